Source: an optimization exercise on an open RTL-to-GDS flow (aim: small area, a short achievable clock period and few clock cycles). Production flows keep margins and buffers that such runs may drop.
Where RTL was checked, it was by simulation tests only, not by an equivalence proof against the original.
Order is by start time. A run may have started before the one above it ended, and the first run may already hold edits.
Some runs may be left out. An edit can pass the tests and still lose a function that they never use.
For runs 3 to 7, 9 to 13, 16, 18, 19, 22 and 35, only the layout was checked, not whether the RTL still works.

$ cat flow/config.mk
export PLATFORM = sky130hd
export DESIGN_NAME = SimpleCPU
export DESIGN_NICKNAME = SimpleCPU
export VERILOG_FILES = /design/flow/design.v
export SDC_FILE = /design/flow/constraint.sdc
export NUM_CORES = 4
export LEC_CHECK = 0
export CAP_MARGIN = 20
export CORE_MARGIN = 2
export CORE_UTILIZATION = 40
export SLEW_MARGIN = 20
$ cat flow/constraint.sdc
create_clock -name core_clock -period 7.0 [get_ports {clk}]
set_input_delay 1.4000 -clock core_clock [delete_from_list [all_inputs] [get_ports {clk}]]
set_output_delay 1.4000 -clock core_clock [all_outputs]
set_load 0.01 [all_outputs]
$ cat flow/design.v
`timescale 1ns / 1ps
module SimpleCPU(clk, rst, data_fromRAM, wrEn, addr_toRAM, data_toRAM, pCounter);
parameter SIZE = 10;
input clk, rst;
input wire [15:0] data_fromRAM;
output reg wrEn;
output reg [SIZE-1:0] addr_toRAM;
output reg [15:0] data_toRAM;
output reg [SIZE-1:0] pCounter;
reg [ 2:0] opcode, opcodeNext;
reg [12:0] operand1, operand1Next;
reg [SIZE-1:0]   pCounterNext;
reg [15:0] num1,  num1Next;
reg [ 3:0] stateNext;
reg [ 3:0] state;
reg [15:0] W;
reg [ 15:0] WNext;
always @(posedge clk)begin
	state    <= stateNext;
	pCounter <= pCounterNext;
	opcode   <= opcodeNext;
	operand1 <= operand1Next;
	num1     <= num1Next;
	W        <= WNext;
end
always @*begin
	stateNext    = state;
	pCounterNext = pCounter;
	opcodeNext   = opcode;
	operand1Next = operand1;
	num1Next     = num1;
	WNext        = W;
	addr_toRAM   = 0;
	wrEn         = 0;
	data_toRAM   = 0;
if(rst)
	begin
	stateNext    = 0;
	pCounterNext = 0;
	opcodeNext   = 0;
	operand1Next = 0;
	num1Next     = 0;
	WNext        = W;
	addr_toRAM   = 0;
	wrEn         = 0;
	data_toRAM   = 0;
	end
else 
	case(state)                       
		0: begin											 
			pCounterNext = pCounter;
			opcodeNext   = opcode;
			operand1Next = 0;
			addr_toRAM   = pCounter;
			num1Next     = 0;
			WNext        = W;
			wrEn         = 0;
			data_toRAM   = 0;
			stateNext    = 1;
		end 
		1:begin  
			pCounterNext = pCounter;
			opcodeNext   = data_fromRAM[15:13]; 
			operand1Next = data_fromRAM[12:0];
			addr_toRAM   = data_fromRAM[12:0];
			num1Next     = 0;
			wrEn         = 0;
			data_toRAM   = 0;
			stateNext    = 2;
			if(operand1Next == 0)begin
				stateNext = 4;
				addr_toRAM = 4;
			end
		end
		2: begin          
			pCounterNext = pCounter;
			operand1Next = operand1;
			opcodeNext   = opcode;
			num1Next     = data_fromRAM;
			stateNext = 3;
		end
		3: begin            
			pCounterNext = pCounter + 1;
			opcodeNext = opcode;
			operand1Next = operand1;
			if(opcode == 3'b000)  
				WNext = num1 + W;
			if(opcode == 3'b001)  
				WNext = ~( num1 & W);
			if(opcode == 3'b010)begin  
				if(num1 <= 16)
					WNext = W >> num1;
				else
					WNext = W << (num1 -16);
			end
			if(opcode == 3'b011)  
				WNext = W < num1;
			if(opcode == 3'b100)begin  
				if( W == 0 ) 
					pCounterNext = num1;
			end
			if(opcode == 3'b101)begin  
				WNext = num1;
				data_toRAM = num1;
		end
			if(opcode == 3'b110)begin  
				wrEn = 1;
				data_toRAM = W;
				addr_toRAM   = operand1;
			end
			if(opcode == 3'b111)  
				WNext = W * num1 ;
			 stateNext = 0;
		end
		4: begin
			pCounterNext = pCounter;
			operand1Next = operand1;
			opcodeNext   = opcode;
			addr_toRAM   = data_fromRAM;
			num1Next   = data_fromRAM;
			stateNext = 5;
		end
		5: begin
			pCounterNext = pCounter;
			operand1Next = operand1;
			opcodeNext   = opcode;
			num1Next    = data_fromRAM; 
			addr_toRAM  = operand1; 
			stateNext = 3;
			if(opcode == 3'b110)begin  
				wrEn = 1;
				data_toRAM = W;
				addr_toRAM   = num1;
				stateNext = 0;
				pCounterNext = pCounter+1;
			end
		end
		6: begin
			pCounterNext = pCounter;
			operand1Next = operand1;
			opcodeNext   = opcode;
			wrEn         = 0;
			data_toRAM   = num1;
			stateNext = 2;
		end
		default: begin
			stateNext    = 0;
			pCounterNext = 0;
			opcodeNext   = 0;
			operand1Next = 0;
			num1Next     = 0;
			addr_toRAM   = 0;
			wrEn         = 0;
			data_toRAM   = 0;
		end
	endcase
end
endmodule
$ cat flow/run.sh
#!/bin/bash
# synth_recipe.tcl (not shown) runs the flow's synth.tcl, then flattens the netlist and writes it again
# the make line also repeats each setting of config.mk as NAME=value (left out here)
make -C /OpenROAD-flow-scripts/flow DESIGN_CONFIG=/design/flow/config.mk WORK_HOME=/design/flow/orfs CLKGATE_MAP_FILE= SYNTH_SCRIPT=/design/flow/synth_recipe.tcl finish
==> parameters.txt, run 1 <==
Parameter                              Value

Clock tree
  Clock tree sinks ... 58
  Hold buffer count at cts ... 0
  Clock latency on the worst-skew pair ... 350 ps
  Clock-pin transition on the worst setup and hold timing paths ... approximately 60 ps
  Buffers inserted by post-CTS timing repair ... 0
  Number of H-tree levels ... 3
  Number of gates resized after cts ... 0
  Inserted Clock Buffers ... 9
  Clock tree buffer depth ... 2
  Clock tree from TritonCTS ... yes
  CTS root buf ... clkbuf_16

Final layout
  Register Area ... 1330 um^2
  Area taken by multi-input logic gates ... slightly above 8000 um^2
  Filler cells ... 2587
  Post-layout instance count excluding filler cells ... between 1500 and 2000
  Fraction of the core area covered by cells at the end of the flow ... 0.452
  Share of cells above drive strength 1 ... 0.0634
  Final nets ... ~1600
  Antenna fix cells ... 0
  Post-synthesis to final-layout area growth ... 10.8%

Logic synthesis
  Post-synthesis async set-or-reset flop share ... 0
  Count of flip-flops with a built-in enable after synthesis ... 16
  Gate count of the mapped netlist ... ~1400
  Leading area contributor after synthesis ... fa_1
  Most instantiated cells after synthesis ... nor2_1, nand2_1, inv_1
  Cell types occupying the most area after synthesis ... fa_1, ha_1, dfxtp_1
  Top_reg_cell synth ... dfxtp_1
  Proportion of netlist area held by the largest area contributor ... 0.155
  Summed instance area of the synthesized netlist ... 10300 um^2
  Sequential element share of the synthesized area ... 0.128
  Yosys reg bits ... 58
  Most frequent cell after synthesis ... nor2_1
  Post-synth cell types ... between 70 and 80
  Number of warnings reported in the yosys synthesis log ... 1
  Synth Area per Inst ... 7.56 um^2

Placement
  Input/output buffers ... 54
  DP Cell Count ... ~1700
  Routability cong. ... between 1 and 1.5
  Post-detail-place hpwl ... roughly 28000 um

Timing
  Maximum clock frequency ... roughly 0.16 GHz
  Hold_ws ... ~520 ps
  Period utilisation layout ... 0.878
  Transition time of the tightest slew-check pin ... 1080 ps
  Max-slew violation total from the final report ... 0
  Final total negative setup slack ... 0 ps
  Post-route clock skew ... approximately 11 ps
  Final count of hold timing violations ... 0
  Rel. slew slack ... 0.275
  Crit path time final ... around 6100 ps
  Unrepaired setup endpoints after global routing ... no
  Final Setup Violations ... 0

Setup path
  Worst Path Class, Setup ... register to register
  Worst setup slack for register-to-register paths ... ~860 ps
  Buffer and inverter count on the worst path ... 3
  Critical register-to-register path startpoint ... num1[3]
  Data arrival time of the critical path ... approximately 6300 ps
  R2R depth ... 17
  Type of destination of the critical path ... register
  Critical path launch point type ... register
  Worst reg2reg endpoint ... W[15]
  Slowest stage cell, crit path ... dfxtp_1
  Largest stage delay on the critical path ... 860 ps
  Series of cell instances along the critical path ... nand2_1 -> fa_1 -> fa_1 -> fa_1 -> fa_1 -> inv_1 -> fa_1 -> inv_1 -> fa_1 -> inv_1 -> ha_1 -> a21o_1 -> a221o_1 -> a21o_1 -> a21oi_1 -> xnor2_1 -> o221a_1
  Critical Path RT ... 7100 ps
  Largest delay share family, worst path ... adder cells
  Largest fanout on the critical path ... 17
  Top cell by count, worst path ... fa_1

Worst hold path
  Hold path cells ... 2
  Hold Crit Class ... register to register
  Hold Path Sink ... operand1[5]
  Hold path start ... operand1[5]

Status
  Result of the run ... finished clean

Floorplan
  Horizontal die dimension ... 165 um
  IO Pins ... 55
  Number of cell rows ... 58
  Chip Height ... ~160 um
  Initial core utilization ... 0.408
  Core Area ... ~25000 um^2
  Total Die Area ... 27100 um^2

Run
  Max-cap violations ... 0

Route
  First DRT Iteration DRCs ... between 1000 and 1500
  Average routed wire per standard cell ... between 20 and 25 um
  Router iterations before antenna repair ... 7
  DR vias/cell ... roughly 6.0
  Antenna Violating Nets Remaining ... 0
  DRC violations left ... 0
  Detailed-route via count ... between 10000 and 15000
  Total length of routed wires ... 38000 um

GRT
  Maximum number of pins on one net before global-route repair ... 49
  Number of global-route vias before repair ... roughly 10000
  Wire length of the first global-routing pass ... 58700 um
  Gr ovfl total ... 0
  Antenna violations before repair ... 0
  GRT Util Overall ... 0.285
==> cell type report <==
class,instances,area share
flip-flops and latches,58,0.116
clock inverters,5,0.00307
well taps,330,0.0361
clock buffers,11,0.0222
multi-input cells,1068,0.707
repair buffers,87,0.0690
inverters,143,0.0470
==> layer usage <==
layer  up-vias  wire length (um)  GRT usage
li1       4663                 -          -
met1      4988             16300      0.392
met2       521             17400      0.459
met3        71              3090     0.0324
met4         0              1200      0.111
met5         -                 0          0
==> worst max-delay path by stage <==
stage | endpoint | cells past startpoint | start | slack (ps)
2_1_floorplan | W[15] | 21 | num1[3] | 640
3_3_place_gp | W[15] | 17 | num1[3] | 980
3_5_place_dp | W[15] | 17 | num1[3] | 940
4_1_cts | W[15] | 17 | num1[3] | 920
5_1_grt | W[15] | 18 | num1[6] | 630
6_report | W[15] | 17 | num1[3] | 860
==> sequential cells by signal, indices dropped and copies added, names as in the netlist <==
signal and flops:
opcode 3, pCounter 10, W 16, state 3
operand1 10, num1 16
==> through the flow <==
step           instance area (um^2)  setup slack (ps)
3_3_place_gp                  11100               978
4_1_cts                       11400               923
2_1_floorplan                 10300               638
3_5_place_dp                  11100               938
5_1_grt                       11400               632
6_report                      11400               857
==> placed cells by master (no fill, tap or decap), types with 7 or more instances in the layout <==
cell type,synthesis,layout
clkbuf_16,0,10
fa_1,80,80
and3_1,7,7
buf_4,1,33
nand2b_1,13,13
o21ai_0,60,60
o21a_1,7,7
and2_1,55,55
xor2_1,14,14
a31oi_1,7,7
a21oi_1,90,90
nor2b_1,14,14
o22ai_1,15,15
a22o_1,18,18
o211ai_1,8,8
ha_1,86,86
a22oi_1,39,39
a222oi_1,9,9
edfxtp_1,16,16
a211oi_1,18,18
nor3_1,21,21
o31ai_1,7,7
mux2i_1,23,23
dfxtp_1,42,39
nor2_1,171,169
clkdlybuf4s50_1,0,54
xnor2_1,39,39
nand3_1,9,9
nand2_1,151,151
mux2_2,9,9
inv_1,141,141
==> logic make-up after synthesis <==
logic type / count (synthesis) / synth area share
adders and majority gates: 166 / 0.260
and+or+nand+nor: 479 / 0.218
muxes: 38 / 0.0453
AOI/OAI and AO/OA: 332 / 0.214
xor gates and xnor gates: 53 / 0.0450
DFF: 58 / 0.128
buffers and inverters: 238 / 0.0892
==> tightest hold or removal path, stage by stage (launching register included) <==
cell and delay (ps):
dfxtp_1 330, a22oi_1 80, nor2_1 80
Testbench counts, summed over its fixed seeds: cycles 204,167.
Power of run 1 is not shown: the default activity estimate is doubtful for this run.
==> run 2: changes to the inputs <==
==> flow/design.v (replaced) <==
`timescale 1ns / 1ps
module SimpleCPU(clk, rst, data_fromRAM, wrEn, addr_toRAM, data_toRAM, pCounter);
parameter SIZE = 10;
input clk, rst;
input wire [15:0] data_fromRAM;
output reg wrEn;
output reg [SIZE-1:0] addr_toRAM;
output wire [15:0] data_toRAM;
output reg [SIZE-1:0] pCounter;
localparam S_D = 2'd0;    
localparam S_E = 2'd1;    
localparam S_F = 2'd2;    
localparam S_I = 2'd3;    
reg [1:0]  state, stateNext;
reg [2:0]  op, opNext;
reg [15:0] W, WNext;
reg [9:0]  S4, S4Next;
reg        s4v, s4vNext;
reg [9:0]  pcNext;
wire [15:0] I     = data_fromRAM;
wire [2:0]  iop   = I[15:13];
wire        azero = (I[12:0] == 13'd0);
wire [9:0]  ea_d  = azero ? S4 : I[9:0];
wire [9:0]  pc1   = pCounter + 10'd1;
wire        Wz    = (W == 16'd0);
assign data_toRAM = W;
wire [15:0] M = data_fromRAM;
wire        sh_zero = (|M[15:5]) | (M[4] & ~|M[3:0]);
wire [15:0] Wrev, sh_in, sh_out, sh_rev;
genvar g;
generate for (g = 0; g < 16; g = g + 1) begin : rv
  assign Wrev[g] = W[15-g];
  assign sh_rev[g] = sh_out[15-g];
end endgenerate
assign sh_in  = M[4] ? Wrev : W;
assign sh_out = sh_in >> M[3:0];
wire [15:0] srl_res = sh_zero ? 16'd0 : (M[4] ? sh_rev : sh_out);
reg [15:0] alu;
always @* begin
  case (op)
    3'd0: alu = W + M;
    3'd1: alu = ~(W & M);
    3'd2: alu = srl_res;
    3'd3: alu = {15'd0, W < M};
    3'd7: alu = W * M;
    default: alu = M;
  endcase
end
always @(posedge clk) begin
  state    <= stateNext;
  pCounter <= pcNext;
  op       <= opNext;
  W        <= WNext;
  S4       <= S4Next;
  s4v      <= s4vNext;
end
always @* begin
  stateNext  = state;
  pcNext     = pCounter;
  opNext     = op;
  WNext      = W;
  S4Next     = S4;
  s4vNext    = s4v;
  addr_toRAM = pCounter;
  wrEn       = 1'b0;
  if (rst) begin
    stateNext  = S_D;
    pcNext     = 10'd0;
    s4vNext    = 1'b0;
    addr_toRAM = 10'd0;
  end else begin
    case (state)
      S_D: begin
        opNext = iop;
        if (iop == 3'd4 && !Wz) begin          
          addr_toRAM = pc1;
          pcNext     = pc1;
          stateNext  = S_D;
        end else if (azero && !s4v) begin      
          addr_toRAM = 10'd4;
          stateNext  = S_I;
        end else if (iop == 3'd6) begin        
          addr_toRAM = ea_d;
          wrEn       = 1'b1;
          pcNext     = pc1;
          stateNext  = S_F;
          if (ea_d == 10'd4) S4Next = W[9:0];
        end else begin
          addr_toRAM = ea_d;
          stateNext  = S_E;
        end
      end
      S_I: begin
        S4Next  = I[9:0];
        s4vNext = 1'b1;
        addr_toRAM = I[9:0];
        if (op == 3'd6) begin
          wrEn      = 1'b1;
          pcNext    = pc1;
          stateNext = S_F;
          if (I[9:0] == 10'd4) S4Next = W[9:0];
        end else begin
          stateNext = S_E;
        end
      end
      S_E: begin
        if (op == 3'd4) begin                  
          addr_toRAM = M[9:0];
          pcNext     = M[9:0];
        end else begin
          WNext      = alu;
          addr_toRAM = pc1;
          pcNext     = pc1;
        end
        stateNext = S_D;
      end
      default: begin                           
        addr_toRAM = pCounter;
        stateNext  = S_D;
      end
    endcase
  end
end
endmodule
==> run 2 against run 1 <==
- still clean on timing, DRC and antenna
- wire length decreased by 19%
- global-route usage shrank 2.1 points
- cell area shrank 8.6%
- worst hold slack better by 26 ps
- fmax shrank 8.7%
- synthesized cell count decreased by 18%
- setup slack got worse by 580 ps
- sequential share of layout area shrank 0.77 points
- register-to-register slack better by 110 ps
==> parameters.txt, run 2 <==
Parameter                              Value

Route
  Antenna Violating Nets Remaining ... 0 (unchanged)
  Average routed wire per standard cell ... 21.0 um (-6.0%)
  Router iterations before antenna repair ... 5 (-2)
  First DRT Iteration DRCs ... 835 (-18%)
  DR vias/cell ... 5.79 (-3.8%)
  DRC violations left ... 0 (unchanged)
  Detailed-route via count ... 8541 (-17%)
  Total length of routed wires ... 30900 um (-19%)

Clock tree
  Clock tree buffer depth ... 2 (unchanged)
  Clock latency on the worst-skew pair ... 290 ps (-60 ps)
  Number of H-tree levels ... 2 (-1)
  CTS root buf ... clkbuf_16
  Clock-pin transition on the worst setup and hold timing paths ... 70 ps (about the same)
  Clock tree from TritonCTS ... yes
  Clock tree sinks ... 42 (-28%)
  Buffers inserted by post-CTS timing repair ... 0 (unchanged)
  Inserted Clock Buffers ... 5 (-4)
  Hold buffer count at cts ... 0 (unchanged)

Logic synthesis
  Most frequent cell after synthesis ... inv_1
  Post-synthesis async set-or-reset flop share ... 0 (unchanged)
  Synth Area per Inst ... 8.11 um^2 (+7.3%)
  Cell types occupying the most area after synthesis ... fa_1, ha_1, edfxtp_1
  Sequential element share of the synthesized area ... 0.125 (-0.00312)
  Proportion of netlist area held by the largest area contributor ... 0.177 (+0.0217)
  Most instantiated cells after synthesis ... inv_1, nand2_1, ha_1
  Summed instance area of the synthesized netlist ... 9040 um^2 (-12%)
  Gate count of the mapped netlist ... 1115 (-18%)
  Count of flip-flops with a built-in enable after synthesis ... 29 (+13)
  Number of warnings reported in the yosys synthesis log ... 1 (unchanged)
  Yosys reg bits ... 42 (-28%)
  Top_reg_cell synth ... edfxtp_1
  Post-synth cell types ... 77 (-1.3%)
  Leading area contributor after synthesis ... fa_1

Timing
  Crit path time final ... 6720 ps (+582 ps)
  Max-slew violation total from the final report ... 0 (unchanged)
  Unrepaired setup endpoints after global routing ... no
  Rel. slew slack ... 0.291 (+0.0161)
  Transition time of the tightest slew-check pin ... 1060 ps (-21.3 ps)
  Post-route clock skew ... 3.12 ps (-7.60 ps)
  Final Setup Violations ... 0 (unchanged)
  Maximum clock frequency ... 0.149 GHz (-8.7%)
  Final count of hold timing violations ... 0 (unchanged)
  Period utilisation layout ... 0.961 (+0.0831)

Final layout
  Share of cells above drive strength 1 ... 0.110 (+0.0467)
  Filler cells ... 2218 (-14%)
  Post-synthesis to final-layout area growth ... 15.5%
  Flip-flop count of the largest register after layout ... 16
  Register containing the most flip-flops in the final layout ... W
  Final nets ... 1375 (-11%)
  Antenna fix cells ... 0 (unchanged)
  Fraction of the core area covered by cells at the end of the flow ... 0.466 (+0.0133)
  Leading cell types in the layout, fill and taps excluded ... inv_1, nand2_1, ha_1
  Leading registers by flop count ... W (16), S4 (10), pCounter (10)
  Most common cell after layout, fill and taps aside ... inv_1

Run
  Max-cap violations ... 0 (unchanged)

Setup path
  Critical path launch point type ... input port
  Data arrival time of the critical path ... 6760 ps (+510 ps)
  Worst Path Class, Setup ... input port to register
  Critical path origin ... data_fromRAM[1]
  Buffer and inverter count on the worst path ... 6 (+3)
  Largest fanout on the critical path ... 9 (-8)
  Top cell by count, worst path ... fa_1
  Worst reg2reg endpoint ... W[15]
  Worst setup slack for register-to-register paths ... 970 ps (+110 ps)
  Largest stage delay on the critical path ... 540 ps (-320 ps)
  Critical Path RT ... 7040 ps (-60 ps)
  Critical register-to-register path startpoint ... W[6]
  R2R depth ... 18 (+1)
  Slowest stage cell, crit path ... fa_1
  Type of destination of the critical path ... register
  Largest delay share family, worst path ... adder cells
  Series of cell instances along the critical path ... clkdlybuf4s50_1 -> buf_4 -> and2_1 -> fa_1 -> inv_1 -> fa_1 -> inv_1 -> fa_1 -> fa_1 -> inv_1 -> fa_1 -> fa_1 -> inv_1 -> ha_1 -> or3_1 -> nor3_2 -> o31a_1 -> nor3_1 -> o32a_1

Floorplan
  Chip Height ... 154 um (-6.2%)
  Total Die Area ... 23800 um^2 (-12%)
  Horizontal die dimension ... 154 um (-6.2%)
  Initial core utilization ... 0.403 (-0.00502)
  Number of cell rows ... 55 (-5.2%)
  Core Area ... 22400 um^2 (-11%)
  IO Pins ... 55 (unchanged)

GRT
  Number of global-route vias before repair ... 8525 (-14%)
  Maximum number of pins on one net before global-route repair ... 31 (-37%)
  Wire length of the first global-routing pass ... 49100 um (-16%)
  GRT Util Overall ... 0.264 (-0.0210)
  Antenna violations before repair ... 0 (unchanged)
  Gr ovfl total ... 0 (unchanged)

Placement
  Input/output buffers ... 54 (unchanged)
  Post-detail-place hpwl ... 24100 um (-14%)
  Routability cong. ... 1.04 (+3.7%)

Worst hold path
  Hold path cells ... 2 (unchanged)
  Hold Path Sink ... s4v
  Hold Crit Class ... register to register
  Hold path start ... s4v

Status
  Result of the run ... finished clean
==> run 2: cell types whose count changed in the layout (fill, tap and decap cells not counted), sizes merged, moves of 28 or more <==
cell   change
a21oi     -32
a22oi     -31
dfxtp     -29
nand2     -28
buf       +48
nor2      -87
==> run 2: logic make-up after synthesis <==
logic type | Yosys count | synth area share
DFF | 42 | 0.125
buffers and inverters | 213 | 0.0932
muxes | 37 | 0.0622
and+or+nand+nor | 357 | 0.190
AOI/OAI and AO/OA | 241 | 0.172
adders and majority gates | 168 | 0.299
xor gates and xnor gates | 57 | 0.0584
==> run 2: worst reg2reg max path: stages, from the launching register on <==
cell and delay [ps]:
edfxtp_1 1040, ha_1 360, fa_1 430, inv_1 80, fa_1 410, inv_1 90, fa_1 450, fa_1 530
fa_1 500, inv_1 50, fa_1 490, inv_1 70, ha_4 280, nand3_1 80, a21oi_2 160, nor3_2 80
nor4_2 260, nor3_1 90, o32a_1 350
==> run 2: area by class of cell <==
cell class / instances / area, um^2 / share of cell area
repair buffers: 133 / 1150 / 0.110
clock inverters: 2 / 13.8 / 0.00132
well taps: 285 / 357 / 0.0341
inverters: 147 / 552 / 0.0528
flip-flops and latches: 42 / 1130 / 0.108
clock buffers: 6 / 129 / 0.0123
multi-input cells: 860 / 7120 / 0.681
==> run 2: worst max-delay path by stage <==
stage,slack (ps),cells after the start,end
after CTS,80,20,W[15]
after floorplan,50,20,W[14]
final,280,19,W[15]
after global routing,40,21,W[11]
after detailed placement,-210,20,W[15]
after global placement,-130,20,W[15]
==> run 2: per-layer routing <==
layer  wire length [um]  GRT usage  vias up
met5                  0          0        -
met4                914     0.0754        0
met3               2840     0.0375       61
met2              13600      0.415      416
met1              13500      0.380     4131
li1                   -          -     3933
==> run 2: timing repair <==
item / 4_1_cts / 5_1_grt
setup endpoints to repair: 0 / 3
resized for setup: 0 / 7
hold endpoints to repair: 0 / 0
==> run 2: per-stage QoR <==
step | cell area (um^2) | TNS (ps) | hold WS (ps) | setup slack (ps) | std cells
finish | 10400 | 0 | 545 | 275 | 1475
floorplan | 9050 | 0 | 493 | 46.3 | 1115
CTS | 10400 | 0 | 543 | 77.8 | 1475
global placement | 10300 | -238 | 518 | -134 | 1467
detailed placement | 10300 | -451 | 535 | -208 | 1467
global route | 10400 | 0 | 582 | 38.6 | 1475
Testbench counts for the RTL of run 2, summed over its fixed seeds: cycles 97,789.
Power of run 2 is not shown: the default activity estimate is doubtful for this run.
==> run 3: changes to the inputs <==
--- a/flow/design.v
+++ b/flow/design.v
@@ -17,4 +17,6 @@
 reg [9:0]  S4, S4Next;
 reg        s4v, s4vNext;
+reg        pend, pendNext;    
+reg [15:0] Mreg;
 reg [9:0]  pcNext;
 wire [15:0] I     = data_fromRAM;
@@ -43,5 +45,4 @@
     3'd2: alu = srl_res;
     3'd3: alu = {15'd0, W < M};
-    3'd7: alu = W * M;
     default: alu = M;
   endcase
@@ -54,5 +55,8 @@
   S4       <= S4Next;
   s4v      <= s4vNext;
+  pend     <= pendNext;
+  Mreg     <= data_fromRAM;
 end
+wire [15:0] prod = W * Mreg;
 always @* begin
   stateNext  = state;
@@ -62,4 +66,6 @@
   S4Next     = S4;
   s4vNext    = s4v;
+  pendNext   = 1'b0;
+  if (pend) WNext = prod;
   addr_toRAM = pCounter;
   wrEn       = 1'b0;
@@ -73,5 +79,8 @@
       S_D: begin
         opNext = iop;
-        if (iop == 3'd4 && !Wz) begin          
+        if (pend && (iop == 3'd4 || iop == 3'd6)) begin   
+          addr_toRAM = pCounter;
+          stateNext  = S_D;
+        end else if (iop == 3'd4 && !Wz) begin          
           addr_toRAM = pc1;
           pcNext     = pc1;
@@ -109,5 +118,6 @@
           pcNext     = M[9:0];
         end else begin
-          WNext      = alu;
+          if (op == 3'd7) pendNext = 1'b1;
+          else WNext = alu;
           addr_toRAM = pc1;
           pcNext     = pc1;
--- a/flow/config.mk
+++ b/flow/config.mk
@@ -9,3 +9,4 @@
 export CORE_MARGIN = 2
 export CORE_UTILIZATION = 40
+export SETUP_SLACK_MARGIN = 3.0
 export SLEW_MARGIN = 20
==> run 3 against run 2 <==
- fmax grew 31%
- via count is 8.0% higher
- sequential share of layout area rose by 1.0 points
- synthesized cell count rose by 6.1%
- setup slack improved by 1600 ps
- critical path depth decreased by 1
- worst hold slack got worse by 47 ps
- die area grew 6.4%
- area after synthesis grew 6.6%
- non-clock buffer count fell by 8
- clock-buffer cell count grew 5
- wire length up 9.8%
- critical endpoint is now W[14]
- highest routed layer unchanged
==> parameters.txt, run 3 <==
Parameter                              Value

Setup path
  Top cell by count, worst path ... fa_1
  Largest fanout on the critical path ... 6 (-3)
  Critical Path RT ... 7230 ps (+190 ps)
  Largest delay share family, worst path ... adder cells
  Buffer and inverter count on the worst path ... 5 (-1)
  Worst setup slack for register-to-register paths ... 1850 ps (+880 ps)
  Type of destination of the critical path ... register
  Number of cells on the critical path ... 18 (-1)
  Data arrival time of the critical path ... 5380 ps (-1380 ps)
  Largest stage delay on the critical path ... 530 ps (about the same)
  Worst Path Class, Setup ... register to register
  Critical register-to-register path startpoint ... Mreg[4]
  Series of cell instances along the critical path ... buf_6 -> and2_4 -> fa_1 -> inv_1 -> fa_1 -> inv_1 -> fa_2 -> fa_1 -> fa_1 -> inv_1 -> fa_1 -> inv_2 -> ha_4 -> or2_4 -> o31a_1 -> a21oi_2 -> and3b_2 -> o32a_1
  Slowest stage cell, crit path ... fa_1
  Worst reg2reg endpoint ... W[14]
  R2R depth ... 18 (unchanged)
  Critical path launch point type ... register

Logic synthesis
  Summed instance area of the synthesized netlist ... 9640 um^2 (+6.6%)
  Top_reg_cell synth ... dfxtp_1
  Sequential element share of the synthesized area ... 0.136 (+0.0109)
  Most instantiated cells after synthesis ... inv_1, nand2_1, ha_1
  Count of flip-flops with a built-in enable after synthesis ... 13 (-55%)
  Proportion of netlist area held by the largest area contributor ... 0.168 (-0.00891)
  Yosys reg bits ... 59 (+40%)
  Cell types occupying the most area after synthesis ... fa_1, ha_1, dfxtp_1
  Post-synth cell types ... 79 (+2.6%)
  Gate count of the mapped netlist ... 1183 (+6.1%)
  Most frequent cell after synthesis ... inv_1
  Post-synthesis async set-or-reset flop share ... 0 (unchanged)
  Leading area contributor after synthesis ... fa_1
  Synth Area per Inst ... 8.15 um^2 (+0.48%)
  Number of warnings reported in the yosys synthesis log ... 1 (unchanged)

Clock tree
  Clock tree sinks ... 59 (+40%)
  Clock latency on the worst-skew pair ... 340 ps (+50 ps)
  CTS root buf ... clkbuf_16
  Clock tree buffer depth ... 2 (unchanged)
  Clock-pin transition on the worst setup and hold timing paths ... 60 ps (about the same)
  Number of H-tree levels ... 3 (+1)
  Inserted Clock Buffers ... 9 (+4)
  Clock tree from TritonCTS ... yes
  Hold buffer count at cts ... 0 (unchanged)

Timing
  Transition time of the tightest slew-check pin ... 1060 ps (-3.04 ps)
  Period utilisation layout ... 0.735 (-0.225)
  Hold_ws ... 498 ps (-47.3 ps)
  Unrepaired setup endpoints after global routing ... yes
  Post-route clock skew ... 12.1 ps (+9.00 ps)
  Max-slew violation total from the final report ... 0 (unchanged)
  Final Setup Violations ... 0 (unchanged)
  Rel. slew slack ... 0.294 (+0.00279)
  Crit path time final ... 5150 ps (-1580 ps)
  Final count of hold timing violations ... 0 (unchanged)
  Maximum clock frequency ... 0.194 GHz (+31%)
  Final total negative setup slack ... 0 ps (unchanged)

GRT
  Number of global-route vias before repair ... 9011 (+5.7%)
  Wire length of the first global-routing pass ... 52500 um (+6.9%)
  Gr ovfl total ... 0 (unchanged)
  Antenna violations before repair ... 1 (+1)
  Maximum number of pins on one net before global-route repair ... 46 (+48%)
  GRT Util Overall ... 0.265 (+0.000795)

Floorplan
  Total Die Area ... 25400 um^2 (+6.4%)
  Core Area ... 23500 um^2 (+4.9%)
  Number of cell rows ... 56 (+1.8%)
  IO Pins ... 55 (unchanged)
  Horizontal die dimension ... 159 um (+3.2%)
  Initial core utilization ... 0.410 (+0.00642)
  Chip Height ... 159 um (+3.2%)

Route
  First DRT Iteration DRCs ... 997 (+19%)
  Router iterations before antenna repair ... 5 (unchanged)
  DR WL met2 ... 15000 um (+10%)
  Antenna Violating Nets Remaining ... 0 (unchanged)
  Total length of routed wires ... 34000 um (+9.8%)
  Average routed wire per standard cell ... 21.7 um (+3.3%)
  Highest routing layer actually used ... met4
  Detailed-route via count ... 9225 (+8.0%)
  Length of routed wiring on met1 ... 14900 um (+9.8%)
  WL met3 ... 2530 um (-11%)
  DR vias/cell ... 5.88 (+1.6%)
  DRC violations left ... 0 (unchanged)

Run
  Max-cap violations ... 0 (unchanged)

Final layout
  Final nets ... 1429 (+3.9%)
  Most common cell after layout, fill and taps aside ... inv_1
  Post-synthesis to final-layout area growth ... 21.7%
  Leading registers by flop count ... Mreg (16), W (16)
  Antenna fix cells ... 0 (unchanged)
  Share of cells above drive strength 1 ... 0.208 (+0.0981)
  Filler cells ... 2305 (+3.9%)
  Leading cell types in the layout, fill and taps excluded ... inv_1, nand2_1, fa_1, ha_1, nor2_1

Status
  Result of the run ... finished clean

Placement
  Post-detail-place hpwl ... 22600 um (-6.5%)
  Input/output buffers ... 54 (unchanged)
  Routability cong. ... 0.935 (-10%)

Worst hold path
  Hold path start ... s4v
  Hold path cells ... 2 (unchanged)
  Hold Path Sink ... s4v
  Hold Crit Class ... register to register
==> run 3: cell types whose count changed after synthesis, moves of 11 or more <==
cell / previous run / this run
a21oi_1: 57 / 77
a221oi_1: 7 / 21
and2_1: 54 / 72
dfxtp_1: 13 / 46
edfxtp_1: 29 / 13
nor2_1: 84 / 73
o21ai_0: 50 / 33
o21ai_1: 20 / 4
==> run 3: worst reg2reg max path, stage by stage, from the launching register on <==
cell and delay (ps):
dfxtp_4 380, buf_6 140, and2_4 130, fa_1 530, inv_1 60, fa_1 480
inv_1 50, fa_2 520, fa_1 440, fa_1 520, inv_1 50, fa_1 490
inv_2 40, ha_4 200, or2_4 240, o31a_1 120, a21oi_2 110, and3b_2 260
o32a_1 290
==> run 3: cells by family after synthesis <==
kind of cell,after synthesis,share of synthesized area
fa+ha+maj,167,0.280
buf+inv,229,0.0947
mux,48,0.0733
xor+xnor,54,0.0505
compound gates,251,0.176
flops,59,0.136
simple gates,375,0.190
==> run 3: area by class of cell <==
class	instances	area [um^2]	share of cell area
clock buffers	11	264	0.0225
clock inverters	5	25.0	0.00213
inverters	153	579	0.0494
multi-input cells	896	7990	0.681
flip-flops and latches	59	1390	0.118
well taps	319	399	0.0340
repair buffers	125	1080	0.0924
==> run 3: per-layer routing <==
layer,global-route usage,vias to the layer above
met2,0.416,427
met1,0.366,4528
met4,0.112,0
met5,0,-
li1,-,4183
met3,0.0388,87
==> run 3: worst max-delay path by stage <==
stage                         start             to  slack, ps
floorplan                      W[9]          W[14]       2030
global placement    data_fromRAM[6]  addr_toRAM[6]       1000
detailed placement  data_fromRAM[7]  addr_toRAM[6]        950
CTS                         Mreg[4]          W[15]       1920
global route                Mreg[4]          W[14]       1720
finish                      Mreg[4]          W[14]       1850
==> run 3: what timing repair did <==
item,CTS,global route
endpoints found under the setup margin,26,22
cloned,1,0
setup buffers,44,10
resized for setup,159,48
pin swaps,43,40
==> run 3: through the flow <==
stage               std cells  setup slack, ps  area [um^2]  utilization
CTS                      1558             1920        11500        0.488
detailed placement       1497              946        10700        0.453
global placement         1497             1000        10700        0.453
finish                   1568             1850        11700        0.498
global route             1568             1720        11700        0.498
floorplan                1183             2030        10100            -
Power of run 3 is not shown: default switching activity piles up to over one toggle a cycle in this logic, so the estimate is an artifact.
==> run 4: changes to the inputs <==
--- a/flow/design.v
+++ b/flow/design.v
@@ -8,9 +8,10 @@
 output wire [15:0] data_toRAM;
 output reg [SIZE-1:0] pCounter;
-localparam S_D = 2'd0;    
-localparam S_E = 2'd1;    
-localparam S_F = 2'd2;    
-localparam S_I = 2'd3;    
-reg [1:0]  state, stateNext;
+localparam S_D = 3'd0;    
+localparam S_E = 3'd1;    
+localparam S_F = 3'd2;    
+localparam S_I = 3'd3;    
+localparam S_M = 3'd4;    
+reg [2:0]  state, stateNext;
 reg [2:0]  op, opNext;
 reg [15:0] W, WNext;
@@ -19,4 +20,6 @@
 reg        pend, pendNext;    
 reg [15:0] Mreg;
+reg [15:0] acc, accNext;
+reg [1:0]  cnt, cntNext;
 reg [9:0]  pcNext;
 wire [15:0] I     = data_fromRAM;
@@ -56,7 +59,20 @@
   s4v      <= s4vNext;
   pend     <= pendNext;
-  Mreg     <= data_fromRAM;
+  acc      <= accNext;
+  cnt      <= cntNext;
+  if (state != S_M) Mreg <= data_fromRAM;
 end
-wire [15:0] prod = W * Mreg;
+reg [3:0] nib;
+always @* begin
+  case (cnt)
+    2'd0: nib = Mreg[15:12];
+    2'd1: nib = Mreg[11:8];
+    2'd2: nib = Mreg[7:4];
+    default: nib = Mreg[3:0];
+  endcase
+end
+wire [15:0] accs = (cnt == 2'd0) ? 16'd0 : {acc[11:0], 4'd0};
+wire [15:0] prod = accs + (nib[0] ? W : 16'd0) + (nib[1] ? {W[14:0], 1'b0} : 16'd0)
+                 + (nib[2] ? {W[13:0], 2'd0} : 16'd0) + (nib[3] ? {W[12:0], 3'd0} : 16'd0);
 always @* begin
   stateNext  = state;
@@ -67,4 +83,6 @@
   s4vNext    = s4v;
   pendNext   = 1'b0;
+  accNext    = prod;
+  cntNext    = 2'd0;
   if (pend) WNext = prod;
   addr_toRAM = pCounter;
@@ -118,10 +136,24 @@
           pcNext     = M[9:0];
         end else begin
-          if (op == 3'd7) pendNext = 1'b1;
-          else WNext = alu;
+          WNext      = alu;
           addr_toRAM = pc1;
           pcNext     = pc1;
         end
         stateNext = S_D;
+        if (op == 3'd7) begin                  
+          WNext      = W;
+          addr_toRAM = pCounter;
+          pcNext     = pCounter;
+          stateNext  = S_M;
+        end
+      end
+      S_M: begin
+        cntNext = cnt + 2'd1;
+        if (cnt == 2'd2) begin                
+          addr_toRAM = pc1;
+          pcNext     = pc1;
+          pendNext   = 1'b1;
+          stateNext  = S_D;
+        end
       end
       default: begin                           
==> run 4 against run 3 <==
- sequential share of layout area grew 6.8 points
- flip-flop and latch count increased by 15
- fmax fell by 0.12%
- non-clock buffer count grew 1
- via count down 8.8%
- synthesized cell count shrank 15%
- critical path depth decreased by 5
- clock-buffer cell count down 2
- final cell count shrank 14%
- register-to-register slack improved by 60 ps
- global-route usage grew 1.1 points
- highest routed layer unchanged
==> parameters.txt, run 4 <==
Parameter                              Value

Worst hold path
  Hold Crit Class ... register to register

Timing
  Max-slew violation total from the final report ... 0 (unchanged)
  Transition time of the tightest slew-check pin ... 1170 ps (+110 ps)
  Final total negative setup slack ... 0 ps (unchanged)
  Maximum clock frequency ... 0.194 GHz (-0.12%)
  Rel. slew slack ... 0.220 (-0.0733)
  Hold_ws ... 521 ps (+23.7 ps)
  Final count of hold timing violations ... 0 (unchanged)
  Period utilisation layout ... 0.736 (+0.000884)
  Crit path time final ... 5150 ps (+6.19 ps)
  Final Setup Violations ... 0 (unchanged)
  Post-route clock skew ... 12.6 ps (+0.531 ps)
  Unrepaired setup endpoints after global routing ... yes

Floorplan
  Total Die Area ... 22200 um^2 (-12%)
  IO Pins ... 55 (unchanged)
  Initial core utilization ... 0.404 (-0.00580)
  Number of cell rows ... 53 (-5.4%)
  Chip Height ... 149 um (-6.5%)
  Horizontal die dimension ... 149 um (-6.5%)
  Core Area ... 20800 um^2 (-12%)

Placement
  Post-detail-place hpwl ... 21000 um (-7.1%)
  Input/output buffers ... 54 (unchanged)
  Routability cong. ... 0.964 (+3.1%)

Clock tree
  Inserted Clock Buffers ... 9 (unchanged)
  Clock latency on the worst-skew pair ... 350 ps (about the same)
  Clock tree sinks ... 74 (+25%)
  Clock-pin transition on the worst setup and hold timing paths ... 50 ps (about the same)
  Clock tree buffer depth ... 2 (unchanged)
  Hold buffer count at cts ... 0 (unchanged)
  Clock tree from TritonCTS ... yes
  Number of H-tree levels ... 3 (unchanged)
  CTS root buf ... clkbuf_16

Route
  DRC violations left ... 0 (unchanged)
  First DRT Iteration DRCs ... 988 (-0.90%)
  Average routed wire per standard cell ... 22.8 um (+5.1%)
  Antenna Violating Nets Remaining ... 0 (unchanged)
  Detailed-route via count ... 8409 (-8.8%)
  DR vias/cell ... 6.22 (+5.8%)
  Router iterations before antenna repair ... 7 (+2)
  Total length of routed wires ... 30800 um (-9.4%)

Logic synthesis
  Synth Area per Inst ... 8.37 um^2 (+2.7%)
  Post-synth cell types ... 75 (-5.1%)
  Gate count of the mapped netlist ... 1004 (-15%)
  Proportion of netlist area held by the largest area contributor ... 0.161 (-0.00744)
  Number of warnings reported in the yosys synthesis log ... 1 (unchanged)
  Top_reg_cell synth ... edfxtp_1
  Sequential element share of the synthesized area ... 0.230 (+0.0938)
  Leading area contributor after synthesis ... edfxtp_1
  Count of flip-flops with a built-in enable after synthesis ... 45 (+32)
  Cell types occupying the most area after synthesis ... edfxtp_1, fa_1, ha_1
  Most instantiated cells after synthesis ... nand2_1, inv_1, nor2_1
  Most frequent cell after synthesis ... nand2_1
  Post-synthesis async set-or-reset flop share ... 0 (unchanged)
  Summed instance area of the synthesized netlist ... 8410 um^2 (-13%)
  Yosys reg bits ... 74 (+25%)

Setup path
  Worst Path Class, Setup ... input port to output pin
  Largest fanout on the critical path ... 4 (-2)
  Critical Path RT ... 5600 ps (-1630 ps)
  Capture point of the critical path ... addr_toRAM[0]
  Worst reg2reg endpoint ... W[8]
  R2R depth ... 23 (+5)
  Type of destination of the critical path ... output pin
  Largest stage delay on the critical path ... 570 ps (+40 ps)
  Critical path origin ... data_fromRAM[1]
  Critical path launch point type ... input port
  Series of cell instances along the critical path ... buf_6 -> or4_4 -> nor4_4 -> buf_6 -> buf_6 -> buf_6 -> nand2_2 -> nand2_1 -> nand4_1 -> a21oi_2 -> o21bai_1 -> a211oi_2 -> buf_2
  Slowest stage cell, crit path ... or4_4
  Worst setup slack for register-to-register paths ... 1910 ps (+60 ps)
  Data arrival time of the critical path ... 3750 ps (-1630 ps)
  Critical register-to-register path startpoint ... cnt[0]
  Top cell by count, worst path ... buf_6

Final layout
  Antenna fix cells ... 0 (unchanged)
  Leading registers by flop count ... Mreg (16), W (16), acc (12)
  Leading cell types in the layout, fill and taps excluded ... nand2_1, nor2_1, inv_1
  Filler cells ... 1991 (-14%)
  Post-synthesis to final-layout area growth ... 23.6%
  Final nets ... 1178 (-18%)
  Most common cell after layout, fill and taps aside ... nand2_1
  Share of cells above drive strength 1 ... 0.217 (+0.00838)
  Area taken by multi-input logic gates ... 6370 um^2 (-20%)
  Register Area ... 1940 um^2 (+39%)

Run
  Max-cap violations ... 0 (unchanged)

GRT
  Gr ovfl total ... 0 (unchanged)
  Number of global-route vias before repair ... 8084 (-10%)
  GRT Util Overall ... 0.276 (+0.0110)
  Maximum number of pins on one net before global-route repair ... 44 (-4.3%)
  Antenna violations before repair ... 1 (unchanged)
  Wire length of the first global-routing pass ... 47000 um (-11%)

Status
  Result of the run ... finished clean
run 4: cell types whose count changed after synthesis, sizes merged, moves of 20 or more:
| cell | previous run | this run |
|---|---|---|
| fa | 81 | 38 |
| xnor2 | 41 | 21 |
| ha | 86 | 51 |
| edfxtp | 13 | 45 |
| o21ai | 37 | 57 |
| inv | 150 | 80 |
| nand2 | 119 | 85 |
| and2 | 72 | 39 |
run 4: kinds of logic (layout without fill, tap and decap cells):
logic type | Yosys count | count (layout) | synth area share
buffers and inverters | 152 | 224 | 0.0720
DFF | 74 | 74 | 0.230
xor gates and xnor gates | 29 | 29 | 0.0318
AOI/OAI and AO/OA | 287 | 287 | 0.228
and+or+nand+nor | 329 | 329 | 0.198
adders and majority gates | 89 | 89 | 0.166
muxes | 44 | 44 | 0.0743
run 4: what timing repair did:
item	CTS	global route
setup endpoints to repair	54	45
setup buffers	34	11
pin swaps	48	46
gates resized for setup	125	71
run 4: worst min-delay path by stage:
| stage | start | end | slack [ps] | cells past startpoint |
|---|---|---|---|---|
| after floorplan | cnt[0] | cnt[0] | 430 | 1 |
| after global placement | cnt[0] | cnt[0] | 440 | 1 |
| after detailed placement | cnt[0] | cnt[0] | 440 | 1 |
| after CTS | s4v | s4v | 530 | 2 |
| after global routing | s4v | s4v | 550 | 2 |
| final | s4v | s4v | 520 | 2 |
run 4: per-stage QoR:
step,instance area (um^2),std cells,util,setup slack (ps)
2_1_floorplan,8520,1004,-,2290
3_3_place_gp,9280,1290,0.446,882
3_5_place_dp,9280,1290,0.446,877
4_1_cts,10100,1340,0.487,1860
5_1_grt,10400,1351,0.499,1690
6_report,10400,1351,0.499,1850
run 4: final cells by class:
| class | instances | share of cell area |
|---|---|---|
| sequential | 74 | 0.186 |
| tap | 275 | 0.0331 |
| multi-input combinational | 778 | 0.613 |
| inverter | 82 | 0.0299 |
| clock buffer | 9 | 0.0217 |
| timing repair buffer | 126 | 0.105 |
| clock inverter | 7 | 0.0113 |
run 4: critical path, delay by kind of cell:
kind | cells | cell delay [ps]
simple gates | 5 | 1130
buf+inv | 5 | 630
compound gates | 3 | 590
run 4: metal layers:
| metal | part of all wire | wire length, um | global-route usage |
|---|---|---|---|
| met1 | 0.42 | 13000 | 0.374 |
| met3 | 0.088 | 2720 | 0.0495 |
| met5 | 0 | 0 | 0 |
| met2 | 0.45 | 13700 | 0.429 |
| met4 | 0.043 | 1340 | 0.129 |
Power of run 4 is not shown: the default activity estimate is doubtful for this run.
==> run 5: changes to the inputs <==
==> flow/design.v (replaced) <==
`timescale 1ns / 1ps
module SimpleCPU(clk, rst, data_fromRAM, wrEn, addr_toRAM, data_toRAM, pCounter);
parameter SIZE = 10;
input clk, rst;
input wire [15:0] data_fromRAM;
output reg wrEn;
output reg [SIZE-1:0] addr_toRAM;
output wire [15:0] data_toRAM;
output reg [SIZE-1:0] pCounter;
localparam S_D = 3'd0;    
localparam S_E = 3'd1;    
localparam S_F = 3'd2;    
localparam S_I = 3'd3;    
localparam S_M = 3'd4;    
reg [2:0]  state, stateNext;
reg [2:0]  op, opNext;
reg [15:0] W, WNext;
reg [9:0]  S4, S4Next;      
reg        s4v, s4vNext;
reg        pend, pendNext;  
reg [15:0] Mreg;
reg [15:0] acc;
reg [1:0]  cnt, cntNext;
reg [9:0]  pcNext;
wire [15:0] I     = data_fromRAM;
wire [2:0]  iop   = I[15:13];
wire        azero = (I[12:0] == 13'd0);
wire [9:0]  pc1   = pCounter + 10'd1;
wire        Wz    = (W == 16'd0);
assign data_toRAM = W;
wire [15:0] M = data_fromRAM;
wire        sh_zero = (|M[15:5]) | (M[4] & ~|M[3:0]);
wire [15:0] Wrev, sh_in, sh_out, sh_rev;
genvar g;
generate for (g = 0; g < 16; g = g + 1) begin : rv
  assign Wrev[g] = W[15-g];
  assign sh_rev[g] = sh_out[15-g];
end endgenerate
assign sh_in  = M[4] ? Wrev : W;
assign sh_out = sh_in >> M[3:0];
wire [15:0] srl_res = sh_zero ? 16'd0 : (M[4] ? sh_rev : sh_out);
reg [15:0] alu;
always @* begin
  case (op)
    3'd0: alu = W + M;
    3'd1: alu = ~(W & M);
    3'd2: alu = srl_res;
    3'd3: alu = {15'd0, W < M};
    default: alu = M;
  endcase
end
reg [3:0] nib;
always @* begin
  case (cnt)
    2'd0: nib = Mreg[15:12];
    2'd1: nib = Mreg[11:8];
    2'd2: nib = Mreg[7:4];
    default: nib = Mreg[3:0];
  endcase
end
wire [15:0] accs = (cnt == 2'd0) ? 16'd0 : {acc[11:0], 4'd0};
wire [15:0] prod = accs + (nib[0] ? W : 16'd0) + (nib[1] ? {W[14:0], 1'b0} : 16'd0)
                 + (nib[2] ? {W[13:0], 2'd0} : 16'd0) + (nib[3] ? {W[12:0], 3'd0} : 16'd0);
wire inD = (state == S_D);
wire inE = (state == S_E);
wire inI = (state == S_I);
wire inM = (state == S_M);
wire inF = (state == S_F);
wire d_bz    = (iop == 3'd4);
wire d_st    = (iop == 3'd6);
wire d_stall = pend & (d_bz | d_st);      
wire d_bznt  = d_bz & ~Wz;                
wire d_ea    = ~d_stall & ~d_bznt;        
reg selI, selEA, selP1, selP;
always @* begin
  selI  = 1'b0;
  selEA = 1'b0;
  selP1 = 1'b0;
  selP  = 1'b0;
  if (!rst) begin
    if (inD) begin
      selEA = d_ea;
      selP1 = ~d_stall & d_bznt;
      selP  = d_stall;
    end
    if (inE) begin
      selI  = (op == 3'd4);
      selP1 = (op != 3'd4) && (op != 3'd7);
      selP  = (op == 3'd7);
    end
    if (inI) selI = 1'b1;
    if (inM) begin
      selP1 = (cnt == 2'd2);
      selP  = (cnt != 2'd2);
    end
    if (inF) selP = 1'b1;
  end
end
always @* begin
  addr_toRAM = ({10{selI | selEA}} & I[9:0]) | ({10{selEA & azero}} & S4)
             | ({10{selP1}} & pc1) | ({10{selP}} & pCounter);
  wrEn = ~rst & ((inD & d_ea & d_st & ~(azero & ~s4v)) | (inI & (op == 3'd6)));
end
always @(posedge clk) begin
  state    <= stateNext;
  pCounter <= pcNext;
  op       <= opNext;
  W        <= WNext;
  S4       <= S4Next;
  s4v      <= s4vNext;
  pend     <= pendNext;
  acc      <= prod;
  cnt      <= cntNext;
  if (!inM) Mreg <= data_fromRAM;
end
wire [9:0] ea_d = I[9:0] | ({10{azero}} & S4);
always @* begin
  stateNext = state;
  pcNext    = pCounter;
  opNext    = op;
  WNext     = pend ? prod : W;
  S4Next    = S4;
  s4vNext   = s4v;
  pendNext  = 1'b0;
  cntNext   = 2'd0;
  if (rst) begin
    stateNext = S_D;
    pcNext    = 10'd0;
    S4Next    = 10'd4;
    s4vNext   = 1'b0;
  end else begin
    case (state)
      S_D: begin
        opNext = iop;
        if (d_stall) begin
          stateNext = S_D;
        end else if (d_bznt) begin
          pcNext    = pc1;
          stateNext = S_D;
        end else if (azero && !s4v) begin      
          stateNext = S_I;
        end else if (d_st) begin               
          pcNext    = pc1;
          stateNext = S_F;
          if (ea_d == 10'd4) begin
            S4Next  = W[9:0];
            s4vNext = 1'b1;
          end
        end else begin
          stateNext = S_E;
        end
      end
      S_I: begin
        S4Next  = I[9:0];
        s4vNext = 1'b1;
        if (op == 3'd6) begin
          pcNext    = pc1;
          stateNext = S_F;
          if (I[9:0] == 10'd4) S4Next = W[9:0];
        end else begin
          stateNext = S_E;
        end
      end
      S_E: begin
        stateNext = S_D;
        if (op == 3'd4) begin                  
          pcNext = M[9:0];
        end else if (op == 3'd7) begin         
          stateNext = S_M;
        end else begin
          WNext  = alu;
          pcNext = pc1;
        end
      end
      S_M: begin
        cntNext = cnt + 2'd1;
        if (cnt == 2'd2) begin                 
          pcNext    = pc1;
          pendNext  = 1'b1;
          stateNext = S_D;
        end
      end
      default: begin                           
        stateNext = S_D;
      end
    endcase
  end
end
endmodule
==> run 5 against run 4 <==
- utilization is 0.66 points higher
- worst hold slack lost 55 ps
- highest routed layer unchanged
- synthesized cell count decreased by 4.5%
- final cell count fell by 3.8%
- via count decreased by 7.8%
- clock skew decreased by 3.9 ps
- critical path depth increased by 6
- still clean
- non-clock buffer count down 9
- setup slack improved by 240 ps
==> parameters.txt, run 5 <==
Parameter                              Value

Logic synthesis
  Proportion of netlist area held by the largest area contributor ... 0.137 (-0.0241)
  Most frequent cell after synthesis ... nand2_1
  Most instantiated cells after synthesis ... nand2_1, inv_1, nor2_1
  Leading area contributor after synthesis ... dfxtp_1
  Gate count of the mapped netlist ... 959 (-4.5%)
  Number of warnings reported in the yosys synthesis log ... 1 (unchanged)
  Synth Area per Inst ... 8.40 um^2 (+0.35%)
  Top_reg_cell synth ... dfxtp_1
  Count of flip-flops with a built-in enable after synthesis ... 19 (-58%)
  Post-synth cell types ... 84 (+12%)
  Sequential element share of the synthesized area ... 0.207 (-0.0223)
  Cell types occupying the most area after synthesis ... dfxtp_1, fa_1, ha_1
  Post-synthesis async set-or-reset flop share ... 0 (unchanged)
  Yosys reg bits ... 74 (unchanged)
  Summed instance area of the synthesized netlist ... 8060 um^2 (-4.2%)

Clock tree
  Clock-pin transition on the worst setup and hold timing paths ... 70 ps (+20 ps)
  Clock tree buffer depth ... 2 (unchanged)
  Clock tree from TritonCTS ... yes
  Clock tree sinks ... 74 (unchanged)
  Hold buffer count at cts ... 0 (unchanged)
  Clock latency on the worst-skew pair ... 360 ps (about the same)
  Inserted Clock Buffers ... 9 (unchanged)
  CTS root buf ... clkbuf_16
  Number of H-tree levels ... 3 (unchanged)

Setup path
  Series of cell instances along the critical path ... inv_4 -> ha_4 -> a222oi_1 -> mux2i_4 -> and2_4 -> fa_1 -> inv_1 -> fa_2 -> fa_1 -> inv_2 -> ha_4 -> fa_2 -> a21oi_2 -> o21ai_2 -> a2111oi_4 -> nor2_1 -> xor2_1 -> a211oi_2 -> a211oi_1
  Data arrival time of the critical path ... 5180 ps (+1430 ps)
  Critical Path RT ... 7270 ps (+1670 ps)
  Largest delay share family, worst path ... adder cells
  Worst Path Class, Setup ... register to register
  Largest fanout on the critical path ... 8 (+4)
  Slowest stage cell, crit path ... fa_1
  Largest stage delay on the critical path ... 520 ps (-50 ps)
  Type of destination of the critical path ... register
  Critical path launch point type ... register
  Buffer and inverter count on the worst path ... 3 (-2)

Final layout
  Final nets ... 1136 (-3.6%)
  Register Area ... 1680 um^2 (-13%)
  Area taken by multi-input logic gates ... 6230 um^2 (-2.2%)
  Share of cells above drive strength 1 ... 0.213 (-0.00378)
  Filler cells ... 1878 (-5.7%)
  Most common cell after layout, fill and taps aside ... nand2_1
  Antenna fix cells ... 0 (unchanged)
  Fraction of the core area covered by cells at the end of the flow ... 0.506 (+0.00662)
  Post-synthesis to final-layout area growth ... 22.9%
  Leading registers by flop count ... Mreg (16), W (16), acc (12)
  Leading cell types in the layout, fill and taps excluded ... nand2_1, inv_1, nor2_1

Timing
  Crit path time final ... 4910 ps (-242 ps)
  Final count of hold timing violations ... 0 (unchanged)
  Final total negative setup slack ... 0 ps (unchanged)
  Max-slew violation total from the final report ... 0 (unchanged)
  Period utilisation layout ... 0.702 (-0.0345)
  Rel. slew slack ... 0.326 (+0.106)
  Maximum clock frequency ... 0.204 GHz (+4.9%)
  Post-route clock skew ... 8.71 ps (-3.94 ps)
  Final Setup Violations ... 0 (unchanged)
  Unrepaired setup endpoints after global routing ... yes
  Transition time of the tightest slew-check pin ... 1010 ps (-160 ps)

GRT
  Antenna violations before repair ... 0 (-1)
  Maximum number of pins on one net before global-route repair ... 36 (-18%)
  GRT Util Overall ... 0.262 (-0.0144)
  Gr ovfl total ... 0 (unchanged)
  Number of global-route vias before repair ... 7407 (-8.4%)
  Wire length of the first global-routing pass ... 43500 um (-7.4%)

Status
  Result of the run ... finished clean

Route
  First DRT Iteration DRCs ... 673 (-32%)
  Total length of routed wires ... 27700 um (-10%)
  Antenna Violating Nets Remaining ... 0 (unchanged)
  Average routed wire per standard cell ... 21.3 um (-6.5%)
  DRC violations left ... 0 (unchanged)
  Router iterations before antenna repair ... 5 (-2)
  DR vias/cell ... 5.97 (-4.1%)
  Detailed-route via count ... 7757 (-7.8%)

Worst hold path
  Hold Crit Class ... register to register

Floorplan
  Chip Height ... 146 um (-2.0%)
  Initial core utilization ... 0.411 (+0.00758)
  Core Area ... 19600 um^2 (-5.9%)
  IO Pins ... 55 (unchanged)
  Total Die Area ... 21300 um^2 (-4.0%)
  Number of cell rows ... 51 (-3.8%)
  Horizontal die dimension ... 146 um (-2.0%)

Placement
  Routability cong. ... 0.950 (-1.4%)
  Post-detail-place hpwl ... 19300 um (-7.8%)
  Input/output buffers ... 54 (unchanged)

Run
  Max-cap violations ... 0 (unchanged)
-- run 5: cell types whose count changed after synthesis, sizes merged, moves of 5 or more --
cell,change
a21oi,-30
dfxtp,+26
edfxtp,-26
nand2,+12
a22o,-11
clkbuf,-11
o311ai,+10
nor2,-8
nor3,+7
inv,+6
a22oi,-5
nor2b,-5
o21ai,-5
o22ai,-5
-- run 5: per-stage QoR --
| stage | setup slack [ps] | instances | instance area [um^2] | hold slack [ps] |
|---|---|---|---|---|
| global route | 1910 | 1299 | 9910 | 477 |
| global placement | 1130 | 1231 | 8810 | 447 |
| finish | 2090 | 1299 | 9910 | 467 |
| CTS | 2170 | 1289 | 9780 | 483 |
| detailed placement | 1110 | 1231 | 8810 | 450 |
| floorplan | 2410 | 959 | 8180 | 427 |
-- run 5: worst paths after layout --
kind | from | to | slack (ps) | cells after the start
max | cnt[1] | W[12] | 2090 | 19
max reg2reg | cnt[1] | W[12] | 2090 | 19
min | cnt[0] | cnt[0] | 470 | 1
min reg2reg | cnt[0] | cnt[0] | 470 | 1
-- run 5: cell families after synthesis --
group           synth area share
simple gates               0.213
compound gates             0.207
buf+inv                   0.0807
fa+ha+maj                  0.174
flops                      0.207
mux                       0.0843
xor+xnor                  0.0331
-- run 5: final cells by class --
cell class | instances | area share
multi-input combinational | 740 | 0.629
sequential | 74 | 0.169
timing repair buffer | 117 | 0.103
inverter | 87 | 0.0342
tap | 265 | 0.0335
clock buffer | 9 | 0.0227
clock inverter | 7 | 0.00871
-- run 5: timing repair --
action	in CTS	in global routing
gates cloned	2	0
resized for setup	152	26
buffers inserted	40	10
pin swaps	43	35
endpoints found under the hold margin	0	0
setup endpoints to repair	31	29
-- run 5: routing by layer --
metal | track usage | up-vias | wire [um]
met1 | 0.359 | 3773 | 11900
li1 | - | 3580 | -
met5 | 0 | - | 0
met2 | 0.395 | 331 | 12400
met3 | 0.0495 | 73 | 2060
met4 | 0.129 | 0 | 1290
Power of run 5 is not shown: the default activity estimate is doubtful for this run.
==> run 6: changes to the inputs <==
--- a/flow/design.v
+++ b/flow/design.v
@@ -50,14 +50,6 @@
   endcase
 end
-reg [3:0] nib;
-always @* begin
-  case (cnt)
-    2'd0: nib = Mreg[15:12];
-    2'd1: nib = Mreg[11:8];
-    2'd2: nib = Mreg[7:4];
-    default: nib = Mreg[3:0];
-  endcase
-end
-wire [15:0] accs = (cnt == 2'd0) ? 16'd0 : {acc[11:0], 4'd0};
+wire [3:0] nib = Mreg[15:12];    
+wire [15:0] accs = {acc[11:0], 4'd0};    
 wire [15:0] prod = accs + (nib[0] ? W : 16'd0) + (nib[1] ? {W[14:0], 1'b0} : 16'd0)
                  + (nib[2] ? {W[13:0], 2'd0} : 16'd0) + (nib[3] ? {W[12:0], 3'd0} : 16'd0);
@@ -69,36 +61,18 @@
 wire d_bz    = (iop == 3'd4);
 wire d_st    = (iop == 3'd6);
-wire d_stall = pend & (d_bz | d_st);      
-wire d_bznt  = d_bz & ~Wz;                
-wire d_ea    = ~d_stall & ~d_bznt;        
-reg selI, selEA, selP1, selP;
+wire dq      = ~rst & inD;
+wire bzq     = dq & ~pend & ~Wz;          
+wire t_bznt  = bzq & d_bz;
+wire eaq     = dq & ~t_bznt;
+wire e_bzt   = (op == 3'd4) & Wz;         
+wire rI      = ~rst & ((inE & e_bzt) | inI);
+wire rP1     = ~rst & ((inE & ~e_bzt & (op != 3'd7)) | (inM & (cnt == 2'd2)));
+wire rP      = ~rst & ((inE & (op == 3'd7)) | (inM & (cnt != 2'd2)) | inF);
 always @* begin
-  selI  = 1'b0;
-  selEA = 1'b0;
-  selP1 = 1'b0;
-  selP  = 1'b0;
-  if (!rst) begin
-    if (inD) begin
-      selEA = d_ea;
-      selP1 = ~d_stall & d_bznt;
-      selP  = d_stall;
-    end
-    if (inE) begin
-      selI  = (op == 3'd4);
-      selP1 = (op != 3'd4) && (op != 3'd7);
-      selP  = (op == 3'd7);
-    end
-    if (inI) selI = 1'b1;
-    if (inM) begin
-      selP1 = (cnt == 2'd2);
-      selP  = (cnt != 2'd2);
-    end
-    if (inF) selP = 1'b1;
-  end
-end
-always @* begin
-  addr_toRAM = ({10{selI | selEA}} & I[9:0]) | ({10{selEA & azero}} & S4)
-             | ({10{selP1}} & pc1) | ({10{selP}} & pCounter);
-  wrEn = ~rst & ((inD & d_ea & d_st & ~(azero & ~s4v)) | (inI & (op == 3'd6)));
+  addr_toRAM = ({10{eaq}} & (I[9:0] | ({10{azero}} & S4)))
+             | ({10{rI}} & I[9:0])
+             | ({10{t_bznt | rP1}} & pc1)
+             | ({10{rP}} & pCounter);
+  wrEn = (dq & ~pend & d_st & ~(azero & ~s4v)) | (~rst & inI & (op == 3'd6));
 end
 always @(posedge clk) begin
@@ -110,7 +84,7 @@
   s4v      <= s4vNext;
   pend     <= pendNext;
-  acc      <= prod;
+  acc      <= inE ? 16'd0 : prod;
   cnt      <= cntNext;
-  if (!inM) Mreg <= data_fromRAM;
+  Mreg     <= inM ? {Mreg[11:0], 4'd0} : data_fromRAM;
 end
 wire [9:0] ea_d = I[9:0] | ({10{azero}} & S4);
@@ -133,7 +107,5 @@
       S_D: begin
         opNext = iop;
-        if (d_stall) begin
-          stateNext = S_D;
-        end else if (d_bznt) begin
+        if (t_bznt) begin                      
           pcNext    = pc1;
           stateNext = S_D;
@@ -141,9 +113,11 @@
           stateNext = S_I;
         end else if (d_st) begin               
-          pcNext    = pc1;
           stateNext = S_F;
-          if (ea_d == 10'd4) begin
-            S4Next  = W[9:0];
-            s4vNext = 1'b1;
+          if (!pend) begin                     
+            pcNext = pc1;
+            if (ea_d == 10'd4) begin
+              S4Next  = W[9:0];
+              s4vNext = 1'b1;
+            end
           end
         end else begin
@@ -165,5 +139,5 @@
         stateNext = S_D;
         if (op == 3'd4) begin                  
-          pcNext = M[9:0];
+          pcNext = Wz ? M[9:0] : pc1;
         end else if (op == 3'd7) begin         
           stateNext = S_M;
--- a/flow/config.mk
+++ b/flow/config.mk
@@ -9,4 +9,4 @@
 export CORE_MARGIN = 2
 export CORE_UTILIZATION = 40
-export SETUP_SLACK_MARGIN = 3.0
+export SETUP_SLACK_MARGIN = 3.3
 export SLEW_MARGIN = 20
==> run 6 against run 5 <==
- critical path type is now input port to output pin
- area after synthesis shrank 3.6%
- worst hold slack worse by 45 ps
- wire length increased by 2.8%
- die area shrank 3.5%
- non-clock buffer count rose by 25
- flip-flop and latch count did not move
- register-to-register slack improved by 900 ps
- fmax grew 1.7%
- critical path depth down 10
- first-iteration DRC count is 59% higher
- cell area is 2.2% higher
- via count grew 2.2%
==> parameters.txt, run 6 <==
Parameter                              Value

Final layout
  Share of cells above drive strength 1 ... 0.252 (+0.0391)
  Final nets ... 1187 (+4.5%)
  Post-layout instance count excluding filler cells ... 1348 (+3.8%)
  Leading cell types in the layout, fill and taps excluded ... nand2_1, inv_1, nor2_1
  Most common cell after layout, fill and taps aside ... nand2_1
  Filler cells ... 1810 (-3.6%)
  Leading registers by flop count ... Mreg (16), W (16), acc (12)
  Antenna fix cells ... 0 (unchanged)
  Post-synthesis to final-layout area growth ... 30.4%

Route
  Detailed-route via count ... 7929 (+2.2%)
  Total length of routed wires ... 28400 um (+2.8%)
  Antenna Violating Nets Remaining ... 0 (unchanged)
  Router iterations before antenna repair ... 5 (unchanged)
  Average routed wire per standard cell ... 21.1 um (-0.96%)
  DR vias/cell ... 5.88 (-1.5%)
  DRC violations left ... 0 (unchanged)
  First DRT Iteration DRCs ... 1072 (+59%)

Logic synthesis
  Post-synthesis async set-or-reset flop share ... 0 (unchanged)
  Summed instance area of the synthesized netlist ... 7770 um^2 (-3.6%)
  Gate count of the mapped netlist ... 992 (+3.4%)
  Sequential element share of the synthesized area ... 0.195 (-0.0129)
  Number of warnings reported in the yosys synthesis log ... 1 (unchanged)
  Count of flip-flops with a built-in enable after synthesis ... 3 (-16)
  Post-synth cell types ... 72 (-14%)
  Most frequent cell after synthesis ... nand2_1
  Synth Area per Inst ... 7.83 um^2 (-6.8%)
  Yosys reg bits ... 74 (unchanged)
  Leading area contributor after synthesis ... dfxtp_1
  Most instantiated cells after synthesis ... nand2_1, inv_1, nor2_1
  Top_reg_cell synth ... dfxtp_1
  Proportion of netlist area held by the largest area contributor ... 0.183 (+0.0463)
  Cell types occupying the most area after synthesis ... dfxtp_1, fa_1, ha_1

Placement
  Routability cong. ... 0.917 (-3.5%)
  Post-detail-place hpwl ... 19300 um (-0.20%)
  Input/output buffers ... 54 (unchanged)
  DP Cell Count ... 1265 (+2.8%)
  Place WS ... 1400 ps (+290 ps)

Timing
  Crit path time final ... 4830 ps (-80.4 ps)
  Final total negative setup slack ... 0 ps (unchanged)
  Post-layout worst setup margin ... 2170 ps (+80.4 ps)
  Maximum clock frequency ... 0.207 GHz (+1.7%)
  Unrepaired setup endpoints after global routing ... yes
  Period utilisation layout ... 0.690 (-0.0115)
  Rel. slew slack ... 0.273 (-0.0531)
  Max-slew violation total from the final report ... 0 (unchanged)
  Transition time of the tightest slew-check pin ... 1080 ps (+72.8 ps)
  Final Setup Violations ... 0 (unchanged)
  Final count of hold timing violations ... 0 (unchanged)
  Post-route clock skew ... 13.5 ps (+4.78 ps)

Clock tree
  Clock tree buffer depth ... 2 (unchanged)
  Number of H-tree levels ... 3 (unchanged)
  Inserted Clock Buffers ... 9 (unchanged)
  Hold buffer count at cts ... 0 (unchanged)
  Clock-pin transition on the worst setup and hold timing paths ... 70 ps (about the same)
  Clock latency on the worst-skew pair ... 360 ps (about the same)
  CTS root buf ... clkbuf_16
  Clock tree sinks ... 74 (unchanged)
  Clock tree from TritonCTS ... yes

Setup path
  Worst Path Class, Setup ... input port to output pin
  Data arrival time of the critical path ... 3430 ps (-1750 ps)
  Worst reg2reg endpoint ... W[14]
  Critical register-to-register path startpoint ... W[3]
  Critical Path RT ... 5600 ps (-1670 ps)
  Worst setup slack for register-to-register paths ... 2990 ps (+900 ps)
  Type of destination of the critical path ... output pin
  Largest fanout on the critical path ... 5 (-3)
  R2R depth ... 17 (-2)
  Critical path origin ... rst
  Capture point of the critical path ... addr_toRAM[0]
  Critical path launch point type ... input port

Floorplan
  Chip Height ... 143 um (-1.8%)
  Horizontal die dimension ... 143 um (-1.8%)
  Initial core utilization ... 0.411 (about the same)
  Total Die Area ... 20600 um^2 (-3.5%)
  Core Area ... 18900 um^2 (-3.6%)
  Number of cell rows ... 50 (-2.0%)
  IO Pins ... 55 (unchanged)

GRT
  Gr ovfl total ... 0 (unchanged)
  Maximum number of pins on one net before global-route repair ... 31 (-14%)
  Antenna violations before repair ... 0 (unchanged)
  GRT Util Overall ... 0.283 (+0.0210)
  Wire length of the first global-routing pass ... 44000 um (+1.1%)
  Number of global-route vias before repair ... 7571 (+2.2%)

Run
  Max-cap violations ... 0 (unchanged)

Worst hold path
  Hold Crit Class ... register to register

Status
  Result of the run ... finished clean
==> run 6: changes by cell type after synthesis, sizes merged, moves of 10 or more <==
cell    previous run  this run
dfxtp             55        71
clkbuf            43        53
o21ai             52        64
and2              40        27
mux2               7        18
nor2              72        89
nor2b             20         9
inv               86       102
edfxtp            19         3
==> run 6: final cells by class <==
cell class                 instances  area [um^2]  share of cell area
multi-input combinational        753         6180               0.610
sequential                        74         1550               0.153
timing repair buffer             142         1380               0.136
inverter                         103          395              0.0390
tap                              260          325              0.0321
clock buffer                      10          239              0.0236
clock inverter                     6         65.1             0.00642
==> run 6: routing by layer <==
layer | track usage | vias up | routed length [um]
li1 | - | 3666 | -
met1 | 0.392 | 3792 | 12000
met2 | 0.428 | 404 | 12700
met3 | 0.0583 | 67 | 2640
met4 | 0.117 | 0 | 1060
met5 | 0 | - | 0
==> run 6: worst min path at each step <==
stage,from,endpoint,slack (ps),depth (start not counted)
final,cnt[0],cnt[0],420,1
after global routing,cnt[0],cnt[0],450,1
after CTS,cnt[0],cnt[0],420,1
after detailed placement,cnt[0],cnt[0],410,1
after global placement,Mreg[4],Mreg[8],410,2
after floorplan,cnt[0],cnt[0],400,1
==> run 6: logic make-up after synthesis <==
group / share of synthesized area
AOI/OAI and AO/OA: 0.209
xor gates and xnor gates: 0.0327
adders and majority gates: 0.175
buffers and inverters: 0.0829
DFF: 0.195
muxes: 0.107
and+or+nand+nor: 0.199
==> run 6: what timing repair did <==
item | in CTS | in global routing
cloned | 2 | 1
pin swaps | 40 | 40
setup buffers | 49 | 15
setup endpoints to repair | 37 | 32
gates resized for setup | 213 | 34
==> run 6: metrics by stage <==
step | hold WS [ps] | area [um^2] | utilization
2_1_floorplan | 397 | 8020 | -
3_3_place_gp | 408 | 8680 | 0.459
3_5_place_dp | 413 | 8680 | 0.459
4_1_cts | 422 | 9830 | 0.520
5_1_grt | 447 | 10100 | 0.536
6_report | 422 | 10100 | 0.536
==> run 6: worst max-delay path, cell delays in order <==
cell and delay, ps:
buf_6 90, or4_4 420, or4_4 510, o21a_4 260, buf_12 130, and3_4 210
a21oi_2 160, o221ai_2 100, buf_2 150
Power of run 6 is not shown: the default activity estimate is doubtful for this run.
==> run 7: changes to the inputs <==
--- a/flow/design.v
+++ b/flow/design.v
@@ -61,12 +61,12 @@
 wire d_bz    = (iop == 3'd4);
 wire d_st    = (iop == 3'd6);
-wire dq      = ~rst & inD;
+wire dq      = inD;
 wire bzq     = dq & ~pend & ~Wz;          
 wire t_bznt  = bzq & d_bz;
 wire eaq     = dq & ~t_bznt;
 wire e_bzt   = (op == 3'd4) & Wz;         
-wire rI      = ~rst & ((inE & e_bzt) | inI);
-wire rP1     = ~rst & ((inE & ~e_bzt & (op != 3'd7)) | (inM & (cnt == 2'd2)));
-wire rP      = ~rst & ((inE & (op == 3'd7)) | (inM & (cnt != 2'd2)) | inF);
+wire rI      = (inE & e_bzt) | inI;
+wire rP1     = (inE & ~e_bzt & (op != 3'd7)) | (inM & (cnt == 2'd2));
+wire rP      = (inE & (op == 3'd7)) | (inM & (cnt != 2'd2)) | inF;
 always @* begin
   addr_toRAM = ({10{eaq}} & (I[9:0] | ({10{azero}} & S4)))
@@ -74,5 +74,5 @@
              | ({10{t_bznt | rP1}} & pc1)
              | ({10{rP}} & pCounter);
-  wrEn = (dq & ~pend & d_st & ~(azero & ~s4v)) | (~rst & inI & (op == 3'd6));
+  wrEn = ~rst & ((dq & ~pend & d_st & ~(azero & ~s4v)) | (inI & (op == 3'd6)));
 end
 always @(posedge clk) begin
@@ -99,5 +99,5 @@
   cntNext   = 2'd0;
   if (rst) begin
-    stateNext = S_D;
+    stateNext = S_F;
     pcNext    = 10'd0;
     S4Next    = 10'd4;
==> run 7 against run 6 <==
- still clean
- worst hold slack better by 2.3 ps
- setup slack better by 320 ps
- flip-flop and latch count unchanged
- sequential share of layout area down 0.26 points
- wire length up 4.1%
- die area up 2.3%
- area after synthesis up 2.3%
- via count up 1.7%
- global-route usage down 0.22 points
- critical path depth unchanged
- critical endpoint is now addr_toRAM[7]
==> parameters.txt, run 7 <==
Parameter                              Value

Status
  Result of the run ... finished clean

Floorplan
  Core Area ... 19500 um^2 (+3.0%)
  Number of cell rows ... 51 (+2.0%)
  Chip Height ... 145 um (+1.1%)
  Initial core utilization ... 0.408 (-0.00271)
  Horizontal die dimension ... 145 um (+1.1%)
  Total Die Area ... 21000 um^2 (+2.3%)
  IO Pins ... 55 (unchanged)

Route
  Detailed-route via count ... 8060 (+1.7%)
  DR vias/cell ... 5.96 (+1.3%)
  First DRT Iteration DRCs ... 821 (-23%)
  Antenna Violating Nets Remaining ... 0 (unchanged)
  Router iterations before antenna repair ... 6 (+1)
  DRC violations left ... 0 (unchanged)
  Average routed wire per standard cell ... 21.9 um (+3.7%)
  Total length of routed wires ... 29600 um (+4.1%)

Final layout
  Final Cell Area ... 10300 um^2 (+2.0%)
  Most common cell after layout, fill and taps aside ... nand2_1
  Share of cells above drive strength 1 ... 0.250 (-0.00184)
  Final nets ... 1187 (unchanged)
  Antenna fix cells ... 0 (unchanged)
  Post-synthesis to final-layout area growth ... 29.9%
  Leading registers by flop count ... Mreg (16), W (16), acc (12)
  Leading cell types in the layout, fill and taps excluded ... nand2_1, inv_1, nor2_1

Setup path
  Data arrival time of the critical path ... 3110 ps (-320 ps)
  Largest stage delay on the critical path ... 540 ps (+30 ps)
  Worst Path Class, Setup ... input port to output pin
  Critical Path RT ... 5600 ps (about the same)
  Type of destination of the critical path ... output pin
  Largest fanout on the critical path ... 6 (+1)
  Series of cell instances along the critical path ... buf_8 -> nor2_4 -> or4b_4 -> o21ai_4 -> a21boi_4 -> buf_12 -> o32a_1 -> nand2_2 -> buf_6
  Slowest stage cell, crit path ... or4b_4
  Critical path launch point type ... input port

Placement
  Routability cong. ... 0.978 (+6.6%)
  Post-detail-place hpwl ... 20200 um (+4.6%)
  Instance area after placement ... 8840 um^2 (+1.9%)
  Input/output buffers ... 54 (unchanged)

Logic synthesis
  Proportion of netlist area held by the largest area contributor ... 0.179 (-0.00418)
  Post-synth cell types ... 75 (+4.2%)
  Yosys reg bits ... 74 (unchanged)
  Most instantiated cells after synthesis ... nand2_1, inv_1, nor2_1
  Top_reg_cell synth ... dfxtp_1
  Gate count of the mapped netlist ... 996 (+0.40%)
  Post-synthesis async set-or-reset flop share ... 0 (unchanged)
  Synth Area per Inst ... 7.98 um^2 (+1.9%)
  Count of flip-flops with a built-in enable after synthesis ... 3 (unchanged)
  Cell types occupying the most area after synthesis ... dfxtp_1, fa_1, ha_1
  Number of warnings reported in the yosys synthesis log ... 1 (unchanged)
  Summed instance area of the synthesized netlist ... 7950 um^2 (+2.3%)
  Leading area contributor after synthesis ... dfxtp_1
  Sequential element share of the synthesized area ... 0.190 (-0.00444)
  Most frequent cell after synthesis ... nand2_1

Timing
  Unrepaired setup endpoints after global routing ... yes
  Final total negative setup slack ... 0 ps (unchanged)
  Crit path time final ... 4510 ps (-323 ps)
  Rel. slew slack ... 0.331 (+0.0582)
  Final Setup Violations ... 0 (unchanged)
  Hold_ws ... 424 ps (+2.26 ps)
  Transition time of the tightest slew-check pin ... 996 ps (-86.6 ps)
  Max-slew violation total from the final report ... 0 (unchanged)
  Period utilisation layout ... 0.644 (-0.0461)
  Post-route clock skew ... 6.93 ps (-6.55 ps)
  Maximum clock frequency ... 0.222 GHz (+7.2%)
  Final count of hold timing violations ... 0 (unchanged)

Clock tree
  Clock latency on the worst-skew pair ... 350 ps (about the same)
  Clock tree from TritonCTS ... yes
  Inserted Clock Buffers ... 9 (unchanged)
  CTS root buf ... clkbuf_16
  Number of H-tree levels ... 3 (unchanged)
  Clock tree buffer depth ... 2 (unchanged)
  Hold buffer count at cts ... 0 (unchanged)
  Clock-pin transition on the worst setup and hold timing paths ... 60 ps (about the same)
  Clock tree sinks ... 74 (unchanged)

GRT
  Wire length of the first global-routing pass ... 46000 um (+4.5%)
  Gr ovfl total ... 0 (unchanged)
  Antenna violations before repair ... 0 (unchanged)
  Number of global-route vias before repair ... 7881 (+4.1%)
  GRT Util Overall ... 0.281 (-0.00216)
  Maximum number of pins on one net before global-route repair ... 38 (+23%)

Run
  Max-cap violations ... 0 (unchanged)

Worst hold path
  Hold Crit Class ... register to register
## run 7: layout make-up
type                            count  area, um^2
Fill cell                        1851        9130
Multi-Input combinational cell    760        6380
Sequential cell                    74        1550
Timing Repair Buffer              140        1380
Inverter                           98         372
Tap cell                          265         332
Clock buffer                       13         293
Clock inverter                      3        17.5
## run 7: metal layers
metal	vias to the layer above	track usage	wire, um
li1	3705	-	-
met5	-	0	0
met2	373	0.447	13300
met1	3898	0.363	12200
met4	0	0.131	1430
met3	84	0.0597	2650
## run 7: worst paths after layout
check / startpoint / to / slack (ps) / cells after the start
max: data_fromRAM[14] / addr_toRAM[7] / 2490 / 9
min: Mreg[0] / Mreg[4] / 420 / 2
max reg2reg: Mreg[12] / W[12] / 2690 / 14
min reg2reg: Mreg[0] / Mreg[4] / 420 / 2
## run 7: critical path, delay by kind of cell
kind / cells / cell delay [ps]
AND/OR/NAND/NOR: 3 / 750
AO/OA/AOI/OAI: 3 / 600
buffers and inverters: 3 / 350
## run 7: repair_timing
item,4_1_cts,5_1_grt
buffers inserted,57,11
pin swaps,55,31
cloned,1,0
resized for setup,217,42
endpoints found under the setup margin,51,31
## run 7: cells by family after synthesis
kind of cell               after synthesis  synth area share
and+or+nand+nor                        332             0.207
AOI/OAI and AO/OA                      246             0.211
buffers and inverters                  162            0.0787
adders and majority gates               86             0.171
DFF                                     74             0.190
muxes                                   69             0.111
xor gates and xnor gates                27            0.0315
## run 7: metrics by stage
stage | util | std cells | setup WS (ps)
after floorplan | - | 996 | 2730
after global placement | 0.454 | 1268 | 1410
after detailed placement | 0.454 | 1268 | 1400
after CTS | 0.516 | 1342 | 2540
after global routing | 0.531 | 1353 | 2430
final | 0.531 | 1353 | 2490
Power of run 7 is not shown: the default activity estimate is doubtful for this run.
==> run 8: changes to the inputs <==
--- a/flow/design.v
+++ b/flow/design.v
@@ -61,18 +61,36 @@
 wire d_bz    = (iop == 3'd4);
 wire d_st    = (iop == 3'd6);
-wire dq      = inD;
-wire bzq     = dq & ~pend & ~Wz;          
-wire t_bznt  = bzq & d_bz;
-wire eaq     = dq & ~t_bznt;
-wire e_bzt   = (op == 3'd4) & Wz;         
-wire rI      = (inE & e_bzt) | inI;
-wire rP1     = (inE & ~e_bzt & (op != 3'd7)) | (inM & (cnt == 2'd2));
-wire rP      = (inE & (op == 3'd7)) | (inM & (cnt != 2'd2)) | inF;
+wire d_stall = pend & (d_bz | d_st);      
+wire d_bznt  = d_bz & ~Wz;                
+wire d_ea    = ~d_stall & ~d_bznt;        
+reg selI, selEA, selP1, selP;
 always @* begin
-  addr_toRAM = ({10{eaq}} & (I[9:0] | ({10{azero}} & S4)))
-             | ({10{rI}} & I[9:0])
-             | ({10{t_bznt | rP1}} & pc1)
-             | ({10{rP}} & pCounter);
-  wrEn = ~rst & ((dq & ~pend & d_st & ~(azero & ~s4v)) | (inI & (op == 3'd6)));
+  selI  = 1'b0;
+  selEA = 1'b0;
+  selP1 = 1'b0;
+  selP  = 1'b0;
+  if (!rst) begin
+    if (inD) begin
+      selEA = d_ea;
+      selP1 = ~d_stall & d_bznt;
+      selP  = d_stall;
+    end
+    if (inE) begin
+      selI  = (op == 3'd4);
+      selP1 = (op != 3'd4) && (op != 3'd7);
+      selP  = (op == 3'd7);
+    end
+    if (inI) selI = 1'b1;
+    if (inM) begin
+      selP1 = (cnt == 2'd2);
+      selP  = (cnt != 2'd2);
+    end
+    if (inF) selP = 1'b1;
+  end
+end
+always @* begin
+  addr_toRAM = ({10{selI | selEA}} & I[9:0]) | ({10{selEA & azero}} & S4)
+             | ({10{selP1}} & pc1) | ({10{selP}} & pCounter);
+  wrEn = ~rst & ((inD & d_ea & d_st & ~(azero & ~s4v)) | (inI & (op == 3'd6)));
 end
 always @(posedge clk) begin
@@ -99,5 +117,5 @@
   cntNext   = 2'd0;
   if (rst) begin
-    stateNext = S_F;
+    stateNext = S_D;
     pcNext    = 10'd0;
     S4Next    = 10'd4;
@@ -107,5 +125,7 @@
       S_D: begin
         opNext = iop;
-        if (t_bznt) begin                      
+        if (d_stall) begin
+          stateNext = S_D;
+        end else if (d_bznt) begin
           pcNext    = pc1;
           stateNext = S_D;
@@ -113,11 +133,9 @@
           stateNext = S_I;
         end else if (d_st) begin               
+          pcNext    = pc1;
           stateNext = S_F;
-          if (!pend) begin                     
-            pcNext = pc1;
-            if (ea_d == 10'd4) begin
-              S4Next  = W[9:0];
-              s4vNext = 1'b1;
-            end
+          if (ea_d == 10'd4) begin
+            S4Next  = W[9:0];
+            s4vNext = 1'b1;
           end
         end else begin
@@ -139,5 +157,5 @@
         stateNext = S_D;
         if (op == 3'd4) begin                  
-          pcNext = Wz ? M[9:0] : pc1;
+          pcNext = M[9:0];
         end else if (op == 3'd7) begin         
           stateNext = S_M;
==> run 8 against run 7 <==
- synthesized cell count grew 2.6%
- flip-flop and latch count unchanged
- global-route usage is 0.35 points higher
- critical path depth is 1 lower
- setup slack improved by 87 ps
- non-clock buffer count down 15
- utilization is 2.0 points lower
- cell area decreased by 2.9%
- via count is 1.5% higher
- area after synthesis rose by 1.6%
- wire length grew 2.8%
- fmax grew 2.0%
- critical endpoint is now addr_toRAM[3]
- largest cell class unchanged
==> parameters.txt, run 8 <==
Parameter                              Value

Timing
  Unrepaired setup endpoints after global routing ... yes
  Final count of hold timing violations ... 0 (unchanged)
  Period utilisation layout ... 0.632 (-0.0125)
  Final total negative setup slack ... 0 ps (unchanged)
  Rel. slew slack ... 0.164 (-0.166)
  Post-route clock skew ... 6.98 ps (+0.0475 ps)
  Max-slew violation total from the final report ... 0 (unchanged)
  Maximum clock frequency ... 0.226 GHz (+2.0%)
  Transition time of the tightest slew-check pin ... 1240 ps (+248 ps)
  Crit path time final ... 4420 ps (-87.2 ps)
  Final Setup Violations ... 0 (unchanged)

Logic synthesis
  Proportion of netlist area held by the largest area contributor ... 0.176 (-0.00288)
  Count of flip-flops with a built-in enable after synthesis ... 3 (unchanged)
  Most instantiated cells after synthesis ... nand2_1, inv_1, nor2_1
  Number of warnings reported in the yosys synthesis log ... 1 (unchanged)
  Top_reg_cell synth ... dfxtp_1
  Sequential element share of the synthesized area ... 0.187 (-0.00306)
  Synth Area per Inst ... 7.91 um^2 (-0.95%)
  Leading area contributor after synthesis ... dfxtp_1
  Summed instance area of the synthesized netlist ... 8080 um^2 (+1.6%)
  Cell types occupying the most area after synthesis ... dfxtp_1, fa_1, ha_1
  Yosys reg bits ... 74 (unchanged)
  Most frequent cell after synthesis ... nand2_1
  Post-synth cell types ... 78 (+4.0%)
  Gate count of the mapped netlist ... 1022 (+2.6%)
  Post-synthesis async set-or-reset flop share ... 0 (unchanged)

Worst hold path
  Hold path start ... cnt[0]
  Hold Crit Class ... register to register

Floorplan
  Initial core utilization ... 0.411 (+0.00264)
  Number of cell rows ... 51 (unchanged)
  Core Area ... 19700 um^2 (+0.98%)
  Horizontal die dimension ... 146 um (+0.79%)
  Total Die Area ... 21400 um^2 (+1.6%)
  IO Pins ... 55 (unchanged)
  Chip Height ... 146 um (+0.79%)

Setup path
  Critical register-to-register path startpoint ... Mreg[13]
  Data arrival time of the critical path ... 3020 ps (-90 ps)
  Critical Path RT ... 5600 ps (about the same)
  Largest fanout on the critical path ... 3 (-3)
  Worst Path Class, Setup ... input port to output pin
  Type of destination of the critical path ... output pin
  Critical path origin ... data_fromRAM[13]
  Critical path launch point type ... input port

GRT
  Maximum number of pins on one net before global-route repair ... 39 (+2.6%)
  Antenna violations before repair ... 0 (unchanged)
  Gr ovfl total ... 0 (unchanged)
  Wire length of the first global-routing pass ... 46800 um (+1.8%)
  GRT Util Overall ... 0.284 (+0.00354)
  Number of global-route vias before repair ... 7878 (-0.038%)

Placement
  Routability cong. ... 0.976 (-0.16%)
  DP Cell Count ... 1291 (+1.8%)
  Input/output buffers ... 54 (unchanged)
  Post-detail-place hpwl ... 21100 um (+4.5%)

Final layout
  Final nets ... 1196 (+0.76%)
  Most common cell after layout, fill and taps aside ... nand2_1
  Leading cell types in the layout, fill and taps excluded ... nand2_1, inv_1, nor2_1
  Share of cells above drive strength 1 ... 0.219 (-0.0312)
  Filler cells ... 1941 (+4.9%)
  Leading registers by flop count ... Mreg (16), W (16), acc (12)
  Antenna fix cells ... 0 (unchanged)
  Post-layout instance count excluding filler cells ... 1362 (+0.67%)
  Post-synthesis to final-layout area growth ... 24.1%

Route
  First DRT Iteration DRCs ... 905 (+10%)
  DR vias/cell ... 6.00 (+0.79%)
  DRC violations left ... 0 (unchanged)
  Detailed-route via count ... 8178 (+1.5%)
  Average routed wire per standard cell ... 22.3 um (+2.1%)
  Antenna Violating Nets Remaining ... 0 (unchanged)
  Router iterations before antenna repair ... 6 (unchanged)
  Total length of routed wires ... 30400 um (+2.8%)

Status
  Result of the run ... finished clean

Clock tree
  CTS root buf ... clkbuf_16
  Inserted Clock Buffers ... 9 (unchanged)
  Clock-pin transition on the worst setup and hold timing paths ... 60 ps (about the same)
  Clock tree from TritonCTS ... yes
  Clock tree buffer depth ... 2 (unchanged)
  Clock tree sinks ... 74 (unchanged)
  Clock latency on the worst-skew pair ... 360 ps (about the same)
  Number of H-tree levels ... 3 (unchanged)

Run
  Max-cap violations ... 0 (unchanged)
run 8: changes by cell type after synthesis, moves of 11 or more:
| cell | change |
|---|---|
| mux2_1 | +16 |
| mux2_2 | -15 |
| nor2_1 | +13 |
| nand2_1 | +17 |
| buf_2 | +11 |
| o21ai_0 | -14 |
run 8: layer usage:
layer	global-route usage	vias up	wire, um
met4	0.120	0	1200
met2	0.420	396	13200
met1	0.403	3968	13400
li1	-	3730	-
met3	0.0588	84	2560
met5	0	-	0
run 8: final timing paths:
| kind | end | slack (ps) | depth (start not counted) |
|---|---|---|---|
| setup / recovery | addr_toRAM[3] | 2580 | 8 |
| hold / removal | cnt[0] | 430 | 1 |
| setup reg to reg | W[12] | 3040 | 14 |
| hold reg to reg | cnt[0] | 430 | 1 |
run 8: cell families (layout without fill, tap and decap cells):
logic type               Yosys count  in the layout  share of synthesized area
AND/OR/NAND/NOR                  363            363                      0.216
AO/OA/AOI/OAI                    225            225                      0.185
buffers and inverters            165            240                     0.0819
adder cells (fa/ha/maj)           86             86                      0.168
multiplexers                      80             80                      0.130
flip-flops                        74             74                      0.187
XOR/XNOR                          29             29                     0.0314
run 8: what timing repair did:
| item | CTS | global route |
|---|---|---|
| setup endpoints to repair | 42 | 33 |
| pin swaps | 31 | 31 |
| buffers inserted | 50 | 5 |
| hold buffers | 0 | 0 |
| gates resized for setup | 176 | 49 |
run 8: through the flow:
step | util | setup WS, ps | area [um^2] | hold WS (ps)
6_report | 0.510 | 2580 | 10000 | 431
5_1_grt | 0.510 | 2490 | 10000 | 448
4_1_cts | 0.498 | 2600 | 9780 | 437
3_5_place_dp | 0.452 | 1290 | 8880 | 420
3_3_place_gp | 0.451 | 1350 | 8870 | 408
2_1_floorplan | - | 2840 | 8270 | 397
run 8: worst max-delay path: stages:
cell and delay (ps):
buf_12 100, buf_12 110, nor3_4 250, nand4_1 220
buf_4 200, a211o_4 340, o31ai_2 210, buf_2 170
run 8: layout make-up:
type,instances,area [um^2],area share
repair buffers,125,1090,0.109
clock buffers,9,225,0.0225
clock inverters,7,76.3,0.00761
flip-flops and latches,74,1560,0.156
multi-input cells,783,6360,0.634
well taps,265,332,0.0331
inverters,99,385,0.0384
Testbench counts for the RTL of run 8, summed over its fixed seeds: cycles 107,331.
Power of run 8 is not shown: the default activity estimate is doubtful for this run.
==> run 9: changes to the inputs <==
--- a/flow/design.v
+++ b/flow/design.v
@@ -30,28 +30,10 @@
 assign data_toRAM = W;
 wire [15:0] M = data_fromRAM;
-wire        sh_zero = (|M[15:5]) | (M[4] & ~|M[3:0]);
-wire [15:0] Wrev, sh_in, sh_out, sh_rev;
-genvar g;
-generate for (g = 0; g < 16; g = g + 1) begin : rv
-  assign Wrev[g] = W[15-g];
-  assign sh_rev[g] = sh_out[15-g];
-end endgenerate
-assign sh_in  = M[4] ? Wrev : W;
-assign sh_out = sh_in >> M[3:0];
-wire [15:0] srl_res = sh_zero ? 16'd0 : (M[4] ? sh_rev : sh_out);
-reg [15:0] alu;
-always @* begin
-  case (op)
-    3'd0: alu = W + M;
-    3'd1: alu = ~(W & M);
-    3'd2: alu = srl_res;
-    3'd3: alu = {15'd0, W < M};
-    default: alu = M;
-  endcase
-end
+wire [15:0] alu;
+SimpleCPU_alu u_alu (.op(op), .W(W), .M(M), .alu(alu));
 wire [3:0] nib = Mreg[15:12];    
 wire [15:0] accs = {acc[11:0], 4'd0};    
-wire [15:0] prod = accs + (nib[0] ? W : 16'd0) + (nib[1] ? {W[14:0], 1'b0} : 16'd0)
-                 + (nib[2] ? {W[13:0], 2'd0} : 16'd0) + (nib[3] ? {W[12:0], 3'd0} : 16'd0);
+wire [15:0] prod;
+SimpleCPU_mul u_mul (.W(W), .nib(nib), .accs(accs), .prod(prod));
 wire inD = (state == S_D);
 wire inE = (state == S_E);
@@ -61,36 +43,20 @@
 wire d_bz    = (iop == 3'd4);
 wire d_st    = (iop == 3'd6);
-wire d_stall = pend & (d_bz | d_st);      
-wire d_bznt  = d_bz & ~Wz;                
-wire d_ea    = ~d_stall & ~d_bznt;        
-reg selI, selEA, selP1, selP;
+wire dq      = inD;
+wire bzq     = dq & ~pend & ~Wz;          
+wire t_bznt  = bzq & d_bz;
+wire eaq     = dq & ~t_bznt;
+wire e_bzt   = (op == 3'd4) & Wz;         
+wire rI      = (inE & e_bzt) | inI;
+wire rP1     = (inE & ~e_bzt & (op != 3'd7)) | (inM & (cnt == 2'd2));
+wire rP      = (inE & (op == 3'd7)) | (inM & (cnt != 2'd2)) | inF;
+wire [9:0] addr_w;
+wire       wrEn_w;
+SimpleCPU_bus u_bus (.I(I), .S4(S4), .pc(pCounter), .pc1(pc1), .eaq(eaq), .rI(rI),
+                     .p1q(t_bznt | rP1), .rP(rP), .wq(~rst & dq & ~pend & d_st),
+                     .s4v(s4v), .wI(~rst & inI & (op == 3'd6)), .addr(addr_w), .wrEn(wrEn_w));
 always @* begin
-  selI  = 1'b0;
-  selEA = 1'b0;
-  selP1 = 1'b0;
-  selP  = 1'b0;
-  if (!rst) begin
-    if (inD) begin
-      selEA = d_ea;
-      selP1 = ~d_stall & d_bznt;
-      selP  = d_stall;
-    end
-    if (inE) begin
-      selI  = (op == 3'd4);
-      selP1 = (op != 3'd4) && (op != 3'd7);
-      selP  = (op == 3'd7);
-    end
-    if (inI) selI = 1'b1;
-    if (inM) begin
-      selP1 = (cnt == 2'd2);
-      selP  = (cnt != 2'd2);
-    end
-    if (inF) selP = 1'b1;
-  end
-end
-always @* begin
-  addr_toRAM = ({10{selI | selEA}} & I[9:0]) | ({10{selEA & azero}} & S4)
-             | ({10{selP1}} & pc1) | ({10{selP}} & pCounter);
-  wrEn = ~rst & ((inD & d_ea & d_st & ~(azero & ~s4v)) | (inI & (op == 3'd6)));
+  addr_toRAM = addr_w;
+  wrEn       = wrEn_w;
 end
 always @(posedge clk) begin
@@ -117,5 +83,5 @@
   cntNext   = 2'd0;
   if (rst) begin
-    stateNext = S_D;
+    stateNext = S_F;
     pcNext    = 10'd0;
     S4Next    = 10'd4;
@@ -125,7 +91,5 @@
       S_D: begin
         opNext = iop;
-        if (d_stall) begin
-          stateNext = S_D;
-        end else if (d_bznt) begin
+        if (t_bznt) begin                      
           pcNext    = pc1;
           stateNext = S_D;
@@ -133,9 +97,11 @@
           stateNext = S_I;
         end else if (d_st) begin               
-          pcNext    = pc1;
           stateNext = S_F;
-          if (ea_d == 10'd4) begin
-            S4Next  = W[9:0];
-            s4vNext = 1'b1;
+          if (!pend) begin                     
+            pcNext = pc1;
+            if (ea_d == 10'd4) begin
+              S4Next  = W[9:0];
+              s4vNext = 1'b1;
+            end
           end
         end else begin
@@ -157,5 +123,5 @@
         stateNext = S_D;
         if (op == 3'd4) begin                  
-          pcNext = M[9:0];
+          pcNext = Wz ? M[9:0] : pc1;
         end else if (op == 3'd7) begin         
           stateNext = S_M;
@@ -180,2 +146,46 @@
 end
 endmodule
+module SimpleCPU_bus(I, S4, pc, pc1, eaq, rI, p1q, rP, wq, s4v, wI, addr, wrEn);
+input  [15:0] I;
+input  [9:0]  S4, pc, pc1;
+input         eaq, rI, p1q, rP, wq, s4v, wI;
+output [9:0]  addr;
+output        wrEn;
+wire azero = (I[12:0] == 13'd0);
+assign addr = ({10{eaq}} & (I[9:0] | ({10{azero}} & S4)))
+            | ({10{rI}} & I[9:0])
+            | ({10{p1q}} & pc1)
+            | ({10{rP}} & pc);
+assign wrEn = (wq & ~(azero & ~s4v)) | wI;
+endmodule
+module SimpleCPU_alu(op, W, M, alu);
+input  [2:0]  op;
+input  [15:0] W, M;
+output reg [15:0] alu;
+wire        sh_zero = (|M[15:5]) | (M[4] & ~|M[3:0]);
+wire [15:0] Wrev, sh_in, sh_out, sh_rev;
+genvar g;
+generate for (g = 0; g < 16; g = g + 1) begin : rv
+  assign Wrev[g] = W[15-g];
+  assign sh_rev[g] = sh_out[15-g];
+end endgenerate
+assign sh_in  = M[4] ? Wrev : W;
+assign sh_out = sh_in >> M[3:0];
+wire [15:0] srl_res = sh_zero ? 16'd0 : (M[4] ? sh_rev : sh_out);
+always @* begin
+  case (op)
+    3'd0: alu = W + M;
+    3'd1: alu = ~(W & M);
+    3'd2: alu = srl_res;
+    3'd3: alu = {15'd0, W < M};
+    default: alu = M;
+  endcase
+end
+endmodule
+module SimpleCPU_mul(W, nib, accs, prod);
+input  [15:0] W, accs;
+input  [3:0]  nib;
+output [15:0] prod;
+assign prod = accs + (nib[0] ? W : 16'd0) + (nib[1] ? {W[14:0], 1'b0} : 16'd0)
+            + (nib[2] ? {W[13:0], 2'd0} : 16'd0) + (nib[3] ? {W[12:0], 3'd0} : 16'd0);
+endmodule
--- a/flow/config.mk
+++ b/flow/config.mk
@@ -11,2 +11,3 @@
 export SETUP_SLACK_MARGIN = 3.3
 export SLEW_MARGIN = 20
+export SYNTH_HIERARCHICAL = 1
==> run 9 against run 8 <==
- critical path depth unchanged
- sequential share of layout area decreased by 0.31 points
- flip-flop and latch count unchanged
- synthesized cell count about the same
- wire length increased by 2.2%
- area after synthesis increased by 3.1%
- final cell count increased by 1.5%
- worst hold slack got worse by 5.9 ps
- first-iteration DRC count decreased by 13%
- highest routed layer unchanged
==> parameters.txt, run 9 <==
Parameter                              Value

Logic synthesis
  Cell types occupying the most area after synthesis ... dfxtp_1, fa_1, ha_1
  Proportion of netlist area held by the largest area contributor ... 0.171 (-0.00534)
  Gate count of the mapped netlist ... 1023 (+0.098%)
  Sequential element share of the synthesized area ... 0.181 (-0.00567)
  Post-synth cell types ... 86 (+10%)
  Yosys reg bits ... 74 (unchanged)
  Leading area contributor after synthesis ... dfxtp_1
  Summed instance area of the synthesized netlist ... 8330 um^2 (+3.1%)
  Synth Area per Inst ... 8.15 um^2 (+3.0%)
  Count of flip-flops with a built-in enable after synthesis ... 3 (unchanged)
  Post-synthesis async set-or-reset flop share ... 0 (unchanged)
  Most frequent cell after synthesis ... nand2_1
  Most instantiated cells after synthesis ... nand2_1, inv_1, dfxtp_1
  Top_reg_cell synth ... dfxtp_1
  Number of warnings reported in the yosys synthesis log ... 8 (+7)

Final layout
  Most common cell after layout, fill and taps aside ... inv_1
  Final nets ... 1216 (+1.7%)
  Leading cell types in the layout, fill and taps excluded ... inv_1, nand2_1, dfxtp_1
  Area taken by multi-input logic gates ... 6490 um^2 (+2.1%)
  Leading registers by flop count ... Mreg (16), W (16), acc (12)
  Register Area ... 1560 um^2 (about the same)
  Post-synthesis to final-layout area growth ... 22.7%
  Filler cells ... 1969 (+1.4%)
  Post-layout instance count excluding filler cells ... 1383 (+1.5%)
  Share of cells above drive strength 1 ... 0.205 (-0.0139)
  Antenna fix cells ... 0 (unchanged)

Clock tree
  CTS root buf ... clkbuf_16
  Number of H-tree levels ... 3 (unchanged)
  Clock tree buffer depth ... 2 (unchanged)
  Clock latency on the worst-skew pair ... 350 ps (about the same)
  Clock tree sinks ... 74 (unchanged)
  Clock-pin transition on the worst setup and hold timing paths ... 60 ps (about the same)
  Inserted Clock Buffers ... 9 (unchanged)
  Clock tree from TritonCTS ... yes

Setup path
  Type of destination of the critical path ... output pin
  Worst Path Class, Setup ... input port to output pin
  Slowest stage cell, crit path ... nor4b_4
  Data arrival time of the critical path ... 2930 ps (-90 ps)
  Series of cell instances along the critical path ... buf_12 -> nor4b_4 -> a21oi_1 -> buf_4 -> or2_4 -> a222oi_1 -> o21ai_1 -> buf_2
  Critical path launch point type ... input port
  Critical Path RT ... 5600 ps (about the same)
  Buffer and inverter count on the worst path ... 3 (-1)
  Largest fanout on the critical path ... 5 (+2)
  Largest stage delay on the critical path ... 290 ps (-50 ps)
  Largest delay share family, worst path ... simple AND/OR/NAND/NOR gates

Placement
  Input/output buffers ... 54 (unchanged)
  DP Cell Count ... 1316 (+1.9%)
  Place WS ... 1660 ps (+366 ps)
  Post-detail-place hpwl ... 21200 um (+0.68%)
  Routability cong. ... 0.964 (-1.2%)

Timing
  Unrepaired setup endpoints after global routing ... yes
  Max-slew violation total from the final report ... 0 (unchanged)
  Transition time of the tightest slew-check pin ... 794 ps (-450 ps)
  Period utilisation layout ... 0.619 (-0.0131)
  Final Setup Violations ... 0 (unchanged)
  Post-route clock skew ... 12.8 ps (+5.77 ps)
  Crit path time final ... 4330 ps (-91.5 ps)
  Rel. slew slack ... 0.470 (+0.305)
  Hold_ws ... 425 ps (-5.95 ps)
  Maximum clock frequency ... 0.231 GHz (+2.1%)
  Post-layout worst setup margin ... 2670 ps (+91.5 ps)
  Final count of hold timing violations ... 0 (unchanged)
  Final total negative setup slack ... 0 ps (unchanged)

GRT
  Number of global-route vias before repair ... 8041 (+2.1%)
  Antenna violations before repair ... 0 (unchanged)
  GRT Util Overall ... 0.280 (-0.00379)
  Gr ovfl total ... 0 (unchanged)
  Wire length of the first global-routing pass ... 47400 um (+1.2%)
  Maximum number of pins on one net before global-route repair ... 33 (-15%)

Status
  Result of the run ... finished clean

Route
  DR vias/cell ... 6.03 (+0.46%)
  Antenna Violating Nets Remaining ... 0 (unchanged)
  Detailed-route via count ... 8342 (+2.0%)
  Total length of routed wires ... 31100 um (+2.2%)
  DRC violations left ... 0 (unchanged)
  Router iterations before antenna repair ... 7 (+1)
  First DRT Iteration DRCs ... 789 (-13%)
  Average routed wire per standard cell ... 22.5 um (+0.67%)

Floorplan
  Chip Height ... 148 um (+1.5%)
  Horizontal die dimension ... 148 um (+1.5%)
  Core Area ... 20400 um^2 (+3.6%)
  Initial core utilization ... 0.409 (-0.00194)
  Total Die Area ... 22000 um^2 (+3.0%)
  IO Pins ... 55 (unchanged)
  Number of cell rows ... 52 (+2.0%)

Run
  Max-cap violations ... 0 (unchanged)

Worst hold path
  Hold Crit Class ... register to register
==> run 9: logic make-up after synthesis <==
family | Yosys count | synth area share
buffers and inverters | 176 | 0.0850
flip-flops | 74 | 0.181
other | 1 | 0.000450
AO/OA/AOI/OAI | 249 | 0.209
XOR/XNOR | 32 | 0.0336
multiplexers | 73 | 0.116
AND/OR/NAND/NOR | 328 | 0.203
adder cells (fa/ha/maj) | 90 | 0.172
==> run 9: final timing paths <==
path / end / slack (ps) / cells after the start / start
setup / recovery: addr_toRAM[3] / 2670 / 8 / data_fromRAM[13]
hold / removal: cnt[0] / 430 / 1 / cnt[0]
setup reg to reg: W[11] / 3000 / 16 / Mreg[13]
hold reg to reg: cnt[0] / 430 / 1 / cnt[0]
==> run 9: final cells by class <==
cell class / count / share of cell area
Multi-Input combinational cell: 777 / 0.635
Tap cell: 270 / 0.0330
Clock inverter: 5 / 0.00404
Timing Repair Buffer: 120 / 0.102
Inverter: 126 / 0.0467
Sequential cell: 74 / 0.153
Clock buffer: 11 / 0.0269
==> run 9: metrics by stage <==
stage,util,area (um^2)
floorplan,-,8480
global placement,0.452,9210
detailed placement,0.452,9210
CTS,0.489,9950
global route,0.502,10200
finish,0.502,10200
==> run 9: timing repair <==
item                       in CTS  in global routing
buffers inserted               36                 14
gates resized for setup       186                 51
pin swaps                      24                 31
cloned                          1                  0
setup endpoints to repair      40                 37
hold buffers                    0                  0
==> run 9: modules after synthesis (local to each module, per instance) <==
module         cell area, um^2  cells  times used  flip-flops and latches
SimpleCPU                 3360    357           1                      74
SimpleCPU_bus              323     45           1                       0
SimpleCPU_alu             2700    370           1                       0
SimpleCPU_mul             1950    251           1                       0
==> run 9: per-layer routing <==
metal | part of all wire | up-vias | global-route usage
met5 | 0 | - | 0
met1 | 0.43 | 4089 | 0.386
li1 | - | 3826 | -
met3 | 0.074 | 57 | 0.0423
met4 | 0.032 | 0 | 0.0990
met2 | 0.46 | 370 | 0.448
Power of run 9 is not shown: the default activity estimate is doubtful for this run.
==> run 10: changes to the inputs <==
--- a/flow/config.mk
+++ b/flow/config.mk
@@ -8,5 +8,6 @@
 export CAP_MARGIN = 20
 export CORE_MARGIN = 2
-export CORE_UTILIZATION = 40
+export CORE_UTILIZATION = 50
+export CTS_BUF_LIST = sky130_fd_sc_hd__clkbuf_4 sky130_fd_sc_hd__clkbuf_8
 export SETUP_SLACK_MARGIN = 3.3
 export SLEW_MARGIN = 20
==> run 10 against run 9 <==
- highest routed layer unchanged
- largest cell class unchanged
- worst hold slack worse by 1.0 ps
- critical path type unchanged
- still clean on timing, DRC and antenna
- die area fell by 19%
- wire length down 3.6%
- final cell count shrank 2.4%
- register-to-register slack hardly changed
==> parameters.txt, run 10 <==
Parameter                              Value

GRT
  Gr ovfl total ... 0 (unchanged)
  Wire length of the first global-routing pass ... 46300 um (-2.2%)
  Maximum number of pins on one net before global-route repair ... 33 (unchanged)
  GRT Util Overall ... 0.338 (+0.0574)
  Number of global-route vias before repair ... 7976 (-0.81%)
  Antenna violations before repair ... 0 (unchanged)

Logic synthesis
  Synth Area per Inst ... 8.15 um^2 (unchanged)
  Post-synth cell types ... 86 (unchanged)
  Number of warnings reported in the yosys synthesis log ... 8 (unchanged)
  Most frequent cell after synthesis ... nand2_1
  Sequential element share of the synthesized area ... 0.181 (unchanged)
  Cell types occupying the most area after synthesis ... dfxtp_1, fa_1, ha_1
  Top_reg_cell synth ... dfxtp_1
  Post-synthesis async set-or-reset flop share ... 0 (unchanged)
  Count of flip-flops with a built-in enable after synthesis ... 3 (unchanged)
  Most instantiated cells after synthesis ... nand2_1, inv_1, dfxtp_1
  Gate count of the mapped netlist ... 1023 (unchanged)
  Yosys reg bits ... 74 (unchanged)
  Summed instance area of the synthesized netlist ... 8330 um^2 (unchanged)
  Proportion of netlist area held by the largest area contributor ... 0.171 (unchanged)
  Leading area contributor after synthesis ... dfxtp_1

Setup path
  Buffer and inverter count on the worst path ... 4 (+1)
  Worst Path Class, Setup ... input port to output pin
  Largest fanout on the critical path ... 5 (unchanged)
  Largest stage delay on the critical path ... 290 ps (about the same)
  Critical path launch point type ... input port
  Series of cell instances along the critical path ... buf_6 -> buf_6 -> nor4b_4 -> a21oi_1 -> buf_4 -> or2_4 -> a222oi_1 -> o21ai_1 -> buf_2
  Data arrival time of the critical path ... 2930 ps (about the same)
  Largest delay share family, worst path ... buffers and inverters
  Slowest stage cell, crit path ... a222oi_1
  Worst setup slack for register-to-register paths ... 2990 ps (about the same)
  Worst reg2reg endpoint ... W[11]
  Critical register-to-register path startpoint ... Mreg[12]
  Top cell by count, worst path ... buf_6
  R2R depth ... 15 (-1)
  Critical Path RT ... 5600 ps (about the same)
  Type of destination of the critical path ... output pin

Route
  Router iterations before antenna repair ... 8 (+1)
  Detailed-route via count ... 8387 (+0.54%)
  Total length of routed wires ... 30000 um (-3.6%)
  First DRT Iteration DRCs ... 909 (+15%)
  DR vias/cell ... 6.21 (+3.0%)
  Antenna Violating Nets Remaining ... 0 (unchanged)
  DRC violations left ... 0 (unchanged)
  Average routed wire per standard cell ... 22.2 um (-1.3%)

Final layout
  Share of cells above drive strength 1 ... 0.219 (+0.0137)
  Post-synthesis to final-layout area growth ... 23.2%
  Leading cell types in the layout, fill and taps excluded ... inv_1, nand2_1, buf_4
  Leading registers by flop count ... Mreg (16), W (16), acc (12)
  Final nets ... 1233 (+1.4%)
  Filler cells ... 1498 (-24%)
  Antenna fix cells ... 0 (unchanged)
  Most common cell after layout, fill and taps aside ... inv_1

Clock tree
  Number of H-tree levels ... 3 (unchanged)
  Clock latency on the worst-skew pair ... 380 ps (+30 ps)
  Clock-pin transition on the worst setup and hold timing paths ... 80 ps (+20 ps)
  Inserted Clock Buffers ... 9 (unchanged)
  CTS root buf ... clkbuf_8
  Clock tree from TritonCTS ... yes
  Clock tree sinks ... 74 (unchanged)
  Clock tree buffer depth ... 2 (unchanged)

Timing
  Final count of hold timing violations ... 0 (unchanged)
  Transition time of the tightest slew-check pin ... 828 ps (+33.9 ps)
  Crit path time final ... 4330 ps (-3.87 ps)
  Post-route clock skew ... 18.3 ps (+5.52 ps)
  Period utilisation layout ... 0.618 (about the same)
  Max-slew violation total from the final report ... 0 (unchanged)
  Unrepaired setup endpoints after global routing ... yes
  Maximum clock frequency ... 0.231 GHz (about the same)
  Final Setup Violations ... 0 (unchanged)
  Final total negative setup slack ... 0 ps (unchanged)
  Rel. slew slack ... 0.448 (-0.0220)

Placement
  Routability cong. ... 0.935 (-3.0%)
  Input/output buffers ... 54 (unchanged)
  Post-detail-place hpwl ... 20100 um (-5.4%)

Run
  Max-cap violations ... 0 (unchanged)

Floorplan
  IO Pins ... 55 (unchanged)
  Core Area ... 16400 um^2 (-19%)
  Initial core utilization ... 0.508 (+0.0987)
  Total Die Area ... 17700 um^2 (-19%)
  Horizontal die dimension ... 133 um (-10%)
  Number of cell rows ... 47 (-9.6%)
  Chip Height ... 133 um (-10%)

Worst hold path
  Hold path cells ... 1 (unchanged)
  Hold Crit Class ... register to register
  Hold path start ... cnt[0]
  Hold Path Sink ... cnt[0]

Status
  Result of the run ... finished clean
==> run 10: how the worst max path moves through the flow <==
stage               cells after the start  slack (ps)            end        startpoint
global route                            9        2600  addr_toRAM[2]  data_fromRAM[14]
floorplan                               7        2970  addr_toRAM[0]  data_fromRAM[14]
detailed placement                      7        1390  addr_toRAM[3]  data_fromRAM[15]
CTS                                     9        2700  addr_toRAM[3]  data_fromRAM[14]
global placement                        7        1390  addr_toRAM[2]  data_fromRAM[15]
finish                                  9        2670  addr_toRAM[6]  data_fromRAM[14]
==> run 10: metal layers <==
layer,vias up,track usage,share of wire
met2,431,0.514,0.44
li1,3843,-,-
met1,4042,0.480,0.43
met3,71,0.0658,0.097
met4,0,0.119,0.033
met5,-,0,0
==> run 10: timing repair <==
| item | 4_1_cts | 5_1_grt |
|---|---|---|
| hold buffers | 0 | 0 |
| endpoints found under the setup margin | 33 | 28 |
| gates cloned | 4 | 0 |
| gates resized for setup | 187 | 37 |
| pin swaps | 38 | 29 |
| buffers inserted | 45 | 17 |
==> run 10: per-module statistics from Yosys, one instance, submodules excluded <==
module         area (um^2)  flip-flops and latches  copies in the design  cells inside
SimpleCPU_mul         1950                       0                     1           251
SimpleCPU             3360                      74                     1           357
SimpleCPU_bus          323                       0                     1            45
SimpleCPU_alu         2700                       0                     1           370
==> run 10: kinds of logic after synthesis <==
family                   count (synthesis)  synth area share
adder cells (fa/ha/maj)                 90             0.172
flip-flops                              74             0.181
AO/OA/AOI/OAI                          249             0.209
multiplexers                            73             0.116
other                                    1          0.000450
XOR/XNOR                                32            0.0336
AND/OR/NAND/NOR                        328             0.203
buffers and inverters                  176            0.0850
==> run 10: layout make-up <==
| class | instances | area [um^2] | area share |
|---|---|---|---|
| multi-input combinational | 777 | 6490 | 0.633 |
| sequential | 74 | 1550 | 0.151 |
| timing repair buffer | 137 | 1260 | 0.123 |
| inverter | 126 | 477 | 0.0464 |
| tap | 220 | 275 | 0.0268 |
| clock buffer | 12 | 153 | 0.0149 |
| clock inverter | 4 | 52.6 | 0.00512 |
==> run 10: per-stage QoR <==
step | std cells | cell area, um^2 | utilization | setup WS [ps] | hold slack [ps]
after floorplan | 1026 | 8480 | - | 2970 | 401
after global placement | 1268 | 9160 | 0.559 | 1390 | 412
after detailed placement | 1268 | 9160 | 0.559 | 1390 | 412
after CTS | 1333 | 10000 | 0.612 | 2700 | 424
after global routing | 1350 | 10300 | 0.626 | 2600 | 451
final | 1350 | 10300 | 0.626 | 2670 | 424
Power of run 10 is not shown: the default activity estimate is doubtful for this run.
==> run 11: changes to the inputs <==
--- a/flow/design.v
+++ b/flow/design.v
@@ -44,6 +44,5 @@
 wire d_st    = (iop == 3'd6);
 wire dq      = inD;
-wire bzq     = dq & ~pend & ~Wz;          
-wire t_bznt  = bzq & d_bz;
+wire t_bznt  = 1'b0;                     
 wire eaq     = dq & ~t_bznt;
 wire e_bzt   = (op == 3'd4) & Wz;         
@@ -91,8 +90,5 @@
       S_D: begin
         opNext = iop;
-        if (t_bznt) begin                      
-          pcNext    = pc1;
-          stateNext = S_D;
-        end else if (azero && !s4v) begin      
+        if (azero && !s4v) begin      
           stateNext = S_I;
         end else if (d_st) begin               
--- a/flow/config.mk
+++ b/flow/config.mk
@@ -8,6 +8,5 @@
 export CAP_MARGIN = 20
 export CORE_MARGIN = 2
-export CORE_UTILIZATION = 50
-export CTS_BUF_LIST = sky130_fd_sc_hd__clkbuf_4 sky130_fd_sc_hd__clkbuf_8
+export CORE_UTILIZATION = 40
 export SETUP_SLACK_MARGIN = 3.3
 export SLEW_MARGIN = 20
==> run 11 against run 10 <==
- largest cell class unchanged
- first-iteration DRC count grew 36%
- via count up 5.2%
- critical path depth down 2
==> parameters.txt, run 11 <==
Parameter                              Value

Status
  Result of the run ... finished clean

Setup path
  Buffer and inverter count on the worst path ... 4 (unchanged)
  Slowest stage cell, crit path ... nor4_4
  Worst Path Class, Setup ... input port to output pin
  Type of destination of the critical path ... output pin
  Series of cell instances along the critical path ... buf_8 -> buf_12 -> nor4_4 -> buf_4 -> nand4_4 -> o21ai_1 -> buf_2
  Critical path launch point type ... input port
  Critical Path RT ... 5600 ps (about the same)
  Largest delay share family, worst path ... buffers and inverters
  Data arrival time of the critical path ... 2590 ps (-340 ps)
  Largest stage delay on the critical path ... 310 ps (+20 ps)
  Largest fanout on the critical path ... 7 (+2)

Clock tree
  Clock latency on the worst-skew pair ... 350 ps (-30 ps)
  Clock tree sinks ... 74 (unchanged)
  Clock-pin transition on the worst setup and hold timing paths ... 60 ps (-20 ps)
  Number of H-tree levels ... 3 (unchanged)
  Clock tree from TritonCTS ... yes
  CTS root buf ... clkbuf_16
  Inserted Clock Buffers ... 9 (unchanged)
  Clock tree buffer depth ... 2 (unchanged)
  Hold buffer count at cts ... 0 (unchanged)

Floorplan
  Total Die Area ... 22600 um^2 (+28%)
  Chip Height ... 150 um (+13%)
  IO Pins ... 55 (unchanged)
  Initial core utilization ... 0.407 (-0.101)
  Core Area ... 21000 um^2 (+28%)
  Number of cell rows ... 53 (+13%)
  Horizontal die dimension ... 150 um (+13%)

Timing
  Final count of hold timing violations ... 0 (unchanged)
  Crit path time final ... 3990 ps (-336 ps)
  Final Setup Violations ... 0 (unchanged)
  Hold_ws ... 415 ps (-8.70 ps)
  Rel. slew slack ... 0.530 (+0.0819)
  Transition time of the tightest slew-check pin ... 699 ps (-129 ps)
  Final total negative setup slack ... 0 ps (unchanged)
  Max-slew violation total from the final report ... 0 (unchanged)
  Post-route clock skew ... 11.5 ps (-6.82 ps)
  Unrepaired setup endpoints after global routing ... yes
  Period utilisation layout ... 0.570 (-0.0479)
  Maximum clock frequency ... 0.251 GHz (+8.4%)

Route
  DRC violations left ... 0 (unchanged)
  Antenna Violating Nets Remaining ... 0 (unchanged)
  DR vias/cell ... 6.12 (-1.6%)
  Total length of routed wires ... 33700 um (+12%)
  Router iterations before antenna repair ... 7 (-1)
  Detailed-route via count ... 8825 (+5.2%)
  Average routed wire per standard cell ... 23.4 um (+5.2%)
  First DRT Iteration DRCs ... 1240 (+36%)

Final layout
  Leading cell types in the layout, fill and taps excluded ... nand2_1, inv_1, buf_4
  Fraction of the core area covered by cells at the end of the flow ... 0.509 (-0.117)
  Final nets ... 1268 (+2.8%)
  Most common cell after layout, fill and taps aside ... nand2_1
  Share of cells above drive strength 1 ... 0.218 (-0.000558)
  Post-synthesis to final-layout area growth ... 25.0%
  Leading registers by flop count ... Mreg (16), W (16), acc (12)

GRT
  Wire length of the first global-routing pass ... 51300 um (+11%)
  Number of global-route vias before repair ... 8422 (+5.6%)
  GRT Util Overall ... 0.302 (-0.0352)
  Antenna violations before repair ... 3 (+3)
  Maximum number of pins on one net before global-route repair ... 33 (unchanged)
  Gr ovfl total ... 0 (unchanged)

Logic synthesis
  Gate count of the mapped netlist ... 1065 (+4.1%)
  Most frequent cell after synthesis ... nand2_1
  Post-synth cell types ... 97 (+13%)
  Yosys reg bits ... 74 (unchanged)
  Proportion of netlist area held by the largest area contributor ... 0.166 (-0.00454)
  Count of flip-flops with a built-in enable after synthesis ... 3 (unchanged)
  Synth Area per Inst ... 8.04 um^2 (-1.3%)
  Post-synthesis async set-or-reset flop share ... 0 (unchanged)
  Sequential element share of the synthesized area ... 0.177 (-0.00482)
  Leading area contributor after synthesis ... dfxtp_1
  Number of warnings reported in the yosys synthesis log ... 8 (unchanged)
  Top_reg_cell synth ... dfxtp_1
  Most instantiated cells after synthesis ... nand2_1, inv_1, dfxtp_1
  Summed instance area of the synthesized netlist ... 8560 um^2 (+2.7%)
  Cell types occupying the most area after synthesis ... dfxtp_1, fa_1, ha_1

Worst hold path
  Hold Crit Class ... register to register

Placement
  Post-detail-place hpwl ... 22300 um (+11%)
  Input/output buffers ... 54 (unchanged)
  Routability cong. ... 0.985 (+5.3%)

Run
  Max-cap violations ... 0 (unchanged)
## run 11: Yosys stat by module (local to each module, per instance)
module         cells  flip-flops and latches
SimpleCPU_mul    235                       0
SimpleCPU_alu    407                       0
SimpleCPU_bus     45                       0
SimpleCPU        378                      74
## run 11: cell type report
| cell class | count | area [um^2] |
|---|---|---|
| fillers | 2015 | 10300 |
| multi-input cells | 824 | 6720 |
| flip-flops and latches | 74 | 1560 |
| repair buffers | 135 | 1350 |
| inverters | 116 | 442 |
| well taps | 275 | 344 |
| clock buffers | 10 | 239 |
| clock inverters | 6 | 40.0 |
| diodes | 3 | 7.51 |
## run 11: logic make-up (layout without fill, tap and decap cells)
family | count (synthesis) | count (layout) | share of synthesized area
other cells | 1 | 7 | 0.000438
mux | 70 | 70 | 0.102
xor+xnor | 32 | 32 | 0.0327
simple gates | 379 | 379 | 0.227
fa+ha+maj | 90 | 90 | 0.167
compound gates | 248 | 249 | 0.213
flops | 74 | 74 | 0.177
buf+inv | 171 | 267 | 0.0799
## run 11: final timing paths
path / slack, ps / cells past startpoint / endpoint / startpoint
hold reg to reg: 420 / 2 / Mreg[9] / Mreg[5]
setup reg to reg: 3190 / 17 / W[15] / W[8]
hold / removal: 420 / 2 / Mreg[9] / Mreg[5]
setup / recovery: 3010 / 7 / addr_toRAM[9] / data_fromRAM[0]
## run 11: what timing repair did
item | 4_1_cts | 5_1_grt
buffers inserted | 47 | 7
cloned | 7 | 0
endpoints found under the setup margin | 50 | 33
pin swaps | 38 | 31
resized for setup | 206 | 40
## run 11: layer usage
| layer | up-vias | global-route usage | part of all wire |
|---|---|---|---|
| met5 | - | 0 | 0 |
| met4 | 0 | 0.109 | 0.043 |
| met3 | 118 | 0.0627 | 0.10 |
| met2 | 509 | 0.447 | 0.42 |
| met1 | 4204 | 0.434 | 0.43 |
| li1 | 3994 | - | - |
## run 11: worst min-delay path, delay by kind of cell (launching register included)
family / cells / cell delay (ps)
flip-flops: 1 / 300
AND/OR/NAND/NOR: 2 / 80
## run 11: through the flow
stage	setup slack [ps]	instance area [um^2]	instances
3_3_place_gp	2090	9390	1363
3_5_place_dp	2000	9390	1363
5_1_grt	2950	10700	1440
2_1_floorplan	3300	8620	1068
4_1_cts	3060	10500	1433
6_report	3010	10700	1443
Power of run 11 is not shown: the default activity estimate is doubtful for this run.
==> run 12: changes to the inputs <==
--- a/flow/config.mk
+++ b/flow/config.mk
@@ -9,5 +9,5 @@
 export CORE_MARGIN = 2
 export CORE_UTILIZATION = 40
-export SETUP_SLACK_MARGIN = 3.3
+export SETUP_SLACK_MARGIN = 2.9
 export SLEW_MARGIN = 20
 export SYNTH_HIERARCHICAL = 1
==> run 12 against run 11 <==
- die area unchanged
- global-route usage decreased by 2.5 points
- setup slack got worse by 48 ps
- area after synthesis unchanged
- cell area decreased by 4.3%
- critical path depth decreased by 1
- first-iteration DRC count decreased by 16%
- highest routed layer unchanged
==> parameters.txt, run 12 <==
Parameter                              Value

Setup path
  Critical Path RT ... 5600 ps (about the same)
  Data arrival time of the critical path ... 2640 ps (+50 ps)
  Largest stage delay on the critical path ... 280 ps (-30 ps)
  Largest fanout on the critical path ... 6 (-1)
  Series of cell instances along the critical path ... clkdlybuf4s15_2 -> nor4_4 -> nand4_1 -> buf_4 -> o22a_1 -> buf_2
  Critical path origin ... data_fromRAM[11]
  Type of destination of the critical path ... output pin
  Critical path launch point type ... input port
  Worst Path Class, Setup ... input port to output pin
  Slowest stage cell, crit path ... clkdlybuf4s15_2
  Critical register-to-register path startpoint ... Mreg[13]

Logic synthesis
  Synth Area per Inst ... 8.04 um^2 (unchanged)
  Compound-gate portion of the synthesized area ... 0.213 (unchanged)
  Gate count of the mapped netlist ... 1065 (unchanged)
  Most instantiated cells after synthesis ... nand2_1, inv_1, dfxtp_1
  Post-synthesis share of cell area spent on xor and xnor gates ... 0.0327 (unchanged)
  Post-synthesis simple-gate area fraction ... 0.227 (unchanged)
  Post-synth cell types ... 97 (unchanged)
  Fraction of the mapped netlist area in adder cells ... 0.167 (unchanged)
  Sequential element share of the synthesized area ... 0.177 (unchanged)
  Dominant combinational cell family by area after synthesis ... simple AND/OR/NAND/NOR gates
  Number of warnings reported in the yosys synthesis log ... 8 (unchanged)
  Summed instance area of the synthesized netlist ... 8560 um^2 (unchanged)
  Proportion of netlist area held by the largest area contributor ... 0.166 (unchanged)
  Yosys reg bits ... 74 (unchanged)
  Count of flip-flops with a built-in enable after synthesis ... 3 (unchanged)
  Mux contribution to synthesized area ... 0.102 (unchanged)
  Most frequent cell after synthesis ... nand2_1
  Top_reg_cell synth ... dfxtp_1
  Post-synthesis async set-or-reset flop share ... 0 (unchanged)
  Cell types occupying the most area after synthesis ... dfxtp_1, fa_1, ha_1
  Leading area contributor after synthesis ... dfxtp_1

Clock tree
  Clock tree sinks ... 74 (unchanged)
  Clock tree from TritonCTS ... yes
  Number of H-tree levels ... 3 (unchanged)
  CTS root buf ... clkbuf_16
  Clock-pin transition on the worst setup and hold timing paths ... 60 ps (about the same)
  Clock latency on the worst-skew pair ... 360 ps (about the same)
  Clock tree buffer depth ... 2 (unchanged)
  Inserted Clock Buffers ... 9 (unchanged)
  Hold buffer count at cts ... 0 (unchanged)

Final layout
  Final nets ... 1242 (-2.1%)
  Area taken by multi-input logic gates ... 6530 um^2 (-2.8%)
  Final Cell Area ... 10200 um^2 (-4.3%)
  Register Area ... 1550 um^2 (-0.88%)
  Most common cell after layout, fill and taps aside ... nand2_1
  Antenna fix cells ... 0 (-3)
  Post-synthesis to final-layout area growth ... 19.6%
  Leading registers by flop count ... Mreg (16), W (16), acc (12)
  Filler cells ... 2073 (+2.9%)
  Share of cells above drive strength 1 ... 0.168 (-0.0503)
  Leading cell types in the layout, fill and taps excluded ... nand2_1, inv_1, nor2_1

Route
  Antenna Violating Nets Remaining ... 0 (unchanged)
  Total length of routed wires ... 31200 um (-7.5%)
  DR vias/cell ... 6.11 (about the same)
  Detailed-route via count ... 8640 (-2.1%)
  Router iterations before antenna repair ... 5 (-2)
  First DRT Iteration DRCs ... 1044 (-16%)
  Average routed wire per standard cell ... 22.1 um (-5.6%)
  DRC violations left ... 0 (unchanged)

Worst hold path
  Hold path start ... Mreg[6]
  Hold Crit Class ... register to register

GRT
  Number of global-route vias before repair ... 8095 (-3.9%)
  Wire length of the first global-routing pass ... 47700 um (-7.1%)
  GRT Util Overall ... 0.277 (-0.0250)
  Antenna violations before repair ... 0 (-3)
  Gr ovfl total ... 0 (unchanged)
  Maximum number of pins on one net before global-route repair ... 35 (+6.1%)

Timing
  Transition time of the tightest slew-check pin ... 871 ps (+172 ps)
  Crit path time final ... 4040 ps (+47.7 ps)
  Final count of hold timing violations ... 0 (unchanged)
  Unrepaired setup endpoints after global routing ... yes
  Hold_ws ... 418 ps (+2.24 ps)
  Final Setup Violations ... 0 (unchanged)
  Final total negative setup slack ... 0 ps (unchanged)
  Period utilisation layout ... 0.577 (+0.00681)
  Rel. slew slack ... 0.415 (-0.115)
  Post-route clock skew ... 16.8 ps (+5.35 ps)
  Maximum clock frequency ... 0.248 GHz (-1.2%)
  Max-slew violation total from the final report ... 0 (unchanged)

Status
  Result of the run ... finished clean

Floorplan
  Initial core utilization ... 0.407 (unchanged)
  Core Area ... 21000 um^2 (unchanged)
  Chip Height ... 150 um (unchanged)
  Number of cell rows ... 53 (unchanged)
  IO Pins ... 55 (unchanged)
  Horizontal die dimension ... 150 um (unchanged)
  Total Die Area ... 22600 um^2 (unchanged)

Placement
  Instance area after placement ... 9400 um^2 (+0.15%)
  Routability cong. ... 1.02 (+3.9%)
  Post-detail-place hpwl ... 21700 um (-2.9%)
  Input/output buffers ... 54 (unchanged)

Run
  Max-cap violations ... 0 (unchanged)
-- run 12: cell types whose count changed in the layout (fill, tap and decap cells not counted), sizes merged --
cell and change:
buf -32, bufbuf -2, clkbuf +4, clkdlybuf4s15 +1
clkinv -1, diode -3, dlygate4sd2 +2, dlymetal6s2s +1
or2 +1
-- run 12: routing by layer --
metal	global-route usage	vias to the layer above	share of wire
li1	-	3926	-
met1	0.405	4131	0.45
met2	0.393	497	0.42
met3	0.0582	86	0.098
met4	0.116	0	0.037
met5	0	-	0
-- run 12: path summary, 6_finish.rpt --
check | end | slack, ps | cells after the start
worst max-delay path | wrEn | 2960 | 6
worst min-delay path | Mreg[10] | 420 | 2
worst max register to register | W[13] | 3090 | 16
worst min register to register | Mreg[10] | 420 | 2
-- run 12: kinds of logic (layout without fill, tap and decap cells) --
logic type	Yosys count	count (layout)
mux	70	70
buf+inv	171	240
simple gates	379	380
fa+ha+maj	90	90
flops	74	74
other cells	1	4
compound gates	248	249
xor+xnor	32	32
-- run 12: per-stage QoR --
stage,setup slack (ps),std cells,util
global placement,2120,1368,0.447
finish,2960,1414,0.487
CTS,2880,1398,0.477
global route,2880,1414,0.487
detailed placement,2070,1368,0.447
floorplan,3070,1068,-
-- run 12: layout make-up --
class	instances	area share
multi-input combinational	825	0.638
sequential	74	0.151
timing repair buffer	108	0.107
inverter	116	0.0429
tap	275	0.0336
clock buffer	11	0.0248
clock inverter	5	0.00342
-- run 12: repair_timing --
action,in CTS,in global routing
resized for setup,129,50
endpoints found under the setup margin,29,17
setup buffers,9,14
pin swaps,13,12
cloned,5,2
-- run 12: worst max-delay path, delay by kind of cell --
kind	cells	cell delay, ps
AO/OA/AOI/OAI	1	180
buffers and inverters	3	600
AND/OR/NAND/NOR	2	460
-- run 12: Yosys stat by module (local to each module, per instance) --
module / cell area (um^2) / cells / times used
SimpleCPU: 3370 / 378 / 1
SimpleCPU_alu: 2960 / 407 / 1
SimpleCPU_bus: 323 / 45 / 1
SimpleCPU_mul: 1910 / 235 / 1
Power of run 12 is not shown: the default activity estimate is doubtful for this run.
==> run 13: changes to the inputs <==
--- a/flow/design.v
+++ b/flow/design.v
@@ -30,10 +30,28 @@
 assign data_toRAM = W;
 wire [15:0] M = data_fromRAM;
-wire [15:0] alu;
-SimpleCPU_alu u_alu (.op(op), .W(W), .M(M), .alu(alu));
+wire        sh_zero = (|M[15:5]) | (M[4] & ~|M[3:0]);
+wire [15:0] Wrev, sh_in, sh_out, sh_rev;
+genvar g;
+generate for (g = 0; g < 16; g = g + 1) begin : rv
+  assign Wrev[g] = W[15-g];
+  assign sh_rev[g] = sh_out[15-g];
+end endgenerate
+assign sh_in  = M[4] ? Wrev : W;
+assign sh_out = sh_in >> M[3:0];
+wire [15:0] srl_res = sh_zero ? 16'd0 : (M[4] ? sh_rev : sh_out);
+reg [15:0] alu;
+always @* begin
+  case (op)
+    3'd0: alu = W + M;
+    3'd1: alu = ~(W & M);
+    3'd2: alu = srl_res;
+    3'd3: alu = {15'd0, W < M};
+    default: alu = M;
+  endcase
+end
 wire [3:0] nib = Mreg[15:12];    
 wire [15:0] accs = {acc[11:0], 4'd0};    
-wire [15:0] prod;
-SimpleCPU_mul u_mul (.W(W), .nib(nib), .accs(accs), .prod(prod));
+wire [15:0] prod = accs + (nib[0] ? W : 16'd0) + (nib[1] ? {W[14:0], 1'b0} : 16'd0)
+                 + (nib[2] ? {W[13:0], 2'd0} : 16'd0) + (nib[3] ? {W[12:0], 3'd0} : 16'd0);
 wire inD = (state == S_D);
 wire inE = (state == S_E);
@@ -155,33 +173,2 @@
 assign wrEn = (wq & ~(azero & ~s4v)) | wI;
 endmodule
-module SimpleCPU_alu(op, W, M, alu);
-input  [2:0]  op;
-input  [15:0] W, M;
-output reg [15:0] alu;
-wire        sh_zero = (|M[15:5]) | (M[4] & ~|M[3:0]);
-wire [15:0] Wrev, sh_in, sh_out, sh_rev;
-genvar g;
-generate for (g = 0; g < 16; g = g + 1) begin : rv
-  assign Wrev[g] = W[15-g];
-  assign sh_rev[g] = sh_out[15-g];
-end endgenerate
-assign sh_in  = M[4] ? Wrev : W;
-assign sh_out = sh_in >> M[3:0];
-wire [15:0] srl_res = sh_zero ? 16'd0 : (M[4] ? sh_rev : sh_out);
-always @* begin
-  case (op)
-    3'd0: alu = W + M;
-    3'd1: alu = ~(W & M);
-    3'd2: alu = srl_res;
-    3'd3: alu = {15'd0, W < M};
-    default: alu = M;
-  endcase
-end
-endmodule
-module SimpleCPU_mul(W, nib, accs, prod);
-input  [15:0] W, accs;
-input  [3:0]  nib;
-output [15:0] prod;
-assign prod = accs + (nib[0] ? W : 16'd0) + (nib[1] ? {W[14:0], 1'b0} : 16'd0)
-            + (nib[2] ? {W[13:0], 2'd0} : 16'd0) + (nib[3] ? {W[12:0], 3'd0} : 16'd0);
-endmodule
==> run 13 against run 12 <==
- utilization shrank 0.27 points
- cell area fell by 5.2%
- setup slack got worse by 57 ps
- synthesized cell count is 4.0% lower
- die area is 5.4% lower
- register-to-register slack got worse by 30 ps
- clock skew fell by 3.5 ps
- clock-buffer cell count down 2
==> parameters.txt, run 13 <==
Parameter                              Value

Setup path
  Critical Path RT ... 5600 ps (about the same)
  Data arrival time of the critical path ... 2700 ps (+60 ps)
  Worst Path Class, Setup ... input port to output pin
  Largest fanout on the critical path ... 7 (+1)
  Type of destination of the critical path ... output pin
  Critical path launch point type ... input port

Route
  DR vias/cell ... 5.95 (-2.7%)
  DRC violations left ... 0 (unchanged)
  Router iterations before antenna repair ... 6 (+1)
  Antenna Violating Nets Remaining ... 0 (unchanged)
  Average routed wire per standard cell ... 21.6 um (-2.0%)
  Detailed-route via count ... 8069 (-6.6%)
  First DRT Iteration DRCs ... 1070 (+2.5%)
  Total length of routed wires ... 29300 um (-6.0%)

Final layout
  Antenna fix cells ... 0 (unchanged)
  Leading registers by flop count ... Mreg (16), W (16), acc (12)
  Leading cell types in the layout, fill and taps excluded ... inv_1, nand2_1, nor2_1
  Post-synthesis to final-layout area growth ... 20.1%
  Fraction of the core area covered by cells at the end of the flow ... 0.485 (-0.00266)
  Post-layout instance count excluding filler cells ... 1357 (-4.0%)
  Most common cell after layout, fill and taps aside ... inv_1
  Final Cell Area ... 9710 um^2 (-5.2%)
  Share of cells above drive strength 1 ... 0.189 (+0.0209)
  Filler cells ... 2029 (-2.1%)
  Final nets ... 1186 (-4.5%)

Timing
  Final count of hold timing violations ... 0 (unchanged)
  Unrepaired setup endpoints after global routing ... yes
  Final total negative setup slack ... 0 ps (unchanged)
  Rel. slew slack ... 0.379 (-0.0352)
  Period utilisation layout ... 0.585 (+0.00812)
  Maximum clock frequency ... 0.244 GHz (-1.4%)
  Max-slew violation total from the final report ... 0 (unchanged)
  Crit path time final ... 4100 ps (+56.8 ps)
  Final Setup Violations ... 0 (unchanged)
  Post-route clock skew ... 13.3 ps (-3.51 ps)
  Transition time of the tightest slew-check pin ... 931 ps (+60.3 ps)

Clock tree
  Clock-pin transition on the worst setup and hold timing paths ... 60 ps (about the same)
  Number of H-tree levels ... 3 (unchanged)
  Clock tree from TritonCTS ... yes
  Clock tree sinks ... 74 (unchanged)
  Clock tree buffer depth ... 2 (unchanged)
  Clock latency on the worst-skew pair ... 360 ps (about the same)
  Inserted Clock Buffers ... 9 (unchanged)
  CTS root buf ... clkbuf_16

Logic synthesis
  Number of warnings reported in the yosys synthesis log ... 7 (-1)
  Cell types occupying the most area after synthesis ... dfxtp_1, fa_1, ha_1
  Proportion of netlist area held by the largest area contributor ... 0.176 (+0.00979)
  Post-synthesis async set-or-reset flop share ... 0 (unchanged)
  Count of flip-flops with a built-in enable after synthesis ... 3 (unchanged)
  Sequential element share of the synthesized area ... 0.187 (+0.0104)
  Post-synth cell types ... 76 (-22%)
  Summed instance area of the synthesized netlist ... 8080 um^2 (-5.6%)
  Yosys reg bits ... 74 (unchanged)
  Most instantiated cells after synthesis ... inv_1, nand2_1, nor2_1
  Gate count of the mapped netlist ... 1022 (-4.0%)
  Most frequent cell after synthesis ... inv_1
  Top_reg_cell synth ... dfxtp_1
  Leading area contributor after synthesis ... dfxtp_1
  Synth Area per Inst ... 7.91 um^2 (-1.6%)

Placement
  DP Cell Count ... 1302 (-4.8%)
  Routability cong. ... 0.956 (-6.6%)
  Post-detail-place hpwl ... 19900 um (-8.0%)
  Instance area after placement ... 8810 um^2 (-6.3%)
  Input/output buffers ... 54 (unchanged)

Run
  Max-cap violations ... 0 (unchanged)

GRT
  Antenna violations before repair ... 0 (unchanged)
  Gr ovfl total ... 0 (unchanged)
  Number of global-route vias before repair ... 7493 (-7.4%)
  Maximum number of pins on one net before global-route repair ... 46 (+31%)
  GRT Util Overall ... 0.271 (-0.00624)
  Wire length of the first global-routing pass ... 44600 um (-6.5%)

Floorplan
  IO Pins ... 55 (unchanged)
  Total Die Area ... 21400 um^2 (-5.4%)
  Horizontal die dimension ... 146 um (-2.8%)
  Number of cell rows ... 52 (-1.9%)
  Chip Height ... 146 um (-2.8%)
  Core Area ... 20000 um^2 (-4.7%)
  Initial core utilization ... 0.403 (-0.00383)

Worst hold path
  Hold Crit Class ... register to register

Status
  Result of the run ... finished clean
[run 13: final timing paths]
kind	start	to	slack, ps	depth (start not counted)
worst max-delay path	data_fromRAM[14]	wrEn	2900	5
worst min-delay path	cnt[0]	cnt[0]	420	1
worst max register to register	Mreg[12]	W[11]	3060	17
worst min register to register	cnt[0]	cnt[0]	420	1
[run 13: modules after synthesis, one instance, submodules excluded]
module / cells inside / flops+latches / times used
SimpleCPU_bus: 45 / 0 / 1
SimpleCPU: 977 / 74 / 1
[run 13: cells by family after synthesis]
kind of cell	Yosys count	share of synthesized area
flops	74	0.187
buf+inv	174	0.0898
fa+ha+maj	86	0.168
simple gates	343	0.213
xor+xnor	36	0.0390
mux	70	0.112
compound gates	239	0.191
[run 13: area by class of cell]
cell class / count / area [um^2] / share of cell area
sequential: 74 / 1550 / 0.159
tap: 270 / 338 / 0.0348
timing repair buffer: 116 / 1060 / 0.110
inverter: 107 / 403 / 0.0415
clock buffer: 9 / 225 / 0.0232
multi-input combinational: 774 / 6050 / 0.623
clock inverter: 7 / 82.6 / 0.00850
[run 13: through the flow]
| stage | setup WS [ps] | hold WS, ps |
|---|---|---|
| 5_1_grt | 2860 | 441 |
| 3_3_place_gp | 2120 | 415 |
| 4_1_cts | 2860 | 423 |
| 3_5_place_dp | 2030 | 414 |
| 2_1_floorplan | 2940 | 401 |
| 6_report | 2900 | 420 |
[run 13: repair_timing]
action / CTS / global route
cloned: 3 / 1
endpoints found under the setup margin: 26 / 20
buffers inserted: 23 / 12
resized for setup: 132 / 51
hold endpoints to repair: 0 / 0
hold buffers: 0 / 0
pin swaps: 10 / 16
[run 13: critical path, cell delays in order]
cell and delay (ps):
clkdlybuf4s15_1 390, nand3_1 180, nor4_2 220, o22a_1 230, dlygate4sd2_1 270
[run 13: routing by layer]
layer,track usage,part of all wire
met5,0,0
met4,0.119,0.043
met3,0.0666,0.10
met2,0.391,0.42
met1,0.384,0.44
Power of run 13 is not shown: the default activity estimate is doubtful for this run.
==> run 14: changes to the inputs <==
--- a/flow/design.v
+++ b/flow/design.v
@@ -11,5 +11,5 @@
 localparam S_E = 3'd1;    
 localparam S_F = 3'd2;    
-localparam S_I = 3'd3;    
+localparam S_R = 3'd3;    
 localparam S_M = 3'd4;    
 reg [2:0]  state, stateNext;
@@ -17,5 +17,4 @@
 reg [15:0] W, WNext;
 reg [9:0]  S4, S4Next;      
-reg        s4v, s4vNext;
 reg        pend, pendNext;  
 reg [15:0] Mreg;
@@ -50,5 +49,5 @@
   endcase
 end
-wire [3:0] nib = Mreg[15:12];    
+wire [3:0]  nib  = Mreg[15:12];
 wire [15:0] accs = {acc[11:0], 4'd0};    
 wire [15:0] prod = accs + (nib[0] ? W : 16'd0) + (nib[1] ? {W[14:0], 1'b0} : 16'd0)
@@ -56,21 +55,17 @@
 wire inD = (state == S_D);
 wire inE = (state == S_E);
-wire inI = (state == S_I);
 wire inM = (state == S_M);
 wire inF = (state == S_F);
-wire d_bz    = (iop == 3'd4);
-wire d_st    = (iop == 3'd6);
-wire dq      = inD;
-wire t_bznt  = 1'b0;                     
-wire eaq     = dq & ~t_bznt;
-wire e_bzt   = (op == 3'd4) & Wz;         
-wire rI      = (inE & e_bzt) | inI;
-wire rP1     = (inE & ~e_bzt & (op != 3'd7)) | (inM & (cnt == 2'd2));
-wire rP      = (inE & (op == 3'd7)) | (inM & (cnt != 2'd2)) | inF;
+wire inR = (state == S_R);
+wire d_st  = (iop == 3'd6);
+wire e_bzt = (op == 3'd4) & Wz;           
+wire rI    = inE & e_bzt;
+wire rP1   = (inE & ~e_bzt & (op != 3'd7)) | (inM & (cnt == 2'd2));
+wire rP    = (inE & (op == 3'd7)) | (inM & (cnt != 2'd2)) | inF;
 wire [9:0] addr_w;
 wire       wrEn_w;
-SimpleCPU_bus u_bus (.I(I), .S4(S4), .pc(pCounter), .pc1(pc1), .eaq(eaq), .rI(rI),
-                     .p1q(t_bznt | rP1), .rP(rP), .wq(~rst & dq & ~pend & d_st),
-                     .s4v(s4v), .wI(~rst & inI & (op == 3'd6)), .addr(addr_w), .wrEn(wrEn_w));
+SimpleCPU_bus u_bus (.I(I), .S4(S4), .pc(pCounter), .pc1(pc1), .eaq(inD), .rI(rI),
+                     .p1q(rP1), .rP(rP), .r4(inR), .wq(~rst & inD & ~pend),
+                     .addr(addr_w), .wrEn(wrEn_w));
 always @* begin
   addr_toRAM = addr_w;
@@ -83,5 +78,4 @@
   W        <= WNext;
   S4       <= S4Next;
-  s4v      <= s4vNext;
   pend     <= pendNext;
   acc      <= inE ? 16'd0 : prod;
@@ -96,38 +90,24 @@
   WNext     = pend ? prod : W;
   S4Next    = S4;
-  s4vNext   = s4v;
   pendNext  = 1'b0;
   cntNext   = 2'd0;
   if (rst) begin
-    stateNext = S_F;
+    stateNext = S_R;
     pcNext    = 10'd0;
-    S4Next    = 10'd4;
-    s4vNext   = 1'b0;
+    if (inR) S4Next = I[9:0];
   end else begin
     case (state)
+      S_R: begin                               
+        S4Next    = I[9:0];
+        stateNext = S_F;
+      end
       S_D: begin
         opNext = iop;
-        if (azero && !s4v) begin      
-          stateNext = S_I;
-        end else if (d_st) begin               
+        if (d_st) begin                        
           stateNext = S_F;
           if (!pend) begin                     
             pcNext = pc1;
-            if (ea_d == 10'd4) begin
-              S4Next  = W[9:0];
-              s4vNext = 1'b1;
-            end
+            if (ea_d == 10'd4) S4Next = W[9:0];
           end
-        end else begin
-          stateNext = S_E;
-        end
-      end
-      S_I: begin
-        S4Next  = I[9:0];
-        s4vNext = 1'b1;
-        if (op == 3'd6) begin
-          pcNext    = pc1;
-          stateNext = S_F;
-          if (I[9:0] == 10'd4) S4Next = W[9:0];
         end else begin
           stateNext = S_E;
@@ -160,8 +140,8 @@
 end
 endmodule
-module SimpleCPU_bus(I, S4, pc, pc1, eaq, rI, p1q, rP, wq, s4v, wI, addr, wrEn);
+module SimpleCPU_bus(I, S4, pc, pc1, eaq, rI, p1q, rP, r4, wq, addr, wrEn);
 input  [15:0] I;
 input  [9:0]  S4, pc, pc1;
-input         eaq, rI, p1q, rP, wq, s4v, wI;
+input         eaq, rI, p1q, rP, r4, wq;
 output [9:0]  addr;
 output        wrEn;
@@ -170,5 +150,6 @@
             | ({10{rI}} & I[9:0])
             | ({10{p1q}} & pc1)
-            | ({10{rP}} & pc);
-assign wrEn = (wq & ~(azero & ~s4v)) | wI;
+            | ({10{rP}} & pc)
+            | {7'd0, r4, 2'd0};
+assign wrEn = wq & (I[15:13] == 3'd6);
 endmodule
==> run 14 against run 13 <==
- sequential share of layout area increased by 1.4 points
- area after synthesis is 3.6% lower
- setup slack got worse by 31 ps
- die area fell by 3.5%
- critical path depth is 13 higher
- clock skew down 7.5 ps
- synthesized cell count is 3.4% lower
- utilization barely moved
- critical endpoint is now W[14]
- highest routed layer unchanged
==> parameters.txt, run 14 <==
Parameter                              Value

Route
  Antenna Violating Nets Remaining ... 0 (unchanged)
  DRC violations left ... 0 (unchanged)
  Average routed wire per standard cell ... 21.4 um (-1.1%)
  First DRT Iteration DRCs ... 769 (-28%)
  Total length of routed wires ... 28000 um (-4.5%)
  Detailed-route via count ... 7659 (-5.1%)
  DR vias/cell ... 5.85 (-1.7%)
  Router iterations before antenna repair ... 5 (-1)

Run
  Max-cap violations ... 0 (unchanged)

Worst hold path
  Hold path cells ... 1 (unchanged)
  Hold Path Sink ... cnt[0]
  Hold path start ... cnt[0]
  Hold Crit Class ... register to register

Clock tree
  Clock latency on the worst-skew pair ... 350 ps (about the same)
  Clock tree from TritonCTS ... yes
  Clock tree sinks ... 73 (-1.4%)
  Number of H-tree levels ... 3 (unchanged)
  Clock-pin transition on the worst setup and hold timing paths ... 60 ps (about the same)
  Hold buffer count at cts ... 0 (unchanged)
  Clock tree buffer depth ... 2 (unchanged)
  Inserted Clock Buffers ... 9 (unchanged)
  CTS root buf ... clkbuf_16

Floorplan
  IO Pins ... 55 (unchanged)
  Number of cell rows ... 51 (-1.9%)
  Initial core utilization ... 0.405 (+0.00115)
  Chip Height ... 144 um (-1.7%)
  Core Area ... 19300 um^2 (-3.8%)
  Horizontal die dimension ... 144 um (-1.7%)
  Total Die Area ... 20600 um^2 (-3.5%)

Logic synthesis
  Leading area contributor after synthesis ... dfxtp_1
  Synth Area per Inst ... 7.90 um^2 (-0.14%)
  Top_reg_cell synth ... dfxtp_1
  Cell types occupying the most area after synthesis ... dfxtp_1, fa_1, ha_1
  Gate count of the mapped netlist ... 987 (-3.4%)
  Proportion of netlist area held by the largest area contributor ... 0.154 (-0.0218)
  Number of warnings reported in the yosys synthesis log ... 7 (unchanged)
  Summed instance area of the synthesized netlist ... 7800 um^2 (-3.6%)
  Sequential element share of the synthesized area ... 0.204 (+0.0172)
  Yosys reg bits ... 73 (-1.4%)
  Most instantiated cells after synthesis ... nand2_1, inv_1, nor2_1
  Post-synthesis async set-or-reset flop share ... 0 (unchanged)
  Count of flip-flops with a built-in enable after synthesis ... 13 (+10)
  Post-synth cell types ... 76 (unchanged)
  Most frequent cell after synthesis ... nand2_1

Status
  Result of the run ... finished clean

Final layout
  Post-synthesis to final-layout area growth ... 19.7%
  Most common cell after layout, fill and taps aside ... nand2_1
  Final nets ... 1144 (-3.5%)
  Share of cells above drive strength 1 ... 0.152 (-0.0364)
  Post-layout instance count excluding filler cells ... 1310 (-3.5%)
  Antenna fix cells ... 0 (unchanged)
  Leading registers by flop count ... Mreg (16), W (16), acc (12)
  Final Cell Area ... 9330 um^2 (-3.9%)
  Leading cell types in the layout, fill and taps excluded ... nand2_1, inv_1, nor2_1

GRT
  Wire length of the first global-routing pass ... 43000 um (-3.5%)
  Number of global-route vias before repair ... 7311 (-2.4%)
  GRT Util Overall ... 0.277 (+0.00580)
  Maximum number of pins on one net before global-route repair ... 36 (-22%)
  Gr ovfl total ... 0 (unchanged)
  Antenna violations before repair ... 1 (+1)

Setup path
  R2R depth ... 18 (+1)
  Critical register-to-register path startpoint ... Mreg[13]
  Type of destination of the critical path ... register
  Worst Path Class, Setup ... register to register
  Largest fanout on the critical path ... 6 (-1)
  Data arrival time of the critical path ... 4360 ps (+1660 ps)
  Worst reg2reg endpoint ... W[14]
  Critical Path RT ... 7230 ps (+1630 ps)
  Worst setup slack for register-to-register paths ... 2870 ps (-190 ps)
  Critical path launch point type ... register

Timing
  Transition time of the tightest slew-check pin ... 1010 ps (+76.7 ps)
  Post-route clock skew ... 5.76 ps (-7.54 ps)
  Post-layout worst setup margin ... 2870 ps (-30.9 ps)
  Max-slew violation total from the final report ... 0 (unchanged)
  Final Setup Violations ... 0 (unchanged)
  Period utilisation layout ... 0.589 (+0.00441)
  Crit path time final ... 4130 ps (+30.9 ps)
  Maximum clock frequency ... 0.242 GHz (-0.75%)
  Unrepaired setup endpoints after global routing ... yes
  Final count of hold timing violations ... 0 (unchanged)
  Final total negative setup slack ... 0 ps (unchanged)
  Rel. slew slack ... 0.323 (-0.0563)

Placement
  Instance area after placement ... 8500 um^2 (-3.5%)
  Place WS ... 1830 ps (-208 ps)
  DP Cell Count ... 1257 (-3.5%)
  Post-detail-place hpwl ... 19200 um (-3.5%)
  Routability cong. ... 0.985 (+3.0%)
  Input/output buffers ... 54 (unchanged)
## run 14: cell types whose count changed after synthesis, moves of 7 or more
cell      change
clkbuf_1     +13
mux4_2        -7
a21oi_1      -14
edfxtp_1     +10
o22ai_1       +8
o21ai_0      +23
dfxtp_1      -11
mux2_2        -9
nor2_1       -14
nand2_1       +8
xnor2_1       +7
or3_1         -7
nand4_1       -7
nand3_1      -12
## run 14: layout make-up
cell class / count / area [um^2]
repair buffers: 107 / 1030
multi-input cells: 747 / 5680
clock buffers: 10 / 229
inverters: 102 / 383
well taps: 265 / 332
fillers: 1965 / 9940
flip-flops and latches: 73 / 1620
clock inverters: 6 / 66.3
## run 14: timing repair
item / 4_1_cts / 5_1_grt
resized for setup: 111 / 23
cloned: 6 / 0
setup buffers: 25 / 6
pin swaps: 11 / 15
endpoints found under the setup margin: 23 / 16
endpoints found under the hold margin: 0 / 0
## run 14: modules after synthesis (local to each module, per instance)
module | flip-flops and latches | times used | cells | cell area (um^2)
SimpleCPU | 73 | 1 | 944 | 7470
SimpleCPU_bus | 0 | 1 | 43 | 329
## run 14: worst max-delay path by stage
| stage | start | endpoint | slack, ps |
|---|---|---|---|
| floorplan | W[5] | W[14] | 2900 |
| global placement | rst | wrEn | 1870 |
| detailed placement | rst | wrEn | 1830 |
| CTS | Mreg[13] | W[14] | 2880 |
| global route | W[6] | W[15] | 2730 |
| finish | Mreg[13] | W[14] | 2870 |
## run 14: kinds of logic after synthesis
family          Yosys count  synth area share
simple gates            318             0.201
compound gates          255             0.214
buf+inv                 168            0.0868
fa+ha+maj                86             0.175
flops                    73             0.204
mux                      49            0.0767
xor+xnor                 38            0.0427
## run 14: through the flow
step / utilization / hold WS (ps)
after floorplan: - / 401
after global placement: 0.441 / 413
after detailed placement: 0.441 / 415
after CTS: 0.481 / 423
after global routing: 0.484 / 458
final: 0.484 / 420
## run 14: metal layers
| metal | track usage | wire length (um) | up-vias |
|---|---|---|---|
| li1 | - | - | 3563 |
| met1 | 0.377 | 12400 | 3747 |
| met2 | 0.438 | 12700 | 297 |
| met3 | 0.0520 | 2020 | 52 |
| met4 | 0.102 | 877 | 0 |
| met5 | 0 | 0 | - |
## run 14: worst max-delay path: stages (launching register included)
cell,delay (ps)
dfxtp_4,410
nand2_2,70
fa_1,500
inv_1,50
fa_1,480
inv_1,60
fa_1,480
inv_1,60
ha_4,170
inv_2,60
fa_2,200
nor2b_1,40
o21a_1,180
a311o_1,390
o31a_1,290
a31oi_1,180
xnor2_1,110
a21oi_1,200
a21oi_1,60
Testbench counts for the RTL of run 14, summed over its fixed seeds: cycles 110,587.
Power of run 14 is not shown: the default activity estimate is doubtful for this run.
==> run 15: changes to the inputs <==
--- a/flow/config.mk
+++ b/flow/config.mk
@@ -9,5 +9,6 @@
 export CORE_MARGIN = 2
 export CORE_UTILIZATION = 40
-export SETUP_SLACK_MARGIN = 2.9
+export SETUP_SLACK_MARGIN = 3.0
 export SLEW_MARGIN = 20
 export SYNTH_HIERARCHICAL = 1
+export TNS_END_PERCENT = 10
==> run 15 against run 14 <==
- fmax shrank 0.53%
- worst hold slack gained 9.5 ps
- first-iteration DRC count shrank 24%
- highest routed layer unchanged
- global-route usage is essentially flat
- wire length grew 0.17%
- die area is the same
- utilization shrank 0.16 points
- via count grew 0.71%
- register-to-register slack lost 20 ps
==> parameters.txt, run 15 <==
Parameter                              Value

Setup path
  Critical path launch point type ... register
  Worst setup slack for register-to-register paths ... 2850 ps (-20 ps)
  Critical Path RT ... 7270 ps (+40 ps)
  Data arrival time of the critical path ... 4420 ps (+60 ps)
  Largest fanout on the critical path ... 13 (+7)
  Largest delay share family, worst path ... adder cells
  Series of cell instances along the critical path ... nand2_1 -> fa_1 -> inv_1 -> fa_1 -> inv_1 -> fa_1 -> inv_1 -> ha_1 -> nor2b_1 -> a311oi_2 -> a21oi_1 -> xnor2_1 -> and3_1 -> a211oi_1
  Type of destination of the critical path ... register
  Slowest stage cell, crit path ... dfxtp_1
  Worst Path Class, Setup ... register to register
  Largest stage delay on the critical path ... 790 ps (+290 ps)
  Buffer and inverter count on the worst path ... 3 (-1)

Floorplan
  Number of cell rows ... 51 (unchanged)
  Chip Height ... 144 um (unchanged)
  IO Pins ... 55 (unchanged)
  Total Die Area ... 20600 um^2 (unchanged)
  Horizontal die dimension ... 144 um (unchanged)
  Initial core utilization ... 0.405 (unchanged)
  Core Area ... 19300 um^2 (unchanged)

Logic synthesis
  Leading area contributor after synthesis ... dfxtp_1
  Yosys reg bits ... 73 (unchanged)
  Proportion of netlist area held by the largest area contributor ... 0.154 (unchanged)
  Count of flip-flops with a built-in enable after synthesis ... 13 (unchanged)
  Cell types occupying the most area after synthesis ... dfxtp_1, fa_1, ha_1
  Post-synthesis async set-or-reset flop share ... 0 (unchanged)
  Gate count of the mapped netlist ... 987 (unchanged)
  Most frequent cell after synthesis ... nand2_1
  Post-synth cell types ... 76 (unchanged)
  Number of warnings reported in the yosys synthesis log ... 7 (unchanged)
  Top_reg_cell synth ... dfxtp_1
  Most instantiated cells after synthesis ... nand2_1, inv_1, nor2_1
  Sequential element share of the synthesized area ... 0.204 (unchanged)
  Summed instance area of the synthesized netlist ... 7800 um^2 (unchanged)
  Synth Area per Inst ... 7.90 um^2 (unchanged)

GRT
  GRT Util Overall ... 0.277 (about the same)
  Wire length of the first global-routing pass ... 42800 um (-0.48%)
  Gr ovfl total ... 0 (unchanged)
  Antenna violations before repair ... 0 (-1)
  Maximum number of pins on one net before global-route repair ... 45 (+25%)
  Number of global-route vias before repair ... 7313 (+0.027%)

Timing
  Crit path time final ... 4150 ps (+21.9 ps)
  Final Setup Violations ... 0 (unchanged)
  Post-route clock skew ... 7.25 ps (+1.49 ps)
  Hold_ws ... 430 ps (+9.46 ps)
  Post-layout worst setup margin ... 2850 ps (-21.9 ps)
  Max-slew violation total from the final report ... 0 (unchanged)
  Final total negative setup slack ... 0 ps (unchanged)
  Period utilisation layout ... 0.593 (+0.00313)
  Maximum clock frequency ... 0.241 GHz (-0.53%)
  Final count of hold timing violations ... 0 (unchanged)
  Rel. slew slack ... 0.358 (+0.0346)
  Transition time of the tightest slew-check pin ... 956 ps (-51.6 ps)
  Unrepaired setup endpoints after global routing ... yes

Route
  Router iterations before antenna repair ... 6 (+1)
  Antenna Violating Nets Remaining ... 0 (unchanged)
  DR vias/cell ... 5.89 (+0.78%)
  DRC violations left ... 0 (unchanged)
  Detailed-route via count ... 7713 (+0.71%)
  Total length of routed wires ... 28100 um (+0.17%)
  Average routed wire per standard cell ... 21.4 um (+0.25%)
  First DRT Iteration DRCs ... 586 (-24%)

Final layout
  Share of cells above drive strength 1 ... 0.154 (+0.00206)
  Leading cell types in the layout, fill and taps excluded ... nand2_1, inv_1, nor2_1
  Antenna fix cells ... 0 (unchanged)
  Filler cells ... 1952 (-0.66%)
  Post-synthesis to final-layout area growth ... 19.3%
  Final nets ... 1143 (-0.087%)
  Leading registers by flop count ... Mreg (16), W (16), acc (12)
  Most common cell after layout, fill and taps aside ... nand2_1
  Fraction of the core area covered by cells at the end of the flow ... 0.483 (-0.00162)

Clock tree
  CTS root buf ... clkbuf_16
  Number of H-tree levels ... 3 (unchanged)
  Clock latency on the worst-skew pair ... 350 ps (about the same)
  Clock tree from TritonCTS ... yes
  Clock tree buffer depth ... 2 (unchanged)
  Clock-pin transition on the worst setup and hold timing paths ... 60 ps (about the same)
  Clock tree sinks ... 73 (unchanged)
  Inserted Clock Buffers ... 9 (unchanged)

Placement
  Place WS ... 1960 ps (+130 ps)
  Input/output buffers ... 54 (unchanged)
  Post-detail-place hpwl ... 19000 um (-1.0%)
  Routability cong. ... 1.01 (+2.0%)

Status
  Result of the run ... finished clean

Worst hold path
  Hold Crit Class ... register to register

Run
  Max-cap violations ... 0 (unchanged)
==> run 15: cell counts after synthesis <==
No cell type changed its count.
==> run 15: metal layers <==
layer	vias up	track usage	share of wire
met3	82	0.0763	0.086
met1	3763	0.355	0.42
met4	0	0.117	0.041
li1	3551	-	-
met2	317	0.440	0.45
met5	-	0	0
==> run 15: worst reg2reg max path, delay by kind of cell (launching register included) <==
family | cells | cell delay, ps
xor gates and xnor gates | 1 | 130
and+or+nand+nor | 3 | 490
buffers and inverters | 3 | 140
adders and majority gates | 4 | 1890
DFF | 1 | 790
AOI/OAI and AO/OA | 3 | 600
==> run 15: cell type report <==
cell class | instances | area, um^2 | share of cell area
clock buffers | 11 | 264 | 0.0284
clock inverters | 5 | 60.1 | 0.00646
inverters | 102 | 383 | 0.0412
multi-input cells | 748 | 5660 | 0.609
flip-flops and latches | 73 | 1630 | 0.175
well taps | 265 | 332 | 0.0356
repair buffers | 105 | 971 | 0.104
==> run 15: cell families (layout without fill, tap and decap cells) <==
logic type,count (synthesis),after routing,synth area share
compound gates,255,255,0.214
flops,73,73,0.204
xor+xnor,38,38,0.0427
simple gates,318,320,0.201
fa+ha+maj,86,86,0.175
buf+inv,168,223,0.0868
mux,49,49,0.0767
==> run 15: repair_timing <==
| item | CTS | global route |
|---|---|---|
| resized for setup | 146 | 1 |
| hold buffers | 0 | 0 |
| setup buffers | 32 | 0 |
| pin swaps | 23 | 0 |
| endpoints found under the setup margin | 26 | 27 |
| cloned | 5 | 0 |
==> run 15: stage by stage <==
step | cells | instance area [um^2]
floorplan | 987 | 7840
CTS | 1309 | 9300
finish | 1309 | 9300
global route | 1309 | 9300
global placement | 1256 | 8500
detailed placement | 1256 | 8500
==> run 15: worst paths after layout <==
kind,cells past startpoint,to,startpoint
worst min register to register,1,cnt[0],cnt[0]
worst max register to register,14,W[15],W[11]
worst min-delay path,1,cnt[0],cnt[0]
worst max-delay path,14,W[15],W[11]
==> run 15: per-module statistics from Yosys (local to each module, per instance) <==
module	flops+latches	cell area (um^2)	cells inside
SimpleCPU_bus	0	329	43
SimpleCPU	73	7470	944
Power of run 15 is not shown: the default activity estimate is doubtful for this run.
==> run 16: changes to the inputs <==
--- a/flow/design.v
+++ b/flow/design.v
@@ -22,4 +22,6 @@
 reg [1:0]  cnt, cntNext;
 reg [9:0]  pcNext;
+reg        sD, sI, sP1, sP, s4;
+reg        sDn, sIn, sP1n, sPn, s4n;
 wire [15:0] I     = data_fromRAM;
 wire [2:0]  iop   = I[15:13];
@@ -59,12 +61,9 @@
 wire inR = (state == S_R);
 wire d_st  = (iop == 3'd6);
-wire e_bzt = (op == 3'd4) & Wz;           
-wire rI    = inE & e_bzt;
-wire rP1   = (inE & ~e_bzt & (op != 3'd7)) | (inM & (cnt == 2'd2));
-wire rP    = (inE & (op == 3'd7)) | (inM & (cnt != 2'd2)) | inF;
+wire d_bz  = (iop == 3'd4);
 wire [9:0] addr_w;
 wire       wrEn_w;
-SimpleCPU_bus u_bus (.I(I), .S4(S4), .pc(pCounter), .pc1(pc1), .eaq(inD), .rI(rI),
-                     .p1q(rP1), .rP(rP), .r4(inR), .wq(~rst & inD & ~pend),
+SimpleCPU_bus u_bus (.I(I), .S4(S4), .pc(pCounter), .pc1(pc1), .eaq(sD), .rI(sI),
+                     .p1q(sP1), .rP(sP), .r4(s4), .wq(~rst & sD & ~pend),
                      .addr(addr_w), .wrEn(wrEn_w));
 always @* begin
@@ -82,4 +81,9 @@
   cnt      <= cntNext;
   Mreg     <= inM ? {Mreg[11:0], 4'd0} : data_fromRAM;
+  sD       <= sDn;
+  sI       <= sIn;
+  sP1      <= sP1n;
+  sP       <= sPn;
+  s4       <= s4n;
 end
 wire [9:0] ea_d = I[9:0] | ({10{azero}} & S4);
@@ -92,6 +96,8 @@
   pendNext  = 1'b0;
   cntNext   = 2'd0;
+  sDn = 1'b0; sIn = 1'b0; sP1n = 1'b0; sPn = 1'b0; s4n = 1'b0;
   if (rst) begin
     stateNext = S_R;
+    s4n       = 1'b1;
     pcNext    = 10'd0;
     if (inR) S4Next = I[9:0];
@@ -101,4 +107,5 @@
         S4Next    = I[9:0];
         stateNext = S_F;
+        sPn       = 1'b1;
       end
       S_D: begin
@@ -106,18 +113,28 @@
         if (d_st) begin                        
           stateNext = S_F;
+          sPn       = 1'b1;
           if (!pend) begin                     
             pcNext = pc1;
             if (ea_d == 10'd4) S4Next = W[9:0];
           end
+        end else if (d_bz && pend) begin       
+          stateNext = S_F;
+          sPn       = 1'b1;
         end else begin
           stateNext = S_E;
+          sIn  = d_bz & Wz;                    
+          sP1n = ~(d_bz & Wz) & (iop != 3'd7);
+          sPn  = (iop == 3'd7);
         end
       end
       S_E: begin
         stateNext = S_D;
+        sDn       = 1'b1;
         if (op == 3'd4) begin                  
           pcNext = Wz ? M[9:0] : pc1;
         end else if (op == 3'd7) begin         
           stateNext = S_M;
+          sDn       = 1'b0;
+          sPn       = 1'b1;
         end else begin
           WNext  = alu;
@@ -127,12 +144,16 @@
       S_M: begin
         cntNext = cnt + 2'd1;
+        sP1n    = (cnt == 2'd1);
+        sPn     = (cnt == 2'd0);
         if (cnt == 2'd2) begin                 
           pcNext    = pc1;
           pendNext  = 1'b1;
           stateNext = S_D;
+          sDn       = 1'b1;
         end
       end
       default: begin                           
         stateNext = S_D;
+        sDn       = 1'b1;
       end
     endcase
--- a/flow/config.mk
+++ b/flow/config.mk
@@ -9,6 +9,5 @@
 export CORE_MARGIN = 2
 export CORE_UTILIZATION = 40
-export SETUP_SLACK_MARGIN = 3.0
+export SETUP_SLACK_MARGIN = 2.9
 export SLEW_MARGIN = 20
 export SYNTH_HIERARCHICAL = 1
-export TNS_END_PERCENT = 10
==> run 16 against run 15 <==
- wire length up 0.40%
- synthesized cell count is 0.61% higher
- cell area shrank 0.98%
- critical path type is now input port to output pin
==> parameters.txt, run 16 <==
Parameter                              Value

Status
  Result of the run ... finished clean

Clock tree
  Number of H-tree levels ... 3 (unchanged)
  Clock tree buffer depth ... 2 (unchanged)
  CTS root buf ... clkbuf_16
  Clock-pin transition on the worst setup and hold timing paths ... 60 ps (about the same)
  Clock tree from TritonCTS ... yes
  Clock tree sinks ... 78 (+6.8%)
  Inserted Clock Buffers ... 9 (unchanged)
  Clock latency on the worst-skew pair ... 360 ps (about the same)

Setup path
  Largest fanout on the critical path ... 8 (-5)
  Critical Path RT ... 5600 ps (-1670 ps)
  Slowest stage cell, crit path ... clkdlybuf4s50_1
  Critical register-to-register path startpoint ... Mreg[12]
  Worst Path Class, Setup ... input port to output pin
  Worst reg2reg endpoint ... W[13]
  Series of cell instances along the critical path ... dlygate4sd2_1 -> and4b_1 -> clkdlybuf4s50_1
  Worst setup slack for register-to-register paths ... 3030 ps (+180 ps)
  Largest stage delay on the critical path ... 530 ps (-260 ps)
  Type of destination of the critical path ... output pin
  Critical path launch point type ... input port
  R2R depth ... 15 (+1)
  Data arrival time of the critical path ... 2650 ps (-1770 ps)

Floorplan
  Chip Height ... 145 um (+0.71%)
  Core Area ... 19500 um^2 (+0.99%)
  Initial core utilization ... 0.406 (+0.00187)
  Number of cell rows ... 51 (unchanged)
  Horizontal die dimension ... 145 um (+0.71%)
  Total Die Area ... 20900 um^2 (+1.4%)
  IO Pins ... 55 (unchanged)

Timing
  Post-route clock skew ... 6.42 ps (-0.837 ps)
  Post-layout worst setup margin ... 2950 ps (+103 ps)
  Rel. slew slack ... 0.366 (+0.00815)
  Unrepaired setup endpoints after global routing ... yes
  Final count of hold timing violations ... 0 (unchanged)
  Final Setup Violations ... 0 (unchanged)
  Crit path time final ... 4050 ps (-103 ps)
  Maximum clock frequency ... 0.247 GHz (+2.5%)
  Transition time of the tightest slew-check pin ... 951 ps (-4.86 ps)
  Max-slew violation total from the final report ... 0 (unchanged)
  Period utilisation layout ... 0.578 (-0.0147)
  Final total negative setup slack ... 0 ps (unchanged)

Logic synthesis
  Sequential element share of the synthesized area ... 0.214 (+0.00972)
  Mux contribution to synthesized area ... 0.0843 (+0.00760)
  Post-synthesis async set-or-reset flop share ... 0 (unchanged)
  Proportion of netlist area held by the largest area contributor ... 0.165 (+0.0104)
  Cell types occupying the most area after synthesis ... dfxtp_1, fa_1, ha_1
  Synth Area per Inst ... 7.97 um^2 (+0.85%)
  Leading area contributor after synthesis ... dfxtp_1
  Gate count of the mapped netlist ... 993 (+0.61%)
  Compound-gate portion of the synthesized area ... 0.203 (-0.0105)
  Post-synthesis simple-gate area fraction ... 0.198 (-0.00369)
  Most frequent cell after synthesis ... nand2_1
  Dominant combinational cell family by area after synthesis ... compound AO/OA/AOI/OAI gates
  Number of warnings reported in the yosys synthesis log ... 7 (unchanged)
  Count of flip-flops with a built-in enable after synthesis ... 13 (unchanged)
  Top_reg_cell synth ... dfxtp_1
  Fraction of the mapped netlist area in adder cells ... 0.175 (+0.000650)
  Post-synth cell types ... 76 (unchanged)
  Post-synthesis share of cell area spent on xor and xnor gates ... 0.0388 (-0.00394)
  Yosys reg bits ... 78 (+6.8%)
  Most instantiated cells after synthesis ... nand2_1, inv_1, nor2_1
  Summed instance area of the synthesized netlist ... 7910 um^2 (+1.5%)

Final layout
  Leading cell types in the layout, fill and taps excluded ... nand2_1, inv_1, nor2_1
  Post-synthesis to final-layout area growth ... 16.4%
  Final Cell Area ... 9210 um^2 (-0.98%)
  Share of cells above drive strength 1 ... 0.129 (-0.0247)
  Most common cell after layout, fill and taps aside ... nand2_1
  Filler cells ... 1987 (+1.8%)
  Fraction of the core area covered by cells at the end of the flow ... 0.473 (-0.00944)
  Leading registers by flop count ... Mreg (16), W (16), acc (12)
  Final nets ... 1136 (-0.61%)
  Area taken by multi-input logic gates ... 5680 um^2 (+0.35%)
  Antenna fix cells ... 0 (unchanged)
  Register Area ... 1730 um^2 (+5.8%)

Placement
  Routability cong. ... 1.01 (+0.74%)
  Input/output buffers ... 54 (unchanged)
  Place WS ... 1820 ps (-138 ps)
  Instance area after placement ... 8610 um^2 (+1.3%)
  Post-detail-place hpwl ... 19800 um (+4.2%)

Worst hold path
  Hold path cells ... 2 (+1)
  Hold Crit Class ... register to register
  Hold path start ... Mreg[7]
  Hold Path Sink ... Mreg[11]

Route
  Router iterations before antenna repair ... 5 (-1)
  Total length of routed wires ... 28200 um (+0.40%)
  First DRT Iteration DRCs ... 958 (+63%)
  Detailed-route via count ... 7791 (+1.0%)
  DR vias/cell ... 5.99 (+1.7%)
  Antenna Violating Nets Remaining ... 0 (unchanged)
  Average routed wire per standard cell ... 21.7 um (+1.1%)
  DRC violations left ... 0 (unchanged)

Run
  Max-cap violations ... 0 (unchanged)

GRT
  Antenna violations before repair ... 1 (+1)
  Wire length of the first global-routing pass ... 42300 um (-1.4%)
  Gr ovfl total ... 0 (unchanged)
  Number of global-route vias before repair ... 7028 (-3.9%)
  GRT Util Overall ... 0.271 (-0.00595)
  Maximum number of pins on one net before global-route repair ... 36 (-20%)
## run 16: cell types whose count changed in the layout (fill, tap and decap cells not counted), moves of 5 or more
cell / change
o22ai_1: -9
nor2b_1: -9
dfxtp_1: +5
a21oi_1: -5
nand3_1: +6
o211ai_1: +8
nor3_1: -14
buf_4: -15
nor2_1: +5
inv_1: +10
nand2_1: +12
xnor2_1: -5
dlygate4sd2_1: +6
## run 16: Yosys stat by module, one instance, submodules excluded
module	flops+latches	cells
SimpleCPU	78	950
SimpleCPU_bus	0	43
## run 16: worst max-delay path by stage
stage | cells after the start | slack (ps) | startpoint | endpoint
floorplan | 12 | 3120 | data_fromRAM[4] | W[14]
global placement | 10 | 1870 | data_fromRAM[2] | W[14]
detailed placement | 10 | 1820 | data_fromRAM[2] | W[14]
CTS | 6 | 2910 | data_fromRAM[0] | addr_toRAM[2]
global route | 11 | 2870 | data_fromRAM[0] | W[14]
finish | 3 | 2950 | data_fromRAM[13] | wrEn
## run 16: area by class of cell
type	instances	share of cell area
multi-input cells	744	0.617
inverters	112	0.0456
repair buffers	85	0.0826
flip-flops and latches	78	0.187
well taps	265	0.0360
clock buffers	10	0.0249
clock inverters	6	0.00666
## run 16: cell families (layout without fill, tap and decap cells)
logic type                 Yosys count  count (layout)
xor gates and xnor gates            35              35
muxes                               51              51
AOI/OAI and AO/OA                  250             250
adders and majority gates           88              88
buffers and inverters              172             213
and+or+nand+nor                    319             320
DFF                                 78              78
## run 16: timing repair
item                       CTS  global route
gates cloned                 2             0
buffers inserted             7            10
setup endpoints to repair   23            16
pin swaps                   14            13
resized for setup          102            34
hold buffers                 0             0
## run 16: routing by layer
layer,wire [um],up-vias,global-route usage
met5,0,-,0
met4,969,0,0.114
met3,2650,62,0.0510
met2,11900,411,0.390
met1,12600,3778,0.395
li1,-,3540,-
## run 16: per-stage QoR
stage                     hold slack (ps)  instances
after floorplan                       401        993
after global placement                406       1265
after detailed placement              419       1265
after CTS                             436       1290
after global routing                  446       1300
final                                 430       1300
## run 16: worst max-delay path: cells and delay by family
kind,cells,cell delay [ps]
simple gates,1,310
buf+inv,2,930
Power of run 16 is not shown: the default activity estimate is doubtful for this run.
==> run 17: changes to the inputs <==
--- a/flow/design.v
+++ b/flow/design.v
@@ -51,8 +51,20 @@
   endcase
 end
-wire [3:0]  nib  = Mreg[15:12];
-wire [15:0] accs = {acc[11:0], 4'd0};    
-wire [15:0] prod = accs + (nib[0] ? W : 16'd0) + (nib[1] ? {W[14:0], 1'b0} : 16'd0)
-                 + (nib[2] ? {W[13:0], 2'd0} : 16'd0) + (nib[3] ? {W[12:0], 3'd0} : 16'd0);
+wire [3:0]  nib   = Mreg[15:12];
+wire        blo   = Mreg[11];
+wire [15:0] accs  = {acc[11:0], 4'd0};   
+wire        one_l = nib[0] ^ blo;
+wire        two_l = (nib[1] & ~nib[0] & ~blo) | (~nib[1] & nib[0] & blo);
+wire        neg_l = nib[1];
+wire        one_h = nib[2] ^ nib[1];
+wire        two_h = (nib[3] & ~nib[2] & ~nib[1]) | (~nib[3] & nib[2] & nib[1]);
+wire        neg_h = nib[3];
+wire [15:0] Wx2   = {W[14:0], 1'b0};
+wire [15:0] row_l = (({16{one_l}} & W) | ({16{two_l}} & Wx2)) ^ {16{neg_l}};
+wire [15:0] row_h = ((({16{one_h}} & W) | ({16{two_h}} & Wx2)) ^ {16{neg_h}}) << 2;
+wire [15:0] row_a = {accs[15:4], 1'b0, neg_h, 1'b0, neg_l};
+wire [15:0] cs_s  = row_l ^ row_h ^ row_a;
+wire [15:0] cs_c  = {((row_l[14:0] & row_h[14:0]) | (row_l[14:0] & row_a[14:0]) | (row_h[14:0] & row_a[14:0])), 1'b0};
+wire [15:0] prod  = cs_s + cs_c;
 wire inD = (state == S_D);
 wire inE = (state == S_E);
==> run 17 against run 16 <==
- still clean on timing, DRC and antenna
- utilization down 0.19 points
- non-clock buffer count down 4
- worst hold slack better by 22 ps
- final cell count down 2.1%
- critical path depth up 2
- synthesized cell count down 0.91%
- setup slack worse by 14 ps
- global-route usage down 0.83 points
- register-to-register slack about the same
- clock-buffer cell count up 1
- largest cell class unchanged
==> parameters.txt, run 17 <==
Parameter                              Value

Final layout
  Filler cells ... 1965 (-1.1%)
  Antenna fix cells ... 0 (unchanged)
  Leading registers by flop count ... Mreg (16), W (16), acc (12)
  Leading cell types in the layout, fill and taps excluded ... nor2_1, a21oi_1, nand2_1
  Post-synthesis to final-layout area growth ... 15.0%
  Most common cell after layout, fill and taps aside ... nor2_1
  Share of cells above drive strength 1 ... 0.156 (+0.0263)
  Final Cell Area ... 9200 um^2 (about the same)
  Final nets ... 1085 (-4.5%)

Logic synthesis
  Count of flip-flops with a built-in enable after synthesis ... 13 (unchanged)
  Number of warnings reported in the yosys synthesis log ... 7 (unchanged)
  Post-synth cell types ... 75 (-1.3%)
  Gate count of the mapped netlist ... 984 (-0.91%)
  Top_reg_cell synth ... dfxtp_1
  Leading area contributor after synthesis ... dfxtp_1
  Post-synthesis async set-or-reset flop share ... 0 (unchanged)
  Proportion of netlist area held by the largest area contributor ... 0.163 (-0.00193)
  Synth Area per Inst ... 8.13 um^2 (+2.1%)
  Cell types occupying the most area after synthesis ... dfxtp_1, ha_1, mux4_2
  Most instantiated cells after synthesis ... nor2_1, a21oi_1, nand2_1
  Yosys reg bits ... 78 (unchanged)
  Summed instance area of the synthesized netlist ... 8000 um^2 (+1.2%)
  Sequential element share of the synthesized area ... 0.211 (-0.00251)
  Most frequent cell after synthesis ... nor2_1

Setup path
  Type of destination of the critical path ... output pin
  Critical path origin ... data_fromRAM[6]
  R2R depth ... 12 (-3)
  Data arrival time of the critical path ... 2660 ps (about the same)
  Worst setup slack for register-to-register paths ... 3020 ps (about the same)
  Critical register-to-register path startpoint ... Mreg[12]
  Worst Path Class, Setup ... input port to output pin
  Critical Path RT ... 5600 ps (about the same)
  Critical path launch point type ... input port
  Worst reg2reg endpoint ... W[15]
  Largest fanout on the critical path ... 8 (unchanged)

Route
  Router iterations before antenna repair ... 6 (+1)
  Detailed-route via count ... 7948 (+2.0%)
  Total length of routed wires ... 28100 um (-0.28%)
  Antenna Violating Nets Remaining ... 0 (unchanged)
  DR vias/cell ... 6.24 (+4.2%)
  First DRT Iteration DRCs ... 925 (-3.4%)
  Average routed wire per standard cell ... 22.1 um (+1.8%)
  DRC violations left ... 0 (unchanged)

Clock tree
  Clock tree sinks ... 78 (unchanged)
  CTS root buf ... clkbuf_16
  Number of H-tree levels ... 3 (unchanged)
  Clock tree buffer depth ... 2 (unchanged)
  Clock latency on the worst-skew pair ... 350 ps (about the same)
  Hold buffer count at cts ... 0 (unchanged)
  Clock-pin transition on the worst setup and hold timing paths ... 60 ps (about the same)
  Inserted Clock Buffers ... 9 (unchanged)
  Clock tree from TritonCTS ... yes

GRT
  Wire length of the first global-routing pass ... 43800 um (+3.8%)
  Met1 Track Usage GR ... 0.381 (-0.0139)
  Top Usage Layer GRT ... met1
  Antenna violations before repair ... 0 (-1)
  Number of global-route vias before repair ... 7427 (+5.7%)
  GRT Util Overall ... 0.263 (-0.00833)
  Met3 track demand over resource ... 0.0555 (+0.00449)
  Gr ovfl total ... 0 (unchanged)
  Global routing met2 resource utilization ... 0.380 (-0.00979)
  Maximum number of pins on one net before global-route repair ... 39 (+8.3%)

Worst hold path
  Hold path cells ... 1 (-1)
  Hold Path Sink ... Mreg[11]
  Hold Crit Class ... register to register
  Hold path start ... Mreg[7]

Timing
  Rel. slew slack ... 0.428 (+0.0623)
  Max-slew violation total from the final report ... 0 (unchanged)
  Final Setup Violations ... 0 (unchanged)
  Unrepaired setup endpoints after global routing ... yes
  Post-route clock skew ... 8.35 ps (+1.93 ps)
  Period utilisation layout ... 0.580 (+0.00204)
  Transition time of the tightest slew-check pin ... 858 ps (-93.4 ps)
  Crit path time final ... 4060 ps (+14.3 ps)
  Final total negative setup slack ... 0 ps (unchanged)
  Post-layout worst setup margin ... 2940 ps (-14.3 ps)
  Maximum clock frequency ... 0.246 GHz (-0.35%)
  Final count of hold timing violations ... 0 (unchanged)

Status
  Result of the run ... finished clean

Floorplan
  Horizontal die dimension ... 145 um (+0.57%)
  Initial core utilization ... 0.410 (+0.00348)
  Total Die Area ... 21200 um^2 (+1.2%)
  Core Area ... 19500 um^2 (+0.33%)
  IO Pins ... 55 (unchanged)
  Chip Height ... 145 um (+0.57%)
  Number of cell rows ... 51 (unchanged)

Placement
  Routability cong. ... 0.912 (-9.9%)
  Post-detail-place hpwl ... 20100 um (+1.3%)
  Input/output buffers ... 54 (unchanged)
  Place WS ... 1710 ps (-110 ps)
  Instance area after placement ... 8690 um^2 (+0.86%)

Run
  Max-cap violations ... 0 (unchanged)
## run 17: cell count changes after synthesis, moves of 13 or more
cell,before,now
a21oi_1,57,86
a221oi_1,2,23
mux4_2,7,21
and2_1,24,4
o22ai_1,3,16
clkbuf_1,42,57
fa_1,38,12
nand2_1,115,70
inv_1,108,52
o21ai_0,67,54
nor2_1,80,96
## run 17: cells by family (layout without fill, tap and decap cells)
family / count (synthesis) / in the layout / share of synthesized area
xor gates and xnor gates: 39 / 39 / 0.0427
DFF: 78 / 78 / 0.211
muxes: 74 / 74 / 0.133
adders and majority gates: 64 / 64 / 0.111
buffers and inverters: 129 / 152 / 0.0639
and+or+nand+nor: 294 / 295 / 0.184
AOI/OAI and AO/OA: 306 / 306 / 0.253
## run 17: area by class of cell
cell class	count	area [um^2]	area share
Timing Repair Buffer	81	733	0.0797
Sequential cell	78	1700	0.185
Inverter	55	215	0.0234
Multi-Input combinational cell	778	5930	0.644
Tap cell	265	332	0.0360
Clock inverter	5	38.8	0.00421
Clock buffer	11	254	0.0276
## run 17: worst max-delay path, cell delays in order
cell	delay, ps
clkdlybuf4s15_2	300
nor3_4	380
a41oi_1	180
o21ai_1	220
buf_2	170
## run 17: routing by layer
layer	up-vias	part of all wire	wire length [um]
met5	-	0	0
met3	50	0.085	2400
met2	362	0.43	12100
met4	0	0.030	833
li1	3697	-	-
met1	3839	0.46	12800
## run 17: what timing repair did
item	CTS	global route
gates resized for setup	100	32
buffers inserted	5	5
gates cloned	2	0
pin swaps	11	2
endpoints found under the setup margin	27	19
## run 17: Yosys stat by module (local to each module, per instance)
module,times used,cells inside,cell area [um^2]
SimpleCPU,1,941,7670
SimpleCPU_bus,1,43,329
## run 17: worst max path at each step
stage                    endpoint  slack [ps]  depth (start not counted)
finish              addr_toRAM[9]        2940                          5
global route                W[15]        2800                         14
CTS                 addr_toRAM[4]        2900                          7
detailed placement          W[13]        1710                         11
global placement            W[13]        1750                         11
floorplan                   W[15]        3000                         13
## run 17: per-stage QoR
step                hold WS [ps]  instances   util
CTS                          456       1268  0.467
global placement             436       1245  0.445
detailed placement           442       1245  0.445
global route                 463       1273  0.471
floorplan                    427        984      -
finish                       453       1273  0.471
Testbench counts for the RTL of run 17, summed over its fixed seeds: cycles 110,687.
Power of run 17 is not shown: the default activity estimate is doubtful for this run.
==> run 18: changes to the inputs <==
--- a/flow/design.v
+++ b/flow/design.v
@@ -51,20 +51,8 @@
   endcase
 end
-wire [3:0]  nib   = Mreg[15:12];
-wire        blo   = Mreg[11];
-wire [15:0] accs  = {acc[11:0], 4'd0};   
-wire        one_l = nib[0] ^ blo;
-wire        two_l = (nib[1] & ~nib[0] & ~blo) | (~nib[1] & nib[0] & blo);
-wire        neg_l = nib[1];
-wire        one_h = nib[2] ^ nib[1];
-wire        two_h = (nib[3] & ~nib[2] & ~nib[1]) | (~nib[3] & nib[2] & nib[1]);
-wire        neg_h = nib[3];
-wire [15:0] Wx2   = {W[14:0], 1'b0};
-wire [15:0] row_l = (({16{one_l}} & W) | ({16{two_l}} & Wx2)) ^ {16{neg_l}};
-wire [15:0] row_h = ((({16{one_h}} & W) | ({16{two_h}} & Wx2)) ^ {16{neg_h}}) << 2;
-wire [15:0] row_a = {accs[15:4], 1'b0, neg_h, 1'b0, neg_l};
-wire [15:0] cs_s  = row_l ^ row_h ^ row_a;
-wire [15:0] cs_c  = {((row_l[14:0] & row_h[14:0]) | (row_l[14:0] & row_a[14:0]) | (row_h[14:0] & row_a[14:0])), 1'b0};
-wire [15:0] prod  = cs_s + cs_c;
+wire [3:0]  nib  = Mreg[15:12];
+wire [15:0] accs = {acc[11:0], 4'd0};    
+wire [15:0] prod = accs + (nib[0] ? W : 16'd0) + (nib[1] ? {W[14:0], 1'b0} : 16'd0)
+                 + (nib[2] ? {W[13:0], 2'd0} : 16'd0) + (nib[3] ? {W[12:0], 3'd0} : 16'd0);
 wire inD = (state == S_D);
 wire inE = (state == S_E);
--- a/flow/config.mk
+++ b/flow/config.mk
@@ -9,4 +9,5 @@
 export CORE_MARGIN = 2
 export CORE_UTILIZATION = 40
+export CTS_BUF_LIST = sky130_fd_sc_hd__clkbuf_4 sky130_fd_sc_hd__clkbuf_8
 export SETUP_SLACK_MARGIN = 2.9
 export SLEW_MARGIN = 20
==> run 18 against run 17 <==
- first-iteration DRC count grew 16%
- setup slack improved by 28 ps
- clock-buffer cell count down 1
- via count shrank 2.9%
- critical path depth fell by 2
- non-clock buffer count is 3 higher
- sequential share of layout area increased by 0.44 points
- clock skew rose by 4.7 ps
==> parameters.txt, run 18 <==
Parameter                              Value

Placement
  Post-detail-place hpwl ... 19800 um (-1.3%)
  Place WS ... 1820 ps (+110 ps)
  Input/output buffers ... 54 (unchanged)
  Routability cong. ... 1.01 (+11%)

Final layout
  Most common cell after layout, fill and taps aside ... nand2_1
  Share of cells above drive strength 1 ... 0.132 (-0.0242)
  Antenna fix cells ... 0 (unchanged)
  Final nets ... 1135 (+4.6%)
  Leading registers by flop count ... Mreg (16), W (16), acc (12)
  Post-synthesis to final-layout area growth ... 15.1%
  Leading cell types in the layout, fill and taps excluded ... nand2_1, inv_1, nor2_1

Worst hold path
  Hold Path Sink ... Mreg[11]
  Hold Crit Class ... register to register
  Hold path start ... Mreg[7]
  Hold path cells ... 2 (+1)

Timing
  Final Setup Violations ... 0 (unchanged)
  Max-slew violation total from the final report ... 0 (unchanged)
  Post-route clock skew ... 13.1 ps (+4.73 ps)
  Unrepaired setup endpoints after global routing ... no
  Final count of hold timing violations ... 0 (unchanged)
  Transition time of the tightest slew-check pin ... 1000 ps (+145 ps)
  Post-layout worst setup margin ... 2970 ps (+27.8 ps)
  Crit path time final ... 4030 ps (-27.8 ps)
  Period utilisation layout ... 0.576 (-0.00398)
  Maximum clock frequency ... 0.248 GHz (+0.69%)
  Rel. slew slack ... 0.331 (-0.0967)
  Final total negative setup slack ... 0 ps (unchanged)

Logic synthesis
  Most instantiated cells after synthesis ... nand2_1, inv_1, nor2_1
  Summed instance area of the synthesized netlist ... 7910 um^2 (-1.2%)
  Proportion of netlist area held by the largest area contributor ... 0.165 (+0.00193)
  Post-synth cell types ... 76 (+1.3%)
  Leading area contributor after synthesis ... dfxtp_1
  Sequential element share of the synthesized area ... 0.214 (+0.00251)
  Post-synthesis async set-or-reset flop share ... 0 (unchanged)
  Yosys reg bits ... 78 (unchanged)
  Gate count of the mapped netlist ... 993 (+0.91%)
  Cell types occupying the most area after synthesis ... dfxtp_1, fa_1, ha_1
  Number of warnings reported in the yosys synthesis log ... 7 (unchanged)
  Most frequent cell after synthesis ... nand2_1
  Top_reg_cell synth ... dfxtp_1
  Count of flip-flops with a built-in enable after synthesis ... 13 (unchanged)
  Synth Area per Inst ... 7.97 um^2 (-2.1%)

Setup path
  Critical register-to-register path startpoint ... Mreg[12]
  Buffer and inverter count on the worst path ... 2 (unchanged)
  Largest delay share family, worst path ... buffers and inverters
  R2R depth ... 16 (+4)
  Critical Path RT ... 5600 ps (about the same)
  Slowest stage cell, crit path ... clkdlybuf4s50_1
  Largest stage delay on the critical path ... 530 ps (+150 ps)
  Worst setup slack for register-to-register paths ... 3050 ps (+30 ps)
  Worst Path Class, Setup ... input port to output pin
  Series of cell instances along the critical path ... dlygate4sd2_1 -> and4b_1 -> clkdlybuf4s50_1
  Worst reg2reg endpoint ... W[12]
  Critical path launch point type ... input port
  Data arrival time of the critical path ... 2630 ps (-30 ps)
  Type of destination of the critical path ... output pin
  Largest fanout on the critical path ... 8 (unchanged)

GRT
  GRT Util Overall ... 0.270 (+0.00761)
  Maximum number of pins on one net before global-route repair ... 36 (-7.7%)
  Gr ovfl total ... 0 (unchanged)
  Wire length of the first global-routing pass ... 41700 um (-4.9%)
  Number of global-route vias before repair ... 6923 (-6.8%)
  Antenna violations before repair ... 1 (+1)

Clock tree
  Clock tree buffer depth ... 2 (unchanged)
  Clock latency on the worst-skew pair ... 390 ps (+40 ps)
  Inserted Clock Buffers ... 9 (unchanged)
  Number of H-tree levels ... 3 (unchanged)
  CTS root buf ... clkbuf_8
  Clock tree from TritonCTS ... yes
  Clock-pin transition on the worst setup and hold timing paths ... 80 ps (+20 ps)
  Hold buffer count at cts ... 0 (unchanged)
  Clock tree sinks ... 78 (unchanged)

Route
  Average routed wire per standard cell ... 21.6 um (-2.3%)
  DRC violations left ... 0 (unchanged)
  Detailed-route via count ... 7720 (-2.9%)
  Router iterations before antenna repair ... 7 (+1)
  Antenna Violating Nets Remaining ... 0 (unchanged)
  First DRT Iteration DRCs ... 1077 (+16%)
  DR vias/cell ... 5.94 (-4.8%)
  Total length of routed wires ... 28000 um (-0.31%)

Floorplan
  Chip Height ... 145 um (-0.57%)
  Total Die Area ... 20900 um^2 (-1.1%)
  IO Pins ... 55 (unchanged)
  Initial core utilization ... 0.406 (-0.00348)
  Horizontal die dimension ... 145 um (-0.57%)
  Core Area ... 19500 um^2 (-0.33%)
  Number of cell rows ... 51 (unchanged)

Run
  Max-cap violations ... 0 (unchanged)

Status
  Result of the run ... finished clean
run 18: cell types whose count changed after synthesis, moves of 20 or more:
cell / before / now
a221oi_1: 23 / 2
inv_1: 52 / 108
fa_1: 12 / 38
nand2_1: 70 / 115
a21oi_1: 86 / 57
and2_1: 4 / 24
run 18: cell type report:
cell class,instances,area (um^2)
clock buffer,10,131
timing repair buffer,84,752
clock inverter,6,61.3
sequential,78,1730
multi-input combinational,744,5680
fill,2003,10400
tap,265,332
inverter,112,420
run 18: per-module statistics from Yosys, one instance, submodules excluded:
module,area [um^2],flops+latches,cells,copies in the design
SimpleCPU,7580,78,950,1
SimpleCPU_bus,329,0,43,1
run 18: per-stage QoR:
| step | hold WS (ps) | cell area (um^2) | utilization | instances |
|---|---|---|---|---|
| after detailed placement | 419 | 8610 | 0.443 | 1265 |
| final | 434 | 9110 | 0.468 | 1299 |
| after global placement | 406 | 8610 | 0.443 | 1265 |
| after CTS | 440 | 8940 | 0.460 | 1291 |
| after floorplan | 401 | 7910 | - | 993 |
| after global routing | 447 | 9110 | 0.468 | 1299 |
run 18: logic make-up (layout without fill, tap and decap cells):
| group | Yosys count | after routing | synth area share |
|---|---|---|---|
| simple gates | 319 | 320 | 0.198 |
| compound gates | 250 | 250 | 0.203 |
| buf+inv | 172 | 212 | 0.0870 |
| fa+ha+maj | 88 | 88 | 0.175 |
| flops | 78 | 78 | 0.214 |
| mux | 51 | 51 | 0.0843 |
| xor+xnor | 35 | 35 | 0.0388 |
run 18: worst register-to-register path: cells and delay by family, from the launching register on:
family	cells	cell delay, ps
xor gates and xnor gates	1	130
AOI/OAI and AO/OA	5	850
adders and majority gates	5	1940
and+or+nand+nor	2	210
DFF	1	410
buffers and inverters	3	320
run 18: metal layers:
| layer | routed length [um] | up-vias | GRT usage |
|---|---|---|---|
| li1 | - | 3534 | - |
| met1 | 12300 | 3732 | 0.394 |
| met2 | 11700 | 385 | 0.386 |
| met3 | 2780 | 69 | 0.0546 |
| met4 | 1170 | 0 | 0.116 |
| met5 | 0 | - | 0 |
run 18: repair_timing:
action / CTS / global route
setup buffers: 8 / 8
pin swaps: 12 / 11
gates resized for setup: 105 / 36
cloned: 2 / 0
endpoints found under the setup margin: 23 / 18
run 18: how the worst max path moves through the flow:
stage,startpoint,end,slack (ps),cells past startpoint
detailed placement,data_fromRAM[2],W[14],1820,10
finish,data_fromRAM[13],wrEn,2970,3
floorplan,data_fromRAM[4],W[14],3120,12
global route,Mreg[12],W[9],2860,15
global placement,data_fromRAM[2],W[14],1870,10
CTS,W[11],W[13],2900,14
Power of run 18 is not shown: the default activity estimate is doubtful for this run.
==> run 19: changes to the inputs <==
--- a/flow/config.mk
+++ b/flow/config.mk
@@ -8,5 +8,5 @@
 export CAP_MARGIN = 20
 export CORE_MARGIN = 2
-export CORE_UTILIZATION = 40
+export CORE_UTILIZATION = 50
 export CTS_BUF_LIST = sky130_fd_sc_hd__clkbuf_4 sky130_fd_sc_hd__clkbuf_8
 export SETUP_SLACK_MARGIN = 2.9
==> run 19 against run 18 <==
- die area decreased by 19%
- fmax decreased by 1.3%
- final cell count is 4.2% lower
- wire length increased by 6.9%
- synthesized cell count unchanged
- non-clock buffer count fell by 2
- cell area fell by 0.62%
- utilization up 12 points
- critical path depth did not move
- critical path type unchanged
- highest routed layer unchanged
==> parameters.txt, run 19 <==
Parameter                              Value

Logic synthesis
  Post-synth cell types ... 76 (unchanged)
  Sequential element share of the synthesized area ... 0.214 (unchanged)
  Synth Area per Inst ... 7.97 um^2 (unchanged)
  Most frequent cell after synthesis ... nand2_1
  Top_reg_cell synth ... dfxtp_1
  Summed instance area of the synthesized netlist ... 7910 um^2 (unchanged)
  Leading area contributor after synthesis ... dfxtp_1
  Post-synthesis async set-or-reset flop share ... 0 (unchanged)
  Cell types occupying the most area after synthesis ... dfxtp_1, fa_1, ha_1
  Yosys reg bits ... 78 (unchanged)
  Gate count of the mapped netlist ... 993 (unchanged)
  Most instantiated cells after synthesis ... nand2_1, inv_1, nor2_1
  Count of flip-flops with a built-in enable after synthesis ... 13 (unchanged)
  Proportion of netlist area held by the largest area contributor ... 0.165 (unchanged)
  Number of warnings reported in the yosys synthesis log ... 7 (unchanged)

Final layout
  Area taken by multi-input logic gates ... 5670 um^2 (-0.31%)
  Leading cell types in the layout, fill and taps excluded ... nand2_1, inv_1, nor2_1
  Most common cell after layout, fill and taps aside ... nand2_1
  Post-synthesis to final-layout area growth ... 14.4%
  Filler cells ... 1468 (-27%)
  Leading registers by flop count ... Mreg (16), W (16), acc (12)
  Register Area ... 1730 um^2 (+0.29%)
  Share of cells above drive strength 1 ... 0.135 (+0.00316)
  Final Cell Area ... 9050 um^2 (-0.62%)
  Final nets ... 1133 (-0.18%)

Worst hold path
  Hold Crit Class ... register to register
  Hold path start ... Mreg[5]

Timing
  Post-route clock skew ... 9.52 ps (-3.55 ps)
  Max-slew violation total from the final report ... 0 (unchanged)
  Unrepaired setup endpoints after global routing ... yes
  Final count of hold timing violations ... 0 (unchanged)
  Final Setup Violations ... 0 (unchanged)
  Crit path time final ... 4080 ps (+53.0 ps)
  Maximum clock frequency ... 0.245 GHz (-1.3%)
  Rel. slew slack ... 0.295 (-0.0364)
  Transition time of the tightest slew-check pin ... 1050 ps (+50.6 ps)
  Final total negative setup slack ... 0 ps (unchanged)
  Period utilisation layout ... 0.584 (+0.00756)

Placement
  Instance area after placement ... 8540 um^2 (-0.90%)
  Routability cong. ... 0.957 (-5.5%)
  Input/output buffers ... 54 (unchanged)
  Post-detail-place hpwl ... 21600 um (+8.9%)

Clock tree
  CTS root buf ... clkbuf_8
  Number of H-tree levels ... 3 (unchanged)
  Clock latency on the worst-skew pair ... 390 ps (about the same)
  Hold buffer count at cts ... 0 (unchanged)
  Inserted Clock Buffers ... 9 (unchanged)
  Clock tree sinks ... 78 (unchanged)
  Clock-pin transition on the worst setup and hold timing paths ... 90 ps (about the same)
  Clock tree from TritonCTS ... yes
  Clock tree buffer depth ... 2 (unchanged)

Floorplan
  Total Die Area ... 16800 um^2 (-19%)
  Initial core utilization ... 0.517 (+0.110)
  Chip Height ... 130 um (-10%)
  Number of cell rows ... 45 (-12%)
  Core Area ... 15300 um^2 (-21%)
  Horizontal die dimension ... 130 um (-10%)
  IO Pins ... 55 (unchanged)

GRT
  Antenna violations before repair ... 1 (unchanged)
  Maximum number of pins on one net before global-route repair ... 29 (-19%)
  Number of global-route vias before repair ... 7579 (+9.5%)
  Top Usage Layer GRT ... met2
  Met1 Track Usage GR ... 0.519 (+0.125)
  Met3 track demand over resource ... 0.0759 (+0.0212)
  Gr ovfl total ... 0 (unchanged)
  Global routing met2 resource utilization ... 0.529 (+0.144)
  Wire length of the first global-routing pass ... 44900 um (+7.7%)
  GRT Util Overall ... 0.360 (+0.0893)

Setup path
  Critical Path RT ... 5600 ps (about the same)
  Series of cell instances along the critical path ... dlygate4sd2_1 -> and4b_1 -> clkdlybuf4s50_1
  Critical path launch point type ... input port
  Slowest stage cell, crit path ... clkdlybuf4s50_1
  Data arrival time of the critical path ... 2680 ps (+50 ps)
  Critical path origin ... data_fromRAM[15]
  Largest fanout on the critical path ... 9 (+1)
  Critical register-to-register path startpoint ... Mreg[12]
  Worst Path Class, Setup ... input port to output pin
  Type of destination of the critical path ... output pin
  Largest stage delay on the critical path ... 530 ps (about the same)

Status
  Result of the run ... finished clean

Route
  Average routed wire per standard cell ... 24.1 um (+12%)
  Router iterations before antenna repair ... 8 (+1)
  Antenna Violating Nets Remaining ... 0 (unchanged)
  First DRT Iteration DRCs ... 957 (-11%)
  Detailed-route via count ... 7922 (+2.6%)
  DRC violations left ... 0 (unchanged)
  Total length of routed wires ... 29900 um (+6.9%)
  DR vias/cell ... 6.37 (+7.2%)

Run
  Max-cap violations ... 0 (unchanged)
run 19: cell counts after synthesis:
Identical to the previous run, type by type.
run 19: metal layers:
metal  wire length, um  share of wire
met4              1060          0.035
met1             13000           0.44
met5                 0              0
met3              3110           0.10
met2             12700           0.43
run 19: cells by family (layout without fill, tap and decap cells):
| group | count (synthesis) | in the layout | synth area share |
|---|---|---|---|
| compound gates | 250 | 250 | 0.203 |
| xor+xnor | 35 | 35 | 0.0388 |
| fa+ha+maj | 88 | 88 | 0.175 |
| buf+inv | 172 | 210 | 0.0870 |
| flops | 78 | 78 | 0.214 |
| mux | 51 | 51 | 0.0843 |
| other cells | 0 | 1 | 0 |
| simple gates | 319 | 320 | 0.198 |
run 19: layout make-up:
| cell class | count | area share |
|---|---|---|
| Tap cell | 211 | 0.0292 |
| Inverter | 112 | 0.0470 |
| Antenna cell | 1 | 0.000276 |
| Clock inverter | 7 | 0.00622 |
| Clock buffer | 9 | 0.0137 |
| Timing Repair Buffer | 82 | 0.0863 |
| Multi-Input combinational cell | 744 | 0.626 |
| Sequential cell | 78 | 0.191 |
run 19: critical path: cells and delay by family:
kind	cells	cell delay [ps]
buffers and inverters	2	1010
AND/OR/NAND/NOR	1	270
run 19: worst paths after layout:
path         endpoint  slack [ps]  cells past startpoint
max reg2reg     W[10]        2940                     16
min reg2reg   Mreg[9]         450                      2
min           Mreg[9]         450                      2
max              wrEn        2920                      3
run 19: Yosys stat by module, one instance, submodules excluded:
| module | flops+latches | times used |
|---|---|---|
| SimpleCPU_bus | 0 | 1 |
| SimpleCPU | 78 | 1 |
run 19: metrics by stage:
step | cells | hold slack (ps) | util | worst slack, ps
floorplan | 993 | 401 | - | 3120
global placement | 1209 | 423 | 0.557 | 1920
detailed placement | 1209 | 422 | 0.557 | 1770
CTS | 1240 | 452 | 0.587 | 2900
global route | 1243 | 502 | 0.591 | 2820
finish | 1244 | 448 | 0.591 | 2920
run 19: timing repair:
| item | 4_1_cts | 5_1_grt |
|---|---|---|
| setup endpoints to repair | 38 | 15 |
| setup buffers | 12 | 3 |
| pin swaps | 12 | 9 |
| cloned | 3 | 0 |
| resized for setup | 116 | 35 |
Power of run 19 is not shown: the default activity estimate is doubtful for this run.
==> run 20: changes to the inputs <==
--- a/flow/design.v
+++ b/flow/design.v
@@ -51,8 +51,20 @@
   endcase
 end
-wire [3:0]  nib  = Mreg[15:12];
-wire [15:0] accs = {acc[11:0], 4'd0};    
-wire [15:0] prod = accs + (nib[0] ? W : 16'd0) + (nib[1] ? {W[14:0], 1'b0} : 16'd0)
-                 + (nib[2] ? {W[13:0], 2'd0} : 16'd0) + (nib[3] ? {W[12:0], 3'd0} : 16'd0);
+wire [3:0]  nib   = Mreg[15:12];
+wire        blo   = Mreg[11];
+wire [15:0] accs  = {acc[11:0], 4'd0};   
+wire        one_l = nib[0] ^ blo;
+wire        two_l = (nib[1] & ~nib[0] & ~blo) | (~nib[1] & nib[0] & blo);
+wire        neg_l = nib[1];
+wire        one_h = nib[2] ^ nib[1];
+wire        two_h = (nib[3] & ~nib[2] & ~nib[1]) | (~nib[3] & nib[2] & nib[1]);
+wire        neg_h = nib[3];
+wire [15:0] Wx2   = {W[14:0], 1'b0};
+wire [15:0] row_l = (({16{one_l}} & W) | ({16{two_l}} & Wx2)) ^ {16{neg_l}};
+wire [15:0] row_h = ((({16{one_h}} & W) | ({16{two_h}} & Wx2)) ^ {16{neg_h}}) << 2;
+wire [15:0] row_a = {accs[15:4], 1'b0, neg_h, 1'b0, neg_l};
+wire [15:0] cs_s  = row_l ^ row_h ^ row_a;
+wire [15:0] cs_c  = {((row_l[14:0] & row_h[14:0]) | (row_l[14:0] & row_a[14:0]) | (row_h[14:0] & row_a[14:0])), 1'b0};
+wire [15:0] prod  = cs_s + cs_c;
 wire inD = (state == S_D);
 wire inE = (state == S_E);
--- a/flow/config.mk
+++ b/flow/config.mk
@@ -6,8 +6,8 @@
 export NUM_CORES = 4
 export LEC_CHECK = 0
+export ABC_AREA = 1
 export CAP_MARGIN = 20
 export CORE_MARGIN = 2
-export CORE_UTILIZATION = 50
-export CTS_BUF_LIST = sky130_fd_sc_hd__clkbuf_4 sky130_fd_sc_hd__clkbuf_8
+export CORE_UTILIZATION = 40
 export SETUP_SLACK_MARGIN = 2.9
 export SLEW_MARGIN = 20
==> run 20 against run 19 <==
- still clean
- area after synthesis is 3.7% lower
- utilization is 12 points lower
- global-route usage is 7.7 points lower
- via count is 6.4% higher
- fmax is 2.9% higher
- clock skew is 1.1 ps lower
- clock-buffer cell count stayed put
- register-to-register slack better by 90 ps
- worst hold slack worse by 13 ps
- largest cell class unchanged
==> parameters.txt, run 20 <==
Parameter                              Value

GRT
  GRT Util Overall ... 0.283 (-0.0772)
  Maximum number of pins on one net before global-route repair ... 56 (+93%)
  Gr ovfl total ... 0 (unchanged)
  Wire length of the first global-routing pass ... 43500 um (-3.0%)
  Number of global-route vias before repair ... 7586 (+0.092%)
  Antenna violations before repair ... 0 (-1)

Status
  Result of the run ... finished clean

Setup path
  Capture point of the critical path ... W[11]
  Critical path launch point type ... register
  Largest fanout on the critical path ... 18 (+9)
  R2R depth ... 16 (unchanged)
  Type of destination of the critical path ... register
  Worst reg2reg endpoint ... W[11]
  Worst Path Class, Setup ... register to register
  Worst setup slack for register-to-register paths ... 3030 ps (+90 ps)
  Data arrival time of the critical path ... 4220 ps (+1540 ps)
  Critical Path RT ... 7250 ps (+1650 ps)
  Critical register-to-register path startpoint ... Mreg[13]
  Critical path origin ... Mreg[13]

Logic synthesis
  Gate count of the mapped netlist ... 1171 (+18%)
  Sequential element share of the synthesized area ... 0.222 (+0.00829)
  Cell types occupying the most area after synthesis ... dfxtp_1, nand2_1, ha_1
  Post-synth cell types ... 55 (-28%)
  Number of warnings reported in the yosys synthesis log ... 7 (unchanged)
  Top_reg_cell synth ... dfxtp_1
  Synth Area per Inst ... 6.50 um^2 (-18%)
  Count of flip-flops with a built-in enable after synthesis ... 13 (unchanged)
  Most frequent cell after synthesis ... nand2_1
  Most instantiated cells after synthesis ... nand2_1, inv_1, nand3_1
  Leading area contributor after synthesis ... dfxtp_1
  Post-synthesis async set-or-reset flop share ... 0 (unchanged)
  Proportion of netlist area held by the largest area contributor ... 0.171 (+0.00638)
  Yosys reg bits ... 78 (unchanged)
  Summed instance area of the synthesized netlist ... 7610 um^2 (-3.7%)

Timing
  Max-slew violation total from the final report ... 0 (unchanged)
  Crit path time final ... 3970 ps (-115 ps)
  Rel. slew slack ... 0.447 (+0.152)
  Final count of hold timing violations ... 0 (unchanged)
  Maximum clock frequency ... 0.252 GHz (+2.9%)
  Final Setup Violations ... 0 (unchanged)
  Final total negative setup slack ... 0 ps (unchanged)
  Unrepaired setup endpoints after global routing ... yes
  Transition time of the tightest slew-check pin ... 825 ps (-228 ps)
  Post-route clock skew ... 8.40 ps (-1.12 ps)
  Period utilisation layout ... 0.567 (-0.0164)

Placement
  Instance area after placement ... 8310 um^2 (-2.7%)
  Input/output buffers ... 54 (unchanged)
  Routability cong. ... 1.03 (+7.9%)
  Post-detail-place hpwl ... 21600 um (-0.15%)

Clock tree
  Inserted Clock Buffers ... 9 (unchanged)
  Clock latency on the worst-skew pair ... 360 ps (-30 ps)
  Clock tree buffer depth ... 2 (unchanged)
  CTS root buf ... clkbuf_16
  Clock tree sinks ... 78 (unchanged)
  Number of H-tree levels ... 3 (unchanged)
  Hold buffer count at cts ... 0 (unchanged)
  Clock-pin transition on the worst setup and hold timing paths ... 70 ps (-20 ps)
  Clock tree from TritonCTS ... yes

Floorplan
  Total Die Area ... 20200 um^2 (+20%)
  IO Pins ... 55 (unchanged)
  Chip Height ... 142 um (+9.4%)
  Core Area ... 18700 um^2 (+22%)
  Horizontal die dimension ... 142 um (+9.4%)
  Number of cell rows ... 50 (+11%)
  Initial core utilization ... 0.407 (-0.109)

Final layout
  Antenna fix cells ... 0 (-1)
  Leading registers by flop count ... Mreg (16), W (16), acc (12)
  Register Area ... 1700 um^2 (-2.0%)
  Area taken by multi-input logic gates ... 5160 um^2 (-8.9%)
  Final nets ... 1293 (+14%)
  Most common cell after layout, fill and taps aside ... nand2_1
  Filler cells ... 1972 (+34%)
  Post-synthesis to final-layout area growth ... 15.3%
  Share of cells above drive strength 1 ... 0.0715 (-0.0631)
  Final Cell Area ... 8780 um^2 (-3.0%)
  Leading cell types in the layout, fill and taps excluded ... nand2_1, inv_1, nand3_1

Route
  First DRT Iteration DRCs ... 842 (-12%)
  Total length of routed wires ... 28700 um (-4.2%)
  DR vias/cell ... 5.81 (-8.7%)
  Antenna Violating Nets Remaining ... 0 (unchanged)
  Router iterations before antenna repair ... 5 (-3)
  Average routed wire per standard cell ... 19.8 um (-18%)
  Detailed-route via count ... 8428 (+6.4%)
  DRC violations left ... 0 (unchanged)

Run
  Max-cap violations ... 0 (unchanged)

Worst hold path
  Hold Crit Class ... register to register
==> run 20: worst min path at each step <==
stage | start | endpoint | slack [ps] | cells past startpoint
floorplan | Mreg[6] | Mreg[10] | 410 | 2
global placement | Mreg[4] | Mreg[8] | 410 | 2
global route | Mreg[5] | Mreg[9] | 460 | 2
CTS | Mreg[6] | Mreg[10] | 440 | 2
finish | Mreg[6] | Mreg[10] | 440 | 2
detailed placement | Mreg[6] | Mreg[10] | 420 | 2
==> run 20: per-stage QoR <==
step	setup slack [ps]	std cells	util	hold slack [ps]
final	3030	1450	0.469	436
after global routing	2800	1450	0.469	457
after CTS	2890	1444	0.469	435
after detailed placement	1850	1422	0.444	419
after global placement	1910	1422	0.444	411
after floorplan	3420	1171	-	406
==> run 20: metal layers <==
metal | GRT usage | up-vias | part of all wire
met4 | 0.0642 | 0 | 0.018
met3 | 0.0343 | 35 | 0.084
li1 | - | 4038 | -
met2 | 0.433 | 395 | 0.43
met1 | 0.423 | 3960 | 0.47
met5 | 0 | - | 0
==> run 20: timing repair <==
action / CTS / global route
setup buffers: 4 / 4
gates resized for setup: 82 / 34
gates cloned: 2 / 2
pin swaps: 3 / 5
endpoints found under the setup margin: 29 / 15
==> run 20: kinds of logic (layout without fill, tap and decap cells) <==
group | Yosys count | in the layout | synth area share
simple gates | 490 | 490 | 0.277
xor+xnor | 48 | 48 | 0.0552
fa+ha+maj | 64 | 64 | 0.117
flops | 78 | 78 | 0.222
mux | 4 | 4 | 0.00526
buf+inv | 199 | 244 | 0.104
compound gates | 288 | 288 | 0.220
==> run 20: worst max-delay path, cell delays in order (launching register included) <==
cell and delay (ps):
dfxtp_4 530, inv_2 160, nand2_1 150, nand2_1 320
o22ai_1 280, xor2_1 240, fa_1 450, ha_1 370
a21o_1 200, o21bai_1 160, a21oi_1 230, inv_1 70
a21oi_1 150, xor2_1 300, o21ai_0 130, nand2_1 90
inv_1 30
==> run 20: modules after synthesis, one instance, submodules excluded <==
module	cell area (um^2)	flops+latches
SimpleCPU	7170	78
SimpleCPU_bus	445	0
==> run 20: layout make-up <==
type | instances | share of cell area
clock inverters | 7 | 0.00855
clock buffers | 9 | 0.0257
multi-input cells | 894 | 0.588
inverters | 151 | 0.0650
repair buffers | 77 | 0.0859
flip-flops and latches | 78 | 0.193
well taps | 234 | 0.0334
Testbench counts for the RTL of run 20, summed over its fixed seeds: cycles 110,687.
Power of run 20 is not shown: the default activity estimate is doubtful for this run.
==> run 21: changes to the inputs <==
--- a/flow/config.mk
+++ b/flow/config.mk
@@ -6,8 +6,8 @@
 export NUM_CORES = 4
 export LEC_CHECK = 0
-export ABC_AREA = 1
 export CAP_MARGIN = 20
 export CORE_MARGIN = 2
 export CORE_UTILIZATION = 40
+export CTS_BUF_LIST = sky130_fd_sc_hd__clkbuf_4 sky130_fd_sc_hd__clkbuf_8
 export SETUP_SLACK_MARGIN = 2.9
 export SLEW_MARGIN = 20
==> run 21 against run 20 <==
- still clean on timing, DRC and antenna
- non-clock buffer count is 1 higher
- fmax is 2.0% lower
- sequential share of layout area is 0.53 points lower
- critical endpoint is now addr_toRAM[9]
- highest routed layer unchanged
==> parameters.txt, run 21 <==
Parameter                              Value

Status
  Result of the run ... finished clean

Route
  First DRT Iteration DRCs ... 840 (-0.24%)
  DR vias/cell ... 6.21 (+6.8%)
  Antenna Violating Nets Remaining ... 0 (unchanged)
  Detailed-route via count ... 7882 (-6.5%)
  Total length of routed wires ... 28000 um (-2.4%)
  DRC violations left ... 0 (unchanged)
  Router iterations before antenna repair ... 6 (+1)
  Average routed wire per standard cell ... 22.0 um (+11%)

Clock tree
  Clock tree from TritonCTS ... yes
  Inserted Clock Buffers ... 9 (unchanged)
  Hold buffer count at cts ... 0 (unchanged)
  Clock tree sinks ... 78 (unchanged)
  Clock latency on the worst-skew pair ... 400 ps (+40 ps)
  CTS root buf ... clkbuf_8
  Number of H-tree levels ... 3 (unchanged)
  Clock-pin transition on the worst setup and hold timing paths ... 90 ps (+20 ps)
  Clock tree buffer depth ... 2 (unchanged)

Placement
  Post-detail-place hpwl ... 20100 um (-6.9%)
  Place WS ... 1710 ps (-139 ps)
  Routability cong. ... 0.912 (-12%)
  Input/output buffers ... 54 (unchanged)
  Instance area after placement ... 8690 um^2 (+4.6%)

Logic synthesis
  Number of warnings reported in the yosys synthesis log ... 7 (unchanged)
  Yosys reg bits ... 78 (unchanged)
  Post-synthesis async set-or-reset flop share ... 0 (unchanged)
  Count of flip-flops with a built-in enable after synthesis ... 13 (unchanged)
  Compound-gate portion of the synthesized area ... 0.253 (+0.0334)
  Gate count of the mapped netlist ... 984 (-16%)
  Most frequent cell after synthesis ... nor2_1
  Proportion of netlist area held by the largest area contributor ... 0.163 (-0.00831)
  Most instantiated cells after synthesis ... nor2_1, a21oi_1, nand2_1
  Mux contribution to synthesized area ... 0.133 (+0.128)
  Dominant combinational cell family by area after synthesis ... compound AO/OA/AOI/OAI gates
  Sequential element share of the synthesized area ... 0.211 (-0.0108)
  Leading area contributor after synthesis ... dfxtp_1
  Top_reg_cell synth ... dfxtp_1
  Post-synthesis simple-gate area fraction ... 0.184 (-0.0924)
  Cell types occupying the most area after synthesis ... dfxtp_1, ha_1, mux4_2
  Fraction of the mapped netlist area in adder cells ... 0.111 (-0.00569)
  Summed instance area of the synthesized netlist ... 8000 um^2 (+5.1%)
  Post-synth cell types ... 75 (+36%)
  Post-synthesis share of cell area spent on xor and xnor gates ... 0.0427 (-0.0125)
  Synth Area per Inst ... 8.13 um^2 (+25%)

Floorplan
  Total Die Area ... 21200 um^2 (+5.0%)
  Initial core utilization ... 0.410 (+0.00282)
  IO Pins ... 55 (unchanged)
  Horizontal die dimension ... 145 um (+2.5%)
  Chip Height ... 145 um (+2.5%)
  Number of cell rows ... 51 (+2.0%)
  Core Area ... 19500 um^2 (+4.4%)

GRT
  Gr ovfl total ... 0 (unchanged)
  GRT Util Overall ... 0.262 (-0.0203)
  Number of global-route vias before repair ... 7435 (-2.0%)
  Antenna violations before repair ... 0 (unchanged)
  Wire length of the first global-routing pass ... 43800 um (+0.60%)
  Maximum number of pins on one net before global-route repair ... 39 (-30%)

Timing
  Crit path time final ... 4050 ps (+79.7 ps)
  Transition time of the tightest slew-check pin ... 883 ps (+57.4 ps)
  Unrepaired setup endpoints after global routing ... yes
  Final count of hold timing violations ... 0 (unchanged)
  Post-layout worst setup margin ... 2950 ps (-79.7 ps)
  Period utilisation layout ... 0.578 (+0.0114)
  Rel. slew slack ... 0.412 (-0.0352)
  Maximum clock frequency ... 0.247 GHz (-2.0%)
  Final Setup Violations ... 0 (unchanged)
  Post-route clock skew ... 15.9 ps (+7.51 ps)
  Max-slew violation total from the final report ... 0 (unchanged)
  Final total negative setup slack ... 0 ps (unchanged)

Setup path
  Critical path launch point type ... input port
  Type of destination of the critical path ... output pin
  Top cell by count, worst path ... buf_4
  Data arrival time of the critical path ... 2650 ps (-1570 ps)
  Buffer and inverter count on the worst path ... 4 (+1)
  Largest stage delay on the critical path ... 280 ps (-250 ps)
  Largest delay share family, worst path ... buffers and inverters
  Critical Path RT ... 5600 ps (-1650 ps)
  Slowest stage cell, crit path ... nor4_4
  Series of cell instances along the critical path ... buf_8 -> nor4_4 -> buf_4 -> buf_4 -> a41oi_1 -> o21ai_1 -> buf_2
  Largest fanout on the critical path ... 33 (+15)
  Worst Path Class, Setup ... input port to output pin

Final layout
  Share of cells above drive strength 1 ... 0.152 (+0.0807)
  Filler cells ... 1977 (+0.25%)
  Register Area ... 1710 um^2 (+0.59%)
  Final nets ... 1082 (-16%)
  Most common cell after layout, fill and taps aside ... nor2_1
  Antenna fix cells ... 0 (unchanged)
  Area taken by multi-input logic gates ... 5920 um^2 (+15%)
  Leading cell types in the layout, fill and taps excluded ... nor2_1, a21oi_1, nand2_1
  Leading registers by flop count ... Mreg (16), W (16), acc (12)
  Final Cell Area ... 9080 um^2 (+3.4%)
  Post-synthesis to final-layout area growth ... 13.5%

Worst hold path
  Hold Crit Class ... register to register

Run
  Max-cap violations ... 0 (unchanged)
==> run 21: cell count changes in the layout (fill, tap and decap cells not counted), sizes merged, moves of 22 or more <==
cell,previous run,this run
mux2,0,28
mux4,0,22
xnor2,4,26
o21ai,97,66
nand3,108,11
nand2,256,71
xor2,44,13
inv,150,55
==> run 21: what timing repair did <==
action / CTS / global route
gates cloned: 2 / 0
gates resized for setup: 103 / 32
setup buffers: 7 / 0
setup endpoints to repair: 27 / 19
pin swaps: 11 / 4
==> run 21: area by class of cell <==
| cell class | count | area share |
|---|---|---|
| multi-input combinational | 778 | 0.652 |
| sequential | 78 | 0.188 |
| timing repair buffer | 78 | 0.0784 |
| tap | 265 | 0.0365 |
| inverter | 55 | 0.0233 |
| clock buffer | 10 | 0.0145 |
| clock inverter | 6 | 0.00758 |
==> run 21: per-module statistics from Yosys (local to each module, per instance) <==
module	area [um^2]	times used
SimpleCPU	7670	1
SimpleCPU_bus	329	1
==> run 21: final timing paths <==
path / endpoint / from / slack [ps] / cells past startpoint
setup reg to reg: W[15] / Mreg[13] / 3080 / 15
hold / removal: Mreg[11] / Mreg[7] / 460 / 1
setup / recovery: addr_toRAM[9] / data_fromRAM[0] / 2950 / 7
hold reg to reg: Mreg[11] / Mreg[7] / 460 / 1
==> run 21: metrics by stage <==
stage / utilization / cells / hold WS (ps)
2_1_floorplan: - / 984 / 427
3_3_place_gp: 0.445 / 1245 / 436
3_5_place_dp: 0.445 / 1245 / 442
4_1_cts: 0.463 / 1270 / 461
5_1_grt: 0.465 / 1270 / 468
6_report: 0.465 / 1270 / 456
==> run 21: per-layer routing <==
| metal | GRT usage | routed length, um | share of wire | up-vias |
|---|---|---|---|---|
| met1 | 0.381 | 13100 | 0.47 | 3817 |
| met2 | 0.382 | 11900 | 0.43 | 323 |
| li1 | - | - | - | 3689 |
| met4 | 0.100 | 846 | 0.030 | 0 |
| met5 | 0 | 0 | 0 | - |
| met3 | 0.0520 | 2140 | 0.076 | 53 |
==> run 21: kinds of logic (layout without fill, tap and decap cells) <==
logic type	Yosys count	after routing
xor gates and xnor gates	39	39
and+or+nand+nor	294	295
DFF	78	78
muxes	74	74
AOI/OAI and AO/OA	306	306
buffers and inverters	129	149
adders and majority gates	64	64
==> run 21: worst reg2reg max path, stage by stage (launching register included) <==
cell and delay (ps):
dfxtp_4 420, buf_8 200, nand2_2 220, o22ai_1 100
nor2_1 140, nor2_1 50, a221oi_1 330, fa_1 480
ha_1 360, a21oi_2 210, o21ai_0 230, a2111o_1 460
a41oi_1 260, xnor2_1 150, mux2i_1 100, a32oi_1 170
Power of run 21 is not shown: the default activity estimate is doubtful for this run.
==> run 22: changes to the inputs <==
--- a/flow/design.v
+++ b/flow/design.v
@@ -18,10 +18,15 @@
 reg [9:0]  S4, S4Next;      
 reg        pend, pendNext;  
-reg [15:0] Mreg;
+reg [11:0] Mr;              
 reg [15:0] acc;
-reg [1:0]  cnt, cntNext;
+reg        cnt, cntNext;
 reg [9:0]  pcNext;
 reg        sD, sI, sP1, sP, s4;
 reg        sDn, sIn, sP1n, sPn, s4n;
+wire inD = (state == S_D);
+wire inE = (state == S_E);
+wire inM = (state == S_M);
+wire inF = (state == S_F);
+wire inR = (state == S_R);
 wire [15:0] I     = data_fromRAM;
 wire [2:0]  iop   = I[15:13];
@@ -51,6 +56,6 @@
   endcase
 end
-wire [3:0]  nib   = Mreg[15:12];
-wire        blo   = Mreg[11];
+wire [3:0]  nib   = inE ? data_fromRAM[15:12] : Mr[11:8];
+wire        blo   = inE ? data_fromRAM[11] : Mr[7];
 wire [15:0] accs  = {acc[11:0], 4'd0};   
 wire        one_l = nib[0] ^ blo;
@@ -67,9 +72,4 @@
 wire [15:0] cs_c  = {((row_l[14:0] & row_h[14:0]) | (row_l[14:0] & row_a[14:0]) | (row_h[14:0] & row_a[14:0])), 1'b0};
 wire [15:0] prod  = cs_s + cs_c;
-wire inD = (state == S_D);
-wire inE = (state == S_E);
-wire inM = (state == S_M);
-wire inF = (state == S_F);
-wire inR = (state == S_R);
 wire d_st  = (iop == 3'd6);
 wire d_bz  = (iop == 3'd4);
@@ -90,7 +90,7 @@
   S4       <= S4Next;
   pend     <= pendNext;
-  acc      <= inE ? 16'd0 : prod;
+  acc      <= inD ? 16'd0 : prod;
   cnt      <= cntNext;
-  Mreg     <= inM ? {Mreg[11:0], 4'd0} : data_fromRAM;
+  Mr       <= inM ? {Mr[7:0], 4'd0} : data_fromRAM[11:0];
   sD       <= sDn;
   sI       <= sIn;
@@ -107,5 +107,5 @@
   S4Next    = S4;
   pendNext  = 1'b0;
-  cntNext   = 2'd0;
+  cntNext   = 1'b0;
   sDn = 1'b0; sIn = 1'b0; sP1n = 1'b0; sPn = 1'b0; s4n = 1'b0;
   if (rst) begin
@@ -155,8 +155,7 @@
       end
       S_M: begin
-        cntNext = cnt + 2'd1;
-        sP1n    = (cnt == 2'd1);
-        sPn     = (cnt == 2'd0);
-        if (cnt == 2'd2) begin                 
+        cntNext = 1'b1;
+        sP1n    = ~cnt;
+        if (cnt) begin                         
           pcNext    = pc1;
           pendNext  = 1'b1;
==> run 22 against run 21 <==
- still clean
- cell area grew 4.6%
- sequential share of layout area is 2.0 points lower
- critical path depth is 12 higher
- flip-flop and latch count shrank 5
- setup slack worse by 650 ps
- fmax decreased by 14%
- utilization increased by 4.3 points
==> parameters.txt, run 22 <==
Parameter                              Value

Logic synthesis
  Synth Area per Inst ... 7.82 um^2 (-3.9%)
  Cell types occupying the most area after synthesis ... dfxtp_1, ha_1, edfxtp_1
  Yosys reg bits ... 73 (-6.4%)
  Proportion of netlist area held by the largest area contributor ... 0.158 (-0.00497)
  Sequential element share of the synthesized area ... 0.209 (-0.00252)
  Post-synthesis async set-or-reset flop share ... 0 (unchanged)
  Summed instance area of the synthesized netlist ... 7620 um^2 (-4.8%)
  Post-synth cell types ... 79 (+5.3%)
  Count of flip-flops with a built-in enable after synthesis ... 13 (unchanged)
  Number of warnings reported in the yosys synthesis log ... 7 (unchanged)
  Top_reg_cell synth ... dfxtp_1
  Gate count of the mapped netlist ... 975 (-0.91%)
  Most instantiated cells after synthesis ... nor2_1, nand2_1, o21ai_0
  Most frequent cell after synthesis ... nor2_1
  Leading area contributor after synthesis ... dfxtp_1

Final layout
  Most common cell after layout, fill and taps aside ... nor2_1
  Antenna fix cells ... 0 (unchanged)
  Final nets ... 1128 (+4.3%)
  Leading cell types in the layout, fill and taps excluded ... nor2_1, nand2_1, o21ai_0
  Share of cells above drive strength 1 ... 0.213 (+0.0612)
  Register containing the most flip-flops in the final layout ... W
  Leading registers by flop count ... W (16), Mr (12), acc (12)
  Filler cells ... 1800 (-9.0%)
  Flip-flop count of the largest register after layout ... 16
  Post-synthesis to final-layout area growth ... 24.7%

Setup path
  Critical Path RT ... 7270 ps (+1670 ps)
  Critical path launch point type ... input port
  Series of cell instances along the critical path ... buf_6 -> buf_6 -> mux2i_4 -> nand2_4 -> o22ai_4 -> buf_12 -> a22oi_2 -> xor2_1 -> fa_1 -> ha_4 -> a21oi_4 -> o21bai_1 -> a21o_1 -> a21o_1 -> a211o_1 -> a21oi_2 -> o21ai_2 -> xor2_1 -> o311a_1
  Largest stage delay on the critical path ... 490 ps (+210 ps)
  Type of destination of the critical path ... register
  Data arrival time of the critical path ... 4970 ps (+2320 ps)
  Worst Path Class, Setup ... input port to register
  Largest fanout on the critical path ... 5 (-85%)
  Buffer and inverter count on the worst path ... 3 (-1)
  Largest delay share family, worst path ... compound AO/OA/AOI/OAI gates
  Slowest stage cell, crit path ... fa_1

GRT
  Number of global-route vias before repair ... 7473 (+0.51%)
  Maximum number of pins on one net before global-route repair ... 44 (+13%)
  GRT Util Overall ... 0.275 (+0.0128)
  Global routing met2 resource utilization ... 0.434 (+0.0510)
  Antenna violations before repair ... 0 (unchanged)
  Wire length of the first global-routing pass ... 42800 um (-2.3%)
  Met1 Track Usage GR ... 0.378 (-0.00265)
  Met3 track demand over resource ... 0.0542 (+0.00213)
  Top Usage Layer GRT ... met2
  Gr ovfl total ... 0 (unchanged)

Placement
  Routability cong. ... 0.960 (+5.3%)
  Input/output buffers ... 54 (unchanged)
  Post-detail-place hpwl ... 18700 um (-7.2%)

Timing
  Final count of hold timing violations ... 0 (unchanged)
  Unrepaired setup endpoints after global routing ... yes
  Period utilisation layout ... 0.672 (+0.0932)
  Crit path time final ... 4700 ps (+652 ps)
  Rel. slew slack ... 0.331 (-0.0809)
  Post-route clock skew ... 16.4 ps (+0.481 ps)
  Transition time of the tightest slew-check pin ... 996 ps (+114 ps)
  Max-slew violation total from the final report ... 0 (unchanged)
  Final total negative setup slack ... 0 ps (unchanged)
  Final Setup Violations ... 0 (unchanged)
  Maximum clock frequency ... 0.213 GHz (-14%)

Route
  Antenna Violating Nets Remaining ... 0 (unchanged)
  Total length of routed wires ... 27800 um (-0.78%)
  Average routed wire per standard cell ... 21.6 um (-2.2%)
  DR vias/cell ... 6.09 (-1.8%)
  First DRT Iteration DRCs ... 705 (-16%)
  Router iterations before antenna repair ... 6 (unchanged)
  Detailed-route via count ... 7848 (-0.43%)
  DRC violations left ... 0 (unchanged)

Clock tree
  Clock tree sinks ... 73 (-6.4%)
  Clock latency on the worst-skew pair ... 380 ps (-20 ps)
  Clock tree buffer depth ... 2 (unchanged)
  CTS root buf ... clkbuf_8
  Number of H-tree levels ... 3 (unchanged)
  Inserted Clock Buffers ... 9 (unchanged)
  Hold buffer count at cts ... 0 (unchanged)
  Clock-pin transition on the worst setup and hold timing paths ... 80 ps (about the same)
  Clock tree from TritonCTS ... yes

Run
  Max-cap violations ... 0 (unchanged)

Floorplan
  Total Die Area ... 20200 um^2 (-4.7%)
  Core Area ... 18700 um^2 (-4.2%)
  Initial core utilization ... 0.407 (-0.00248)
  IO Pins ... 55 (unchanged)
  Number of cell rows ... 50 (-2.0%)
  Chip Height ... 142 um (-2.4%)
  Horizontal die dimension ... 142 um (-2.4%)

Worst hold path
  Hold Crit Class ... register to register

Status
  Result of the run ... finished clean
run 22: area by class of cell:
class / count / area (um^2) / share of cell area
repair inverters: 1 / 8.76 / 0.000922
clock buffers: 11 / 139 / 0.0146
well taps: 234 / 293 / 0.0308
inverters: 56 / 226 / 0.0238
repair buffers: 133 / 1190 / 0.125
flip-flops and latches: 73 / 1590 / 0.168
clock inverters: 5 / 56.3 / 0.00593
multi-input cells: 775 / 6000 / 0.632
run 22: final timing paths:
| path | startpoint | cells past startpoint | endpoint | slack (ps) |
|---|---|---|---|---|
| min reg2reg | Mr[3] | 2 | Mr[7] | 430 |
| max reg2reg | state[0] | 19 | W[14] | 2520 |
| max | data_fromRAM[15] | 19 | W[14] | 2300 |
| min | Mr[3] | 2 | Mr[7] | 430 |
run 22: routing by layer:
metal  up-vias  share of wire
met5         -              0
met4         0          0.025
met3        45          0.077
met2       342           0.46
met1      3783           0.44
li1       3678              -
run 22: kinds of logic (layout without fill, tap and decap cells):
logic type,after synthesis,count (layout),share of synthesized area
xor+xnor,56,56,0.0644
buf+inv,128,206,0.0676
mux,53,53,0.0974
simple gates,318,319,0.207
flops,73,73,0.209
compound gates,286,286,0.243
fa+ha+maj,61,61,0.112
run 22: timing repair:
action | in CTS | in global routing
pin swaps | 56 | 35
setup endpoints to repair | 37 | 28
setup buffers | 49 | 12
gates resized for setup | 163 | 39
cloned | 4 | 0
run 22: through the flow:
step,hold WS (ps),std cells,util,area [um^2],worst slack (ps)
floorplan,401,975,-,7710,2070
global placement,416,1206,0.446,8340,855
detailed placement,416,1206,0.446,8340,772
CTS,434,1275,0.499,9340,2350
global route,456,1288,0.508,9500,2150
finish,430,1288,0.508,9500,2300
run 22: modules after synthesis, one instance, submodules excluded:
module | times used | area [um^2]
SimpleCPU | 1 | 7290
SimpleCPU_bus | 1 | 329
run 22: tightest hold or removal path: stages (launching register included):
cell and delay, ps:
dfxtp_1 310, nand2_1 40, o21ai_0 50
Power of run 22 is not shown: the default activity estimate is doubtful for this run.
==> run 23: changes to the inputs <==
--- a/flow/design.v
+++ b/flow/design.v
@@ -18,15 +18,10 @@
 reg [9:0]  S4, S4Next;      
 reg        pend, pendNext;  
-reg [11:0] Mr;              
+reg [15:0] Mreg;
 reg [15:0] acc;
-reg        cnt, cntNext;
+reg [1:0]  cnt, cntNext;
 reg [9:0]  pcNext;
 reg        sD, sI, sP1, sP, s4;
 reg        sDn, sIn, sP1n, sPn, s4n;
-wire inD = (state == S_D);
-wire inE = (state == S_E);
-wire inM = (state == S_M);
-wire inF = (state == S_F);
-wire inR = (state == S_R);
 wire [15:0] I     = data_fromRAM;
 wire [2:0]  iop   = I[15:13];
@@ -56,6 +51,6 @@
   endcase
 end
-wire [3:0]  nib   = inE ? data_fromRAM[15:12] : Mr[11:8];
-wire        blo   = inE ? data_fromRAM[11] : Mr[7];
+wire [3:0]  nib   = Mreg[15:12];
+wire        blo   = Mreg[11];
 wire [15:0] accs  = {acc[11:0], 4'd0};   
 wire        one_l = nib[0] ^ blo;
@@ -72,4 +67,9 @@
 wire [15:0] cs_c  = {((row_l[14:0] & row_h[14:0]) | (row_l[14:0] & row_a[14:0]) | (row_h[14:0] & row_a[14:0])), 1'b0};
 wire [15:0] prod  = cs_s + cs_c;
+wire inD = (state == S_D);
+wire inE = (state == S_E);
+wire inM = (state == S_M);
+wire inF = (state == S_F);
+wire inR = (state == S_R);
 wire d_st  = (iop == 3'd6);
 wire d_bz  = (iop == 3'd4);
@@ -90,7 +90,7 @@
   S4       <= S4Next;
   pend     <= pendNext;
-  acc      <= inD ? 16'd0 : prod;
+  acc      <= inE ? 16'd0 : prod;
   cnt      <= cntNext;
-  Mr       <= inM ? {Mr[7:0], 4'd0} : data_fromRAM[11:0];
+  Mreg     <= inM ? {Mreg[11:0], 4'd0} : data_fromRAM;
   sD       <= sDn;
   sI       <= sIn;
@@ -107,5 +107,5 @@
   S4Next    = S4;
   pendNext  = 1'b0;
-  cntNext   = 1'b0;
+  cntNext   = 2'd0;
   sDn = 1'b0; sIn = 1'b0; sP1n = 1'b0; sPn = 1'b0; s4n = 1'b0;
   if (rst) begin
@@ -155,7 +155,8 @@
       end
       S_M: begin
-        cntNext = 1'b1;
-        sP1n    = ~cnt;
-        if (cnt) begin                         
+        cntNext = cnt + 2'd1;
+        sP1n    = (cnt == 2'd1);
+        sPn     = (cnt == 2'd0);
+        if (cnt == 2'd2) begin                 
           pcNext    = pc1;
           pendNext  = 1'b1;
--- a/flow/config.mk
+++ b/flow/config.mk
@@ -6,9 +6,9 @@
 export NUM_CORES = 4
 export LEC_CHECK = 0
+export ABC_AREA = 1
 export CAP_MARGIN = 20
 export CORE_MARGIN = 2
 export CORE_UTILIZATION = 40
-export CTS_BUF_LIST = sky130_fd_sc_hd__clkbuf_4 sky130_fd_sc_hd__clkbuf_8
-export SETUP_SLACK_MARGIN = 2.9
+export SETUP_SLACK_MARGIN = 3.1
 export SLEW_MARGIN = 20
 export SYNTH_HIERARCHICAL = 1
==> run 23 against run 22 <==
- still clean
- register-to-register slack gained 810 ps
- cell area shrank 5.5%
- first-iteration DRC count grew 20%
- global-route usage grew 1.4 points
- sequential share of layout area grew 2.2 points
- critical path type is now input port to output pin
==> parameters.txt, run 23 <==
Parameter                              Value

Floorplan
  Chip Height ... 142 um (about the same)
  Total Die Area ... 20200 um^2 (about the same)
  Initial core utilization ... 0.407 (about the same)
  Core Area ... 18700 um^2 (unchanged)
  IO Pins ... 55 (unchanged)
  Horizontal die dimension ... 142 um (about the same)
  Number of cell rows ... 50 (unchanged)

Final layout
  Final Cell Area ... 8980 um^2 (-5.5%)
  Antenna fix cells ... 0 (unchanged)
  Leading cell types in the layout, fill and taps excluded ... nand2_1, inv_1, nand3_1
  Share of cells above drive strength 1 ... 0.0899 (-0.124)
  Filler cells ... 1955 (+8.6%)
  Leading registers by flop count ... Mreg (16), W (16), acc (12)
  Fraction of the core area covered by cells at the end of the flow ... 0.480 (-0.0279)
  Most common cell after layout, fill and taps aside ... nand2_1
  Post-synthesis to final-layout area growth ... 17.9%
  Post-layout instance count excluding filler cells ... 1458 (+13%)
  Final nets ... 1301 (+15%)

Logic synthesis
  Summed instance area of the synthesized netlist ... 7610 um^2 (about the same)
  Number of warnings reported in the yosys synthesis log ... 7 (unchanged)
  Gate count of the mapped netlist ... 1171 (+20%)
  Proportion of netlist area held by the largest area contributor ... 0.171 (+0.0133)
  Yosys reg bits ... 78 (+6.8%)
  Post-synth cell types ... 55 (-30%)
  Most frequent cell after synthesis ... nand2_1
  Cell types occupying the most area after synthesis ... dfxtp_1, nand2_1, ha_1
  Most instantiated cells after synthesis ... nand2_1, inv_1, nand3_1
  Sequential element share of the synthesized area ... 0.222 (+0.0133)
  Count of flip-flops with a built-in enable after synthesis ... 13 (unchanged)
  Leading area contributor after synthesis ... dfxtp_1
  Synth Area per Inst ... 6.50 um^2 (-17%)
  Top_reg_cell synth ... dfxtp_1
  Post-synthesis async set-or-reset flop share ... 0 (unchanged)

Route
  Total length of routed wires ... 29100 um (+4.8%)
  Average routed wire per standard cell ... 20.0 um (-7.5%)
  DRC violations left ... 0 (unchanged)
  Antenna Violating Nets Remaining ... 0 (unchanged)
  Router iterations before antenna repair ... 5 (-1)
  First DRT Iteration DRCs ... 848 (+20%)
  DR vias/cell ... 5.82 (-4.5%)
  Detailed-route via count ... 8480 (+8.1%)

Setup path
  Data arrival time of the critical path ... 2490 ps (-2480 ps)
  Top cell by count, worst path ... nand2_1
  Largest fanout on the critical path ... 5 (unchanged)
  Series of cell instances along the critical path ... buf_8 -> nor2_4 -> nand2_2 -> nor2_4 -> buf_6 -> buf_6 -> buf_12 -> nand3_2 -> nand2_1 -> nand2_1 -> nand2_1 -> buf_2
  Worst Path Class, Setup ... input port to output pin
  Critical path origin ... data_fromRAM[11]
  Critical register-to-register path startpoint ... W[7]
  Critical path launch point type ... input port
  Largest stage delay on the critical path ... 140 ps (-350 ps)
  Critical Path RT ... 5600 ps (-1670 ps)
  Type of destination of the critical path ... output pin
  Slowest stage cell, crit path ... nor2_4

Clock tree
  Clock latency on the worst-skew pair ... 360 ps (-20 ps)
  Inserted Clock Buffers ... 9 (unchanged)
  CTS root buf ... clkbuf_16
  Hold buffer count at cts ... 0 (unchanged)
  Clock-pin transition on the worst setup and hold timing paths ... 70 ps (about the same)
  Clock tree buffer depth ... 2 (unchanged)
  Number of H-tree levels ... 3 (unchanged)
  Clock tree sinks ... 78 (+6.8%)
  Clock tree from TritonCTS ... yes

GRT
  Number of global-route vias before repair ... 7703 (+3.1%)
  Gr ovfl total ... 0 (unchanged)
  Maximum number of pins on one net before global-route repair ... 32 (-27%)
  Antenna violations before repair ... 0 (unchanged)
  Wire length of the first global-routing pass ... 44400 um (+3.7%)
  GRT Util Overall ... 0.289 (+0.0139)

Timing
  Rel. slew slack ... 0.454 (+0.124)
  Final total negative setup slack ... 0 ps (unchanged)
  Final Setup Violations ... 0 (unchanged)
  Transition time of the tightest slew-check pin ... 814 ps (-182 ps)
  Unrepaired setup endpoints after global routing ... yes
  Period utilisation layout ... 0.556 (-0.116)
  Post-route clock skew ... 8.04 ps (-8.36 ps)
  Maximum clock frequency ... 0.257 GHz (+21%)
  Final count of hold timing violations ... 0 (unchanged)
  Max-slew violation total from the final report ... 0 (unchanged)
  Crit path time final ... 3890 ps (-810 ps)

Placement
  Input/output buffers ... 54 (unchanged)
  Post-detail-place hpwl ... 21600 um (+16%)
  DP Cell Count ... 1422 (+18%)
  Routability cong. ... 1.03 (+7.5%)
  Instance area after placement ... 8310 um^2 (-0.36%)

Worst hold path
  Hold Crit Class ... register to register
  Hold path start ... Mreg[5]

Run
  Max-cap violations ... 0 (unchanged)

Status
  Result of the run ... finished clean
==> run 23: cell count changes after synthesis, moves of 19 or more <==
cell and change:
a21oi_1 +27, clkbuf_1 -31, inv_1 +89, mux2i_1 -26
nand2_1 +160, nand3_1 +89, o21ai_0 +19, o22ai_1 +25
xnor2_1 -25
==> run 23: layout make-up <==
class / count / area, um^2 / area share
multi-input cells: 894 / 5230 / 0.582
flip-flops and latches: 78 / 1700 / 0.189
repair buffers: 85 / 883 / 0.0984
inverters: 151 / 574 / 0.0640
well taps: 234 / 293 / 0.0326
clock buffers: 9 / 225 / 0.0251
clock inverters: 7 / 75.1 / 0.00836
==> run 23: logic make-up (layout without fill, tap and decap cells) <==
kind of cell	after synthesis	after routing	share of synthesized area
xor gates and xnor gates	48	48	0.0552
muxes	4	4	0.00526
buffers and inverters	199	252	0.104
DFF	78	78	0.222
and+or+nand+nor	490	490	0.277
adders and majority gates	64	64	0.117
AOI/OAI and AO/OA	288	288	0.220
==> run 23: worst max-delay path: cells and delay by family <==
| family | cells | cell delay [ps] |
|---|---|---|
| and+or+nand+nor | 7 | 550 |
| buffers and inverters | 5 | 520 |
==> run 23: per-layer routing <==
| layer | track usage | vias up | wire length, um |
|---|---|---|---|
| met5 | 0 | - | 0 |
| met4 | 0.0653 | 0 | 543 |
| met3 | 0.0377 | 36 | 2240 |
| met2 | 0.446 | 438 | 12600 |
| met1 | 0.429 | 3952 | 13700 |
| li1 | - | 4054 | - |
==> run 23: worst paths after layout <==
| check | end | slack [ps] | depth (start not counted) |
|---|---|---|---|
| min | Mreg[9] | 440 | 2 |
| max reg2reg | W[11] | 3330 | 14 |
| max | addr_toRAM[9] | 3110 | 12 |
| min reg2reg | Mreg[9] | 440 | 2 |
==> run 23: Yosys stat by module (local to each module, per instance) <==
module / times used / cells
SimpleCPU: 1 / 1082
SimpleCPU_bus: 1 / 89
==> run 23: repair_timing <==
| action | in CTS | in global routing |
|---|---|---|
| cloned | 5 | 0 |
| resized for setup | 127 | 35 |
| buffers inserted | 9 | 6 |
| endpoints found under the setup margin | 34 | 16 |
| pin swaps | 7 | 17 |
==> run 23: per-stage QoR <==
step | hold WS, ps | setup slack [ps]
4_1_cts | 435 | 2960
3_3_place_gp | 411 | 1910
6_report | 435 | 3110
5_1_grt | 457 | 3020
2_1_floorplan | 406 | 3420
3_5_place_dp | 419 | 1850
Testbench counts for the RTL of run 23, summed over its fixed seeds: cycles 110,687.
Power of run 23 is not shown: the default activity estimate is doubtful for this run.
==> run 24: changes to the inputs <==
==> flow/flow/run.sh (new file) <==
#!/bin/bash
# The standard layout (standard.sh), with two changes to how the
# resizer treats the port buffers: buffer_ports inserts buf_4 cells instead of
# its default delay-cell buffer, and sizing may swap a cell for one of another
# footprint, so that the port buffers can be sized for speed.
# Each tool's output goes to standard.log in this folder.
set -o pipefail
bash standard.sh MATCH_CELL_FOOTPRINT=0 "BUFFER_PORTS_ARGS=-buffer_cell sky130_fd_sc_hd__buf_4" finish > standard.log 2>&1
==> flow/standard.sh (new file) <==
#!/bin/bash
# synth_recipe.tcl (not shown) runs the flow's synth.tcl, then flattens the netlist and writes it again
# the make line also repeats each setting of config.mk as NAME=value (left out here)
make -C /OpenROAD-flow-scripts/flow DESIGN_CONFIG=/design/flow/config.mk WORK_HOME=/design/flow/orfs CLKGATE_MAP_FILE= SYNTH_SCRIPT=/design/flow/synth_recipe.tcl "${@:-finish}"
--- a/flow/config.mk
+++ b/flow/config.mk
@@ -10,5 +10,5 @@
 export CORE_MARGIN = 2
 export CORE_UTILIZATION = 40
-export SETUP_SLACK_MARGIN = 3.1
+export SETUP_SLACK_MARGIN = 2.9
 export SLEW_MARGIN = 20
 export SYNTH_HIERARCHICAL = 1
removed: flow/run.sh
==> run 24 against run 23 <==
- register-to-register slack lost 90 ps
- clock-buffer cell count is the same
- flip-flop and latch count is the same
- cell area decreased by 5.6%
- first-iteration DRC count increased by 5.2%
- utilization fell by 2.7 points
- non-clock buffer count decreased by 25
- via count shrank 2.8%
- critical path depth shrank 5
- final cell count shrank 1.6%
- sequential share of layout area up 1.1 points
- wire length is 5.0% lower
==> parameters.txt, run 24 <==
Parameter                              Value

Clock tree
  Inserted Clock Buffers ... 9 (unchanged)
  Number of H-tree levels ... 3 (unchanged)
  CTS root buf ... clkbuf_16
  Hold buffer count at cts ... 0 (unchanged)
  Clock tree sinks ... 78 (unchanged)
  Clock tree from TritonCTS ... yes
  Clock-pin transition on the worst setup and hold timing paths ... 80 ps (about the same)
  Buffers inserted by post-CTS timing repair ... 0 (-9)
  Clock tree buffer depth ... 2 (unchanged)
  Clock latency on the worst-skew pair ... 360 ps (about the same)

Logic synthesis
  Synth Area per Inst ... 6.50 um^2 (unchanged)
  Cell types occupying the most area after synthesis ... dfxtp_1, nand2_1, ha_1
  Count of flip-flops with a built-in enable after synthesis ... 13 (unchanged)
  Proportion of netlist area held by the largest area contributor ... 0.171 (unchanged)
  Post-synth cell types ... 55 (unchanged)
  Summed instance area of the synthesized netlist ... 7610 um^2 (unchanged)
  Leading area contributor after synthesis ... dfxtp_1
  Gate count of the mapped netlist ... 1171 (unchanged)
  Top_reg_cell synth ... dfxtp_1
  Yosys reg bits ... 78 (unchanged)
  Sequential element share of the synthesized area ... 0.222 (unchanged)
  Most frequent cell after synthesis ... nand2_1
  Post-synthesis async set-or-reset flop share ... 0 (unchanged)
  Number of warnings reported in the yosys synthesis log ... 7 (unchanged)
  Most instantiated cells after synthesis ... nand2_1, inv_1, nand3_1

Timing
  Post-route clock skew ... 18.2 ps (+10.1 ps)
  Period utilisation layout ... 0.572 (+0.0159)
  Unrepaired setup endpoints after global routing ... no
  Crit path time final ... 4000 ps (+112 ps)
  Transition time of the tightest slew-check pin ... 936 ps (+122 ps)
  Maximum clock frequency ... 0.250 GHz (-2.8%)
  Final Setup Violations ... 0 (unchanged)
  Max-slew violation total from the final report ... 0 (unchanged)
  Final total negative setup slack ... 0 ps (unchanged)
  Rel. slew slack ... 0.372 (-0.0818)
  Final count of hold timing violations ... 0 (unchanged)

Route
  Average routed wire per standard cell ... 19.3 um (-3.4%)
  Detailed-route via count ... 8239 (-2.8%)
  DRC violations left ... 0 (unchanged)
  Antenna Violating Nets Remaining ... 0 (unchanged)
  Total length of routed wires ... 27700 um (-5.0%)
  Router iterations before antenna repair ... 6 (+1)
  First DRT Iteration DRCs ... 892 (+5.2%)
  DR vias/cell ... 5.75 (-1.2%)

Setup path
  Critical path launch point type ... input port
  Series of cell instances along the critical path ... buf_4 -> inv_1 -> nand2_1 -> nor2_1 -> nand2_1 -> nor3b_1 -> buf_4
  Type of destination of the critical path ... output pin
  Worst setup slack for register-to-register paths ... 3240 ps (-90 ps)
  Critical Path RT ... 5600 ps (about the same)
  Critical register-to-register path startpoint ... Mreg[13]
  Slowest stage cell, crit path ... inv_1
  Largest fanout on the critical path ... 13 (+8)
  R2R depth ... 16 (+2)
  Worst Path Class, Setup ... input port to output pin
  Worst reg2reg endpoint ... W[11]
  Largest stage delay on the critical path ... 330 ps (+190 ps)
  Data arrival time of the critical path ... 2600 ps (+110 ps)

Final layout
  Final nets ... 1277 (-1.8%)
  Antenna fix cells ... 0 (unchanged)
  Share of cells above drive strength 1 ... 0.0833 (-0.00654)
  Leading registers by flop count ... Mreg (16), W (16), acc (12)
  Most common cell after layout, fill and taps aside ... nand2_1
  Post-synthesis to final-layout area growth ... 11.3%
  Leading cell types in the layout, fill and taps excluded ... nand2_1, inv_1, nand3_1

Floorplan
  Number of cell rows ... 50 (unchanged)
  IO Pins ... 55 (unchanged)
  Total Die Area ... 20200 um^2 (unchanged)
  Initial core utilization ... 0.407 (unchanged)
  Horizontal die dimension ... 142 um (unchanged)
  Core Area ... 18700 um^2 (unchanged)
  Chip Height ... 142 um (unchanged)

Worst hold path
  Hold Crit Class ... register to register
  Hold path start ... Mreg[4]
  Hold Path Sink ... Mreg[8]
  Hold path cells ... 2 (unchanged)

GRT
  Maximum number of pins on one net before global-route repair ... 56 (+75%)
  Antenna violations before repair ... 0 (unchanged)
  Number of global-route vias before repair ... 7552 (-2.0%)
  Gr ovfl total ... 0 (unchanged)
  Wire length of the first global-routing pass ... 42800 um (-3.6%)
  GRT Util Overall ... 0.276 (-0.0126)

Placement
  Input/output buffers ... 54 (unchanged)
  Post-detail-place hpwl ... 20900 um (-3.1%)
  Routability cong. ... 0.985 (-4.6%)

Run
  Max-cap violations ... 0 (unchanged)

Status
  Result of the run ... finished clean
==> run 24: metal layers <==
layer	vias up	track usage	share of wire
li1	4006	-	-
met1	3838	0.394	0.46
met2	355	0.427	0.44
met3	40	0.0508	0.079
met4	0	0.0789	0.020
met5	-	0	0
==> run 24: worst max-delay path by stage <==
stage / slack [ps] / start / to
6_report: 3000 / rst / wrEn
5_1_grt: 2900 / data_fromRAM[9] / addr_toRAM[5]
4_1_cts: 2980 / Mreg[13] / W[11]
3_5_place_dp: 2560 / Mreg[13] / W[11]
3_3_place_gp: 2590 / Mreg[13] / W[11]
2_1_floorplan: 3420 / rst / wrEn
==> run 24: what timing repair did <==
item / 4_1_cts / 5_1_grt
endpoints found under the hold margin: 0 / 0
pin swaps: 0 / 1
gates cloned: 0 / 1
setup endpoints to repair: 13 / 15
resized for setup: 2 / 5
==> run 24: cell type report <==
cell class / count / area (um^2)
Fill cell: 1950 / 10200
Multi-Input combinational cell: 895 / 5160
Sequential cell: 78 / 1700
Inverter: 151 / 571
Timing Repair Buffer: 60 / 454
Tap cell: 234 / 293
Clock buffer: 9 / 225
Clock inverter: 7 / 75.1
==> run 24: logic make-up (layout without fill, tap and decap cells) <==
group	after synthesis	count (layout)	synth area share
multiplexers	4	4	0.00526
XOR/XNOR	48	48	0.0552
AO/OA/AOI/OAI	288	288	0.220
buffers and inverters	199	227	0.104
AND/OR/NAND/NOR	490	491	0.277
adder cells (fa/ha/maj)	64	64	0.117
flip-flops	78	78	0.222
==> run 24: through the flow <==
stage / area (um^2) / hold WS (ps) / util / std cells / setup slack, ps
2_1_floorplan: 7610 / 406 / - / 1171 / 3420
3_3_place_gp: 8140 / 409 / 0.435 / 1417 / 2590
3_5_place_dp: 8140 / 418 / 0.435 / 1417 / 2560
4_1_cts: 8450 / 435 / 0.452 / 1433 / 2980
5_1_grt: 8480 / 461 / 0.453 / 1434 / 2900
6_report: 8480 / 438 / 0.453 / 1434 / 3000
==> run 24: worst max-delay path, delay by kind of cell <==
family                 cells  cell delay [ps]
buffers and inverters      3              680
and+or+nand+nor            4              520
==> run 24: modules after synthesis (local to each module, per instance) <==
module / flops+latches / times used / cells inside / cell area [um^2]
SimpleCPU: 78 / 1 / 1082 / 7170
SimpleCPU_bus: 0 / 1 / 89 / 445
Power of run 24 is not shown: the default activity estimate is doubtful for this run.
==> run 25: changes to the inputs <==
==> flow/run.sh (new file) <==
#!/bin/bash
# synth_recipe.tcl (not shown) runs the flow's synth.tcl, then flattens the netlist and writes it again
# the make line also repeats each setting of config.mk as NAME=value (left out here)
make -C /OpenROAD-flow-scripts/flow DESIGN_CONFIG=/design/flow/config.mk WORK_HOME=/design/flow/orfs CLKGATE_MAP_FILE= SYNTH_SCRIPT=/design/flow/synth_recipe.tcl finish
--- a/flow/config.mk
+++ b/flow/config.mk
@@ -10,4 +10,5 @@
 export CORE_MARGIN = 2
 export CORE_UTILIZATION = 40
+export CTS_BUF_LIST = sky130_fd_sc_hd__clkbuf_4 sky130_fd_sc_hd__clkbuf_8
 export SETUP_SLACK_MARGIN = 2.9
 export SLEW_MARGIN = 20
removed: flow/flow/run.sh
removed: flow/standard.sh
==> run 25 against run 24 <==
- first-iteration DRC count is 5.8% lower
- via count is 1.3% higher
- synthesized cell count stayed put
- flip-flop and latch count stayed put
- wire length is 3.4% higher
- largest cell class unchanged
==> parameters.txt, run 25 <==
Parameter                              Value

Timing
  Final count of hold timing violations ... 0 (unchanged)
  Post-route clock skew ... 10.0 ps (-8.14 ps)
  Unrepaired setup endpoints after global routing ... yes
  Rel. slew slack ... 0.449 (+0.0761)
  Period utilisation layout ... 0.567 (-0.00473)
  Max-slew violation total from the final report ... 0 (unchanged)
  Maximum clock frequency ... 0.252 GHz (+0.83%)
  Final total negative setup slack ... 0 ps (unchanged)
  Transition time of the tightest slew-check pin ... 823 ps (-114 ps)
  Crit path time final ... 3970 ps (-33.1 ps)
  Final Setup Violations ... 0 (unchanged)

Clock tree
  Inserted Clock Buffers ... 9 (unchanged)
  Clock tree buffer depth ... 2 (unchanged)
  Clock tree sinks ... 78 (unchanged)
  Number of H-tree levels ... 3 (unchanged)
  CTS root buf ... clkbuf_8
  Clock tree from TritonCTS ... yes
  Clock latency on the worst-skew pair ... 380 ps (+20 ps)
  Hold buffer count at cts ... 0 (unchanged)
  Clock-pin transition on the worst setup and hold timing paths ... 100 ps (+20 ps)

Logic synthesis
  Number of warnings reported in the yosys synthesis log ... 7 (unchanged)
  Most frequent cell after synthesis ... nand2_1
  Sequential element share of the synthesized area ... 0.222 (unchanged)
  Gate count of the mapped netlist ... 1171 (unchanged)
  Synth Area per Inst ... 6.50 um^2 (unchanged)
  Post-synthesis async set-or-reset flop share ... 0 (unchanged)
  Leading area contributor after synthesis ... dfxtp_1
  Most instantiated cells after synthesis ... nand2_1, inv_1, nand3_1
  Cell types occupying the most area after synthesis ... dfxtp_1, nand2_1, ha_1
  Summed instance area of the synthesized netlist ... 7610 um^2 (unchanged)
  Top_reg_cell synth ... dfxtp_1
  Count of flip-flops with a built-in enable after synthesis ... 13 (unchanged)
  Proportion of netlist area held by the largest area contributor ... 0.171 (unchanged)
  Post-synth cell types ... 55 (unchanged)
  Yosys reg bits ... 78 (unchanged)

Route
  Total length of routed wires ... 28600 um (+3.4%)
  First DRT Iteration DRCs ... 840 (-5.8%)
  Average routed wire per standard cell ... 19.7 um (+2.2%)
  Antenna Violating Nets Remaining ... 0 (unchanged)
  Detailed-route via count ... 8346 (+1.3%)
  DR vias/cell ... 5.75 (+0.11%)
  Router iterations before antenna repair ... 5 (-1)
  DRC violations left ... 0 (unchanged)

Final layout
  Final nets ... 1293 (+1.3%)
  Fraction of the core area covered by cells at the end of the flow ... 0.464 (+0.0110)
  Filler cells ... 1986 (+1.8%)
  Leading registers by flop count ... Mreg (16), W (16), acc (12)
  Most common cell after layout, fill and taps aside ... nand2_1
  Post-synthesis to final-layout area growth ... 14.0%
  Leading cell types in the layout, fill and taps excluded ... nand2_1, inv_1, nand3_1
  Share of cells above drive strength 1 ... 0.0715 (-0.0118)

Setup path
  Critical Path RT ... 7290 ps (+1690 ps)
  Largest stage delay on the critical path ... 530 ps (+200 ps)
  Worst reg2reg endpoint ... W[11]
  Worst setup slack for register-to-register paths ... 3030 ps (-210 ps)
  R2R depth ... 16 (unchanged)
  Data arrival time of the critical path ... 4260 ps (+1660 ps)
  Critical path launch point type ... register
  Worst Path Class, Setup ... register to register
  Top cell by count, worst path ... nand2_1
  Largest fanout on the critical path ... 18 (+5)
  Slowest stage cell, crit path ... dfxtp_4
  Series of cell instances along the critical path ... inv_2 -> nand2_1 -> nand2_1 -> o22ai_1 -> xor2_1 -> fa_1 -> ha_1 -> a21o_1 -> o21bai_1 -> a21oi_1 -> inv_1 -> a21oi_1 -> xor2_1 -> o21ai_0 -> nand2_1 -> inv_1
  Capture point of the critical path ... W[11]
  Critical path origin ... Mreg[13]
  Critical register-to-register path startpoint ... Mreg[13]
  Type of destination of the critical path ... register

Floorplan
  Total Die Area ... 20200 um^2 (unchanged)
  IO Pins ... 55 (unchanged)
  Horizontal die dimension ... 142 um (unchanged)
  Core Area ... 18700 um^2 (unchanged)
  Initial core utilization ... 0.407 (unchanged)
  Number of cell rows ... 50 (unchanged)
  Chip Height ... 142 um (unchanged)

Worst hold path
  Hold Crit Class ... register to register

GRT
  Antenna violations before repair ... 1 (+1)
  Wire length of the first global-routing pass ... 43400 um (+1.3%)
  GRT Util Overall ... 0.282 (+0.00536)
  Number of global-route vias before repair ... 7630 (+1.0%)
  Gr ovfl total ... 0 (unchanged)
  Maximum number of pins on one net before global-route repair ... 56 (unchanged)

Placement
  Input/output buffers ... 54 (unchanged)
  Routability cong. ... 1.03 (+4.8%)
  Post-detail-place hpwl ... 21600 um (+3.2%)

Run
  Max-cap violations ... 0 (unchanged)

Status
  Result of the run ... finished clean
## run 25: routing by layer
metal	track usage	vias up	part of all wire
met5	0	-	0
met4	0.0842	0	0.028
met3	0.0491	42	0.084
met2	0.418	387	0.42
met1	0.416	3874	0.47
li1	-	4043	-
## run 25: modules after synthesis, one instance, submodules excluded
module	copies in the design	area (um^2)	flip-flops and latches
SimpleCPU	1	7170	78
SimpleCPU_bus	1	445	0
## run 25: repair_timing
item,4_1_cts,5_1_grt
pin swaps,3,5
setup buffers,4,4
setup endpoints to repair,29,15
cloned,2,2
resized for setup,82,30
## run 25: stage by stage
| step | worst slack (ps) | instances | cell area [um^2] | hold slack, ps |
|---|---|---|---|---|
| 2_1_floorplan | 3420 | 1171 | 7610 | 406 |
| 3_3_place_gp | 1910 | 1422 | 8310 | 411 |
| 3_5_place_dp | 1850 | 1422 | 8310 | 419 |
| 4_1_cts | 2890 | 1444 | 8660 | 442 |
| 5_1_grt | 2800 | 1450 | 8680 | 465 |
| 6_report | 3030 | 1451 | 8680 | 442 |
## run 25: critical path, delay by kind of cell, from the launching register on
kind,cells,cell delay (ps)
and+or+nand+nor,3,550
xor gates and xnor gates,2,540
AOI/OAI and AO/OA,6,1150
DFF,1,530
adders and majority gates,2,820
buffers and inverters,3,270
## run 25: kinds of logic after synthesis
kind of cell	synth area share
flip-flops	0.222
AND/OR/NAND/NOR	0.277
XOR/XNOR	0.0552
AO/OA/AOI/OAI	0.220
multiplexers	0.00526
adder cells (fa/ha/maj)	0.117
buffers and inverters	0.104
## run 25: worst min path at each step
stage,depth (start not counted),slack (ps),to,start
final,2,440,Mreg[10],Mreg[6]
after global routing,2,460,Mreg[9],Mreg[5]
after CTS,2,440,Mreg[10],Mreg[6]
after detailed placement,2,420,Mreg[10],Mreg[6]
after global placement,2,410,Mreg[8],Mreg[4]
after floorplan,2,410,Mreg[10],Mreg[6]
## run 25: layout make-up
class / count / area (um^2) / area share
antenna: 1 / 2.50 / 0.000288
clock buffer: 9 / 124 / 0.0143
clock inverter: 7 / 75.1 / 0.00865
inverter: 151 / 571 / 0.0657
multi-input combinational: 894 / 5160 / 0.595
sequential: 78 / 1700 / 0.195
tap: 234 / 293 / 0.0337
timing repair buffer: 77 / 758 / 0.0873
Power of run 25 is not shown: the default activity estimate is doubtful for this run.
==> run 26: changes to the inputs <==
--- a/flow/config.mk
+++ b/flow/config.mk
@@ -11,5 +11,5 @@
 export CORE_UTILIZATION = 40
 export CTS_BUF_LIST = sky130_fd_sc_hd__clkbuf_4 sky130_fd_sc_hd__clkbuf_8
-export SETUP_SLACK_MARGIN = 2.9
+export SETUP_SLACK_MARGIN = 3.1
 export SLEW_MARGIN = 20
 export SYNTH_HIERARCHICAL = 1
==> run 26 against run 25 <==
- first-iteration DRC count is 12% lower
- critical path depth is 5 lower
- critical path type is now input port to output pin
- setup slack better by 98 ps
- final cell count is 0.55% higher
- flip-flop and latch count stayed put
==> parameters.txt, run 26 <==
Parameter                              Value

Status
  Result of the run ... finished clean

Logic synthesis
  Post-synth cell types ... 55 (unchanged)
  Most frequent cell after synthesis ... nand2_1
  Post-synthesis async set-or-reset flop share ... 0 (unchanged)
  Top_reg_cell synth ... dfxtp_1
  Yosys reg bits ... 78 (unchanged)
  Cell types occupying the most area after synthesis ... dfxtp_1, nand2_1, ha_1
  Gate count of the mapped netlist ... 1171 (unchanged)
  Proportion of netlist area held by the largest area contributor ... 0.171 (unchanged)
  Summed instance area of the synthesized netlist ... 7610 um^2 (unchanged)
  Leading area contributor after synthesis ... dfxtp_1
  Number of warnings reported in the yosys synthesis log ... 7 (unchanged)
  Most instantiated cells after synthesis ... nand2_1, inv_1, nand3_1
  Synth Area per Inst ... 6.50 um^2 (unchanged)
  Count of flip-flops with a built-in enable after synthesis ... 13 (unchanged)
  Sequential element share of the synthesized area ... 0.222 (unchanged)

Timing
  Unrepaired setup endpoints after global routing ... yes
  Post-route clock skew ... 10.3 ps (+0.261 ps)
  Final count of hold timing violations ... 0 (unchanged)
  Maximum clock frequency ... 0.258 GHz (+2.5%)
  Rel. slew slack ... 0.459 (+0.0102)
  Final Setup Violations ... 0 (unchanged)
  Max-slew violation total from the final report ... 0 (unchanged)
  Post-layout worst setup margin ... 3130 ps (+98.5 ps)
  Crit path time final ... 3870 ps (-98.5 ps)
  Final total negative setup slack ... 0 ps (unchanged)
  Transition time of the tightest slew-check pin ... 808 ps (-15.2 ps)
  Period utilisation layout ... 0.553 (-0.0141)

Floorplan
  Chip Height ... 142 um (unchanged)
  Number of cell rows ... 50 (unchanged)
  Horizontal die dimension ... 142 um (unchanged)
  Core Area ... 18700 um^2 (unchanged)
  Initial core utilization ... 0.407 (unchanged)
  Total Die Area ... 20200 um^2 (unchanged)
  IO Pins ... 55 (unchanged)

Route
  Total length of routed wires ... 28900 um (+1.2%)
  Average routed wire per standard cell ... 19.8 um (+0.68%)
  First DRT Iteration DRCs ... 736 (-12%)
  Detailed-route via count ... 8450 (+1.2%)
  Antenna Violating Nets Remaining ... 0 (unchanged)
  DR vias/cell ... 5.79 (+0.69%)
  Router iterations before antenna repair ... 5 (unchanged)
  DRC violations left ... 0 (unchanged)

Final layout
  Leading registers by flop count ... Mreg (16), W (16), acc (12)
  Register Area ... 1700 um^2 (unchanged)
  Filler cells ... 1972 (-0.70%)
  Share of cells above drive strength 1 ... 0.0932 (+0.0217)
  Post-synthesis to final-layout area growth ... 17.1%
  Area taken by multi-input logic gates ... 5260 um^2 (+1.8%)
  Final nets ... 1300 (+0.54%)
  Most common cell after layout, fill and taps aside ... nand2_1
  Leading cell types in the layout, fill and taps excluded ... nand2_1, inv_1, nand3_1

Setup path
  Worst Path Class, Setup ... input port to output pin
  Critical path launch point type ... input port
  Data arrival time of the critical path ... 2470 ps (-1790 ps)
  Type of destination of the critical path ... output pin
  Largest fanout on the critical path ... 5 (-13)
  Critical Path RT ... 5600 ps (-1690 ps)

Placement
  Input/output buffers ... 54 (unchanged)
  Post-detail-place hpwl ... 21600 um (unchanged)
  Place WS ... 1850 ps (unchanged)
  Routability cong. ... 1.03 (unchanged)

GRT
  Wire length of the first global-routing pass ... 44200 um (+2.0%)
  Number of global-route vias before repair ... 7751 (+1.6%)
  GRT Util Overall ... 0.288 (+0.00629)
  Gr ovfl total ... 0 (unchanged)
  Maximum number of pins on one net before global-route repair ... 32 (-43%)
  Antenna violations before repair ... 2 (+1)

Clock tree
  Number of H-tree levels ... 3 (unchanged)
  Clock latency on the worst-skew pair ... 390 ps (about the same)
  Clock tree sinks ... 78 (unchanged)
  Clock tree from TritonCTS ... yes
  Clock tree buffer depth ... 2 (unchanged)
  Inserted Clock Buffers ... 9 (unchanged)
  Clock-pin transition on the worst setup and hold timing paths ... 100 ps (about the same)
  Hold buffer count at cts ... 0 (unchanged)
  CTS root buf ... clkbuf_8

Worst hold path
  Hold Crit Class ... register to register

Run
  Max-cap violations ... 0 (unchanged)
==> run 26: through the flow <==
| stage | util | cells | instance area (um^2) | hold WS (ps) |
|---|---|---|---|---|
| after floorplan | - | 1171 | 7610 | 406 |
| after global placement | 0.444 | 1422 | 8310 | 411 |
| after detailed placement | 0.444 | 1422 | 8310 | 419 |
| after CTS | 0.468 | 1452 | 8760 | 442 |
| after global routing | 0.476 | 1457 | 8910 | 465 |
| final | 0.477 | 1459 | 8910 | 443 |
==> run 26: cell type report <==
type,count,share of cell area
clock inverter,7,0.00842
clock buffer,9,0.0139
inverter,151,0.0644
sequential,78,0.190
antenna,2,0.000561
tap,234,0.0328
multi-input combinational,894,0.590
timing repair buffer,84,0.0999
==> run 26: layer usage <==
metal	vias to the layer above	wire length (um)	GRT usage
met5	-	0	0
met4	0	809	0.0916
met3	42	2420	0.0572
met2	400	12200	0.429
met1	3956	13500	0.418
li1	4052	-	-
==> run 26: worst paths after layout <==
path | startpoint | endpoint | slack (ps) | cells past startpoint
worst max-delay path | data_fromRAM[11] | addr_toRAM[4] | 3130 | 11
worst min-delay path | Mreg[6] | Mreg[10] | 440 | 2
worst max register to register | W[5] | W[11] | 3240 | 14
worst min register to register | Mreg[6] | Mreg[10] | 440 | 2
==> run 26: logic make-up after synthesis <==
group,after synthesis,share of synthesized area
buffers and inverters,199,0.104
muxes,4,0.00526
and+or+nand+nor,490,0.277
AOI/OAI and AO/OA,288,0.220
xor gates and xnor gates,48,0.0552
adders and majority gates,64,0.117
DFF,78,0.222
==> run 26: Yosys stat by module, one instance, submodules excluded <==
module / area [um^2] / flip-flops and latches
SimpleCPU: 7170 / 78
SimpleCPU_bus: 445 / 0
==> run 26: critical path, cell delays in order <==
cell and delay [ps]:
buf_8 100, nor2_4 150, nand2_2 80, nor2_4 120
buf_12 120, buf_16 110, nand3_2 50, nand2_1 60
nand2_1 40, nand2_1 80, buf_2 130
==> run 26: repair_timing <==
action	CTS	global route
pin swaps	7	31
resized for setup	129	38
gates cloned	5	0
buffers inserted	9	5
endpoints found under the setup margin	33	16
Power of run 26 is not shown: the default activity estimate is doubtful for this run.
==> run 27: changes to the inputs <==
==> flow/flow/run.sh (new file) <==
#!/bin/bash
# The standard layout (standard.sh), with two changes to how the
# resizer treats the port buffers: buffer_ports inserts buf_4 cells instead of
# its default delay-cell buffer, and sizing may swap a cell for one of another
# footprint, so that the port buffers can be sized for speed.
# Each tool's output goes to standard.log in this folder.
set -o pipefail
bash standard.sh MATCH_CELL_FOOTPRINT=0 "BUFFER_PORTS_ARGS=-buffer_cell sky130_fd_sc_hd__buf_4" finish > standard.log 2>&1
==> flow/standard.sh (new file) <==
#!/bin/bash
# synth_recipe.tcl (not shown) runs the flow's synth.tcl, then flattens the netlist and writes it again
# the make line also repeats each setting of config.mk as NAME=value (left out here)
make -C /OpenROAD-flow-scripts/flow DESIGN_CONFIG=/design/flow/config.mk WORK_HOME=/design/flow/orfs CLKGATE_MAP_FILE= SYNTH_SCRIPT=/design/flow/synth_recipe.tcl "${@:-finish}"
--- a/flow/config.mk
+++ b/flow/config.mk
@@ -11,5 +11,5 @@
 export CORE_UTILIZATION = 40
 export CTS_BUF_LIST = sky130_fd_sc_hd__clkbuf_4 sky130_fd_sc_hd__clkbuf_8
-export SETUP_SLACK_MARGIN = 3.1
+export SETUP_SLACK_MARGIN = 3.4
 export SLEW_MARGIN = 20
 export SYNTH_HIERARCHICAL = 1
removed: flow/run.sh
==> run 27 against run 26 <==
- via count is 1.3% lower
- sequential share of layout area increased by 0.59 points
- critical endpoint is now addr_toRAM[6]
- non-clock buffer count up 1
- global-route usage down 1.1 points
==> parameters.txt, run 27 <==
Parameter                              Value

Final layout
  Antenna fix cells ... 0 (-2)
  Leading registers by flop count ... Mreg (16), W (16), acc (12)
  Final Cell Area ... 8690 um^2 (-2.5%)
  Most common cell after layout, fill and taps aside ... nand2_1
  Leading cell types in the layout, fill and taps excluded ... nand2_1, inv_1, nand3_1
  Final nets ... 1303 (+0.23%)
  Post-synthesis to final-layout area growth ... 14.1%
  Fraction of the core area covered by cells at the end of the flow ... 0.465 (-0.0119)
  Share of cells above drive strength 1 ... 0.125 (+0.0316)

Route
  Router iterations before antenna repair ... 5 (unchanged)
  Antenna Violating Nets Remaining ... 0 (unchanged)
  Detailed-route via count ... 8342 (-1.3%)
  Total length of routed wires ... 27900 um (-3.5%)
  Average routed wire per standard cell ... 19.1 um (-3.6%)
  First DRT Iteration DRCs ... 878 (+19%)
  DRC violations left ... 0 (unchanged)
  DR vias/cell ... 5.71 (-1.3%)

Clock tree
  Clock latency on the worst-skew pair ... 390 ps (about the same)
  Inserted Clock Buffers ... 9 (unchanged)
  Clock-pin transition on the worst setup and hold timing paths ... 110 ps (about the same)
  Number of H-tree levels ... 3 (unchanged)
  Clock tree sinks ... 78 (unchanged)
  Clock tree from TritonCTS ... yes
  CTS root buf ... clkbuf_8
  Clock tree buffer depth ... 2 (unchanged)
  Hold buffer count at cts ... 0 (unchanged)

Timing
  Period utilisation layout ... 0.549 (-0.00388)
  Final count of hold timing violations ... 0 (unchanged)
  Maximum clock frequency ... 0.260 GHz (+0.71%)
  Final Setup Violations ... 0 (unchanged)
  Max-slew violation total from the final report ... 0 (unchanged)
  Final total negative setup slack ... 0 ps (unchanged)
  Rel. slew slack ... 0.390 (-0.0683)
  Hold_ws ... 443 ps (-0.257 ps)
  Crit path time final ... 3840 ps (-27.2 ps)
  Transition time of the tightest slew-check pin ... 909 ps (+102 ps)
  Unrepaired setup endpoints after global routing ... yes
  Post-route clock skew ... 26.9 ps (+16.6 ps)

Placement
  Post-detail-place hpwl ... 20900 um (-3.1%)
  Input/output buffers ... 54 (unchanged)
  Instance area after placement ... 8140 um^2 (-2.0%)
  Routability cong. ... 0.985 (-4.6%)

Setup path
  Type of destination of the critical path ... output pin
  Critical path launch point type ... input port
  R2R depth ... 16 (+2)
  Worst Path Class, Setup ... input port to output pin
  Critical Path RT ... 5600 ps (about the same)
  Largest fanout on the critical path ... 10 (+5)
  Data arrival time of the critical path ... 2440 ps (-30 ps)

Logic synthesis
  Gate count of the mapped netlist ... 1171 (unchanged)
  Cell types occupying the most area after synthesis ... dfxtp_1, nand2_1, ha_1
  Yosys reg bits ... 78 (unchanged)
  Synth Area per Inst ... 6.50 um^2 (unchanged)
  Post-synth cell types ... 55 (unchanged)
  Most instantiated cells after synthesis ... nand2_1, inv_1, nand3_1
  Post-synthesis async set-or-reset flop share ... 0 (unchanged)
  Summed instance area of the synthesized netlist ... 7610 um^2 (unchanged)
  Proportion of netlist area held by the largest area contributor ... 0.171 (unchanged)
  Top_reg_cell synth ... dfxtp_1
  Number of warnings reported in the yosys synthesis log ... 7 (unchanged)
  Post-synthesis simple-gate area fraction ... 0.277 (unchanged)
  Leading area contributor after synthesis ... dfxtp_1
  Sequential element share of the synthesized area ... 0.222 (unchanged)
  Dominant combinational cell family by area after synthesis ... simple AND/OR/NAND/NOR gates
  Fraction of the mapped netlist area in adder cells ... 0.117 (unchanged)
  Count of flip-flops with a built-in enable after synthesis ... 13 (unchanged)
  Most frequent cell after synthesis ... nand2_1
  Mux contribution to synthesized area ... 0.00526 (unchanged)
  Compound-gate portion of the synthesized area ... 0.220 (unchanged)
  Post-synthesis share of cell area spent on xor and xnor gates ... 0.0552 (unchanged)

Status
  Result of the run ... finished clean

Floorplan
  Initial core utilization ... 0.407 (unchanged)
  Chip Height ... 142 um (unchanged)
  Core Area ... 18700 um^2 (unchanged)
  Total Die Area ... 20200 um^2 (unchanged)
  Number of cell rows ... 50 (unchanged)
  Horizontal die dimension ... 142 um (unchanged)
  IO Pins ... 55 (unchanged)

GRT
  Antenna violations before repair ... 0 (-2)
  Gr ovfl total ... 0 (unchanged)
  Maximum number of pins on one net before global-route repair ... 56 (+75%)
  Number of global-route vias before repair ... 7562 (-2.4%)
  GRT Util Overall ... 0.277 (-0.0113)
  Wire length of the first global-routing pass ... 42900 um (-3.0%)

Worst hold path
  Hold path cells ... 2 (unchanged)
  Hold Crit Class ... register to register

Run
  Max-cap violations ... 0 (unchanged)
[run 27: cell counts after synthesis]
Identical to the previous run, type by type.
[run 27: final cells by class]
type                            instances  area, um^2
Multi-Input combinational cell        895        5230
Fill cell                            1945       10000
Timing Repair Buffer                   85         671
Sequential cell                        78        1710
Inverter                              151         586
Clock inverter                          7        75.1
Timing Repair inverter                  1        5.00
Tap cell                              234         293
Clock buffer                            9         124
[run 27: through the flow]
stage	cells	worst slack, ps
detailed placement	1417	2560
global placement	1417	2590
floorplan	1171	3420
global route	1460	3070
CTS	1436	3190
finish	1460	3160
[run 27: metal layers]
metal / vias up / routed length, um / track usage
met5: - / 0 / 0
met4: 0 / 533 / 0.0742
met3: 36 / 2360 / 0.0474
met2: 394 / 12400 / 0.427
met1: 3848 / 12600 / 0.399
li1: 4064 / - / -
[run 27: critical path: stages]
cell	delay (ps)
buf_4	160
nor2_4	130
nand2_2	70
nor2_4	130
buf_12	140
nand3_1	80
nand2_1	60
nand2_1	70
nand2_1	80
buf_4	110
[run 27: path summary, 6_finish.rpt]
check | endpoint | slack, ps | from
worst max register to register | W[11] | 3450 | Mreg[13]
worst min register to register | Mreg[8] | 440 | Mreg[4]
worst max-delay path | addr_toRAM[6] | 3160 | data_fromRAM[9]
worst min-delay path | Mreg[8] | 440 | Mreg[4]
[run 27: modules after synthesis (local to each module, per instance)]
| module | cells inside | flip-flops and latches | cell area, um^2 | times used |
|---|---|---|---|---|
| SimpleCPU_bus | 89 | 0 | 445 | 1 |
| SimpleCPU | 1082 | 78 | 7170 | 1 |
[run 27: kinds of logic after synthesis]
kind of cell,count (synthesis)
compound gates,288
fa+ha+maj,64
simple gates,490
xor+xnor,48
mux,4
flops,78
buf+inv,199
[run 27: timing repair]
item | 4_1_cts | 5_1_grt
setup endpoints to repair | 31 | 25
pin swaps | 3 | 0
buffers inserted | 2 | 23
gates resized for setup | 22 | 23
gates cloned | 1 | 1
hold endpoints to repair | 0 | 0
Power of run 27 is not shown: the default activity estimate is doubtful for this run.
==> run 28: changes to the inputs <==
--- a/flow/config.mk
+++ b/flow/config.mk
@@ -11,5 +11,5 @@
 export CORE_UTILIZATION = 40
 export CTS_BUF_LIST = sky130_fd_sc_hd__clkbuf_4 sky130_fd_sc_hd__clkbuf_8
-export SETUP_SLACK_MARGIN = 3.4
+export SETUP_SLACK_MARGIN = 3.2
 export SLEW_MARGIN = 20
 export SYNTH_HIERARCHICAL = 1
==> run 28 against run 27 <==
- non-clock buffer count shrank 18
- clock-buffer cell count is the same
- fmax is essentially flat
- area after synthesis is the same
- global-route usage is the same
- final cell count shrank 1.3%
- register-to-register slack lost 110 ps
- die area is the same
- first-iteration DRC count shrank 3.8%
- cell area shrank 2.1%
- highest routed layer unchanged
==> parameters.txt, run 28 <==
Parameter                              Value

Status
  Result of the run ... finished clean

Timing
  Max-slew violation total from the final report ... 0 (unchanged)
  Post-route clock skew ... 30.2 ps (+3.28 ps)
  Unrepaired setup endpoints after global routing ... yes
  Final Setup Violations ... 0 (unchanged)
  Period utilisation layout ... 0.549 (about the same)
  Final total negative setup slack ... 0 ps (unchanged)
  Post-layout worst setup margin ... 3160 ps (+0.330 ps)
  Final count of hold timing violations ... 0 (unchanged)
  Transition time of the tightest slew-check pin ... 912 ps (+2.52 ps)
  Maximum clock frequency ... 0.260 GHz (about the same)
  Rel. slew slack ... 0.389 (-0.00169)
  Crit path time final ... 3840 ps (-0.330 ps)

Logic synthesis
  Most instantiated cells after synthesis ... nand2_1, inv_1, nand3_1
  Number of warnings reported in the yosys synthesis log ... 7 (unchanged)
  Summed instance area of the synthesized netlist ... 7610 um^2 (unchanged)
  Post-synthesis async set-or-reset flop share ... 0 (unchanged)
  Most frequent cell after synthesis ... nand2_1
  Gate count of the mapped netlist ... 1171 (unchanged)
  Mux contribution to synthesized area ... 0.00526 (unchanged)
  Post-synthesis simple-gate area fraction ... 0.277 (unchanged)
  Dominant combinational cell family by area after synthesis ... simple AND/OR/NAND/NOR gates
  Post-synth cell types ... 55 (unchanged)
  Sequential element share of the synthesized area ... 0.222 (unchanged)
  Synth Area per Inst ... 6.50 um^2 (unchanged)
  Fraction of the mapped netlist area in adder cells ... 0.117 (unchanged)
  Leading area contributor after synthesis ... dfxtp_1
  Post-synthesis share of cell area spent on xor and xnor gates ... 0.0552 (unchanged)
  Compound-gate portion of the synthesized area ... 0.220 (unchanged)
  Count of flip-flops with a built-in enable after synthesis ... 13 (unchanged)
  Cell types occupying the most area after synthesis ... dfxtp_1, nand2_1, ha_1
  Proportion of netlist area held by the largest area contributor ... 0.171 (unchanged)
  Top_reg_cell synth ... dfxtp_1
  Yosys reg bits ... 78 (unchanged)

Final layout
  Final nets ... 1284 (-1.5%)
  Register Area ... 1700 um^2 (-0.51%)
  Most common cell after layout, fill and taps aside ... nand2_1
  Filler cells ... 1954 (+0.46%)
  Leading cell types in the layout, fill and taps excluded ... nand2_1, inv_1, nand3_1
  Share of cells above drive strength 1 ... 0.0986 (-0.0262)
  Leading registers by flop count ... Mreg (16), W (16), acc (12)
  Antenna fix cells ... 0 (unchanged)
  Post-synthesis to final-layout area growth ... 11.7%
  Area taken by multi-input logic gates ... 5200 um^2 (-0.55%)

Worst hold path
  Hold path start ... Mreg[6]
  Hold path cells ... 2 (unchanged)
  Hold Crit Class ... register to register
  Hold Path Sink ... Mreg[10]

Floorplan
  Chip Height ... 142 um (unchanged)
  Horizontal die dimension ... 142 um (unchanged)
  Number of cell rows ... 50 (unchanged)
  Initial core utilization ... 0.407 (unchanged)
  IO Pins ... 55 (unchanged)
  Core Area ... 18700 um^2 (unchanged)
  Total Die Area ... 20200 um^2 (unchanged)

Route
  First DRT Iteration DRCs ... 845 (-3.8%)
  DR vias/cell ... 5.73 (+0.36%)
  Average routed wire per standard cell ... 19.1 um (+0.12%)
  Total length of routed wires ... 27600 um (-1.2%)
  DRC violations left ... 0 (unchanged)
  Detailed-route via count ... 8263 (-0.95%)
  Antenna Violating Nets Remaining ... 0 (unchanged)
  Router iterations before antenna repair ... 7 (+2)

Setup path
  Worst Path Class, Setup ... input port to output pin
  Top cell by count, worst path ... nand2_1
  Type of destination of the critical path ... output pin
  Worst reg2reg endpoint ... W[11]
  Slowest stage cell, crit path ... buf_4
  Data arrival time of the critical path ... 2440 ps (about the same)
  Critical Path RT ... 5600 ps (about the same)
  Series of cell instances along the critical path ... buf_4 -> nor2_4 -> nand2_2 -> nor2_4 -> buf_12 -> nand3_1 -> nand2_1 -> nand2_1 -> nand2_1 -> buf_4
  Critical path origin ... data_fromRAM[9]
  Largest stage delay on the critical path ... 160 ps (about the same)
  Worst setup slack for register-to-register paths ... 3340 ps (-110 ps)
  Largest fanout on the critical path ... 10 (unchanged)
  Critical path launch point type ... input port
  Critical register-to-register path startpoint ... W[8]
  R2R depth ... 14 (-2)

Placement
  Routability cong. ... 0.985 (unchanged)
  Post-detail-place hpwl ... 20900 um (unchanged)
  Place WS ... 2560 ps (unchanged)
  Input/output buffers ... 54 (unchanged)

Clock tree
  Inserted Clock Buffers ... 9 (unchanged)
  CTS root buf ... clkbuf_8
  Clock tree from TritonCTS ... yes
  Clock tree buffer depth ... 2 (unchanged)
  Number of H-tree levels ... 3 (unchanged)
  Clock tree sinks ... 78 (unchanged)
  Clock latency on the worst-skew pair ... 400 ps (about the same)
  Clock-pin transition on the worst setup and hold timing paths ... 110 ps (about the same)

GRT
  Gr ovfl total ... 0 (unchanged)
  Wire length of the first global-routing pass ... 42900 um (unchanged)
  Number of global-route vias before repair ... 7568 (+0.079%)
  Maximum number of pins on one net before global-route repair ... 56 (unchanged)
  GRT Util Overall ... 0.277 (unchanged)
  Antenna violations before repair ... 0 (unchanged)

Run
  Max-cap violations ... 0 (unchanged)
[run 28: cell families after synthesis]
| group | after synthesis |
|---|---|
| simple gates | 490 |
| buf+inv | 199 |
| mux | 4 |
| fa+ha+maj | 64 |
| xor+xnor | 48 |
| flops | 78 |
| compound gates | 288 |
[run 28: metal layers]
| layer | vias up | part of all wire | GRT usage |
|---|---|---|---|
| met1 | 3816 | 0.45 | 0.398 |
| li1 | 4025 | - | - |
| met3 | 35 | 0.090 | 0.0474 |
| met5 | - | 0 | 0 |
| met2 | 387 | 0.44 | 0.428 |
| met4 | 0 | 0.020 | 0.0742 |
[run 28: worst max-delay path, delay by kind of cell]
family	cells	cell delay, ps
AND/OR/NAND/NOR	7	620
buffers and inverters	3	410
[run 28: layout make-up]
| type | count | share of cell area |
|---|---|---|
| Clock buffer | 9 | 0.0146 |
| Clock inverter | 7 | 0.00883 |
| Inverter | 151 | 0.0680 |
| Multi-Input combinational cell | 895 | 0.612 |
| Sequential cell | 78 | 0.199 |
| Tap cell | 234 | 0.0344 |
| Timing Repair Buffer | 67 | 0.0628 |
[run 28: worst max-delay path by stage]
stage / to / slack (ps) / cells after the start
global route: addr_toRAM[5] / 3070 / 10
detailed placement: W[11] / 2560 / 15
finish: addr_toRAM[6] / 3160 / 10
CTS: addr_toRAM[6] / 3190 / 10
floorplan: wrEn / 3420 / 6
global placement: W[11] / 2590 / 15
[run 28: stage by stage]
| step | hold WS (ps) | utilization | instance area, um^2 | cells |
|---|---|---|---|---|
| 6_report | 446 | 0.455 | 8510 | 1441 |
| 4_1_cts | 434 | 0.451 | 8430 | 1436 |
| 2_1_floorplan | 406 | - | 7610 | 1171 |
| 5_1_grt | 470 | 0.455 | 8510 | 1441 |
| 3_5_place_dp | 418 | 0.435 | 8140 | 1417 |
| 3_3_place_gp | 409 | 0.435 | 8140 | 1417 |
[run 28: what timing repair did]
item,in CTS,in global routing
gates resized for setup,20,7
endpoints found under the setup margin,29,17
pin swaps,3,0
hold endpoints to repair,0,0
buffers inserted,2,5
hold buffers,0,0
gates cloned,1,0
[run 28: per-module statistics from Yosys, one instance, submodules excluded]
module | cells inside | area (um^2)
SimpleCPU_bus | 89 | 445
SimpleCPU | 1082 | 7170
Power of run 28 is not shown: the default activity estimate is doubtful for this run.
==> run 29: changes to the inputs <==
--- a/flow/config.mk
+++ b/flow/config.mk
@@ -10,5 +10,4 @@
 export CORE_MARGIN = 2
 export CORE_UTILIZATION = 40
-export CTS_BUF_LIST = sky130_fd_sc_hd__clkbuf_4 sky130_fd_sc_hd__clkbuf_8
 export SETUP_SLACK_MARGIN = 3.2
 export SLEW_MARGIN = 20
==> run 29 against run 28 <==
- critical path type unchanged
- critical endpoint unchanged
- cell area increased by 1.8%
- utilization grew 0.80 points
- global-route usage grew 0.14 points
- still clean
==> parameters.txt, run 29 <==
Parameter                              Value

Final layout
  Share of cells above drive strength 1 ... 0.103 (+0.00446)
  Area taken by multi-input logic gates ... 5200 um^2 (unchanged)
  Fraction of the core area covered by cells at the end of the flow ... 0.463 (+0.00803)
  Final nets ... 1290 (+0.47%)
  Leading registers by flop count ... Mreg (16), W (16), acc (12)
  Most common cell after layout, fill and taps aside ... nand2_1
  Antenna fix cells ... 0 (unchanged)
  Register Area ... 1700 um^2 (unchanged)
  Post-synthesis to final-layout area growth ... 13.7%
  Filler cells ... 1943 (-0.56%)
  Leading cell types in the layout, fill and taps excluded ... nand2_1, inv_1, nand3_1

Placement
  Input/output buffers ... 54 (unchanged)
  Post-detail-place hpwl ... 20900 um (unchanged)
  Routability cong. ... 0.985 (unchanged)

Logic synthesis
  Count of flip-flops with a built-in enable after synthesis ... 13 (unchanged)
  Sequential element share of the synthesized area ... 0.222 (unchanged)
  Synth Area per Inst ... 6.50 um^2 (unchanged)
  Number of warnings reported in the yosys synthesis log ... 7 (unchanged)
  Most instantiated cells after synthesis ... nand2_1, inv_1, nand3_1
  Cell types occupying the most area after synthesis ... dfxtp_1, nand2_1, ha_1
  Leading area contributor after synthesis ... dfxtp_1
  Gate count of the mapped netlist ... 1171 (unchanged)
  Top_reg_cell synth ... dfxtp_1
  Proportion of netlist area held by the largest area contributor ... 0.171 (unchanged)
  Post-synthesis async set-or-reset flop share ... 0 (unchanged)
  Most frequent cell after synthesis ... nand2_1
  Yosys reg bits ... 78 (unchanged)
  Summed instance area of the synthesized netlist ... 7610 um^2 (unchanged)
  Post-synth cell types ... 55 (unchanged)

GRT
  Maximum number of pins on one net before global-route repair ... 56 (unchanged)
  GRT Util Overall ... 0.278 (+0.00139)
  Gr ovfl total ... 0 (unchanged)
  Antenna violations before repair ... 0 (unchanged)
  Wire length of the first global-routing pass ... 43100 um (+0.39%)
  Number of global-route vias before repair ... 7576 (+0.11%)

Setup path
  Critical Path RT ... 5600 ps (about the same)
  Largest fanout on the critical path ... 10 (unchanged)
  Worst Path Class, Setup ... input port to output pin
  Type of destination of the critical path ... output pin
  Critical path launch point type ... input port
  Data arrival time of the critical path ... 2430 ps (about the same)

Timing
  Rel. slew slack ... 0.396 (+0.00686)
  Final Setup Violations ... 0 (unchanged)
  Final count of hold timing violations ... 0 (unchanged)
  Post-route clock skew ... 18.6 ps (-11.6 ps)
  Period utilisation layout ... 0.547 (-0.00162)
  Transition time of the tightest slew-check pin ... 902 ps (-10.2 ps)
  Max-slew violation total from the final report ... 0 (unchanged)
  Final total negative setup slack ... 0 ps (unchanged)
  Maximum clock frequency ... 0.261 GHz (+0.30%)
  Unrepaired setup endpoints after global routing ... yes
  Crit path time final ... 3830 ps (-11.3 ps)

Clock tree
  Clock-pin transition on the worst setup and hold timing paths ... 70 ps (-40 ps)
  Clock tree buffer depth ... 2 (unchanged)
  Clock tree sinks ... 78 (unchanged)
  Number of H-tree levels ... 3 (unchanged)
  Clock latency on the worst-skew pair ... 360 ps (-40 ps)
  Inserted Clock Buffers ... 9 (unchanged)
  Clock tree from TritonCTS ... yes
  CTS root buf ... clkbuf_16

Route
  Total length of routed wires ... 27800 um (+0.71%)
  DRC violations left ... 0 (unchanged)
  Detailed-route via count ... 8255 (-0.097%)
  Router iterations before antenna repair ... 6 (-1)
  Average routed wire per standard cell ... 19.2 um (+0.30%)
  Antenna Violating Nets Remaining ... 0 (unchanged)
  DR vias/cell ... 5.70 (-0.51%)
  First DRT Iteration DRCs ... 947 (+12%)

Status
  Result of the run ... finished clean

Floorplan
  Chip Height ... 142 um (unchanged)
  Initial core utilization ... 0.407 (unchanged)
  Total Die Area ... 20200 um^2 (unchanged)
  IO Pins ... 55 (unchanged)
  Horizontal die dimension ... 142 um (unchanged)
  Core Area ... 18700 um^2 (unchanged)
  Number of cell rows ... 50 (unchanged)

Worst hold path
  Hold Crit Class ... register to register

Run
  Max-cap violations ... 0 (unchanged)
run 29: cell type report:
class / count / share of cell area
sequential: 78 / 0.196
inverter: 151 / 0.0672
clock buffer: 9 / 0.0260
tap: 234 / 0.0338
timing repair buffer: 73 / 0.0669
multi-input combinational: 895 / 0.601
clock inverter: 7 / 0.00867
run 29: critical path, cell delays in order:
cell	delay [ps]
buf_4	160
nor2_4	120
nand2_2	70
nor2_4	130
buf_12	140
nand3_1	80
nand2_1	60
nand2_1	60
nand2_1	80
buf_4	110
run 29: path summary, 6_finish.rpt:
path	start	endpoint	slack, ps	cells after the start
worst max register to register	W[8]	W[11]	3350	14
worst min register to register	Mreg[4]	Mreg[8]	430	2
worst max-delay path	data_fromRAM[9]	addr_toRAM[6]	3170	10
worst min-delay path	Mreg[4]	Mreg[8]	430	2
run 29: cell families after synthesis:
family / count (synthesis) / share of synthesized area
AND/OR/NAND/NOR: 490 / 0.277
AO/OA/AOI/OAI: 288 / 0.220
buffers and inverters: 199 / 0.104
flip-flops: 78 / 0.222
adder cells (fa/ha/maj): 64 / 0.117
XOR/XNOR: 48 / 0.0552
multiplexers: 4 / 0.00526
run 29: layer usage:
layer / track usage / part of all wire / up-vias
met5: 0 / 0 / -
met4: 0.0732 / 0.017 / 0
met3: 0.0508 / 0.085 / 37
met2: 0.434 / 0.45 / 375
met1: 0.396 / 0.45 / 3803
li1: - / - / 4040
run 29: modules after synthesis (local to each module, per instance):
| module | copies in the design | area (um^2) | cells inside |
|---|---|---|---|
| SimpleCPU | 1 | 7170 | 1082 |
| SimpleCPU_bus | 1 | 445 | 89 |
run 29: per-stage QoR:
| step | std cells | setup WS (ps) | area (um^2) | hold slack (ps) |
|---|---|---|---|---|
| after floorplan | 1171 | 3420 | 7610 | 406 |
| after global placement | 1417 | 2590 | 8140 | 409 |
| after detailed placement | 1417 | 2560 | 8140 | 418 |
| after CTS | 1436 | 3190 | 8540 | 435 |
| after global routing | 1447 | 3070 | 8660 | 461 |
| final | 1447 | 3170 | 8660 | 433 |
run 29: repair_timing:
action	CTS	global route
setup endpoints to repair	28	18
hold buffers	0	0
buffers inserted	2	11
pin swaps	3	1
gates resized for setup	20	8
gates cloned	1	0
Power of run 29 is not shown: the default activity estimate is doubtful for this run.
==> run 30: changes to the inputs <==
--- a/flow/config.mk
+++ b/flow/config.mk
@@ -10,4 +10,5 @@
 export CORE_MARGIN = 2
 export CORE_UTILIZATION = 40
+export CTS_BUF_LIST = sky130_fd_sc_hd__clkbuf_8
 export SETUP_SLACK_MARGIN = 3.2
 export SLEW_MARGIN = 20
==> run 30 against run 29 <==
- still clean on timing, DRC and antenna
- non-clock buffer count down 6
- die area unchanged
- wire length down 0.71%
- via count about the same
- global-route usage down 0.14 points
- sequential share of layout area up 0.35 points
- critical path depth unchanged
- area after synthesis unchanged
- utilization down 0.80 points
- flip-flop and latch count unchanged
- first-iteration DRC count down 11%
- synthesized cell count unchanged
==> parameters.txt, run 30 <==
Parameter                              Value

Status
  Result of the run ... finished clean

GRT
  Gr ovfl total ... 0 (unchanged)
  GRT Util Overall ... 0.277 (-0.00139)
  Antenna violations before repair ... 0 (unchanged)
  Number of global-route vias before repair ... 7568 (-0.11%)
  Wire length of the first global-routing pass ... 42900 um (-0.39%)
  Maximum number of pins on one net before global-route repair ... 56 (unchanged)

Clock tree
  Clock tree buffer depth ... 2 (unchanged)
  Number of H-tree levels ... 3 (unchanged)
  Hold buffer count at cts ... 0 (unchanged)
  Clock tree from TritonCTS ... yes
  Inserted Clock Buffers ... 9 (unchanged)
  Clock latency on the worst-skew pair ... 400 ps (+40 ps)
  Clock-pin transition on the worst setup and hold timing paths ... 110 ps (+40 ps)
  CTS root buf ... clkbuf_8
  Clock tree sinks ... 78 (unchanged)

Logic synthesis
  Leading area contributor after synthesis ... dfxtp_1
  Gate count of the mapped netlist ... 1171 (unchanged)
  Sequential element share of the synthesized area ... 0.222 (unchanged)
  Yosys reg bits ... 78 (unchanged)
  Cell types occupying the most area after synthesis ... dfxtp_1, nand2_1, ha_1
  Proportion of netlist area held by the largest area contributor ... 0.171 (unchanged)
  Summed instance area of the synthesized netlist ... 7610 um^2 (unchanged)
  Number of warnings reported in the yosys synthesis log ... 7 (unchanged)
  Most frequent cell after synthesis ... nand2_1
  Count of flip-flops with a built-in enable after synthesis ... 13 (unchanged)
  Top_reg_cell synth ... dfxtp_1
  Most instantiated cells after synthesis ... nand2_1, inv_1, nand3_1
  Post-synthesis async set-or-reset flop share ... 0 (unchanged)
  Post-synth cell types ... 55 (unchanged)
  Synth Area per Inst ... 6.50 um^2 (unchanged)

Timing
  Crit path time final ... 3840 ps (+11.3 ps)
  Final count of hold timing violations ... 0 (unchanged)
  Max-slew violation total from the final report ... 0 (unchanged)
  Post-route clock skew ... 30.2 ps (+11.6 ps)
  Unrepaired setup endpoints after global routing ... yes
  Period utilisation layout ... 0.549 (+0.00162)
  Final total negative setup slack ... 0 ps (unchanged)
  Rel. slew slack ... 0.389 (-0.00686)
  Final Setup Violations ... 0 (unchanged)
  Maximum clock frequency ... 0.260 GHz (-0.29%)
  Transition time of the tightest slew-check pin ... 912 ps (+10.2 ps)

Route
  Router iterations before antenna repair ... 7 (+1)
  DR vias/cell ... 5.73 (+0.51%)
  DRC violations left ... 0 (unchanged)
  Detailed-route via count ... 8263 (+0.097%)
  First DRT Iteration DRCs ... 845 (-11%)
  Antenna Violating Nets Remaining ... 0 (unchanged)
  Total length of routed wires ... 27600 um (-0.71%)
  Average routed wire per standard cell ... 19.1 um (-0.30%)

Final layout
  Share of cells above drive strength 1 ... 0.0986 (-0.00446)
  Post-layout instance count excluding filler cells ... 1441 (-0.41%)
  Fraction of the core area covered by cells at the end of the flow ... 0.455 (-0.00803)
  Antenna fix cells ... 0 (unchanged)
  Leading registers by flop count ... Mreg (16), W (16), acc (12)
  Final nets ... 1284 (-0.47%)
  Post-synthesis to final-layout area growth ... 11.7%
  Leading cell types in the layout, fill and taps excluded ... nand2_1, inv_1, nand3_1
  Most common cell after layout, fill and taps aside ... nand2_1

Setup path
  Buffer and inverter count on the worst path ... 3 (unchanged)
  Data arrival time of the critical path ... 2440 ps (about the same)
  Top cell by count, worst path ... nand2_1
  Series of cell instances along the critical path ... buf_4 -> nor2_4 -> nand2_2 -> nor2_4 -> buf_12 -> nand3_1 -> nand2_1 -> nand2_1 -> nand2_1 -> buf_4
  Worst Path Class, Setup ... input port to output pin
  Critical Path RT ... 5600 ps (about the same)
  Slowest stage cell, crit path ... buf_4
  Largest stage delay on the critical path ... 160 ps (about the same)
  Largest fanout on the critical path ... 10 (unchanged)
  Type of destination of the critical path ... output pin
  Critical path launch point type ... input port
  Largest delay share family, worst path ... simple AND/OR/NAND/NOR gates

Placement
  Routability cong. ... 0.985 (unchanged)
  Post-detail-place hpwl ... 20900 um (unchanged)
  Input/output buffers ... 54 (unchanged)
  DP Cell Count ... 1417 (unchanged)

Floorplan
  Number of cell rows ... 50 (unchanged)
  Total Die Area ... 20200 um^2 (unchanged)
  Horizontal die dimension ... 142 um (unchanged)
  IO Pins ... 55 (unchanged)
  Core Area ... 18700 um^2 (unchanged)
  Initial core utilization ... 0.407 (unchanged)
  Chip Height ... 142 um (unchanged)

Run
  Max-cap violations ... 0 (unchanged)

Worst hold path
  Hold Crit Class ... register to register
-- run 30: cell counts after synthesis --
No cell type changed its count.
-- run 30: what timing repair did --
action,in CTS,in global routing
pin swaps,3,0
gates resized for setup,20,7
cloned,1,0
endpoints found under the hold margin,0,0
setup buffers,2,5
endpoints found under the setup margin,29,17
-- run 30: worst register-to-register path, delay by kind of cell, from the launching register on --
family / cells / cell delay [ps]
xor+xnor: 2 / 480
compound gates: 6 / 1160
buf+inv: 3 / 360
flops: 1 / 660
fa+ha+maj: 2 / 820
simple gates: 1 / 100
-- run 30: logic make-up after synthesis --
logic type	Yosys count	share of synthesized area
AO/OA/AOI/OAI	288	0.220
XOR/XNOR	48	0.0552
adder cells (fa/ha/maj)	64	0.117
buffers and inverters	199	0.104
flip-flops	78	0.222
multiplexers	4	0.00526
AND/OR/NAND/NOR	490	0.277
-- run 30: final cells by class --
| type | count | area [um^2] |
|---|---|---|
| Multi-Input combinational cell | 895 | 5200 |
| Sequential cell | 78 | 1700 |
| Timing Repair Buffer | 67 | 534 |
| Clock buffer | 9 | 124 |
| Tap cell | 234 | 293 |
| Fill cell | 1954 | 10200 |
| Clock inverter | 7 | 75.1 |
| Inverter | 151 | 578 |
-- run 30: path summary, 6_finish.rpt --
path	depth (start not counted)	start	to	slack [ps]
max	10	data_fromRAM[9]	addr_toRAM[6]	3160
min	2	Mreg[6]	Mreg[10]	450
max reg2reg	14	W[8]	W[11]	3340
min reg2reg	2	Mreg[6]	Mreg[10]	450
-- run 30: routing by layer --
metal | global-route usage | wire [um]
met5 | 0 | 0
met4 | 0.0742 | 543
met3 | 0.0474 | 2490
met2 | 0.428 | 12200
met1 | 0.398 | 12400
-- run 30: modules after synthesis, one instance, submodules excluded --
module / area [um^2] / flops+latches / cells / times used
SimpleCPU: 7170 / 78 / 1082 / 1
SimpleCPU_bus: 445 / 0 / 89 / 1
-- run 30: per-stage QoR --
stage	worst slack, ps	hold slack, ps	area (um^2)
2_1_floorplan	3420	406	7610
3_3_place_gp	2590	409	8140
3_5_place_dp	2560	418	8140
4_1_cts	3190	434	8430
5_1_grt	3070	470	8510
6_report	3160	446	8510
Power of run 30 is not shown: the default activity estimate is doubtful for this run.
==> run 31: changes to the inputs <==
--- a/flow/config.mk
+++ b/flow/config.mk
@@ -10,6 +10,6 @@
 export CORE_MARGIN = 2
 export CORE_UTILIZATION = 40
-export CTS_BUF_LIST = sky130_fd_sc_hd__clkbuf_8
-export SETUP_SLACK_MARGIN = 3.2
+export CTS_BUF_LIST = sky130_fd_sc_hd__clkbuf_4 sky130_fd_sc_hd__clkbuf_8
+export SETUP_SLACK_MARGIN = 3.0
 export SLEW_MARGIN = 20
 export SYNTH_HIERARCHICAL = 1
==> run 31 against run 30 <==
- global-route usage fell by 0.16 points
- first-iteration DRC count up 1.3%
- clock skew decreased by 3.0 ps
- critical endpoint is now addr_toRAM[1]
==> parameters.txt, run 31 <==
Parameter                              Value

Setup path
  Critical register-to-register path startpoint ... W[8]
  Data arrival time of the critical path ... 2490 ps (+50 ps)
  Largest stage delay on the critical path ... 160 ps (about the same)
  Worst Path Class, Setup ... input port to output pin
  Largest fanout on the critical path ... 10 (unchanged)
  Critical path origin ... data_fromRAM[9]
  Type of destination of the critical path ... output pin
  Critical path launch point type ... input port
  Slowest stage cell, crit path ... nor2_2
  Top cell by count, worst path ... nand2_1
  Critical Path RT ... 5600 ps (about the same)
  Series of cell instances along the critical path ... buf_4 -> nor2_2 -> nand2_2 -> nor2_4 -> buf_12 -> nand3_1 -> nand2_1 -> nand2_1 -> nand2_1 -> buf_4

Clock tree
  Clock latency on the worst-skew pair ... 400 ps (about the same)
  Hold buffer count at cts ... 0 (unchanged)
  Clock tree from TritonCTS ... yes
  Clock tree buffer depth ... 2 (unchanged)
  CTS root buf ... clkbuf_8
  Number of H-tree levels ... 3 (unchanged)
  Clock tree sinks ... 78 (unchanged)
  Inserted Clock Buffers ... 9 (unchanged)
  Clock-pin transition on the worst setup and hold timing paths ... 110 ps (about the same)

Final layout
  Register Area ... 1700 um^2 (unchanged)
  Antenna fix cells ... 0 (unchanged)
  Fraction of the core area covered by cells at the end of the flow ... 0.452 (-0.00281)
  Leading registers by flop count ... Mreg (16), W (16), acc (12)
  Final nets ... 1283 (-0.078%)
  Leading cell types in the layout, fill and taps excluded ... nand2_1, inv_1, nand3_1
  Most common cell after layout, fill and taps aside ... nand2_1
  Share of cells above drive strength 1 ... 0.0904 (-0.00821)
  Area taken by multi-input logic gates ... 5180 um^2 (-0.43%)
  Post-synthesis to final-layout area growth ... 11.0%
  Filler cells ... 1954 (unchanged)

Logic synthesis
  Top_reg_cell synth ... dfxtp_1
  Cell types occupying the most area after synthesis ... dfxtp_1, nand2_1, ha_1
  Leading area contributor after synthesis ... dfxtp_1
  Most instantiated cells after synthesis ... nand2_1, inv_1, nand3_1
  Yosys reg bits ... 78 (unchanged)
  Post-synthesis async set-or-reset flop share ... 0 (unchanged)
  Synth Area per Inst ... 6.50 um^2 (unchanged)
  Summed instance area of the synthesized netlist ... 7610 um^2 (unchanged)
  Number of warnings reported in the yosys synthesis log ... 7 (unchanged)
  Gate count of the mapped netlist ... 1171 (unchanged)
  Post-synth cell types ... 55 (unchanged)
  Proportion of netlist area held by the largest area contributor ... 0.171 (unchanged)
  Count of flip-flops with a built-in enable after synthesis ... 13 (unchanged)
  Most frequent cell after synthesis ... nand2_1
  Sequential element share of the synthesized area ... 0.222 (unchanged)

Floorplan
  Total Die Area ... 20200 um^2 (unchanged)
  Number of cell rows ... 50 (unchanged)
  Horizontal die dimension ... 142 um (unchanged)
  Core Area ... 18700 um^2 (unchanged)
  IO Pins ... 55 (unchanged)
  Initial core utilization ... 0.407 (unchanged)
  Chip Height ... 142 um (unchanged)

Timing
  Post-route clock skew ... 27.2 ps (-3.04 ps)
  Final total negative setup slack ... 0 ps (unchanged)
  Rel. slew slack ... 0.382 (-0.00643)
  Unrepaired setup endpoints after global routing ... no
  Period utilisation layout ... 0.555 (+0.00592)
  Transition time of the tightest slew-check pin ... 921 ps (+9.59 ps)
  Final Setup Violations ... 0 (unchanged)
  Final count of hold timing violations ... 0 (unchanged)
  Maximum clock frequency ... 0.257 GHz (-1.1%)
  Crit path time final ... 3890 ps (+41.5 ps)
  Max-slew violation total from the final report ... 0 (unchanged)

Route
  DR vias/cell ... 5.74 (about the same)
  First DRT Iteration DRCs ... 856 (+1.3%)
  Average routed wire per standard cell ... 19.2 um (+0.31%)
  Total length of routed wires ... 27700 um (+0.24%)
  Detailed-route via count ... 8265 (+0.024%)
  Router iterations before antenna repair ... 9 (+2)
  Antenna Violating Nets Remaining ... 0 (unchanged)
  DRC violations left ... 0 (unchanged)

Run
  Max-cap violations ... 0 (unchanged)

GRT
  Global routing met2 resource utilization ... 0.421 (-0.00715)
  Top Usage Layer GRT ... met2
  Met3 track demand over resource ... 0.0468 (-0.000673)
  Number of global-route vias before repair ... 7536 (-0.42%)
  GRT Util Overall ... 0.275 (-0.00157)
  Wire length of the first global-routing pass ... 42600 um (-0.59%)
  Met1 Track Usage GR ... 0.399 (+0.000626)
  Gr ovfl total ... 0 (unchanged)
  Antenna violations before repair ... 0 (unchanged)
  Maximum number of pins on one net before global-route repair ... 56 (unchanged)

Placement
  Routability cong. ... 0.985 (unchanged)
  Input/output buffers ... 54 (unchanged)
  Post-detail-place hpwl ... 20900 um (unchanged)

Worst hold path
  Hold Crit Class ... register to register
  Hold path start ... Mreg[4]

Status
  Result of the run ... finished clean
run 31: cell families after synthesis:
group                      synth area share
adders and majority gates             0.117
xor gates and xnor gates             0.0552
AOI/OAI and AO/OA                     0.220
and+or+nand+nor                       0.277
buffers and inverters                 0.104
muxes                               0.00526
DFF                                   0.222
run 31: through the flow:
step	cells	hold slack (ps)	area, um^2	setup slack [ps]
6_report	1440	440	8450	3110
3_5_place_dp	1417	418	8140	2560
5_1_grt	1440	470	8450	3000
3_3_place_gp	1417	409	8140	2590
2_1_floorplan	1171	406	7610	3420
4_1_cts	1433	434	8350	3020
run 31: cell type report:
type                       count  area share
inverter                     151      0.0675
tap                          234      0.0346
clock buffer                   9      0.0147
sequential                    78       0.201
timing repair buffer          66      0.0605
clock inverter                 7     0.00888
multi-input combinational    895       0.613
run 31: path summary, 6_finish.rpt:
| kind | to | slack, ps | cells after the start |
|---|---|---|---|
| max | addr_toRAM[1] | 3110 | 10 |
| min | Mreg[8] | 440 | 2 |
| max reg2reg | W[11] | 3340 | 14 |
| min reg2reg | Mreg[8] | 440 | 2 |
run 31: what timing repair did:
action	in CTS	in global routing
resized for setup	3	9
endpoints found under the setup margin	15	18
gates cloned	0	1
endpoints found under the hold margin	0	0
buffers inserted	0	6
pin swaps	0	2
run 31: per-module statistics from Yosys (local to each module, per instance):
module	flip-flops and latches	times used
SimpleCPU	78	1
SimpleCPU_bus	0	1
run 31: routing by layer:
layer	up-vias	share of wire
li1	4027	-
met1	3819	0.45
met2	382	0.44
met3	37	0.086
met4	0	0.020
met5	-	0
run 31: critical path: cells and delay by family:
| family | cells | cell delay (ps) |
|---|---|---|
| simple gates | 7 | 680 |
| buf+inv | 3 | 410 |
Power of run 31 is not shown: the default activity estimate is doubtful for this run.
==> run 32: changes to the inputs <==
--- a/flow/config.mk
+++ b/flow/config.mk
@@ -11,5 +11,5 @@
 export CORE_UTILIZATION = 40
 export CTS_BUF_LIST = sky130_fd_sc_hd__clkbuf_4 sky130_fd_sc_hd__clkbuf_8
-export SETUP_SLACK_MARGIN = 3.0
+export SETUP_SLACK_MARGIN = 3.1
 export SLEW_MARGIN = 20
 export SYNTH_HIERARCHICAL = 1
==> run 32 against run 31 <==
- flip-flop and latch count did not move
- setup slack better by 18 ps
- utilization increased by 0.16 points
- wire length fell by 0.17%
- largest cell class unchanged
- register-to-register slack hardly changed
- clock-buffer cell count did not move
- critical path depth shrank 3
- die area unchanged
- worst hold slack better by 3.2 ps
- clock skew grew 0.94 ps
- final cell count is the same
==> parameters.txt, run 32 <==
Parameter                              Value

Logic synthesis
  Most frequent cell after synthesis ... nand2_1
  Summed instance area of the synthesized netlist ... 7610 um^2 (unchanged)
  Leading area contributor after synthesis ... dfxtp_1
  Synth Area per Inst ... 6.50 um^2 (unchanged)
  Count of flip-flops with a built-in enable after synthesis ... 13 (unchanged)
  Sequential element share of the synthesized area ... 0.222 (unchanged)
  Yosys reg bits ... 78 (unchanged)
  Proportion of netlist area held by the largest area contributor ... 0.171 (unchanged)
  Cell types occupying the most area after synthesis ... dfxtp_1, nand2_1, ha_1
  Number of warnings reported in the yosys synthesis log ... 7 (unchanged)
  Post-synthesis async set-or-reset flop share ... 0 (unchanged)
  Post-synth cell types ... 55 (unchanged)
  Gate count of the mapped netlist ... 1171 (unchanged)
  Top_reg_cell synth ... dfxtp_1
  Most instantiated cells after synthesis ... nand2_1, inv_1, nand3_1

Floorplan
  Number of cell rows ... 50 (unchanged)
  Total Die Area ... 20200 um^2 (unchanged)
  Initial core utilization ... 0.407 (unchanged)
  Chip Height ... 142 um (unchanged)
  Core Area ... 18700 um^2 (unchanged)
  IO Pins ... 55 (unchanged)
  Horizontal die dimension ... 142 um (unchanged)

Route
  Router iterations before antenna repair ... 7 (-2)
  Antenna Violating Nets Remaining ... 0 (unchanged)
  DRC violations left ... 0 (unchanged)
  DR WL met2 ... 12200 um (+0.60%)
  Detailed-route via count ... 8273 (+0.097%)
  Highest routing layer actually used ... met4
  Average routed wire per standard cell ... 19.2 um (-0.17%)
  Length of routed wiring on met1 ... 12500 um (-0.41%)
  Total length of routed wires ... 27600 um (-0.17%)
  First DRT Iteration DRCs ... 879 (+2.7%)
  DR vias/cell ... 5.75 (about the same)
  WL met3 ... 2330 um (-1.5%)

Placement
  Post-detail-place hpwl ... 20900 um (unchanged)
  Routability cong. ... 0.985 (unchanged)
  DP Cell Count ... 1417 (unchanged)
  Input/output buffers ... 54 (unchanged)

Timing
  Period utilisation layout ... 0.552 (-0.00260)
  Max-slew violation total from the final report ... 0 (unchanged)
  Transition time of the tightest slew-check pin ... 902 ps (-19.6 ps)
  Final count of hold timing violations ... 0 (unchanged)
  Unrepaired setup endpoints after global routing ... yes
  Post-route clock skew ... 28.1 ps (+0.937 ps)
  Crit path time final ... 3870 ps (-18.2 ps)
  Final total negative setup slack ... 0 ps (unchanged)
  Maximum clock frequency ... 0.259 GHz (+0.47%)
  Final Setup Violations ... 0 (unchanged)
  Rel. slew slack ... 0.395 (+0.0131)

Clock tree
  Inserted Clock Buffers ... 9 (unchanged)
  Number of H-tree levels ... 3 (unchanged)
  Clock latency on the worst-skew pair ... 400 ps (about the same)
  Clock tree buffer depth ... 2 (unchanged)
  CTS root buf ... clkbuf_8
  Clock tree sinks ... 78 (unchanged)
  Clock-pin transition on the worst setup and hold timing paths ... 110 ps (about the same)
  Clock tree from TritonCTS ... yes

Setup path
  Critical path launch point type ... input port
  Type of destination of the critical path ... output pin
  Data arrival time of the critical path ... 2470 ps (-20 ps)
  Worst Path Class, Setup ... input port to output pin
  Largest fanout on the critical path ... 13 (+3)
  R2R depth ... 14 (unchanged)
  Critical Path RT ... 5600 ps (about the same)

Final layout
  Post-layout instance count excluding filler cells ... 1440 (unchanged)
  Share of cells above drive strength 1 ... 0.0954 (+0.00498)
  Post-synthesis to final-layout area growth ... 11.4%
  Fraction of the core area covered by cells at the end of the flow ... 0.454 (+0.00161)
  Leading cell types in the layout, fill and taps excluded ... nand2_1, inv_1, nand3_1
  Antenna fix cells ... 0 (unchanged)
  Leading registers by flop count ... Mreg (16), W (16), acc (12)
  Final nets ... 1283 (unchanged)
  Most common cell after layout, fill and taps aside ... nand2_1

Worst hold path
  Hold Crit Class ... register to register
  Hold path cells ... 2 (unchanged)

Run
  Max-cap violations ... 0 (unchanged)

GRT
  GRT Util Overall ... 0.276 (+0.00136)
  Maximum number of pins on one net before global-route repair ... 56 (unchanged)
  Antenna violations before repair ... 0 (unchanged)
  Gr ovfl total ... 0 (unchanged)
  Number of global-route vias before repair ... 7551 (+0.20%)
  Wire length of the first global-routing pass ... 42800 um (+0.44%)

Status
  Result of the run ... finished clean
==> run 32: cell counts after synthesis <==
Identical to the previous run, type by type.
==> run 32: final timing paths <==
check,slack [ps],to,from
setup / recovery,3130,wrEn,rst
setup reg to reg,3330,W[11],W[8]
hold / removal,440,Mreg[8],Mreg[4]
hold reg to reg,440,Mreg[8],Mreg[4]
==> run 32: critical path, cell delays in order <==
cell,delay [ps]
buf_4,180
clkinvlp_4,210
nand2_1,80
nor2_1,100
nand2_1,60
nor3b_1,250
buf_4,180
==> run 32: metrics by stage <==
stage               instance area, um^2  hold slack (ps)  setup WS (ps)
floorplan                          7610              406           3420
global placement                   8140              409           2590
detailed placement                 8140              418           2560
CTS                                8390              434           3050
global route                       8480              470           3080
finish                             8480              443           3130
==> run 32: what timing repair did <==
item,CTS,global route
cloned,1,0
hold buffers,0,0
endpoints found under the setup margin,28,21
gates resized for setup,7,17
pin swaps,2,2
buffers inserted,1,5
==> run 32: kinds of logic after synthesis <==
family | share of synthesized area
fa+ha+maj | 0.117
xor+xnor | 0.0552
compound gates | 0.220
buf+inv | 0.104
mux | 0.00526
simple gates | 0.277
flops | 0.222
==> run 32: layout make-up <==
class | instances | area, um^2
Tap cell | 234 | 293
Multi-Input combinational cell | 895 | 5200
Sequential cell | 78 | 1700
Fill cell | 1951 | 10200
Clock buffer | 9 | 124
Clock inverter | 7 | 75.1
Inverter | 151 | 571
Timing Repair Buffer | 66 | 524
==> run 32: metal layers <==
| metal | vias to the layer above | GRT usage |
|---|---|---|
| met4 | 0 | 0.0747 |
| li1 | 4030 | - |
| met5 | - | 0 |
| met1 | 3832 | 0.396 |
| met3 | 35 | 0.0511 |
| met2 | 376 | 0.427 |
==> run 32: Yosys stat by module, one instance, submodules excluded <==
| module | cells inside | flops+latches | area, um^2 |
|---|---|---|---|
| SimpleCPU_bus | 89 | 0 | 445 |
| SimpleCPU | 1082 | 78 | 7170 |
Power of run 32 is not shown: the default activity estimate is doubtful for this run.
==> run 33: changes to the inputs <==
--- a/flow/config.mk
+++ b/flow/config.mk
@@ -11,5 +11,5 @@
 export CORE_UTILIZATION = 40
 export CTS_BUF_LIST = sky130_fd_sc_hd__clkbuf_4 sky130_fd_sc_hd__clkbuf_8
-export SETUP_SLACK_MARGIN = 3.1
+export SETUP_SLACK_MARGIN = 3.3
 export SLEW_MARGIN = 20
 export SYNTH_HIERARCHICAL = 1
==> run 33 against run 32 <==
- still clean
- synthesized cell count unchanged
- critical path depth is 3 higher
- register-to-register slack lost 30 ps
- largest cell class unchanged
- highest routed layer unchanged
==> parameters.txt, run 33 <==
Parameter                              Value

Final layout
  Leading registers by flop count ... Mreg (16), W (16), acc (12)
  Post-layout instance count excluding filler cells ... 1447 (+0.49%)
  Leading cell types in the layout, fill and taps excluded ... nand2_1, inv_1, nand3_1
  Most common cell after layout, fill and taps aside ... nand2_1
  Share of cells above drive strength 1 ... 0.107 (+0.0118)
  Post-synthesis to final-layout area growth ... 12.5%
  Filler cells ... 1952 (+0.051%)
  Antenna fix cells ... 0 (unchanged)
  Final nets ... 1290 (+0.55%)

Setup path
  Largest stage delay on the critical path ... 160 ps (-90 ps)
  R2R depth ... 14 (unchanged)
  Critical Path RT ... 5600 ps (about the same)
  Series of cell instances along the critical path ... buf_4 -> nor2_4 -> nand2_2 -> nor2_4 -> buf_12 -> nand3_1 -> nand2_1 -> nand2_1 -> nand2_1 -> buf_4
  Buffer and inverter count on the worst path ... 3 (unchanged)
  Worst setup slack for register-to-register paths ... 3300 ps (-30 ps)
  Critical path launch point type ... input port
  Critical register-to-register path startpoint ... W[8]
  Data arrival time of the critical path ... 2430 ps (-40 ps)
  Worst reg2reg endpoint ... W[11]
  Largest fanout on the critical path ... 10 (-3)
  Largest delay share family, worst path ... simple AND/OR/NAND/NOR gates
  Slowest stage cell, crit path ... buf_4
  Top cell by count, worst path ... nand2_1
  Worst Path Class, Setup ... input port to output pin
  Type of destination of the critical path ... output pin

Worst hold path
  Hold Path Sink ... Mreg[8]
  Hold path start ... Mreg[4]
  Hold Crit Class ... register to register
  Hold path cells ... 2 (unchanged)

GRT
  Gr ovfl total ... 0 (unchanged)
  Antenna violations before repair ... 0 (unchanged)
  Wire length of the first global-routing pass ... 42900 um (+0.16%)
  GRT Util Overall ... 0.277 (about the same)
  Maximum number of pins on one net before global-route repair ... 56 (unchanged)
  Number of global-route vias before repair ... 7568 (+0.23%)

Logic synthesis
  Synth Area per Inst ... 6.50 um^2 (unchanged)
  Proportion of netlist area held by the largest area contributor ... 0.171 (unchanged)
  Sequential element share of the synthesized area ... 0.222 (unchanged)
  Most instantiated cells after synthesis ... nand2_1, inv_1, nand3_1
  Cell types occupying the most area after synthesis ... dfxtp_1, nand2_1, ha_1
  Summed instance area of the synthesized netlist ... 7610 um^2 (unchanged)
  Gate count of the mapped netlist ... 1171 (unchanged)
  Most frequent cell after synthesis ... nand2_1
  Leading area contributor after synthesis ... dfxtp_1
  Number of warnings reported in the yosys synthesis log ... 7 (unchanged)
  Top_reg_cell synth ... dfxtp_1
  Count of flip-flops with a built-in enable after synthesis ... 13 (unchanged)
  Yosys reg bits ... 78 (unchanged)
  Post-synthesis async set-or-reset flop share ... 0 (unchanged)
  Post-synth cell types ... 55 (unchanged)

Timing
  Maximum clock frequency ... 0.261 GHz (+0.96%)
  Transition time of the tightest slew-check pin ... 923 ps (+20.8 ps)
  Rel. slew slack ... 0.382 (-0.0139)
  Period utilisation layout ... 0.547 (-0.00524)
  Post-route clock skew ... 28.3 ps (+0.227 ps)
  Crit path time final ... 3830 ps (-36.7 ps)
  Final count of hold timing violations ... 0 (unchanged)
  Post-layout worst setup margin ... 3170 ps (+36.7 ps)
  Final total negative setup slack ... 0 ps (unchanged)
  Max-slew violation total from the final report ... 0 (unchanged)
  Final Setup Violations ... 0 (unchanged)
  Unrepaired setup endpoints after global routing ... yes

Clock tree
  CTS root buf ... clkbuf_8
  Inserted Clock Buffers ... 9 (unchanged)
  Clock tree from TritonCTS ... yes
  Clock latency on the worst-skew pair ... 400 ps (about the same)
  Number of H-tree levels ... 3 (unchanged)
  Clock tree sinks ... 78 (unchanged)
  Hold buffer count at cts ... 0 (unchanged)
  Clock tree buffer depth ... 2 (unchanged)
  Clock-pin transition on the worst setup and hold timing paths ... 110 ps (about the same)

Run
  Max-cap violations ... 0 (unchanged)

Placement
  Input/output buffers ... 54 (unchanged)
  Post-detail-place hpwl ... 20900 um (unchanged)
  Routability cong. ... 0.985 (unchanged)
  DP Cell Count ... 1417 (unchanged)
  Place WS ... 2560 ps (unchanged)

Route
  DRC violations left ... 0 (unchanged)
  Total length of routed wires ... 27800 um (+0.57%)
  Average routed wire per standard cell ... 19.2 um (about the same)
  Router iterations before antenna repair ... 5 (-2)
  Detailed-route via count ... 8270 (-0.036%)
  Antenna Violating Nets Remaining ... 0 (unchanged)
  DR vias/cell ... 5.72 (-0.52%)
  First DRT Iteration DRCs ... 858 (-2.4%)

Floorplan
  Number of cell rows ... 50 (unchanged)
  Chip Height ... 142 um (unchanged)
  Total Die Area ... 20200 um^2 (unchanged)
  IO Pins ... 55 (unchanged)
  Initial core utilization ... 0.407 (unchanged)
  Horizontal die dimension ... 142 um (unchanged)
  Core Area ... 18700 um^2 (unchanged)

Status
  Result of the run ... finished clean
run 33: area by class of cell:
| class | count | area, um^2 | area share |
|---|---|---|---|
| flip-flops and latches | 78 | 1700 | 0.198 |
| repair buffers | 73 | 579 | 0.0676 |
| clock buffers | 9 | 124 | 0.0145 |
| inverters | 151 | 582 | 0.0679 |
| well taps | 234 | 293 | 0.0342 |
| clock inverters | 7 | 75.1 | 0.00876 |
| multi-input cells | 895 | 5220 | 0.609 |
run 33: worst max-delay path by stage:
stage	start	endpoint	slack [ps]	cells after the start
after floorplan	rst	wrEn	3420	6
after global placement	Mreg[13]	W[11]	2590	15
after detailed placement	Mreg[13]	W[11]	2560	15
after CTS	data_fromRAM[9]	addr_toRAM[6]	3190	10
after global routing	data_fromRAM[9]	addr_toRAM[5]	3070	10
final	data_fromRAM[9]	addr_toRAM[1]	3170	10
run 33: routing by layer:
layer  routed length (um)  part of all wire  track usage
met1                12500              0.45        0.398
met5                    0                 0            0
met3                 2380             0.086       0.0474
met2                12300              0.44        0.428
met4                  614             0.022       0.0742
run 33: logic make-up (layout without fill, tap and decap cells):
kind of cell | Yosys count | after routing | synth area share
DFF | 78 | 78 | 0.222
and+or+nand+nor | 490 | 491 | 0.277
muxes | 4 | 4 | 0.00526
AOI/OAI and AO/OA | 288 | 288 | 0.220
buffers and inverters | 199 | 240 | 0.104
xor gates and xnor gates | 48 | 48 | 0.0552
adders and majority gates | 64 | 64 | 0.117
run 33: what timing repair did:
item / CTS / global route
pin swaps: 3 / 0
setup endpoints to repair: 29 / 23
cloned: 1 / 0
setup buffers: 2 / 11
resized for setup: 20 / 13
run 33: Yosys stat by module, one instance, submodules excluded:
| module | cell area (um^2) | cells inside | flip-flops and latches |
|---|---|---|---|
| SimpleCPU | 7170 | 1082 | 78 |
| SimpleCPU_bus | 445 | 89 | 0 |
run 33: per-stage QoR:
step	utilization	instance area, um^2	hold WS [ps]
CTS	0.451	8430	434
finish	0.458	8570	442
global placement	0.435	8140	409
floorplan	-	7610	406
global route	0.458	8570	470
detailed placement	0.435	8140	418
run 33: worst register-to-register path, cell delays in order, from the launching register on:
cell      delay, ps
dfxtp_1         690
inv_1           260
o22ai_1         250
xor2_1          230
fa_1            460
ha_1            360
a21o_1          200
o21bai_1        170
a21oi_1         220
inv_1            60
a21oi_1         170
xor2_1          270
o21ai_0         150
nand2_1         100
inv_1            30
Power of run 33 is not shown: the default activity estimate is doubtful for this run.
==> run 34: changes to the inputs <==
==> flow/flow/run.sh (replaced) <==
#!/bin/bash
# The standard layout (standard.sh), with two changes to how the
# resizer treats the port buffers: buffer_ports inserts buf_1 cells instead of
# its default delay-cell buffer, and sizing may swap a cell for one of another
# footprint, so that the port buffers can be sized for speed.
# Each tool's output goes to standard.log in this folder.
set -o pipefail
bash standard.sh MATCH_CELL_FOOTPRINT=0 "BUFFER_PORTS_ARGS=-buffer_cell sky130_fd_sc_hd__buf_1" finish > standard.log 2>&1
--- a/flow/config.mk
+++ b/flow/config.mk
@@ -11,5 +11,5 @@
 export CORE_UTILIZATION = 40
 export CTS_BUF_LIST = sky130_fd_sc_hd__clkbuf_4 sky130_fd_sc_hd__clkbuf_8
-export SETUP_SLACK_MARGIN = 3.3
+export SETUP_SLACK_MARGIN = 3.2
 export SLEW_MARGIN = 20
 export SYNTH_HIERARCHICAL = 1
==> run 34 against run 33 <==
- highest routed layer unchanged
- first-iteration DRC count fell by 14%
- flip-flop and latch count did not move
- still clean
- fmax fell by 1.0%
- clock-buffer cell count did not move
- register-to-register slack improved by 130 ps
- via count rose by 0.17%
- synthesized cell count did not move
- critical path type unchanged
- non-clock buffer count rose by 7
- die area did not move
==> parameters.txt, run 34 <==
Parameter                              Value

Logic synthesis
  Post-synth cell types ... 55 (unchanged)
  Cell types occupying the most area after synthesis ... dfxtp_1, nand2_1, ha_1
  Top_reg_cell synth ... dfxtp_1
  Post-synthesis async set-or-reset flop share ... 0 (unchanged)
  Summed instance area of the synthesized netlist ... 7610 um^2 (unchanged)
  Proportion of netlist area held by the largest area contributor ... 0.171 (unchanged)
  Gate count of the mapped netlist ... 1171 (unchanged)
  Yosys reg bits ... 78 (unchanged)
  Most frequent cell after synthesis ... nand2_1
  Most instantiated cells after synthesis ... nand2_1, inv_1, nand3_1
  Synth Area per Inst ... 6.50 um^2 (unchanged)
  Leading area contributor after synthesis ... dfxtp_1
  Sequential element share of the synthesized area ... 0.222 (unchanged)
  Count of flip-flops with a built-in enable after synthesis ... 13 (unchanged)
  Number of warnings reported in the yosys synthesis log ... 7 (unchanged)

Run
  Max-cap violations ... 0 (unchanged)

Worst hold path
  Hold path cells ... 2 (unchanged)
  Hold Path Sink ... Mreg[10]
  Hold path start ... Mreg[6]
  Hold Crit Class ... register to register

Timing
  Maximum clock frequency ... 0.258 GHz (-1.0%)
  Post-route clock skew ... 17.3 ps (-11.0 ps)
  Final count of hold timing violations ... 0 (unchanged)
  Final total negative setup slack ... 0 ps (unchanged)
  Period utilisation layout ... 0.553 (+0.00561)
  Hold_ws ... 441 ps (-0.605 ps)
  Rel. slew slack ... 0.361 (-0.0204)
  Crit path time final ... 3870 ps (+39.3 ps)
  Unrepaired setup endpoints after global routing ... yes
  Max-slew violation total from the final report ... 0 (unchanged)
  Transition time of the tightest slew-check pin ... 953 ps (+30.4 ps)
  Final Setup Violations ... 0 (unchanged)

Route
  WL met3 ... 2240 um (-5.9%)
  Highest routing layer actually used ... met4
  Detailed-route via count ... 8284 (+0.17%)
  Antenna Violating Nets Remaining ... 0 (unchanged)
  DRC violations left ... 0 (unchanged)
  Router iterations before antenna repair ... 7 (+2)
  First DRT Iteration DRCs ... 735 (-14%)
  Total length of routed wires ... 28700 um (+3.5%)
  Length of routed wiring on met1 ... 13100 um (+4.6%)
  Average routed wire per standard cell ... 19.8 um (+3.0%)
  DR vias/cell ... 5.70 (-0.31%)
  DR WL met2 ... 12700 um (+3.2%)

Clock tree
  Clock tree sinks ... 78 (unchanged)
  Hold buffer count at cts ... 0 (unchanged)
  Clock tree from TritonCTS ... yes
  CTS root buf ... clkbuf_8
  Clock-pin transition on the worst setup and hold timing paths ... 110 ps (about the same)
  Clock latency on the worst-skew pair ... 390 ps (about the same)
  Inserted Clock Buffers ... 9 (unchanged)
  Clock tree buffer depth ... 2 (unchanged)
  Number of H-tree levels ... 3 (unchanged)

Placement
  Post-detail-place hpwl ... 21200 um (+1.4%)
  Routability cong. ... 0.963 (-2.3%)
  Input/output buffers ... 54 (unchanged)

Setup path
  Data arrival time of the critical path ... 2470 ps (+40 ps)
  R2R depth ... 11 (-3)
  Critical Path RT ... 5600 ps (about the same)
  Worst Path Class, Setup ... input port to output pin
  Worst reg2reg endpoint ... W[6]
  Series of cell instances along the critical path ... clkbuf_4 -> nor2_4 -> nand2_2 -> nor2_4 -> buf_12 -> nand3_2 -> nand2_1 -> nand2_1 -> nand2_1 -> buf_2
  Type of destination of the critical path ... output pin
  Largest fanout on the critical path ... 10 (unchanged)
  Top cell by count, worst path ... nand2_1
  Critical path launch point type ... input port
  Worst setup slack for register-to-register paths ... 3430 ps (+130 ps)
  Critical register-to-register path startpoint ... W[5]
  Largest stage delay on the critical path ... 180 ps (+20 ps)
  Slowest stage cell, crit path ... clkbuf_4

Floorplan
  Horizontal die dimension ... 142 um (unchanged)
  Total Die Area ... 20200 um^2 (unchanged)
  Core Area ... 18700 um^2 (unchanged)
  Chip Height ... 142 um (unchanged)
  Initial core utilization ... 0.407 (unchanged)
  IO Pins ... 55 (unchanged)
  Number of cell rows ... 50 (unchanged)

GRT
  GRT Util Overall ... 0.290 (+0.0135)
  Antenna violations before repair ... 0 (unchanged)
  Wire length of the first global-routing pass ... 44500 um (+3.8%)
  Gr ovfl total ... 0 (unchanged)
  Maximum number of pins on one net before global-route repair ... 32 (-43%)
  Number of global-route vias before repair ... 7593 (+0.33%)

Final layout
  Post-synthesis to final-layout area growth ... 13.0%
  Share of cells above drive strength 1 ... 0.0852 (-0.0219)
  Antenna fix cells ... 0 (unchanged)
  Filler cells ... 1997 (+2.3%)
  Most common cell after layout, fill and taps aside ... nand2_1
  Leading cell types in the layout, fill and taps excluded ... nand2_1, inv_1, nand3_1
  Leading registers by flop count ... Mreg (16), W (16), acc (12)
  Fraction of the core area covered by cells at the end of the flow ... 0.460 (+0.00214)
  Final nets ... 1297 (+0.54%)

Status
  Result of the run ... finished clean
run 34: cell types whose count changed in the layout (fill, tap and decap cells not counted), sizes merged:
cell	delta
buf	-8
bufinv	+1
clkbuf	+15
clkinv	+1
clkinvlp	-1
inv	-1
run 34: routing by layer:
| metal | track usage | vias up |
|---|---|---|
| li1 | - | 4039 |
| met1 | 0.410 | 3852 |
| met2 | 0.451 | 350 |
| met3 | 0.0555 | 43 |
| met4 | 0.0847 | 0 |
| met5 | 0 | - |
run 34: how the worst max path moves through the flow:
stage / cells past startpoint / slack [ps] / startpoint / end
final: 10 / 3130 / data_fromRAM[8] / addr_toRAM[6]
after global placement: 14 / 2560 / data_fromRAM[3] / W[8]
after CTS: 10 / 3140 / data_fromRAM[8] / addr_toRAM[7]
after floorplan: 6 / 3420 / rst / wrEn
after detailed placement: 15 / 2550 / data_fromRAM[3] / W[14]
after global routing: 10 / 3040 / data_fromRAM[8] / addr_toRAM[4]
run 34: per-stage QoR:
step           cells  area (um^2)  worst slack [ps]
2_1_floorplan   1171         7610              3420
3_3_place_gp    1422         7980              2560
3_5_place_dp    1422         7980              2550
4_1_cts         1452         8560              3140
5_1_grt         1454         8610              3040
6_report        1454         8610              3130
run 34: cell families (layout without fill, tap and decap cells):
| kind of cell | Yosys count | after routing | share of synthesized area |
|---|---|---|---|
| AOI/OAI and AO/OA | 288 | 288 | 0.220 |
| xor gates and xnor gates | 48 | 48 | 0.0552 |
| adders and majority gates | 64 | 64 | 0.117 |
| buffers and inverters | 199 | 247 | 0.104 |
| DFF | 78 | 78 | 0.222 |
| muxes | 4 | 4 | 0.00526 |
| and+or+nand+nor | 490 | 491 | 0.277 |
run 34: cell type report:
cell class | instances | area [um^2] | area share
Multi-Input combinational cell | 895 | 5260 | 0.610
Sequential cell | 78 | 1700 | 0.197
Timing Repair Buffer | 80 | 584 | 0.0679
Inverter | 151 | 578 | 0.0672
Tap cell | 234 | 293 | 0.0340
Clock buffer | 9 | 124 | 0.0144
Clock inverter | 7 | 77.6 | 0.00901
run 34: critical path: cells and delay by family:
kind	cells	cell delay, ps
simple gates	7	610
buf+inv	3	450
run 34: modules after synthesis (local to each module, per instance):
module | times used | cells | flops+latches
SimpleCPU | 1 | 1082 | 78
SimpleCPU_bus | 1 | 89 | 0
run 34: timing repair:
action,in CTS,in global routing
gates resized for setup,83,8
pin swaps,11,0
setup endpoints to repair,29,27
setup buffers,8,2
gates cloned,6,0
Power of run 34 is not shown: the default activity estimate is doubtful for this run.
==> run 35: changes to the inputs <==
--- a/flow/design.v
+++ b/flow/design.v
@@ -76,7 +76,8 @@
 wire [9:0] addr_w;
 wire       wrEn_w;
-SimpleCPU_bus u_bus (.I(I), .S4(S4), .pc(pCounter), .pc1(pc1), .eaq(sD), .rI(sI),
-                     .p1q(sP1), .rP(sP), .r4(s4), .wq(~rst & sD & ~pend),
-                     .addr(addr_w), .wrEn(wrEn_w));
+wire [9:0] a_reg = ({10{sP1}} & pc1) | ({10{sP}} & pCounter) | {7'd0, s4, 2'd0};
+wire [9:0] a_s4  = {10{sD}} & S4;
+SimpleCPU_bus u_bus (.I(I), .rst(rst), .sDI(sD | sI), .a_s4(a_s4), .a_reg(a_reg),
+                     .wq(sD & ~pend), .addr(addr_w), .wrEn(wrEn_w));
 always @* begin
   addr_toRAM = addr_w;
@@ -173,16 +174,32 @@
 end
 endmodule
-module SimpleCPU_bus(I, S4, pc, pc1, eaq, rI, p1q, rP, r4, wq, addr, wrEn);
+module SimpleCPU_bus(I, rst, sDI, a_s4, a_reg, wq, addr, wrEn);
 input  [15:0] I;
-input  [9:0]  S4, pc, pc1;
-input         eaq, rI, p1q, rP, r4, wq;
+input         rst, sDI, wq;
+input  [9:0]  a_s4, a_reg;
 output [9:0]  addr;
 output        wrEn;
-wire azero = (I[12:0] == 13'd0);
-assign addr = ({10{eaq}} & (I[9:0] | ({10{azero}} & S4)))
-            | ({10{rI}} & I[9:0])
-            | ({10{p1q}} & pc1)
-            | ({10{rP}} & pc)
-            | {7'd0, r4, 2'd0};
-assign wrEn = wq & (I[15:13] == 3'd6);
-endmodule
+wire azero;
+SimpleCPU_az u_az (.A(I[12:0]), .z(azero));
+genvar i;
+generate for (i = 0; i < 10; i = i + 1) begin : ab
+  SimpleCPU_abit u_ab (.i(I[i]), .si(sDI), .z(azero), .s4(a_s4[i]), .r(a_reg[i]), .a(addr[i]));
+end endgenerate
+SimpleCPU_we u_we (.op(I[15:13]), .rst(rst), .wq(wq), .we(wrEn));
+endmodule
+module SimpleCPU_az(A, z);
+input  [12:0] A;
+output        z;
+assign z = ~|A;
+endmodule
+module SimpleCPU_abit(i, si, z, s4, r, a);
+input  i, si, z, s4, r;
+output a;
+assign a = (i & si) | (z & s4) | r;
+endmodule
+module SimpleCPU_we(op, rst, wq, we);
+input  [2:0] op;
+input        rst, wq;
+output       we;
+assign we = wq & ~rst & op[2] & op[1] & ~op[0];
+endmodule
==> flow/flow/run.sh (replaced) <==
#!/bin/bash
# The standard layout (standard.sh), with two changes to how the
# resizer treats the port buffers: buffer_ports inserts buf_4 cells instead of
# its default delay-cell buffer, and sizing may swap a cell for one of another
# footprint, so that the port buffers can be sized for speed.
# Each tool's output goes to standard.log in this folder.
set -o pipefail
bash standard.sh MATCH_CELL_FOOTPRINT=0 "BUFFER_PORTS_ARGS=-buffer_cell sky130_fd_sc_hd__buf_4" finish > standard.log 2>&1
--- a/flow/config.mk
+++ b/flow/config.mk
@@ -11,5 +11,5 @@
 export CORE_UTILIZATION = 40
 export CTS_BUF_LIST = sky130_fd_sc_hd__clkbuf_4 sky130_fd_sc_hd__clkbuf_8
-export SETUP_SLACK_MARGIN = 3.2
+export SETUP_SLACK_MARGIN = 3.3
 export SLEW_MARGIN = 20
 export SYNTH_HIERARCHICAL = 1
==> run 35 against run 34 <==
- still clean
- non-clock buffer count shrank 12
- sequential share of layout area shrank 0.67 points
- area after synthesis grew 2.9%
- die area grew 2.8%
- flip-flop and latch count is the same
- clock-buffer cell count is the same
- critical path depth shrank 1
- via count grew 0.88%
- final cell count grew 3.6%
- worst hold slack lost 3.2 ps
- register-to-register slack gained 150 ps
- critical path type unchanged
- critical endpoint is now addr_toRAM[7]
==> parameters.txt, run 35 <==
Parameter                              Value

Status
  Result of the run ... finished clean

Floorplan
  Initial core utilization ... 0.405 (-0.00173)
  Total Die Area ... 20700 um^2 (+2.8%)
  Number of cell rows ... 51 (+2.0%)
  Horizontal die dimension ... 144 um (+1.4%)
  Chip Height ... 144 um (+1.4%)
  IO Pins ... 55 (unchanged)
  Core Area ... 19300 um^2 (+3.4%)

Logic synthesis
  Yosys reg bits ... 78 (unchanged)
  Summed instance area of the synthesized netlist ... 7840 um^2 (+2.9%)
  Sequential element share of the synthesized area ... 0.216 (-0.00631)
  Synth Area per Inst ... 6.53 um^2 (+0.35%)
  Most instantiated cells after synthesis ... nand2_1, inv_1, nor2_1
  Count of flip-flops with a built-in enable after synthesis ... 13 (unchanged)
  Proportion of netlist area held by the largest area contributor ... 0.166 (-0.00486)
  Leading area contributor after synthesis ... dfxtp_1
  Most frequent cell after synthesis ... nand2_1
  Top_reg_cell synth ... dfxtp_1
  Post-synthesis async set-or-reset flop share ... 0 (unchanged)
  Number of warnings reported in the yosys synthesis log ... 7 (unchanged)
  Cell types occupying the most area after synthesis ... dfxtp_1, nand2_1, ha_1
  Gate count of the mapped netlist ... 1201 (+2.6%)
  Post-synth cell types ... 57 (+3.6%)

Timing
  Rel. slew slack ... 0.511 (+0.150)
  Final Setup Violations ... 0 (unchanged)
  Post-route clock skew ... 22.6 ps (+5.21 ps)
  Final count of hold timing violations ... 0 (unchanged)
  Unrepaired setup endpoints after global routing ... yes
  Crit path time final ... 3690 ps (-180 ps)
  Maximum clock frequency ... 0.271 GHz (+4.9%)
  Period utilisation layout ... 0.527 (-0.0257)
  Transition time of the tightest slew-check pin ... 731 ps (-223 ps)
  Max-slew violation total from the final report ... 0 (unchanged)
  Final total negative setup slack ... 0 ps (unchanged)
  Post-layout worst setup margin ... 3310 ps (+180 ps)

Final layout
  Final nets ... 1319 (+1.7%)
  Share of cells above drive strength 1 ... 0.150 (+0.0645)
  Leading registers by flop count ... Mreg (16), W (16), acc (12)
  Area taken by multi-input logic gates ... 5430 um^2 (+3.3%)
  Post-layout instance count excluding filler cells ... 1507 (+3.6%)
  Most common cell after layout, fill and taps aside ... nand2_1
  Filler cells ... 2034 (+1.9%)
  Antenna fix cells ... 0 (unchanged)
  Leading cell types in the layout, fill and taps excluded ... nand2_1, inv_1, nor2_1
  Post-synthesis to final-layout area growth ... 14.6%
  Register Area ... 1710 um^2 (+0.81%)

Setup path
  Worst setup slack for register-to-register paths ... 3580 ps (+150 ps)
  Worst reg2reg endpoint ... W[15]
  Worst Path Class, Setup ... input port to output pin
  Data arrival time of the critical path ... 2290 ps (-180 ps)
  R2R depth ... 17 (+6)
  Critical path launch point type ... input port
  Critical Path RT ... 5600 ps (about the same)
  Type of destination of the critical path ... output pin
  Largest fanout on the critical path ... 5 (-5)
  Critical register-to-register path startpoint ... W[2]

Route
  Router iterations before antenna repair ... 7 (unchanged)
  Total length of routed wires ... 27500 um (-4.3%)
  First DRT Iteration DRCs ... 668 (-9.1%)
  Detailed-route via count ... 8357 (+0.88%)
  DRC violations left ... 0 (unchanged)
  Antenna Violating Nets Remaining ... 0 (unchanged)
  Average routed wire per standard cell ... 18.2 um (-7.7%)
  DR vias/cell ... 5.55 (-2.7%)

Worst hold path
  Hold path cells ... 2 (unchanged)
  Hold Crit Class ... register to register
  Hold path start ... Mreg[1]
  Hold Path Sink ... Mreg[5]

Clock tree
  Clock tree sinks ... 78 (unchanged)
  Inserted Clock Buffers ... 9 (unchanged)
  CTS root buf ... clkbuf_8
  Clock tree buffer depth ... 2 (unchanged)
  Hold buffer count at cts ... 0 (unchanged)
  Clock-pin transition on the worst setup and hold timing paths ... 90 ps (-20 ps)
  Number of H-tree levels ... 3 (unchanged)
  Clock tree from TritonCTS ... yes
  Clock latency on the worst-skew pair ... 390 ps (about the same)

GRT
  Number of global-route vias before repair ... 7582 (-0.14%)
  GRT Util Overall ... 0.269 (-0.0208)
  Wire length of the first global-routing pass ... 42700 um (-4.2%)
  Antenna violations before repair ... 0 (unchanged)
  Gr ovfl total ... 0 (unchanged)
  Maximum number of pins on one net before global-route repair ... 53 (+66%)

Placement
  Input/output buffers ... 54 (unchanged)
  DP Cell Count ... 1481 (+4.1%)
  Post-detail-place hpwl ... 20800 um (-1.7%)
  Routability cong. ... 0.927 (-3.7%)
  Place WS ... 2660 ps (+106 ps)

Run
  Max-cap violations ... 0 (unchanged)
==> run 35: worst max-delay path, cell delays in order <==
cell,delay (ps)
buf_6,110
inv_4,60
nand2_2,60
nor2_4,110
nand2_4,90
nor2_4,190
nand2_2,80
nand3_2,80
buf_6,100
==> run 35: modules after synthesis (local to each module, per instance), a selection <==
module | copies in the design | cells
SimpleCPU | 1 | 1139
SimpleCPU_abit | 10 | 4
SimpleCPU_az | 1 | 17
SimpleCPU_we | 1 | 5
==> run 35: cells by family (layout without fill, tap and decap cells) <==
kind of cell	Yosys count	after routing	share of synthesized area
AO/OA/AOI/OAI	293	293	0.220
XOR/XNOR	47	47	0.0525
adder cells (fa/ha/maj)	64	64	0.114
buffers and inverters	215	255	0.112
flip-flops	78	78	0.216
multiplexers	1	1	0.00128
AND/OR/NAND/NOR	503	504	0.285
==> run 35: repair_timing <==
action / 4_1_cts / 5_1_grt
gates cloned: 1 / 2
pin swaps: 16 / 14
resized for setup: 45 / 38
setup buffers: 3 / 4
setup endpoints to repair: 28 / 20
==> run 35: worst max path at each step <==
| stage | startpoint | endpoint | cells past startpoint |
|---|---|---|---|
| after global placement | Mreg[13] | W[15] | 18 |
| final | data_fromRAM[12] | addr_toRAM[7] | 9 |
| after CTS | data_fromRAM[11] | addr_toRAM[9] | 9 |
| after detailed placement | Mreg[13] | W[15] | 17 |
| after global routing | Mreg[13] | W[11] | 15 |
| after floorplan | data_fromRAM[4] | S4[0] | 6 |
==> run 35: cell type report <==
| class | instances | share of cell area |
|---|---|---|
| Multi-Input combinational cell | 909 | 0.604 |
| Sequential cell | 78 | 0.190 |
| Timing Repair Buffer | 68 | 0.0738 |
| Inverter | 171 | 0.0733 |
| Tap cell | 265 | 0.0369 |
| Clock buffer | 9 | 0.0138 |
| Clock inverter | 7 | 0.00752 |
==> run 35: routing by layer <==
metal | up-vias | global-route usage | wire, um
met4 | 0 | 0.0841 | 760
met3 | 49 | 0.0427 | 2100
li1 | 4103 | - | -
met1 | 3867 | 0.379 | 12500
met5 | - | 0 | 0
met2 | 338 | 0.423 | 12200
==> run 35: stage by stage <==
stage               hold WS (ps)   util  instance area, um^2
finish                       438  0.465                 8980
global route                 462  0.465                 8980
CTS                          436  0.453                 8750
detailed placement           417  0.434                 8390
global placement             412  0.434                 8390
floorplan                    406      -                 7840
Power of run 35 is not shown: the default activity estimate is doubtful for this run.
==> run 36: changes to the inputs <==
--- a/flow/design.v
+++ b/flow/design.v
@@ -24,4 +24,9 @@
 reg        sD, sI, sP1, sP, s4;
 reg        sDn, sIn, sP1n, sPn, s4n;
+wire inD = (state == S_D);
+wire inE = (state == S_E);
+wire inM = (state == S_M);
+wire inF = (state == S_F);
+wire inR = (state == S_R);
 wire [15:0] I     = data_fromRAM;
 wire [2:0]  iop   = I[15:13];
@@ -51,13 +56,16 @@
   endcase
 end
-wire [3:0]  nib   = Mreg[15:12];
-wire        blo   = Mreg[11];
 wire [15:0] accs  = {acc[11:0], 4'd0};   
-wire        one_l = nib[0] ^ blo;
-wire        two_l = (nib[1] & ~nib[0] & ~blo) | (~nib[1] & nib[0] & blo);
-wire        neg_l = nib[1];
-wire        one_h = nib[2] ^ nib[1];
-wire        two_h = (nib[3] & ~nib[2] & ~nib[1]) | (~nib[3] & nib[2] & nib[1]);
-wire        neg_h = nib[3];
+reg         one_l, two_l, neg_l, one_h, two_h, neg_h;
+wire [15:0] MregNext = inM ? {Mreg[11:0], 4'd0} : data_fromRAM;
+wire [4:0]  nb       = MregNext[15:11];   
+always @(posedge clk) begin
+  one_l <= nb[1] ^ nb[0];
+  two_l <= (nb[2] & ~nb[1] & ~nb[0]) | (~nb[2] & nb[1] & nb[0]);
+  neg_l <= nb[2];
+  one_h <= nb[3] ^ nb[2];
+  two_h <= (nb[4] & ~nb[3] & ~nb[2]) | (~nb[4] & nb[3] & nb[2]);
+  neg_h <= nb[4];
+end
 wire [15:0] Wx2   = {W[14:0], 1'b0};
 wire [15:0] row_l = (({16{one_l}} & W) | ({16{two_l}} & Wx2)) ^ {16{neg_l}};
@@ -67,9 +75,4 @@
 wire [15:0] cs_c  = {((row_l[14:0] & row_h[14:0]) | (row_l[14:0] & row_a[14:0]) | (row_h[14:0] & row_a[14:0])), 1'b0};
 wire [15:0] prod  = cs_s + cs_c;
-wire inD = (state == S_D);
-wire inE = (state == S_E);
-wire inM = (state == S_M);
-wire inF = (state == S_F);
-wire inR = (state == S_R);
 wire d_st  = (iop == 3'd6);
 wire d_bz  = (iop == 3'd4);
@@ -93,5 +96,5 @@
   acc      <= inE ? 16'd0 : prod;
   cnt      <= cntNext;
-  Mreg     <= inM ? {Mreg[11:0], 4'd0} : data_fromRAM;
+  Mreg     <= MregNext;
   sD       <= sDn;
   sI       <= sIn;
==> run 36 against run 35 <==
- flip-flop and latch count rose by 2
- final cell count grew 2.4%
- utilization fell by 0.47 points
- clock-buffer cell count rose by 2
- worst hold slack improved by 1.6 ps
- global-route usage is 1.4 points higher
- wire length is 4.4% higher
- die area is 0.30% higher
- area after synthesis increased by 0.30%
- largest cell class unchanged
- highest routed layer unchanged
==> parameters.txt, run 36 <==
Parameter                              Value

Clock tree
  Clock-pin transition on the worst setup and hold timing paths ... 80 ps (about the same)
  Clock tree from TritonCTS ... yes
  Clock tree sinks ... 80 (+2.6%)
  Number of H-tree levels ... 3 (unchanged)
  Clock tree buffer depth ... 2 (unchanged)
  CTS root buf ... clkbuf_8
  Clock latency on the worst-skew pair ... 390 ps (about the same)
  Inserted Clock Buffers ... 9 (unchanged)

Floorplan
  Core Area ... 19400 um^2 (+0.33%)
  Number of cell rows ... 51 (unchanged)
  Initial core utilization ... 0.405 (about the same)
  IO Pins ... 55 (unchanged)
  Chip Height ... 144 um (+0.15%)
  Horizontal die dimension ... 144 um (+0.15%)
  Total Die Area ... 20800 um^2 (+0.30%)

Setup path
  Largest stage delay on the critical path ... 230 ps (+40 ps)
  Critical path launch point type ... input port
  Worst Path Class, Setup ... input port to output pin
  Largest delay share family, worst path ... simple AND/OR/NAND/NOR gates
  Type of destination of the critical path ... output pin
  Critical Path RT ... 5600 ps (about the same)
  Buffer and inverter count on the worst path ... 2 (-1)
  Data arrival time of the critical path ... 2300 ps (about the same)
  Largest fanout on the critical path ... 35 (+30)
  Number of cells on the critical path ... 7 (-2)
  Series of cell instances along the critical path ... buf_8 -> nor2_2 -> nand3_4 -> nor2_4 -> nand2_2 -> nand3_2 -> buf_6
  Slowest stage cell, crit path ... nor2_4
  R2R depth ... 12 (-5)

Final layout
  Area taken by multi-input logic gates ... 5360 um^2 (-1.2%)
  Leading registers by flop count ... W (16), Mreg (12), acc (12)
  Post-synthesis to final-layout area growth ... 13.5%
  Filler cells ... 2099 (+3.2%)
  Final nets ... 1355 (+2.7%)
  Antenna fix cells ... 0 (unchanged)
  Most common cell after layout, fill and taps aside ... nand2_1
  Leading cell types in the layout, fill and taps excluded ... nand2_1, nand3_1, inv_1
  Register containing the most flip-flops in the final layout ... W
  Flip-flop count of the largest register after layout ... 16
  Register Area ... 1740 um^2 (+1.8%)
  Share of cells above drive strength 1 ... 0.127 (-0.0230)

Route
  Router iterations before antenna repair ... 5 (-2)
  Detailed-route via count ... 8548 (+2.3%)
  DR vias/cell ... 5.54 (-0.10%)
  DRC violations left ... 0 (unchanged)
  First DRT Iteration DRCs ... 793 (+19%)
  Average routed wire per standard cell ... 18.6 um (+2.0%)
  Total length of routed wires ... 28700 um (+4.4%)
  Antenna Violating Nets Remaining ... 0 (unchanged)

Placement
  Input/output buffers ... 54 (unchanged)
  Routability cong. ... 0.946 (+2.0%)
  Post-detail-place hpwl ... 22100 um (+6.1%)

GRT
  Gr ovfl total ... 0 (unchanged)
  Wire length of the first global-routing pass ... 44600 um (+4.7%)
  Antenna violations before repair ... 0 (unchanged)
  Number of global-route vias before repair ... 7929 (+4.6%)
  GRT Util Overall ... 0.283 (+0.0136)
  Maximum number of pins on one net before global-route repair ... 36 (-32%)

Logic synthesis
  Post-synthesis async set-or-reset flop share ... 0 (unchanged)
  Count of flip-flops with a built-in enable after synthesis ... 13 (unchanged)
  Summed instance area of the synthesized netlist ... 7860 um^2 (+0.30%)
  Post-synth cell types ... 47 (-18%)
  Most frequent cell after synthesis ... nand2_1
  Proportion of netlist area held by the largest area contributor ... 0.171 (+0.00459)
  Synth Area per Inst ... 6.36 um^2 (-2.6%)
  Yosys reg bits ... 80 (+2.6%)
  Gate count of the mapped netlist ... 1237 (+3.0%)
  Sequential element share of the synthesized area ... 0.220 (+0.00444)
  Most instantiated cells after synthesis ... nand2_1, nand3_1, inv_1
  Cell types occupying the most area after synthesis ... dfxtp_1, nand2_1, nand3_1
  Leading area contributor after synthesis ... dfxtp_1
  Number of warnings reported in the yosys synthesis log ... 7 (unchanged)
  Top_reg_cell synth ... dfxtp_1

Timing
  Final count of hold timing violations ... 0 (unchanged)
  Crit path time final ... 3700 ps (+8.78 ps)
  Maximum clock frequency ... 0.270 GHz (-0.24%)
  Unrepaired setup endpoints after global routing ... yes
  Final Setup Violations ... 0 (unchanged)
  Transition time of the tightest slew-check pin ... 816 ps (+85.0 ps)
  Final total negative setup slack ... 0 ps (unchanged)
  Rel. slew slack ... 0.453 (-0.0581)
  Max-slew violation total from the final report ... 0 (unchanged)
  Post-route clock skew ... 22.1 ps (-0.430 ps)
  Period utilisation layout ... 0.528 (+0.00125)

Worst hold path
  Hold path cells ... 2 (unchanged)
  Hold Crit Class ... register to register

Run
  Max-cap violations ... 0 (unchanged)

Status
  Result of the run ... finished clean
[run 36: cell type report]
type / instances / share of cell area
clock inverter: 5 / 0.00687
multi-input combinational: 939 / 0.601
tap: 265 / 0.0372
timing repair buffer: 67 / 0.0675
inverter: 176 / 0.0757
sequential: 80 / 0.195
clock buffer: 11 / 0.0163
[run 36: worst paths after layout]
kind,startpoint,to,slack [ps]
setup reg to reg,W[3],W[9],3550
hold / removal,Mreg[2],Mreg[6],440
setup / recovery,data_fromRAM[4],addr_toRAM[3],3300
hold reg to reg,Mreg[2],Mreg[6],440
[run 36: kinds of logic (layout without fill, tap and decap cells)]
| logic type | after synthesis | count (layout) | share of synthesized area |
|---|---|---|---|
| and+or+nand+nor | 592 | 593 | 0.340 |
| adders and majority gates | 64 | 64 | 0.113 |
| DFF | 80 | 80 | 0.220 |
| xor gates and xnor gates | 48 | 48 | 0.0535 |
| buffers and inverters | 219 | 259 | 0.108 |
| AOI/OAI and AO/OA | 234 | 234 | 0.165 |
[run 36: Yosys stat by module, one instance, submodules excluded, excerpt]
module	cells inside	cell area, um^2	times used
SimpleCPU_abit	4	21.3	10
SimpleCPU	1175	7550	1
SimpleCPU_we	5	27.5	1
SimpleCPU_az	17	67.6	1
[run 36: what timing repair did]
| item | CTS | global route |
|---|---|---|
| endpoints found under the setup margin | 10 | 13 |
| pin swaps | 9 | 17 |
| resized for setup | 31 | 36 |
| hold buffers | 0 | 0 |
| cloned | 1 | 0 |
| setup buffers | 1 | 7 |
[run 36: through the flow]
stage / util / instance area, um^2 / hold slack (ps) / std cells / setup slack, ps
2_1_floorplan: - / 7860 / 406 / 1237 / 3550
3_3_place_gp: 0.435 / 8440 / 411 / 1517 / 2980
3_5_place_dp: 0.435 / 8440 / 419 / 1518 / 3060
4_1_cts: 0.451 / 8760 / 441 / 1536 / 3250
5_1_grt: 0.460 / 8920 / 459 / 1543 / 3260
6_report: 0.460 / 8920 / 440 / 1543 / 3300
[run 36: worst min-delay path, stage by stage (launching register included)]
cell and delay (ps):
dfxtp_1 320, nand2_1 40, o21ai_0 50
[run 36: per-layer routing]
layer | up-vias | global-route usage | wire length (um)
li1 | 4193 | - | -
met1 | 3925 | 0.380 | 12600
met2 | 361 | 0.456 | 13000
met3 | 69 | 0.0447 | 2080
met4 | 0 | 0.111 | 1060
met5 | - | 0 | 0
Testbench counts for the RTL of run 36, summed over its fixed seeds: cycles 110,687.
Power of run 36 is not shown: the default activity estimate is doubtful for this run.
==> run 37: changes to the inputs <==
==> flow/design.v: back to that of run 17 <==
==> flow/flow/run.sh (replaced) <==
#!/bin/bash
# The standard layout (standard.sh), with two changes to how the
# resizer treats the port buffers: buffer_ports inserts buf_2 cells instead of
# its default delay-cell buffer, and sizing may swap a cell for one of another
# footprint, so that the port buffers can be sized for speed.
# Each tool's output goes to standard.log in this folder.
set -o pipefail
bash standard.sh MATCH_CELL_FOOTPRINT=0 "BUFFER_PORTS_ARGS=-buffer_cell sky130_fd_sc_hd__buf_2" finish > standard.log 2>&1
--- a/flow/config.mk
+++ b/flow/config.mk
@@ -11,5 +11,5 @@
 export CORE_UTILIZATION = 40
 export CTS_BUF_LIST = sky130_fd_sc_hd__clkbuf_4 sky130_fd_sc_hd__clkbuf_8
-export SETUP_SLACK_MARGIN = 3.3
+export SETUP_SLACK_MARGIN = 3.2
 export SLEW_MARGIN = 20
 export SYNTH_HIERARCHICAL = 1
==> run 37 against run 36 <==
- still clean on timing, DRC and antenna
- clock skew fell by 5.0 ps
- synthesized cell count down 5.3%
- worst hold slack improved by 13 ps
- non-clock buffer count grew 4
- cell area is 4.5% lower
- utilization decreased by 0.46 points
==> parameters.txt, run 37 <==
Parameter                              Value

Timing
  Crit path time final ... 3840 ps (+139 ps)
  Period utilisation layout ... 0.548 (+0.0199)
  Maximum clock frequency ... 0.261 GHz (-3.6%)
  Final Setup Violations ... 0 (unchanged)
  Rel. slew slack ... 0.299 (-0.154)
  Final count of hold timing violations ... 0 (unchanged)
  Transition time of the tightest slew-check pin ... 1040 ps (+227 ps)
  Post-route clock skew ... 17.1 ps (-5.04 ps)
  Unrepaired setup endpoints after global routing ... yes
  Final total negative setup slack ... 0 ps (unchanged)
  Max-slew violation total from the final report ... 0 (unchanged)

Clock tree
  Clock-pin transition on the worst setup and hold timing paths ... 100 ps (+20 ps)
  Number of H-tree levels ... 3 (unchanged)
  Clock tree sinks ... 78 (-2.5%)
  Clock latency on the worst-skew pair ... 390 ps (about the same)
  Hold buffer count at cts ... 0 (unchanged)
  CTS root buf ... clkbuf_8
  Clock tree buffer depth ... 2 (unchanged)
  Inserted Clock Buffers ... 9 (unchanged)
  Clock tree from TritonCTS ... yes

Logic synthesis
  Top_reg_cell synth ... dfxtp_1
  Most instantiated cells after synthesis ... nand2_1, inv_1, nand3_1
  Yosys reg bits ... 78 (-2.5%)
  Number of warnings reported in the yosys synthesis log ... 7 (unchanged)
  Count of flip-flops with a built-in enable after synthesis ... 13 (unchanged)
  Cell types occupying the most area after synthesis ... dfxtp_1, nand2_1, ha_1
  Sequential element share of the synthesized area ... 0.222 (+0.00187)
  Synth Area per Inst ... 6.50 um^2 (+2.3%)
  Proportion of netlist area held by the largest area contributor ... 0.171 (+0.000265)
  Gate count of the mapped netlist ... 1171 (-5.3%)
  Post-synth cell types ... 55 (+17%)
  Post-synthesis async set-or-reset flop share ... 0 (unchanged)
  Leading area contributor after synthesis ... dfxtp_1
  Most frequent cell after synthesis ... nand2_1
  Summed instance area of the synthesized netlist ... 7610 um^2 (-3.1%)

Setup path
  Worst setup slack for register-to-register paths ... 3490 ps (-60 ps)
  Type of destination of the critical path ... output pin
  R2R depth ... 14 (+2)
  Critical Path RT ... 5600 ps (about the same)
  Critical register-to-register path startpoint ... W[9]
  Worst reg2reg endpoint ... W[15]
  Data arrival time of the critical path ... 2440 ps (+140 ps)
  Critical path launch point type ... input port
  Worst Path Class, Setup ... input port to output pin
  Largest fanout on the critical path ... 10 (-71%)

Final layout
  Leading registers by flop count ... Mreg (16), W (16), acc (12)
  Share of cells above drive strength 1 ... 0.106 (-0.0211)
  Most common cell after layout, fill and taps aside ... nand2_1
  Post-synthesis to final-layout area growth ... 11.8%
  Final nets ... 1288 (-4.9%)
  Leading cell types in the layout, fill and taps excluded ... nand2_1, inv_1, nand3_1
  Antenna fix cells ... 0 (unchanged)

Route
  First DRT Iteration DRCs ... 845 (+6.6%)
  Antenna Violating Nets Remaining ... 0 (unchanged)
  Total length of routed wires ... 27900 um (-2.9%)
  DR WL met2 ... 12000 um (-7.2%)
  Highest routing layer actually used ... met4
  DR vias/cell ... 5.71 (+3.0%)
  Length of routed wiring on met1 ... 13000 um (+3.0%)
  Average routed wire per standard cell ... 19.3 um (+3.7%)
  WL met3 ... 2050 um (-1.4%)
  DRC violations left ... 0 (unchanged)
  Detailed-route via count ... 8244 (-3.6%)
  Router iterations before antenna repair ... 5 (unchanged)

Worst hold path
  Hold path start ... Mreg[0]
  Hold path cells ... 2 (unchanged)
  Hold Path Sink ... Mreg[4]
  Hold Crit Class ... register to register

Placement
  Routability cong. ... 0.933 (-1.4%)
  Post-detail-place hpwl ... 21100 um (-4.7%)
  Input/output buffers ... 54 (unchanged)

GRT
  Wire length of the first global-routing pass ... 43200 um (-3.1%)
  Antenna violations before repair ... 0 (unchanged)
  GRT Util Overall ... 0.280 (-0.00316)
  Gr ovfl total ... 0 (unchanged)
  Maximum number of pins on one net before global-route repair ... 33 (-8.3%)
  Number of global-route vias before repair ... 7602 (-4.1%)

Floorplan
  Total Die Area ... 20200 um^2 (-3.0%)
  Initial core utilization ... 0.407 (+0.00184)
  Horizontal die dimension ... 142 um (-1.5%)
  Chip Height ... 142 um (-1.5%)
  IO Pins ... 55 (unchanged)
  Number of cell rows ... 50 (-2.0%)
  Core Area ... 18700 um^2 (-3.6%)

Status
  Result of the run ... finished clean

Run
  Max-cap violations ... 0 (unchanged)
## run 37: cell count changes in the layout (fill, tap and decap cells not counted), moves of 10 or more
cell / before / now
nand3_1: 165 / 105
buf_4: 49 / 15
buf_2: 0 / 45
inv_2: 18 / 2
inv_1: 152 / 142
a21oi_1: 82 / 96
## run 37: critical path: stages
cell and delay, ps:
buf_4 160, nor2_4 120, nand2_2 70, nor2_4 120
buf_12 140, nand3_1 70, nand2_1 80, nand2_1 50
nand2_1 80, buf_2 130
## run 37: cell families after synthesis
group                    Yosys count  synth area share
AND/OR/NAND/NOR                  490             0.277
adder cells (fa/ha/maj)           64             0.117
flip-flops                        78             0.222
buffers and inverters            199             0.104
multiplexers                       4           0.00526
AO/OA/AOI/OAI                    288             0.220
XOR/XNOR                          48            0.0552
## run 37: Yosys stat by module (local to each module, per instance)
module / flip-flops and latches / cells inside / copies in the design / cell area, um^2
SimpleCPU_bus: 0 / 89 / 1 / 445
SimpleCPU: 78 / 1082 / 1 / 7170
## run 37: timing repair
item	in CTS	in global routing
resized for setup	33	21
gates cloned	3	0
pin swaps	7	8
buffers inserted	3	6
setup endpoints to repair	38	25
## run 37: through the flow
stage / hold WS (ps) / setup WS (ps) / utilization / instance area (um^2) / cells
after floorplan: 406 / 3420 / - / 7610 / 1171
after global placement: 411 / 2650 / 0.428 / 8010 / 1417
after detailed placement: 425 / 2680 / 0.428 / 8010 / 1417
after CTS: 458 / 3180 / 0.448 / 8390 / 1439
after global routing: 471 / 3080 / 0.455 / 8510 / 1445
final: 453 / 3160 / 0.455 / 8510 / 1445
## run 37: layer usage
| layer | GRT usage | up-vias |
|---|---|---|
| met4 | 0.0968 | 0 |
| met5 | 0 | - |
| met3 | 0.0417 | 60 |
| met1 | 0.409 | 3786 |
| met2 | 0.419 | 368 |
| li1 | - | 4030 |
## run 37: final cells by class
cell class                      instances  area (um^2)
Sequential cell                        78         1700
Multi-Input combinational cell        895         5240
Timing Repair Buffer                   71          499
Fill cell                            2005        10200
Tap cell                              234          293
Clock inverter                          7         80.1
Inverter                              151          582
Clock buffer                            9          124
## run 37: worst max path at each step
stage                      from       endpoint  slack, ps  cells past startpoint
2_1_floorplan               rst           wrEn       3420                      6
6_report        data_fromRAM[8]  addr_toRAM[0]       3160                     10
5_1_grt        data_fromRAM[11]  addr_toRAM[5]       3080                     10
3_3_place_gp    data_fromRAM[4]           W[8]       2650                     13
4_1_cts                Mreg[13]          W[15]       3180                     17
3_5_place_dp    data_fromRAM[4]           W[8]       2680                     13
Testbench counts for the RTL of run 37, summed over its fixed seeds: cycles 110,687.
Power of run 37 is not shown: the default activity estimate is doubtful for this run.
==> run 38: changes to the inputs <==
==> flow/design.v: back to that of run 36 <==
--- a/flow/config.mk
+++ b/flow/config.mk
@@ -11,5 +11,5 @@
 export CORE_UTILIZATION = 40
 export CTS_BUF_LIST = sky130_fd_sc_hd__clkbuf_4 sky130_fd_sc_hd__clkbuf_8
-export SETUP_SLACK_MARGIN = 3.2
+export SETUP_SLACK_MARGIN = 3.1
 export SLEW_MARGIN = 20
 export SYNTH_HIERARCHICAL = 1
==> run 38 against run 37 <==
- critical endpoint is now addr_toRAM[9]
- area after synthesis is 3.2% higher
- highest routed layer unchanged
- largest cell class unchanged
- setup slack better by 5.3 ps
- first-iteration DRC count is 0.24% higher
- non-clock buffer count is 15 lower
- still clean
- via count is 3.4% higher
- flip-flop and latch count is 2 higher
- utilization is 1.6 points lower
- clock skew is 1.3 ps higher
==> parameters.txt, run 38 <==
Parameter                              Value

Status
  Result of the run ... finished clean

Timing
  Final count of hold timing violations ... 0 (unchanged)
  Unrepaired setup endpoints after global routing ... yes
  Final Setup Violations ... 0 (unchanged)
  Period utilisation layout ... 0.547 (-0.000756)
  Crit path time final ... 3830 ps (-5.29 ps)
  Rel. slew slack ... 0.311 (+0.0114)
  Max-slew violation total from the final report ... 0 (unchanged)
  Maximum clock frequency ... 0.261 GHz (+0.14%)
  Post-route clock skew ... 18.3 ps (+1.25 ps)
  Post-layout worst setup margin ... 3170 ps (+5.29 ps)
  Final total negative setup slack ... 0 ps (unchanged)
  Transition time of the tightest slew-check pin ... 1030 ps (-9.02 ps)

Logic synthesis
  Leading area contributor after synthesis ... dfxtp_1
  Post-synthesis async set-or-reset flop share ... 0 (unchanged)
  Count of flip-flops with a built-in enable after synthesis ... 13 (unchanged)
  Top_reg_cell synth ... dfxtp_1
  Cell types occupying the most area after synthesis ... dfxtp_1, nand2_1, nand3_1
  Synth Area per Inst ... 6.36 um^2 (-2.3%)
  Gate count of the mapped netlist ... 1237 (+5.6%)
  Yosys reg bits ... 80 (+2.6%)
  Sequential element share of the synthesized area ... 0.220 (-0.00187)
  Proportion of netlist area held by the largest area contributor ... 0.171 (-0.000265)
  Number of warnings reported in the yosys synthesis log ... 7 (unchanged)
  Summed instance area of the synthesized netlist ... 7860 um^2 (+3.2%)
  Post-synth cell types ... 47 (-15%)
  Most instantiated cells after synthesis ... nand2_1, nand3_1, inv_1
  Most frequent cell after synthesis ... nand2_1

Placement
  Post-detail-place hpwl ... 21500 um (+2.1%)
  DP Cell Count ... 1515 (+6.9%)
  Input/output buffers ... 54 (unchanged)
  Place WS ... 2860 ps (+179 ps)
  Routability cong. ... 1.02 (+9.4%)

GRT
  Gr ovfl total ... 0 (unchanged)
  Wire length of the first global-routing pass ... 43700 um (+0.99%)
  Number of global-route vias before repair ... 7622 (+0.26%)
  GRT Util Overall ... 0.275 (-0.00443)
  Maximum number of pins on one net before global-route repair ... 38 (+15%)
  Antenna violations before repair ... 0 (unchanged)

Setup path
  R2R depth ... 16 (+2)
  Slowest stage cell, crit path ... clkbuf_4
  Worst reg2reg endpoint ... W[15]
  Critical Path RT ... 5600 ps (about the same)
  Series of cell instances along the critical path ... clkbuf_4 -> inv_1 -> nand2_1 -> nor2_1 -> nand2_2 -> nor2_4 -> nand2_1 -> nand3_2 -> buf_2
  Critical path launch point type ... input port
  Worst Path Class, Setup ... input port to output pin
  Largest fanout on the critical path ... 13 (+3)
  Largest delay share family, worst path ... simple AND/OR/NAND/NOR gates
  Data arrival time of the critical path ... 2430 ps (about the same)
  Critical path origin ... data_fromRAM[3]
  Critical register-to-register path startpoint ... W[4]
  Largest stage delay on the critical path ... 220 ps (+60 ps)
  Worst setup slack for register-to-register paths ... 3410 ps (-80 ps)
  Type of destination of the critical path ... output pin
  Top cell by count, worst path ... nand2_1
  Number of cells on the critical path ... 9 (-1)
  Buffer and inverter count on the worst path ... 3 (unchanged)
  Capture point of the critical path ... addr_toRAM[9]

Route
  First DRT Iteration DRCs ... 847 (+0.24%)
  DR vias/cell ... 5.57 (-2.4%)
  Total length of routed wires ... 28400 um (+1.7%)
  Detailed-route via count ... 8528 (+3.4%)
  Average routed wire per standard cell ... 18.5 um (-4.1%)
  Router iterations before antenna repair ... 5 (unchanged)
  DRC violations left ... 0 (unchanged)
  Antenna Violating Nets Remaining ... 0 (unchanged)

Worst hold path
  Hold Crit Class ... register to register

Clock tree
  Clock tree buffer depth ... 2 (unchanged)
  Clock latency on the worst-skew pair ... 390 ps (about the same)
  Clock tree from TritonCTS ... yes
  CTS root buf ... clkbuf_8
  Number of H-tree levels ... 3 (unchanged)
  Inserted Clock Buffers ... 9 (unchanged)
  Clock tree sinks ... 80 (+2.6%)
  Clock-pin transition on the worst setup and hold timing paths ... 80 ps (-20 ps)
  Buffers inserted by post-CTS timing repair ... 0 (-3)

Run
  Max-cap violations ... 0 (unchanged)

Floorplan
  Initial core utilization ... 0.405 (-0.00184)
  Number of cell rows ... 51 (+2.0%)
  Horizontal die dimension ... 144 um (+1.6%)
  Total Die Area ... 20800 um^2 (+3.1%)
  IO Pins ... 55 (unchanged)
  Core Area ... 19400 um^2 (+3.7%)
  Chip Height ... 144 um (+1.6%)

Final layout
  Leading registers by flop count ... W (16), Mreg (12), acc (12)
  Post-layout instance count excluding filler cells ... 1532 (+6.0%)
  Leading cell types in the layout, fill and taps excluded ... nand2_1, nand3_1, inv_1
  Most common cell after layout, fill and taps aside ... nand2_1
  Register containing the most flip-flops in the final layout ... W
  Antenna fix cells ... 0 (unchanged)
  Flip-flop count of the largest register after layout ... 16
  Final nets ... 1344 (+4.3%)
  Post-synthesis to final-layout area growth ... 8.31%
  Fraction of the core area covered by cells at the end of the flow ... 0.439 (-0.0163)
  Share of cells above drive strength 1 ... 0.0987 (-0.00704)
run 38: cell types whose count changed after synthesis, moves of 7 or more:
cell,before,now
a21oi_1,97,82
nand3_1,107,166
o211ai_1,11,4
nand2_1,254,266
inv_2,2,16
inv_1,144,158
o21ai_0,90,82
nand3_2,1,12
a22o_1,10,1
run 38: per-stage QoR:
step           cell area, um^2  hold WS [ps]
3_5_place_dp              8290           419
3_3_place_gp              8290           415
4_1_cts                   8480           437
2_1_floorplan             7860           406
5_1_grt                   8510           451
6_report                  8510           434
run 38: final cells by class:
type / instances / area (um^2)
Inverter: 176 / 664
Clock buffer: 11 / 145
Sequential cell: 80 / 1730
Multi-Input combinational cell: 939 / 5310
Clock inverter: 5 / 37.5
Fill cell: 2137 / 10900
Timing Repair Buffer: 56 / 298
Tap cell: 265 / 332
run 38: worst register-to-register path, delay by kind of cell, from the launching register on:
| family | cells | cell delay [ps] |
|---|---|---|
| DFF | 1 | 720 |
| adders and majority gates | 2 | 860 |
| AOI/OAI and AO/OA | 3 | 630 |
| buffers and inverters | 1 | 250 |
| xor gates and xnor gates | 1 | 240 |
| and+or+nand+nor | 9 | 810 |
run 38: layer usage:
layer	track usage	wire length, um	part of all wire
met3	0.0384	2250	0.079
met1	0.399	13000	0.46
met4	0.0807	797	0.028
met2	0.425	12300	0.43
met5	0	0	0
run 38: repair_timing:
| action | 4_1_cts | 5_1_grt |
|---|---|---|
| gates cloned | 0 | 1 |
| pin swaps | 1 | 1 |
| hold buffers | 0 | 0 |
| endpoints found under the hold margin | 0 | 0 |
| endpoints found under the setup margin | 10 | 14 |
| gates resized for setup | 4 | 9 |
run 38: worst min-delay path by stage:
stage,start,to,slack [ps],cells after the start
after floorplan,Mreg[6],Mreg[10],410,2
after global placement,Mreg[2],Mreg[6],420,2
after detailed placement,Mreg[3],Mreg[7],420,2
after CTS,Mreg[3],Mreg[7],440,2
after global routing,Mreg[3],Mreg[7],450,2
final,Mreg[3],Mreg[7],430,2
run 38: kinds of logic (layout without fill, tap and decap cells):
family | after synthesis | in the layout | synth area share
AOI/OAI and AO/OA | 234 | 234 | 0.165
xor gates and xnor gates | 48 | 48 | 0.0535
adders and majority gates | 64 | 64 | 0.113
buffers and inverters | 219 | 248 | 0.108
DFF | 80 | 80 | 0.220
and+or+nand+nor | 592 | 593 | 0.340
run 38: modules after synthesis, one instance, submodules excluded, excerpt:
module / area (um^2) / flops+latches
SimpleCPU: 7550 / 80
SimpleCPU_az: 67.6 / 0
SimpleCPU_we: 27.5 / 0
SimpleCPU_abit: 21.3 / 0
Testbench counts for the RTL of run 38, summed over its fixed seeds: cycles 110,687.
Power of run 38 is not shown: the default activity estimate is doubtful for this run.
==> run 39: changes to the inputs <==
--- a/flow/config.mk
+++ b/flow/config.mk
@@ -11,5 +11,5 @@
 export CORE_UTILIZATION = 40
 export CTS_BUF_LIST = sky130_fd_sc_hd__clkbuf_4 sky130_fd_sc_hd__clkbuf_8
-export SETUP_SLACK_MARGIN = 3.1
+export SETUP_SLACK_MARGIN = 3.3
 export SLEW_MARGIN = 20
 export SYNTH_HIERARCHICAL = 1
==> run 39 against run 38 <==
- still clean
- clock-buffer cell count unchanged
- critical path depth down 2
- non-clock buffer count up 3
- critical path type unchanged
==> parameters.txt, run 39 <==
Parameter                              Value

Status
  Result of the run ... finished clean

Logic synthesis
  Proportion of netlist area held by the largest area contributor ... 0.171 (unchanged)
  Number of warnings reported in the yosys synthesis log ... 7 (unchanged)
  Summed instance area of the synthesized netlist ... 7860 um^2 (unchanged)
  Yosys reg bits ... 80 (unchanged)
  Most instantiated cells after synthesis ... nand2_1, nand3_1, inv_1
  Post-synth cell types ... 47 (unchanged)
  Sequential element share of the synthesized area ... 0.220 (unchanged)
  Most frequent cell after synthesis ... nand2_1
  Count of flip-flops with a built-in enable after synthesis ... 13 (unchanged)
  Gate count of the mapped netlist ... 1237 (unchanged)
  Leading area contributor after synthesis ... dfxtp_1
  Synth Area per Inst ... 6.36 um^2 (unchanged)
  Post-synthesis async set-or-reset flop share ... 0 (unchanged)
  Top_reg_cell synth ... dfxtp_1
  Cell types occupying the most area after synthesis ... dfxtp_1, nand2_1, nand3_1

Setup path
  Slowest stage cell, crit path ... nor2_4
  Critical path launch point type ... input port
  Top cell by count, worst path ... nor2_4
  Worst setup slack for register-to-register paths ... 3570 ps (+160 ps)
  Data arrival time of the critical path ... 2250 ps (-180 ps)
  R2R depth ... 16 (unchanged)
  Largest stage delay on the critical path ... 190 ps (-30 ps)
  Series of cell instances along the critical path ... buf_12 -> nor2_4 -> nand3_4 -> nor2_4 -> nand2_1 -> nand3_2 -> buf_6
  Type of destination of the critical path ... output pin
  Critical register-to-register path startpoint ... W[5]
  Worst Path Class, Setup ... input port to output pin
  Worst reg2reg endpoint ... W[15]
  Largest fanout on the critical path ... 35 (+22)
  Critical Path RT ... 5600 ps (about the same)

Timing
  Post-route clock skew ... 14.1 ps (-4.23 ps)
  Post-layout worst setup margin ... 3350 ps (+179 ps)
  Final Setup Violations ... 0 (unchanged)
  Transition time of the tightest slew-check pin ... 1040 ps (+2.79 ps)
  Final total negative setup slack ... 0 ps (unchanged)
  Crit path time final ... 3650 ps (-179 ps)
  Unrepaired setup endpoints after global routing ... yes
  Maximum clock frequency ... 0.274 GHz (+4.9%)
  Rel. slew slack ... 0.309 (-0.00186)
  Max-slew violation total from the final report ... 0 (unchanged)
  Final count of hold timing violations ... 0 (unchanged)
  Hold_ws ... 434 ps (+0.0170 ps)
  Period utilisation layout ... 0.522 (-0.0256)

Route
  DR vias/cell ... 5.61 (+0.78%)
  Detailed-route via count ... 8617 (+1.0%)
  Router iterations before antenna repair ... 5 (unchanged)
  DRC violations left ... 0 (unchanged)
  First DRT Iteration DRCs ... 969 (+14%)
  Total length of routed wires ... 28500 um (+0.65%)
  Average routed wire per standard cell ... 18.6 um (+0.38%)
  Antenna Violating Nets Remaining ... 0 (unchanged)

GRT
  Global routing met2 resource utilization ... 0.432 (+0.00677)
  Maximum number of pins on one net before global-route repair ... 38 (unchanged)
  Wire length of the first global-routing pass ... 44000 um (+0.82%)
  GRT Util Overall ... 0.277 (+0.00196)
  Number of global-route vias before repair ... 7667 (+0.59%)
  Met1 Track Usage GR ... 0.402 (+0.00224)
  Met3 track demand over resource ... 0.0354 (-0.00298)
  Top Usage Layer GRT ... met2
  Antenna violations before repair ... 0 (unchanged)
  Gr ovfl total ... 0 (unchanged)

Final layout
  Leading registers by flop count ... W (16), Mreg (12), acc (12)
  Share of cells above drive strength 1 ... 0.117 (+0.0186)
  Post-layout instance count excluding filler cells ... 1536 (+0.26%)
  Final nets ... 1348 (+0.30%)
  Area taken by multi-input logic gates ... 5370 um^2 (+1.1%)
  Register Area ... 1740 um^2 (+0.29%)
  Antenna fix cells ... 0 (unchanged)
  Most common cell after layout, fill and taps aside ... nand2_1
  Register containing the most flip-flops in the final layout ... W
  Post-synthesis to final-layout area growth ... 11.4%
  Filler cells ... 2106 (-1.5%)
  Flip-flop count of the largest register after layout ... 16 (unchanged)
  Leading cell types in the layout, fill and taps excluded ... nand2_1, nand3_1, inv_1

Worst hold path
  Hold path start ... Mreg[3]
  Hold Crit Class ... register to register
  Hold Path Sink ... Mreg[7]
  Hold path cells ... 2 (unchanged)

Clock tree
  Inserted Clock Buffers ... 9 (unchanged)
  Clock tree buffer depth ... 2 (unchanged)
  Clock tree sinks ... 80 (unchanged)
  Clock-pin transition on the worst setup and hold timing paths ... 80 ps (about the same)
  Hold buffer count at cts ... 0 (unchanged)
  Number of H-tree levels ... 3 (unchanged)
  CTS root buf ... clkbuf_8
  Clock tree from TritonCTS ... yes
  Clock latency on the worst-skew pair ... 380 ps (about the same)

Floorplan
  Horizontal die dimension ... 144 um (unchanged)
  Chip Height ... 144 um (unchanged)
  Core Area ... 19400 um^2 (unchanged)
  Total Die Area ... 20800 um^2 (unchanged)
  IO Pins ... 55 (unchanged)
  Number of cell rows ... 51 (unchanged)
  Initial core utilization ... 0.405 (unchanged)

Placement
  Routability cong. ... 1.02 (unchanged)
  Place WS ... 2860 ps (unchanged)
  Input/output buffers ... 54 (unchanged)
  Post-detail-place hpwl ... 21500 um (unchanged)
  DP Cell Count ... 1515 (unchanged)

Run
  Max-cap violations ... 0 (unchanged)
run 39: cell counts after synthesis:
No cell type changed its count.
run 39: kinds of logic (layout without fill, tap and decap cells):
group,after synthesis,after routing,share of synthesized area
compound gates,234,234,0.165
simple gates,592,593,0.340
xor+xnor,48,48,0.0535
flops,80,80,0.220
buf+inv,219,252,0.108
fa+ha+maj,64,64,0.113
run 39: layout make-up:
| cell class | instances | area share |
|---|---|---|
| Multi-Input combinational cell | 939 | 0.613 |
| Sequential cell | 80 | 0.198 |
| Inverter | 176 | 0.0778 |
| Timing Repair Buffer | 59 | 0.0520 |
| Tap cell | 265 | 0.0379 |
| Clock buffer | 11 | 0.0166 |
| Clock inverter | 5 | 0.00429 |
| Timing Repair inverter | 1 | 0.000571 |
run 39: Yosys stat by module, one instance, submodules excluded, a selection:
module | copies in the design | cells | cell area, um^2
SimpleCPU | 1 | 1175 | 7550
SimpleCPU_az | 1 | 17 | 67.6
SimpleCPU_we | 1 | 5 | 27.5
SimpleCPU_abit | 10 | 4 | 21.3
run 39: repair_timing:
item                       CTS  global route
gates cloned                 1             1
setup endpoints to repair   11            17
gates resized for setup     54            35
buffers inserted             1             2
pin swaps                   13            11
run 39: worst max-delay path, delay by kind of cell:
| family | cells | cell delay [ps] |
|---|---|---|
| and+or+nand+nor | 5 | 590 |
| buffers and inverters | 2 | 250 |
run 39: through the flow:
stage | cell area (um^2) | util
final | 8760 | 0.452
after global routing | 8760 | 0.452
after CTS | 8630 | 0.445
after detailed placement | 8290 | 0.427
after global placement | 8290 | 0.427
after floorplan | 7860 | -
run 39: layer usage:
metal,wire [um],up-vias,part of all wire
li1,-,4181,-
met1,12900,3965,0.45
met2,12600,419,0.44
met3,2290,52,0.080
met4,760,0,0.027
met5,0,-,0
run 39: how the worst max path moves through the flow:
stage                startpoint            end  slack [ps]  cells past startpoint
2_1_floorplan   data_fromRAM[8]  addr_toRAM[0]        3550                      7
3_5_place_dp    data_fromRAM[2]          W[13]        2860                     14
5_1_grt        data_fromRAM[12]  addr_toRAM[4]        3280                      9
6_report        data_fromRAM[4]  addr_toRAM[4]        3350                      7
4_1_cts         data_fromRAM[6]  addr_toRAM[9]        3300                      7
3_3_place_gp    data_fromRAM[3]          S4[1]        2860                      6
Power of run 39 is not shown: the default activity estimate is doubtful for this run.
==> run 40: changes to the inputs <==
--- a/flow/config.mk
+++ b/flow/config.mk
@@ -11,5 +11,5 @@
 export CORE_UTILIZATION = 40
 export CTS_BUF_LIST = sky130_fd_sc_hd__clkbuf_4 sky130_fd_sc_hd__clkbuf_8
-export SETUP_SLACK_MARGIN = 3.3
+export SETUP_SLACK_MARGIN = 3.5
 export SLEW_MARGIN = 20
 export SYNTH_HIERARCHICAL = 1
==> run 40 against run 39 <==
- global-route usage rose by 0.43 points
- synthesized cell count stayed put
- via count rose by 0.74%
- still clean
- cell area increased by 1.0%
- highest routed layer unchanged
- die area is the same
==> parameters.txt, run 40 <==
Parameter                              Value

Status
  Result of the run ... finished clean

Logic synthesis
  Cell types occupying the most area after synthesis ... dfxtp_1, nand2_1, nand3_1
  Summed instance area of the synthesized netlist ... 7860 um^2 (unchanged)
  Yosys reg bits ... 80 (unchanged)
  Sequential element share of the synthesized area ... 0.220 (unchanged)
  Most instantiated cells after synthesis ... nand2_1, nand3_1, inv_1
  Most frequent cell after synthesis ... nand2_1
  Post-synth cell types ... 47 (unchanged)
  Gate count of the mapped netlist ... 1237 (unchanged)
  Proportion of netlist area held by the largest area contributor ... 0.171 (unchanged)
  Leading area contributor after synthesis ... dfxtp_1
  Top_reg_cell synth ... dfxtp_1
  Synth Area per Inst ... 6.36 um^2 (unchanged)
  Post-synthesis async set-or-reset flop share ... 0 (unchanged)
  Count of flip-flops with a built-in enable after synthesis ... 13 (unchanged)
  Number of warnings reported in the yosys synthesis log ... 7 (unchanged)

Clock tree
  Clock-pin transition on the worst setup and hold timing paths ... 80 ps (about the same)
  Inserted Clock Buffers ... 9 (unchanged)
  Clock latency on the worst-skew pair ... 380 ps (about the same)
  Number of H-tree levels ... 3 (unchanged)
  Clock tree sinks ... 80 (unchanged)
  Hold buffer count at cts ... 0 (unchanged)
  CTS root buf ... clkbuf_8
  Clock tree buffer depth ... 2 (unchanged)
  Clock tree from TritonCTS ... yes

Setup path
  Buffer and inverter count on the worst path ... 3 (+1)
  Largest delay share family, worst path ... simple AND/OR/NAND/NOR gates
  Worst setup slack for register-to-register paths ... 3740 ps (+170 ps)
  Critical Path RT ... 5600 ps (about the same)
  Critical path launch point type ... input port
  R2R depth ... 17 (+1)
  Critical path origin ... data_fromRAM[9]
  Top cell by count, worst path ... nand2_2
  Worst Path Class, Setup ... input port to output pin
  Worst reg2reg endpoint ... W[15]
  Slowest stage cell, crit path ... nor2_4
  Data arrival time of the critical path ... 2270 ps (+20 ps)
  Critical register-to-register path startpoint ... W[8]
  Type of destination of the critical path ... output pin
  Series of cell instances along the critical path ... buf_12 -> clkinv_4 -> nand2_2 -> nor2_2 -> nand2_2 -> nor2_4 -> nand2_1 -> nand3_2 -> buf_6
  Number of cells on the critical path ... 9 (+2)
  Largest stage delay on the critical path ... 200 ps (about the same)
  Largest fanout on the critical path ... 5 (-86%)
  Capture point of the critical path ... addr_toRAM[3]

Placement
  Input/output buffers ... 54 (unchanged)
  Post-detail-place hpwl ... 21500 um (unchanged)
  Routability cong. ... 1.02 (unchanged)

Timing
  Post-route clock skew ... 13.7 ps (-0.395 ps)
  Final total negative setup slack ... 0 ps (unchanged)
  Transition time of the tightest slew-check pin ... 1050 ps (+16.4 ps)
  Rel. slew slack ... 0.298 (-0.0110)
  Maximum clock frequency ... 0.273 GHz (-0.42%)
  Final Setup Violations ... 0 (unchanged)
  Final count of hold timing violations ... 0 (unchanged)
  Crit path time final ... 3670 ps (+15.2 ps)
  Period utilisation layout ... 0.524 (+0.00218)
  Unrepaired setup endpoints after global routing ... yes
  Max-slew violation total from the final report ... 0 (unchanged)

GRT
  Antenna violations before repair ... 0 (unchanged)
  GRT Util Overall ... 0.282 (+0.00427)
  Wire length of the first global-routing pass ... 44600 um (+1.3%)
  Maximum number of pins on one net before global-route repair ... 38 (unchanged)
  Gr ovfl total ... 0 (unchanged)
  Number of global-route vias before repair ... 7795 (+1.7%)

Route
  DR vias/cell ... 5.63 (+0.35%)
  Average routed wire per standard cell ... 18.8 um (+0.91%)
  Total length of routed wires ... 28900 um (+1.3%)
  DRC violations left ... 0 (unchanged)
  Detailed-route via count ... 8681 (+0.74%)
  Antenna Violating Nets Remaining ... 0 (unchanged)
  First DRT Iteration DRCs ... 912 (-5.9%)
  Router iterations before antenna repair ... 7 (+2)

Final layout
  Filler cells ... 2106 (unchanged)
  Share of cells above drive strength 1 ... 0.128 (+0.0112)
  Flip-flop count of the largest register after layout ... 16 (unchanged)
  Post-synthesis to final-layout area growth ... 12.6%
  Register containing the most flip-flops in the final layout ... W
  Most common cell after layout, fill and taps aside ... nand2_1
  Leading cell types in the layout, fill and taps excluded ... nand2_1, nand3_1, inv_1
  Antenna fix cells ... 0 (unchanged)
  Leading registers by flop count ... W (16), Mreg (12), acc (12)
  Final nets ... 1354 (+0.45%)

Floorplan
  Initial core utilization ... 0.405 (unchanged)
  Core Area ... 19400 um^2 (unchanged)
  Total Die Area ... 20800 um^2 (unchanged)
  Number of cell rows ... 51 (unchanged)
  Horizontal die dimension ... 144 um (unchanged)
  IO Pins ... 55 (unchanged)
  Chip Height ... 144 um (unchanged)

Run
  Max-cap violations ... 0 (unchanged)

Worst hold path
  Hold Crit Class ... register to register
[run 40: changes by cell type in the layout (fill, tap and decap cells not counted), moves of 3 or more]
cell | previous run | this run
buf_4 | 6 | 11
buf_8 | 2 | 5
buf_6 | 8 | 13
dfxtp_1 | 63 | 57
nand2_2 | 6 | 9
dfxtp_2 | 4 | 9
buf_2 | 38 | 31
[run 40: worst register-to-register path: stages, from the launching register on]
cell,delay [ps]
dfxtp_1,680
inv_2,140
o22ai_1,230
xor2_1,120
fa_1,510
inv_1,40
ha_1,370
nand2_1,100
nor2_1,160
nand3_1,100
nand3_1,170
nand2_1,100
nor2_1,130
nor2_1,60
nand2_1,60
nand3_1,70
nand2_1,80
nand2_1,50
[run 40: final cells by class]
cell class / instances / area, um^2 / area share
clock buffer: 11 / 145 / 0.0164
clock inverter: 5 / 37.5 / 0.00424
inverter: 176 / 676 / 0.0763
multi-input combinational: 939 / 5360 / 0.606
sequential: 80 / 1750 / 0.197
tap: 265 / 332 / 0.0375
timing repair buffer: 65 / 547 / 0.0618
timing repair inverter: 1 / 5.00 / 0.000566
[run 40: kinds of logic after synthesis]
group	count (synthesis)	share of synthesized area
compound gates	234	0.165
xor+xnor	48	0.0535
fa+ha+maj	64	0.113
buf+inv	219	0.108
flops	80	0.220
simple gates	592	0.340
[run 40: through the flow]
step | instance area (um^2) | hold slack [ps] | utilization | setup WS, ps | std cells
floorplan | 7860 | 406 | - | 3550 | 1237
finish | 8850 | 433 | 0.456 | 3330 | 1542
global placement | 8290 | 415 | 0.427 | 2860 | 1515
detailed placement | 8290 | 419 | 0.427 | 2860 | 1515
global route | 8850 | 451 | 0.456 | 3270 | 1542
CTS | 8760 | 437 | 0.452 | 3320 | 1539
[run 40: worst min-delay path by stage]
stage                to  startpoint  cells past startpoint  slack (ps)
2_1_floorplan  Mreg[10]     Mreg[6]                      2         410
3_3_place_gp    Mreg[6]     Mreg[2]                      2         420
3_5_place_dp    Mreg[7]     Mreg[3]                      2         420
4_1_cts         Mreg[7]     Mreg[3]                      2         440
5_1_grt         Mreg[7]     Mreg[3]                      2         450
6_report        Mreg[7]     Mreg[3]                      2         430
[run 40: per-layer routing]
| layer | wire [um] | GRT usage |
|---|---|---|
| met1 | 13200 | 0.410 |
| met2 | 12400 | 0.430 |
| met3 | 2410 | 0.0387 |
| met4 | 903 | 0.0899 |
| met5 | 0 | 0 |
[run 40: modules after synthesis (local to each module, per instance), excerpt]
| module | cells | copies in the design | cell area, um^2 | flip-flops and latches |
|---|---|---|---|---|
| SimpleCPU_abit | 4 | 10 | 21.3 | 0 |
| SimpleCPU_az | 17 | 1 | 67.6 | 0 |
| SimpleCPU | 1175 | 1 | 7550 | 80 |
| SimpleCPU_we | 5 | 1 | 27.5 | 0 |
[run 40: what timing repair did]
action	4_1_cts	5_1_grt
pin swaps	24	15
setup buffers	6	3
setup endpoints to repair	22	23
resized for setup	73	30
cloned	2	0
Power of run 40 is not shown: the default activity estimate is doubtful for this run.
==> run 41: changes to the inputs <==
--- a/flow/config.mk
+++ b/flow/config.mk
@@ -11,5 +11,5 @@
 export CORE_UTILIZATION = 40
 export CTS_BUF_LIST = sky130_fd_sc_hd__clkbuf_4 sky130_fd_sc_hd__clkbuf_8
-export SETUP_SLACK_MARGIN = 3.5
+export SETUP_SLACK_MARGIN = 3.2
 export SLEW_MARGIN = 20
 export SYNTH_HIERARCHICAL = 1
==> run 41 against run 40 <==
- critical path depth unchanged
- sequential share of layout area increased by 0.45 points
- via count shrank 1.1%
- register-to-register slack worse by 260 ps
- cell area shrank 2.9%
- clock-buffer cell count unchanged
- global-route usage decreased by 0.54 points
- area after synthesis unchanged
- wire length decreased by 2.0%
- clock skew fell by 1.8 ps
- fmax down 2.4%
- critical endpoint is now addr_toRAM[4]
- largest cell class unchanged
==> parameters.txt, run 41 <==
Parameter                              Value

Status
  Result of the run ... finished clean

Logic synthesis
  Top_reg_cell synth ... dfxtp_1
  Mux contribution to synthesized area ... 0 (unchanged)
  Dominant combinational cell family by area after synthesis ... simple AND/OR/NAND/NOR gates
  Proportion of netlist area held by the largest area contributor ... 0.171 (unchanged)
  Compound-gate portion of the synthesized area ... 0.165 (unchanged)
  Sequential element share of the synthesized area ... 0.220 (unchanged)
  Post-synthesis share of cell area spent on xor and xnor gates ... 0.0535 (unchanged)
  Fraction of the mapped netlist area in adder cells ... 0.113 (unchanged)
  Post-synthesis async set-or-reset flop share ... 0 (unchanged)
  Yosys reg bits ... 80 (unchanged)
  Gate count of the mapped netlist ... 1237 (unchanged)
  Synth Area per Inst ... 6.36 um^2 (unchanged)
  Cell types occupying the most area after synthesis ... dfxtp_1, nand2_1, nand3_1
  Leading area contributor after synthesis ... dfxtp_1
  Summed instance area of the synthesized netlist ... 7860 um^2 (unchanged)
  Most frequent cell after synthesis ... nand2_1
  Most instantiated cells after synthesis ... nand2_1, nand3_1, inv_1
  Number of warnings reported in the yosys synthesis log ... 7 (unchanged)
  Count of flip-flops with a built-in enable after synthesis ... 13 (unchanged)
  Post-synth cell types ... 47 (unchanged)
  Post-synthesis simple-gate area fraction ... 0.340 (unchanged)

Clock tree
  Clock tree sinks ... 80 (unchanged)
  Buffers inserted by post-CTS timing repair ... 0 (-6)
  Clock latency on the worst-skew pair ... 380 ps (about the same)
  Inserted Clock Buffers ... 9 (unchanged)
  Number of H-tree levels ... 3 (unchanged)
  Clock tree from TritonCTS ... yes
  Clock-pin transition on the worst setup and hold timing paths ... 80 ps (about the same)
  Hold buffer count at cts ... 0 (unchanged)
  CTS root buf ... clkbuf_8
  Clock tree buffer depth ... 2 (unchanged)

Timing
  Maximum clock frequency ... 0.266 GHz (-2.4%)
  Unrepaired setup endpoints after global routing ... no
  Final count of hold timing violations ... 0 (unchanged)
  Rel. slew slack ... 0.311 (+0.0133)
  Final Setup Violations ... 0 (unchanged)
  Crit path time final ... 3760 ps (+89.0 ps)
  Hold_ws ... 433 ps (-0.107 ps)
  Max-slew violation total from the final report ... 0 (unchanged)
  Period utilisation layout ... 0.537 (+0.0127)
  Final total negative setup slack ... 0 ps (unchanged)
  Transition time of the tightest slew-check pin ... 1030 ps (-19.9 ps)
  Post-route clock skew ... 11.9 ps (-1.78 ps)

Final layout
  Post-synthesis to final-layout area growth ... 9.28%
  Leading registers by flop count ... W (16), Mreg (12), acc (12)
  Leading cell types in the layout, fill and taps excluded ... nand2_1, nand3_1, inv_1
  Most common cell after layout, fill and taps aside ... nand2_1
  Antenna fix cells ... 0 (unchanged)
  Register containing the most flip-flops in the final layout ... W
  Final nets ... 1344 (-0.74%)
  Flip-flop count of the largest register after layout ... 16 (unchanged)
  Filler cells ... 2134 (+1.3%)
  Share of cells above drive strength 1 ... 0.110 (-0.0187)

GRT
  Wire length of the first global-routing pass ... 43800 um (-1.8%)
  Antenna violations before repair ... 0 (unchanged)
  Gr ovfl total ... 0 (unchanged)
  Maximum number of pins on one net before global-route repair ... 38 (unchanged)
  Number of global-route vias before repair ... 7634 (-2.1%)
  GRT Util Overall ... 0.276 (-0.00539)

Floorplan
  Horizontal die dimension ... 144 um (unchanged)
  Initial core utilization ... 0.405 (unchanged)
  Core Area ... 19400 um^2 (unchanged)
  Chip Height ... 144 um (unchanged)
  IO Pins ... 55 (unchanged)
  Number of cell rows ... 51 (unchanged)
  Total Die Area ... 20800 um^2 (unchanged)

Route
  DRC violations left ... 0 (unchanged)
  Detailed-route via count ... 8584 (-1.1%)
  DR vias/cell ... 5.60 (-0.47%)
  Average routed wire per standard cell ... 18.5 um (-1.3%)
  Total length of routed wires ... 28400 um (-2.0%)
  First DRT Iteration DRCs ... 898 (-1.5%)
  Antenna Violating Nets Remaining ... 0 (unchanged)
  Router iterations before antenna repair ... 5 (-2)

Placement
  Routability cong. ... 1.02 (unchanged)
  Post-detail-place hpwl ... 21500 um (unchanged)
  Input/output buffers ... 54 (unchanged)

Setup path
  Data arrival time of the critical path ... 2360 ps (+90 ps)
  Critical path launch point type ... input port
  Type of destination of the critical path ... output pin
  Worst Path Class, Setup ... input port to output pin
  Worst setup slack for register-to-register paths ... 3480 ps (-260 ps)
  Critical Path RT ... 5600 ps (about the same)
  Largest fanout on the critical path ... 5 (unchanged)

Run
  Max-cap violations ... 0 (unchanged)

Worst hold path
  Hold Crit Class ... register to register
## run 41: cell counts after synthesis
No cell type changed its count.
## run 41: what timing repair did
| action | 4_1_cts | 5_1_grt |
|---|---|---|
| setup endpoints to repair | 10 | 13 |
| cloned | 1 | 0 |
| resized for setup | 14 | 32 |
| pin swaps | 1 | 9 |
## run 41: area by class of cell
type	instances	area [um^2]	area share
clock buffers	11	145	0.0169
well taps	265	332	0.0386
clock inverters	5	37.5	0.00437
inverters	176	664	0.0773
repair buffers	56	347	0.0403
flip-flops and latches	80	1730	0.202
multi-input cells	939	5330	0.621
## run 41: critical path: stages
cell and delay (ps):
buf_2 150, inv_1 90, nand2_1 60, nor2_2 90, nand2_2 120, nor2_4 190, nand2_2 70, nand3_2 90
buf_6 100
## run 41: logic make-up after synthesis
kind of cell	count (synthesis)
AOI/OAI and AO/OA	234
and+or+nand+nor	592
buffers and inverters	219
xor gates and xnor gates	48
adders and majority gates	64
DFF	80
## run 41: Yosys stat by module (local to each module, per instance), excerpt
| module | cells inside | cell area (um^2) |
|---|---|---|
| SimpleCPU_abit | 4 | 21.3 |
| SimpleCPU_we | 5 | 27.5 |
| SimpleCPU_az | 17 | 67.6 |
| SimpleCPU | 1175 | 7550 |
## run 41: stage by stage
stage | util | cell area (um^2) | instances | setup WS, ps
2_1_floorplan | - | 7860 | 1237 | 3550
3_3_place_gp | 0.427 | 8290 | 1515 | 2860
3_5_place_dp | 0.427 | 8290 | 1515 | 2860
4_1_cts | 0.439 | 8510 | 1532 | 3200
5_1_grt | 0.443 | 8590 | 1532 | 3180
6_report | 0.443 | 8590 | 1532 | 3240
## run 41: path summary, 6_finish.rpt
| kind | start | end | cells after the start |
|---|---|---|---|
| setup / recovery | data_fromRAM[12] | addr_toRAM[4] | 9 |
| hold / removal | Mreg[3] | Mreg[7] | 2 |
| setup reg to reg | W[6] | W[15] | 17 |
| hold reg to reg | Mreg[3] | Mreg[7] | 2 |
## run 41: routing by layer
metal,vias up,routed length (um),global-route usage
li1,4177,-,-
met1,3950,12900,0.401
met2,404,12300,0.427
met3,53,2320,0.0371
met4,0,775,0.0797
met5,-,0,0
Power of run 41 is not shown: the default activity estimate is doubtful for this run.
==> run 42: changes to the inputs <==
--- a/flow/config.mk
+++ b/flow/config.mk
@@ -11,5 +11,5 @@
 export CORE_UTILIZATION = 40
 export CTS_BUF_LIST = sky130_fd_sc_hd__clkbuf_4 sky130_fd_sc_hd__clkbuf_8
-export SETUP_SLACK_MARGIN = 3.2
+export SETUP_SLACK_MARGIN = 3.4
 export SLEW_MARGIN = 20
 export SYNTH_HIERARCHICAL = 1
==> run 42 against run 41 <==
- cell area increased by 3.1%
- synthesized cell count unchanged
- non-clock buffer count increased by 10
- final cell count increased by 0.72%
- via count increased by 0.47%
- setup slack improved by 88 ps
- clock-buffer cell count unchanged
- critical path depth decreased by 2
- global-route usage increased by 0.43 points
- sequential share of layout area decreased by 0.49 points
- critical path type unchanged
- critical endpoint is now addr_toRAM[3]
- highest routed layer unchanged
==> parameters.txt, run 42 <==
Parameter                              Value

Floorplan
  Horizontal die dimension ... 144 um (unchanged)
  Number of cell rows ... 51 (unchanged)
  IO Pins ... 55 (unchanged)
  Core Area ... 19400 um^2 (unchanged)
  Initial core utilization ... 0.405 (unchanged)
  Chip Height ... 144 um (unchanged)
  Total Die Area ... 20800 um^2 (unchanged)

Clock tree
  Number of H-tree levels ... 3 (unchanged)
  Inserted Clock Buffers ... 9 (unchanged)
  Clock latency on the worst-skew pair ... 380 ps (about the same)
  Clock tree sinks ... 80 (unchanged)
  Clock-pin transition on the worst setup and hold timing paths ... 80 ps (about the same)
  Clock tree buffer depth ... 2 (unchanged)
  CTS root buf ... clkbuf_8
  Clock tree from TritonCTS ... yes

Final layout
  Register Area ... 1740 um^2 (+0.58%)
  Register containing the most flip-flops in the final layout ... W
  Filler cells ... 2101 (-1.5%)
  Post-layout instance count excluding filler cells ... 1543 (+0.72%)
  Most common cell after layout, fill and taps aside ... nand2_1
  Final nets ... 1355 (+0.82%)
  Flip-flop count of the largest register after layout ... 16 (unchanged)
  Area taken by multi-input logic gates ... 5360 um^2 (+0.56%)
  Share of cells above drive strength 1 ... 0.129 (+0.0194)
  Post-synthesis to final-layout area growth ... 12.6%
  Leading cell types in the layout, fill and taps excluded ... nand2_1, nand3_1, inv_1
  Leading registers by flop count ... W (16), Mreg (12), acc (12)
  Antenna fix cells ... 0 (unchanged)

GRT
  Antenna violations before repair ... 0 (unchanged)
  Wire length of the first global-routing pass ... 44400 um (+1.4%)
  Number of global-route vias before repair ... 7751 (+1.5%)
  Gr ovfl total ... 0 (unchanged)
  Maximum number of pins on one net before global-route repair ... 38 (unchanged)
  GRT Util Overall ... 0.280 (+0.00427)

Setup path
  Type of destination of the critical path ... output pin
  Data arrival time of the critical path ... 2270 ps (-90 ps)
  Critical Path RT ... 5600 ps (about the same)
  Largest fanout on the critical path ... 23 (+18)
  Worst Path Class, Setup ... input port to output pin
  Critical path launch point type ... input port

Placement
  Post-detail-place hpwl ... 21500 um (unchanged)
  Input/output buffers ... 54 (unchanged)
  DP Cell Count ... 1515 (unchanged)
  Routability cong. ... 1.02 (unchanged)

Logic synthesis
  Summed instance area of the synthesized netlist ... 7860 um^2 (unchanged)
  Yosys reg bits ... 80 (unchanged)
  Synth Area per Inst ... 6.36 um^2 (unchanged)
  Leading area contributor after synthesis ... dfxtp_1
  Post-synthesis async set-or-reset flop share ... 0 (unchanged)
  Most instantiated cells after synthesis ... nand2_1, nand3_1, inv_1
  Proportion of netlist area held by the largest area contributor ... 0.171 (unchanged)
  Most frequent cell after synthesis ... nand2_1
  Top_reg_cell synth ... dfxtp_1
  Cell types occupying the most area after synthesis ... dfxtp_1, nand2_1, nand3_1
  Gate count of the mapped netlist ... 1237 (unchanged)
  Number of warnings reported in the yosys synthesis log ... 7 (unchanged)
  Post-synth cell types ... 47 (unchanged)
  Sequential element share of the synthesized area ... 0.220 (unchanged)
  Count of flip-flops with a built-in enable after synthesis ... 13 (unchanged)

Route
  Router iterations before antenna repair ... 6 (+1)
  Total length of routed wires ... 29000 um (+2.1%)
  Detailed-route via count ... 8624 (+0.47%)
  Average routed wire per standard cell ... 18.8 um (+1.4%)
  DR vias/cell ... 5.59 (-0.25%)
  DRC violations left ... 0 (unchanged)
  First DRT Iteration DRCs ... 924 (+2.9%)
  Antenna Violating Nets Remaining ... 0 (unchanged)

Timing
  Final count of hold timing violations ... 0 (unchanged)
  Transition time of the tightest slew-check pin ... 1020 ps (-11.2 ps)
  Final total negative setup slack ... 0 ps (unchanged)
  Max-slew violation total from the final report ... 0 (unchanged)
  Crit path time final ... 3670 ps (-87.6 ps)
  Rel. slew slack ... 0.319 (+0.00744)
  Maximum clock frequency ... 0.272 GHz (+2.4%)
  Post-route clock skew ... 13.6 ps (+1.64 ps)
  Final Setup Violations ... 0 (unchanged)
  Period utilisation layout ... 0.524 (-0.0125)
  Unrepaired setup endpoints after global routing ... yes

Status
  Result of the run ... finished clean

Worst hold path
  Hold Crit Class ... register to register

Run
  Max-cap violations ... 0 (unchanged)
[run 42: cell counts after synthesis]
Identical to the previous run, type by type.
[run 42: per-module statistics from Yosys (local to each module, per instance), excerpt]
module | flip-flops and latches | cells inside | area (um^2) | copies in the design
SimpleCPU_we | 0 | 5 | 27.5 | 1
SimpleCPU | 80 | 1175 | 7550 | 1
SimpleCPU_abit | 0 | 4 | 21.3 | 10
SimpleCPU_az | 0 | 17 | 67.6 | 1
[run 42: cell type report]
type | count | share of cell area
timing repair inverter | 1 | 0.000565
clock inverter | 5 | 0.00424
multi-input combinational | 939 | 0.605
sequential | 80 | 0.197
tap | 265 | 0.0374
inverter | 176 | 0.0763
clock buffer | 11 | 0.0164
timing repair buffer | 66 | 0.0626
[run 42: metrics by stage]
stage	instance area [um^2]	util	setup slack (ps)	hold WS, ps
6_report	8850	0.456	3330	433
5_1_grt	8850	0.456	3270	451
4_1_cts	8750	0.451	3320	437
3_5_place_dp	8290	0.427	2860	419
3_3_place_gp	8290	0.427	2860	415
2_1_floorplan	7860	-	3550	406
[run 42: kinds of logic (layout without fill, tap and decap cells)]
| family | after synthesis | in the layout | synth area share |
|---|---|---|---|
| compound gates | 234 | 234 | 0.165 |
| xor+xnor | 48 | 48 | 0.0535 |
| buf+inv | 219 | 259 | 0.108 |
| simple gates | 592 | 593 | 0.340 |
| flops | 80 | 80 | 0.220 |
| fa+ha+maj | 64 | 64 | 0.113 |
[run 42: what timing repair did]
action / in CTS / in global routing
setup buffers: 6 / 4
hold buffers: 0 / 0
setup endpoints to repair: 17 / 31
gates resized for setup: 71 / 30
pin swaps: 24 / 15
gates cloned: 1 / 1
[run 42: worst max-delay path, stage by stage]
cell	delay, ps
buf_6	170
nor2_2	130
nand2_2	120
nor2_4	200
nand2_1	90
nand3_2	70
buf_6	100
[run 42: routing by layer]
layer  global-route usage  vias up  share of wire
met4               0.0843        0          0.027
met3               0.0351       52          0.091
li1                     -     4202              -
met2                0.432      430           0.43
met1                0.409     3940           0.45
met5                    0        -              0
[run 42: path summary, 6_finish.rpt]
kind | start | endpoint | slack (ps) | cells past startpoint
min | Mreg[3] | Mreg[7] | 430 | 2
max reg2reg | W[4] | W[15] | 3690 | 16
max | data_fromRAM[2] | addr_toRAM[3] | 3330 | 7
min reg2reg | Mreg[3] | Mreg[7] | 430 | 2
Power of run 42 is not shown: the default activity estimate is doubtful for this run.

separate check: timing with driven ports:
How much do the figures lean on ideal ports? The routed layouts below were timed once more, with nothing changed but the port constraints.
Step 1: set_driving_cell puts a clkbuf_16 on clk and a buf_2 on each other input, an assumption about the parent block.
Step 2 times the ports against the registers' clock, not the clock port: input delays grow and output delays shrink by t, the midpoint of the rising clock arrivals with the driver on.
Slacks: ideal / step 1 / step 2; pairs: ideal / step 1.
| run | t, ns | setup slack, ns | worst setup path at the end | latest minus earliest clock arrival (ns) |
|---|---|---|---|---|
| run 1 | 0.391 | 0.857 / 0.857 / 0.857 | register to register | 0.014 / 0.014 |
| run 2 | 0.324 | 0.275 / 0.286 / -0.037 | input to register | 0.003 / 0.003 |
| run 3 | 0.383 | 1.853 / 1.853 / 1.853 | register to register | 0.013 / 0.013 |
| run 4 | 0.398 | 1.846 / 1.815 / 1.815 | input to output | 0.013 / 0.013 |
| run 5 | 0.394 | 2.088 / 2.088 / 2.088 | register to register | 0.009 / 0.008 |
| run 6 | 0.400 | 2.168 / 2.133 / 2.133 | input to output | 0.014 / 0.014 |
| run 7 | 0.393 | 2.491 / 2.452 / 2.126 | input to register | 0.007 / 0.007 |
| run 8 | 0.400 | 2.578 / 2.533 / 2.533 | input to output | 0.007 / 0.007 |
| run 9 | 0.389 | 2.670 / 2.623 / 2.623 | input to output | 0.013 / 0.013 |
| run 10 | 0.410 | 2.674 / 2.640 / 2.640 | input to output | 0.018 / 0.018 |
| run 11 | 0.391 | 3.009 / 2.971 / 2.888 | input to register | 0.013 / 0.012 |
| run 12 | 0.396 | 2.962 / 2.917 / 2.725 | input to register | 0.017 / 0.017 |
| run 13 | 0.400 | 2.905 / 2.883 / 2.740 | input to register | 0.014 / 0.013 |
| run 14 | 0.395 | 2.874 / 2.829 / 2.678 | input to register | 0.006 / 0.006 |
| run 15 | 0.394 | 2.852 / 2.841 / 2.663 | input to register | 0.008 / 0.007 |
| run 16 | 0.398 | 2.955 / 2.934 / 2.580 | input to register | 0.007 / 0.007 |
| run 17 | 0.396 | 2.940 / 2.919 / 2.732 | input to register | 0.008 / 0.008 |
| run 18 | 0.429 | 2.968 / 2.946 / 2.621 | input to register | 0.013 / 0.013 |
| run 19 | 0.421 | 2.915 / 2.894 / 2.626 | input to register | 0.010 / 0.010 |
| run 20 | 0.400 | 3.030 / 3.016 / 2.903 | input to register | 0.010 / 0.009 |
| run 21 | 0.427 | 2.951 / 2.911 / 2.836 | input to register | 0.017 / 0.017 |
| run 22 | 0.409 | 2.299 / 2.287 / 1.878 | input to register | 0.016 / 0.017 |
| run 23 | 0.401 | 3.109 / 3.070 / 2.996 | input to register | 0.009 / 0.009 |
| run 24 | 0.403 | 2.997 / 2.977 / 2.906 | input to register | 0.018 / 0.018 |
| run 25 | 0.417 | 3.030 / 3.004 / 2.859 | input to register | 0.010 / 0.010 |
| run 26 | 0.421 | 3.129 / 3.090 / 3.016 | input to register | 0.010 / 0.011 |
| run 27 | 0.419 | 3.156 / 3.132 / 3.132 | input to output | 0.027 / 0.027 |
| run 28 | 0.424 | 3.156 / 3.133 / 3.052 | input to register | 0.031 / 0.030 |
| run 29 | 0.405 | 3.168 / 3.144 / 3.116 | input to register | 0.018 / 0.019 |
| run 30 | 0.424 | 3.156 / 3.133 / 3.052 | input to register | 0.031 / 0.030 |
| run 31 | 0.421 | 3.115 / 3.091 / 2.961 | input to register | 0.027 / 0.027 |
| run 32 | 0.421 | 3.133 / 3.112 / 2.919 | input to register | 0.028 / 0.028 |
| run 33 | 0.422 | 3.170 / 3.142 / 3.114 | input to register | 0.028 / 0.028 |
| run 34 | 0.419 | 3.131 / 3.109 / 2.857 | input to register | 0.017 / 0.017 |
| run 35 | 0.415 | 3.310 / 3.207 / 3.110 | input to register | 0.022 / 0.023 |
| run 36 | 0.423 | 3.302 / 3.264 / 3.154 | input to register | 0.022 / 0.023 |
| run 37 | 0.421 | 3.162 / 3.139 / 2.953 | input to register | 0.017 / 0.017 |
| run 38 | 0.417 | 3.168 / 3.146 / 3.063 | input to register | 0.018 / 0.018 |
| run 39 | 0.416 | 3.347 / 3.301 / 3.073 | input to register | 0.014 / 0.014 |
| run 40 | 0.414 | 3.332 / 3.283 / 3.283 | input to output | 0.013 / 0.014 |
| run 41 | 0.412 | 3.243 / 3.224 / 3.162 | input to register | 0.011 / 0.012 |
| run 42 | 0.418 | 3.330 / 3.289 / 3.263 | input to register | 0.014 / 0.013 |
With both steps, setup timing fails in run 2, where it was met with ideal ports. The setup slack of run 22, which loses most, moves by -0.012 ns with the drivers and by -0.421 ns with both steps.
